Source: an optimization exercise on an open RTL-to-GDS flow (aim: small area and a short achievable clock period). Production flows keep margins and buffers that such runs may drop.
RTL that was checked went through simulation tests only; none was proved equivalent to the original.
Order is by start time. A run may have started before the one above it ended, and the first run may already hold edits.
The series may have gaps, and a smaller design here may also do less where the tests do not look.
Function not checked in runs 6, 7, 10 to 12, 23, 27, 29 and 35: the RTL went through the layout flow alone.

File: run.sh
#!/bin/bash
# synth_recipe.tcl (not shown) runs the flow's synth.tcl, then flattens the netlist and writes it again
# the make line also repeats each setting of config.mk as NAME=value (left out here)
make -C /OpenROAD-flow-scripts/flow DESIGN_CONFIG=/design/flow/config.mk WORK_HOME=/design/flow/orfs CLKGATE_MAP_FILE= SYNTH_SCRIPT=/design/flow/synth_recipe.tcl finish
File: config.mk
export PLATFORM = sky130hd
export DESIGN_NAME = filter
export DESIGN_NICKNAME = filter
export VERILOG_FILES = /design/flow/design.v
export SDC_FILE = /design/flow/constraint.sdc
export NUM_CORES = 4
export LEC_CHECK = 0
export CAP_MARGIN = 20
export CORE_MARGIN = 2
export CORE_UTILIZATION = 40
export SLEW_MARGIN = 20
File: constraint.sdc
create_clock -name core_clock -period 10.0 [get_ports {clk}]
set_input_delay 2.0000 -clock core_clock [delete_from_list [all_inputs] [get_ports {clk}]]
set_output_delay 2.0000 -clock core_clock [all_outputs]
set_load 0.01 [all_outputs]
File: design.v
module multiply
  #(
    parameter WDTH = 0
    )
   (
    input wire                   clk,
    input wire                   rst_n,
    input wire                   ce,
    input wire signed [WDTH-1:0] x,
    input wire signed [WDTH-1:0] y,
    output wire signed [WDTH-1:0] z
    );
   wire signed [17:0]            xb;
   wire signed [17:0]            yb;
   assign xb = x;
   assign yb = y;
   wire signed [35:0]       xy;
   reg signed [WDTH-1:0]    zr;
   assign xy = xb * yb;
   always @ (posedge clk)
     if (~rst_n)
       zr <= {WDTH{1'b0}};
     else if (ce)
       zr <= xy >>> (WDTH-1);
   assign z = zr;
endmodule
module summult 
  #(
    parameter WDTH = 16,
    parameter MWDTH = 1,
    parameter N = 10
    )
   (
    input wire                clk,
    input wire                rst_n,
    input wire                in_nd,
    input wire [MWDTH-1:0]    in_m,
    input wire [2*WDTH*N-1:0] in_xs,
    input wire [WDTH*N-1:0]   in_ys,
    output wire [2*WDTH-1:0]  out_data,
    output reg                out_nd,
    output reg [MWDTH-1:0]    out_m,
    output reg                overflow
    );
   wire signed [WDTH-1:0]     x_re_y [N-1:0];
   wire signed [WDTH-1:0]     x_im_y [N-1:0];
   reg signed [WDTH-1:0]      out_data_re;
   reg signed [WDTH-1:0]      out_data_im;
   reg [1:0]                  p_nd;
   reg [MWDTH-1:0]            p_m[1:0];           
   assign out_data = {out_data_re, out_data_im};
   genvar i;
   generate
      for (i=0; i<N; i=i+1) begin: loop_0
         wire signed [WDTH-1:0]     x_re;
         wire signed [WDTH-1:0]     x_im;
         wire signed [WDTH-1:0]     y;
         assign x_re = in_xs[WDTH*(2*(i+1))-1 -:WDTH];
         assign x_im = in_xs[WDTH*(2*(i+1)-1)-1 -:WDTH];
         assign y = in_ys[WDTH*(i+1)-1 -:WDTH];
         multiply #(WDTH) mult_inst0 (clk, rst_n, in_nd, x_re, y, x_re_y[i]);
         multiply #(WDTH) mult_inst1 (clk, rst_n, in_nd, x_im, y, x_im_y[i]);
      end
   endgenerate
   always @ (posedge clk)
     if (~rst_n)
       begin
          p_nd <= 2'b0;
          out_nd <= 1'b0;
          overflow <= 1'b0;
       end
     else
       begin
          p_nd[0] <= in_nd;
          p_nd[1] <= p_nd[0];
          out_nd <= p_nd[1];
          p_m[0] <= in_m;
          p_m[1] <= p_m[0];
          out_m <= p_m[1];
          if (p_nd[1])
            begin
               out_data_re <= x_re_y[0] + x_re_y[1] + x_re_y[2] + x_re_y[3] + x_re_y[4] + x_re_y[5] + x_re_y[6] + x_re_y[7];
               out_data_im <= x_im_y[0] + x_im_y[1] + x_im_y[2] + x_im_y[3] + x_im_y[4] + x_im_y[5] + x_im_y[6] + x_im_y[7];
            end
       end
endmodule
module filter
  #(
    parameter WIDTH = 32,
    parameter MWIDTH = 1,
    parameter FLTLEN = 8,
    parameter ID = 123
    )
   (
    input wire                   clk,
    input wire                   rst_n,
    input wire [WIDTH-1:0]       in_data,
    input wire                   in_nd,
    input wire [MWIDTH-1:0]      in_m,
    input wire [32-1:0]  in_msg,
    input wire                   in_msg_nd, 
    output wire [WIDTH-1:0]      out_data,
    output wire                  out_nd,
    output wire [MWIDTH-1:0]     out_m,
    output wire                  error
    );
   function integer clog2;
      input integer              value;
      begin
         value = value-1;
         for (clog2=0; value>0; clog2=clog2+1)
           value = value>>1;
      end
   endfunction
   localparam integer            LOG_FLTLEN = clog2(FLTLEN);
   reg [WIDTH*(FLTLEN-1)-1:0]   history;
   wire                         in_first_filter;
   reg [LOG_FLTLEN-1:0]         which_pos;
   reg                          setting_taps;
   reg [WIDTH/2-1:0]            tapvalues[FLTLEN-1:0];
   wire signed [32-1:0] signed_msg;
   wire signed [WIDTH/2-1:0]    small_signed_msg;
   wire                         summult_error;
   reg                          tap_set_error;
   assign error = summult_error | tap_set_error;
   assign signed_msg = in_msg;
   assign small_signed_msg = signed_msg;
   genvar                       i;
   generate
      for (i=0; i<FLTLEN; i=i+1) begin: loop_0
         always @ (posedge clk)
           if (!rst_n)
             tapvalues[i] <= {WIDTH/2{1'b0}};
           else if (in_msg_nd & setting_taps)
             if (which_pos == i)
               tapvalues[i] <= small_signed_msg;
      end
   endgenerate
   always @ (posedge clk)
     if (!rst_n)
       begin
          setting_taps <= 1'b0;
          tap_set_error <= 1'b0;
       end
     else if (in_msg_nd)
       begin
          if (in_msg[32-1])
            begin
               if (setting_taps)
                 begin
                    tap_set_error <= 1'b1;
                 end
               if (in_msg[16:7] == ID)
                 begin
                    which_pos <= {LOG_FLTLEN{1'b0}};
                    setting_taps <= 1'b1;
                 end
            end
          else if (setting_taps)
            begin
               if (which_pos == FLTLEN-1)
                 begin
                    which_pos <= {LOG_FLTLEN{1'b0}};
                    setting_taps <= 1'b0;
                 end
               else
                 which_pos <= which_pos + 1;
            end
       end
   always @ (posedge clk)
     begin
        if (~rst_n)
          begin
             history <= {WIDTH*(FLTLEN-1){1'b0}};
          end
        else
          begin
             if (in_nd)
               begin
                  history <= {history[WIDTH*(FLTLEN-2)-1:0], in_data};
               end
           end
     end
   summult #(WIDTH/2, MWIDTH, FLTLEN) summult_i
     (.clk(clk),
      .rst_n(rst_n),
      .in_nd(in_nd),
      .in_m({in_m}),
      .in_xs({history, in_data}),
      .in_ys({tapvalues[7], tapvalues[6], tapvalues[5], tapvalues[4], tapvalues[3], tapvalues[2], tapvalues[1], tapvalues[0]}),
      .out_data(out_data),
      .out_nd(out_nd),
      .out_m({out_m}),
      .overflow(summult_error)
      );
endmodule
==> results.yml, run 1 <==
status:
  status: "complete, no violations"
placed_design:
  numPortBuffers: 89
  dp_hpwl_um: 391000
  place_congestion: 0.907
synthesis:
  ys_warn_count: 6
  ys_async_sr_fraction_pct: 0
  ys_ff_latch: 651
  yosysUniqueCellTypes: 86
  netlist_area_um2: 174000
  yosysSeqAreaShare_pct: 7.72
  syn_avg_cell_area_um2: 9.28
  synth_edf_count: 38
  synthFlopType: "dfxtp_1"
  syn_nets: 24315
  syn_inst: 18722
route:
  vias_per_cell: 5.03
  wl_per_cell_um: 20.7
  drt_iter0_markers: 7822
  antenna_left: 0
  remaining_drc_errors: 0
  finalWirelength_um: 501000
  vias: 121833
  firstDrtPassIters: 8
floorplan:
  fp.coreArea_um2: 434000
  rows: 242
  io_pins: 104
  initial_core_util_pct: 40.1
  die_w_um: 663
  die_h_um: 663
  fp.dieArea_um2: 440000
clock_network:
  cts-htree-levels: 3
  max-clock-path-buffers: 4
  cts-resized-gates: 0
  worstSkewPairLatency_ns: 0.85
  path_clk_slew_ns: 0.06
  clockRootBuffer: "clkbuf_16"
  cts_hold_buf: 0
  cts_sinks: 651
  cts_setup_buffers: 0
  cts_tree: "built"
  numCtsBuffers: 93
critical_path:
  critPathMaxFanout: 18
  start_kind: "input port"
  critPathKind: "input port to flip-flop"
  cp_slowest_cell: "clkdlybuf4s50_1"
  required_ns: 10.71
  cp_cell_sequence: "clkdlybuf4s50_1 -> nand2_1 -> inv_1 -> fa_1 -> inv_1 -> fa_1 -> fa_1 -> inv_1 -> fa_1 -> fa_1 -> inv_1 -> fa_1 -> inv_1 -> ha_1 -> a21o_1 -> a211o_1 -> nor3b_2 -> a21oi_1 -> a31o_2 -> a211o_1 -> a31o_1 -> a21oi_2 -> xnor2_1 -> o21ai_1"
  worst_ep_arrival_time_ns: 9.00
  cpMostUsedCell: "fa_1"
  max_stage_delay_ns: 1.15
  end_kind: "flip-flop"
global_route:
  gr-usage-met2_pct: 38.5
  grt_pass1_wl_um: 791000
  met3_usage_pct: 3.76
  use_met1_pct: 30.8
  grt_pass1_vias: 131665
  overflow: 0
  grt_use_total_pct: 23.4
  antenna_found_initial: 26
  grt_max_degree: 115
  top_usage_layer: "met2"
sta:
  min_period_over_period_pct: 82.8
  skew_ns: 0.0513
  setup_tns_ns: 0
  relSlewSlack_pct: 17.2
  rsz0062_at_grt: "false"
  finalCriticalPeriod_ns: 8.28
  worstMarginPinSlew_ns: 1.23
  max_freq_mhz: 121
  hold_violations: 0
  finalMaxSlewViolations: 0
  setup_viol: 0
final_layout:
  area_growth_pct: 5.98
  drive_gt1_share_pct: 2.95
  nets: 23969
  nFillCells: 42812
flow_run:
  cap_violations: 0
min_path:
  hold_class: "flip-flop to flip-flop"
[cell families (layout without fill, tap and decap cells)]
kind of cell,count (synthesis),in the layout,share of synthesized area (%)
compound gates,987,987,3.58
xor+xnor,478,478,2.41
fa+ha+maj,5524,5524,58.1
buf+inv,5529,5254,12.0
flops,651,651,7.72
mux,291,291,1.68
other cells,0,40,0
simple gates,5262,5262,14.5
[per-stage QoR]
step | cells | hold slack [ns] | util [%] | worst slack [ns] | instance area, um2
2_1_floorplan | 18722 | 0.400 | - | 2.15 | 174000
3_3_place_gp | 24014 | 0.401 | 41.8 | 0.943 | 181000
3_5_place_dp | 24014 | 0.406 | 41.8 | 0.872 | 181000
4_1_cts | 24180 | 0.417 | 42.5 | 1.77 | 184000
5_1_grt | 24203 | 0.419 | 42.5 | 1.46 | 184000
6_report | 24221 | 0.395 | 42.5 | 1.72 | 184000
[cells in the mapped netlist (48+ instances only)]
master    count  area, um2
a21o_1      107        803
o21ai_0     203       1020
nand4_1      52        325
fa_1       4254      85200
ha_1       1270      15900
inv_1      4693      17600
nand2b_1    101        632
mux2i_1     291       2910
xnor2_1     351       3070
a21oi_1     337       1690
nor2_1      612       2300
xor2_1      127       1110
clkbuf_1    803       3010
nand2_1    2435       9140
and2_1     1866      11700
nor3_1       48        240
dfxtp_1     613      12300
[registers in the layout, summed over array words and instances (netlist names)]
signal / cells
summult_i.out_m: 1
summult_i.loop_0.mult_inst0.zr: 128
summult_i.loop_0.mult_inst1.zr: 128
setting_taps: 1
tap_set_error: 1
summult_i.p_nd: 2
summult_i.out_data_im: 16
history: 224
summult_i.out_nd: 1
summult_i.out_data_re: 16
which_pos: 3
summult_i.p_m: 2
tapvalues: 128
[layer usage]
metal,share of wire [%],up-vias,wire length [um]
li1,-,53473,-
met1,41,63882,208000
met2,47,3655,235000
met3,6.8,804,34300
met4,4.7,19,23800
met5,0.048,-,241
[cell usage in the layout, fill, tap and decap left out, types with 101 or more instances in the layout]
cell and count:
ha_1 1270, inv_1 4692, dfxtp_1 584, nand2_1 2434, buf_4 301, mux2i_1 291, nand2b_1 101, and2_1 1865
o21ai_0 203, xor2_1 127, a21o_1 107, a21oi_1 337, xnor2_1 351, fa_1 4254, nor2_1 609
[final timing paths]
check                                      start                                    end  slack, ns  depth (start not counted)
worst max-delay path                 in_data[15]  summult_i.loop_0[0].mult_inst1.zr[15]       1.72                         24
worst min-delay path            summult_i.p_m[0]                       summult_i.p_m[1]       0.40                          0
worst max register to register   tapvalues[4][3]  summult_i.loop_0[4].mult_inst1.zr[12]       2.15                         21
worst min register to register  summult_i.p_m[0]                       summult_i.p_m[1]       0.40                          0
[critical path: cells and delay by family]
family                     cells  cell delay [ns]
adders and majority gates      7             3.14
and+or+nand+nor                2             0.38
xor gates and xnor gates       1             0.13
buffers and inverters          6             1.61
AOI/OAI and AO/OA              8             1.71
[layout make-up]
type	count	area (um2)	share of cell area [%]
Multi-Input combinational cell	12542	140000	75.8
Inverter	4695	17600	9.57
Sequential cell	651	13400	7.30
Tap cell	5734	7170	3.89
Timing Repair Buffer	393	3150	1.71
Clock buffer	122	2570	1.39
Clock inverter	44	494	0.268
Antenna cell	40	100	0.0543
Power of run 1 is not shown: the default activity estimate is doubtful for this run.
==> inputs of run 2 (changes only) <==
==> design.v (replaced) <==
module multiply
  (
   input wire               clk,
   input wire signed [15:0] x,
   input wire signed [15:0] y,
   output reg [15:0]        z
   );
   wire signed [31:0] xy = x * y;
   always @(posedge clk)
     z <= xy[30:15];
endmodule
module summult
  (
   input wire         clk,
   input wire         first,
   input wire [15:0]  p_ra,
   input wire [15:0]  p_rb,
   input wire [15:0]  p_ia,
   input wire [15:0]  p_ib,
   output wire [31:0] out_data
   );
   reg [15:0] acc_re, acc_im;
   always @(posedge clk) begin
      acc_re <= (first ? 16'd0 : acc_re) + p_ra + p_rb;
      acc_im <= (first ? 16'd0 : acc_im) + p_ia + p_ib;
   end
   assign out_data = {acc_re, acc_im};
endmodule
module filter
  #(
    parameter WIDTH = 32,
    parameter MWIDTH = 1,
    parameter FLTLEN = 8,
    parameter ID = 123
    )
   (
    input wire                   clk,
    input wire                   rst_n,
    input wire [WIDTH-1:0]       in_data,
    input wire                   in_nd,
    input wire [MWIDTH-1:0]      in_m,
    input wire [32-1:0]  in_msg,
    input wire                   in_msg_nd,
    output wire [WIDTH-1:0]      out_data,
    output wire                  out_nd,
    output wire [MWIDTH-1:0]     out_m,
    output wire                  error
    );
   reg [2:0]   which_pos;
   reg         setting_taps;
   reg         tap_set_error;
   reg [15:0]  tap [0:7];
   reg [7:0]   tap_ok;
   assign error = tap_set_error;
   wire hdr    = in_msg[32-1];
   wire our_id = (in_msg[16:7] == ID);
   genvar i;
   generate
      for (i = 0; i < 8; i = i + 1) begin: taps
         always @(posedge clk)
           if (in_msg_nd & setting_taps & (which_pos == i))
             tap[i] <= in_msg[15:0];
         always @(posedge clk)
           if (!rst_n)
             tap_ok[i] <= 1'b0;
           else if (in_msg_nd & setting_taps & (which_pos == i))
             tap_ok[i] <= 1'b1;
      end
   endgenerate
   always @(posedge clk)
     if (!rst_n) begin
        setting_taps <= 1'b0;
        tap_set_error <= 1'b0;
     end else if (in_msg_nd) begin
        if (hdr) begin
           if (setting_taps)
             tap_set_error <= 1'b1;
           if (our_id) begin
              which_pos <= 3'd0;
              setting_taps <= 1'b1;
           end
        end else if (setting_taps) begin
           if (which_pos == 3'd7) begin
              which_pos <= 3'd0;
              setting_taps <= 1'b0;
           end else
             which_pos <= which_pos + 3'd1;
        end
     end
   reg [31:0]  hist [0:7];
   reg [7:0]   hist_ok;
   integer     j;
   always @(posedge clk)
     if (in_nd) begin
        hist[0] <= in_data;
        for (j = 1; j < 8; j = j + 1)
          hist[j] <= hist[j-1];
     end
   always @(posedge clk)
     if (!rst_n)
       hist_ok <= 8'd0;
     else if (in_nd)
       hist_ok <= {hist_ok[6:0], 1'b1};
   reg [5:0]   st;
   always @(posedge clk)
     if (!rst_n)
       st <= 6'd0;
     else
       st <= {st[4:0], in_nd};
   reg m0, m1;
   always @(posedge clk) begin
      if (in_nd)  m0 <= in_m;
      if (st[3])  m1 <= m0;
   end
   assign out_m  = m1;
   assign out_nd = st[5];
   reg [31:0] xa, xb;
   reg [15:0] ta, tb;
   integer k;
   always @* begin
      xa = 32'd0; xb = 32'd0; ta = 16'd0; tb = 16'd0;
      for (k = 0; k < 4; k = k + 1) begin
         xa = xa | ({32{st[k] & hist_ok[2*k]}}   & hist[2*k]);
         xb = xb | ({32{st[k] & hist_ok[2*k+1]}} & hist[2*k+1]);
         ta = ta | ({16{st[k] & tap_ok[2*k]}}    & tap[2*k]);
         tb = tb | ({16{st[k] & tap_ok[2*k+1]}}  & tap[2*k+1]);
      end
   end
   wire [15:0] p_ra, p_rb, p_ia, p_ib;
   multiply mra (.clk(clk), .x(xa[31:16]), .y(ta), .z(p_ra));
   multiply mrb (.clk(clk), .x(xb[31:16]), .y(tb), .z(p_rb));
   multiply mia (.clk(clk), .x(xa[15:0]),  .y(ta), .z(p_ia));
   multiply mib (.clk(clk), .x(xb[15:0]),  .y(tb), .z(p_ib));
   summult acc (.clk(clk), .first(st[1]),
                .p_ra(p_ra), .p_rb(p_rb), .p_ia(p_ia), .p_ib(p_ib),
                .out_data(out_data));
endmodule
==> results.yml, run 2 <==
clock_network:
  worstSkewPairLatency_ns: 0.69
  cts_setup_buffers: 0
  numCtsBuffers: 60
  path_clk_slew_ns: 0.06
  max-clock-path-buffers: 3
  cts_hold_buf: 0
  cts-resized-gates: 0
  clockRootBuffer: "clkbuf_16"
  cts_tree: "built"
  cts-htree-levels: 2
  cts_sinks: 509
critical_path:
  cp_cell_sequence: "and2_1 -> buf_4 -> a22o_1 -> a221o_1 -> nand2_1 -> fa_1 -> fa_1 -> fa_1 -> inv_1 -> fa_1 -> fa_1 -> inv_1 -> fa_1 -> inv_1 -> ha_1 -> a211o_1 -> o22a_1 -> a31oi_1 -> a31oi_2 -> o311a_1 -> a211oi_2 -> nor2_1 -> xnor2_1"
  worst_ep_arrival_time_ns: 9.12
  end_kind: "flip-flop"
  start_kind: "flip-flop"
  critPathKind: "flip-flop to flip-flop"
  cpMostUsedCell: "fa_1"
  required_ns: 10.46
  critPathMaxFanout: 16
  max_stage_delay_ns: 0.77
  cp_slowest_cell: "and2_1"
  rr_worst_depth: 23
synthesis:
  synth_top_area_share_pct: 37.9
  synthFlopType: "edfxtp_1"
  synth_edf_count: 389
  ys_warn_count: 5
  yosysSeqAreaShare_pct: 25.3
  syn_avg_cell_area_um2: 10.6
  yosysTopAreaCell: "fa_1"
  yosysMostFrequentCell: "inv_1"
  netlist_area_um2: 55600
  yosys-top-cells-count: "1164 x inv_1, 1052 x fa_1, 573 x nor2_1"
  ys_async_sr_fraction_pct: 0
  syn_nets: 6692
  yosysUniqueCellTypes: 85
  syn_inst: 5229
  yosys-top-cells-area: "fa_1 38%, edfxtp_1 21%, inv_1 7.9%"
  ys_ff_latch: 509
sta:
  worstMarginPinSlew_ns: 1.16
  max_freq_mhz: 115
  setup_tns_ns: 0
  setup_viol: 0
  min_period_over_period_pct: 86.6
  relSlewSlack_pct: 22.6
  skew_ns: 0.0737
  finalMaxSlewViolations: 0
  rsz0062_at_grt: "false"
  finalCriticalPeriod_ns: 8.66
  hold_violations: 0
global_route:
  grt_max_degree: 180
  grt_pass1_vias: 41334
  grt_use_total_pct: 22.7
  antenna_found_initial: 3
  grt_pass1_wl_um: 243000
  overflow: 0
min_path:
  hold_depth: 0
  hold_class: "flip-flop to flip-flop"
floorplan:
  rows: 136
  die_h_um: 377
  die_w_um: 377
  io_pins: 104
  fp.dieArea_um2: 142000
  fp.coreArea_um2: 138000
  initial_core_util_pct: 40.4
final_layout:
  nFillCells: 12895
  drive_gt1_share_pct: 5.51
  area_growth_pct: 10.3
  top_regs: "hist: 256 flops, tap: 128 flops"
  largest-register: "hist"
  multi_input_area_um2: 36700
  nets: 6786
  seq_area_um2: 14100
  final_cell_mix: "1164 x inv_1, 1052 x fa_1, 573 x nor2_1, 516 x nand2_1, 389 x edfxtp_1"
  final_common_cell: "inv_1"
  largest_reg_flops: 256
route:
  antenna_left: 0
  vias: 38201
  drt_iter0_markers: 3076
  finalWirelength_um: 156000
  firstDrtPassIters: 6
  vias_per_cell: 5.33
  wl_per_cell_um: 21.7
  remaining_drc_errors: 0
flow_run:
  cap_violations: 0
placed_design:
  numPortBuffers: 89
  dp_hpwl_um: 124000
  place_congestion: 0.931
status:
  status: "complete, no violations"
run 2: cell types whose count changed after synthesis, sizes merged, moves of 493 or more:
| cell | before | now |
|---|---|---|
| nand2 | 2435 | 516 |
| fa | 4254 | 1052 |
| ha | 1270 | 342 |
| dfxtp | 613 | 120 |
| inv | 4693 | 1164 |
| and2 | 1867 | 31 |
| clkbuf | 803 | 153 |
run 2: worst max-delay path: cells and delay by family (launching register included):
kind	cells	cell delay (ns)
adder cells (fa/ha/maj)	7	3.33
AO/OA/AOI/OAI	8	2.34
AND/OR/NAND/NOR	3	1.06
flip-flops	1	0.73
buffers and inverters	4	0.53
XOR/XNOR	1	0.43
run 2: path summary, 6_finish.rpt:
check,startpoint,to,slack (ns)
hold reg to reg,m0,m1,0.42
hold / removal,m0,m1,0.42
setup reg to reg,st[3],mra.z[9],1.34
setup / recovery,st[3],mra.z[9],1.34
run 2: logic make-up after synthesis:
family | Yosys count | synth area share, %
fa+ha+maj | 1394 | 45.6
buf+inv | 1353 | 9.22
compound gates | 494 | 7.49
flops | 509 | 25.3
xor+xnor | 126 | 1.99
mux | 8 | 0.144
simple gates | 1345 | 10.2
run 2: stage by stage:
stage	hold WS (ns)	util, %	worst slack, ns	instance area [um2]	std cells
floorplan	0.400	-	2.60	55600	5229
global placement	0.403	43.0	1.48	59200	7050
detailed placement	0.408	43.0	1.43	59200	7050
CTS	0.423	44.5	1.37	61300	7164
global route	0.424	44.5	0.972	61300	7169
finish	0.419	44.5	1.34	61300	7170
run 2: cell type report:
cell class              count  area share [%]
flip-flops and latches    509            23.0
multi-input cells        3367            59.8
inverters                1165            7.13
clock inverters            36           0.704
repair buffers            220            3.09
diodes                      1         0.00408
well taps                1794            3.66
clock buffers              78            2.62
run 2: metal layers:
metal / wire length (um) / vias to the layer above / global-route usage, % / share of wire, %
li1: - / 16588 / - / -
met4: 6810 / 2 / 8.97 / 4.4
met5: 13 / - / 0 / 0.0083
met1: 62700 / 19908 / 29.3 / 40
met3: 10200 / 331 / 3.20 / 6.6
met2: 76000 / 1372 / 38.5 / 49
Power of run 2 is not shown: the default activity estimate is doubtful for this run.
==> inputs of run 3 (changes only) <==
==> design.v (replaced) <==
module multiply
  (
   input wire [15:0]  x,
   input wire [23:0]  d,    
   output wire [15:0] z0,
   output wire [15:0] z1,
   output wire        zc
   );
   wire [17:0] xs = {x[15], x, 1'b0};   
   wire one0 = d[0], two0 = d[1], neg0 = d[2];
   wire [16:0] pp0 = (({17{one0}} & xs[17:1]) | ({17{two0}} & xs[16:0])) ^ {17{neg0}};
   wire one1 = d[3], two1 = d[4], neg1 = d[5];
   wire [16:0] pp1 = (({17{one1}} & xs[17:1]) | ({17{two1}} & xs[16:0])) ^ {17{neg1}};
   wire one2 = d[6], two2 = d[7], neg2 = d[8];
   wire [16:0] pp2 = (({17{one2}} & xs[17:1]) | ({17{two2}} & xs[16:0])) ^ {17{neg2}};
   wire one3 = d[9], two3 = d[10], neg3 = d[11];
   wire [16:0] pp3 = (({17{one3}} & xs[17:1]) | ({17{two3}} & xs[16:0])) ^ {17{neg3}};
   wire one4 = d[12], two4 = d[13], neg4 = d[14];
   wire [16:0] pp4 = (({17{one4}} & xs[17:1]) | ({17{two4}} & xs[16:0])) ^ {17{neg4}};
   wire one5 = d[15], two5 = d[16], neg5 = d[17];
   wire [16:0] pp5 = (({17{one5}} & xs[17:1]) | ({17{two5}} & xs[16:0])) ^ {17{neg5}};
   wire one6 = d[18], two6 = d[19], neg6 = d[20];
   wire [16:0] pp6 = (({17{one6}} & xs[17:1]) | ({17{two6}} & xs[16:0])) ^ {17{neg6}};
   wire one7 = d[21], two7 = d[22], neg7 = d[23];
   wire [16:0] pp7 = (({17{one7}} & xs[17:1]) | ({17{two7}} & xs[16:0])) ^ {17{neg7}};
   wire n0 = pp0[10] ^ pp1[8];
   wire n1 = pp0[10] & pp1[8];
   wire n2 = pp0[11] ^ pp1[9];
   wire n3 = pp0[11] & pp1[9];
   wire n4 = pp0[12] ^ pp1[10] ^ pp2[8];
   wire n5 = (pp0[12] & pp1[10]) | (pp0[12] & pp2[8]) | (pp1[10] & pp2[8]);
   wire n6 = pp3[6] ^ pp4[4];
   wire n7 = pp3[6] & pp4[4];
   wire n8 = pp0[13] ^ pp1[11] ^ pp2[9];
   wire n9 = (pp0[13] & pp1[11]) | (pp0[13] & pp2[9]) | (pp1[11] & pp2[9]);
   wire n10 = pp3[7] ^ pp4[5];
   wire n11 = pp3[7] & pp4[5];
   wire n12 = pp0[14] ^ pp1[12] ^ pp2[10];
   wire n13 = (pp0[14] & pp1[12]) | (pp0[14] & pp2[10]) | (pp1[12] & pp2[10]);
   wire n14 = pp3[8] ^ pp4[6] ^ pp5[4];
   wire n15 = (pp3[8] & pp4[6]) | (pp3[8] & pp5[4]) | (pp4[6] & pp5[4]);
   wire n16 = pp6[2] ^ pp7[0];
   wire n17 = pp6[2] & pp7[0];
   wire n18 = pp0[15] ^ pp1[13] ^ pp2[11];
   wire n19 = (pp0[15] & pp1[13]) | (pp0[15] & pp2[11]) | (pp1[13] & pp2[11]);
   wire n20 = pp3[9] ^ pp4[7] ^ pp5[5];
   wire n21 = (pp3[9] & pp4[7]) | (pp3[9] & pp5[5]) | (pp4[7] & pp5[5]);
   wire n22 = pp6[3] ^ pp7[1];
   wire n23 = pp6[3] & pp7[1];
   wire n24 = ~pp0[16] ^ pp1[14] ^ pp2[12];
   wire n25 = (~pp0[16] & pp1[14]) | (~pp0[16] & pp2[12]) | (pp1[14] & pp2[12]);
   wire n26 = pp3[10] ^ pp4[8] ^ pp5[6];
   wire n27 = (pp3[10] & pp4[8]) | (pp3[10] & pp5[6]) | (pp4[8] & pp5[6]);
   wire n28 = pp6[4] ^ pp7[2] ^ 1'b1;
   wire n29 = (pp6[4] & pp7[2]) | (pp6[4] & 1'b1) | (pp7[2] & 1'b1);
   wire n30 = pp1[15] ^ pp2[13] ^ pp3[11];
   wire n31 = (pp1[15] & pp2[13]) | (pp1[15] & pp3[11]) | (pp2[13] & pp3[11]);
   wire n32 = pp4[9] ^ pp5[7] ^ pp6[5];
   wire n33 = (pp4[9] & pp5[7]) | (pp4[9] & pp6[5]) | (pp5[7] & pp6[5]);
   wire n34 = pp7[3] ^ 1'b1;
   wire n35 = pp7[3] & 1'b1;
   wire n36 = ~pp1[16] ^ pp2[14] ^ pp3[12];
   wire n37 = (~pp1[16] & pp2[14]) | (~pp1[16] & pp3[12]) | (pp2[14] & pp3[12]);
   wire n38 = pp4[10] ^ pp5[8] ^ pp6[6];
   wire n39 = (pp4[10] & pp5[8]) | (pp4[10] & pp6[6]) | (pp5[8] & pp6[6]);
   wire n40 = pp2[15] ^ pp3[13] ^ pp4[11];
   wire n41 = (pp2[15] & pp3[13]) | (pp2[15] & pp4[11]) | (pp3[13] & pp4[11]);
   wire n42 = pp5[9] ^ pp6[7];
   wire n43 = pp5[9] & pp6[7];
   wire n44 = ~pp2[16] ^ pp3[14] ^ pp4[12];
   wire n45 = (~pp2[16] & pp3[14]) | (~pp2[16] & pp4[12]) | (pp3[14] & pp4[12]);
   wire n46 = pp3[15] ^ pp4[13];
   wire n47 = pp3[15] & pp4[13];
   wire n48 = pp0[6] ^ pp1[4];
   wire n49 = pp0[6] & pp1[4];
   wire n50 = pp0[7] ^ pp1[5];
   wire n51 = pp0[7] & pp1[5];
   wire n52 = pp0[8] ^ pp1[6] ^ pp2[4];
   wire n53 = (pp0[8] & pp1[6]) | (pp0[8] & pp2[4]) | (pp1[6] & pp2[4]);
   wire n54 = pp3[2] ^ pp4[0];
   wire n55 = pp3[2] & pp4[0];
   wire n56 = pp0[9] ^ pp1[7] ^ pp2[5];
   wire n57 = (pp0[9] & pp1[7]) | (pp0[9] & pp2[5]) | (pp1[7] & pp2[5]);
   wire n58 = pp3[3] ^ pp4[1];
   wire n59 = pp3[3] & pp4[1];
   wire n60 = pp2[6] ^ pp3[4] ^ pp4[2];
   wire n61 = (pp2[6] & pp3[4]) | (pp2[6] & pp4[2]) | (pp3[4] & pp4[2]);
   wire n62 = pp5[0] ^ neg5 ^ n0;
   wire n63 = (pp5[0] & neg5) | (pp5[0] & n0) | (neg5 & n0);
   wire n64 = pp2[7] ^ pp3[5] ^ pp4[3];
   wire n65 = (pp2[7] & pp3[5]) | (pp2[7] & pp4[3]) | (pp3[5] & pp4[3]);
   wire n66 = pp5[1] ^ n1 ^ n2;
   wire n67 = (pp5[1] & n1) | (pp5[1] & n2) | (n1 & n2);
   wire n68 = pp5[2] ^ pp6[0] ^ neg6;
   wire n69 = (pp5[2] & pp6[0]) | (pp5[2] & neg6) | (pp6[0] & neg6);
   wire n70 = n3 ^ n6 ^ n4;
   wire n71 = (n3 & n6) | (n3 & n4) | (n6 & n4);
   wire n72 = pp5[3] ^ pp6[1] ^ n7;
   wire n73 = (pp5[3] & pp6[1]) | (pp5[3] & n7) | (pp6[1] & n7);
   wire n74 = n10 ^ n5 ^ n8;
   wire n75 = (n10 & n5) | (n10 & n8) | (n5 & n8);
   wire n76 = neg7 ^ n11 ^ n16;
   wire n77 = (neg7 & n11) | (neg7 & n16) | (n11 & n16);
   wire n78 = n9 ^ n12 ^ n14;
   wire n79 = (n9 & n12) | (n9 & n14) | (n12 & n14);
   wire n80 = n17 ^ n22 ^ n13;
   wire n81 = (n17 & n22) | (n17 & n13) | (n22 & n13);
   wire n82 = n15 ^ n18 ^ n20;
   wire n83 = (n15 & n18) | (n15 & n20) | (n18 & n20);
   wire n84 = n23 ^ n19 ^ n21;
   wire n85 = (n23 & n19) | (n23 & n21) | (n19 & n21);
   wire n86 = n24 ^ n26 ^ n28;
   wire n87 = (n24 & n26) | (n24 & n28) | (n26 & n28);
   wire n88 = n34 ^ n25 ^ n27;
   wire n89 = (n34 & n25) | (n34 & n27) | (n25 & n27);
   wire n90 = n29 ^ n30 ^ n32;
   wire n91 = (n29 & n30) | (n29 & n32) | (n30 & n32);
   wire n92 = pp7[4] ^ n35 ^ n31;
   wire n93 = (pp7[4] & n35) | (pp7[4] & n31) | (n35 & n31);
   wire n94 = n33 ^ n36 ^ n38;
   wire n95 = (n33 & n36) | (n33 & n38) | (n36 & n38);
   wire n96 = pp7[5] ^ 1'b1 ^ n42;
   wire n97 = (pp7[5] & 1'b1) | (pp7[5] & n42) | (1'b1 & n42);
   wire n98 = n37 ^ n39 ^ n40;
   wire n99 = (n37 & n39) | (n37 & n40) | (n39 & n40);
   wire n100 = pp5[10] ^ pp6[8] ^ pp7[6];
   wire n101 = (pp5[10] & pp6[8]) | (pp5[10] & pp7[6]) | (pp6[8] & pp7[6]);
   wire n102 = n43 ^ n41 ^ n44;
   wire n103 = (n43 & n41) | (n43 & n44) | (n41 & n44);
   wire n104 = pp5[11] ^ pp6[9] ^ pp7[7];
   wire n105 = (pp5[11] & pp6[9]) | (pp5[11] & pp7[7]) | (pp6[9] & pp7[7]);
   wire n106 = 1'b1 ^ n46 ^ n45;
   wire n107 = (1'b1 & n46) | (1'b1 & n45) | (n46 & n45);
   wire n108 = ~pp3[16] ^ pp4[14] ^ pp5[12];
   wire n109 = (~pp3[16] & pp4[14]) | (~pp3[16] & pp5[12]) | (pp4[14] & pp5[12]);
   wire n110 = pp6[10] ^ pp7[8] ^ n47;
   wire n111 = (pp6[10] & pp7[8]) | (pp6[10] & n47) | (pp7[8] & n47);
   wire n112 = pp4[15] ^ pp5[13] ^ pp6[11];
   wire n113 = (pp4[15] & pp5[13]) | (pp4[15] & pp6[11]) | (pp5[13] & pp6[11]);
   wire n114 = pp7[9] ^ 1'b1;
   wire n115 = pp7[9] & 1'b1;
   wire n116 = ~pp4[16] ^ pp5[14] ^ pp6[12];
   wire n117 = (~pp4[16] & pp5[14]) | (~pp4[16] & pp6[12]) | (pp5[14] & pp6[12]);
   wire n118 = pp5[15] ^ pp6[13];
   wire n119 = pp5[15] & pp6[13];
   wire n120 = pp0[4] ^ pp1[2];
   wire n121 = pp0[4] & pp1[2];
   wire n122 = pp0[5] ^ pp1[3];
   wire n123 = pp0[5] & pp1[3];
   wire n124 = pp2[2] ^ pp3[0] ^ neg3;
   wire n125 = (pp2[2] & pp3[0]) | (pp2[2] & neg3) | (pp3[0] & neg3);
   wire n126 = pp2[3] ^ pp3[1] ^ n49;
   wire n127 = (pp2[3] & pp3[1]) | (pp2[3] & n49) | (pp3[1] & n49);
   wire n128 = neg4 ^ n51 ^ n54;
   wire n129 = (neg4 & n51) | (neg4 & n54) | (n51 & n54);
   wire n130 = n55 ^ n58 ^ n53;
   wire n131 = (n55 & n58) | (n55 & n53) | (n58 & n53);
   wire n132 = n59 ^ n57 ^ n60;
   wire n133 = (n59 & n57) | (n59 & n60) | (n57 & n60);
   wire n134 = n61 ^ n64 ^ n63;
   wire n135 = (n61 & n64) | (n61 & n63) | (n64 & n63);
   wire n136 = n65 ^ n68 ^ n67;
   wire n137 = (n65 & n68) | (n65 & n67) | (n68 & n67);
   wire n138 = n69 ^ n72 ^ n71;
   wire n139 = (n69 & n72) | (n69 & n71) | (n72 & n71);
   wire n140 = n73 ^ n76 ^ n75;
   wire n141 = (n73 & n76) | (n73 & n75) | (n76 & n75);
   wire n142 = n77 ^ n79 ^ n80;
   wire n143 = (n77 & n79) | (n77 & n80) | (n79 & n80);
   wire n144 = n81 ^ n83 ^ n84;
   wire n145 = (n81 & n83) | (n81 & n84) | (n83 & n84);
   wire n146 = n85 ^ n87 ^ n88;
   wire n147 = (n85 & n87) | (n85 & n88) | (n87 & n88);
   wire n148 = n89 ^ n91 ^ n92;
   wire n149 = (n89 & n91) | (n89 & n92) | (n91 & n92);
   wire n150 = n93 ^ n96 ^ n95;
   wire n151 = (n93 & n96) | (n93 & n95) | (n96 & n95);
   wire n152 = n100 ^ n97 ^ n99;
   wire n153 = (n100 & n97) | (n100 & n99) | (n97 & n99);
   wire n154 = n101 ^ n104 ^ n103;
   wire n155 = (n101 & n104) | (n101 & n103) | (n104 & n103);
   wire n156 = n105 ^ n108 ^ n110;
   wire n157 = (n105 & n108) | (n105 & n110) | (n108 & n110);
   wire n158 = n114 ^ n109 ^ n112;
   wire n159 = (n114 & n109) | (n114 & n112) | (n109 & n112);
   wire n160 = pp7[10] ^ n115 ^ n113;
   wire n161 = (pp7[10] & n115) | (pp7[10] & n113) | (n115 & n113);
   wire n162 = pp7[11] ^ 1'b1 ^ n118;
   wire n163 = (pp7[11] & 1'b1) | (pp7[11] & n118) | (1'b1 & n118);
   wire n164 = ~pp5[16] ^ pp6[14] ^ pp7[12];
   wire n165 = (~pp5[16] & pp6[14]) | (~pp5[16] & pp7[12]) | (pp6[14] & pp7[12]);
   wire n166 = pp6[15] ^ pp7[13];
   wire n167 = pp6[15] & pp7[13];
   wire n168 = pp0[2] ^ pp1[0];
   wire n169 = pp0[2] & pp1[0];
   wire n170 = pp0[3] ^ pp1[1];
   wire n171 = pp0[3] & pp1[1];
   wire n172 = pp2[0] ^ neg2 ^ n120;
   wire n173 = (pp2[0] & neg2) | (pp2[0] & n120) | (neg2 & n120);
   wire n174 = pp2[1] ^ n121 ^ n122;
   wire n175 = (pp2[1] & n121) | (pp2[1] & n122) | (n121 & n122);
   wire n176 = n123 ^ n48 ^ n124;
   wire n177 = (n123 & n48) | (n123 & n124) | (n48 & n124);
   wire n178 = n50 ^ n125 ^ n126;
   wire n179 = (n50 & n125) | (n50 & n126) | (n125 & n126);
   wire n180 = n52 ^ n127 ^ n128;
   wire n181 = (n52 & n127) | (n52 & n128) | (n127 & n128);
   wire n182 = n56 ^ n129 ^ n130;
   wire n183 = (n56 & n129) | (n56 & n130) | (n129 & n130);
   wire n184 = n131 ^ n62 ^ n132;
   wire n185 = (n131 & n62) | (n131 & n132) | (n62 & n132);
   wire n186 = n66 ^ n133 ^ n134;
   wire n187 = (n66 & n133) | (n66 & n134) | (n133 & n134);
   wire n188 = n70 ^ n135 ^ n136;
   wire n189 = (n70 & n135) | (n70 & n136) | (n135 & n136);
   wire n190 = n74 ^ n137 ^ n138;
   wire n191 = (n74 & n137) | (n74 & n138) | (n137 & n138);
   wire n192 = n78 ^ n139 ^ n140;
   wire n193 = (n78 & n139) | (n78 & n140) | (n139 & n140);
   wire n194 = n82 ^ n141 ^ n142;
   wire n195 = (n82 & n141) | (n82 & n142) | (n141 & n142);
   wire n196 = n86 ^ n143 ^ n144;
   wire n197 = (n86 & n143) | (n86 & n144) | (n143 & n144);
   wire n198 = n90 ^ n145 ^ n146;
   wire n199 = (n90 & n145) | (n90 & n146) | (n145 & n146);
   wire n200 = n94 ^ n147 ^ n148;
   wire n201 = (n94 & n147) | (n94 & n148) | (n147 & n148);
   wire n202 = n98 ^ n149 ^ n150;
   wire n203 = (n98 & n149) | (n98 & n150) | (n149 & n150);
   wire n204 = n102 ^ n151 ^ n152;
   wire n205 = (n102 & n151) | (n102 & n152) | (n151 & n152);
   wire n206 = n106 ^ n153 ^ n154;
   wire n207 = (n106 & n153) | (n106 & n154) | (n153 & n154);
   wire n208 = n107 ^ n156 ^ n155;
   wire n209 = (n107 & n156) | (n107 & n155) | (n156 & n155);
   wire n210 = n111 ^ n158 ^ n157;
   wire n211 = (n111 & n158) | (n111 & n157) | (n158 & n157);
   wire n212 = n116 ^ n159 ^ n160;
   wire n213 = (n116 & n159) | (n116 & n160) | (n159 & n160);
   wire n214 = n117 ^ n161 ^ n162;
   wire n215 = (n117 & n161) | (n117 & n162) | (n161 & n162);
   wire n216 = n119 ^ n164 ^ n163;
   wire n217 = (n119 & n164) | (n119 & n163) | (n164 & n163);
   wire n218 = 1'b1 ^ n166 ^ n165;
   wire n219 = (1'b1 & n166) | (1'b1 & n165) | (n166 & n165);
   wire n220 = ~pp6[16] ^ pp7[14] ^ n167;
   wire n221 = (~pp6[16] & pp7[14]) | (~pp6[16] & n167) | (pp7[14] & n167);
   wire n222 = pp7[15] ^ 1'b1;
   wire n223 = pp7[15] & 1'b1;
   wire n224 = pp0[0] & neg0;
   wire n225 = pp0[0] | neg0;
   wire n226 = n168 & neg1;
   wire n227 = n168 | neg1;
   wire n228 = n169 & n170;
   wire n229 = n169 | n170;
   wire n230 = n171 & n172;
   wire n231 = n171 | n172;
   wire n232 = n173 & n174;
   wire n233 = n173 | n174;
   wire n234 = n175 & n176;
   wire n235 = n175 | n176;
   wire n236 = n177 & n178;
   wire n237 = n177 | n178;
   wire n238 = n179 & n180;
   wire n239 = n179 | n180;
   wire n240 = n181 & n182;
   wire n241 = n181 | n182;
   wire n242 = n183 & n184;
   wire n243 = n183 | n184;
   wire n244 = n185 & n186;
   wire n245 = n185 | n186;
   wire n246 = n187 & n188;
   wire n247 = n187 | n188;
   wire n248 = n189 & n190;
   wire n249 = n189 | n190;
   wire n250 = n191 & n192;
   wire n251 = n191 | n192;
   wire n252 = pp0[1] & n224;
   wire n253 = n228 | (n229 & n226);
   wire n254 = n229 & n227;
   wire n255 = n253 | (n254 & n252);
   wire n256 = n232 | (n233 & n230);
   wire n257 = n233 & n231;
   wire n258 = n236 | (n237 & n234);
   wire n259 = n237 & n235;
   wire n260 = n256 | (n257 & n255);
   wire n261 = n240 | (n241 & n238);
   wire n262 = n241 & n239;
   wire n263 = n244 | (n245 & n242);
   wire n264 = n245 & n243;
   wire n265 = n258 | (n259 & n260);
   wire n266 = n248 | (n249 & n246);
   wire n267 = n249 & n247;
   wire n268 = n263 | (n264 & n261);
   wire n269 = n264 & n262;
   wire n270 = n250 | (n251 & n266);
   wire n271 = n251 & n267;
   wire n272 = n268 | (n269 & n265);
   wire n273 = n270 | (n271 & n272);
   assign zc = n273;
   assign z0 = {n223, n221, n219, n217, n215, n213, n211, n209, n207, n205, n203, n201, n199, n197, n195, n193};
   assign z1 = {~pp7[16], n222, n220, n218, n216, n214, n212, n210, n208, n206, n204, n202, n200, n198, n196, n194};
endmodule
module recode
  (
   input wire [15:0]  y,
   output wire [23:0] d
   );
   wire [16:0] yy = {y, 1'b0};
   genvar j;
   generate
      for (j = 0; j < 8; j = j + 1) begin: dig
         wire b2 = yy[2*j+2], b1 = yy[2*j+1], b0 = yy[2*j];
         assign d[3*j]   = b1 ^ b0;
         assign d[3*j+1] = (b2 & ~b1 & ~b0) | (~b2 & b1 & b0);
         assign d[3*j+2] = b2 & ~(b1 & b0);
      end
   endgenerate
endmodule
module summult
  (
   input wire         clk,
   input wire         first,
   input wire [15:0]  a0,
   input wire [15:0]  a1,
   input wire         ac,
   input wire [15:0]  b0,
   input wire [15:0]  b1,
   input wire         bc,
   output reg [15:0]  acc
   );
   wire [15:0] q = acc & {16{~first}};
   wire s0 = q[0] ^ a0[0];
   wire s1 = q[0] & a0[0];
   wire s2 = a1[0] ^ b0[0] ^ b1[0];
   wire s3 = (a1[0] & b0[0]) | (a1[0] & b1[0]) | (b0[0] & b1[0]);
   wire s4 = q[1] ^ a0[1] ^ a1[1];
   wire s5 = (q[1] & a0[1]) | (q[1] & a1[1]) | (a0[1] & a1[1]);
   wire s6 = b0[1] ^ b1[1];
   wire s7 = b0[1] & b1[1];
   wire s8 = q[2] ^ a0[2] ^ a1[2];
   wire s9 = (q[2] & a0[2]) | (q[2] & a1[2]) | (a0[2] & a1[2]);
   wire s10 = b0[2] ^ b1[2];
   wire s11 = b0[2] & b1[2];
   wire s12 = q[3] ^ a0[3] ^ a1[3];
   wire s13 = (q[3] & a0[3]) | (q[3] & a1[3]) | (a0[3] & a1[3]);
   wire s14 = b0[3] ^ b1[3];
   wire s15 = b0[3] & b1[3];
   wire s16 = q[4] ^ a0[4] ^ a1[4];
   wire s17 = (q[4] & a0[4]) | (q[4] & a1[4]) | (a0[4] & a1[4]);
   wire s18 = b0[4] ^ b1[4];
   wire s19 = b0[4] & b1[4];
   wire s20 = q[5] ^ a0[5] ^ a1[5];
   wire s21 = (q[5] & a0[5]) | (q[5] & a1[5]) | (a0[5] & a1[5]);
   wire s22 = b0[5] ^ b1[5];
   wire s23 = b0[5] & b1[5];
   wire s24 = q[6] ^ a0[6] ^ a1[6];
   wire s25 = (q[6] & a0[6]) | (q[6] & a1[6]) | (a0[6] & a1[6]);
   wire s26 = b0[6] ^ b1[6];
   wire s27 = b0[6] & b1[6];
   wire s28 = q[7] ^ a0[7] ^ a1[7];
   wire s29 = (q[7] & a0[7]) | (q[7] & a1[7]) | (a0[7] & a1[7]);
   wire s30 = b0[7] ^ b1[7];
   wire s31 = b0[7] & b1[7];
   wire s32 = q[8] ^ a0[8] ^ a1[8];
   wire s33 = (q[8] & a0[8]) | (q[8] & a1[8]) | (a0[8] & a1[8]);
   wire s34 = b0[8] ^ b1[8];
   wire s35 = b0[8] & b1[8];
   wire s36 = q[9] ^ a0[9] ^ a1[9];
   wire s37 = (q[9] & a0[9]) | (q[9] & a1[9]) | (a0[9] & a1[9]);
   wire s38 = b0[9] ^ b1[9];
   wire s39 = b0[9] & b1[9];
   wire s40 = q[10] ^ a0[10] ^ a1[10];
   wire s41 = (q[10] & a0[10]) | (q[10] & a1[10]) | (a0[10] & a1[10]);
   wire s42 = b0[10] ^ b1[10];
   wire s43 = b0[10] & b1[10];
   wire s44 = q[11] ^ a0[11] ^ a1[11];
   wire s45 = (q[11] & a0[11]) | (q[11] & a1[11]) | (a0[11] & a1[11]);
   wire s46 = b0[11] ^ b1[11];
   wire s47 = b0[11] & b1[11];
   wire s48 = q[12] ^ a0[12] ^ a1[12];
   wire s49 = (q[12] & a0[12]) | (q[12] & a1[12]) | (a0[12] & a1[12]);
   wire s50 = b0[12] ^ b1[12];
   wire s51 = b0[12] & b1[12];
   wire s52 = q[13] ^ a0[13] ^ a1[13];
   wire s53 = (q[13] & a0[13]) | (q[13] & a1[13]) | (a0[13] & a1[13]);
   wire s54 = b0[13] ^ b1[13];
   wire s55 = b0[13] & b1[13];
   wire s56 = q[14] ^ a0[14] ^ a1[14];
   wire s57 = (q[14] & a0[14]) | (q[14] & a1[14]) | (a0[14] & a1[14]);
   wire s58 = b0[14] ^ b1[14];
   wire s59 = b0[14] & b1[14];
   wire s60 = q[15] ^ a0[15] ^ a1[15];
   wire s61 = (q[15] & a0[15]) | (q[15] & a1[15]) | (a0[15] & a1[15]);
   wire s62 = b0[15] ^ b1[15];
   wire s63 = b0[15] & b1[15];
   wire s64 = ac ^ bc;
   wire s65 = ac & bc;
   wire s66 = s1 ^ s6 ^ s3;
   wire s67 = (s1 & s6) | (s1 & s3) | (s6 & s3);
   wire s68 = s7 ^ s10 ^ s5;
   wire s69 = (s7 & s10) | (s7 & s5) | (s10 & s5);
   wire s70 = s11 ^ s14 ^ s9;
   wire s71 = (s11 & s14) | (s11 & s9) | (s14 & s9);
   wire s72 = s15 ^ s18 ^ s13;
   wire s73 = (s15 & s18) | (s15 & s13) | (s18 & s13);
   wire s74 = s19 ^ s22 ^ s17;
   wire s75 = (s19 & s22) | (s19 & s17) | (s22 & s17);
   wire s76 = s23 ^ s26 ^ s21;
   wire s77 = (s23 & s26) | (s23 & s21) | (s26 & s21);
   wire s78 = s27 ^ s30 ^ s25;
   wire s79 = (s27 & s30) | (s27 & s25) | (s30 & s25);
   wire s80 = s31 ^ s34 ^ s29;
   wire s81 = (s31 & s34) | (s31 & s29) | (s34 & s29);
   wire s82 = s35 ^ s38 ^ s33;
   wire s83 = (s35 & s38) | (s35 & s33) | (s38 & s33);
   wire s84 = s39 ^ s42 ^ s37;
   wire s85 = (s39 & s42) | (s39 & s37) | (s42 & s37);
   wire s86 = s43 ^ s46 ^ s41;
   wire s87 = (s43 & s46) | (s43 & s41) | (s46 & s41);
   wire s88 = s47 ^ s50 ^ s45;
   wire s89 = (s47 & s50) | (s47 & s45) | (s50 & s45);
   wire s90 = s51 ^ s54 ^ s49;
   wire s91 = (s51 & s54) | (s51 & s49) | (s54 & s49);
   wire s92 = s55 ^ s58 ^ s53;
   wire s93 = (s55 & s58) | (s55 & s53) | (s58 & s53);
   wire s94 = s59 ^ s62 ^ s57;
   wire s95 = (s59 & s62) | (s59 & s57) | (s62 & s57);
   wire s96 = s64 ^ s0;
   wire s97 = s64 & s0;
   wire s98 = s65 ^ s4 ^ s66;
   wire s99 = (s65 & s4) | (s65 & s66) | (s4 & s66);
   wire s100 = s8 ^ s67 ^ s68;
   wire s101 = (s8 & s67) | (s8 & s68) | (s67 & s68);
   wire s102 = s12 ^ s69 ^ s70;
   wire s103 = (s12 & s69) | (s12 & s70) | (s69 & s70);
   wire s104 = s16 ^ s71 ^ s72;
   wire s105 = (s16 & s71) | (s16 & s72) | (s71 & s72);
   wire s106 = s20 ^ s73 ^ s74;
   wire s107 = (s20 & s73) | (s20 & s74) | (s73 & s74);
   wire s108 = s24 ^ s75 ^ s76;
   wire s109 = (s24 & s75) | (s24 & s76) | (s75 & s76);
   wire s110 = s28 ^ s77 ^ s78;
   wire s111 = (s28 & s77) | (s28 & s78) | (s77 & s78);
   wire s112 = s32 ^ s79 ^ s80;
   wire s113 = (s32 & s79) | (s32 & s80) | (s79 & s80);
   wire s114 = s36 ^ s81 ^ s82;
   wire s115 = (s36 & s81) | (s36 & s82) | (s81 & s82);
   wire s116 = s40 ^ s83 ^ s84;
   wire s117 = (s40 & s83) | (s40 & s84) | (s83 & s84);
   wire s118 = s44 ^ s85 ^ s86;
   wire s119 = (s44 & s85) | (s44 & s86) | (s85 & s86);
   wire s120 = s48 ^ s87 ^ s88;
   wire s121 = (s48 & s87) | (s48 & s88) | (s87 & s88);
   wire s122 = s52 ^ s89 ^ s90;
   wire s123 = (s52 & s89) | (s52 & s90) | (s89 & s90);
   wire s124 = s56 ^ s91 ^ s92;
   wire s125 = (s56 & s91) | (s56 & s92) | (s91 & s92);
   wire s126 = s60 ^ s93 ^ s94;
   wire s127 = (s60 & s93) | (s60 & s94) | (s93 & s94);
   wire [15:0] r0 = {s125, s123, s121, s119, s117, s115, s113, s111, s109, s107, s105, s103, s101, s99, s97, s96};
   wire [15:0] r1 = {s126, s124, s122, s120, s118, s116, s114, s112, s110, s108, s106, s104, s102, s100, s98, s2};
   always @(posedge clk)
     acc <= r0 + r1;
endmodule
module filter
  #(
    parameter WIDTH = 32,
    parameter MWIDTH = 1,
    parameter FLTLEN = 8,
    parameter ID = 123
    )
   (
    input wire                   clk,
    input wire                   rst_n,
    input wire [WIDTH-1:0]       in_data,
    input wire                   in_nd,
    input wire [MWIDTH-1:0]      in_m,
    input wire [32-1:0]  in_msg,
    input wire                   in_msg_nd,
    output wire [WIDTH-1:0]      out_data,
    output wire                  out_nd,
    output wire [MWIDTH-1:0]     out_m,
    output wire                  error
    );
   integer j;
   reg [1:0] g;
   always @(posedge clk)
     if (!rst_n)
       g <= 2'd0;
     else
       g <= g + 2'd1;
   wire last = (g == 2'd3);
   reg [2:0]   which_pos;
   reg         setting_taps;
   reg         tap_set_error;
   assign error = tap_set_error;
   wire hdr    = in_msg[32-1];
   wire our_id = (in_msg[16:7] == ID);
   always @(posedge clk)
     if (!rst_n) begin
        setting_taps <= 1'b0;
        tap_set_error <= 1'b0;
     end else if (in_msg_nd) begin
        if (hdr) begin
           if (setting_taps)
             tap_set_error <= 1'b1;
           if (our_id) begin
              which_pos <= 3'd0;
              setting_taps <= 1'b1;
           end
        end else if (setting_taps) begin
           if (which_pos == 3'd7) begin
              which_pos <= 3'd0;
              setting_taps <= 1'b0;
           end else
             which_pos <= which_pos + 3'd1;
        end
     end
   reg [15:0]  tr [0:7];
   reg [7:0]   tv;
   wire [2:0]  wslot = which_pos - {g, 1'b0} - 3'd2;
   wire        twr = in_msg_nd & setting_taps;
   reg [15:0]  tr_d [0:7];
   reg [7:0]   tv_d;
   always @* begin
      for (j = 0; j < 8; j = j + 1) begin
         tr_d[j] = (twr && wslot == j) ? in_msg[15:0] : tr[(j+2)%8];
         tv_d[j] = rst_n & ((twr && wslot == j) | tv[(j+2)%8]);
      end
   end
   always @(posedge clk)
     for (j = 0; j < 8; j = j + 1)
       tr[j] <= tr_d[j];
   always @(posedge clk)
     tv <= tv_d;
   reg [31:0]  inbuf;
   reg         mbuf;
   reg         pending;
   always @(posedge clk)
     if (in_nd) begin
        inbuf <= in_data;
        mbuf <= in_m;
     end
   always @(posedge clk)
     if (!rst_n)
       pending <= 1'b0;
     else
       pending <= in_nd | (pending & ~last);
   wire ins = pending & last;
   reg [31:0]  hr [0:7];
   reg [7:0]   hv;
   always @(posedge clk)
     if (ins) begin
        hr[0] <= inbuf;
        for (j = 1; j < 8; j = j + 1)
          hr[j] <= hr[(j+1)%8];
     end else
       for (j = 0; j < 8; j = j + 1)
         hr[j] <= hr[(j+2)%8];
   wire [7:0]  hv_d = !rst_n ? 8'd0 :
                      ins ? ({hv[0], hv[7:1]} | 8'd1) : {hv[1:0], hv[7:2]};
   always @(posedge clk)
     hv <= hv_d;
   reg [5:0]   q;
   always @(posedge clk)
     if (!rst_n)
       q <= 6'd0;
     else
       q <= {q[4:0], ins};
   assign out_nd = q[5];
   reg mframe, mout;
   always @(posedge clk)
     if (last) begin
        mout <= mframe;
        if (pending)
          mframe <= mbuf;
     end
   assign out_m = mout;
   wire [15:0] ta_d = tr_d[0] & {16{tv_d[0] & hv_d[0]}};
   wire [15:0] tb_d = tr_d[1] & {16{tv_d[1] & hv_d[1]}};
   wire [23:0] da_d, db_d;
   recode rca (.y(ta_d), .d(da_d));
   recode rcb (.y(tb_d), .d(db_d));
   reg [23:0]  da, db;
   always @(posedge clk) begin
      da <= da_d;
      db <= db_d;
   end
   wire [15:0] ra0, ra1, rb0, rb1, ia0, ia1, ib0, ib1;
   wire        rac, rbc, iac, ibc;
   multiply mra (.x(hr[0][31:16]), .d(da), .z0(ra0), .z1(ra1), .zc(rac));
   multiply mrb (.x(hr[1][31:16]), .d(db), .z0(rb0), .z1(rb1), .zc(rbc));
   multiply mia (.x(hr[0][15:0]),  .d(da), .z0(ia0), .z1(ia1), .zc(iac));
   multiply mib (.x(hr[1][15:0]),  .d(db), .z0(ib0), .z1(ib1), .zc(ibc));
   reg [15:0] pra0, pra1, prb0, prb1, pia0, pia1, pib0, pib1;
   reg        prac, prbc, piac, pibc;
   always @(posedge clk) begin
      pra0 <= ra0; pra1 <= ra1; prac <= rac;
      prb0 <= rb0; prb1 <= rb1; prbc <= rbc;
      pia0 <= ia0; pia1 <= ia1; piac <= iac;
      pib0 <= ib0; pib1 <= ib1; pibc <= ibc;
   end
   wire [15:0] acc_re, acc_im;
   summult sre (.clk(clk), .first(q[1]),
                .a0(pra0), .a1(pra1), .ac(prac), .b0(prb0), .b1(prb1), .bc(prbc),
                .acc(acc_re));
   summult sim (.clk(clk), .first(q[1]),
                .a0(pia0), .a1(pia1), .ac(piac), .b0(pib0), .b1(pib1), .bc(pibc),
                .acc(acc_im));
   assign out_data = {acc_re, acc_im};
endmodule
==> results.yml, run 3 <==
synthesis:
  ys_ff_latch: 661
  yosysTopAreaCell: "dfxtp_1"
  synth_edf_count: 38
  netlist_area_um2: 43300
  yosys-top-cells-area: "dfxtp_1 29%, fa_1 19%, a22oi_1 8.3%"
  yosysUniqueCellTypes: 68
  synthFlopType: "dfxtp_1"
  yosys-top-cells-count: "829 x nand2_1, 623 x dfxtp_1, 477 x a22oi_1"
  yosysSeqAreaShare_pct: 31.5
  syn_inst: 4554
  synth_top_area_share_pct: 28.8
  ys_warn_count: 8
  yosysMostFrequentCell: "nand2_1"
  syn_nets: 5213
  ys_async_sr_fraction_pct: 0
  syn_avg_cell_area_um2: 9.50
min_path:
  hold_class: "flip-flop to flip-flop"
  hold_depth: 2
flow_run:
  cap_violations: 0
status:
  status: "complete, no violations"
sta:
  finalCriticalPeriod_ns: 4.51
  hold_ws_ns: 0.412
  min_period_over_period_pct: 45.1
  finalMaxSlewViolations: 0
  worstMarginPinSlew_ns: 1.14
  rsz0062_at_grt: "false"
  hold_violations: 0
  skew_ns: 0.0335
  setup_tns_ns: 0
  max_freq_mhz: 222
  relSlewSlack_pct: 24.3
  setup_viol: 0
global_route:
  overflow: 0
  grt_use_total_pct: 20.9
  antenna_found_initial: 2
  grt_max_degree: 119
  grt_pass1_vias: 31355
  grt_pass1_wl_um: 183000
critical_path:
  critical_path_cell_count: 13
  rr_worst_depth: 13
  critPathMaxFanout: 32
  path_delay_family: "adder cells"
  start_kind: "flip-flop"
  worst_ep_arrival_time_ns: 5.10
  max_stage_delay_ns: 0.91
  cp_cell_sequence: "a22oi_1 -> xor2_1 -> fa_1 -> fa_1 -> inv_1 -> fa_1 -> o22a_1 -> nand2_1 -> o311ai_1 -> o22ai_1 -> a21oi_1 -> maj3_2 -> maj3_2"
  cp.buffers_inverters: 1
  critPathKind: "flip-flop to flip-flop"
  cp_slowest_cell: "dfxtp_2"
  end_kind: "flip-flop"
  cpMostUsedCell: "fa_1"
  required_ns: 10.59
route:
  vias_per_cell: 5.23
  vias: 30743
  remaining_drc_errors: 0
  finalWirelength_um: 116000
  antenna_left: 0
  wl_per_cell_um: 19.7
  drt_iter0_markers: 2500
  firstDrtPassIters: 6
floorplan:
  io_pins: 104
  rows: 120
  die_h_um: 333
  die_w_um: 333
  initial_core_util_pct: 40.4
  fp.coreArea_um2: 107000
  fp.dieArea_um2: 111000
clock_network:
  worstSkewPairLatency_ns: 0.65
  path_clk_slew_ns: 0.06
  cts_tree: "built"
  cts-htree-levels: 3
  max-clock-path-buffers: 3
  cts_setup_buffers: 0
  numCtsBuffers: 70
  clockRootBuffer: "clkbuf_16"
  cts_hold_buf: 0
  cts_sinks: 661
  cts-resized-gates: 0
final_layout:
  drive_gt1_share_pct: 8.12
  largest-register: "hr"
  final_cell_mix: "828 x nand2_1, 601 x dfxtp_1, 477 x a22oi_1, 468 x inv_1, 416 x fa_1"
  nets: 5077
  final_common_cell: "nand2_1"
  finalNonFillerCells: 5876
  area_growth_pct: 9.92
  top_regs: "hr: 256 flops, tr: 128 flops, inbuf: 32 flops"
  largest_reg_flops: 256
placed_design:
  dp.cells: 5749
  place_congestion: 0.864
  dp_hpwl_um: 76200
  numPortBuffers: 89
run 3: cell families after synthesis:
| family | synth area share, % |
|---|---|
| muxes | 3.70 |
| and+or+nand+nor | 9.72 |
| adders and majority gates | 24.6 |
| xor gates and xnor gates | 11.8 |
| DFF | 31.5 |
| AOI/OAI and AO/OA | 11.3 |
| buffers and inverters | 7.51 |
run 3: layout make-up:
cell class / instances / area (um2)
clock inverters: 21 / 249
well taps: 1403 / 1760
inverters: 469 / 1770
clock buffers: 105 / 2130
multi-input cells: 3036 / 26500
repair buffers: 180 / 1570
diodes: 1 / 2.50
flip-flops and latches: 661 / 13600
fillers: 10327 / 59600
run 3: final timing paths:
kind / slack [ns] / start / end
setup / recovery: 5.49 / db[13] / prbc
hold / removal: 0.41 / hr[3][12] / hr[2][12]
hold reg to reg: 0.41 / hr[3][12] / hr[2][12]
setup reg to reg: 5.49 / db[13] / prbc
run 3: metrics by stage:
step	cell area [um2]	util [%]	setup slack [ns]
global route	47600	44.4	5.24
detailed placement	45200	42.2	5.42
finish	47600	44.4	5.49
global placement	45200	42.2	5.46
floorplan	43300	-	5.85
CTS	47600	44.4	5.47
run 3: routing by layer:
layer  global-route usage (%)  up-vias  share of wire (%)
met5                        0        -              0.020
met4                     7.82        4                3.5
met3                     3.29      223                6.8
met2                     33.3     1123                 45
met1                     28.7    15049                 44
li1                         -    14344                  -
run 3: worst min-delay path: cells and delay by family, from the launching register on:
kind             cells  cell delay [ns]
DFF                  1             0.31
and+or+nand+nor      2             0.09
Power of run 3 is not shown: the default activity estimate is doubtful for this run.
==> inputs of run 4 (changes only) <==
--- a/config.mk
+++ b/config.mk
@@ -5,7 +5,9 @@
 export SDC_FILE = /design/flow/constraint.sdc
 export NUM_CORES = 4
 export LEC_CHECK = 0
+export ABC_CLOCK_PERIOD_IN_PS = 3000
 export CAP_MARGIN = 20
 export CORE_MARGIN = 2
 export CORE_UTILIZATION = 40
+export GPL_TIMING_DRIVEN = 0
 export SLEW_MARGIN = 20
==> results.yml, run 4 <==
final_layout:
  final_common_cell: "nand2_1"
  final_cell_mix: "829 x nand2_1, 623 x dfxtp_1, 477 x a22oi_1, 469 x inv_1, 416 x fa_1"
  area_growth_pct: 11.7
  largest_reg_flops: 256
  drive_gt1_share_pct: 5.66
  top_regs: "hr: 256 flops, tr: 128 flops, inbuf: 32 flops"
  largest-register: "hr"
  nets: 5369
global_route:
  overflow: 0
  grt_pass1_vias: 33182
  grt_pass1_wl_um: 220000
  grt_use_total_pct: 26.8
  grt_max_degree: 21
  antenna_found_initial: 3
flow_run:
  cap_violations: 0
sta:
  finalCriticalPeriod_ns: 5.48
  max_freq_mhz: 182
  hold_violations: 0
  setup_tns_ns: 0
  relSlewSlack_pct: 22.7
  finalMaxSlewViolations: 0
  min_period_over_period_pct: 54.8
  rsz0062_at_grt: "false"
  worstMarginPinSlew_ns: 1.16
  skew_ns: 0.0399
  setup_viol: 0
route:
  firstDrtPassIters: 7
  wl_per_cell_um: 24.3
  vias: 33423
  vias_per_cell: 5.41
  finalWirelength_um: 150000
  remaining_drc_errors: 0
  antenna_left: 0
  drt_iter0_markers: 3891
floorplan:
  fp.dieArea_um2: 111000
  fp.coreArea_um2: 107000
  initial_core_util_pct: 40.4
  io_pins: 104
  die_w_um: 333
  rows: 120
  die_h_um: 333
synthesis:
  yosysSeqAreaShare_pct: 31.5
  ys_ff_latch: 661
  yosys-top-cells-area: "dfxtp_1 29%, fa_1 19%, a22oi_1 8.3%"
  yosysMostFrequentCell: "nand2_1"
  syn_inst: 4554
  ys_warn_count: 8
  synth_edf_count: 38
  syn_avg_cell_area_um2: 9.50
  yosysTopAreaCell: "dfxtp_1"
  netlist_area_um2: 43300
  synthFlopType: "dfxtp_1"
  ys_async_sr_fraction_pct: 0
  syn_nets: 5213
  yosys-top-cells-count: "829 x nand2_1, 623 x dfxtp_1, 477 x a22oi_1"
  synth_top_area_share_pct: 28.8
  yosysUniqueCellTypes: 68
clock_network:
  worstSkewPairLatency_ns: 0.65
  max-clock-path-buffers: 3
  path_clk_slew_ns: 0.07
  numCtsBuffers: 71
  cts-htree-levels: 3
  clockRootBuffer: "clkbuf_16"
  cts-resized-gates: 0
  cts_hold_buf: 0
  cts_setup_buffers: 0
  cts_sinks: 661
  cts_tree: "built"
critical_path:
  start_kind: "flip-flop"
  max_stage_delay_ns: 0.77
  cp.buffers_inverters: 3
  critPathMaxFanout: 10
  critPathKind: "flip-flop to flip-flop"
  cp_slowest_cell: "clkbuf_1"
  path_delay_family: "adder cells"
  required_ns: 10.59
  worst_ep_arrival_time_ns: 6.07
  end_kind: "flip-flop"
  cp_cell_sequence: "clkbuf_1 -> clkbuf_1 -> a22oi_1 -> xor2_1 -> fa_1 -> inv_1 -> fa_1 -> fa_1 -> o22a_1 -> nand2_1 -> o311ai_1 -> o22ai_1 -> a21oi_1 -> maj3_2 -> maj3_2"
  cpMostUsedCell: "fa_1"
placed_design:
  numPortBuffers: 82
  place_congestion: 1.00
  dp_hpwl_um: 115000
status:
  status: "complete, no violations"
min_path:
  hold_class: "flip-flop to flip-flop"
==> run 4: layout make-up <==
cell class / instances / area (um2)
buffer: 388 / 1490
fill: 10429 / 58900
multi-input combinational: 3036 / 26400
sequential: 661 / 13600
tap: 1403 / 1760
timing repair buffer: 83 / 836
inverter: 469 / 1760
clock inverter: 34 / 417
clock buffer: 97 / 2030
antenna: 2 / 5.00
==> run 4: path summary, 6_finish.rpt <==
kind | end | slack, ns | cells after the start | startpoint
max | prbc | 4.52 | 15 | hr[1][18]
min | hr[5][10] | 0.43 | 2 | hr[6][10]
max reg2reg | prbc | 4.52 | 15 | hr[1][18]
min reg2reg | hr[5][10] | 0.43 | 2 | hr[6][10]
==> run 4: layer usage <==
metal	share of wire [%]	up-vias	GRT usage (%)	wire (um)
met3	10	321	6.82	15400
met1	42	16369	36.2	63300
li1	-	14965	-	-
met2	43	1768	41.0	65000
met5	0	-	0	0
met4	4.4	0	10.3	6560
==> run 4: logic make-up after synthesis <==
family | after synthesis | share of synthesized area, %
AND/OR/NAND/NOR | 1030 | 9.72
buffers and inverters | 857 | 7.51
adder cells (fa/ha/maj) | 602 | 24.6
AO/OA/AOI/OAI | 682 | 11.3
flip-flops | 661 | 31.5
multiplexers | 143 | 3.70
XOR/XNOR | 579 | 11.8
==> run 4: through the flow <==
stage	hold slack [ns]	setup slack [ns]	area (um2)	utilization, %	std cells
2_1_floorplan	0.400	5.85	43300	-	4554
3_3_place_gp	0.405	4.67	45900	42.8	6039
3_5_place_dp	0.408	4.70	45900	42.8	6040
4_1_cts	0.423	4.63	48300	45.1	6171
5_1_grt	0.439	4.35	48300	45.1	6171
6_report	0.428	4.52	48300	45.1	6173
==> run 4: worst min-delay path, delay by kind of cell (launching register included) <==
family / cells / cell delay [ns]
DFF: 1 / 0.31
and+or+nand+nor: 2 / 0.09
Power of run 4 is not shown: the default activity estimate is doubtful for this run.
==> inputs of run 5 (changes only) <==
==> flow/run.sh (new file) <==
#!/bin/bash
# Standard layout, with timing repair aiming past the 10 ns constraint and
# regular buffers on the ports. Each tool's log stays under orfs/logs/.
set -euo pipefail
bash standard.sh SETUP_SLACK_MARGIN=6.5 "BUFFER_PORTS_ARGS=-buffer_cell sky130_fd_sc_hd__buf_2" finish > make_finish.log 2>&1
==> standard.sh (new file) <==
#!/bin/bash
# synth_recipe.tcl (not shown) runs the flow's synth.tcl, then flattens the netlist and writes it again
# the make line also repeats each setting of config.mk as NAME=value (left out here)
make -C /OpenROAD-flow-scripts/flow DESIGN_CONFIG=/design/flow/config.mk WORK_HOME=/design/flow/orfs CLKGATE_MAP_FILE= SYNTH_SCRIPT=/design/flow/synth_recipe.tcl "${@:-finish}"
--- a/config.mk
+++ b/config.mk
@@ -5,9 +5,7 @@
 export SDC_FILE = /design/flow/constraint.sdc
 export NUM_CORES = 4
 export LEC_CHECK = 0
-export ABC_CLOCK_PERIOD_IN_PS = 3000
 export CAP_MARGIN = 20
 export CORE_MARGIN = 2
 export CORE_UTILIZATION = 40
-export GPL_TIMING_DRIVEN = 0
 export SLEW_MARGIN = 20
removed: run.sh
==> results.yml, run 5 <==
status:
  status: "complete, no violations"
route:
  remaining_drc_errors: 0
  drt_iter0_markers: 3375
  met2_wirelength_um: 57800
  top_layer_used: "met5"
  firstDrtPassIters: 6
  vias_per_cell: 5.36
  vias: 32647
  wl_per_cell_um: 21.6
  routed-wl-met3_um: 12700
  wl_met1_um: 54600
  antenna_left: 0
  finalWirelength_um: 131000
final_layout:
  nets: 5282
  multi_input_area_um2: 27600
  final_common_cell: "nand2_1"
  area_growth_pct: 19.1
  drive_gt1_share_pct: 20.3
  final_cell_mix: "824 x nand2_1, 546 x dfxtp_1, 456 x inv_1, 415 x a22oi_1, 379 x xnor2_1"
  seq_area_um2: 13800
  largest-register: "hr"
  nFillCells: 9831
  largest_reg_flops: 256
  top_regs: "hr: 256 flops, tr: 128 flops, inbuf: 32 flops"
critical_path:
  start_kind: "flip-flop"
  required_ns: 10.53
  reg2reg_from: "db[12]"
  worst_ep_arrival_time_ns: 4.37
  critPathMaxFanout: 8
  crit_start: "db[12]"
  critPathKind: "flip-flop to flip-flop"
  end_kind: "flip-flop"
synthesis:
  ys_warn_count: 8
  yosysSeqAreaShare_pct: 31.5
  yosysMostFrequentCell: "nand2_1"
  yosys-top-cells-area: "dfxtp_1 29%, fa_1 19%, a22oi_1 8.3%"
  syn_nets: 5213
  ys_ff_latch: 661
  yosysTopAreaCell: "dfxtp_1"
  synthFlopType: "dfxtp_1"
  syn_inst: 4554
  yosysUniqueCellTypes: 68
  syn_avg_cell_area_um2: 9.50
  yosys-top-cells-count: "829 x nand2_1, 623 x dfxtp_1, 477 x a22oi_1"
  synth_top_area_share_pct: 28.8
  ys_async_sr_fraction_pct: 0
  netlist_area_um2: 43300
  synth_edf_count: 38
sta:
  hold_violations: 0
  rsz0062_at_grt: "true"
  finalMaxSlewViolations: 0
  skew_ns: 0.0183
  relSlewSlack_pct: 36.9
  setup_viol: 0
  min_period_over_period_pct: 38.4
  worstMarginPinSlew_ns: 0.943
  max_freq_mhz: 261
  finalCriticalPeriod_ns: 3.84
  setup_tns_ns: 0
global_route:
  grt_use_total_pct: 23.6
  overflow: 0
  grt_max_degree: 104
  antenna_found_initial: 12
  grt_pass1_wl_um: 201000
  grt_pass1_vias: 32678
clock_network:
  worstSkewPairLatency_ns: 0.64
  max-clock-path-buffers: 3
  cts_sinks: 661
  path_clk_slew_ns: 0.06
  cts_tree: "built"
  clockRootBuffer: "clkbuf_16"
  cts-htree-levels: 3
  numCtsBuffers: 73
floorplan:
  rows: 120
  die_w_um: 333
  io_pins: 104
  initial_core_util_pct: 40.4
  fp.coreArea_um2: 107000
  fp.dieArea_um2: 111000
  die_h_um: 333
placed_design:
  numPortBuffers: 89
  dp_hpwl_um: 76200
  place_congestion: 0.849
flow_run:
  cap_violations: 0
min_path:
  hold_class: "flip-flop to flip-flop"
  hold_path.startpoint: "hr[2][20]"
-- run 5: changes by cell type in the layout (fill, tap and decap cells not counted), moves of 77 or more --
cell             before  now
clkbuf_1            344   15
dfxtp_1             623  546
buf_4                 1  182
buf_2                11   88
clkdlybuf4s50_1      81    0
-- run 5: cells by family (layout without fill, tap and decap cells) --
family	count (synthesis)	after routing	share of synthesized area [%]
other cells	0	4	0
buf+inv	857	985	7.51
fa+ha+maj	602	602	24.6
mux	143	143	3.70
xor+xnor	579	579	11.8
simple gates	1030	1030	9.72
flops	661	661	31.5
compound gates	682	682	11.3
-- run 5: routing by layer --
metal / global-route usage, % / up-vias
met5: 0 / -
met2: 36.0 / 1563
met1: 31.8 / 15979
li1: - / 14784
met4: 10.6 / 12
met3: 5.45 / 309
-- run 5: critical path: stages (launching register included) --
cell and delay [ns]:
dfxtp_4 0.35, buf_12 0.14, a22oi_2 0.20, xor2_1 0.12
fa_1 0.57, inv_1 0.06, fa_1 0.50, fa_1 0.45
a31oi_2 0.18, a2bb2oi_2 0.18, o311ai_2 0.13, nor2_1 0.16
a21oi_2 0.09, maj3_2 0.30, maj3_2 0.28
-- run 5: worst paths after layout --
kind / endpoint / slack (ns) / cells after the start
hold / removal: hr[0][20] / 0.42 / 2
setup reg to reg: prbc / 6.16 / 14
setup / recovery: prbc / 6.16 / 14
hold reg to reg: hr[0][20] / 0.42 / 2
-- run 5: final cells by class --
| class | count | area share, % |
|---|---|---|
| Tap cell | 1403 | 3.41 |
| Antenna cell | 4 | 0.0194 |
| Multi-Input combinational cell | 3036 | 53.6 |
| Clock buffer | 104 | 4.12 |
| Clock inverter | 30 | 0.716 |
| Inverter | 469 | 3.45 |
| Timing Repair Buffer | 382 | 7.86 |
| Sequential cell | 661 | 26.8 |
-- run 5: metrics by stage --
stage	instances	utilization [%]	instance area (um2)	setup WS, ns	hold slack [ns]
6_report	6089	48.1	51600	6.16	0.419
5_1_grt	6086	48.1	51500	6.04	0.436
4_1_cts	6059	47.4	50800	6.18	0.420
3_5_place_dp	5734	41.8	44800	5.65	0.408
3_3_place_gp	5734	41.8	44800	5.68	0.406
2_1_floorplan	4554	-	44100	6.37	0.400
-- run 5: timing repair --
action | 4_1_cts | 5_1_grt
gates resized for setup | 345 | 124
hold endpoints to repair | 0 | 0
hold buffers | 0 | 0
setup endpoints to repair | 203 | 251
cloned | 18 | 0
buffers inserted | 173 | 26
pin swaps | 115 | 100
Power of run 5 is not shown: the default activity estimate is doubtful for this run.
## Run 6: large edit since run 5, in outline
design.v: 612 -> 620 lines; modules unchanged: 1
  multiply: edited, 303 -> 289 lines, shown in part
  summult: edited, 146 -> 162 lines
  filter: edited, 147 -> 153 lines
==> module multiply, changes in run 6, first 42 of 372 lines <==
@@ -4,9 +4,11 @@
    input wire [23:0]  d,    
    output wire [15:0] z0,
    output wire [15:0] z1,
-   output wire        zc
+   output wire        zg,
+   output wire [5:0]  zl0,
+   output wire [5:0]  zl1
    );
-   wire [17:0] xs = {x[15], x, 1'b0};   
+   wire [17:0] xs = {x[15], x, 1'b0};
    wire one0 = d[0], two0 = d[1], neg0 = d[2];
    wire [16:0] pp0 = (({17{one0}} & xs[17:1]) | ({17{two0}} & xs[16:0])) ^ {17{neg0}};
    wire one1 = d[3], two1 = d[4], neg1 = d[5];
@@ -83,58 +85,58 @@
    wire n57 = (pp0[9] & pp1[7]) | (pp0[9] & pp2[5]) | (pp1[7] & pp2[5]);
    wire n58 = pp3[3] ^ pp4[1];
    wire n59 = pp3[3] & pp4[1];
-   wire n60 = pp2[6] ^ pp3[4] ^ pp4[2];
-   wire n61 = (pp2[6] & pp3[4]) | (pp2[6] & pp4[2]) | (pp3[4] & pp4[2]);
-   wire n62 = pp5[0] ^ neg5 ^ n0;
-   wire n63 = (pp5[0] & neg5) | (pp5[0] & n0) | (neg5 & n0);
-   wire n64 = pp2[7] ^ pp3[5] ^ pp4[3];
-   wire n65 = (pp2[7] & pp3[5]) | (pp2[7] & pp4[3]) | (pp3[5] & pp4[3]);
-   wire n66 = pp5[1] ^ n1 ^ n2;
-   wire n67 = (pp5[1] & n1) | (pp5[1] & n2) | (n1 & n2);
-   wire n68 = pp5[2] ^ pp6[0] ^ neg6;
-   wire n69 = (pp5[2] & pp6[0]) | (pp5[2] & neg6) | (pp6[0] & neg6);
-   wire n70 = n3 ^ n6 ^ n4;
-   wire n71 = (n3 & n6) | (n3 & n4) | (n6 & n4);
-   wire n72 = pp5[3] ^ pp6[1] ^ n7;
-   wire n73 = (pp5[3] & pp6[1]) | (pp5[3] & n7) | (pp6[1] & n7);
-   wire n74 = n10 ^ n5 ^ n8;
-   wire n75 = (n10 & n5) | (n10 & n8) | (n5 & n8);
-   wire n76 = neg7 ^ n11 ^ n16;
-   wire n77 = (neg7 & n11) | (neg7 & n16) | (n11 & n16);
-   wire n78 = n9 ^ n12 ^ n14;
-   wire n79 = (n9 & n12) | (n9 & n14) | (n12 & n14);
-   wire n80 = n17 ^ n22 ^ n13;
-   wire n81 = (n17 & n22) | (n17 & n13) | (n22 & n13);
-   wire n82 = n15 ^ n18 ^ n20;
-   wire n83 = (n15 & n18) | (n15 & n20) | (n18 & n20);
==> module summult as of run 6 <==
module summult
  (
   input wire         clk,
   input wire         first,
   input wire [15:0]  a0,
   input wire [15:0]  a1,
   input wire         ag,
   input wire [5:0]  al0,
   input wire [5:0]  al1,
   input wire [15:0]  b0,
   input wire [15:0]  b1,
   input wire         bg,
   input wire [5:0]  bl0,
   input wire [5:0]  bl1,
   output reg [15:0]  acc
   );
   wire [15:0] q = acc & {16{~first}};
   wire s0 = al0[0] & al1[0];
   wire s1 = al0[0] | al1[0];
   wire s2 = al0[1] & al1[1];
   wire s3 = al0[1] | al1[1];
   wire s4 = al0[2] & al1[2];
   wire s5 = al0[2] | al1[2];
   wire s6 = al0[3] & al1[3];
   wire s7 = al0[3] | al1[3];
   wire s8 = al0[4] & al1[4];
   wire s9 = al0[4] | al1[4];
   wire s10 = al0[5] & al1[5];
   wire s11 = al0[5] | al1[5];
   wire s12 = s2 | (s3 & s0);
   wire s13 = s3 & s1;
   wire s14 = s12 | (s13 & ag);
   wire s15 = s6 | (s7 & s4);
   wire s16 = s7 & s5;
   wire s17 = s10 | (s11 & s8);
   wire s18 = s11 & s9;
   wire s19 = s17 | (s18 & s15);
   wire s20 = s18 & s16;
   wire s21 = s19 | (s20 & s14);
   wire s22 = bl0[0] & bl1[0];
   wire s23 = bl0[0] | bl1[0];
   wire s24 = bl0[1] & bl1[1];
   wire s25 = bl0[1] | bl1[1];
   wire s26 = bl0[2] & bl1[2];
   wire s27 = bl0[2] | bl1[2];
   wire s28 = bl0[3] & bl1[3];
   wire s29 = bl0[3] | bl1[3];
   wire s30 = bl0[4] & bl1[4];
   wire s31 = bl0[4] | bl1[4];
   wire s32 = bl0[5] & bl1[5];
   wire s33 = bl0[5] | bl1[5];
   wire s34 = s24 | (s25 & s22);
   wire s35 = s25 & s23;
   wire s36 = s34 | (s35 & bg);
   wire s37 = s28 | (s29 & s26);
   wire s38 = s29 & s27;
   wire s39 = s32 | (s33 & s30);
   wire s40 = s33 & s31;
   wire s41 = s39 | (s40 & s37);
   wire s42 = s40 & s38;
   wire s43 = s41 | (s42 & s36);
   wire s44 = q[0] ^ a0[0];
   wire s45 = q[0] & a0[0];
   wire s46 = q[1] ^ a0[1] ^ a1[1];
   wire s47 = (q[1] & a0[1]) | (q[1] & a1[1]) | (a0[1] & a1[1]);
   wire s48 = q[2] ^ a0[2] ^ a1[2];
   wire s49 = (q[2] & a0[2]) | (q[2] & a1[2]) | (a0[2] & a1[2]);
   wire s50 = q[3] ^ a0[3] ^ a1[3];
   wire s51 = (q[3] & a0[3]) | (q[3] & a1[3]) | (a0[3] & a1[3]);
   wire s52 = q[4] ^ a0[4] ^ a1[4];
   wire s53 = (q[4] & a0[4]) | (q[4] & a1[4]) | (a0[4] & a1[4]);
   wire s54 = q[5] ^ a0[5] ^ a1[5];
   wire s55 = (q[5] & a0[5]) | (q[5] & a1[5]) | (a0[5] & a1[5]);
   wire s56 = q[6] ^ a0[6] ^ a1[6];
   wire s57 = (q[6] & a0[6]) | (q[6] & a1[6]) | (a0[6] & a1[6]);
   wire s58 = q[7] ^ a0[7] ^ a1[7];
   wire s59 = (q[7] & a0[7]) | (q[7] & a1[7]) | (a0[7] & a1[7]);
   wire s60 = q[8] ^ a0[8] ^ a1[8];
   wire s61 = (q[8] & a0[8]) | (q[8] & a1[8]) | (a0[8] & a1[8]);
   wire s62 = q[9] ^ a0[9] ^ a1[9];
   wire s63 = (q[9] & a0[9]) | (q[9] & a1[9]) | (a0[9] & a1[9]);
   wire s64 = q[10] ^ a0[10] ^ a1[10];
   wire s65 = (q[10] & a0[10]) | (q[10] & a1[10]) | (a0[10] & a1[10]);
   wire s66 = q[11] ^ a0[11] ^ a1[11];
   wire s67 = (q[11] & a0[11]) | (q[11] & a1[11]) | (a0[11] & a1[11]);
   wire s68 = q[12] ^ a0[12] ^ a1[12];
   wire s69 = (q[12] & a0[12]) | (q[12] & a1[12]) | (a0[12] & a1[12]);
   wire s70 = q[13] ^ a0[13] ^ a1[13];
   wire s71 = (q[13] & a0[13]) | (q[13] & a1[13]) | (a0[13] & a1[13]);
   wire s72 = q[14] ^ a0[14] ^ a1[14];
   wire s73 = (q[14] & a0[14]) | (q[14] & a1[14]) | (a0[14] & a1[14]);
   wire s74 = q[15] ^ a0[15] ^ a1[15];
   wire s75 = (q[15] & a0[15]) | (q[15] & a1[15]) | (a0[15] & a1[15]);
   wire s76 = s44 ^ a1[0];
   wire s77 = s44 & a1[0];
   wire s78 = s45 ^ s46 ^ b0[1];
   wire s79 = (s45 & s46) | (s45 & b0[1]) | (s46 & b0[1]);
   wire s80 = s47 ^ s48 ^ b0[2];
   wire s81 = (s47 & s48) | (s47 & b0[2]) | (s48 & b0[2]);
   wire s82 = s49 ^ s50 ^ b0[3];
   wire s83 = (s49 & s50) | (s49 & b0[3]) | (s50 & b0[3]);
   wire s84 = s51 ^ s52 ^ b0[4];
   wire s85 = (s51 & s52) | (s51 & b0[4]) | (s52 & b0[4]);
   wire s86 = s53 ^ s54 ^ b0[5];
   wire s87 = (s53 & s54) | (s53 & b0[5]) | (s54 & b0[5]);
   wire s88 = s55 ^ s56 ^ b0[6];
   wire s89 = (s55 & s56) | (s55 & b0[6]) | (s56 & b0[6]);
   wire s90 = s57 ^ s58 ^ b0[7];
   wire s91 = (s57 & s58) | (s57 & b0[7]) | (s58 & b0[7]);
   wire s92 = s59 ^ s60 ^ b0[8];
   wire s93 = (s59 & s60) | (s59 & b0[8]) | (s60 & b0[8]);
   wire s94 = s61 ^ s62 ^ b0[9];
   wire s95 = (s61 & s62) | (s61 & b0[9]) | (s62 & b0[9]);
   wire s96 = s63 ^ s64 ^ b0[10];
   wire s97 = (s63 & s64) | (s63 & b0[10]) | (s64 & b0[10]);
   wire s98 = s65 ^ s66 ^ b0[11];
   wire s99 = (s65 & s66) | (s65 & b0[11]) | (s66 & b0[11]);
   wire s100 = s67 ^ s68 ^ b0[12];
   wire s101 = (s67 & s68) | (s67 & b0[12]) | (s68 & b0[12]);
   wire s102 = s69 ^ s70 ^ b0[13];
   wire s103 = (s69 & s70) | (s69 & b0[13]) | (s70 & b0[13]);
   wire s104 = s71 ^ s72 ^ b0[14];
   wire s105 = (s71 & s72) | (s71 & b0[14]) | (s72 & b0[14]);
   wire s106 = s73 ^ s74 ^ b0[15];
   wire s107 = (s73 & s74) | (s73 & b0[15]) | (s74 & b0[15]);
   wire s108 = s76 ^ b0[0] ^ b1[0];
   wire s109 = (s76 & b0[0]) | (s76 & b1[0]) | (b0[0] & b1[0]);
   wire s110 = s77 ^ s78 ^ b1[1];
   wire s111 = (s77 & s78) | (s77 & b1[1]) | (s78 & b1[1]);
   wire s112 = s79 ^ s80 ^ b1[2];
   wire s113 = (s79 & s80) | (s79 & b1[2]) | (s80 & b1[2]);
   wire s114 = s81 ^ s82 ^ b1[3];
   wire s115 = (s81 & s82) | (s81 & b1[3]) | (s82 & b1[3]);
   wire s116 = s83 ^ s84 ^ b1[4];
   wire s117 = (s83 & s84) | (s83 & b1[4]) | (s84 & b1[4]);
   wire s118 = s85 ^ s86 ^ b1[5];
   wire s119 = (s85 & s86) | (s85 & b1[5]) | (s86 & b1[5]);
   wire s120 = s87 ^ s88 ^ b1[6];
   wire s121 = (s87 & s88) | (s87 & b1[6]) | (s88 & b1[6]);
   wire s122 = s89 ^ s90 ^ b1[7];
   wire s123 = (s89 & s90) | (s89 & b1[7]) | (s90 & b1[7]);
   wire s124 = s91 ^ s92 ^ b1[8];
   wire s125 = (s91 & s92) | (s91 & b1[8]) | (s92 & b1[8]);
   wire s126 = s93 ^ s94 ^ b1[9];
   wire s127 = (s93 & s94) | (s93 & b1[9]) | (s94 & b1[9]);
   wire s128 = s95 ^ s96 ^ b1[10];
   wire s129 = (s95 & s96) | (s95 & b1[10]) | (s96 & b1[10]);
   wire s130 = s97 ^ s98 ^ b1[11];
   wire s131 = (s97 & s98) | (s97 & b1[11]) | (s98 & b1[11]);
   wire s132 = s99 ^ s100 ^ b1[12];
   wire s133 = (s99 & s100) | (s99 & b1[12]) | (s100 & b1[12]);
   wire s134 = s101 ^ s102 ^ b1[13];
   wire s135 = (s101 & s102) | (s101 & b1[13]) | (s102 & b1[13]);
   wire s136 = s103 ^ s104 ^ b1[14];
   wire s137 = (s103 & s104) | (s103 & b1[14]) | (s104 & b1[14]);
   wire s138 = s105 ^ s106 ^ b1[15];
   wire s139 = (s105 & s106) | (s105 & b1[15]) | (s106 & b1[15]);
   wire [15:0] r0 = {s137, s135, s133, s131, s129, s127, s125, s123, s121, s119, s117, s115, s113, s111, s109, s108};
   wire [15:0] r1 = {s138, s136, s134, s132, s130, s128, s126, s124, s122, s120, s118, s116, s114, s112, s110, s43};
   always @(posedge clk)
     acc <= r0 + r1 + {15'd0, s21};
endmodule
==> module filter, changes in run 6 <==
@@ -112,8 +112,8 @@
           mframe <= mbuf;
      end
    assign out_m = mout;
-   wire [15:0] ta_d = tr_d[0] & {16{tv_d[0] & hv_d[0]}};
-   wire [15:0] tb_d = tr_d[1] & {16{tv_d[1] & hv_d[1]}};
+   wire [15:0] ta_d = tr[2] & {16{tv[2] & hv_d[0]}};
+   wire [15:0] tb_d = tr[3] & {16{tv[3] & hv_d[1]}};
    wire [23:0] da_d, db_d;
    recode rca (.y(ta_d), .d(da_d));
    recode rcb (.y(tb_d), .d(db_d));
@@ -122,26 +122,32 @@
       da <= da_d;
       db <= db_d;
    end
-   wire [15:0] ra0, ra1, rb0, rb1, ia0, ia1, ib0, ib1;
-   wire        rac, rbc, iac, ibc;
-   multiply mra (.x(hr[0][31:16]), .d(da), .z0(ra0), .z1(ra1), .zc(rac));
-   multiply mrb (.x(hr[1][31:16]), .d(db), .z0(rb0), .z1(rb1), .zc(rbc));
-   multiply mia (.x(hr[0][15:0]),  .d(da), .z0(ia0), .z1(ia1), .zc(iac));
-   multiply mib (.x(hr[1][15:0]),  .d(db), .z0(ib0), .z1(ib1), .zc(ibc));
-   reg [15:0] pra0, pra1, prb0, prb1, pia0, pia1, pib0, pib1;
-   reg        prac, prbc, piac, pibc;
+   localparam K = 8;             
+   localparam W = 14 - K;
+   wire [15:0]  ra0, ra1, rb0, rb1, ia0, ia1, ib0, ib1;
+   wire         rag, rbg, iag, ibg;
+   wire [W-1:0] ral0, ral1, rbl0, rbl1, ial0, ial1, ibl0, ibl1;
+   multiply mra (.x(hr[0][31:16]), .d(da), .z0(ra0), .z1(ra1), .zg(rag), .zl0(ral0), .zl1(ral1));
+   multiply mrb (.x(hr[1][31:16]), .d(db), .z0(rb0), .z1(rb1), .zg(rbg), .zl0(rbl0), .zl1(rbl1));
+   multiply mia (.x(hr[0][15:0]),  .d(da), .z0(ia0), .z1(ia1), .zg(iag), .zl0(ial0), .zl1(ial1));
+   multiply mib (.x(hr[1][15:0]),  .d(db), .z0(ib0), .z1(ib1), .zg(ibg), .zl0(ibl0), .zl1(ibl1));
+   reg [15:0]  pra0, pra1, prb0, prb1, pia0, pia1, pib0, pib1;
+   reg         prag, prbg, piag, pibg;
+   reg [W-1:0] pral0, pral1, prbl0, prbl1, pial0, pial1, pibl0, pibl1;
    always @(posedge clk) begin
-      pra0 <= ra0; pra1 <= ra1; prac <= rac;
-      prb0 <= rb0; prb1 <= rb1; prbc <= rbc;
-      pia0 <= ia0; pia1 <= ia1; piac <= iac;
-      pib0 <= ib0; pib1 <= ib1; pibc <= ibc;
+      pra0 <= ra0; pra1 <= ra1; prag <= rag; pral0 <= ral0; pral1 <= ral1;
+      prb0 <= rb0; prb1 <= rb1; prbg <= rbg; prbl0 <= rbl0; prbl1 <= rbl1;
+      pia0 <= ia0; pia1 <= ia1; piag <= iag; pial0 <= ial0; pial1 <= ial1;
+      pib0 <= ib0; pib1 <= ib1; pibg <= ibg; pibl0 <= ibl0; pibl1 <= ibl1;
    end
    wire [15:0] acc_re, acc_im;
    summult sre (.clk(clk), .first(q[1]),
-                .a0(pra0), .a1(pra1), .ac(prac), .b0(prb0), .b1(prb1), .bc(prbc),
+                .a0(pra0), .a1(pra1), .ag(prag), .al0(pral0), .al1(pral1),
+                .b0(prb0), .b1(prb1), .bg(prbg), .bl0(prbl0), .bl1(prbl1),
                 .acc(acc_re));
    summult sim (.clk(clk), .first(q[1]),
-                .a0(pia0), .a1(pia1), .ac(piac), .b0(pib0), .b1(pib1), .bc(pibc),
+                .a0(pia0), .a1(pia1), .ag(piag), .al0(pial0), .al1(pial1),
+                .b0(pib0), .b1(pib1), .bg(pibg), .bl0(pibl0), .bl1(pibl1),
                 .acc(acc_im));
    assign out_data = {acc_re, acc_im};
 endmodule
==> flow/run.sh (replaced) <==
#!/bin/bash
# Standard layout, with timing repair aiming past the 10 ns constraint and
# regular buffers on the ports. Each tool's log stays under orfs/logs/.
set -euo pipefail
bash standard.sh SETUP_SLACK_MARGIN=7.0 "BUFFER_PORTS_ARGS=-buffer_cell sky130_fd_sc_hd__buf_2" finish > make_finish.log 2>&1
==> results.yml, run 6 <==
sta:
  min_period_over_period_pct: 39.8
  relSlewSlack_pct: 24.2
  worstMarginPinSlew_ns: 1.13
  setup_tns_ns: 0
  finalMaxSlewViolations: 0
  setup_viol: 0
  finalCriticalPeriod_ns: 3.98
  rsz0062_at_grt: "true"
  skew_ns: 0.0313
  hold_violations: 0
  max_freq_mhz: 251
final_layout:
  top_regs: "hr: 256 flops, tr: 128 flops, inbuf: 32 flops"
  drive_gt1_share_pct: 28.4
  final_cell_mix: "844 x nand2_1, 559 x dfxtp_1, 477 x inv_1, 355 x xnor2_1, 306 x fa_1"
  largest-register: "hr"
  largest_reg_flops: 256
  nets: 5552
  area_growth_pct: 26.8
  final_common_cell: "nand2_1"
synthesis:
  syn_inst: 4706
  yosysTopAreaCell: "dfxtp_1"
  yosys-top-cells-count: "848 x nand2_1, 671 x dfxtp_1, 575 x inv_1"
  synth_top_area_share_pct: 30.1
  synth-compound-area-share_pct: 11.1
  synth_xor_area_share_pct: 11.3
  ys_ff_latch: 709
  syn_avg_cell_area_um2: 9.47
  ys_warn_count: 8
  yosysUniqueCellTypes: 69
  yosys-top-cells-area: "dfxtp_1 30%, fa_1 19%, a22oi_1 8.0%"
  yosysMostFrequentCell: "nand2_1"
  syn_nets: 5339
  synth_top_family_by_area: "adder cells"
  muxShareOfSynthArea_pct: 3.56
  yosysSeqAreaShare_pct: 32.7
  ys_async_sr_fraction_pct: 0
  synth_fa_ha_area_share_pct: 23.2
  synth_edf_count: 38
  synthFlopType: "dfxtp_1"
  synthSimpleGateAreaFrac_pct: 9.82
  netlist_area_um2: 44600
critical_path:
  rr_worst_depth: 15
  start_kind: "flip-flop"
  r2r-end: "sre.acc[15]"
  reg2reg_from: "q[1]"
  cp_cell_sequence: "buf_12 -> nand2b_1 -> fa_1 -> inv_1 -> fa_1 -> inv_1 -> fa_1 -> inv_1 -> ha_4 -> and3_1 -> a221oi_2 -> o22ai_1 -> o31a_1 -> nor2_2 -> xnor2_1"
  cp_slowest_cell: "fa_1"
  critPathKind: "flip-flop to flip-flop"
  critPathMaxFanout: 9
  required_ns: 10.56
  worst_ep_arrival_time_ns: 4.55
  timing.reg2reg.setup_slack_ns: 6.02
  max_stage_delay_ns: 0.49
  end_kind: "flip-flop"
route:
  wl_per_cell_um: 21.0
  antenna_left: 0
  finalWirelength_um: 136000
  vias: 34246
  vias_per_cell: 5.29
  drt_iter0_markers: 3189
  firstDrtPassIters: 6
  remaining_drc_errors: 0
global_route:
  grt_pass1_wl_um: 206000
  overflow: 0
  grt_pass1_vias: 33488
  grt_max_degree: 93
  grt_use_total_pct: 23.6
  antenna_found_initial: 7
floorplan:
  fp.dieArea_um2: 114000
  die_h_um: 338
  rows: 122
  initial_core_util_pct: 40.3
  fp.coreArea_um2: 111000
  io_pins: 104
  die_w_um: 338
placed_design:
  dp_hpwl_um: 78800
  numPortBuffers: 89
  place_congestion: 0.837
clock_network:
  path_clk_slew_ns: 0.06
  cts_sinks: 709
  worstSkewPairLatency_ns: 0.66
  numCtsBuffers: 77
  cts_tree: "built"
  cts-htree-levels: 3
  clockRootBuffer: "clkbuf_16"
  max-clock-path-buffers: 3
min_path:
  hold_depth: 0
  holdPathEnd: "mframe"
  hold_class: "flip-flop to flip-flop"
  hold_path.startpoint: "mbuf"
status:
  status: "complete, no violations"
flow_run:
  cap_violations: 0
[run 6: cell count changes in the layout (fill, tap and decap cells not counted), moves of 34 or more]
cell	delta
inv_2	+83
fa_2	+66
a22oi_1	-113
mux2_4	+34
buf_12	+41
fa_1	-60
a22oi_2	+113
buf_6	+70
[run 6: area by class of cell]
cell class / instances / area [um2]
timing repair inverter: 2 / 17.5
clock buffer: 105 / 2150
sequential: 709 / 14900
antenna: 2 / 5.00
fill: 9727 / 54000
tap: 1488 / 1860
clock inverter: 38 / 558
timing repair buffer: 513 / 6350
multi-input combinational: 3039 / 28400
inverter: 577 / 2230
[run 6: critical path, delay by kind of cell (launching register included)]
| family | cells | cell delay, ns |
|---|---|---|
| buf+inv | 4 | 0.34 |
| flops | 1 | 0.43 |
| compound gates | 3 | 0.75 |
| xor+xnor | 1 | 0.12 |
| fa+ha+maj | 4 | 1.72 |
| simple gates | 3 | 0.50 |
[run 6: cell families after synthesis]
logic type	after synthesis
xor gates and xnor gates	576
AOI/OAI and AO/OA	685
buffers and inverters	959
and+or+nand+nor	1061
adders and majority gates	577
muxes	139
DFF	709
[run 6: routing by layer]
metal  track usage [%]  wire length (um)  vias to the layer above
li1                  -                 -                    15419
met1              31.8             58200                    16906
met2              36.0             59600                     1555
met3              5.62             11800                      362
met4              10.5              6590                        4
met5                 0                27                        -
[run 6: how the worst max path moves through the flow]
stage,from,slack [ns],depth (start not counted),to
3_3_place_gp,q[1],5.58,12,sre.acc[15]
5_1_grt,q[1],5.90,13,sim.acc[12]
3_5_place_dp,q[1],5.60,12,sre.acc[15]
6_report,q[1],6.02,15,sre.acc[15]
2_1_floorplan,q[1],6.36,13,sim.acc[12]
4_1_cts,q[1],6.05,13,sim.acc[12]
[run 6: timing repair]
| item | in CTS | in global routing |
|---|---|---|
| setup buffers | 228 | 66 |
| pin swaps | 256 | 218 |
| gates resized for setup | 677 | 238 |
| cloned | 44 | 3 |
| hold buffers | 0 | 0 |
| hold endpoints to repair | 0 | 0 |
| setup endpoints to repair | 363 | 221 |
[run 6: per-stage QoR]
stage / cells / setup WS (ns) / instance area [um2] / hold WS (ns) / utilization [%]
floorplan: 4706 / 6.36 / 46500 / 0.400 / -
global placement: 5987 / 5.58 / 46700 / 0.402 / 42.3
detailed placement: 5987 / 5.60 / 46700 / 0.406 / 42.3
CTS: 6402 / 6.05 / 55200 / 0.421 / 50.0
global route: 6471 / 5.90 / 56500 / 0.433 / 51.1
finish: 6473 / 6.02 / 56500 / 0.418 / 51.1
Power of run 6 is not shown: the default activity estimate is doubtful for this run.
==> inputs of run 7 (changes only) <==
==> flow/run.sh (replaced) <==
#!/bin/bash
# Standard layout, with timing repair aiming past the 10 ns constraint and
# regular buffers on the ports. Each tool's log stays under orfs/logs/.
set -euo pipefail
bash standard.sh SETUP_SLACK_MARGIN=6.5 "BUFFER_PORTS_ARGS=-buffer_cell sky130_fd_sc_hd__buf_2" finish > make_finish.log 2>&1
==> results.yml, run 7 <==
status:
  status: "complete, no violations"
route:
  wl_per_cell_um: 19.5
  antenna_left: 0
  remaining_drc_errors: 0
  vias_per_cell: 5.17
  drt_iter0_markers: 2768
  vias: 32042
  finalWirelength_um: 121000
  firstDrtPassIters: 5
synthesis:
  yosys-top-cells-area: "dfxtp_1 30%, fa_1 19%, a22oi_1 8.0%"
  syn_nets: 5339
  yosysSeqAreaShare_pct: 32.7
  synth_top_area_share_pct: 30.1
  ys_async_sr_fraction_pct: 0
  ys_warn_count: 8
  syn_avg_cell_area_um2: 9.47
  synthFlopType: "dfxtp_1"
  yosysTopAreaCell: "dfxtp_1"
  synth_edf_count: 38
  yosysMostFrequentCell: "nand2_1"
  syn_inst: 4706
  yosysUniqueCellTypes: 69
  netlist_area_um2: 44600
  ys_ff_latch: 709
  yosys-top-cells-count: "848 x nand2_1, 671 x dfxtp_1, 575 x inv_1"
clock_network:
  cts_hold_buf: 0
  cts_sinks: 709
  numCtsBuffers: 75
  cts-htree-levels: 3
  cts_tree: "built"
  max-clock-path-buffers: 3
  clockRootBuffer: "clkbuf_16"
  worstSkewPairLatency_ns: 0.66
  path_clk_slew_ns: 0.06
final_layout:
  nFillCells: 10545
  seq_area_um2: 14700
  multi_input_area_um2: 26700
  drive_gt1_share_pct: 13.8
  area_growth_pct: 13.2
  nets: 5279
  largest-register: "hr"
  final_cell_mix: "847 x nand2_1, 609 x dfxtp_1, 570 x inv_1, 470 x a22oi_1, 419 x fa_1"
  final_common_cell: "nand2_1"
  largest_reg_flops: 256
  top_regs: "hr: 256 flops, tr: 128 flops, inbuf: 32 flops"
critical_path:
  critPathKind: "flip-flop to flip-flop"
  end_kind: "flip-flop"
  critPathMaxFanout: 16
  required_ns: 10.58
  start_kind: "flip-flop"
  worst_ep_arrival_time_ns: 4.48
placed_design:
  place_congestion: 0.848
  numPortBuffers: 89
  dp_hpwl_um: 79300
sta:
  finalMaxSlewViolations: 0
  finalCriticalPeriod_ns: 3.90
  worstMarginPinSlew_ns: 1.01
  skew_ns: 0.0359
  min_period_over_period_pct: 39.0
  relSlewSlack_pct: 32.8
  setup_tns_ns: 0
  setup_viol: 0
  rsz0062_at_grt: "true"
  hold_violations: 0
  max_freq_mhz: 257
floorplan:
  fp.coreArea_um2: 111000
  io_pins: 104
  rows: 122
  fp.dieArea_um2: 114000
  die_h_um: 338
  initial_core_util_pct: 40.3
  die_w_um: 338
flow_run:
  cap_violations: 0
global_route:
  grt_pass1_wl_um: 185000
  grt_max_degree: 202
  grt_pass1_vias: 31685
  grt_use_total_pct: 20.7
  overflow: 0
  antenna_found_initial: 6
min_path:
  hold_class: "flip-flop to flip-flop"
==> run 7: cell counts after synthesis <==
Identical to the previous run, type by type.
==> run 7: repair_timing <==
action / 4_1_cts / 5_1_grt
gates resized for setup: 125 / 94
pin swaps: 8 / 30
setup endpoints to repair: 113 / 71
cloned: 5 / 9
buffers inserted: 23 / 32
==> run 7: worst paths after layout <==
kind | start | end | slack (ns) | cells past startpoint
setup / recovery | q[1] | sim.acc[12] | 6.10 | 13
hold reg to reg | hr[4][27] | hr[3][27] | 0.42 | 2
setup reg to reg | q[1] | sim.acc[12] | 6.10 | 13
hold / removal | hr[4][27] | hr[3][27] | 0.42 | 2
==> run 7: through the flow <==
step | instance area [um2] | std cells | util (%) | setup WS (ns) | hold slack, ns
floorplan | 44700 | 4706 | - | 6.36 | 0.400
global placement | 46200 | 5988 | 41.8 | 5.76 | 0.403
detailed placement | 46200 | 5988 | 41.8 | 5.75 | 0.413
CTS | 49700 | 6155 | 44.9 | 6.10 | 0.416
global route | 50400 | 6199 | 45.6 | 5.93 | 0.432
finish | 50400 | 6199 | 45.6 | 6.10 | 0.421
==> run 7: cell type report <==
cell class                 instances  area share, %
sequential                       709           29.1
inverter                         577           4.36
clock buffer                     102           4.24
antenna                            3         0.0149
tap                             1488           3.69
multi-input combinational       3038           53.0
clock inverter                    37           1.11
timing repair buffer             245           4.45
==> run 7: cell families (layout without fill, tap and decap cells) <==
family                   after synthesis  in the layout  share of synthesized area [%]
AND/OR/NAND/NOR                     1061           1061                           9.82
buffers and inverters                959            961                           8.24
flip-flops                           709            709                           32.7
AO/OA/AOI/OAI                        685            685                           11.1
adder cells (fa/ha/maj)              577            577                           23.2
XOR/XNOR                             576            576                           11.3
multiplexers                         139            139                           3.56
other                                  0              3                              0
==> run 7: routing by layer <==
| metal | vias to the layer above | GRT usage [%] | wire length [um] |
|---|---|---|---|
| met5 | - | 0 | 22 |
| li1 | 14861 | - | - |
| met3 | 222 | 4.14 | 9630 |
| met1 | 15718 | 29.6 | 55200 |
| met2 | 1237 | 31.6 | 52200 |
| met4 | 4 | 6.34 | 4020 |
==> run 7: worst max-delay path: stages (launching register included) <==
cell      delay (ns)
dfxtp_4         0.36
buf_12          0.19
nand2b_4        0.15
fa_1            0.42
fa_1            0.51
inv_1           0.05
fa_1            0.48
fa_2            0.38
a21o_1          0.17
a21o_1          0.21
a211o_1         0.33
a311o_1         0.30
a21oi_2         0.13
xnor2_1         0.12
Power of run 7 is not shown: the default activity estimate is doubtful for this run.
## Run 8: large edit since run 7, in outline
design.v: 620 -> 673 lines; modules unchanged: 1
  multiply: edited, 289 -> 275 lines, shown in part
  summult: edited, 162 -> 229 lines
  filter: edited, 153 -> 153 lines
==> module multiply as of run 8, first 38 of 275 lines <==
module multiply
  (
   input wire [15:0]  x,
   input wire [23:0]  d,    
   output wire [15:0] z0,
   output wire [15:0] z1,
   output wire        zg,
   output wire [5:0]  zl0,
   output wire [5:0]  zl1
   );
   wire [17:0] xs = {x[15], x, 1'b0};
   wire one0 = d[0], two0 = d[1], neg0 = d[2];
   wire [16:0] pp0 = (({17{one0}} & xs[17:1]) | ({17{two0}} & xs[16:0])) ^ {17{neg0}};
   wire one1 = d[3], two1 = d[4], neg1 = d[5];
   wire [16:0] pp1 = (({17{one1}} & xs[17:1]) | ({17{two1}} & xs[16:0])) ^ {17{neg1}};
   wire one2 = d[6], two2 = d[7], neg2 = d[8];
   wire [16:0] pp2 = (({17{one2}} & xs[17:1]) | ({17{two2}} & xs[16:0])) ^ {17{neg2}};
   wire one3 = d[9], two3 = d[10], neg3 = d[11];
   wire [16:0] pp3 = (({17{one3}} & xs[17:1]) | ({17{two3}} & xs[16:0])) ^ {17{neg3}};
   wire one4 = d[12], two4 = d[13], neg4 = d[14];
   wire [16:0] pp4 = (({17{one4}} & xs[17:1]) | ({17{two4}} & xs[16:0])) ^ {17{neg4}};
   wire one5 = d[15], two5 = d[16], neg5 = d[17];
   wire [16:0] pp5 = (({17{one5}} & xs[17:1]) | ({17{two5}} & xs[16:0])) ^ {17{neg5}};
   wire one6 = d[18], two6 = d[19], neg6 = d[20];
   wire [16:0] pp6 = (({17{one6}} & xs[17:1]) | ({17{two6}} & xs[16:0])) ^ {17{neg6}};
   wire one7 = d[21], two7 = d[22], neg7 = d[23];
   wire [16:0] pp7 = (({17{one7}} & xs[17:1]) | ({17{two7}} & xs[16:0])) ^ {17{neg7}};
   wire n0 = pp0[10] ^ pp1[8];
   wire n1 = pp0[10] & pp1[8];
   wire n2 = pp0[11] ^ pp1[9];
   wire n3 = pp0[11] & pp1[9];
   wire n4 = pp0[12] ^ pp1[10] ^ pp2[8];
   wire n5 = (pp0[12] & pp1[10]) | (pp0[12] & pp2[8]) | (pp1[10] & pp2[8]);
   wire n6 = pp3[6] ^ pp4[4];
   wire n7 = pp3[6] & pp4[4];
   wire n8 = pp0[13] ^ pp1[11] ^ pp2[9];
   wire n9 = (pp0[13] & pp1[11]) | (pp0[13] & pp2[9]) | (pp1[11] & pp2[9]);
   wire n10 = pp3[7] ^ pp4[5];
==> module summult as of run 8 <==
module summult
  (
   input wire         clk,
   input wire         first,
   input wire [15:0]  a0,
   input wire [15:0]  a1,
   input wire         ag,
   input wire [5:0]  al0,
   input wire [5:0]  al1,
   input wire [15:0]  b0,
   input wire [15:0]  b1,
   input wire         bg,
   input wire [5:0]  bl0,
   input wire [5:0]  bl1,
   output reg [15:0]  sum
   );
   reg [15:0] acc0, acc1;
   wire [15:0] q0 = first ? 16'hAAB0 : acc0;
   wire [15:0] q1 = first ? 16'h0000 : acc1;
   wire s0 = al0[0] & al1[0];
   wire s1 = al0[0] | al1[0];
   wire s2 = al0[1] & al1[1];
   wire s3 = al0[1] | al1[1];
   wire s4 = al0[2] & al1[2];
   wire s5 = al0[2] | al1[2];
   wire s6 = al0[3] & al1[3];
   wire s7 = al0[3] | al1[3];
   wire s8 = al0[4] & al1[4];
   wire s9 = al0[4] | al1[4];
   wire s10 = al0[5] & al1[5];
   wire s11 = al0[5] | al1[5];
   wire s12 = s2 | (s3 & s0);
   wire s13 = s3 & s1;
   wire s14 = s12 | (s13 & ag);
   wire s15 = s6 | (s7 & s4);
   wire s16 = s7 & s5;
   wire s17 = s10 | (s11 & s8);
   wire s18 = s11 & s9;
   wire s19 = s17 | (s18 & s15);
   wire s20 = s18 & s16;
   wire s21 = s19 | (s20 & s14);
   wire s22 = bl0[0] & bl1[0];
   wire s23 = bl0[0] | bl1[0];
   wire s24 = bl0[1] & bl1[1];
   wire s25 = bl0[1] | bl1[1];
   wire s26 = bl0[2] & bl1[2];
   wire s27 = bl0[2] | bl1[2];
   wire s28 = bl0[3] & bl1[3];
   wire s29 = bl0[3] | bl1[3];
   wire s30 = bl0[4] & bl1[4];
   wire s31 = bl0[4] | bl1[4];
   wire s32 = bl0[5] & bl1[5];
   wire s33 = bl0[5] | bl1[5];
   wire s34 = s24 | (s25 & s22);
   wire s35 = s25 & s23;
   wire s36 = s34 | (s35 & bg);
   wire s37 = s28 | (s29 & s26);
   wire s38 = s29 & s27;
   wire s39 = s32 | (s33 & s30);
   wire s40 = s33 & s31;
   wire s41 = s39 | (s40 & s37);
   wire s42 = s40 & s38;
   wire s43 = s41 | (s42 & s36);
   wire s44 = q0[0] ^ q1[0] ^ a0[0];
   wire s45 = (q0[0] & q1[0]) | (q0[0] & a0[0]) | (q1[0] & a0[0]);
   wire s46 = q0[1] ^ q1[1];
   wire s47 = q0[1] & q1[1];
   wire s48 = q0[2] ^ q1[2];
   wire s49 = q0[2] & q1[2];
   wire s50 = q0[3] ^ q1[3];
   wire s51 = q0[3] & q1[3];
   wire s52 = q0[4] ^ q1[4];
   wire s53 = q0[4] & q1[4];
   wire s54 = q0[5] ^ q1[5];
   wire s55 = q0[5] & q1[5];
   wire s56 = q0[6] ^ q1[6];
   wire s57 = q0[6] & q1[6];
   wire s58 = q0[7] ^ q1[7];
   wire s59 = q0[7] & q1[7];
   wire s60 = q0[8] ^ q1[8];
   wire s61 = q0[8] & q1[8];
   wire s62 = q0[9] ^ q1[9];
   wire s63 = q0[9] & q1[9];
   wire s64 = q0[10] ^ q1[10];
   wire s65 = q0[10] & q1[10];
   wire s66 = q0[11] ^ q1[11];
   wire s67 = q0[11] & q1[11];
   wire s68 = q0[12] ^ q1[12];
   wire s69 = q0[12] & q1[12];
   wire s70 = q0[13] ^ q1[13];
   wire s71 = q0[13] & q1[13];
   wire s72 = q0[14] ^ q1[14];
   wire s73 = q0[14] & q1[14];
   wire s74 = q0[15] ^ q1[15];
   wire s75 = q0[15] & q1[15];
   wire s76 = s44 ^ a1[0] ^ b0[0];
   wire s77 = (s44 & a1[0]) | (s44 & b0[0]) | (a1[0] & b0[0]);
   wire s78 = s45 ^ s46 ^ a0[1];
   wire s79 = (s45 & s46) | (s45 & a0[1]) | (s46 & a0[1]);
   wire s80 = a1[1] ^ b0[1];
   wire s81 = a1[1] & b0[1];
   wire s82 = s47 ^ s48 ^ a0[2];
   wire s83 = (s47 & s48) | (s47 & a0[2]) | (s48 & a0[2]);
   wire s84 = a1[2] ^ b0[2] ^ b1[2];
   wire s85 = (a1[2] & b0[2]) | (a1[2] & b1[2]) | (b0[2] & b1[2]);
   wire s86 = s49 ^ s50 ^ a0[3];
   wire s87 = (s49 & s50) | (s49 & a0[3]) | (s50 & a0[3]);
   wire s88 = a1[3] ^ b0[3] ^ b1[3];
   wire s89 = (a1[3] & b0[3]) | (a1[3] & b1[3]) | (b0[3] & b1[3]);
   wire s90 = s51 ^ s52 ^ a0[4];
   wire s91 = (s51 & s52) | (s51 & a0[4]) | (s52 & a0[4]);
   wire s92 = a1[4] ^ b0[4] ^ b1[4];
   wire s93 = (a1[4] & b0[4]) | (a1[4] & b1[4]) | (b0[4] & b1[4]);
   wire s94 = s53 ^ s54 ^ a0[5];
   wire s95 = (s53 & s54) | (s53 & a0[5]) | (s54 & a0[5]);
   wire s96 = a1[5] ^ b0[5] ^ b1[5];
   wire s97 = (a1[5] & b0[5]) | (a1[5] & b1[5]) | (b0[5] & b1[5]);
   wire s98 = s55 ^ s56 ^ a0[6];
   wire s99 = (s55 & s56) | (s55 & a0[6]) | (s56 & a0[6]);
   wire s100 = a1[6] ^ b0[6] ^ b1[6];
   wire s101 = (a1[6] & b0[6]) | (a1[6] & b1[6]) | (b0[6] & b1[6]);
   wire s102 = s57 ^ s58 ^ a0[7];
   wire s103 = (s57 & s58) | (s57 & a0[7]) | (s58 & a0[7]);
   wire s104 = a1[7] ^ b0[7] ^ b1[7];
   wire s105 = (a1[7] & b0[7]) | (a1[7] & b1[7]) | (b0[7] & b1[7]);
   wire s106 = s59 ^ s60 ^ a0[8];
   wire s107 = (s59 & s60) | (s59 & a0[8]) | (s60 & a0[8]);
   wire s108 = a1[8] ^ b0[8] ^ b1[8];
   wire s109 = (a1[8] & b0[8]) | (a1[8] & b1[8]) | (b0[8] & b1[8]);
   wire s110 = s61 ^ s62 ^ a0[9];
   wire s111 = (s61 & s62) | (s61 & a0[9]) | (s62 & a0[9]);
   wire s112 = a1[9] ^ b0[9] ^ b1[9];
   wire s113 = (a1[9] & b0[9]) | (a1[9] & b1[9]) | (b0[9] & b1[9]);
   wire s114 = s63 ^ s64 ^ a0[10];
   wire s115 = (s63 & s64) | (s63 & a0[10]) | (s64 & a0[10]);
   wire s116 = a1[10] ^ b0[10] ^ b1[10];
   wire s117 = (a1[10] & b0[10]) | (a1[10] & b1[10]) | (b0[10] & b1[10]);
   wire s118 = s65 ^ s66 ^ a0[11];
   wire s119 = (s65 & s66) | (s65 & a0[11]) | (s66 & a0[11]);
   wire s120 = a1[11] ^ b0[11] ^ b1[11];
   wire s121 = (a1[11] & b0[11]) | (a1[11] & b1[11]) | (b0[11] & b1[11]);
   wire s122 = s67 ^ s68 ^ a0[12];
   wire s123 = (s67 & s68) | (s67 & a0[12]) | (s68 & a0[12]);
   wire s124 = a1[12] ^ b0[12] ^ b1[12];
   wire s125 = (a1[12] & b0[12]) | (a1[12] & b1[12]) | (b0[12] & b1[12]);
   wire s126 = s69 ^ s70 ^ a0[13];
   wire s127 = (s69 & s70) | (s69 & a0[13]) | (s70 & a0[13]);
   wire s128 = a1[13] ^ b0[13] ^ b1[13];
   wire s129 = (a1[13] & b0[13]) | (a1[13] & b1[13]) | (b0[13] & b1[13]);
   wire s130 = s71 ^ s72 ^ a0[14];
   wire s131 = (s71 & s72) | (s71 & a0[14]) | (s72 & a0[14]);
   wire s132 = a1[14] ^ b0[14] ^ b1[14];
   wire s133 = (a1[14] & b0[14]) | (a1[14] & b1[14]) | (b0[14] & b1[14]);
   wire s134 = s73 ^ s74 ^ a0[15];
   wire s135 = (s73 & s74) | (s73 & a0[15]) | (s74 & a0[15]);
   wire s136 = a1[15] ^ b0[15] ^ b1[15];
   wire s137 = (a1[15] & b0[15]) | (a1[15] & b1[15]) | (b0[15] & b1[15]);
   wire s138 = s76 ^ b1[0];
   wire s139 = s76 & b1[0];
   wire s140 = s77 ^ s78 ^ s80;
   wire s141 = (s77 & s78) | (s77 & s80) | (s78 & s80);
   wire s142 = s79 ^ s81 ^ s82;
   wire s143 = (s79 & s81) | (s79 & s82) | (s81 & s82);
   wire s144 = s83 ^ s85 ^ s86;
   wire s145 = (s83 & s85) | (s83 & s86) | (s85 & s86);
   wire s146 = s87 ^ s89 ^ s90;
   wire s147 = (s87 & s89) | (s87 & s90) | (s89 & s90);
   wire s148 = s91 ^ s93 ^ s94;
   wire s149 = (s91 & s93) | (s91 & s94) | (s93 & s94);
   wire s150 = s95 ^ s97 ^ s98;
   wire s151 = (s95 & s97) | (s95 & s98) | (s97 & s98);
   wire s152 = s99 ^ s101 ^ s102;
   wire s153 = (s99 & s101) | (s99 & s102) | (s101 & s102);
   wire s154 = s103 ^ s105 ^ s106;
   wire s155 = (s103 & s105) | (s103 & s106) | (s105 & s106);
   wire s156 = s107 ^ s109 ^ s110;
   wire s157 = (s107 & s109) | (s107 & s110) | (s109 & s110);
   wire s158 = s111 ^ s113 ^ s114;
   wire s159 = (s111 & s113) | (s111 & s114) | (s113 & s114);
   wire s160 = s115 ^ s117 ^ s118;
   wire s161 = (s115 & s117) | (s115 & s118) | (s117 & s118);
   wire s162 = s119 ^ s121 ^ s122;
   wire s163 = (s119 & s121) | (s119 & s122) | (s121 & s122);
   wire s164 = s123 ^ s125 ^ s126;
   wire s165 = (s123 & s125) | (s123 & s126) | (s125 & s126);
   wire s166 = s127 ^ s129 ^ s130;
   wire s167 = (s127 & s129) | (s127 & s130) | (s129 & s130);
   wire s168 = s131 ^ s133 ^ s134;
   wire s169 = (s131 & s133) | (s131 & s134) | (s133 & s134);
   wire s170 = s138 ^ s21;
   wire s171 = s138 & s21;
   wire s172 = s139 ^ s140 ^ b1[1];
   wire s173 = (s139 & s140) | (s139 & b1[1]) | (s140 & b1[1]);
   wire s174 = s141 ^ s142 ^ s84;
   wire s175 = (s141 & s142) | (s141 & s84) | (s142 & s84);
   wire s176 = s143 ^ s144 ^ s88;
   wire s177 = (s143 & s144) | (s143 & s88) | (s144 & s88);
   wire s178 = s145 ^ s146 ^ s92;
   wire s179 = (s145 & s146) | (s145 & s92) | (s146 & s92);
   wire s180 = s147 ^ s148 ^ s96;
   wire s181 = (s147 & s148) | (s147 & s96) | (s148 & s96);
   wire s182 = s149 ^ s150 ^ s100;
   wire s183 = (s149 & s150) | (s149 & s100) | (s150 & s100);
   wire s184 = s151 ^ s152 ^ s104;
   wire s185 = (s151 & s152) | (s151 & s104) | (s152 & s104);
   wire s186 = s153 ^ s154 ^ s108;
   wire s187 = (s153 & s154) | (s153 & s108) | (s154 & s108);
   wire s188 = s155 ^ s156 ^ s112;
   wire s189 = (s155 & s156) | (s155 & s112) | (s156 & s112);
   wire s190 = s157 ^ s158 ^ s116;
   wire s191 = (s157 & s158) | (s157 & s116) | (s158 & s116);
   wire s192 = s159 ^ s160 ^ s120;
   wire s193 = (s159 & s160) | (s159 & s120) | (s160 & s120);
   wire s194 = s161 ^ s162 ^ s124;
   wire s195 = (s161 & s162) | (s161 & s124) | (s162 & s124);
   wire s196 = s163 ^ s164 ^ s128;
   wire s197 = (s163 & s164) | (s163 & s128) | (s164 & s128);
   wire s198 = s165 ^ s166 ^ s132;
   wire s199 = (s165 & s166) | (s165 & s132) | (s166 & s132);
   wire s200 = s167 ^ s168 ^ s136;
   wire s201 = (s167 & s168) | (s167 & s136) | (s168 & s136);
   wire [15:0] r0 = {s199, s197, s195, s193, s191, s189, s187, s185, s183, s181, s179, s177, s175, s173, s171, s170};
   wire [15:0] r1 = {s200, s198, s196, s194, s192, s190, s188, s186, s184, s182, s180, s178, s176, s174, s172, s43};
   always @(posedge clk) begin
      acc0 <= r0;
      acc1 <= r1;
      sum <= acc0 + acc1;
   end
endmodule
==> module filter, changes in run 8 <==
@@ -97,13 +97,13 @@
                       ins ? ({hv[0], hv[7:1]} | 8'd1) : {hv[1:0], hv[7:2]};
    always @(posedge clk)
      hv <= hv_d;
-   reg [5:0]   q;
+   reg [6:0]   q;
    always @(posedge clk)
      if (!rst_n)
-       q <= 6'd0;
+       q <= 7'd0;
      else
-       q <= {q[4:0], ins};
-   assign out_nd = q[5];
+       q <= {q[5:0], ins};
+   assign out_nd = q[6];
    reg mframe, mout;
    always @(posedge clk)
      if (last) begin
@@ -144,10 +144,10 @@
    summult sre (.clk(clk), .first(q[1]),
                 .a0(pra0), .a1(pra1), .ag(prag), .al0(pral0), .al1(pral1),
                 .b0(prb0), .b1(prb1), .bg(prbg), .bl0(prbl0), .bl1(prbl1),
-                .acc(acc_re));
+                .sum(acc_re));
    summult sim (.clk(clk), .first(q[1]),
                 .a0(pia0), .a1(pia1), .ag(piag), .al0(pial0), .al1(pial1),
                 .b0(pib0), .b1(pib1), .bg(pibg), .bl0(pibl0), .bl1(pibl1),
-                .acc(acc_im));
+                .sum(acc_im));
    assign out_data = {acc_re, acc_im};
 endmodule
==> flow/run.sh (replaced) <==
#!/bin/bash
# Standard layout, with timing repair aiming past the 10 ns constraint and
# regular buffers on the ports. Each tool's log stays under orfs/logs/.
set -euo pipefail
bash standard.sh SETUP_SLACK_MARGIN=6.8 "BUFFER_PORTS_ARGS=-buffer_cell sky130_fd_sc_hd__buf_2" finish > make_finish.log 2>&1
==> results.yml, run 8 <==
route:
  wl_per_cell_um: 20.1
  remaining_drc_errors: 0
  drt_iter0_markers: 2986
  finalWirelength_um: 127000
  antenna_left: 0
  firstDrtPassIters: 6
  vias: 32923
  vias_per_cell: 5.20
min_path:
  hold_class: "flip-flop to flip-flop"
  hold_path.startpoint: "hr[2][1]"
  holdPathEnd: "hr[1][1]"
  hold_depth: 2
critical_path:
  timing.reg2reg.setup_slack_ns: 6.74
  critPathMaxFanout: 5
  required_ns: 10.59
  cp_cell_sequence: "buf_12 -> a22oi_2 -> xor2_1 -> fa_1 -> inv_2 -> fa_1 -> inv_1 -> fa_1 -> nor2b_2 -> a311oi_2 -> o21ai_1 -> nor2_1 -> nor2_1"
  rr_worst_depth: 13
  crit_start: "da[6]"
  path_delay_family: "adder cells"
  end_kind: "flip-flop"
  max_stage_delay_ns: 0.57
  cp_slowest_cell: "fa_1"
  worst_ep_arrival_time_ns: 3.85
  cpMostUsedCell: "fa_1"
  cp.buffers_inverters: 3
  critPathKind: "flip-flop to flip-flop"
  reg2reg_from: "da[6]"
  start_kind: "flip-flop"
  r2r-end: "piag"
floorplan:
  io_pins: 104
  die_h_um: 344
  die_w_um: 344
  fp.dieArea_um2: 118000
  fp.coreArea_um2: 114000
  initial_core_util_pct: 40.4
  rows: 124
synthesis:
  yosys-top-cells-count: "849 x nand2_1, 732 x dfxtp_1, 527 x inv_1"
  yosys-top-cells-area: "dfxtp_1 32%, fa_1 19%, a22oi_1 7.7%"
  synthFlopType: "dfxtp_1"
  ys_ff_latch: 770
  yosysSeqAreaShare_pct: 34.2
  syn_inst: 4763
  synth_top_area_share_pct: 31.8
  yosysTopAreaCell: "dfxtp_1"
  syn_avg_cell_area_um2: 9.69
  yosysMostFrequentCell: "nand2_1"
  synth_edf_count: 38
  netlist_area_um2: 46100
  ys_async_sr_fraction_pct: 0
  ys_warn_count: 8
  yosysUniqueCellTypes: 55
  syn_nets: 5438
final_layout:
  drive_gt1_share_pct: 18.4
  area_growth_pct: 17.4
  top_regs: "hr: 256 flops, tr: 128 flops, inbuf: 32 flops"
  final_cell_mix: "848 x nand2_1, 644 x dfxtp_1, 497 x inv_1, 410 x fa_1, 379 x a22oi_1"
  largest-register: "hr"
  largest_reg_flops: 256
  nets: 5426
  final_common_cell: "nand2_1"
status:
  status: "complete, no violations"
global_route:
  grt_pass1_wl_um: 192000
  grt_use_total_pct: 20.9
  grt_pass1_vias: 32556
  grt_max_degree: 93
  overflow: 0
  antenna_found_initial: 5
flow_run:
  cap_violations: 0
clock_network:
  cts_sinks: 770
  numCtsBuffers: 85
  max-clock-path-buffers: 3
  worstSkewPairLatency_ns: 0.71
  cts_hold_buf: 0
  cts-htree-levels: 3
  clockRootBuffer: "clkbuf_16"
  path_clk_slew_ns: 0.06
  cts_tree: "built"
sta:
  finalMaxSlewViolations: 0
  relSlewSlack_pct: 31.6
  worstMarginPinSlew_ns: 1.02
  skew_ns: 0.0490
  setup_tns_ns: 0
  hold_ws_ns: 0.384
  min_period_over_period_pct: 32.6
  max_freq_mhz: 307
  finalCriticalPeriod_ns: 3.26
  setup_viol: 0
  hold_violations: 0
  rsz0062_at_grt: "true"
placed_design:
  numPortBuffers: 89
  place_congestion: 0.847
  dp_hpwl_um: 75600
## run 8: how the worst max path moves through the flow
| stage | cells after the start | endpoint |
|---|---|---|
| 5_1_grt | 13 | piag |
| 6_report | 13 | piag |
| 4_1_cts | 1 | out_m[0] |
| 3_3_place_gp | 9 | pral1[4] |
| 2_1_floorplan | 4 | tr[3][0] |
| 3_5_place_dp | 9 | pral1[5] |
## run 8: stage by stage
stage / cells / cell area (um2) / util, % / setup slack [ns]
after global placement: 6052 / 47600 / 41.7 / 6.24
after CTS: 6286 / 52800 / 46.2 / 6.68
after global routing: 6335 / 54200 / 47.4 / 6.65
after detailed placement: 6052 / 47600 / 41.7 / 6.20
final: 6335 / 54200 / 47.4 / 6.74
after floorplan: 4763 / 46300 / - / 6.72
## run 8: final cells by class
class | count | area [um2]
well taps | 1512 | 1890
clock buffers | 118 | 2450
inverters | 531 | 2030
diodes | 1 | 2.50
multi-input cells | 3077 | 27800
clock inverters | 40 | 559
flip-flops and latches | 770 | 16100
repair buffers | 286 | 3350
fillers | 10523 | 60200
## run 8: cell families (layout without fill, tap and decap cells)
family,count (synthesis),in the layout,share of synthesized area (%)
other cells,0,1,0
buf+inv,916,975,7.47
simple gates,1082,1082,9.66
compound gates,639,639,9.96
fa+ha+maj,640,640,24.4
xor+xnor,577,577,11.0
flops,770,770,34.2
mux,139,139,3.37
## run 8: timing repair
action,in CTS,in global routing
buffers inserted,55,34
pin swaps,58,128
gates resized for setup,290,209
setup endpoints to repair,120,81
cloned,21,13
## run 8: worst min-delay path: cells and delay by family, from the launching register on
family           cells  cell delay, ns
DFF                  1            0.31
and+or+nand+nor      2            0.09
## run 8: layer usage
metal  share of wire, %  up-vias  GRT usage [%]
met4                4.9        8           8.89
li1                   -    15120              -
met2                 42     1388           31.0
met1                 44    16072           29.4
met5              0.027        -              0
met3                8.9      335           4.64
Power of run 8 is not shown: the default activity estimate is doubtful for this run.
==> inputs of run 9 (changes only) <==
==> flow/run.sh (replaced) <==
#!/bin/bash
# Standard layout, with timing repair aiming past the 10 ns constraint and
# regular buffers on the ports. Each tool's log stays under orfs/logs/.
set -euo pipefail
bash standard.sh SETUP_SLACK_MARGIN=6.5 "BUFFER_PORTS_ARGS=-buffer_cell sky130_fd_sc_hd__buf_2" finish > make_finish.log 2>&1
==> results.yml, run 9 <==
floorplan:
  die_w_um: 344
  io_pins: 104
  initial_core_util_pct: 40.4
  rows: 124
  die_h_um: 344
  fp.dieArea_um2: 118000
  fp.coreArea_um2: 114000
final_layout:
  largest_reg_flops: 256
  final_common_cell: "nand2_1"
  drive_gt1_share_pct: 11.3
  nets: 5312
  largest-register: "hr"
  top_regs: "hr: 256 flops, tr: 128 flops, inbuf: 32 flops"
  final_cell_mix: "848 x nand2_1, 679 x dfxtp_1, 526 x inv_1, 476 x a22oi_1, 440 x fa_1"
  area_growth_pct: 10.4
flow_run:
  cap_violations: 0
synthesis:
  syn_inst: 4763
  ys_warn_count: 8
  synth_edf_count: 38
  syn_avg_cell_area_um2: 9.69
  yosys-top-cells-count: "849 x nand2_1, 732 x dfxtp_1, 527 x inv_1"
  yosysTopAreaCell: "dfxtp_1"
  yosysMostFrequentCell: "nand2_1"
  ys_async_sr_fraction_pct: 0
  ys_ff_latch: 770
  yosysUniqueCellTypes: 55
  yosysSeqAreaShare_pct: 34.2
  synthFlopType: "dfxtp_1"
  netlist_area_um2: 46100
  yosys-top-cells-area: "dfxtp_1 32%, fa_1 19%, a22oi_1 7.7%"
  syn_nets: 5438
  synth_top_area_share_pct: 31.8
sta:
  setup_tns_ns: 0
  hold_ws_ns: 0.377
  max_freq_mhz: 292
  finalMaxSlewViolations: 0
  skew_ns: 0.0535
  finalCriticalPeriod_ns: 3.42
  worstMarginPinSlew_ns: 1.01
  hold_violations: 0
  setup_viol: 0
  rsz0062_at_grt: "true"
  min_period_over_period_pct: 34.2
  relSlewSlack_pct: 32.7
min_path:
  hold_class: "flip-flop to flip-flop"
critical_path:
  cp_slowest_cell: "buf_4"
  critPathCapture: "pia1[0]"
  cp_cell_sequence: "buf_4 -> xor2_1 -> fa_1 -> fa_1 -> fa_1 -> inv_1 -> fa_1"
  crit_start: "da[17]"
  cpMostUsedCell: "fa_1"
  worst_ep_arrival_time_ns: 3.95
  end_kind: "flip-flop"
  required_ns: 10.52
  start_kind: "flip-flop"
  critPathKind: "flip-flop to flip-flop"
  r2r-end: "pia1[0]"
  reg2reg_from: "da[17]"
  timing.reg2reg.setup_slack_ns: 6.58
  rr_worst_depth: 7
  critPathMaxFanout: 34
  max_stage_delay_ns: 0.56
clock_network:
  worstSkewPairLatency_ns: 0.70
  path_clk_slew_ns: 0.07
  numCtsBuffers: 84
  max-clock-path-buffers: 3
  cts-htree-levels: 3
  cts_tree: "built"
  cts_sinks: 770
  clockRootBuffer: "clkbuf_16"
  cts_hold_buf: 0
placed_design:
  place_congestion: 0.854
  dp_hpwl_um: 76300
  numPortBuffers: 89
global_route:
  grt_use_total_pct: 19.7
  grt_pass1_vias: 31810
  grt_pass1_wl_um: 184000
  antenna_found_initial: 5
  overflow: 0
  grt_max_degree: 105
route:
  finalWirelength_um: 116000
  remaining_drc_errors: 0
  wl_per_cell_um: 18.6
  firstDrtPassIters: 7
  vias_per_cell: 5.08
  antenna_left: 0
  drt_iter0_markers: 2518
  vias: 31568
status:
  status: "complete, no violations"
[run 9: changes by cell type in the layout (fill, tap and decap cells not counted), sizes merged]
cell	before	now
inv	535	537
bufbuf	13	0
clkinvlp	2	4
clkinv	27	24
clkbuf	132	119
bufinv	7	6
buf	259	170
[run 9: what timing repair did]
item,in CTS,in global routing
gates resized for setup,40,46
endpoints found under the setup margin,73,45
buffers inserted,0,4
[run 9: worst min-delay path by stage]
stage / startpoint / endpoint / slack (ns) / cells past startpoint
4_1_cts: hr[2][5] / hr[1][5] / 0.37 / 2
6_report: hr[2][5] / hr[1][5] / 0.38 / 2
2_1_floorplan: tr[2][0] / da[1] / 0.40 / 1
3_5_place_dp: mbuf / mframe / 0.41 / 0
5_1_grt: hr[2][5] / hr[0][5] / 0.39 / 2
3_3_place_gp: mbuf / mframe / 0.40 / 0
[run 9: cell families after synthesis]
kind of cell               Yosys count  share of synthesized area (%)
AOI/OAI and AO/OA                  639                           9.96
DFF                                770                           34.2
buffers and inverters              916                           7.47
xor gates and xnor gates           577                           11.0
adders and majority gates          640                           24.4
and+or+nand+nor                   1082                           9.66
muxes                              139                           3.37
[run 9: stage by stage]
step	worst slack, ns	cell area [um2]	instances	util, %
6_report	6.58	51000	6220	44.6
2_1_floorplan	6.52	46200	4763	-
5_1_grt	6.45	51000	6219	44.6
4_1_cts	6.51	50700	6215	44.3
3_5_place_dp	6.21	47700	6059	41.7
3_3_place_gp	6.27	47700	6059	41.7
[run 9: layout make-up]
cell class,count,area [um2]
diodes,1,2.50
clock buffers,116,2400
clock inverters,40,557
fillers,10826,63400
inverters,531,2010
multi-input cells,3077,26900
flip-flops and latches,770,15900
well taps,1512,1890
repair buffers,173,1280
[run 9: metal layers]
layer	track usage (%)	wire length [um]
met4	7.16	4190
met2	30.1	50000
met1	27.7	52900
met5	0	53
met3	3.88	8300
[run 9: critical path: cells and delay by family, from the launching register on]
family / cells / cell delay, ns
XOR/XNOR: 1 / 0.20
buffers and inverters: 2 / 0.62
flip-flops: 1 / 0.32
adder cells (fa/ha/maj): 4 / 2.10
Power of run 9 is not shown: the default activity estimate is doubtful for this run.
==> inputs of run 10 (changes only) <==
--- a/design.v
+++ b/design.v
@@ -602,17 +602,21 @@
        pending <= 1'b0;
      else
        pending <= in_nd | (pending & ~last);
-   wire ins = pending & last;
+   reg ins, ins_n;
+   wire ins_d = rst_n & (g == 2'd2) & (in_nd | pending);
+   always @(posedge clk) begin
+      ins <= ins_d;
+      ins_n <= ~ins_d;
+   end
    reg [31:0]  hr [0:7];
    reg [7:0]   hv;
-   always @(posedge clk)
-     if (ins) begin
-        hr[0] <= inbuf;
-        for (j = 1; j < 8; j = j + 1)
-          hr[j] <= hr[(j+1)%8];
-     end else
-       for (j = 0; j < 8; j = j + 1)
-         hr[j] <= hr[(j+2)%8];
+   always @(posedge clk) begin
+      hr[0] <= ins ? inbuf : hr[2];
+      for (j = 1; j < 4; j = j + 1)
+        hr[j] <= ins ? hr[j+1] : hr[j+2];
+      for (j = 4; j < 8; j = j + 1)
+        hr[j] <= !ins_n ? hr[(j+1)%8] : hr[(j+2)%8];
+   end
    wire [7:0]  hv_d = !rst_n ? 8'd0 :
                       ins ? ({hv[0], hv[7:1]} | 8'd1) : {hv[1:0], hv[7:2]};
    always @(posedge clk)
@@ -624,6 +628,9 @@
      else
        q <= {q[5:0], ins};
    assign out_nd = q[6];
+   reg first_n;
+   always @(posedge clk)
+     first_n <= ~(rst_n & q[0]);
    reg mframe, mout;
    always @(posedge clk)
      if (last) begin
@@ -637,10 +644,12 @@
    wire [23:0] da_d, db_d;
    recode rca (.y(ta_d), .d(da_d));
    recode rcb (.y(tb_d), .d(db_d));
-   reg [23:0]  da, db;
+   reg [23:0]  da, db, da_n, db_n;
    always @(posedge clk) begin
       da <= da_d;
       db <= db_d;
+      da_n <= ~da_d;
+      db_n <= ~db_d;
    end
    localparam K = 8;             
    localparam W = 14 - K;
@@ -649,8 +658,8 @@
    wire [W-1:0] ral0, ral1, rbl0, rbl1, ial0, ial1, ibl0, ibl1;
    multiply mra (.x(hr[0][31:16]), .d(da), .z0(ra0), .z1(ra1), .zg(rag), .zl0(ral0), .zl1(ral1));
    multiply mrb (.x(hr[1][31:16]), .d(db), .z0(rb0), .z1(rb1), .zg(rbg), .zl0(rbl0), .zl1(rbl1));
-   multiply mia (.x(hr[0][15:0]),  .d(da), .z0(ia0), .z1(ia1), .zg(iag), .zl0(ial0), .zl1(ial1));
-   multiply mib (.x(hr[1][15:0]),  .d(db), .z0(ib0), .z1(ib1), .zg(ibg), .zl0(ibl0), .zl1(ibl1));
+   multiply mia (.x(hr[0][15:0]),  .d(~da_n), .z0(ia0), .z1(ia1), .zg(iag), .zl0(ial0), .zl1(ial1));
+   multiply mib (.x(hr[1][15:0]),  .d(~db_n), .z0(ib0), .z1(ib1), .zg(ibg), .zl0(ibl0), .zl1(ibl1));
    reg [15:0]  pra0, pra1, prb0, prb1, pia0, pia1, pib0, pib1;
    reg         prag, prbg, piag, pibg;
    reg [W-1:0] pral0, pral1, prbl0, prbl1, pial0, pial1, pibl0, pibl1;
@@ -665,7 +674,7 @@
                 .a0(pra0), .a1(pra1), .ag(prag), .al0(pral0), .al1(pral1),
                 .b0(prb0), .b1(prb1), .bg(prbg), .bl0(prbl0), .bl1(prbl1),
                 .sum(acc_re));
-   summult sim (.clk(clk), .first(q[1]),
+   summult sim (.clk(clk), .first(~first_n),
                 .a0(pia0), .a1(pia1), .ag(piag), .al0(pial0), .al1(pial1),
                 .b0(pib0), .b1(pib1), .bg(pibg), .bl0(pibl0), .bl1(pibl1),
                 .sum(acc_im));
==> results.yml, run 10 <==
status:
  status: "complete, no violations"
sta:
  worstMarginPinSlew_ns: 0.971
  setup_tns_ns: 0
  rsz0062_at_grt: "true"
  max_freq_mhz: 294
  min_period_over_period_pct: 34.0
  hold_violations: 0
  relSlewSlack_pct: 35.0
  skew_ns: 0.0261
  finalMaxSlewViolations: 0
  setup_ws_ns: 6.60
  finalCriticalPeriod_ns: 3.40
  setup_viol: 0
synthesis:
  yosys-top-cells-count: "783 x dfxtp_1, 594 x inv_1, 440 x fa_1"
  ys_async_sr_fraction_pct: 0
  yosysSeqAreaShare_pct: 35.8
  ys_warn_count: 8
  yosys-top-cells-area: "dfxtp_1 33%, fa_1 19%, mux2_2 9.0%"
  netlist_area_um2: 47000
  synth_top_area_share_pct: 33.4
  synthFlopType: "dfxtp_1"
  yosysMostFrequentCell: "dfxtp_1"
  yosysTopAreaCell: "dfxtp_1"
  syn_inst: 4342
  synth_edf_count: 38
  syn_nets: 5018
  ys_ff_latch: 821
  yosysUniqueCellTypes: 57
  syn_avg_cell_area_um2: 10.8
floorplan:
  io_pins: 104
  fp.coreArea_um2: 116000
  die_w_um: 347
  fp.dieArea_um2: 120000
  initial_core_util_pct: 40.4
  rows: 125
  die_h_um: 347
final_layout:
  multi_input_area_um2: 26700
  final_common_cell: "dfxtp_1"
  area_growth_pct: 10.8
  nFillCells: 10911
  largest-register: "hr"
  nets: 4963
  drive_gt1_share_pct: 19.8
  top_regs: "hr: 256 flops, tr: 128 flops, inbuf: 32 flops"
  final_cell_mix: "697 x dfxtp_1, 580 x inv_1, 440 x fa_1, 394 x xnor2_1, 374 x mux2_2"
  largest_reg_flops: 256
  seq_area_um2: 16900
critical_path:
  cp_cell_sequence: "o22ai_1 -> xnor2_1 -> ha_1 -> inv_1 -> fa_1 -> fa_1 -> inv_1 -> fa_1"
  critPathKind: "flip-flop to flip-flop"
  end_kind: "flip-flop"
  start_kind: "flip-flop"
  timing.reg2reg.setup_slack_ns: 6.60
  required_ns: 10.50
  cp_slowest_cell: "dfxtp_1"
  path_delay_family: "adder cells"
  cp.buffers_inverters: 2
  crit_start: "da_n[21]"
  r2r-end: "pia1[1]"
  worst_ep_arrival_time_ns: 3.90
  cpMostUsedCell: "fa_1"
  rr_worst_depth: 8
  critPathMaxFanout: 17
  reg2reg_from: "da_n[21]"
  max_stage_delay_ns: 0.88
min_path:
  holdPathEnd: "mout"
  hold_depth: 0
  hold_path.startpoint: "mframe"
  hold_class: "flip-flop to flip-flop"
route:
  wl_per_cell_um: 18.4
  met2_wirelength_um: 49000
  finalWirelength_um: 108000
  drt_iter0_markers: 2028
  remaining_drc_errors: 0
  vias: 29724
  top_layer_used: "met5"
  vias_per_cell: 5.05
  wl_met1_um: 50500
  routed-wl-met3_um: 5950
  antenna_left: 0
  firstDrtPassIters: 6
placed_design:
  dp_slack_ns: 6.07
  dp_hpwl_um: 77500
  place_congestion: 0.852
  numPortBuffers: 89
global_route:
  grt_max_degree: 61
  overflow: 0
  grt_use_total_pct: 18.2
  grt_pass1_wl_um: 175000
  grt_pass1_vias: 30934
  antenna_found_initial: 7
clock_network:
  clockRootBuffer: "clkbuf_16"
  path_clk_slew_ns: 0.06
  numCtsBuffers: 88
  worstSkewPairLatency_ns: 0.67
  cts-htree-levels: 3
  cts_tree: "built"
  max-clock-path-buffers: 3
  cts_sinks: 821
flow_run:
  cap_violations: 0
[run 10: through the flow]
stage          hold WS (ns)  util (%)  instances  instance area [um2]
5_1_grt               0.441      44.7       5885                52000
6_report              0.422      44.7       5887                52000
2_1_floorplan         0.382         -       4342                47000
3_5_place_dp          0.414      41.7       5685                48500
4_1_cts               0.426      44.4       5856                51700
3_3_place_gp          0.402      41.7       5685                48500
[run 10: logic make-up after synthesis]
| family | Yosys count | share of synthesized area, % |
|---|---|---|
| buffers and inverters | 932 | 7.47 |
| flip-flops | 821 | 35.8 |
| adder cells (fa/ha/maj) | 642 | 24.0 |
| AO/OA/AOI/OAI | 631 | 9.02 |
| XOR/XNOR | 575 | 10.7 |
| multiplexers | 386 | 9.22 |
| AND/OR/NAND/NOR | 355 | 3.74 |
[run 10: repair_timing]
item,CTS,global route
setup endpoints to repair,60,55
cloned,0,2
hold buffers,0,0
buffers inserted,7,27
gates resized for setup,71,49
[run 10: worst max-delay path by stage]
stage,cells after the start,to,slack (ns)
6_report,8,pia1[1],6.60
5_1_grt,12,pibg,6.40
4_1_cts,10,prbg,6.49
3_5_place_dp,8,da[5],6.07
3_3_place_gp,8,da[5],6.10
2_1_floorplan,9,pial1[4],6.52
[run 10: cell type report]
type | count | share of cell area (%)
Inverter | 616 | 4.59
Timing Repair Buffer | 169 | 2.08
Clock buffer | 119 | 5.00
Sequential cell | 821 | 32.5
Clock inverter | 45 | 0.873
Tap cell | 1524 | 3.66
Antenna cell | 2 | 0.00962
Multi-Input combinational cell | 2589 | 51.2
Timing Repair inverter | 2 | 0.0192
[run 10: metal layers]
| metal | global-route usage [%] | vias to the layer above |
|---|---|---|
| li1 | - | 14045 |
| met1 | 25.4 | 14750 |
| met2 | 28.8 | 753 |
| met3 | 3.02 | 162 |
| met4 | 5.74 | 14 |
| met5 | 0 | - |
Power of run 10 is not shown: the default activity estimate is doubtful for this run.
==> inputs of run 11 (changes only) <==
==> flow/run.sh (replaced) <==
#!/bin/bash
# Standard layout, with timing repair aiming past the 10 ns constraint and
# regular buffers on the ports. Each tool's log stays under orfs/logs/.
set -euo pipefail
bash standard.sh SETUP_SLACK_MARGIN=6.8 "BUFFER_PORTS_ARGS=-buffer_cell sky130_fd_sc_hd__buf_2" finish > make_finish.log 2>&1
==> results.yml, run 11 <==
status:
  status: "complete, no violations"
synthesis:
  synth_xor_area_share_pct: 10.7
  synth_top_family_by_area: "adder cells"
  yosysUniqueCellTypes: 57
  synth_top_area_share_pct: 33.4
  synthSimpleGateAreaFrac_pct: 3.74
  yosys-top-cells-count: "783 x dfxtp_1, 594 x inv_1, 440 x fa_1"
  synth_fa_ha_area_share_pct: 24.0
  yosysTopAreaCell: "dfxtp_1"
  muxShareOfSynthArea_pct: 9.22
  netlist_area_um2: 47000
  yosys-top-cells-area: "dfxtp_1 33%, fa_1 19%, mux2_2 9.0%"
  syn_inst: 4342
  ys_warn_count: 8
  syn_avg_cell_area_um2: 10.8
  yosysSeqAreaShare_pct: 35.8
  yosysMostFrequentCell: "dfxtp_1"
  syn_nets: 5018
  ys_async_sr_fraction_pct: 0
  synth_edf_count: 38
  ys_ff_latch: 821
  synth-compound-area-share_pct: 9.02
  synthFlopType: "dfxtp_1"
final_layout:
  nets: 5128
  largest-register: "hr"
  top_regs: "hr: 256 flops, tr: 128 flops, inbuf: 32 flops"
  largest_reg_flops: 256
  final_cell_mix: "654 x dfxtp_1, 567 x inv_1, 419 x fa_1, 374 x mux2_2, 370 x xnor2_1"
  drive_gt1_share_pct: 26.7
  final_common_cell: "dfxtp_1"
  area_growth_pct: 16.8
global_route:
  grt_max_degree: 61
  antenna_found_initial: 5
  grt_pass1_vias: 31274
  overflow: 0
  grt_pass1_wl_um: 177000
  grt_use_total_pct: 18.5
placed_design:
  place_congestion: 0.854
  numPortBuffers: 89
  dp_hpwl_um: 77700
flow_run:
  cap_violations: 0
sta:
  skew_ns: 0.0202
  worstMarginPinSlew_ns: 1.04
  finalMaxSlewViolations: 0
  finalCriticalPeriod_ns: 3.22
  relSlewSlack_pct: 30.9
  hold_violations: 0
  rsz0062_at_grt: "true"
  max_freq_mhz: 311
  setup_tns_ns: 0
  setup_viol: 0
  min_period_over_period_pct: 32.2
critical_path:
  crit_start: "hr[1][7]"
  reg2reg_from: "hr[1][7]"
  cp_cell_sequence: "clkinvlp_4 -> buf_4 -> o22ai_2 -> xor2_1 -> fa_1 -> inv_1 -> fa_1 -> inv_1 -> fa_1 -> inv_1 -> fa_1"
  end_kind: "flip-flop"
  path_delay_family: "adder cells"
  cp_slowest_cell: "fa_1"
  critPathMaxFanout: 4
  critPathKind: "flip-flop to flip-flop"
  required_ns: 10.54
  cp.buffers_inverters: 5
  start_kind: "flip-flop"
  worst_ep_arrival_time_ns: 3.76
  cpMostUsedCell: "fa_1"
  max_stage_delay_ns: 0.55
route:
  vias_per_cell: 5.12
  routed-wl-met3_um: 7730
  wl_met1_um: 51500
  firstDrtPassIters: 6
  antenna_left: 0
  top_layer_used: "met5"
  finalWirelength_um: 114000
  remaining_drc_errors: 0
  wl_per_cell_um: 18.9
  met2_wirelength_um: 52500
  drt_iter0_markers: 2445
  vias: 31001
floorplan:
  fp.dieArea_um2: 120000
  die_h_um: 347
  io_pins: 104
  fp.coreArea_um2: 116000
  initial_core_util_pct: 40.4
  die_w_um: 347
  rows: 125
clock_network:
  clockRootBuffer: "clkbuf_16"
  cts_tree: "built"
  numCtsBuffers: 88
  worstSkewPairLatency_ns: 0.67
  path_clk_slew_ns: 0.06
  cts_sinks: 821
  cts-htree-levels: 3
  max-clock-path-buffers: 3
min_path:
  hold_path.startpoint: "mframe"
  hold_class: "flip-flop to flip-flop"
[run 11: layout make-up]
class,count,area (um2)
fill,10632,61500
multi-input combinational,2589,27500
sequential,821,17200
clock buffer,115,2540
timing repair buffer,326,2480
inverter,616,2460
tap,1524,1910
clock inverter,49,676
timing repair inverter,10,61.3
antenna,1,2.50
[run 11: final timing paths]
kind         cells past startpoint       end  slack [ns]
max                             11  pibl1[3]        6.78
min                              0      mout        0.42
max reg2reg                     11  pibl1[3]        6.78
min reg2reg                      0      mout        0.42
[run 11: timing repair]
action	4_1_cts	5_1_grt
hold buffers	0	0
resized for setup	257	213
pin swaps	15	96
buffers inserted	78	122
gates cloned	4	7
endpoints found under the setup margin	114	110
hold endpoints to repair	0	0
[run 11: metal layers]
metal / global-route usage [%] / vias to the layer above
met1: 25.5 / 15421
li1: - / 14381
met2: 29.7 / 1002
met3: 3.21 / 187
met4: 5.11 / 10
met5: 0 / -
[run 11: cell families (layout without fill, tap and decap cells)]
group	count (synthesis)	in the layout
and+or+nand+nor	355	355
xor gates and xnor gates	575	575
DFF	821	821
AOI/OAI and AO/OA	631	631
other	0	1
buffers and inverters	932	1116
adders and majority gates	642	642
muxes	386	386
[run 11: metrics by stage]
step,worst slack (ns),cell area (um2),hold slack (ns),util [%],std cells
3_5_place_dp,5.90,48400,0.409,41.6,5675
2_1_floorplan,6.69,47200,0.382,-,4342
4_1_cts,6.62,52900,0.423,45.4,5921
6_report,6.78,54800,0.421,47.1,6051
3_3_place_gp,5.91,48400,0.403,41.6,5675
5_1_grt,6.69,54800,0.422,47.1,6050
Power of run 11 is not shown: the default activity estimate is doubtful for this run.
==> inputs of run 12 (changes only) <==
==> flow/run.sh (replaced) <==
#!/bin/bash
# Standard layout, with timing repair aiming past the 10 ns constraint and
# regular buffers on the ports. Each tool's log stays under orfs/logs/.
set -euo pipefail
bash standard.sh SETUP_SLACK_MARGIN=7.0 "BUFFER_PORTS_ARGS=-buffer_cell sky130_fd_sc_hd__buf_2" finish > make_finish.log 2>&1
==> results.yml, run 12 <==
status:
  status: "complete, no violations"
clock_network:
  cts_tree: "built"
  cts_hold_buf: 0
  max-clock-path-buffers: 3
  path_clk_slew_ns: 0.06
  clockRootBuffer: "clkbuf_16"
  cts-htree-levels: 3
  cts_sinks: 821
  numCtsBuffers: 91
  worstSkewPairLatency_ns: 0.70
sta:
  setup_tns_ns: 0
  skew_ns: 0.0401
  min_period_over_period_pct: 33.1
  setup_viol: 0
  finalCriticalPeriod_ns: 3.31
  max_freq_mhz: 302
  hold_violations: 0
  finalMaxSlewViolations: 0
  worstMarginPinSlew_ns: 1.00
  rsz0062_at_grt: "true"
  relSlewSlack_pct: 33.2
critical_path:
  critPathKind: "flip-flop to flip-flop"
  required_ns: 10.63
  end_kind: "flip-flop"
  critPathMaxFanout: 4
  worst_ep_arrival_time_ns: 3.94
  start_kind: "flip-flop"
synthesis:
  synth_top_area_share_pct: 33.4
  yosysUniqueCellTypes: 57
  ys_async_sr_fraction_pct: 0
  yosys-top-cells-area: "dfxtp_1 33%, fa_1 19%, mux2_2 9.0%"
  yosysMostFrequentCell: "dfxtp_1"
  yosysSeqAreaShare_pct: 35.8
  ys_warn_count: 8
  synthFlopType: "dfxtp_1"
  syn_avg_cell_area_um2: 10.8
  syn_inst: 4342
  synth_edf_count: 38
  yosysTopAreaCell: "dfxtp_1"
  yosys-top-cells-count: "783 x dfxtp_1, 594 x inv_1, 440 x fa_1"
  netlist_area_um2: 47000
  ys_ff_latch: 821
  syn_nets: 5018
placed_design:
  numPortBuffers: 89
  dp_hpwl_um: 77800
  place_congestion: 0.852
final_layout:
  final_cell_mix: "631 x dfxtp_1, 517 x inv_1, 356 x mux2_2, 351 x fa_1, 346 x xnor2_1"
  top_regs: "hr: 256 flops, tr: 128 flops, inbuf: 32 flops"
  drive_gt1_share_pct: 34.3
  final_common_cell: "dfxtp_1"
  seq_area_um2: 17300
  area_growth_pct: 22.5
  largest_reg_flops: 256
  nFillCells: 10367
  multi_input_area_um2: 28500
  largest-register: "hr"
  nets: 5275
global_route:
  top_usage_layer: "met2"
  grt_max_degree: 81
  grt_pass1_vias: 32672
  use_met1_pct: 26.9
  grt_pass1_wl_um: 187000
  met3_usage_pct: 3.36
  overflow: 0
  grt_use_total_pct: 19.7
  antenna_found_initial: 5
  gr-usage-met2_pct: 31.6
flow_run:
  cap_violations: 0
route:
  firstDrtPassIters: 6
  vias_per_cell: 5.15
  drt_iter0_markers: 2432
  antenna_left: 0
  vias: 31930
  remaining_drc_errors: 0
  finalWirelength_um: 121000
  wl_per_cell_um: 19.4
floorplan:
  io_pins: 104
  initial_core_util_pct: 40.4
  rows: 125
  fp.dieArea_um2: 120000
  fp.coreArea_um2: 116000
  die_h_um: 347
  die_w_um: 347
min_path:
  hold_class: "flip-flop to flip-flop"
## run 12: cell counts after synthesis
Identical to the previous run, type by type.
## run 12: cell families (layout without fill, tap and decap cells)
group                    Yosys count  count (layout)  share of synthesized area [%]
flip-flops                       821             821                           35.8
AO/OA/AOI/OAI                    631             631                           9.02
buffers and inverters            932            1265                           7.47
other                              0               3                              0
adder cells (fa/ha/maj)          642             642                           24.0
multiplexers                     386             386                           9.22
XOR/XNOR                         575             575                           10.7
AND/OR/NAND/NOR                  355             355                           3.74
## run 12: cell type report
class,instances,area share [%]
well taps,1524,3.31
repair buffers,473,7.15
inverters,616,4.35
clock inverters,39,0.998
diodes,3,0.0130
multi-input cells,2589,49.4
flip-flops and latches,821,30.0
repair inverters,7,0.0848
clock buffers,130,4.60
## run 12: stage by stage
stage / instances / hold WS (ns) / instance area (um2) / util (%) / setup WS (ns)
3_3_place_gp: 5673 / 0.404 / 48800 / 42.0 / 6.14
4_1_cts: 6115 / 0.422 / 55800 / 48.0 / 6.79
3_5_place_dp: 5673 / 0.408 / 48800 / 42.0 / 6.09
2_1_floorplan: 4342 / 0.382 / 48600 / - / 6.72
6_report: 6202 / 0.419 / 57500 / 49.5 / 6.69
5_1_grt: 6199 / 0.441 / 57500 / 49.4 / 6.61
## run 12: per-layer routing
layer / wire length (um) / vias to the layer above
li1: - / 14680
met1: 53100 / 15835
met2: 55000 / 1137
met3: 8110 / 270
met4: 4400 / 8
met5: 54 / -
## run 12: final timing paths
check,startpoint,endpoint,slack [ns],cells past startpoint
max,hr[1][7],pibl1[3],6.69,12
min,mbuf,mframe,0.42,0
max reg2reg,hr[1][7],pibl1[3],6.69,12
min reg2reg,mbuf,mframe,0.42,0
## run 12: timing repair
action                     CTS  global route
resized for setup          516           261
cloned                       5             3
buffers inserted           268            80
setup endpoints to repair  224           173
pin swaps                  132           155
## run 12: critical path: stages, from the launching register on
cell and delay, ns:
dfxtp_4 0.39, clkinvlp_4 0.17, buf_12 0.17, buf_12 0.13, o22ai_4 0.18, xor2_2 0.09, fa_2 0.53, inv_2 0.04
fa_1 0.48, inv_2 0.04, fa_2 0.52, inv_2 0.04, fa_2 0.50
Power of run 12 is not shown: the default activity estimate is doubtful for this run.
==> inputs of run 13 (changes only) <==
==> design.v: back to that of run 8 <==
==> flow/run.sh (replaced) <==
#!/bin/bash
# Standard layout, with timing repair aiming past the 10 ns constraint and
# regular buffers on the ports. Each tool's log stays under orfs/logs/.
set -euo pipefail
bash standard.sh SETUP_SLACK_MARGIN=6.5 "BUFFER_PORTS_ARGS=-buffer_cell sky130_fd_sc_hd__buf_2" finish > make_finish.log 2>&1
--- a/config.mk
+++ b/config.mk
@@ -5,6 +5,7 @@
 export SDC_FILE = /design/flow/constraint.sdc
 export NUM_CORES = 4
 export LEC_CHECK = 0
+export ABC_CLOCK_PERIOD_IN_PS = 3400
 export CAP_MARGIN = 20
 export CORE_MARGIN = 2
 export CORE_UTILIZATION = 40
==> results.yml, run 13 <==
sta:
  skew_ns: 0.0535
  max_freq_mhz: 292
  setup_ws_ns: 6.58
  setup_tns_ns: 0
  finalCriticalPeriod_ns: 3.42
  worstMarginPinSlew_ns: 1.01
  rsz0062_at_grt: "true"
  setup_viol: 0
  min_period_over_period_pct: 34.2
  hold_violations: 0
  finalMaxSlewViolations: 0
  relSlewSlack_pct: 32.7
final_layout:
  drive_gt1_share_pct: 11.3
  largest-register: "hr"
  nets: 5312
  final_cell_mix: "848 x nand2_1, 679 x dfxtp_1, 526 x inv_1, 476 x a22oi_1, 440 x fa_1"
  multi_input_area_um2: 26900
  final_common_cell: "nand2_1"
  finalNonFillerCells: 6220
  nFillCells: 10826
  area_growth_pct: 10.4
  top_regs: "hr: 256 flops, tr: 128 flops, inbuf: 32 flops"
  post-route-util_pct: 44.6
  largest_reg_flops: 256
  seq_area_um2: 15900
route:
  finalWirelength_um: 116000
  vias: 31568
  drt_iter0_markers: 2518
  antenna_left: 0
  vias_per_cell: 5.08
  wl_per_cell_um: 18.6
  remaining_drc_errors: 0
  firstDrtPassIters: 7
clock_network:
  cts-htree-levels: 3
  worstSkewPairLatency_ns: 0.70
  cts_tree: "built"
  cts_hold_buf: 0
  numCtsBuffers: 84
  path_clk_slew_ns: 0.07
  max-clock-path-buffers: 3
  cts_sinks: 770
  clockRootBuffer: "clkbuf_16"
status:
  status: "complete, no violations"
synthesis:
  ys_ff_latch: 770
  yosysMostFrequentCell: "nand2_1"
  netlist_area_um2: 46100
  synth_top_area_share_pct: 31.8
  syn_inst: 4763
  syn_nets: 5438
  ys_async_sr_fraction_pct: 0
  syn_avg_cell_area_um2: 9.69
  synthFlopType: "dfxtp_1"
  yosys-top-cells-count: "849 x nand2_1, 732 x dfxtp_1, 527 x inv_1"
  yosys-top-cells-area: "dfxtp_1 32%, fa_1 19%, a22oi_1 7.7%"
  yosysUniqueCellTypes: 55
  yosysTopAreaCell: "dfxtp_1"
  yosysSeqAreaShare_pct: 34.2
  ys_warn_count: 8
  synth_edf_count: 38
flow_run:
  cap_violations: 0
floorplan:
  io_pins: 104
  fp.coreArea_um2: 114000
  fp.dieArea_um2: 118000
  die_h_um: 344
  rows: 124
  initial_core_util_pct: 40.4
  die_w_um: 344
critical_path:
  critPathMaxFanout: 34
  max_stage_delay_ns: 0.56
  r2r-end: "pia1[0]"
  critPathKind: "flip-flop to flip-flop"
  cp.buffers_inverters: 2
  timing.reg2reg.setup_slack_ns: 6.58
  rr_worst_depth: 7
  cpMostUsedCell: "fa_1"
  cp_slowest_cell: "buf_4"
  worst_ep_arrival_time_ns: 3.95
  required_ns: 10.52
  start_kind: "flip-flop"
  path_delay_family: "adder cells"
  reg2reg_from: "da[17]"
  end_kind: "flip-flop"
  cp_cell_sequence: "buf_4 -> xor2_1 -> fa_1 -> fa_1 -> fa_1 -> inv_1 -> fa_1"
global_route:
  overflow: 0
  grt_max_degree: 105
  antenna_found_initial: 5
  grt_use_total_pct: 19.7
  grt_pass1_vias: 31810
  grt_pass1_wl_um: 184000
placed_design:
  place_congestion: 0.854
  dp.cells: 6059
  dp_slack_ns: 6.21
  numPortBuffers: 89
  dp_hpwl_um: 76300
min_path:
  hold_depth: 2
  holdPathEnd: "hr[1][5]"
  hold_path.startpoint: "hr[2][5]"
  hold_class: "flip-flop to flip-flop"
run 13: cell types whose count changed after synthesis, sizes merged, moves of 22 or more:
| cell | delta |
|---|---|
| nand2 | +722 |
| mux2 | -243 |
| o22ai | -238 |
| a22oi | +236 |
| inv | -71 |
| clkbuf | +56 |
| dfxtp | -51 |
| nor2b | +30 |
| and2 | -27 |
| nor2 | +22 |
run 13: worst register-to-register path, delay by kind of cell, from the launching register on:
kind / cells / cell delay (ns)
buffers and inverters: 2 / 0.62
XOR/XNOR: 1 / 0.22
adder cells (fa/ha/maj): 4 / 2.10
flip-flops: 1 / 0.32
run 13: kinds of logic (layout without fill, tap and decap cells):
| group | Yosys count | after routing | synth area share [%] |
|---|---|---|---|
| xor gates and xnor gates | 577 | 577 | 11.0 |
| and+or+nand+nor | 1082 | 1082 | 9.66 |
| buffers and inverters | 916 | 860 | 7.47 |
| AOI/OAI and AO/OA | 639 | 639 | 9.96 |
| adders and majority gates | 640 | 640 | 24.4 |
| other | 0 | 1 | 0 |
| DFF | 770 | 770 | 34.2 |
| muxes | 139 | 139 | 3.37 |
run 13: layout make-up:
cell class,instances,area share [%]
Tap cell,1512,3.71
Clock buffer,116,4.72
Antenna cell,1,0.00491
Multi-Input combinational cell,3077,52.8
Sequential cell,770,31.2
Inverter,531,3.95
Clock inverter,40,1.09
Timing Repair Buffer,173,2.52
run 13: worst max-delay path by stage:
stage | slack, ns | endpoint | start | cells past startpoint
after floorplan | 6.52 | pibl1[4] | db[5] | 9
after global placement | 6.27 | prbl1[3] | hr[1][23] | 9
after detailed placement | 6.21 | prbg | hr[1][21] | 10
after CTS | 6.51 | piag | hr[0][1] | 10
after global routing | 6.45 | piag | da[7] | 12
final | 6.58 | pia1[0] | da[17] | 7
run 13: what timing repair did:
| item | CTS | global route |
|---|---|---|
| buffers inserted | 0 | 4 |
| gates resized for setup | 40 | 46 |
| endpoints found under the hold margin | 0 | 0 |
| endpoints found under the setup margin | 73 | 45 |
run 13: routing by layer:
layer	vias up	global-route usage, %	wire, um
li1	14899	-	-
met1	15354	27.7	52900
met2	1092	30.1	50000
met3	215	3.88	8300
met4	8	7.16	4190
met5	-	0	53
run 13: metrics by stage:
step | hold slack [ns] | instance area, um2
after floorplan | 0.400 | 46200
after detailed placement | 0.411 | 47700
after global routing | 0.393 | 51000
final | 0.377 | 51000
after global placement | 0.402 | 47700
after CTS | 0.371 | 50700
Power of run 13 is not shown: the default activity estimate is doubtful for this run.
==> inputs of run 14 (changes only) <==
==> flow/run.sh (replaced) <==
#!/bin/bash
# Standard layout, with timing repair aiming past the 10 ns constraint and
# regular buffers on the ports. Each tool's log stays under orfs/logs/.
set -euo pipefail
bash standard.sh SETUP_SLACK_MARGIN=0 "BUFFER_PORTS_ARGS=-buffer_cell sky130_fd_sc_hd__buf_2" finish > make_finish.log 2>&1
--- a/config.mk
+++ b/config.mk
@@ -5,7 +5,6 @@
 export SDC_FILE = /design/flow/constraint.sdc
 export NUM_CORES = 4
 export LEC_CHECK = 0
-export ABC_CLOCK_PERIOD_IN_PS = 3400
 export CAP_MARGIN = 20
 export CORE_MARGIN = 2
 export CORE_UTILIZATION = 40
==> results.yml, run 14 <==
sta:
  relSlewSlack_pct: 28.7
  worstMarginPinSlew_ns: 1.07
  setup_viol: 0
  min_period_over_period_pct: 38.3
  setup_tns_ns: 0
  finalCriticalPeriod_ns: 3.83
  hold_violations: 0
  skew_ns: 0.0644
  max_freq_mhz: 261
  rsz0062_at_grt: "false"
  finalMaxSlewViolations: 0
critical_path:
  reg2reg_from: "da[14]"
  timing.reg2reg.setup_slack_ns: 6.17
  path_delay_family: "adder cells"
  critPathKind: "flip-flop to flip-flop"
  required_ns: 10.51
  r2r-end: "pia1[0]"
  end_kind: "flip-flop"
  cp_cell_sequence: "buf_4 -> inv_2 -> xnor2_1 -> fa_1 -> fa_1 -> fa_1 -> inv_1 -> fa_1"
  cpMostUsedCell: "fa_1"
  cp.buffers_inverters: 3
  rr_worst_depth: 8
  critPathMaxFanout: 20
  worst_ep_arrival_time_ns: 4.35
  max_stage_delay_ns: 0.68
  start_kind: "flip-flop"
  cp_slowest_cell: "inv_2"
route:
  finalWirelength_um: 116000
  vias_per_cell: 5.10
  wl_per_cell_um: 18.6
  vias: 31751
  antenna_left: 0
  remaining_drc_errors: 0
  drt_iter0_markers: 2658
  firstDrtPassIters: 6
final_layout:
  largest_reg_flops: 256
  area_growth_pct: 10.2
  top_regs: "hr: 256 flops, tr: 128 flops, inbuf: 32 flops"
  final_cell_mix: "848 x nand2_1, 713 x dfxtp_1, 526 x inv_1, 476 x a22oi_1, 440 x fa_1"
  final_common_cell: "nand2_1"
  largest-register: "hr"
  nFillCells: 10932
  drive_gt1_share_pct: 10.7
  nets: 5313
synthesis:
  syn_inst: 4763
  yosysUniqueCellTypes: 55
  syn_avg_cell_area_um2: 9.69
  syn_nets: 5438
  synth_top_area_share_pct: 31.8
  ys_async_sr_fraction_pct: 0
  ys_ff_latch: 770
  yosys-top-cells-count: "849 x nand2_1, 732 x dfxtp_1, 527 x inv_1"
  yosys-top-cells-area: "dfxtp_1 32%, fa_1 19%, a22oi_1 7.7%"
  ys_warn_count: 8
  synthFlopType: "dfxtp_1"
  netlist_area_um2: 46100
  yosysTopAreaCell: "dfxtp_1"
  yosysMostFrequentCell: "nand2_1"
  synth_edf_count: 38
  yosysSeqAreaShare_pct: 34.2
floorplan:
  fp.coreArea_um2: 114000
  die_w_um: 344
  fp.dieArea_um2: 118000
  initial_core_util_pct: 40.4
  io_pins: 104
  rows: 124
  die_h_um: 344
min_path:
  hold_path.startpoint: "hr[3][1]"
  hold_class: "flip-flop to flip-flop"
  holdPathEnd: "hr[2][1]"
  hold_depth: 2
clock_network:
  max-clock-path-buffers: 3
  cts_hold_buf: 0
  cts_setup_buffers: 0
  cts_sinks: 770
  cts-resized-gates: 0
  worstSkewPairLatency_ns: 0.70
  cts-htree-levels: 3
  numCtsBuffers: 86
  path_clk_slew_ns: 0.06
  cts_tree: "built"
  clockRootBuffer: "clkbuf_16"
placed_design:
  place_congestion: 0.862
  dp_hpwl_um: 76700
  numPortBuffers: 89
global_route:
  grt_pass1_wl_um: 184000
  grt_max_degree: 98
  grt_use_total_pct: 19.8
  grt_pass1_vias: 31857
  antenna_found_initial: 4
  overflow: 0
flow_run:
  cap_violations: 0
status:
  status: "complete, no violations"
run 14: kinds of logic after synthesis:
kind of cell	count (synthesis)	synth area share, %
AOI/OAI and AO/OA	639	9.96
xor gates and xnor gates	577	11.0
adders and majority gates	640	24.4
buffers and inverters	916	7.47
DFF	770	34.2
muxes	139	3.37
and+or+nand+nor	1082	9.66
run 14: worst max path at each step:
stage              from       to  slack, ns  depth (start not counted)
3_5_place_dp     da[14]  pia1[0]       6.22                          8
3_3_place_gp     da[11]  pia1[0]       6.23                          8
4_1_cts          da[14]  pia1[0]       6.20                          8
5_1_grt        hr[0][4]     piag       6.02                         12
2_1_floorplan     db[5]     prbg       6.46                         11
6_report         da[14]  pia1[0]       6.17                          8
run 14: layout make-up:
type	count	area, um2	area share (%)
repair buffers	172	1070	2.10
diodes	1	2.50	0.00492
multi-input cells	3077	26900	52.9
inverters	531	2000	3.93
flip-flops and latches	770	15800	31.1
clock buffers	119	2530	4.98
clock inverters	41	617	1.21
well taps	1512	1890	3.72
run 14: worst register-to-register path, stage by stage (launching register included):
cell	delay [ns]
dfxtp_1	0.30
buf_4	0.26
inv_2	0.70
xnor2_1	0.21
fa_1	0.47
fa_1	0.51
fa_1	0.58
inv_1	0.07
fa_1	0.55
run 14: metrics by stage:
step | util, % | std cells | hold WS (ns) | setup WS [ns] | cell area [um2]
4_1_cts | 44.5 | 6222 | 0.371 | 6.20 | 50900
2_1_floorplan | - | 4763 | 0.400 | 6.46 | 46100
6_report | 44.5 | 6223 | 0.377 | 6.17 | 50900
5_1_grt | 44.5 | 6222 | 0.396 | 6.02 | 50900
3_5_place_dp | 41.7 | 6062 | 0.408 | 6.22 | 47700
3_3_place_gp | 41.7 | 6062 | 0.403 | 6.23 | 47700
run 14: routing by layer:
| metal | share of wire [%] | wire (um) | GRT usage [%] | vias to the layer above |
|---|---|---|---|---|
| li1 | - | - | - | 14868 |
| met1 | 45 | 52100 | 27.6 | 15447 |
| met2 | 44 | 50800 | 30.5 | 1197 |
| met3 | 7.3 | 8430 | 3.51 | 231 |
| met4 | 3.9 | 4550 | 7.78 | 8 |
| met5 | 0.034 | 40 | 0 | - |
Power of run 14 is not shown: the default activity estimate is doubtful for this run.
==> inputs of run 15 (changes only) <==
==> flow/run.sh (replaced) <==
#!/bin/bash
# Standard layout, with timing repair aiming past the 10 ns constraint and
# regular buffers on the ports. Each tool's log stays under orfs/logs/.
set -euo pipefail
bash standard.sh SETUP_SLACK_MARGIN=6.5 "BUFFER_PORTS_ARGS=-buffer_cell sky130_fd_sc_hd__buf_2" finish > make_finish.log 2>&1
--- a/config.mk
+++ b/config.mk
@@ -8,4 +8,5 @@
 export CAP_MARGIN = 20
 export CORE_MARGIN = 2
 export CORE_UTILIZATION = 40
+export CTS_BUF_LIST = sky130_fd_sc_hd__clkbuf_2 sky130_fd_sc_hd__clkbuf_4 sky130_fd_sc_hd__clkbuf_8
 export SLEW_MARGIN = 20
==> results.yml, run 15 <==
floorplan:
  die_w_um: 344
  fp.dieArea_um2: 118000
  fp.coreArea_um2: 114000
  rows: 124
  io_pins: 104
  initial_core_util_pct: 40.4
  die_h_um: 344
route:
  vias: 31858
  wl_per_cell_um: 18.4
  wl_met1_um: 52900
  vias_per_cell: 5.05
  top_layer_used: "met5"
  finalWirelength_um: 116000
  met2_wirelength_um: 50500
  remaining_drc_errors: 0
  routed-wl-met3_um: 8390
  drt_iter0_markers: 2461
  firstDrtPassIters: 8
  antenna_left: 0
synthesis:
  yosys-top-cells-count: "849 x nand2_1, 732 x dfxtp_1, 527 x inv_1"
  syn_inst: 4763
  ys_ff_latch: 770
  syn_nets: 5438
  yosysUniqueCellTypes: 55
  yosys-top-cells-area: "dfxtp_1 32%, fa_1 19%, a22oi_1 7.7%"
  synth_edf_count: 38
  ys_async_sr_fraction_pct: 0
  yosysTopAreaCell: "dfxtp_1"
  synth_top_area_share_pct: 31.8
  yosysMostFrequentCell: "nand2_1"
  netlist_area_um2: 46100
  synthFlopType: "dfxtp_1"
  yosysSeqAreaShare_pct: 34.2
  ys_warn_count: 8
  syn_avg_cell_area_um2: 9.69
final_layout:
  top_regs: "hr: 256 flops, tr: 128 flops, inbuf: 32 flops"
  final_cell_mix: "848 x nand2_1, 679 x dfxtp_1, 526 x inv_1, 476 x a22oi_1, 440 x fa_1"
  area_growth_pct: 10.2
  largest_reg_flops: 256
  nets: 5361
  drive_gt1_share_pct: 13.2
  largest-register: "hr"
  final_common_cell: "nand2_1"
sta:
  rsz0062_at_grt: "true"
  relSlewSlack_pct: 32.9
  finalMaxSlewViolations: 0
  max_freq_mhz: 290
  hold_violations: 0
  finalCriticalPeriod_ns: 3.45
  setup_tns_ns: 0
  setup_viol: 0
  skew_ns: 0.0512
  worstMarginPinSlew_ns: 1.01
  min_period_over_period_pct: 34.5
min_path:
  hold_class: "flip-flop to flip-flop"
global_route:
  antenna_found_initial: 6
  grt_use_total_pct: 19.9
  grt_pass1_vias: 32337
  grt_pass1_wl_um: 185000
  grt_max_degree: 105
  overflow: 0
clock_network:
  path_clk_slew_ns: 0.06
  cts_hold_buf: 0
  cts-htree-levels: 4
  max-clock-path-buffers: 3
  numCtsBuffers: 134
  worstSkewPairLatency_ns: 0.87
  clockRootBuffer: "clkbuf_8"
  cts_sinks: 770
  cts_tree: "built"
critical_path:
  required_ns: 10.69
  critPathKind: "flip-flop to flip-flop"
  end_kind: "flip-flop"
  worst_ep_arrival_time_ns: 4.14
  start_kind: "flip-flop"
  critPathMaxFanout: 32
placed_design:
  dp_hpwl_um: 76300
  place_congestion: 0.854
  numPortBuffers: 89
status:
  status: "complete, no violations"
flow_run:
  cap_violations: 0
run 15: cell counts after synthesis:
Identical to the previous run, type by type.
run 15: cells by family after synthesis:
kind of cell | synth area share [%]
adders and majority gates | 24.4
DFF | 34.2
and+or+nand+nor | 9.66
buffers and inverters | 7.47
xor gates and xnor gates | 11.0
muxes | 3.37
AOI/OAI and AO/OA | 9.96
run 15: layout make-up:
cell class                      count  area, um2
Antenna cell                        3       7.51
Clock buffer                      196       2480
Clock inverter                     46        418
Fill cell                       10870      63500
Inverter                          531       2010
Multi-Input combinational cell   3077      26900
Sequential cell                   770      15900
Tap cell                         1512       1890
Timing Repair Buffer              172       1230
run 15: worst paths after layout:
| check | startpoint | endpoint | slack, ns | depth (start not counted) |
|---|---|---|---|---|
| hold reg to reg | hr[2][5] | hr[1][5] | 0.40 | 2 |
| setup reg to reg | da[16] | pia1[0] | 6.55 | 8 |
| hold / removal | hr[2][5] | hr[1][5] | 0.40 | 2 |
| setup / recovery | da[16] | pia1[0] | 6.55 | 8 |
run 15: critical path, stage by stage, from the launching register on:
cell	delay (ns)
dfxtp_1	0.31
buf_4	0.42
a22oi_1	0.19
xor2_1	0.20
fa_1	0.49
fa_1	0.50
fa_1	0.56
inv_1	0.06
fa_1	0.55
run 15: repair_timing:
item | 4_1_cts | 5_1_grt
resized for setup | 40 | 35
endpoints found under the hold margin | 0 | 0
endpoints found under the setup margin | 72 | 41
setup buffers | 0 | 3
run 15: stage by stage:
| stage | hold WS [ns] | cells | instance area [um2] | util, % | setup WS (ns) |
|---|---|---|---|---|---|
| detailed placement | 0.411 | 6059 | 47700 | 41.7 | 6.21 |
| global placement | 0.402 | 6059 | 47700 | 41.7 | 6.27 |
| finish | 0.398 | 6307 | 50800 | 44.5 | 6.55 |
| floorplan | 0.400 | 4763 | 46200 | - | 6.52 |
| global route | 0.418 | 6306 | 50800 | 44.5 | 6.47 |
| CTS | 0.409 | 6301 | 50600 | 44.3 | 6.51 |
run 15: routing by layer:
layer	up-vias	GRT usage (%)
li1	15000	-
met3	233	4.17
met1	15488	27.6
met5	-	0
met2	1129	30.3
met4	8	8.09
Power of run 15 is not shown: the default activity estimate is doubtful for this run.
==> inputs of run 16 (changes only) <==
--- a/config.mk
+++ b/config.mk
@@ -8,5 +8,5 @@
 export CAP_MARGIN = 20
 export CORE_MARGIN = 2
 export CORE_UTILIZATION = 40
-export CTS_BUF_LIST = sky130_fd_sc_hd__clkbuf_2 sky130_fd_sc_hd__clkbuf_4 sky130_fd_sc_hd__clkbuf_8
+export CTS_BUF_LIST = sky130_fd_sc_hd__clkbuf_4
 export SLEW_MARGIN = 20
==> results.yml, run 16 <==
synthesis:
  synth_top_family_by_area: "adder cells"
  yosys-top-cells-area: "dfxtp_1 32%, fa_1 19%, a22oi_1 7.7%"
  netlist_area_um2: 46100
  synthSimpleGateAreaFrac_pct: 9.66
  ys_warn_count: 8
  yosysTopAreaCell: "dfxtp_1"
  synth_top_area_share_pct: 31.8
  yosysMostFrequentCell: "nand2_1"
  synth_fa_ha_area_share_pct: 24.4
  yosysUniqueCellTypes: 55
  ys_async_sr_fraction_pct: 0
  syn_avg_cell_area_um2: 9.69
  synthFlopType: "dfxtp_1"
  syn_nets: 5438
  yosys-top-cells-count: "849 x nand2_1, 732 x dfxtp_1, 527 x inv_1"
  yosysSeqAreaShare_pct: 34.2
  ys_ff_latch: 770
  synth-compound-area-share_pct: 9.96
  muxShareOfSynthArea_pct: 3.37
  syn_inst: 4763
  synth_xor_area_share_pct: 11.0
  synth_edf_count: 38
clock_network:
  cts-htree-levels: 4
  max-clock-path-buffers: 3
  numCtsBuffers: 198
  path_clk_slew_ns: 0.07
  clockRootBuffer: "clkbuf_4"
  worstSkewPairLatency_ns: 1.11
  cts_tree: "built"
  cts_sinks: 770
sta:
  hold_violations: 0
  setup_tns_ns: 0
  worstMarginPinSlew_ns: 1.01
  finalCriticalPeriod_ns: 3.63
  setup_ws_ns: 6.37
  rsz0062_at_grt: "true"
  finalMaxSlewViolations: 0
  relSlewSlack_pct: 32.5
  max_freq_mhz: 276
  min_period_over_period_pct: 36.3
  setup_viol: 0
  skew_ns: 0.0876
global_route:
  grt_use_total_pct: 20.0
  overflow: 0
  grt_pass1_vias: 32989
  grt_pass1_wl_um: 185000
  grt_max_degree: 105
  antenna_found_initial: 7
final_layout:
  largest-register: "hr"
  drive_gt1_share_pct: 14.4
  largest_reg_flops: 256
  final_area_um2: 50600
  top_regs: "hr: 256 flops, tr: 128 flops, inbuf: 32 flops"
  area_growth_pct: 9.71
  final_common_cell: "nand2_1"
  nets: 5425
  final_cell_mix: "848 x nand2_1, 662 x dfxtp_1, 526 x inv_1, 475 x a22oi_1, 440 x fa_1"
  nFillCells: 10980
critical_path:
  reg2reg_from: "hr[0][13]"
  max_stage_delay_ns: 0.38
  cp_cell_sequence: "buf_2"
  critical_path_cell_count: 1
  critPathMaxFanout: 1
  crit_start: "mout"
  cp_slowest_cell: "edfxtp_1"
  end_kind: "primary output"
  rr_worst_depth: 8
  required_ns: 8.00
  path_delay_family: "flip-flops"
  critPathKind: "flip-flop to primary output"
  start_kind: "flip-flop"
  cp.buffers_inverters: 1
  worst_ep_arrival_time_ns: 1.63
route:
  finalWirelength_um: 116000
  vias: 32256
  drt_iter0_markers: 2374
  vias_per_cell: 5.03
  antenna_left: 0
  wl_per_cell_um: 18.0
  remaining_drc_errors: 0
  firstDrtPassIters: 5
floorplan:
  initial_core_util_pct: 40.4
  fp.dieArea_um2: 118000
  die_h_um: 344
  io_pins: 104
  fp.coreArea_um2: 114000
  rows: 124
  die_w_um: 344
placed_design:
  dp_slack_ns: 6.21
  placed_area_um2: 47700
  dp_hpwl_um: 76300
  place_congestion: 0.854
  numPortBuffers: 89
flow_run:
  cap_violations: 0
status:
  status: "complete, no violations"
min_path:
  hold_path.startpoint: "hr[7][13]"
  hold_depth: 2
  hold_class: "flip-flop to flip-flop"
## run 16: cells by family (layout without fill, tap and decap cells)
kind of cell	Yosys count	after routing
simple gates	1082	1082
buf+inv	916	1048
xor+xnor	577	577
compound gates	639	639
fa+ha+maj	640	640
flops	770	770
mux	139	139
other cells	0	6
## run 16: final timing paths
check,endpoint,slack [ns]
max,out_m[0],6.37
min,hr[5][13],0.37
max reg2reg,pia1[0],6.57
min reg2reg,hr[5][13],0.37
## run 16: through the flow
step           util [%]  instances  hold slack (ns)
2_1_floorplan         -       4763            0.400
3_5_place_dp       41.7       6059            0.411
4_1_cts            44.0       6404            0.369
6_report           44.3       6413            0.368
3_3_place_gp       41.7       6059            0.402
5_1_grt            44.3       6412            0.401
## run 16: layer usage
layer / global-route usage [%] / vias to the layer above / share of wire [%]
li1: - / 15251 / -
met1: 27.3 / 15573 / 45
met2: 30.3 / 1168 / 44
met3: 4.29 / 256 / 7.3
met4: 8.96 / 8 / 3.8
met5: 0 / - / 0.047
## run 16: cell type report
class	instances	area, um2	share of cell area [%]
repair buffers	172	1380	2.72
clock inverters	77	493	0.974
multi-input cells	3077	26900	53.2
clock buffers	268	2010	3.97
well taps	1512	1890	3.74
diodes	6	15.0	0.0297
flip-flops and latches	770	15900	31.4
inverters	531	2010	3.97
## run 16: repair_timing
action / 4_1_cts / 5_1_grt
resized for setup: 57 / 71
buffers inserted: 0 / 3
hold buffers: 0 / 0
endpoints found under the setup margin: 104 / 82
pin swaps: 0 / 0
Power of run 16 is not shown: the default activity estimate is doubtful for this run.
==> inputs of run 17 (changes only) <==
==> flow/run.sh (replaced) <==
#!/bin/bash
# The standard layout with two changes in how it is made:
#  - after the standard synthesis, flow/fapol.py chooses the polarity of each
#    full-adder cell so that fewer inverters are needed (registers and their
#    names are untouched; the netlist computes the same function);
#  - timing repair aims past the 10 ns constraint, and the ports are buffered
#    with buf_2 cells.
# Each step's output goes to a log file of its own here (and ORFS's own logs
# stay under orfs/logs/).
set -euo pipefail
R=orfs/results/sky130hd/filter/base
bash standard.sh synth > make_synth.log 2>&1
cp $R/1_2_yosys.v $R/1_2_yosys_std.v
python3 flow/fapol.py $R/1_2_yosys_std.v $R/1_2_yosys.v > fapol.log 2>&1
rm -f $R/1_synth.odb
bash standard.sh SETUP_SLACK_MARGIN=6.5 "BUFFER_PORTS_ARGS=-buffer_cell sky130_fd_sc_hd__buf_2" finish > make_finish.log 2>&1
==> flow/fapol.py (new file) <==
#!/usr/bin/env python3
"""Full-adder polarity clean-up on a Yosys gate netlist (sky130hd).

A full adder is self-dual: FA(~a, ~b, ~c) = (~sum, ~cout). Yosys's
extract_fa leaves many inverters between full adders. This pass chooses,
for each fa cell, whether it computes its true or its complemented outputs
(by taking the complements of all three inputs), so that fewer inverters are
needed, and writes the netlist back with the inverters that the choice needs.
Registers and all other cells are kept as they are, with their names; every
net that is kept carries the same function as before.

Usage: fapol.py IN.v OUT.v
"""
import re, sys
from collections import defaultdict

INV = {"sky130_fd_sc_hd__inv_1", "sky130_fd_sc_hd__inv_2"}
FA = "sky130_fd_sc_hd__fa_1"
OUTPINS = {"X", "Y", "Q", "Q_N", "SUM", "COUT", "HI", "LO"}

cell_re = re.compile(r'^[ \t]*(sky130_fd_sc_hd__\w+)\s+(\S+)\s*\((.*?)\);[ \t]*\n', re.S | re.M)
pin_re = re.compile(r'\.(\w+)\(\s*(.*?)\s*\)\s*(?:,|$)', re.S)


def main(inp, outp):
    txt = open(inp).read()
    cells = []
    for m in cell_re.finditer(txt):
        typ, name, body = m.group(1), m.group(2), m.group(3)
        pins = {}
        for pm in pin_re.finditer(body.strip()):
            pins[pm.group(1)] = pm.group(2).strip()
        cells.append({"typ": typ, "name": name, "pins": pins, "span": m.span()})
    rest = cell_re.sub("", txt)
    if re.search(r'\bassign\b', rest):
        raise SystemExit("fapol: netlist has assign statements; not handled")
    if len(re.findall(r'\bmodule\b', txt)) != 1:
        raise SystemExit("fapol: expected exactly one module")
    hdr = re.search(r'module\s+\S+\s*\((.*?)\);', txt, re.S)
    ports = set(p.strip() for p in hdr.group(1).split(','))

    def is_port(n):
        return n.split('[')[0].strip() in ports

    # the cells must sit together, with nothing else between them
    body_start = cells[0]["span"][0]
    body_end = cells[-1]["span"][1]
    between = txt[body_start:body_end]
    if cell_re.sub("", between).strip():
        raise SystemExit("fapol: unexpected text between cells")

    driver = {}
    for i, c in enumerate(cells):
        for p, n in c["pins"].items():
            if n and p in OUTPINS:
                if n in driver:
                    raise SystemExit(f"fapol: net {n} has two drivers")
                driver[n] = (i, p)

    # removable inverters: out net -> in net
    inv_of = {}
    for i, c in enumerate(cells):
        if c["typ"] in INV and not is_port(c["pins"]["Y"]):
            c["removable"] = True
            inv_of[c["pins"]["Y"]] = c["pins"]["A"]

    def base(n):
        pol = 0
        while n in inv_of:
            n = inv_of[n]
            pol ^= 1
        return n, pol

    fas = [i for i, c in enumerate(cells) if c["typ"] == FA
           and not any(is_port(c["pins"][p]) for p in ("SUM", "COUT"))]
    fa_set = set(fas)
    flip = defaultdict(int)

    # consumers of each base signal: (polarity wanted, cell index)
    req = defaultdict(list)
    for i, c in enumerate(cells):
        if c.get("removable"):
            continue
        for p, n in c["pins"].items():
            if p in OUTPINS or not n:
                continue
            b, pol = base(n)
            req[b].append((pol, i))

    def prod(b):
        d = driver.get(b)
        return flip[d[0]] if d is not None and d[0] in fa_set else 0

    def cost_of(b):
        pp = prod(b)
        for pol, i in req.get(b, []):
            if pol ^ flip[i] != pp:
                return 1
        return 0

    def fa_signals(i):
        c = cells[i]
        return {base(c["pins"][p])[0] for p in ("A", "B", "CIN")} | \
               {c["pins"][p] for p in ("SUM", "COUT")}

    allb = set(req) | set(driver)
    before = sum(cost_of(b) for b in allb)
    for _ in range(30):
        improved = False
        for i in fas:
            sig = fa_signals(i)
            c0 = sum(cost_of(b) for b in sig)
            flip[i] ^= 1
            if sum(cost_of(b) for b in sig) < c0:
                improved = True
            else:
                flip[i] ^= 1
        if not improved:
            break
    after = sum(cost_of(b) for b in allb)
    nflip = sum(flip[i] for i in fas)
    print(f"fapol: inverters {before} -> {after}; {nflip} of {len(fas)} fa cells complemented",
          file=sys.stderr)
    if outp is None:
        return

    # net names: polarity 0 of b keeps the name b; polarity 1 reuses the
    # name of an old inverter output of b if there is one
    inv_names = defaultdict(list)
    for n in inv_of:
        b, pol = base(n)
        if pol == 1:
            inv_names[b].append(n)
    wires = []
    cnt = [0]

    def fresh():
        cnt[0] += 1
        n = f"_fapol{cnt[0]}_"
        wires.append(n)
        return n

    names = {}

    def name_for(b, pol):
        if (b, pol) not in names:
            if pol == 0:
                names[(b, pol)] = b
            elif inv_names[b]:
                names[(b, pol)] = inv_names[b][0]
            else:
                names[(b, pol)] = fresh()
        return names[(b, pol)]

    made = set()
    newcells = []

    def net_at(b, want):
        pp = prod(b)
        if want != pp and (b, want) not in made:
            made.add((b, want))
            cnt[0] += 1
            newcells.append(("sky130_fd_sc_hd__inv_1", f"_fapolinv{cnt[0]}_",
                             {"A": name_for(b, pp), "Y": name_for(b, want)}))
        return name_for(b, want)

    out_cells = []
    for i, c in enumerate(cells):
        if c.get("removable"):
            continue
        f = flip[i]
        pins = {}
        for p, n in c["pins"].items():
            if not n:
                pins[p] = n
            elif p in OUTPINS:
                pins[p] = name_for(n, f)
            else:
                b, pol = base(n)
                pins[p] = net_at(b, pol ^ f)
        out_cells.append((c["typ"], c["name"], pins))

    head = txt[:body_start]
    tail = txt[body_end:]
    decl = "".join(f"  wire {w};\n" for w in wires)
    lines = []
    for typ, name, pins in out_cells + newcells:
        ps = ",\n".join(f"    .{p}({n} )" for p, n in pins.items())
        lines.append(f"  {typ} {name} (\n{ps}\n  );\n")
    open(outp, "w").write(head + decl + "".join(lines) + tail)


if __name__ == "__main__":
    main(sys.argv[1], sys.argv[2] if len(sys.argv) > 2 else None)
--- a/config.mk
+++ b/config.mk
@@ -8,5 +8,4 @@
 export CAP_MARGIN = 20
 export CORE_MARGIN = 2
 export CORE_UTILIZATION = 40
-export CTS_BUF_LIST = sky130_fd_sc_hd__clkbuf_4
 export SLEW_MARGIN = 20
==> results.yml, run 17 <==
floorplan:
  fp.coreArea_um2: 112000
  initial_core_util_pct: 40.2
  fp.dieArea_um2: 115000
  io_pins: 104
  rows: 123
  die_w_um: 339
  die_h_um: 339
critical_path:
  start_kind: "flip-flop"
  critPathKind: "flip-flop to flip-flop"
  worst_ep_arrival_time_ns: 4.01
  critPathMaxFanout: 17
  required_ns: 10.57
  end_kind: "flip-flop"
global_route:
  overflow: 0
  grt_use_total_pct: 20.3
  grt_max_degree: 100
  grt_pass1_vias: 31421
  antenna_found_initial: 6
  grt_pass1_wl_um: 185000
placed_design:
  placed_area_um2: 46600
  numPortBuffers: 89
  place_congestion: 0.852
  dp_hpwl_um: 76100
sta:
  setup_tns_ns: 0
  setup_viol: 0
  max_freq_mhz: 291
  worstMarginPinSlew_ns: 0.996
  min_period_over_period_pct: 34.4
  finalMaxSlewViolations: 0
  hold_violations: 0
  finalCriticalPeriod_ns: 3.44
  hold_ws_ns: 0.399
  rsz0062_at_grt: "true"
  relSlewSlack_pct: 33.6
  skew_ns: 0.0550
route:
  wl_per_cell_um: 19.6
  finalWirelength_um: 116000
  wl_met1_um: 52300
  vias_per_cell: 5.19
  vias: 30674
  top_layer_used: "met5"
  firstDrtPassIters: 6
  remaining_drc_errors: 0
  routed-wl-met3_um: 8270
  met2_wirelength_um: 48900
  drt_iter0_markers: 2562
  antenna_left: 0
clock_network:
  path_clk_slew_ns: 0.06
  cts_hold_buf: 0
  clockRootBuffer: "clkbuf_16"
  max-clock-path-buffers: 3
  cts_tree: "built"
  numCtsBuffers: 84
  worstSkewPairLatency_ns: 0.69
  cts-htree-levels: 3
  cts_sinks: 770
synthesis:
  syn_nets: 5131
  syn_inst: 4456
  ys_warn_count: 8
  syn_avg_cell_area_um2: 10.1
  netlist_area_um2: 45000
final_layout:
  nFillCells: 10740
  nets: 5020
  final_cell_mix: "848 x nand2_1, 686 x dfxtp_1, 476 x a22oi_1, 439 x fa_1, 381 x xnor2_1"
  largest-register: "hr"
  final_area_um2: 49700
  largest_reg_flops: 256
  final_common_cell: "nand2_1"
  drive_gt1_share_pct: 12.0
  seq_area_um2: 15900
  post-route-util_pct: 44.4
  area_growth_pct: 10.5
  top_regs: "hr: 256 flops, tr: 128 flops, inbuf: 32 flops"
  multi_input_area_um2: 26900
status:
  status: "complete, no violations"
min_path:
  hold_class: "flip-flop to flip-flop"
flow_run:
  cap_violations: 0
-- run 17: worst paths after layout --
kind	from	end	slack, ns	cells past startpoint
setup / recovery	hr[1][21]	prbg	6.56	10
hold / removal	hr[4][11]	hr[3][11]	0.40	2
setup reg to reg	hr[1][21]	prbg	6.56	10
hold reg to reg	hr[4][11]	hr[3][11]	0.40	2
-- run 17: layout make-up --
type | count | area share (%)
diodes | 1 | 0.00503
clock buffers | 129 | 5.08
clock inverters | 26 | 0.798
inverters | 224 | 1.73
multi-input cells | 3077 | 54.2
flip-flops and latches | 770 | 31.9
well taps | 1500 | 3.77
repair buffers | 188 | 2.56
-- run 17: critical path: stages, from the launching register on --
cell	delay (ns)
dfxtp_2	0.71
a22oi_1	0.21
xnor2_1	0.16
ha_1	0.29
inv_1	0.04
fa_1	0.45
fa_1	0.54
nor2_1	0.05
maj3_1	0.35
maj3_1	0.36
a21o_1	0.17
-- run 17: repair_timing --
item | CTS | global route
endpoints found under the setup margin | 51 | 42
gates cloned | 0 | 0
gates resized for setup | 27 | 30
setup buffers | 6 | 0
-- run 17: layer usage --
metal,up-vias,track usage [%]
li1,14293,-
met1,14932,28.2
met2,1165,30.1
met3,278,4.11
met4,6,9.96
met5,-,0
-- run 17: stage by stage --
stage | cells | worst slack [ns]
final | 5915 | 6.56
after global routing | 5914 | 6.38
after CTS | 5914 | 6.51
after detailed placement | 5753 | 6.18
after global placement | 5753 | 6.20
after floorplan | 4456 | 6.52
Power of run 17 is not shown: the default activity estimate is doubtful for this run.
==> inputs of run 18 (changes only) <==
--- a/flow/run.sh
+++ b/flow/run.sh
@@ -13,4 +13,4 @@
 cp $R/1_2_yosys.v $R/1_2_yosys_std.v
 python3 flow/fapol.py $R/1_2_yosys_std.v $R/1_2_yosys.v > fapol.log 2>&1
 rm -f $R/1_synth.odb
-bash standard.sh SETUP_SLACK_MARGIN=6.5 "BUFFER_PORTS_ARGS=-buffer_cell sky130_fd_sc_hd__buf_2" finish > make_finish.log 2>&1
+bash standard.sh SETUP_SLACK_MARGIN=6.9 "BUFFER_PORTS_ARGS=-buffer_cell sky130_fd_sc_hd__buf_2" finish > make_finish.log 2>&1
==> results.yml, run 18 <==
clock_network:
  cts-htree-levels: 3
  cts_tree: "built"
  cts_sinks: 770
  worstSkewPairLatency_ns: 0.71
  path_clk_slew_ns: 0.06
  max-clock-path-buffers: 3
  numCtsBuffers: 88
  clockRootBuffer: "clkbuf_16"
floorplan:
  rows: 123
  fp.dieArea_um2: 115000
  die_w_um: 339
  fp.coreArea_um2: 112000
  die_h_um: 339
  initial_core_util_pct: 40.2
  io_pins: 104
route:
  finalWirelength_um: 131000
  drt_iter0_markers: 3293
  vias: 32531
  wl_per_cell_um: 21.6
  antenna_left: 0
  remaining_drc_errors: 0
  vias_per_cell: 5.35
  firstDrtPassIters: 6
sta:
  worstMarginPinSlew_ns: 1.08
  min_period_over_period_pct: 32.7
  skew_ns: 0.0467
  setup_tns_ns: 0
  rsz0062_at_grt: "true"
  finalCriticalPeriod_ns: 3.27
  hold_violations: 0
  max_freq_mhz: 306
  relSlewSlack_pct: 27.5
  setup_viol: 0
  finalMaxSlewViolations: 0
critical_path:
  cp.buffers_inverters: 1
  critPathMaxFanout: 1
  path_delay_family: "flip-flops"
  required_ns: 8.00
  end_kind: "primary output"
  max_stage_delay_ns: 0.40
  worst_ep_arrival_time_ns: 1.27
  start_kind: "flip-flop"
  cp_slowest_cell: "edfxtp_1"
  cp_cell_sequence: "buf_2"
  critPathKind: "flip-flop to primary output"
final_layout:
  area_growth_pct: 20.4
  drive_gt1_share_pct: 21.2
  finalNonFillerCells: 6086
  final_cell_mix: "848 x nand2_1, 638 x dfxtp_1, 379 x fa_1, 371 x a22oi_1, 363 x xnor2_1"
  largest_reg_flops: 256
  final_common_cell: "nand2_1"
  nets: 5187
  largest-register: "hr"
  top_regs: "hr: 256 flops, tr: 128 flops, inbuf: 32 flops"
placed_design:
  dp_hpwl_um: 76200
  dp.cells: 5743
  place_congestion: 0.850
  numPortBuffers: 89
global_route:
  grt_pass1_wl_um: 197000
  overflow: 0
  grt_max_degree: 107
  antenna_found_initial: 6
  grt_use_total_pct: 22.0
  grt_pass1_vias: 32414
synthesis:
  syn_nets: 5131
  netlist_area_um2: 45000
  syn_inst: 4456
  ys_warn_count: 8
  syn_avg_cell_area_um2: 10.1
min_path:
  hold_class: "flip-flop to flip-flop"
status:
  status: "complete, no violations"
flow_run:
  cap_violations: 0
## run 18: cell type report
cell class                 count  area [um2]
clock inverter                45         646
sequential                   770       16100
tap                         1500        1880
inverter                     224         868
antenna                        1        2.50
multi-input combinational   3077       27900
clock buffer                 118        2490
fill                       10161       57900
timing repair buffer         351        4300
## run 18: final timing paths
kind	slack, ns	start	depth (start not counted)	to
min	0.39	hr[5][2]	2	hr[3][2]
max reg2reg	6.79	db[7]	8	pibl1[5]
max	6.73	mout	1	out_m[0]
min reg2reg	0.39	hr[5][2]	2	hr[3][2]
## run 18: timing repair
action                     in CTS  in global routing
pin swaps                      88                175
gates cloned                   25                 16
setup endpoints to repair     280                245
resized for setup             321                259
hold buffers                    0                  0
setup buffers                  51                 87
## run 18: through the flow
stage | cell area, um2 | setup WS [ns] | hold WS (ns) | util (%)
3_3_place_gp | 46600 | 5.92 | 0.405 | 41.6
6_report | 54200 | 6.73 | 0.391 | 48.3
5_1_grt | 54200 | 6.69 | 0.419 | 48.3
4_1_cts | 52100 | 6.69 | 0.394 | 46.5
3_5_place_dp | 46600 | 5.91 | 0.413 | 41.6
2_1_floorplan | 45400 | 6.72 | 0.400 | -
## run 18: routing by layer
| layer | up-vias | GRT usage [%] | wire (um) |
|---|---|---|---|
| met3 | 417 | 4.70 | 12900 |
| met4 | 10 | 9.95 | 6970 |
| met2 | 1646 | 33.0 | 56200 |
| met5 | - | 0 | 51 |
| li1 | 14660 | - | - |
| met1 | 15798 | 30.3 | 55300 |
Power of run 18 is not shown: the default activity estimate is doubtful for this run.
==> inputs of run 19 (changes only) <==
--- a/flow/run.sh
+++ b/flow/run.sh
@@ -13,4 +13,4 @@
 cp $R/1_2_yosys.v $R/1_2_yosys_std.v
 python3 flow/fapol.py $R/1_2_yosys_std.v $R/1_2_yosys.v > fapol.log 2>&1
 rm -f $R/1_synth.odb
-bash standard.sh SETUP_SLACK_MARGIN=6.9 "BUFFER_PORTS_ARGS=-buffer_cell sky130_fd_sc_hd__buf_2" finish > make_finish.log 2>&1
+bash standard.sh SETUP_SLACK_MARGIN=6.7 "BUFFER_PORTS_ARGS=-buffer_cell sky130_fd_sc_hd__buf_2" finish > make_finish.log 2>&1
==> results.yml, run 19 <==
sta:
  min_period_over_period_pct: 32.5
  hold_violations: 0
  rsz0062_at_grt: "true"
  worstMarginPinSlew_ns: 1.07
  skew_ns: 0.0321
  max_freq_mhz: 307
  finalCriticalPeriod_ns: 3.25
  setup_viol: 0
  setup_ws_ns: 6.75
  finalMaxSlewViolations: 0
  relSlewSlack_pct: 28.8
  setup_tns_ns: 0
critical_path:
  crit_start: "db[4]"
  worst_ep_arrival_time_ns: 3.82
  required_ns: 10.57
  start_kind: "flip-flop"
  reg2reg_from: "db[4]"
  critPathKind: "flip-flop to flip-flop"
  end_kind: "flip-flop"
  critPathMaxFanout: 16
final_layout:
  post-route-util_pct: 45.1
  nFillCells: 10586
  seq_area_um2: 15900
  nets: 5045
  multi_input_area_um2: 27000
  antenna_cells: 0
  largest_reg_flops: 256
  area_growth_pct: 12.3
  final_cell_mix: "848 x nand2_1, 673 x dfxtp_1, 470 x a22oi_1, 437 x fa_1, 381 x xnor2_1"
  drive_gt1_share_pct: 13.0
  final_common_cell: "nand2_1"
  top_regs: "hr: 256 flops, tr: 128 flops, inbuf: 32 flops"
  largest-register: "hr"
  finalNonFillerCells: 5933
floorplan:
  io_pins: 104
  initial_core_util_pct: 40.2
  fp.coreArea_um2: 112000
  die_w_um: 339
  rows: 123
  fp.dieArea_um2: 115000
  die_h_um: 339
synthesis:
  syn_avg_cell_area_um2: 10.1
  syn_nets: 5131
  netlist_area_um2: 45000
  syn_inst: 4456
  ys_warn_count: 8
min_path:
  hold_path.startpoint: "hr[2][4]"
  hold_class: "flip-flop to flip-flop"
global_route:
  grt_max_degree: 111
  overflow: 0
  grt_pass1_vias: 30935
  grt_use_total_pct: 20.1
  grt_pass1_wl_um: 183000
  antenna_found_initial: 4
clock_network:
  path_clk_slew_ns: 0.06
  max-clock-path-buffers: 3
  cts_sinks: 770
  cts-htree-levels: 3
  worstSkewPairLatency_ns: 0.68
  cts_tree: "built"
  numCtsBuffers: 86
  clockRootBuffer: "clkbuf_16"
placed_design:
  dp_hpwl_um: 75500
  place_congestion: 0.862
  numPortBuffers: 89
  dp_slack_ns: 6.07
  dp.cells: 5748
route:
  routed-wl-met3_um: 8950
  vias_per_cell: 5.23
  remaining_drc_errors: 0
  antenna_left: 0
  wl_per_cell_um: 20.0
  drt_iter0_markers: 2829
  met2_wirelength_um: 51500
  top_layer_used: "met5"
  finalWirelength_um: 118000
  firstDrtPassIters: 6
  wl_met1_um: 52800
  vias: 31000
status:
  status: "complete, no violations"
flow_run:
  cap_violations: 0
-- run 19: cell count changes in the layout (fill, tap and decap cells not counted), sizes merged --
cell / delta
buf: -120
bufbuf: -16
clkbuf: -9
clkinv: -11
clkinvlp: +1
diode: -1
inv: +3
-- run 19: through the flow --
stage / hold slack [ns] / area, um2
finish: 0.417 / 50500
global route: 0.442 / 50500
CTS: 0.423 / 49800
detailed placement: 0.417 / 46600
global placement: 0.404 / 46600
floorplan: 0.400 / 45000
-- run 19: what timing repair did --
item,4_1_cts,5_1_grt
pin swaps,0,2
hold buffers,0,0
gates resized for setup,89,125
buffers inserted,7,19
cloned,0,8
endpoints found under the setup margin,197,148
-- run 19: cell type report --
type                    instances  share of cell area, %
multi-input cells            3077                   53.4
flip-flops and latches        770                   31.5
clock buffers                 113                   4.68
repair buffers                211                   3.93
well taps                    1500                   3.71
inverters                     224                   1.72
clock inverters                38                   1.03
-- run 19: worst max-delay path, cell delays in order, from the launching register on --
cell     delay [ns]
dfxtp_4        0.37
buf_12         0.16
a22oi_2        0.19
xnor2_1        0.15
ha_1           0.25
inv_1          0.07
fa_1           0.43
fa_1           0.55
nor2_1         0.06
maj3_1         0.38
maj3_1         0.37
a21o_1         0.17
-- run 19: final timing paths --
kind                    to  slack (ns)  depth (start not counted)
hold / removal    hr[1][4]        0.42                          2
setup / recovery      prbg        6.75                         11
setup reg to reg      prbg        6.75                         11
hold reg to reg   hr[1][4]        0.42                          2
-- run 19: layer usage --
layer | track usage [%] | up-vias
li1 | - | 14357
met1 | 28.1 | 15153
met2 | 30.1 | 1230
met3 | 4.31 | 252
met4 | 8.43 | 8
met5 | 0 | -
Power of run 19 is not shown: the default activity estimate is doubtful for this run.
==> inputs of run 20 (changes only) <==
--- a/config.mk
+++ b/config.mk
@@ -7,5 +7,5 @@
 export LEC_CHECK = 0
 export CAP_MARGIN = 20
 export CORE_MARGIN = 2
-export CORE_UTILIZATION = 40
+export CORE_UTILIZATION = 55
 export SLEW_MARGIN = 20
==> results.yml, run 20 <==
clock_network:
  cts_sinks: 770
  path_clk_slew_ns: 0.06
  max-clock-path-buffers: 3
  clockRootBuffer: "clkbuf_16"
  worstSkewPairLatency_ns: 0.67
  cts-htree-levels: 3
  numCtsBuffers: 86
  cts_hold_buf: 0
  cts_tree: "built"
sta:
  skew_ns: 0.0451
  worstMarginPinSlew_ns: 1.07
  finalMaxSlewViolations: 0
  hold_violations: 0
  rsz0062_at_grt: "true"
  min_period_over_period_pct: 32.7
  finalCriticalPeriod_ns: 3.27
  relSlewSlack_pct: 28.9
  setup_tns_ns: 0
  max_freq_mhz: 306
  setup_viol: 0
  setup_ws_ns: 6.73
final_layout:
  finalNonFillerCells: 5481
  antenna_cells: 0
  largest_reg_flops: 256
  drive_gt1_share_pct: 12.8
  area_growth_pct: 11.0
  final_common_cell: "nand2_1"
  largest-register: "hr"
  nFillCells: 6680
  final_cell_mix: "848 x nand2_1, 669 x dfxtp_1, 470 x a22oi_1, 440 x fa_1, 381 x xnor2_1"
  top_regs: "hr: 256 flops, tr: 128 flops, inbuf: 32 flops"
  nets: 5026
  final_area_um2: 50000
synthesis:
  netlist_area_um2: 45000
  ys_warn_count: 8
  syn_avg_cell_area_um2: 10.1
  syn_inst: 4456
  syn_nets: 5131
route:
  drt_iter0_markers: 2653
  vias: 30760
  vias_per_cell: 5.61
  wl_per_cell_um: 20.9
  firstDrtPassIters: 6
  finalWirelength_um: 115000
  remaining_drc_errors: 0
  antenna_left: 0
placed_design:
  place_congestion: 0.833
  numPortBuffers: 89
  dp_slack_ns: 6.25
  dp_hpwl_um: 73600
  dp.cells: 5301
  placed_area_um2: 46000
status:
  status: "complete, no violations"
critical_path:
  critPathCapture: "prbg"
  rr_worst_depth: 10
  start_kind: "flip-flop"
  crit_start: "db[5]"
  end_kind: "flip-flop"
  r2r-end: "prbg"
  critPathMaxFanout: 38
  critPathKind: "flip-flop to flip-flop"
  reg2reg_from: "db[5]"
  worst_ep_arrival_time_ns: 3.79
  timing.reg2reg.setup_slack_ns: 6.73
  required_ns: 10.53
global_route:
  grt_pass1_vias: 30619
  grt_use_total_pct: 26.8
  grt_max_degree: 233
  overflow: 0
  grt_pass1_wl_um: 179000
  antenna_found_initial: 1
min_path:
  hold_depth: 0
  hold_class: "flip-flop to flip-flop"
floorplan:
  die_h_um: 290
  fp.coreArea_um2: 80800
  io_pins: 104
  rows: 104
  die_w_um: 290
  fp.dieArea_um2: 84100
  initial_core_util_pct: 55.7
flow_run:
  cap_violations: 0
## run 20: worst min-delay path by stage
stage,from,slack (ns),end
3_5_place_dp,mframe,0.41,mout
3_3_place_gp,mbuf,0.40,mframe
6_report,mframe,0.42,mout
2_1_floorplan,tr[2][0],0.40,da[1]
4_1_cts,hr[7][30],0.42,hr[6][30]
5_1_grt,mframe,0.44,mout
## run 20: through the flow
step / utilization, % / hold slack (ns)
detailed placement: 56.9 / 0.409
floorplan: - / 0.400
global route: 61.8 / 0.441
global placement: 56.9 / 0.401
CTS: 60.9 / 0.423
finish: 61.8 / 0.419
## run 20: area by class of cell
cell class / instances / area (um2) / share of cell area (%)
clock inverters: 31 / 489 / 0.979
inverters: 224 / 861 / 1.72
clock buffers: 127 / 2550 / 5.10
repair buffers: 192 / 1790 / 3.57
well taps: 1060 / 1330 / 2.66
flip-flops and latches: 770 / 16000 / 32.0
multi-input cells: 3077 / 27000 / 54.0
## run 20: timing repair
| action | in CTS | in global routing |
|---|---|---|
| buffers inserted | 3 | 10 |
| pin swaps | 0 | 6 |
| gates cloned | 0 | 9 |
| endpoints found under the setup margin | 91 | 55 |
| gates resized for setup | 76 | 124 |
## run 20: layer usage
metal  up-vias  wire, um  track usage (%)  part of all wire, %
met5         -         0                0                    0
met4         0      3900             7.94                  3.4
met3       221      8450             4.38                  7.4
met2      1138     50800             41.6                   44
met1     15090     51400             38.6                   45
li1      14311         -                -                    -
## run 20: critical path, cell delays in order (launching register included)
cell     delay, ns
dfxtp_2       0.33
buf_8         0.33
xnor2_1       0.13
ha_1          0.30
inv_1         0.07
fa_1          0.45
fa_1          0.55
nor2_1        0.05
maj3_1        0.35
maj3_1        0.37
a21o_1        0.18
Power of run 20 is not shown: the default activity estimate is doubtful for this run.
==> inputs of run 21 (changes only) <==
--- a/config.mk
+++ b/config.mk
@@ -7,5 +7,8 @@
 export LEC_CHECK = 0
 export CAP_MARGIN = 20
 export CORE_MARGIN = 2
-export CORE_UTILIZATION = 55
+export CORE_UTILIZATION = 40
+export CTS_BUF_LIST = sky130_fd_sc_hd__clkbuf_8
+export CTS_CLUSTER_DIAMETER = 80
+export CTS_CLUSTER_SIZE = 15
 export SLEW_MARGIN = 20
==> results.yml, run 21 <==
global_route:
  antenna_found_initial: 7
  overflow: 0
  grt_max_degree: 111
  grt_pass1_vias: 30650
  grt_pass1_wl_um: 182000
  grt_use_total_pct: 20.0
sta:
  max_freq_mhz: 303
  finalMaxSlewViolations: 0
  min_period_over_period_pct: 33.0
  hold_violations: 0
  skew_ns: 0.0395
  setup_viol: 0
  relSlewSlack_pct: 27.6
  setup_tns_ns: 0
  finalCriticalPeriod_ns: 3.30
  rsz0062_at_grt: "true"
  setup_ws_ns: 6.70
  worstMarginPinSlew_ns: 1.09
clock_network:
  cts-htree-levels: 3
  max-clock-path-buffers: 3
  cts_sinks: 770
  cts_hold_buf: 0
  numCtsBuffers: 66
  worstSkewPairLatency_ns: 0.77
  path_clk_slew_ns: 0.09
  cts_tree: "built"
  clockRootBuffer: "clkbuf_8"
status:
  status: "complete, no violations"
route:
  finalWirelength_um: 118000
  drt_iter0_markers: 2945
  wl_per_cell_um: 20.1
  vias_per_cell: 5.26
  remaining_drc_errors: 0
  antenna_left: 0
  firstDrtPassIters: 6
  vias: 30930
final_layout:
  largest_reg_flops: 256
  final_cell_mix: "848 x nand2_1, 666 x dfxtp_1, 468 x a22oi_1, 437 x fa_1, 381 x xnor2_1"
  largest-register: "hr"
  nFillCells: 10748
  seq_area_um2: 16000
  multi_input_area_um2: 27000
  top_regs: "hr: 256 flops, tr: 128 flops, inbuf: 32 flops"
  nets: 5020
  area_growth_pct: 8.70
  final_common_cell: "nand2_1"
  drive_gt1_share_pct: 12.2
critical_path:
  required_ns: 8.00
  r2r-end: "prbg"
  critPathKind: "flip-flop to primary output"
  reg2reg_from: "db[3]"
  path_delay_family: "flip-flops"
  end_kind: "primary output"
  critical_path_cell_count: 1
  start_kind: "flip-flop"
  rr_worst_depth: 11
  timing.reg2reg.setup_slack_ns: 6.71
  critPathMaxFanout: 1
  cp_cell_sequence: "buf_2"
  worst_ep_arrival_time_ns: 1.30
  cp.buffers_inverters: 1
  max_stage_delay_ns: 0.40
  cp_slowest_cell: "edfxtp_1"
  crit_start: "mout"
  critPathCapture: "out_m[0]"
placed_design:
  dp_hpwl_um: 75500
  place_congestion: 0.862
  dp_slack_ns: 6.07
  numPortBuffers: 89
synthesis:
  syn_nets: 5131
  syn_avg_cell_area_um2: 10.1
  netlist_area_um2: 45000
  ys_warn_count: 8
  syn_inst: 4456
flow_run:
  cap_violations: 0
floorplan:
  die_h_um: 339
  fp.dieArea_um2: 115000
  die_w_um: 339
  fp.coreArea_um2: 112000
  rows: 123
  io_pins: 104
  initial_core_util_pct: 40.2
min_path:
  hold_class: "flip-flop to flip-flop"
[run 21: layout make-up]
| type | count | area share [%] |
|---|---|---|
| Clock buffer | 69 | 1.94 |
| Antenna cell | 6 | 0.0307 |
| Multi-Input combinational cell | 3077 | 55.2 |
| Tap cell | 1500 | 3.84 |
| Inverter | 224 | 1.78 |
| Sequential cell | 770 | 32.6 |
| Timing Repair Buffer | 206 | 4.14 |
| Clock inverter | 27 | 0.468 |
[run 21: repair_timing]
action / in CTS / in global routing
resized for setup: 92 / 142
cloned: 0 / 10
setup buffers: 8 / 11
pin swaps: 0 / 4
setup endpoints to repair: 199 / 155
[run 21: worst min path at each step]
stage | startpoint | slack (ns) | to | depth (start not counted)
2_1_floorplan | tr[2][0] | 0.40 | da[1] | 1
3_3_place_gp | mframe | 0.40 | mout | 0
3_5_place_dp | q[0] | 0.42 | q[1] | 1
4_1_cts | hr[5][1] | 0.41 | hr[4][1] | 2
5_1_grt | hr[7][25] | 0.44 | hr[5][25] | 2
6_report | hr[5][1] | 0.40 | hr[4][1] | 2
[run 21: worst register-to-register path, cell delays in order, from the launching register on]
cell and delay (ns):
dfxtp_2 0.42, buf_12 0.19, a22oi_2 0.10, xnor2_1 0.15, ha_1 0.30, inv_1 0.07, fa_1 0.43, fa_1 0.55
nor2_1 0.06, maj3_1 0.39, maj3_1 0.37, a21o_1 0.17
[run 21: metrics by stage]
step	std cells	utilization [%]	hold WS [ns]	cell area [um2]
2_1_floorplan	4456	-	0.400	45000
3_5_place_dp	5748	41.6	0.417	46600
5_1_grt	5878	43.6	0.440	48900
6_report	5879	43.7	0.402	48900
3_3_place_gp	5748	41.6	0.404	46600
4_1_cts	5852	42.9	0.410	48100
[run 21: metal layers]
metal | part of all wire (%) | global-route usage, %
met4 | 4.2 | 7.94
met3 | 8.0 | 3.94
met1 | 44 | 28.1
met5 | 0.043 | 0
met2 | 43 | 30.1
Power of run 21 is not shown: the default activity estimate is doubtful for this run.
==> inputs of run 22 (changes only) <==
--- a/config.mk
+++ b/config.mk
@@ -8,7 +8,7 @@
 export CAP_MARGIN = 20
 export CORE_MARGIN = 2
 export CORE_UTILIZATION = 40
-export CTS_BUF_LIST = sky130_fd_sc_hd__clkbuf_8
-export CTS_CLUSTER_DIAMETER = 80
-export CTS_CLUSTER_SIZE = 15
+export CTS_BUF_LIST = sky130_fd_sc_hd__clkbuf_8 sky130_fd_sc_hd__clkbuf_16
+export CTS_CLUSTER_DIAMETER = 100
+export CTS_CLUSTER_SIZE = 20
 export SLEW_MARGIN = 20
==> results.yml, run 22 <==
global_route:
  grt_max_degree: 111
  grt_pass1_wl_um: 181000
  met3_usage_pct: 3.94
  use_met1_pct: 28.0
  antenna_found_initial: 7
  overflow: 0
  gr-usage-met2_pct: 30.3
  top_usage_layer: "met2"
  grt_pass1_vias: 30585
  grt_use_total_pct: 19.9
sta:
  finalMaxSlewViolations: 0
  setup_viol: 0
  min_period_over_period_pct: 32.4
  setup_tns_ns: 0
  relSlewSlack_pct: 28.3
  skew_ns: 0.0325
  hold_violations: 0
  finalCriticalPeriod_ns: 3.24
  worstMarginPinSlew_ns: 1.08
  max_freq_mhz: 309
  rsz0062_at_grt: "true"
critical_path:
  worst_ep_arrival_time_ns: 3.73
  cp_cell_sequence: "buf_12 -> clkinvlp_4 -> buf_4 -> xnor2_1 -> fa_1 -> inv_1 -> fa_1 -> fa_1 -> fa_1"
  r2r-end: "pia0[2]"
  cp.buffers_inverters: 4
  max_stage_delay_ns: 0.53
  critPathMaxFanout: 11
  critPathKind: "flip-flop to flip-flop"
  rr_worst_depth: 9
  reg2reg_from: "da[11]"
  required_ns: 10.50
  end_kind: "flip-flop"
  path_delay_family: "adder cells"
  cp_slowest_cell: "fa_1"
  critical_path_cell_count: 9
  timing.reg2reg.setup_slack_ns: 6.76
  cpMostUsedCell: "fa_1"
  start_kind: "flip-flop"
min_path:
  hold_class: "flip-flop to flip-flop"
  holdPathEnd: "hr[0][27]"
  hold_depth: 2
  hold_path.startpoint: "hr[2][27]"
floorplan:
  die_w_um: 339
  die_h_um: 339
  rows: 123
  fp.coreArea_um2: 112000
  io_pins: 104
  initial_core_util_pct: 40.2
  fp.dieArea_um2: 115000
synthesis:
  ys_warn_count: 8
  netlist_area_um2: 45000
  syn_avg_cell_area_um2: 10.1
  syn_inst: 4456
  syn_nets: 5131
final_layout:
  drive_gt1_share_pct: 11.7
  final_common_cell: "nand2_1"
  final_cell_mix: "848 x nand2_1, 670 x dfxtp_1, 469 x a22oi_1, 437 x fa_1, 381 x xnor2_1"
  nets: 5002
  area_growth_pct: 9.21
  largest-register: "hr"
  largest_reg_flops: 256
  post-route-util_pct: 43.9
  top_regs: "hr: 256 flops, tr: 128 flops, inbuf: 32 flops"
clock_network:
  path_clk_slew_ns: 0.09
  max-clock-path-buffers: 3
  worstSkewPairLatency_ns: 0.67
  cts_hold_buf: 0
  clockRootBuffer: "clkbuf_16"
  cts_sinks: 770
  numCtsBuffers: 48
  cts_tree: "built"
  cts-htree-levels: 2
route:
  antenna_left: 0
  firstDrtPassIters: 5
  remaining_drc_errors: 0
  finalWirelength_um: 118000
  wl_per_cell_um: 20.1
  vias_per_cell: 5.25
  vias: 30700
  drt_iter0_markers: 2896
status:
  status: "complete, no violations"
placed_design:
  place_congestion: 0.862
  numPortBuffers: 89
  dp_hpwl_um: 75500
flow_run:
  cap_violations: 0
==> run 22: how the worst max path moves through the flow <==
stage,start,slack (ns),endpoint
final,da[11],6.76,pia0[2]
after detailed placement,da[11],6.07,pia1[0]
after floorplan,hr[1][22],6.65,prbg
after CTS,da[14],6.67,pia1[0]
after global placement,da[11],6.04,pia1[0]
after global routing,db[8],6.67,pibl1[3]
==> run 22: final cells by class <==
class	count	area (um2)
diodes	1	2.50
clock buffers	49	1230
clock inverters	22	189
fillers	10707	62900
inverters	224	870
multi-input cells	3077	27000
flip-flops and latches	770	15900
well taps	1500	1880
repair buffers	206	2030
==> run 22: tightest hold or removal path, cell delays in order (launching register included) <==
cell and delay [ns]:
dfxtp_1 0.31, nand2_1 0.05, nand2_1 0.04
==> run 22: metrics by stage <==
step,instance area (um2),setup WS [ns],hold WS [ns],instances
final,49100,6.76,0.412,5849
after floorplan,45000,6.65,0.400,4456
after detailed placement,46600,6.07,0.417,5748
after global placement,46600,6.04,0.404,5748
after CTS,48300,6.67,0.417,5827
after global routing,49100,6.67,0.431,5848
==> run 22: metal layers <==
| layer | up-vias | share of wire (%) |
|---|---|---|
| li1 | 14225 | - |
| met1 | 15015 | 45 |
| met2 | 1231 | 43 |
| met3 | 221 | 7.8 |
| met4 | 8 | 4.1 |
| met5 | - | 0.043 |
==> run 22: repair_timing <==
item / CTS / global route
gates cloned: 0 / 10
pin swaps: 0 / 4
resized for setup: 91 / 144
endpoints found under the hold margin: 0 / 0
endpoints found under the setup margin: 197 / 151
buffers inserted: 8 / 11
Power of run 22 is not shown: the default activity estimate is doubtful for this run.
==> inputs of run 23 (changes only) <==
==> design.v: back to that of run 10 <==
==> results.yml, run 23 <==
floorplan:
  initial_core_util_pct: 40.2
  io_pins: 104
  die_h_um: 342
  fp.dieArea_um2: 117000
  rows: 124
  fp.coreArea_um2: 114000
  die_w_um: 342
synthesis:
  syn_nets: 4703
  syn_inst: 4027
  syn_avg_cell_area_um2: 11.4
  netlist_area_um2: 45800
  ys_warn_count: 8
critical_path:
  rr_worst_depth: 12
  worst_ep_arrival_time_ns: 3.87
  r2r-end: "pibg"
  cpMostUsedCell: "fa_1"
  required_ns: 10.60
  cp_slowest_cell: "fa_1"
  critPathKind: "flip-flop to flip-flop"
  cp.buffers_inverters: 1
  crit_start: "db_n[6]"
  start_kind: "flip-flop"
  path_delay_family: "adder cells"
  critical_path_cell_count: 12
  reg2reg_from: "db_n[6]"
  critPathCapture: "pibg"
  max_stage_delay_ns: 0.56
  end_kind: "flip-flop"
  timing.reg2reg.setup_slack_ns: 6.73
  critPathMaxFanout: 17
  cp_cell_sequence: "o22ai_2 -> xor2_1 -> fa_1 -> inv_1 -> fa_1 -> fa_1 -> nor2_1 -> a21oi_1 -> o21ai_0 -> a221oi_1 -> nand3_1 -> o21ai_2"
status:
  status: "complete, no violations"
clock_network:
  numCtsBuffers: 51
  cts_tree: "built"
  cts_sinks: 821
  worstSkewPairLatency_ns: 0.68
  cts-htree-levels: 2
  max-clock-path-buffers: 3
  clockRootBuffer: "clkbuf_16"
  cts_hold_buf: 0
  path_clk_slew_ns: 0.08
sta:
  finalMaxSlewViolations: 0
  relSlewSlack_pct: 39.5
  max_freq_mhz: 306
  hold_violations: 0
  skew_ns: 0.0234
  setup_tns_ns: 0
  setup_viol: 0
  rsz0062_at_grt: "true"
  min_period_over_period_pct: 32.7
  worstMarginPinSlew_ns: 0.905
  finalCriticalPeriod_ns: 3.27
final_layout:
  nFillCells: 10725
  post-route-util_pct: 43.8
  final_common_cell: "dfxtp_1"
  largest-register: "hr"
  top_regs: "hr: 256 flops, tr: 128 flops, inbuf: 32 flops"
  drive_gt1_share_pct: 20.9
  finalNonFillerCells: 5506
  largest_reg_flops: 256
  area_growth_pct: 8.86
  nets: 4648
  final_cell_mix: "687 x dfxtp_1, 438 x fa_1, 393 x xnor2_1, 374 x mux2_2, 271 x inv_1"
route:
  vias: 28770
  firstDrtPassIters: 5
  vias_per_cell: 5.23
  finalWirelength_um: 109000
  wl_per_cell_um: 19.7
  antenna_left: 0
  drt_iter0_markers: 2049
  remaining_drc_errors: 0
global_route:
  grt_use_total_pct: 18.7
  grt_pass1_wl_um: 173000
  antenna_found_initial: 4
  grt_max_degree: 76
  grt_pass1_vias: 29674
  overflow: 0
min_path:
  hold_path.startpoint: "mframe"
  hold_class: "flip-flop to flip-flop"
placed_design:
  dp_hpwl_um: 77300
  numPortBuffers: 89
  dp.cells: 5367
  place_congestion: 0.855
flow_run:
  cap_violations: 0
run 23: area by class of cell:
cell class	count	area [um2]	share of cell area, %
clock inverter	22	213	0.427
antenna	1	2.50	0.00502
clock buffer	52	1300	2.61
inverter	301	1250	2.51
tap	1512	1890	3.80
timing repair buffer	205	1380	2.77
timing repair inverter	3	15.0	0.0301
sequential	821	17000	34.2
multi-input combinational	2589	26700	53.7
run 23: worst min path at each step:
stage               cells past startpoint  slack (ns)      end
finish                                  0        0.43     mout
global route                            0        0.44     mout
CTS                                     0        0.43     mout
detailed placement                      0        0.41     mout
global placement                        0        0.40     mout
floorplan                               1        0.38  da_n[0]
run 23: stage by stage:
step           setup WS, ns  hold slack, ns  area [um2]
2_1_floorplan          6.62           0.382       45800
3_3_place_gp           6.07           0.401       47400
3_5_place_dp           6.09           0.405       47400
4_1_cts                6.60           0.425       49400
5_1_grt                6.55           0.441       49800
6_report               6.73           0.425       49800
run 23: worst register-to-register path, cell delays in order (launching register included):
cell      delay (ns)
dfxtp_4         0.50
o22ai_2         0.12
xor2_1          0.17
fa_1            0.56
inv_1           0.06
fa_1            0.47
fa_1            0.53
nor2_1          0.08
a21oi_1         0.10
o21ai_0         0.12
a221oi_1        0.25
nand3_1         0.16
o21ai_2         0.10
run 23: what timing repair did:
| action | 4_1_cts | 5_1_grt |
|---|---|---|
| pin swaps | 0 | 10 |
| cloned | 3 | 0 |
| resized for setup | 130 | 80 |
| setup buffers | 39 | 22 |
| setup endpoints to repair | 79 | 55 |
| hold endpoints to repair | 0 | 0 |
run 23: metal layers:
layer  share of wire (%)  routed length (um)  vias up  track usage (%)
li1                    -                   -    13345                -
met2                  45               48400      801             29.2
met5               0.025                  27        -                0
met4                 2.7                2990        2             5.92
met3                 5.7                6160      177             2.62
met1                  47               51100    14445             26.8
Power of run 23 is not shown: the default activity estimate is doubtful for this run.
==> inputs of run 24 (changes only) <==
==> design.v: back to that of run 8 <==
--- a/config.mk
+++ b/config.mk
@@ -8,7 +8,7 @@
 export CAP_MARGIN = 20
 export CORE_MARGIN = 2
 export CORE_UTILIZATION = 40
-export CTS_BUF_LIST = sky130_fd_sc_hd__clkbuf_8 sky130_fd_sc_hd__clkbuf_16
-export CTS_CLUSTER_DIAMETER = 100
-export CTS_CLUSTER_SIZE = 20
+export CTS_BUF_LIST = sky130_fd_sc_hd__clkbuf_8
+export CTS_CLUSTER_DIAMETER = 90
+export CTS_CLUSTER_SIZE = 18
 export SLEW_MARGIN = 20
==> results.yml, run 24 <==
route:
  remaining_drc_errors: 0
  wl_per_cell_um: 20.1
  firstDrtPassIters: 6
  vias: 30599
  finalWirelength_um: 117000
  vias_per_cell: 5.23
  antenna_left: 0
  drt_iter0_markers: 2689
clock_network:
  cts_hold_buf: 0
  max-clock-path-buffers: 3
  cts_tree: "built"
  numCtsBuffers: 52
  cts_sinks: 770
  cts-htree-levels: 2
  worstSkewPairLatency_ns: 0.80
  path_clk_slew_ns: 0.11
  clockRootBuffer: "clkbuf_8"
global_route:
  overflow: 0
  grt_pass1_wl_um: 182000
  grt_use_total_pct: 19.9
  antenna_found_initial: 5
  grt_pass1_vias: 30499
  grt_max_degree: 111
placed_design:
  placed_area_um2: 46600
  dp.cells: 5748
  dp_hpwl_um: 75500
  numPortBuffers: 89
  place_congestion: 0.862
final_layout:
  largest_reg_flops: 256
  final_common_cell: "nand2_1"
  finalNonFillerCells: 5851
  top_regs: "hr: 256 flops, tr: 128 flops, inbuf: 32 flops"
  final_area_um2: 48700
  nFillCells: 10787
  multi_input_area_um2: 27000
  nets: 5002
  drive_gt1_share_pct: 12.0
  final_cell_mix: "848 x nand2_1, 658 x dfxtp_1, 469 x a22oi_1, 436 x fa_1, 381 x xnor2_1"
  area_growth_pct: 8.16
  largest-register: "hr"
  seq_area_um2: 16000
status:
  status: "complete, no violations"
sta:
  rsz0062_at_grt: "true"
  relSlewSlack_pct: 27.9
  setup_tns_ns: 0
  setup_viol: 0
  max_freq_mhz: 298
  finalCriticalPeriod_ns: 3.36
  finalMaxSlewViolations: 0
  hold_violations: 0
  skew_ns: 0.0711
  worstMarginPinSlew_ns: 1.08
  min_period_over_period_pct: 33.6
synthesis:
  netlist_area_um2: 45000
  syn_avg_cell_area_um2: 10.1
  syn_inst: 4456
  ys_warn_count: 8
  syn_nets: 5131
min_path:
  hold_class: "flip-flop to flip-flop"
critical_path:
  worst_ep_arrival_time_ns: 1.36
  critPathKind: "flip-flop to primary output"
  end_kind: "primary output"
  path_delay_family: "flip-flops"
  critPathMaxFanout: 1
  cp_slowest_cell: "edfxtp_1"
  required_ns: 8.00
  start_kind: "flip-flop"
  cp_cell_sequence: "buf_2"
  cp.buffers_inverters: 1
  max_stage_delay_ns: 0.40
floorplan:
  initial_core_util_pct: 40.2
  die_w_um: 339
  rows: 123
  io_pins: 104
  fp.coreArea_um2: 112000
  die_h_um: 339
  fp.dieArea_um2: 115000
flow_run:
  cap_violations: 0
[run 24: changes by cell type in the layout (fill, tap and decap cells not counted), moves of 22 or more]
cell and change:
inv_1 -43, o22ai_1 -230, a22oi_1 +231, mux2_2 -243, nor2b_1 +30, nand2_1 +721
and2_1 -27, clkbuf_8 +58, buf_12 +28, buf_4 -59, dfxtp_1 -29, clkbuf_16 -44
nor2_1 +22, buf_6 +24
[run 24: cell type report]
type	count	area share (%)
Clock inverter	22	0.347
Clock buffer	54	1.53
Tap cell	1500	3.86
Sequential cell	770	32.8
Multi-Input combinational cell	3077	55.5
Inverter	224	1.79
Antenna cell	2	0.0103
Timing Repair Buffer	202	4.20
[run 24: path summary, 6_finish.rpt]
check | from | end | slack (ns) | cells after the start
setup / recovery | mout | out_m[0] | 6.64 | 1
setup reg to reg | da[11] | pia0[3] | 6.75 | 9
hold reg to reg | hr[3][3] | hr[2][3] | 0.40 | 2
hold / removal | hr[3][3] | hr[2][3] | 0.40 | 2
[run 24: per-stage QoR]
| step | utilization (%) | hold slack (ns) | worst slack, ns |
|---|---|---|---|
| finish | 43.4 | 0.395 | 6.64 |
| global route | 43.4 | 0.408 | 6.54 |
| CTS | 42.8 | 0.393 | 6.55 |
| detailed placement | 41.6 | 0.417 | 6.07 |
| global placement | 41.6 | 0.404 | 6.04 |
| floorplan | - | 0.400 | 6.65 |
[run 24: what timing repair did]
action,in CTS,in global routing
gates cloned,0,8
gates resized for setup,110,153
endpoints found under the setup margin,226,172
buffers inserted,14,3
pin swaps,0,4
[run 24: layer usage]
| metal | vias to the layer above | global-route usage (%) | share of wire (%) |
|---|---|---|---|
| met1 | 14975 | 28.1 | 45 |
| met2 | 1184 | 30.2 | 44 |
| met3 | 215 | 3.80 | 7.6 |
| li1 | 14217 | - | - |
| met4 | 8 | 7.88 | 3.7 |
| met5 | - | 0 | 0.043 |
Power of run 24 is not shown: the default activity estimate is doubtful for this run.
==> inputs of run 25 (changes only) <==
--- a/flow/run.sh
+++ b/flow/run.sh
@@ -13,4 +13,4 @@
 cp $R/1_2_yosys.v $R/1_2_yosys_std.v
 python3 flow/fapol.py $R/1_2_yosys_std.v $R/1_2_yosys.v > fapol.log 2>&1
 rm -f $R/1_synth.odb
-bash standard.sh SETUP_SLACK_MARGIN=6.7 "BUFFER_PORTS_ARGS=-buffer_cell sky130_fd_sc_hd__buf_2" finish > make_finish.log 2>&1
+bash standard.sh SETUP_SLACK_MARGIN=6.8 "BUFFER_PORTS_ARGS=-buffer_cell sky130_fd_sc_hd__buf_2" finish > make_finish.log 2>&1
--- a/config.mk
+++ b/config.mk
@@ -8,7 +8,7 @@
 export CAP_MARGIN = 20
 export CORE_MARGIN = 2
 export CORE_UTILIZATION = 40
-export CTS_BUF_LIST = sky130_fd_sc_hd__clkbuf_8
-export CTS_CLUSTER_DIAMETER = 90
-export CTS_CLUSTER_SIZE = 18
+export CTS_BUF_LIST = sky130_fd_sc_hd__clkbuf_8 sky130_fd_sc_hd__clkbuf_16
+export CTS_CLUSTER_DIAMETER = 100
+export CTS_CLUSTER_SIZE = 20
 export SLEW_MARGIN = 20
==> results.yml, run 25 <==
status:
  status: "complete, no violations"
critical_path:
  timing.reg2reg.setup_slack_ns: 6.79
  max_stage_delay_ns: 0.39
  critPathMaxFanout: 1
  cp_slowest_cell: "edfxtp_1"
  required_ns: 8.00
  cp_cell_sequence: "buf_2"
  worst_ep_arrival_time_ns: 1.22
  path_delay_family: "flip-flops"
  start_kind: "flip-flop"
  critPathKind: "flip-flop to primary output"
  end_kind: "primary output"
  cp.buffers_inverters: 1
floorplan:
  fp.coreArea_um2: 112000
  rows: 123
  initial_core_util_pct: 40.2
  die_w_um: 339
  io_pins: 104
  die_h_um: 339
  fp.dieArea_um2: 115000
placed_design:
  dp_hpwl_um: 76300
  dp_slack_ns: 6.21
  place_congestion: 0.869
  numPortBuffers: 89
  dp.cells: 5740
route:
  remaining_drc_errors: 0
  drt_iter0_markers: 3123
  vias: 31504
  wl_per_cell_um: 21.2
  finalWirelength_um: 125000
  firstDrtPassIters: 9
  vias_per_cell: 5.34
  antenna_left: 0
global_route:
  grt_pass1_wl_um: 189000
  grt_max_degree: 112
  antenna_found_initial: 6
  grt_pass1_vias: 31224
  grt_use_total_pct: 21.0
  overflow: 0
clock_network:
  cts_sinks: 770
  max-clock-path-buffers: 3
  clockRootBuffer: "clkbuf_16"
  path_clk_slew_ns: 0.08
  cts_tree: "built"
  worstSkewPairLatency_ns: 0.68
  cts-htree-levels: 2
  numCtsBuffers: 48
  cts_hold_buf: 0
min_path:
  hold_class: "flip-flop to flip-flop"
synthesis:
  netlist_area_um2: 45000
  syn_inst: 4456
  syn_avg_cell_area_um2: 10.1
  ys_warn_count: 8
  syn_nets: 5131
sta:
  worstMarginPinSlew_ns: 1.01
  setup_ws_ns: 6.78
  finalMaxSlewViolations: 0
  rsz0062_at_grt: "true"
  finalCriticalPeriod_ns: 3.22
  min_period_over_period_pct: 32.2
  hold_ws_ns: 0.415
  hold_violations: 0
  setup_tns_ns: 0
  skew_ns: 0.0320
  setup_viol: 0
  max_freq_mhz: 310
  relSlewSlack_pct: 32.7
final_layout:
  largest-register: "hr"
  nFillCells: 10676
  finalNonFillerCells: 5898
  nets: 5050
  drive_gt1_share_pct: 13.7
  final_common_cell: "nand2_1"
  final_cell_mix: "848 x nand2_1, 656 x dfxtp_1, 450 x a22oi_1, 428 x fa_1, 379 x xnor2_1"
  largest_reg_flops: 256
  area_growth_pct: 11.5
  top_regs: "hr: 256 flops, tr: 128 flops, inbuf: 32 flops"
flow_run:
  cap_violations: 0
run 25: worst paths after layout:
check        depth (start not counted)       from         to
max                                  1       mout   out_m[0]
min                                  2  hr[5][16]  hr[4][16]
max reg2reg                         13      da[4]       piag
min reg2reg                          2  hr[5][16]  hr[4][16]
run 25: cell type report:
class / count / area, um2 / share of cell area, %
well taps: 1500 / 1880 / 3.74
clock buffers: 49 / 1210 / 2.42
inverters: 224 / 868 / 1.73
flip-flops and latches: 770 / 16000 / 31.9
diodes: 1 / 2.50 / 0.00499
repair buffers: 254 / 2870 / 5.71
multi-input cells: 3077 / 27100 / 54.1
clock inverters: 23 / 209 / 0.416
run 25: worst reg2reg max path: cells and delay by family, from the launching register on:
family / cells / cell delay, ns
XOR/XNOR: 1 / 0.14
adder cells (fa/ha/maj): 4 / 1.62
AND/OR/NAND/NOR: 3 / 0.20
buffers and inverters: 2 / 0.28
AO/OA/AOI/OAI: 3 / 0.49
flip-flops: 1 / 0.37
run 25: routing by layer:
metal  vias up  routed length, um  track usage (%)
li1      14313                  -                -
met1     15416              53900             29.3
met2      1439              54300             32.0
met3       326              11200             4.13
met4        10               5490             8.21
met5         -                 65                0
run 25: what timing repair did:
item                                    4_1_cts  5_1_grt
setup buffers                                26       39
gates cloned                                  4       16
gates resized for setup                     159      156
pin swaps                                     2       54
endpoints found under the setup margin      199      179
run 25: stage by stage:
stage / instance area, um2 / util [%]
6_report: 50200 / 44.8
3_3_place_gp: 46500 / 41.5
5_1_grt: 50200 / 44.8
3_5_place_dp: 46500 / 41.5
2_1_floorplan: 45100 / -
4_1_cts: 48900 / 43.6
Power of run 25 is not shown: the default activity estimate is doubtful for this run.
==> inputs of run 26 (changes only) <==
--- a/flow/run.sh
+++ b/flow/run.sh
@@ -13,4 +13,4 @@
 cp $R/1_2_yosys.v $R/1_2_yosys_std.v
 python3 flow/fapol.py $R/1_2_yosys_std.v $R/1_2_yosys.v > fapol.log 2>&1
 rm -f $R/1_synth.odb
-bash standard.sh SETUP_SLACK_MARGIN=6.8 "BUFFER_PORTS_ARGS=-buffer_cell sky130_fd_sc_hd__buf_2" finish > make_finish.log 2>&1
+bash standard.sh SETUP_SLACK_MARGIN=6.6 "BUFFER_PORTS_ARGS=-buffer_cell sky130_fd_sc_hd__buf_2" finish > make_finish.log 2>&1
--- a/config.mk
+++ b/config.mk
@@ -8,7 +8,7 @@
 export CAP_MARGIN = 20
 export CORE_MARGIN = 2
 export CORE_UTILIZATION = 40
-export CTS_BUF_LIST = sky130_fd_sc_hd__clkbuf_8 sky130_fd_sc_hd__clkbuf_16
-export CTS_CLUSTER_DIAMETER = 100
-export CTS_CLUSTER_SIZE = 20
+export CTS_BUF_LIST = sky130_fd_sc_hd__clkbuf_8
+export CTS_CLUSTER_DIAMETER = 90
+export CTS_CLUSTER_SIZE = 18
 export SLEW_MARGIN = 20
==> results.yml, run 26 <==
status:
  status: "complete, no violations"
route:
  drt_iter0_markers: 2577
  finalWirelength_um: 116000
  remaining_drc_errors: 0
  vias: 30302
  wl_per_cell_um: 19.8
  vias_per_cell: 5.19
  antenna_left: 0
  firstDrtPassIters: 6
global_route:
  grt_pass1_vias: 30730
  antenna_found_initial: 7
  grt_pass1_wl_um: 183000
  top_usage_layer: "met2"
  overflow: 0
  met3_usage_pct: 3.49
  gr-usage-met2_pct: 30.9
  use_met1_pct: 27.7
  grt_use_total_pct: 20.0
  grt_max_degree: 112
clock_network:
  worstSkewPairLatency_ns: 0.78
  numCtsBuffers: 53
  cts_tree: "built"
  clockRootBuffer: "clkbuf_8"
  cts-htree-levels: 2
  cts_sinks: 770
  max-clock-path-buffers: 3
  path_clk_slew_ns: 0.11
synthesis:
  syn_inst: 4456
  netlist_area_um2: 45000
  ys_warn_count: 8
  syn_avg_cell_area_um2: 10.1
  syn_nets: 5131
critical_path:
  worst_ep_arrival_time_ns: 1.34
  cp_slowest_cell: "edfxtp_1"
  r2r-end: "pia1[1]"
  cp_cell_sequence: "buf_2"
  cp.buffers_inverters: 1
  max_stage_delay_ns: 0.40
  critical_path_cell_count: 1
  required_ns: 8.00
  start_kind: "flip-flop"
  timing.reg2reg.setup_slack_ns: 6.68
  rr_worst_depth: 9
  critPathMaxFanout: 1
  end_kind: "primary output"
  critPathCapture: "out_m[0]"
  reg2reg_from: "da[14]"
  crit_start: "mout"
  critPathKind: "flip-flop to primary output"
  path_delay_family: "flip-flops"
final_layout:
  final_common_cell: "nand2_1"
  area_growth_pct: 6.80
  finalNonFillerCells: 5841
  final_cell_mix: "848 x nand2_1, 687 x dfxtp_1, 476 x a22oi_1, 437 x fa_1, 381 x xnor2_1"
  multi_input_area_um2: 26900
  drive_gt1_share_pct: 10.7
  nets: 4988
  largest_reg_flops: 256
  top_regs: "hr: 256 flops, tr: 128 flops, inbuf: 32 flops"
  largest-register: "hr"
  seq_area_um2: 15900
  nFillCells: 10905
floorplan:
  rows: 123
  io_pins: 104
  fp.dieArea_um2: 115000
  fp.coreArea_um2: 112000
  die_h_um: 339
  die_w_um: 339
  initial_core_util_pct: 40.2
sta:
  setup_tns_ns: 0
  setup_ws_ns: 6.66
  setup_viol: 0
  rsz0062_at_grt: "true"
  relSlewSlack_pct: 33.4
  min_period_over_period_pct: 33.4
  skew_ns: 0.0475
  finalCriticalPeriod_ns: 3.34
  hold_violations: 0
  max_freq_mhz: 300
  hold_ws_ns: 0.397
  finalMaxSlewViolations: 0
  worstMarginPinSlew_ns: 0.999
placed_design:
  dp_slack_ns: 6.25
  dp_hpwl_um: 76200
  place_congestion: 0.863
  dp.cells: 5752
  numPortBuffers: 89
flow_run:
  cap_violations: 0
min_path:
  hold_class: "flip-flop to flip-flop"
-- run 26: area by class of cell --
class,count,share of cell area [%]
diodes,5,0.0260
clock buffers,53,1.52
clock inverters,25,0.544
inverters,224,1.77
multi-input cells,3077,56.0
flip-flops and latches,770,33.0
well taps,1500,3.91
repair buffers,187,3.15
-- run 26: how the worst min path moves through the flow --
| stage | endpoint | start | cells past startpoint | slack [ns] |
|---|---|---|---|---|
| 5_1_grt | mout | mframe | 0 | 0.40 |
| 3_3_place_gp | mframe | mbuf | 0 | 0.40 |
| 2_1_floorplan | da[1] | tr[2][0] | 1 | 0.40 |
| 3_5_place_dp | mframe | mbuf | 0 | 0.41 |
| 4_1_cts | mout | mframe | 0 | 0.40 |
| 6_report | mout | mframe | 0 | 0.40 |
-- run 26: metrics by stage --
| step | util [%] | area [um2] |
|---|---|---|
| 2_1_floorplan | - | 45000 |
| 3_3_place_gp | 41.6 | 46600 |
| 3_5_place_dp | 41.6 | 46600 |
| 4_1_cts | 42.6 | 47700 |
| 5_1_grt | 42.9 | 48100 |
| 6_report | 42.9 | 48100 |
-- run 26: repair_timing --
| item | 4_1_cts | 5_1_grt |
|---|---|---|
| setup endpoints to repair | 78 | 48 |
| gates cloned | 0 | 2 |
| buffers inserted | 1 | 2 |
| gates resized for setup | 48 | 66 |
| hold buffers | 0 | 0 |
| pin swaps | 0 | 1 |
-- run 26: layer usage --
| metal | wire length [um] | share of wire, % |
|---|---|---|
| met1 | 52000 | 45 |
| met2 | 51100 | 44 |
| met3 | 7790 | 6.7 |
| met4 | 5000 | 4.3 |
| met5 | 48 | 0.041 |
Power of run 26 is not shown: the default activity estimate is doubtful for this run.
==> inputs of run 27 (changes only) <==
--- a/design.v
+++ b/design.v
@@ -5,8 +5,8 @@
    output wire [15:0] z0,
    output wire [15:0] z1,
    output wire        zg,
-   output wire [5:0]  zl0,
-   output wire [5:0]  zl1
+   output wire [3:0]  zl0,
+   output wire [3:0]  zl1
    );
    wire [17:0] xs = {x[15], x, 1'b0};
    wire one0 = d[0], two0 = d[1], neg0 = d[2];
@@ -251,25 +251,33 @@
    wire n223 = n165 | n166;
    wire n224 = n167 & n168;
    wire n225 = n167 | n168;
-   wire n226 = pp0[1] & n210;
-   wire n227 = pp0[1] & n211;
-   wire n228 = n214 | (n215 & n212);
-   wire n229 = n215 & n213;
-   wire n230 = n228 | (n229 & n226);
-   wire n231 = n229 & n227;
-   wire n232 = n218 | (n219 & n216);
-   wire n233 = n219 & n217;
-   wire n234 = n224 | (n225 & n222);
-   wire n235 = n225 & n223;
-   wire n236 = n234 | (n235 & n220);
-   wire n237 = n235 & n221;
-   wire n238 = n236 | (n237 & n232);
-   wire n239 = n237 & n233;
-   wire n240 = n238 | (n239 & n230);
-   wire n241 = n239 & n231;
-   assign zg = n240;
-   assign zl0 = {n179, n177, n175, n173, n171, n169};
-   assign zl1 = {n180, n178, n176, n174, n172, n170};
+   wire n226 = n169 & n170;
+   wire n227 = n169 | n170;
+   wire n228 = n171 & n172;
+   wire n229 = n171 | n172;
+   wire n230 = pp0[1] & n210;
+   wire n231 = pp0[1] & n211;
+   wire n232 = n216 | (n217 & n214);
+   wire n233 = n217 & n215;
+   wire n234 = n232 | (n233 & n212);
+   wire n235 = n233 & n213;
+   wire n236 = n234 | (n235 & n230);
+   wire n237 = n235 & n231;
+   wire n238 = n222 | (n223 & n220);
+   wire n239 = n223 & n221;
+   wire n240 = n238 | (n239 & n218);
+   wire n241 = n239 & n219;
+   wire n242 = n228 | (n229 & n226);
+   wire n243 = n229 & n227;
+   wire n244 = n242 | (n243 & n224);
+   wire n245 = n243 & n225;
+   wire n246 = n244 | (n245 & n240);
+   wire n247 = n245 & n241;
+   wire n248 = n246 | (n247 & n236);
+   wire n249 = n247 & n237;
+   assign zg = n248;
+   assign zl0 = {n179, n177, n175, n173};
+   assign zl1 = {n180, n178, n176, n174};
    assign z0 = {~pp7[16], n209, n207, n205, n203, n201, n199, n197, n195, n193, n191, n189, n187, n185, n183, n181};
    assign z1 = {1'b0, pp7[15], n208, n206, n204, n202, n200, n198, n196, n194, n192, n190, n188, n186, n184, n182};
 endmodule
@@ -296,13 +304,13 @@
    input wire [15:0]  a0,
    input wire [15:0]  a1,
    input wire         ag,
-   input wire [5:0]  al0,
-   input wire [5:0]  al1,
+   input wire [3:0]  al0,
+   input wire [3:0]  al1,
    input wire [15:0]  b0,
    input wire [15:0]  b1,
    input wire         bg,
-   input wire [5:0]  bl0,
-   input wire [5:0]  bl1,
+   input wire [3:0]  bl0,
+   input wire [3:0]  bl1,
    output reg [15:0]  sum
    );
    reg [15:0] acc0, acc1;
@@ -316,202 +324,186 @@
    wire s5 = al0[2] | al1[2];
    wire s6 = al0[3] & al1[3];
    wire s7 = al0[3] | al1[3];
-   wire s8 = al0[4] & al1[4];
-   wire s9 = al0[4] | al1[4];
-   wire s10 = al0[5] & al1[5];
-   wire s11 = al0[5] | al1[5];
-   wire s12 = s2 | (s3 & s0);
-   wire s13 = s3 & s1;
-   wire s14 = s12 | (s13 & ag);
-   wire s15 = s6 | (s7 & s4);
-   wire s16 = s7 & s5;
-   wire s17 = s10 | (s11 & s8);
-   wire s18 = s11 & s9;
-   wire s19 = s17 | (s18 & s15);
-   wire s20 = s18 & s16;
-   wire s21 = s19 | (s20 & s14);
-   wire s22 = bl0[0] & bl1[0];
-   wire s23 = bl0[0] | bl1[0];
-   wire s24 = bl0[1] & bl1[1];
-   wire s25 = bl0[1] | bl1[1];
-   wire s26 = bl0[2] & bl1[2];
-   wire s27 = bl0[2] | bl1[2];
-   wire s28 = bl0[3] & bl1[3];
-   wire s29 = bl0[3] | bl1[3];
-   wire s30 = bl0[4] & bl1[4];
-   wire s31 = bl0[4] | bl1[4];
-   wire s32 = bl0[5] & bl1[5];
-   wire s33 = bl0[5] | bl1[5];
-   wire s34 = s24 | (s25 & s22);
-   wire s35 = s25 & s23;
-   wire s36 = s34 | (s35 & bg);
-   wire s37 = s28 | (s29 & s26);
-   wire s38 = s29 & s27;
-   wire s39 = s32 | (s33 & s30);
-   wire s40 = s33 & s31;
-   wire s41 = s39 | (s40 & s37);
-   wire s42 = s40 & s38;
-   wire s43 = s41 | (s42 & s36);
-   wire s44 = q0[0] ^ q1[0] ^ a0[0];
-   wire s45 = (q0[0] & q1[0]) | (q0[0] & a0[0]) | (q1[0] & a0[0]);
-   wire s46 = q0[1] ^ q1[1];
-   wire s47 = q0[1] & q1[1];
-   wire s48 = q0[2] ^ q1[2];
-   wire s49 = q0[2] & q1[2];
-   wire s50 = q0[3] ^ q1[3];
-   wire s51 = q0[3] & q1[3];
-   wire s52 = q0[4] ^ q1[4];
-   wire s53 = q0[4] & q1[4];
-   wire s54 = q0[5] ^ q1[5];
-   wire s55 = q0[5] & q1[5];
-   wire s56 = q0[6] ^ q1[6];
-   wire s57 = q0[6] & q1[6];
-   wire s58 = q0[7] ^ q1[7];
-   wire s59 = q0[7] & q1[7];
-   wire s60 = q0[8] ^ q1[8];
-   wire s61 = q0[8] & q1[8];
-   wire s62 = q0[9] ^ q1[9];
-   wire s63 = q0[9] & q1[9];
-   wire s64 = q0[10] ^ q1[10];
-   wire s65 = q0[10] & q1[10];
-   wire s66 = q0[11] ^ q1[11];
-   wire s67 = q0[11] & q1[11];
-   wire s68 = q0[12] ^ q1[12];
-   wire s69 = q0[12] & q1[12];
-   wire s70 = q0[13] ^ q1[13];
-   wire s71 = q0[13] & q1[13];
-   wire s72 = q0[14] ^ q1[14];
-   wire s73 = q0[14] & q1[14];
-   wire s74 = q0[15] ^ q1[15];
-   wire s75 = q0[15] & q1[15];
-   wire s76 = s44 ^ a1[0] ^ b0[0];
-   wire s77 = (s44 & a1[0]) | (s44 & b0[0]) | (a1[0] & b0[0]);
-   wire s78 = s45 ^ s46 ^ a0[1];
-   wire s79 = (s45 & s46) | (s45 & a0[1]) | (s46 & a0[1]);
-   wire s80 = a1[1] ^ b0[1];
-   wire s81 = a1[1] & b0[1];
-   wire s82 = s47 ^ s48 ^ a0[2];
-   wire s83 = (s47 & s48) | (s47 & a0[2]) | (s48 & a0[2]);
-   wire s84 = a1[2] ^ b0[2] ^ b1[2];
-   wire s85 = (a1[2] & b0[2]) | (a1[2] & b1[2]) | (b0[2] & b1[2]);
-   wire s86 = s49 ^ s50 ^ a0[3];
-   wire s87 = (s49 & s50) | (s49 & a0[3]) | (s50 & a0[3]);
-   wire s88 = a1[3] ^ b0[3] ^ b1[3];
-   wire s89 = (a1[3] & b0[3]) | (a1[3] & b1[3]) | (b0[3] & b1[3]);
-   wire s90 = s51 ^ s52 ^ a0[4];
-   wire s91 = (s51 & s52) | (s51 & a0[4]) | (s52 & a0[4]);
-   wire s92 = a1[4] ^ b0[4] ^ b1[4];
-   wire s93 = (a1[4] & b0[4]) | (a1[4] & b1[4]) | (b0[4] & b1[4]);
-   wire s94 = s53 ^ s54 ^ a0[5];
-   wire s95 = (s53 & s54) | (s53 & a0[5]) | (s54 & a0[5]);
-   wire s96 = a1[5] ^ b0[5] ^ b1[5];
-   wire s97 = (a1[5] & b0[5]) | (a1[5] & b1[5]) | (b0[5] & b1[5]);
-   wire s98 = s55 ^ s56 ^ a0[6];
-   wire s99 = (s55 & s56) | (s55 & a0[6]) | (s56 & a0[6]);
-   wire s100 = a1[6] ^ b0[6] ^ b1[6];
-   wire s101 = (a1[6] & b0[6]) | (a1[6] & b1[6]) | (b0[6] & b1[6]);
-   wire s102 = s57 ^ s58 ^ a0[7];
-   wire s103 = (s57 & s58) | (s57 & a0[7]) | (s58 & a0[7]);
-   wire s104 = a1[7] ^ b0[7] ^ b1[7];
-   wire s105 = (a1[7] & b0[7]) | (a1[7] & b1[7]) | (b0[7] & b1[7]);
-   wire s106 = s59 ^ s60 ^ a0[8];
-   wire s107 = (s59 & s60) | (s59 & a0[8]) | (s60 & a0[8]);
-   wire s108 = a1[8] ^ b0[8] ^ b1[8];
-   wire s109 = (a1[8] & b0[8]) | (a1[8] & b1[8]) | (b0[8] & b1[8]);
-   wire s110 = s61 ^ s62 ^ a0[9];
-   wire s111 = (s61 & s62) | (s61 & a0[9]) | (s62 & a0[9]);
-   wire s112 = a1[9] ^ b0[9] ^ b1[9];
-   wire s113 = (a1[9] & b0[9]) | (a1[9] & b1[9]) | (b0[9] & b1[9]);
-   wire s114 = s63 ^ s64 ^ a0[10];
-   wire s115 = (s63 & s64) | (s63 & a0[10]) | (s64 & a0[10]);
-   wire s116 = a1[10] ^ b0[10] ^ b1[10];
-   wire s117 = (a1[10] & b0[10]) | (a1[10] & b1[10]) | (b0[10] & b1[10]);
-   wire s118 = s65 ^ s66 ^ a0[11];
-   wire s119 = (s65 & s66) | (s65 & a0[11]) | (s66 & a0[11]);
-   wire s120 = a1[11] ^ b0[11] ^ b1[11];
-   wire s121 = (a1[11] & b0[11]) | (a1[11] & b1[11]) | (b0[11] & b1[11]);
-   wire s122 = s67 ^ s68 ^ a0[12];
-   wire s123 = (s67 & s68) | (s67 & a0[12]) | (s68 & a0[12]);
-   wire s124 = a1[12] ^ b0[12] ^ b1[12];
-   wire s125 = (a1[12] & b0[12]) | (a1[12] & b1[12]) | (b0[12] & b1[12]);
-   wire s126 = s69 ^ s70 ^ a0[13];
-   wire s127 = (s69 & s70) | (s69 & a0[13]) | (s70 & a0[13]);
-   wire s128 = a1[13] ^ b0[13] ^ b1[13];
-   wire s129 = (a1[13] & b0[13]) | (a1[13] & b1[13]) | (b0[13] & b1[13]);
-   wire s130 = s71 ^ s72 ^ a0[14];
-   wire s131 = (s71 & s72) | (s71 & a0[14]) | (s72 & a0[14]);
-   wire s132 = a1[14] ^ b0[14] ^ b1[14];
-   wire s133 = (a1[14] & b0[14]) | (a1[14] & b1[14]) | (b0[14] & b1[14]);
-   wire s134 = s73 ^ s74 ^ a0[15];
-   wire s135 = (s73 & s74) | (s73 & a0[15]) | (s74 & a0[15]);
-   wire s136 = a1[15] ^ b0[15] ^ b1[15];
-   wire s137 = (a1[15] & b0[15]) | (a1[15] & b1[15]) | (b0[15] & b1[15]);
-   wire s138 = s76 ^ b1[0];
-   wire s139 = s76 & b1[0];
-   wire s140 = s77 ^ s78 ^ s80;
-   wire s141 = (s77 & s78) | (s77 & s80) | (s78 & s80);
-   wire s142 = s79 ^ s81 ^ s82;
-   wire s143 = (s79 & s81) | (s79 & s82) | (s81 & s82);
-   wire s144 = s83 ^ s85 ^ s86;
-   wire s145 = (s83 & s85) | (s83 & s86) | (s85 & s86);
-   wire s146 = s87 ^ s89 ^ s90;
-   wire s147 = (s87 & s89) | (s87 & s90) | (s89 & s90);
-   wire s148 = s91 ^ s93 ^ s94;
-   wire s149 = (s91 & s93) | (s91 & s94) | (s93 & s94);
-   wire s150 = s95 ^ s97 ^ s98;
-   wire s151 = (s95 & s97) | (s95 & s98) | (s97 & s98);
-   wire s152 = s99 ^ s101 ^ s102;
-   wire s153 = (s99 & s101) | (s99 & s102) | (s101 & s102);
-   wire s154 = s103 ^ s105 ^ s106;
-   wire s155 = (s103 & s105) | (s103 & s106) | (s105 & s106);
-   wire s156 = s107 ^ s109 ^ s110;
-   wire s157 = (s107 & s109) | (s107 & s110) | (s109 & s110);
-   wire s158 = s111 ^ s113 ^ s114;
-   wire s159 = (s111 & s113) | (s111 & s114) | (s113 & s114);
-   wire s160 = s115 ^ s117 ^ s118;
-   wire s161 = (s115 & s117) | (s115 & s118) | (s117 & s118);
-   wire s162 = s119 ^ s121 ^ s122;
-   wire s163 = (s119 & s121) | (s119 & s122) | (s121 & s122);
-   wire s164 = s123 ^ s125 ^ s126;
-   wire s165 = (s123 & s125) | (s123 & s126) | (s125 & s126);
-   wire s166 = s127 ^ s129 ^ s130;
-   wire s167 = (s127 & s129) | (s127 & s130) | (s129 & s130);
-   wire s168 = s131 ^ s133 ^ s134;
-   wire s169 = (s131 & s133) | (s131 & s134) | (s133 & s134);
-   wire s170 = s138 ^ s21;
-   wire s171 = s138 & s21;
-   wire s172 = s139 ^ s140 ^ b1[1];
-   wire s173 = (s139 & s140) | (s139 & b1[1]) | (s140 & b1[1]);
-   wire s174 = s141 ^ s142 ^ s84;
-   wire s175 = (s141 & s142) | (s141 & s84) | (s142 & s84);
-   wire s176 = s143 ^ s144 ^ s88;
-   wire s177 = (s143 & s144) | (s143 & s88) | (s144 & s88);
-   wire s178 = s145 ^ s146 ^ s92;
-   wire s179 = (s145 & s146) | (s145 & s92) | (s146 & s92);
-   wire s180 = s147 ^ s148 ^ s96;
-   wire s181 = (s147 & s148) | (s147 & s96) | (s148 & s96);
-   wire s182 = s149 ^ s150 ^ s100;
-   wire s183 = (s149 & s150) | (s149 & s100) | (s150 & s100);
-   wire s184 = s151 ^ s152 ^ s104;
-   wire s185 = (s151 & s152) | (s151 & s104) | (s152 & s104);
-   wire s186 = s153 ^ s154 ^ s108;
-   wire s187 = (s153 & s154) | (s153 & s108) | (s154 & s108);
-   wire s188 = s155 ^ s156 ^ s112;
-   wire s189 = (s155 & s156) | (s155 & s112) | (s156 & s112);
-   wire s190 = s157 ^ s158 ^ s116;
-   wire s191 = (s157 & s158) | (s157 & s116) | (s158 & s116);
-   wire s192 = s159 ^ s160 ^ s120;
-   wire s193 = (s159 & s160) | (s159 & s120) | (s160 & s120);
-   wire s194 = s161 ^ s162 ^ s124;
-   wire s195 = (s161 & s162) | (s161 & s124) | (s162 & s124);
-   wire s196 = s163 ^ s164 ^ s128;
-   wire s197 = (s163 & s164) | (s163 & s128) | (s164 & s128);
-   wire s198 = s165 ^ s166 ^ s132;
-   wire s199 = (s165 & s166) | (s165 & s132) | (s166 & s132);
-   wire s200 = s167 ^ s168 ^ s136;
-   wire s201 = (s167 & s168) | (s167 & s136) | (s168 & s136);
-   wire [15:0] r0 = {s199, s197, s195, s193, s191, s189, s187, s185, s183, s181, s179, s177, s175, s173, s171, s170};
-   wire [15:0] r1 = {s200, s198, s196, s194, s192, s190, s188, s186, s184, s182, s180, s178, s176, s174, s172, s43};
+   wire s8 = s0 | (s1 & ag);
+   wire s9 = s6 | (s7 & s4);
+   wire s10 = s7 & s5;
+   wire s11 = s9 | (s10 & s2);
+   wire s12 = s10 & s3;
+   wire s13 = s11 | (s12 & s8);
+   wire s14 = bl0[0] & bl1[0];
+   wire s15 = bl0[0] | bl1[0];
+   wire s16 = bl0[1] & bl1[1];
+   wire s17 = bl0[1] | bl1[1];
+   wire s18 = bl0[2] & bl1[2];
+   wire s19 = bl0[2] | bl1[2];
+   wire s20 = bl0[3] & bl1[3];
+   wire s21 = bl0[3] | bl1[3];
+   wire s22 = s14 | (s15 & bg);
+   wire s23 = s20 | (s21 & s18);
+   wire s24 = s21 & s19;
+   wire s25 = s23 | (s24 & s16);
+   wire s26 = s24 & s17;
+   wire s27 = s25 | (s26 & s22);
+   wire s28 = q0[0] ^ q1[0] ^ a0[0];
+   wire s29 = (q0[0] & q1[0]) | (q0[0] & a0[0]) | (q1[0] & a0[0]);
+   wire s30 = q0[1] ^ q1[1];
+   wire s31 = q0[1] & q1[1];
+   wire s32 = q0[2] ^ q1[2];
+   wire s33 = q0[2] & q1[2];
+   wire s34 = q0[3] ^ q1[3];
+   wire s35 = q0[3] & q1[3];
+   wire s36 = q0[4] ^ q1[4];
+   wire s37 = q0[4] & q1[4];
+   wire s38 = q0[5] ^ q1[5];
+   wire s39 = q0[5] & q1[5];
+   wire s40 = q0[6] ^ q1[6];
+   wire s41 = q0[6] & q1[6];
+   wire s42 = q0[7] ^ q1[7];
+   wire s43 = q0[7] & q1[7];
+   wire s44 = q0[8] ^ q1[8];
+   wire s45 = q0[8] & q1[8];
+   wire s46 = q0[9] ^ q1[9];
+   wire s47 = q0[9] & q1[9];
+   wire s48 = q0[10] ^ q1[10];
+   wire s49 = q0[10] & q1[10];
+   wire s50 = q0[11] ^ q1[11];
+   wire s51 = q0[11] & q1[11];
+   wire s52 = q0[12] ^ q1[12];
+   wire s53 = q0[12] & q1[12];
+   wire s54 = q0[13] ^ q1[13];
+   wire s55 = q0[13] & q1[13];
+   wire s56 = q0[14] ^ q1[14];
+   wire s57 = q0[14] & q1[14];
+   wire s58 = q0[15] ^ q1[15];
+   wire s59 = q0[15] & q1[15];
+   wire s60 = s28 ^ a1[0] ^ b0[0];
+   wire s61 = (s28 & a1[0]) | (s28 & b0[0]) | (a1[0] & b0[0]);
+   wire s62 = s29 ^ s30 ^ a0[1];
+   wire s63 = (s29 & s30) | (s29 & a0[1]) | (s30 & a0[1]);
+   wire s64 = a1[1] ^ b0[1];
+   wire s65 = a1[1] & b0[1];
+   wire s66 = s31 ^ s32 ^ a0[2];
+   wire s67 = (s31 & s32) | (s31 & a0[2]) | (s32 & a0[2]);
+   wire s68 = a1[2] ^ b0[2] ^ b1[2];
+   wire s69 = (a1[2] & b0[2]) | (a1[2] & b1[2]) | (b0[2] & b1[2]);
+   wire s70 = s33 ^ s34 ^ a0[3];
+   wire s71 = (s33 & s34) | (s33 & a0[3]) | (s34 & a0[3]);
+   wire s72 = a1[3] ^ b0[3] ^ b1[3];
+   wire s73 = (a1[3] & b0[3]) | (a1[3] & b1[3]) | (b0[3] & b1[3]);
+   wire s74 = s35 ^ s36 ^ a0[4];
+   wire s75 = (s35 & s36) | (s35 & a0[4]) | (s36 & a0[4]);
+   wire s76 = a1[4] ^ b0[4] ^ b1[4];
+   wire s77 = (a1[4] & b0[4]) | (a1[4] & b1[4]) | (b0[4] & b1[4]);
+   wire s78 = s37 ^ s38 ^ a0[5];
+   wire s79 = (s37 & s38) | (s37 & a0[5]) | (s38 & a0[5]);
+   wire s80 = a1[5] ^ b0[5] ^ b1[5];
+   wire s81 = (a1[5] & b0[5]) | (a1[5] & b1[5]) | (b0[5] & b1[5]);
+   wire s82 = s39 ^ s40 ^ a0[6];
+   wire s83 = (s39 & s40) | (s39 & a0[6]) | (s40 & a0[6]);
+   wire s84 = a1[6] ^ b0[6] ^ b1[6];
+   wire s85 = (a1[6] & b0[6]) | (a1[6] & b1[6]) | (b0[6] & b1[6]);
+   wire s86 = s41 ^ s42 ^ a0[7];
+   wire s87 = (s41 & s42) | (s41 & a0[7]) | (s42 & a0[7]);
+   wire s88 = a1[7] ^ b0[7] ^ b1[7];
+   wire s89 = (a1[7] & b0[7]) | (a1[7] & b1[7]) | (b0[7] & b1[7]);
+   wire s90 = s43 ^ s44 ^ a0[8];
+   wire s91 = (s43 & s44) | (s43 & a0[8]) | (s44 & a0[8]);
+   wire s92 = a1[8] ^ b0[8] ^ b1[8];
+   wire s93 = (a1[8] & b0[8]) | (a1[8] & b1[8]) | (b0[8] & b1[8]);
+   wire s94 = s45 ^ s46 ^ a0[9];
+   wire s95 = (s45 & s46) | (s45 & a0[9]) | (s46 & a0[9]);
+   wire s96 = a1[9] ^ b0[9] ^ b1[9];
+   wire s97 = (a1[9] & b0[9]) | (a1[9] & b1[9]) | (b0[9] & b1[9]);
+   wire s98 = s47 ^ s48 ^ a0[10];
+   wire s99 = (s47 & s48) | (s47 & a0[10]) | (s48 & a0[10]);
+   wire s100 = a1[10] ^ b0[10] ^ b1[10];
+   wire s101 = (a1[10] & b0[10]) | (a1[10] & b1[10]) | (b0[10] & b1[10]);
+   wire s102 = s49 ^ s50 ^ a0[11];
+   wire s103 = (s49 & s50) | (s49 & a0[11]) | (s50 & a0[11]);
+   wire s104 = a1[11] ^ b0[11] ^ b1[11];
+   wire s105 = (a1[11] & b0[11]) | (a1[11] & b1[11]) | (b0[11] & b1[11]);
+   wire s106 = s51 ^ s52 ^ a0[12];
+   wire s107 = (s51 & s52) | (s51 & a0[12]) | (s52 & a0[12]);
+   wire s108 = a1[12] ^ b0[12] ^ b1[12];
+   wire s109 = (a1[12] & b0[12]) | (a1[12] & b1[12]) | (b0[12] & b1[12]);
+   wire s110 = s53 ^ s54 ^ a0[13];
+   wire s111 = (s53 & s54) | (s53 & a0[13]) | (s54 & a0[13]);
+   wire s112 = a1[13] ^ b0[13] ^ b1[13];
+   wire s113 = (a1[13] & b0[13]) | (a1[13] & b1[13]) | (b0[13] & b1[13]);
+   wire s114 = s55 ^ s56 ^ a0[14];
+   wire s115 = (s55 & s56) | (s55 & a0[14]) | (s56 & a0[14]);
+   wire s116 = a1[14] ^ b0[14] ^ b1[14];
+   wire s117 = (a1[14] & b0[14]) | (a1[14] & b1[14]) | (b0[14] & b1[14]);
+   wire s118 = s57 ^ s58 ^ a0[15];
+   wire s119 = (s57 & s58) | (s57 & a0[15]) | (s58 & a0[15]);
+   wire s120 = a1[15] ^ b0[15] ^ b1[15];
+   wire s121 = (a1[15] & b0[15]) | (a1[15] & b1[15]) | (b0[15] & b1[15]);
+   wire s122 = s60 ^ b1[0];
+   wire s123 = s60 & b1[0];
+   wire s124 = s61 ^ s62 ^ s64;
+   wire s125 = (s61 & s62) | (s61 & s64) | (s62 & s64);
+   wire s126 = s63 ^ s65 ^ s66;
+   wire s127 = (s63 & s65) | (s63 & s66) | (s65 & s66);
+   wire s128 = s67 ^ s69 ^ s70;
+   wire s129 = (s67 & s69) | (s67 & s70) | (s69 & s70);
+   wire s130 = s71 ^ s73 ^ s74;
+   wire s131 = (s71 & s73) | (s71 & s74) | (s73 & s74);
+   wire s132 = s75 ^ s77 ^ s78;
+   wire s133 = (s75 & s77) | (s75 & s78) | (s77 & s78);
+   wire s134 = s79 ^ s81 ^ s82;
+   wire s135 = (s79 & s81) | (s79 & s82) | (s81 & s82);
+   wire s136 = s83 ^ s85 ^ s86;
+   wire s137 = (s83 & s85) | (s83 & s86) | (s85 & s86);
+   wire s138 = s87 ^ s89 ^ s90;
+   wire s139 = (s87 & s89) | (s87 & s90) | (s89 & s90);
+   wire s140 = s91 ^ s93 ^ s94;
+   wire s141 = (s91 & s93) | (s91 & s94) | (s93 & s94);
+   wire s142 = s95 ^ s97 ^ s98;
+   wire s143 = (s95 & s97) | (s95 & s98) | (s97 & s98);
+   wire s144 = s99 ^ s101 ^ s102;
+   wire s145 = (s99 & s101) | (s99 & s102) | (s101 & s102);
+   wire s146 = s103 ^ s105 ^ s106;
+   wire s147 = (s103 & s105) | (s103 & s106) | (s105 & s106);
+   wire s148 = s107 ^ s109 ^ s110;
+   wire s149 = (s107 & s109) | (s107 & s110) | (s109 & s110);
+   wire s150 = s111 ^ s113 ^ s114;
+   wire s151 = (s111 & s113) | (s111 & s114) | (s113 & s114);
+   wire s152 = s115 ^ s117 ^ s118;
+   wire s153 = (s115 & s117) | (s115 & s118) | (s117 & s118);
+   wire s154 = s122 ^ s13;
+   wire s155 = s122 & s13;
+   wire s156 = s123 ^ s124 ^ b1[1];
+   wire s157 = (s123 & s124) | (s123 & b1[1]) | (s124 & b1[1]);
+   wire s158 = s125 ^ s126 ^ s68;
+   wire s159 = (s125 & s126) | (s125 & s68) | (s126 & s68);
+   wire s160 = s127 ^ s128 ^ s72;
+   wire s161 = (s127 & s128) | (s127 & s72) | (s128 & s72);
+   wire s162 = s129 ^ s130 ^ s76;
+   wire s163 = (s129 & s130) | (s129 & s76) | (s130 & s76);
+   wire s164 = s131 ^ s132 ^ s80;
+   wire s165 = (s131 & s132) | (s131 & s80) | (s132 & s80);
+   wire s166 = s133 ^ s134 ^ s84;
+   wire s167 = (s133 & s134) | (s133 & s84) | (s134 & s84);
+   wire s168 = s135 ^ s136 ^ s88;
+   wire s169 = (s135 & s136) | (s135 & s88) | (s136 & s88);
+   wire s170 = s137 ^ s138 ^ s92;
+   wire s171 = (s137 & s138) | (s137 & s92) | (s138 & s92);
+   wire s172 = s139 ^ s140 ^ s96;
+   wire s173 = (s139 & s140) | (s139 & s96) | (s140 & s96);
+   wire s174 = s141 ^ s142 ^ s100;
+   wire s175 = (s141 & s142) | (s141 & s100) | (s142 & s100);
+   wire s176 = s143 ^ s144 ^ s104;
+   wire s177 = (s143 & s144) | (s143 & s104) | (s144 & s104);
+   wire s178 = s145 ^ s146 ^ s108;
+   wire s179 = (s145 & s146) | (s145 & s108) | (s146 & s108);
+   wire s180 = s147 ^ s148 ^ s112;
+   wire s181 = (s147 & s148) | (s147 & s112) | (s148 & s112);
+   wire s182 = s149 ^ s150 ^ s116;
+   wire s183 = (s149 & s150) | (s149 & s116) | (s150 & s116);
+   wire s184 = s151 ^ s152 ^ s120;
+   wire s185 = (s151 & s152) | (s151 & s120) | (s152 & s120);
+   wire [15:0] r0 = {s183, s181, s179, s177, s175, s173, s171, s169, s167, s165, s163, s161, s159, s157, s155, s154};
+   wire [15:0] r1 = {s184, s182, s180, s178, s176, s174, s172, s170, s168, s166, s164, s162, s160, s158, s156, s27};
    always @(posedge clk) begin
       acc0 <= r0;
       acc1 <= r1;
@@ -642,7 +634,7 @@
       da <= da_d;
       db <= db_d;
    end
-   localparam K = 8;             
+   localparam K = 10;             
    localparam W = 14 - K;
    wire [15:0]  ra0, ra1, rb0, rb1, ia0, ia1, ib0, ib1;
    wire         rag, rbg, iag, ibg;
--- a/flow/run.sh
+++ b/flow/run.sh
@@ -13,4 +13,4 @@
 cp $R/1_2_yosys.v $R/1_2_yosys_std.v
 python3 flow/fapol.py $R/1_2_yosys_std.v $R/1_2_yosys.v > fapol.log 2>&1
 rm -f $R/1_synth.odb
-bash standard.sh SETUP_SLACK_MARGIN=6.6 "BUFFER_PORTS_ARGS=-buffer_cell sky130_fd_sc_hd__buf_2" finish > make_finish.log 2>&1
+bash standard.sh SETUP_SLACK_MARGIN=6.7 "BUFFER_PORTS_ARGS=-buffer_cell sky130_fd_sc_hd__buf_2" finish > make_finish.log 2>&1
--- a/config.mk
+++ b/config.mk
@@ -8,7 +8,7 @@
 export CAP_MARGIN = 20
 export CORE_MARGIN = 2
 export CORE_UTILIZATION = 40
-export CTS_BUF_LIST = sky130_fd_sc_hd__clkbuf_8
-export CTS_CLUSTER_DIAMETER = 90
-export CTS_CLUSTER_SIZE = 18
+export CTS_BUF_LIST = sky130_fd_sc_hd__clkbuf_8 sky130_fd_sc_hd__clkbuf_16
+export CTS_CLUSTER_DIAMETER = 100
+export CTS_CLUSTER_SIZE = 20
 export SLEW_MARGIN = 20
==> results.yml, run 27 <==
status:
  status: "complete, no violations"
final_layout:
  drive_gt1_share_pct: 13.3
  top_regs: "hr: 256 flops, tr: 128 flops, inbuf: 32 flops"
  area_growth_pct: 10.8
  final_cell_mix: "847 x nand2_1, 653 x dfxtp_1, 450 x a22oi_1, 427 x fa_1, 401 x xnor2_1"
  largest_reg_flops: 256
  nets: 5057
  post-route-util_pct: 44.5
  largest-register: "hr"
  final_common_cell: "nand2_1"
  multi_input_area_um2: 27400
  seq_area_um2: 15600
  nFillCells: 10625
clock_network:
  clockRootBuffer: "clkbuf_16"
  worstSkewPairLatency_ns: 0.67
  cts_tree: "built"
  path_clk_slew_ns: 0.08
  numCtsBuffers: 49
  cts_sinks: 754
  cts-htree-levels: 2
  max-clock-path-buffers: 3
sta:
  setup_tns_ns: 0
  max_freq_mhz: 293
  skew_ns: 0.0305
  rsz0062_at_grt: "true"
  worstMarginPinSlew_ns: 1.03
  min_period_over_period_pct: 34.2
  finalCriticalPeriod_ns: 3.42
  relSlewSlack_pct: 31.3
  finalMaxSlewViolations: 0
  setup_viol: 0
  hold_violations: 0
route:
  drt_iter0_markers: 2778
  finalWirelength_um: 119000
  wl_per_cell_um: 20.2
  vias_per_cell: 5.27
  antenna_left: 0
  firstDrtPassIters: 6
  remaining_drc_errors: 0
  vias: 31127
critical_path:
  required_ns: 10.59
  rr_worst_depth: 13
  worst_ep_arrival_time_ns: 4.01
  critPathKind: "flip-flop to flip-flop"
  end_kind: "flip-flop"
  timing.reg2reg.setup_slack_ns: 6.58
  reg2reg_from: "da[0]"
  start_kind: "flip-flop"
  r2r-end: "piag"
  critPathMaxFanout: 17
min_path:
  hold_class: "flip-flop to flip-flop"
  holdPathEnd: "hr[1][4]"
  hold_path.startpoint: "hr[3][4]"
  hold_depth: 2
flow_run:
  cap_violations: 0
synthesis:
  syn_nets: 5150
  ys_warn_count: 8
  syn_avg_cell_area_um2: 10.1
  netlist_area_um2: 45000
  syn_inst: 4475
global_route:
  grt_use_total_pct: 20.6
  overflow: 0
  grt_pass1_vias: 31601
  antenna_found_initial: 5
  grt_max_degree: 108
  grt_pass1_wl_um: 187000
floorplan:
  fp.dieArea_um2: 115000
  initial_core_util_pct: 40.2
  rows: 123
  die_w_um: 339
  io_pins: 104
  fp.coreArea_um2: 112000
  die_h_um: 339
placed_design:
  numPortBuffers: 89
  place_congestion: 0.854
  dp_hpwl_um: 76600
## run 27: critical path: stages, from the launching register on
cell      delay (ns)
dfxtp_2         0.39
buf_12          0.17
a22oi_2         0.07
xnor2_1         0.13
ha_1            0.32
fa_1            0.46
fa_1            0.54
nand2b_4        0.15
o211ai_1        0.09
nor4_1          0.34
o21ai_1         0.14
and3_1          0.16
o211ai_1        0.18
maj3_2          0.21
## run 27: worst max-delay path by stage
stage          startpoint  slack [ns]  endpoint
6_report            da[0]        6.58      piag
5_1_grt         hr[0][21]        6.44      prag
4_1_cts         hr[0][19]        6.55      prag
3_5_place_dp       da[11]        5.64      prag
3_3_place_gp       da[11]        5.63      prag
2_1_floorplan       da[6]        6.61      prag
## run 27: per-stage QoR
step                setup WS [ns]  hold WS, ns  instances  instance area, um2
floorplan                    6.61        0.400       4475               45100
global placement             5.63        0.402       5765               46500
detailed placement           5.64        0.411       5765               46500
CTS                          6.55        0.422       5884               49200
global route                 6.44        0.435       5906               49800
finish                       6.58        0.416       5907               49800
## run 27: final cells by class
cell class	count	share of cell area, %
Clock inverter	26	0.522
Multi-Input combinational cell	3101	55.0
Inverter	236	1.87
Antenna cell	1	0.00502
Sequential cell	754	31.4
Clock buffer	49	2.46
Tap cell	1500	3.77
Timing Repair Buffer	240	4.99
## run 27: routing by layer
metal | vias to the layer above | share of wire [%] | wire (um) | GRT usage, %
met2 | 1215 | 44 | 51900 | 32.0
met3 | 265 | 7.7 | 9160 | 3.66
met5 | - | 0.023 | 27 | 0
li1 | 14392 | - | - | -
met1 | 15249 | 44 | 52000 | 28.1
met4 | 6 | 5.2 | 6250 | 9.06
## run 27: what timing repair did
item                                    CTS  global route
hold buffers                              0             0
pin swaps                                19            67
gates resized for setup                 177           112
gates cloned                             11             3
endpoints found under the setup margin  109            46
buffers inserted                         33            19
Power of run 27 is not shown: the default activity estimate is doubtful for this run.
==> inputs of run 28 (changes only) <==
==> design.v: back to that of run 8 <==
--- a/config.mk
+++ b/config.mk
@@ -11,4 +11,5 @@
 export CTS_BUF_LIST = sky130_fd_sc_hd__clkbuf_8 sky130_fd_sc_hd__clkbuf_16
 export CTS_CLUSTER_DIAMETER = 100
 export CTS_CLUSTER_SIZE = 20
+export PLACE_DENSITY = 0.75
 export SLEW_MARGIN = 20
==> results.yml, run 28 <==
flow_run:
  cap_violations: 0
clock_network:
  worstSkewPairLatency_ns: 0.65
  cts-htree-levels: 2
  path_clk_slew_ns: 0.08
  cts_tree: "built"
  clockRootBuffer: "clkbuf_16"
  numCtsBuffers: 48
  max-clock-path-buffers: 3
  cts_sinks: 770
placed_design:
  dp_hpwl_um: 74100
  numPortBuffers: 89
  dp.cells: 5729
  place_congestion: 0.906
route:
  vias: 31527
  vias_per_cell: 5.40
  wl_met1_um: 47400
  antenna_left: 0
  met2_wirelength_um: 49500
  top_layer_used: "met5"
  firstDrtPassIters: 6
  wl_per_cell_um: 19.8
  remaining_drc_errors: 0
  drt_iter0_markers: 3506
  finalWirelength_um: 115000
  routed-wl-met3_um: 11900
critical_path:
  required_ns: 10.59
  critPathMaxFanout: 17
  worst_ep_arrival_time_ns: 3.90
  start_kind: "flip-flop"
  critPathKind: "flip-flop to flip-flop"
  end_kind: "flip-flop"
sta:
  finalCriticalPeriod_ns: 3.31
  relSlewSlack_pct: 32.9
  worstMarginPinSlew_ns: 1.01
  max_freq_mhz: 302
  skew_ns: 0.0398
  finalMaxSlewViolations: 0
  setup_viol: 0
  min_period_over_period_pct: 33.1
  hold_violations: 0
  setup_tns_ns: 0
  rsz0062_at_grt: "true"
floorplan:
  die_w_um: 339
  rows: 123
  fp.coreArea_um2: 112000
  fp.dieArea_um2: 115000
  die_h_um: 339
  initial_core_util_pct: 40.2
  io_pins: 104
final_layout:
  antenna_cells: 0
  finalNonFillerCells: 5834
  largest-register: "hr"
  final_common_cell: "nand2_1"
  final_cell_mix: "848 x nand2_1, 659 x dfxtp_1, 472 x a22oi_1, 436 x fa_1, 381 x xnor2_1"
  drive_gt1_share_pct: 11.7
  nets: 4991
  largest_reg_flops: 256
  top_regs: "hr: 256 flops, tr: 128 flops, inbuf: 32 flops"
  area_growth_pct: 8.76
synthesis:
  ys_warn_count: 8
  syn_avg_cell_area_um2: 10.1
  syn_inst: 4456
  netlist_area_um2: 45000
  syn_nets: 5131
global_route:
  grt_max_degree: 108
  antenna_found_initial: 8
  overflow: 0
  grt_pass1_wl_um: 178000
  grt_pass1_vias: 31426
  grt_use_total_pct: 19.3
min_path:
  hold_class: "flip-flop to flip-flop"
status:
  status: "complete, no violations"
## run 28: changes by cell type in the layout (fill, tap and decap cells not counted), sizes merged, moves of 8 or more
cell	change
inv	-18
xnor2	-26
dfxtp	+16
bufbuf	-11
o211ai	-8
buf	-39
xor2	+27
maj3	+12
## run 28: worst max-delay path, cell delays in order, from the launching register on
cell and delay (ns):
dfxtp_2 0.69, a22oi_1 0.21, xor2_1 0.20, fa_1 0.53, inv_1 0.06, fa_1 0.49
fa_1 0.54, inv_1 0.07, a222oi_1 0.24, a22o_1 0.18
## run 28: final cells by class
cell class	count	area, um2
fill	10451	63100
multi-input combinational	3077	27000
sequential	770	16000
tap	1500	1880
timing repair buffer	195	1870
clock buffer	48	1200
inverter	224	865
clock inverter	20	180
## run 28: what timing repair did
action	CTS	global route
pin swaps	0	8
buffers inserted	7	21
endpoints found under the setup margin	163	191
resized for setup	84	124
hold buffers	0	0
cloned	0	9
## run 28: routing by layer
metal  vias to the layer above  track usage, %
li1                      14200               -
met3                       346            4.25
met2                      1674            29.2
met4                        16            9.31
met1                     15291            26.1
met5                         -               0
## run 28: worst paths after layout
| kind | start | to | slack [ns] | cells after the start |
|---|---|---|---|---|
| min reg2reg | hr[2][31] | hr[1][31] | 0.42 | 2 |
| max reg2reg | hr[1][6] | pibg | 6.69 | 9 |
| min | hr[2][31] | hr[1][31] | 0.42 | 2 |
| max | hr[1][6] | pibg | 6.69 | 9 |
## run 28: stage by stage
stage	worst slack, ns	area (um2)	util, %	hold WS, ns
3_5_place_dp	6.25	46400	41.4	0.419
6_report	6.69	48900	43.7	0.418
5_1_grt	6.55	48900	43.7	0.432
4_1_cts	6.61	48100	42.9	0.415
3_3_place_gp	6.30	46400	41.4	0.401
2_1_floorplan	6.65	45000	-	0.400
Power of run 28 is not shown: the default activity estimate is doubtful for this run.
==> inputs of run 29 (changes only) <==
--- a/design.v
+++ b/design.v
@@ -5,8 +5,8 @@
    output wire [15:0] z0,
    output wire [15:0] z1,
    output wire        zg,
-   output wire [5:0]  zl0,
-   output wire [5:0]  zl1
+   output wire [9:0]  zl0,
+   output wire [9:0]  zl1
    );
    wire [17:0] xs = {x[15], x, 1'b0};
    wire one0 = d[0], two0 = d[1], neg0 = d[2];
@@ -243,33 +243,17 @@
    wire n215 = n157 | n158;
    wire n216 = n159 & n160;
    wire n217 = n159 | n160;
-   wire n218 = n161 & n162;
-   wire n219 = n161 | n162;
-   wire n220 = n163 & n164;
-   wire n221 = n163 | n164;
-   wire n222 = n165 & n166;
-   wire n223 = n165 | n166;
-   wire n224 = n167 & n168;
-   wire n225 = n167 | n168;
-   wire n226 = pp0[1] & n210;
-   wire n227 = pp0[1] & n211;
-   wire n228 = n214 | (n215 & n212);
-   wire n229 = n215 & n213;
-   wire n230 = n228 | (n229 & n226);
-   wire n231 = n229 & n227;
-   wire n232 = n218 | (n219 & n216);
-   wire n233 = n219 & n217;
-   wire n234 = n224 | (n225 & n222);
-   wire n235 = n225 & n223;
-   wire n236 = n234 | (n235 & n220);
-   wire n237 = n235 & n221;
-   wire n238 = n236 | (n237 & n232);
-   wire n239 = n237 & n233;
-   wire n240 = n238 | (n239 & n230);
-   wire n241 = n239 & n231;
-   assign zg = n240;
-   assign zl0 = {n179, n177, n175, n173, n171, n169};
-   assign zl1 = {n180, n178, n176, n174, n172, n170};
+   wire n218 = pp0[1] & n210;
+   wire n219 = pp0[1] & n211;
+   wire n220 = n216 | (n217 & n214);
+   wire n221 = n217 & n215;
+   wire n222 = n220 | (n221 & n212);
+   wire n223 = n221 & n213;
+   wire n224 = n222 | (n223 & n218);
+   wire n225 = n223 & n219;
+   assign zg = n224;
+   assign zl0 = {n179, n177, n175, n173, n171, n169, n167, n165, n163, n161};
+   assign zl1 = {n180, n178, n176, n174, n172, n170, n168, n166, n164, n162};
    assign z0 = {~pp7[16], n209, n207, n205, n203, n201, n199, n197, n195, n193, n191, n189, n187, n185, n183, n181};
    assign z1 = {1'b0, pp7[15], n208, n206, n204, n202, n200, n198, n196, n194, n192, n190, n188, n186, n184, n182};
 endmodule
@@ -296,13 +280,13 @@
    input wire [15:0]  a0,
    input wire [15:0]  a1,
    input wire         ag,
-   input wire [5:0]  al0,
-   input wire [5:0]  al1,
+   input wire [9:0]  al0,
+   input wire [9:0]  al1,
    input wire [15:0]  b0,
    input wire [15:0]  b1,
    input wire         bg,
-   input wire [5:0]  bl0,
-   input wire [5:0]  bl1,
+   input wire [9:0]  bl0,
+   input wire [9:0]  bl1,
    output reg [15:0]  sum
    );
    reg [15:0] acc0, acc1;
@@ -320,198 +304,228 @@
    wire s9 = al0[4] | al1[4];
    wire s10 = al0[5] & al1[5];
    wire s11 = al0[5] | al1[5];
-   wire s12 = s2 | (s3 & s0);
-   wire s13 = s3 & s1;
-   wire s14 = s12 | (s13 & ag);
-   wire s15 = s6 | (s7 & s4);
-   wire s16 = s7 & s5;
-   wire s17 = s10 | (s11 & s8);
-   wire s18 = s11 & s9;
-   wire s19 = s17 | (s18 & s15);
-   wire s20 = s18 & s16;
-   wire s21 = s19 | (s20 & s14);
-   wire s22 = bl0[0] & bl1[0];
-   wire s23 = bl0[0] | bl1[0];
-   wire s24 = bl0[1] & bl1[1];
-   wire s25 = bl0[1] | bl1[1];
-   wire s26 = bl0[2] & bl1[2];
-   wire s27 = bl0[2] | bl1[2];
-   wire s28 = bl0[3] & bl1[3];
-   wire s29 = bl0[3] | bl1[3];
-   wire s30 = bl0[4] & bl1[4];
-   wire s31 = bl0[4] | bl1[4];
-   wire s32 = bl0[5] & bl1[5];
-   wire s33 = bl0[5] | bl1[5];
-   wire s34 = s24 | (s25 & s22);
-   wire s35 = s25 & s23;
-   wire s36 = s34 | (s35 & bg);
-   wire s37 = s28 | (s29 & s26);
-   wire s38 = s29 & s27;
-   wire s39 = s32 | (s33 & s30);
-   wire s40 = s33 & s31;
-   wire s41 = s39 | (s40 & s37);
-   wire s42 = s40 & s38;
-   wire s43 = s41 | (s42 & s36);
-   wire s44 = q0[0] ^ q1[0] ^ a0[0];
-   wire s45 = (q0[0] & q1[0]) | (q0[0] & a0[0]) | (q1[0] & a0[0]);
-   wire s46 = q0[1] ^ q1[1];
-   wire s47 = q0[1] & q1[1];
-   wire s48 = q0[2] ^ q1[2];
-   wire s49 = q0[2] & q1[2];
-   wire s50 = q0[3] ^ q1[3];
-   wire s51 = q0[3] & q1[3];
-   wire s52 = q0[4] ^ q1[4];
-   wire s53 = q0[4] & q1[4];
-   wire s54 = q0[5] ^ q1[5];
-   wire s55 = q0[5] & q1[5];
-   wire s56 = q0[6] ^ q1[6];
-   wire s57 = q0[6] & q1[6];
-   wire s58 = q0[7] ^ q1[7];
-   wire s59 = q0[7] & q1[7];
-   wire s60 = q0[8] ^ q1[8];
-   wire s61 = q0[8] & q1[8];
-   wire s62 = q0[9] ^ q1[9];
-   wire s63 = q0[9] & q1[9];
-   wire s64 = q0[10] ^ q1[10];
-   wire s65 = q0[10] & q1[10];
-   wire s66 = q0[11] ^ q1[11];
-   wire s67 = q0[11] & q1[11];
-   wire s68 = q0[12] ^ q1[12];
-   wire s69 = q0[12] & q1[12];
-   wire s70 = q0[13] ^ q1[13];
-   wire s71 = q0[13] & q1[13];
-   wire s72 = q0[14] ^ q1[14];
-   wire s73 = q0[14] & q1[14];
-   wire s74 = q0[15] ^ q1[15];
-   wire s75 = q0[15] & q1[15];
-   wire s76 = s44 ^ a1[0] ^ b0[0];
-   wire s77 = (s44 & a1[0]) | (s44 & b0[0]) | (a1[0] & b0[0]);
-   wire s78 = s45 ^ s46 ^ a0[1];
-   wire s79 = (s45 & s46) | (s45 & a0[1]) | (s46 & a0[1]);
-   wire s80 = a1[1] ^ b0[1];
-   wire s81 = a1[1] & b0[1];
-   wire s82 = s47 ^ s48 ^ a0[2];
-   wire s83 = (s47 & s48) | (s47 & a0[2]) | (s48 & a0[2]);
-   wire s84 = a1[2] ^ b0[2] ^ b1[2];
-   wire s85 = (a1[2] & b0[2]) | (a1[2] & b1[2]) | (b0[2] & b1[2]);
-   wire s86 = s49 ^ s50 ^ a0[3];
-   wire s87 = (s49 & s50) | (s49 & a0[3]) | (s50 & a0[3]);
-   wire s88 = a1[3] ^ b0[3] ^ b1[3];
-   wire s89 = (a1[3] & b0[3]) | (a1[3] & b1[3]) | (b0[3] & b1[3]);
-   wire s90 = s51 ^ s52 ^ a0[4];
-   wire s91 = (s51 & s52) | (s51 & a0[4]) | (s52 & a0[4]);
-   wire s92 = a1[4] ^ b0[4] ^ b1[4];
-   wire s93 = (a1[4] & b0[4]) | (a1[4] & b1[4]) | (b0[4] & b1[4]);
-   wire s94 = s53 ^ s54 ^ a0[5];
-   wire s95 = (s53 & s54) | (s53 & a0[5]) | (s54 & a0[5]);
-   wire s96 = a1[5] ^ b0[5] ^ b1[5];
-   wire s97 = (a1[5] & b0[5]) | (a1[5] & b1[5]) | (b0[5] & b1[5]);
-   wire s98 = s55 ^ s56 ^ a0[6];
-   wire s99 = (s55 & s56) | (s55 & a0[6]) | (s56 & a0[6]);
-   wire s100 = a1[6] ^ b0[6] ^ b1[6];
-   wire s101 = (a1[6] & b0[6]) | (a1[6] & b1[6]) | (b0[6] & b1[6]);
-   wire s102 = s57 ^ s58 ^ a0[7];
-   wire s103 = (s57 & s58) | (s57 & a0[7]) | (s58 & a0[7]);
-   wire s104 = a1[7] ^ b0[7] ^ b1[7];
-   wire s105 = (a1[7] & b0[7]) | (a1[7] & b1[7]) | (b0[7] & b1[7]);
-   wire s106 = s59 ^ s60 ^ a0[8];
-   wire s107 = (s59 & s60) | (s59 & a0[8]) | (s60 & a0[8]);
-   wire s108 = a1[8] ^ b0[8] ^ b1[8];
-   wire s109 = (a1[8] & b0[8]) | (a1[8] & b1[8]) | (b0[8] & b1[8]);
-   wire s110 = s61 ^ s62 ^ a0[9];
-   wire s111 = (s61 & s62) | (s61 & a0[9]) | (s62 & a0[9]);
-   wire s112 = a1[9] ^ b0[9] ^ b1[9];
-   wire s113 = (a1[9] & b0[9]) | (a1[9] & b1[9]) | (b0[9] & b1[9]);
-   wire s114 = s63 ^ s64 ^ a0[10];
-   wire s115 = (s63 & s64) | (s63 & a0[10]) | (s64 & a0[10]);
-   wire s116 = a1[10] ^ b0[10] ^ b1[10];
-   wire s117 = (a1[10] & b0[10]) | (a1[10] & b1[10]) | (b0[10] & b1[10]);
-   wire s118 = s65 ^ s66 ^ a0[11];
-   wire s119 = (s65 & s66) | (s65 & a0[11]) | (s66 & a0[11]);
-   wire s120 = a1[11] ^ b0[11] ^ b1[11];
-   wire s121 = (a1[11] & b0[11]) | (a1[11] & b1[11]) | (b0[11] & b1[11]);
-   wire s122 = s67 ^ s68 ^ a0[12];
-   wire s123 = (s67 & s68) | (s67 & a0[12]) | (s68 & a0[12]);
-   wire s124 = a1[12] ^ b0[12] ^ b1[12];
-   wire s125 = (a1[12] & b0[12]) | (a1[12] & b1[12]) | (b0[12] & b1[12]);
-   wire s126 = s69 ^ s70 ^ a0[13];
-   wire s127 = (s69 & s70) | (s69 & a0[13]) | (s70 & a0[13]);
-   wire s128 = a1[13] ^ b0[13] ^ b1[13];
-   wire s129 = (a1[13] & b0[13]) | (a1[13] & b1[13]) | (b0[13] & b1[13]);
-   wire s130 = s71 ^ s72 ^ a0[14];
-   wire s131 = (s71 & s72) | (s71 & a0[14]) | (s72 & a0[14]);
-   wire s132 = a1[14] ^ b0[14] ^ b1[14];
-   wire s133 = (a1[14] & b0[14]) | (a1[14] & b1[14]) | (b0[14] & b1[14]);
-   wire s134 = s73 ^ s74 ^ a0[15];
-   wire s135 = (s73 & s74) | (s73 & a0[15]) | (s74 & a0[15]);
-   wire s136 = a1[15] ^ b0[15] ^ b1[15];
-   wire s137 = (a1[15] & b0[15]) | (a1[15] & b1[15]) | (b0[15] & b1[15]);
-   wire s138 = s76 ^ b1[0];
-   wire s139 = s76 & b1[0];
-   wire s140 = s77 ^ s78 ^ s80;
-   wire s141 = (s77 & s78) | (s77 & s80) | (s78 & s80);
-   wire s142 = s79 ^ s81 ^ s82;
-   wire s143 = (s79 & s81) | (s79 & s82) | (s81 & s82);
-   wire s144 = s83 ^ s85 ^ s86;
-   wire s145 = (s83 & s85) | (s83 & s86) | (s85 & s86);
-   wire s146 = s87 ^ s89 ^ s90;
-   wire s147 = (s87 & s89) | (s87 & s90) | (s89 & s90);
-   wire s148 = s91 ^ s93 ^ s94;
-   wire s149 = (s91 & s93) | (s91 & s94) | (s93 & s94);
-   wire s150 = s95 ^ s97 ^ s98;
-   wire s151 = (s95 & s97) | (s95 & s98) | (s97 & s98);
-   wire s152 = s99 ^ s101 ^ s102;
-   wire s153 = (s99 & s101) | (s99 & s102) | (s101 & s102);
-   wire s154 = s103 ^ s105 ^ s106;
-   wire s155 = (s103 & s105) | (s103 & s106) | (s105 & s106);
-   wire s156 = s107 ^ s109 ^ s110;
-   wire s157 = (s107 & s109) | (s107 & s110) | (s109 & s110);
-   wire s158 = s111 ^ s113 ^ s114;
-   wire s159 = (s111 & s113) | (s111 & s114) | (s113 & s114);
-   wire s160 = s115 ^ s117 ^ s118;
-   wire s161 = (s115 & s117) | (s115 & s118) | (s117 & s118);
-   wire s162 = s119 ^ s121 ^ s122;
-   wire s163 = (s119 & s121) | (s119 & s122) | (s121 & s122);
-   wire s164 = s123 ^ s125 ^ s126;
-   wire s165 = (s123 & s125) | (s123 & s126) | (s125 & s126);
-   wire s166 = s127 ^ s129 ^ s130;
-   wire s167 = (s127 & s129) | (s127 & s130) | (s129 & s130);
-   wire s168 = s131 ^ s133 ^ s134;
-   wire s169 = (s131 & s133) | (s131 & s134) | (s133 & s134);
-   wire s170 = s138 ^ s21;
-   wire s171 = s138 & s21;
-   wire s172 = s139 ^ s140 ^ b1[1];
-   wire s173 = (s139 & s140) | (s139 & b1[1]) | (s140 & b1[1]);
-   wire s174 = s141 ^ s142 ^ s84;
-   wire s175 = (s141 & s142) | (s141 & s84) | (s142 & s84);
-   wire s176 = s143 ^ s144 ^ s88;
-   wire s177 = (s143 & s144) | (s143 & s88) | (s144 & s88);
-   wire s178 = s145 ^ s146 ^ s92;
-   wire s179 = (s145 & s146) | (s145 & s92) | (s146 & s92);
-   wire s180 = s147 ^ s148 ^ s96;
-   wire s181 = (s147 & s148) | (s147 & s96) | (s148 & s96);
-   wire s182 = s149 ^ s150 ^ s100;
-   wire s183 = (s149 & s150) | (s149 & s100) | (s150 & s100);
-   wire s184 = s151 ^ s152 ^ s104;
-   wire s185 = (s151 & s152) | (s151 & s104) | (s152 & s104);
-   wire s186 = s153 ^ s154 ^ s108;
-   wire s187 = (s153 & s154) | (s153 & s108) | (s154 & s108);
-   wire s188 = s155 ^ s156 ^ s112;
-   wire s189 = (s155 & s156) | (s155 & s112) | (s156 & s112);
-   wire s190 = s157 ^ s158 ^ s116;
-   wire s191 = (s157 & s158) | (s157 & s116) | (s158 & s116);
-   wire s192 = s159 ^ s160 ^ s120;
-   wire s193 = (s159 & s160) | (s159 & s120) | (s160 & s120);
-   wire s194 = s161 ^ s162 ^ s124;
-   wire s195 = (s161 & s162) | (s161 & s124) | (s162 & s124);
-   wire s196 = s163 ^ s164 ^ s128;
-   wire s197 = (s163 & s164) | (s163 & s128) | (s164 & s128);
-   wire s198 = s165 ^ s166 ^ s132;
-   wire s199 = (s165 & s166) | (s165 & s132) | (s166 & s132);
-   wire s200 = s167 ^ s168 ^ s136;
-   wire s201 = (s167 & s168) | (s167 & s136) | (s168 & s136);
-   wire [15:0] r0 = {s199, s197, s195, s193, s191, s189, s187, s185, s183, s181, s179, s177, s175, s173, s171, s170};
-   wire [15:0] r1 = {s200, s198, s196, s194, s192, s190, s188, s186, s184, s182, s180, s178, s176, s174, s172, s43};
+   wire s12 = al0[6] & al1[6];
+   wire s13 = al0[6] | al1[6];
+   wire s14 = al0[7] & al1[7];
+   wire s15 = al0[7] | al1[7];
+   wire s16 = al0[8] & al1[8];
+   wire s17 = al0[8] | al1[8];
+   wire s18 = al0[9] & al1[9];
+   wire s19 = al0[9] | al1[9];
+   wire s20 = s0 | (s1 & ag);
+   wire s21 = s6 | (s7 & s4);
+   wire s22 = s7 & s5;
+   wire s23 = s21 | (s22 & s2);
+   wire s24 = s22 & s3;
+   wire s25 = s23 | (s24 & s20);
+   wire s26 = s12 | (s13 & s10);
+   wire s27 = s13 & s11;
+   wire s28 = s26 | (s27 & s8);
+   wire s29 = s27 & s9;
+   wire s30 = s18 | (s19 & s16);
+   wire s31 = s19 & s17;
+   wire s32 = s30 | (s31 & s14);
+   wire s33 = s31 & s15;
+   wire s34 = s32 | (s33 & s28);
+   wire s35 = s33 & s29;
+   wire s36 = s34 | (s35 & s25);
+   wire s37 = bl0[0] & bl1[0];
+   wire s38 = bl0[0] | bl1[0];
+   wire s39 = bl0[1] & bl1[1];
+   wire s40 = bl0[1] | bl1[1];
+   wire s41 = bl0[2] & bl1[2];
+   wire s42 = bl0[2] | bl1[2];
+   wire s43 = bl0[3] & bl1[3];
+   wire s44 = bl0[3] | bl1[3];
+   wire s45 = bl0[4] & bl1[4];
+   wire s46 = bl0[4] | bl1[4];
+   wire s47 = bl0[5] & bl1[5];
+   wire s48 = bl0[5] | bl1[5];
+   wire s49 = bl0[6] & bl1[6];
+   wire s50 = bl0[6] | bl1[6];
+   wire s51 = bl0[7] & bl1[7];
+   wire s52 = bl0[7] | bl1[7];
+   wire s53 = bl0[8] & bl1[8];
+   wire s54 = bl0[8] | bl1[8];
+   wire s55 = bl0[9] & bl1[9];
+   wire s56 = bl0[9] | bl1[9];
+   wire s57 = s37 | (s38 & bg);
+   wire s58 = s43 | (s44 & s41);
+   wire s59 = s44 & s42;
+   wire s60 = s58 | (s59 & s39);
+   wire s61 = s59 & s40;
+   wire s62 = s60 | (s61 & s57);
+   wire s63 = s49 | (s50 & s47);
+   wire s64 = s50 & s48;
+   wire s65 = s63 | (s64 & s45);
+   wire s66 = s64 & s46;
+   wire s67 = s55 | (s56 & s53);
+   wire s68 = s56 & s54;
+   wire s69 = s67 | (s68 & s51);
+   wire s70 = s68 & s52;
+   wire s71 = s69 | (s70 & s65);
+   wire s72 = s70 & s66;
+   wire s73 = s71 | (s72 & s62);
+   wire s74 = q0[0] ^ q1[0] ^ a0[0];
+   wire s75 = (q0[0] & q1[0]) | (q0[0] & a0[0]) | (q1[0] & a0[0]);
+   wire s76 = q0[1] ^ q1[1];
+   wire s77 = q0[1] & q1[1];
+   wire s78 = q0[2] ^ q1[2];
+   wire s79 = q0[2] & q1[2];
+   wire s80 = q0[3] ^ q1[3];
+   wire s81 = q0[3] & q1[3];
+   wire s82 = q0[4] ^ q1[4];
+   wire s83 = q0[4] & q1[4];
+   wire s84 = q0[5] ^ q1[5];
+   wire s85 = q0[5] & q1[5];
+   wire s86 = q0[6] ^ q1[6];
+   wire s87 = q0[6] & q1[6];
+   wire s88 = q0[7] ^ q1[7];
+   wire s89 = q0[7] & q1[7];
+   wire s90 = q0[8] ^ q1[8];
+   wire s91 = q0[8] & q1[8];
+   wire s92 = q0[9] ^ q1[9];
+   wire s93 = q0[9] & q1[9];
+   wire s94 = q0[10] ^ q1[10];
+   wire s95 = q0[10] & q1[10];
+   wire s96 = q0[11] ^ q1[11];
+   wire s97 = q0[11] & q1[11];
+   wire s98 = q0[12] ^ q1[12];
+   wire s99 = q0[12] & q1[12];
+   wire s100 = q0[13] ^ q1[13];
+   wire s101 = q0[13] & q1[13];
+   wire s102 = q0[14] ^ q1[14];
+   wire s103 = q0[14] & q1[14];
+   wire s104 = q0[15] ^ q1[15];
+   wire s105 = q0[15] & q1[15];
+   wire s106 = s74 ^ a1[0] ^ b0[0];
+   wire s107 = (s74 & a1[0]) | (s74 & b0[0]) | (a1[0] & b0[0]);
+   wire s108 = s75 ^ s76 ^ a0[1];
+   wire s109 = (s75 & s76) | (s75 & a0[1]) | (s76 & a0[1]);
+   wire s110 = a1[1] ^ b0[1];
+   wire s111 = a1[1] & b0[1];
+   wire s112 = s77 ^ s78 ^ a0[2];
+   wire s113 = (s77 & s78) | (s77 & a0[2]) | (s78 & a0[2]);
+   wire s114 = a1[2] ^ b0[2] ^ b1[2];
+   wire s115 = (a1[2] & b0[2]) | (a1[2] & b1[2]) | (b0[2] & b1[2]);
+   wire s116 = s79 ^ s80 ^ a0[3];
+   wire s117 = (s79 & s80) | (s79 & a0[3]) | (s80 & a0[3]);
+   wire s118 = a1[3] ^ b0[3] ^ b1[3];
+   wire s119 = (a1[3] & b0[3]) | (a1[3] & b1[3]) | (b0[3] & b1[3]);
+   wire s120 = s81 ^ s82 ^ a0[4];
+   wire s121 = (s81 & s82) | (s81 & a0[4]) | (s82 & a0[4]);
+   wire s122 = a1[4] ^ b0[4] ^ b1[4];
+   wire s123 = (a1[4] & b0[4]) | (a1[4] & b1[4]) | (b0[4] & b1[4]);
+   wire s124 = s83 ^ s84 ^ a0[5];
+   wire s125 = (s83 & s84) | (s83 & a0[5]) | (s84 & a0[5]);
+   wire s126 = a1[5] ^ b0[5] ^ b1[5];
+   wire s127 = (a1[5] & b0[5]) | (a1[5] & b1[5]) | (b0[5] & b1[5]);
+   wire s128 = s85 ^ s86 ^ a0[6];
+   wire s129 = (s85 & s86) | (s85 & a0[6]) | (s86 & a0[6]);
+   wire s130 = a1[6] ^ b0[6] ^ b1[6];
+   wire s131 = (a1[6] & b0[6]) | (a1[6] & b1[6]) | (b0[6] & b1[6]);
+   wire s132 = s87 ^ s88 ^ a0[7];
+   wire s133 = (s87 & s88) | (s87 & a0[7]) | (s88 & a0[7]);
+   wire s134 = a1[7] ^ b0[7] ^ b1[7];
+   wire s135 = (a1[7] & b0[7]) | (a1[7] & b1[7]) | (b0[7] & b1[7]);
+   wire s136 = s89 ^ s90 ^ a0[8];
+   wire s137 = (s89 & s90) | (s89 & a0[8]) | (s90 & a0[8]);
+   wire s138 = a1[8] ^ b0[8] ^ b1[8];
+   wire s139 = (a1[8] & b0[8]) | (a1[8] & b1[8]) | (b0[8] & b1[8]);
+   wire s140 = s91 ^ s92 ^ a0[9];
+   wire s141 = (s91 & s92) | (s91 & a0[9]) | (s92 & a0[9]);
+   wire s142 = a1[9] ^ b0[9] ^ b1[9];
+   wire s143 = (a1[9] & b0[9]) | (a1[9] & b1[9]) | (b0[9] & b1[9]);
+   wire s144 = s93 ^ s94 ^ a0[10];
+   wire s145 = (s93 & s94) | (s93 & a0[10]) | (s94 & a0[10]);
+   wire s146 = a1[10] ^ b0[10] ^ b1[10];
+   wire s147 = (a1[10] & b0[10]) | (a1[10] & b1[10]) | (b0[10] & b1[10]);
+   wire s148 = s95 ^ s96 ^ a0[11];
+   wire s149 = (s95 & s96) | (s95 & a0[11]) | (s96 & a0[11]);
+   wire s150 = a1[11] ^ b0[11] ^ b1[11];
+   wire s151 = (a1[11] & b0[11]) | (a1[11] & b1[11]) | (b0[11] & b1[11]);
+   wire s152 = s97 ^ s98 ^ a0[12];
+   wire s153 = (s97 & s98) | (s97 & a0[12]) | (s98 & a0[12]);
+   wire s154 = a1[12] ^ b0[12] ^ b1[12];
+   wire s155 = (a1[12] & b0[12]) | (a1[12] & b1[12]) | (b0[12] & b1[12]);
+   wire s156 = s99 ^ s100 ^ a0[13];
+   wire s157 = (s99 & s100) | (s99 & a0[13]) | (s100 & a0[13]);
+   wire s158 = a1[13] ^ b0[13] ^ b1[13];
+   wire s159 = (a1[13] & b0[13]) | (a1[13] & b1[13]) | (b0[13] & b1[13]);
+   wire s160 = s101 ^ s102 ^ a0[14];
+   wire s161 = (s101 & s102) | (s101 & a0[14]) | (s102 & a0[14]);
+   wire s162 = a1[14] ^ b0[14] ^ b1[14];
+   wire s163 = (a1[14] & b0[14]) | (a1[14] & b1[14]) | (b0[14] & b1[14]);
+   wire s164 = s103 ^ s104 ^ a0[15];
+   wire s165 = (s103 & s104) | (s103 & a0[15]) | (s104 & a0[15]);
+   wire s166 = a1[15] ^ b0[15] ^ b1[15];
+   wire s167 = (a1[15] & b0[15]) | (a1[15] & b1[15]) | (b0[15] & b1[15]);
+   wire s168 = s106 ^ b1[0];
+   wire s169 = s106 & b1[0];
+   wire s170 = s107 ^ s108 ^ s110;
+   wire s171 = (s107 & s108) | (s107 & s110) | (s108 & s110);
+   wire s172 = s109 ^ s111 ^ s112;
+   wire s173 = (s109 & s111) | (s109 & s112) | (s111 & s112);
+   wire s174 = s113 ^ s115 ^ s116;
+   wire s175 = (s113 & s115) | (s113 & s116) | (s115 & s116);
+   wire s176 = s117 ^ s119 ^ s120;
+   wire s177 = (s117 & s119) | (s117 & s120) | (s119 & s120);
+   wire s178 = s121 ^ s123 ^ s124;
+   wire s179 = (s121 & s123) | (s121 & s124) | (s123 & s124);
+   wire s180 = s125 ^ s127 ^ s128;
+   wire s181 = (s125 & s127) | (s125 & s128) | (s127 & s128);
+   wire s182 = s129 ^ s131 ^ s132;
+   wire s183 = (s129 & s131) | (s129 & s132) | (s131 & s132);
+   wire s184 = s133 ^ s135 ^ s136;
+   wire s185 = (s133 & s135) | (s133 & s136) | (s135 & s136);
+   wire s186 = s137 ^ s139 ^ s140;
+   wire s187 = (s137 & s139) | (s137 & s140) | (s139 & s140);
+   wire s188 = s141 ^ s143 ^ s144;
+   wire s189 = (s141 & s143) | (s141 & s144) | (s143 & s144);
+   wire s190 = s145 ^ s147 ^ s148;
+   wire s191 = (s145 & s147) | (s145 & s148) | (s147 & s148);
+   wire s192 = s149 ^ s151 ^ s152;
+   wire s193 = (s149 & s151) | (s149 & s152) | (s151 & s152);
+   wire s194 = s153 ^ s155 ^ s156;
+   wire s195 = (s153 & s155) | (s153 & s156) | (s155 & s156);
+   wire s196 = s157 ^ s159 ^ s160;
+   wire s197 = (s157 & s159) | (s157 & s160) | (s159 & s160);
+   wire s198 = s161 ^ s163 ^ s164;
+   wire s199 = (s161 & s163) | (s161 & s164) | (s163 & s164);
+   wire s200 = s168 ^ s36;
+   wire s201 = s168 & s36;
+   wire s202 = s169 ^ s170 ^ b1[1];
+   wire s203 = (s169 & s170) | (s169 & b1[1]) | (s170 & b1[1]);
+   wire s204 = s171 ^ s172 ^ s114;
+   wire s205 = (s171 & s172) | (s171 & s114) | (s172 & s114);
+   wire s206 = s173 ^ s174 ^ s118;
+   wire s207 = (s173 & s174) | (s173 & s118) | (s174 & s118);
+   wire s208 = s175 ^ s176 ^ s122;
+   wire s209 = (s175 & s176) | (s175 & s122) | (s176 & s122);
+   wire s210 = s177 ^ s178 ^ s126;
+   wire s211 = (s177 & s178) | (s177 & s126) | (s178 & s126);
+   wire s212 = s179 ^ s180 ^ s130;
+   wire s213 = (s179 & s180) | (s179 & s130) | (s180 & s130);
+   wire s214 = s181 ^ s182 ^ s134;
+   wire s215 = (s181 & s182) | (s181 & s134) | (s182 & s134);
+   wire s216 = s183 ^ s184 ^ s138;
+   wire s217 = (s183 & s184) | (s183 & s138) | (s184 & s138);
+   wire s218 = s185 ^ s186 ^ s142;
+   wire s219 = (s185 & s186) | (s185 & s142) | (s186 & s142);
+   wire s220 = s187 ^ s188 ^ s146;
+   wire s221 = (s187 & s188) | (s187 & s146) | (s188 & s146);
+   wire s222 = s189 ^ s190 ^ s150;
+   wire s223 = (s189 & s190) | (s189 & s150) | (s190 & s150);
+   wire s224 = s191 ^ s192 ^ s154;
+   wire s225 = (s191 & s192) | (s191 & s154) | (s192 & s154);
+   wire s226 = s193 ^ s194 ^ s158;
+   wire s227 = (s193 & s194) | (s193 & s158) | (s194 & s158);
+   wire s228 = s195 ^ s196 ^ s162;
+   wire s229 = (s195 & s196) | (s195 & s162) | (s196 & s162);
+   wire s230 = s197 ^ s198 ^ s166;
+   wire s231 = (s197 & s198) | (s197 & s166) | (s198 & s166);
+   wire [15:0] r0 = {s229, s227, s225, s223, s221, s219, s217, s215, s213, s211, s209, s207, s205, s203, s201, s200};
+   wire [15:0] r1 = {s230, s228, s226, s224, s222, s220, s218, s216, s214, s212, s210, s208, s206, s204, s202, s73};
    always @(posedge clk) begin
       acc0 <= r0;
       acc1 <= r1;
@@ -642,7 +656,7 @@
       da <= da_d;
       db <= db_d;
    end
-   localparam K = 8;             
+   localparam K = 4;             
    localparam W = 14 - K;
    wire [15:0]  ra0, ra1, rb0, rb1, ia0, ia1, ib0, ib1;
    wire         rag, rbg, iag, ibg;
--- a/config.mk
+++ b/config.mk
@@ -11,5 +11,4 @@
 export CTS_BUF_LIST = sky130_fd_sc_hd__clkbuf_8 sky130_fd_sc_hd__clkbuf_16
 export CTS_CLUSTER_DIAMETER = 100
 export CTS_CLUSTER_SIZE = 20
-export PLACE_DENSITY = 0.75
 export SLEW_MARGIN = 20
==> results.yml, run 29 <==
sta:
  relSlewSlack_pct: 35.5
  setup_tns_ns: 0
  finalMaxSlewViolations: 0
  skew_ns: 0.0483
  worstMarginPinSlew_ns: 0.965
  rsz0062_at_grt: "true"
  hold_violations: 0
  finalCriticalPeriod_ns: 3.34
  max_freq_mhz: 299
  min_period_over_period_pct: 33.4
  setup_viol: 0
global_route:
  grt_pass1_vias: 30773
  grt_pass1_wl_um: 184000
  grt_use_total_pct: 20.1
  overflow: 0
  grt_max_degree: 103
  antenna_found_initial: 4
min_path:
  holdPathEnd: "hr[4][18]"
  hold_class: "flip-flop to flip-flop"
  hold_path.startpoint: "hr[5][18]"
  hold_depth: 2
floorplan:
  fp.dieArea_um2: 116000
  die_h_um: 341
  die_w_um: 341
  io_pins: 104
  fp.coreArea_um2: 112000
  rows: 123
  initial_core_util_pct: 40.4
clock_network:
  numCtsBuffers: 49
  cts-htree-levels: 2
  path_clk_slew_ns: 0.09
  clockRootBuffer: "clkbuf_16"
  worstSkewPairLatency_ns: 0.66
  cts_hold_buf: 0
  cts_sinks: 802
  cts_tree: "built"
  max-clock-path-buffers: 3
critical_path:
  cp_slowest_cell: "fa_1"
  max_stage_delay_ns: 0.72
  r2r-end: "pia1[1]"
  rr_worst_depth: 8
  critPathMaxFanout: 34
  worst_ep_arrival_time_ns: 3.87
  critPathKind: "flip-flop to flip-flop"
  cp_cell_sequence: "buf_8 -> a22oi_1 -> xor2_1 -> fa_1 -> inv_1 -> fa_1 -> fa_1 -> fa_1"
  timing.reg2reg.setup_slack_ns: 6.66
  end_kind: "flip-flop"
  start_kind: "flip-flop"
  required_ns: 10.52
  cp.buffers_inverters: 2
  reg2reg_from: "da[15]"
  cpMostUsedCell: "fa_1"
  path_delay_family: "adder cells"
final_layout:
  largest-register: "hr"
  antenna_cells: 0
  drive_gt1_share_pct: 11.2
  final_common_cell: "nand2_1"
  nets: 4969
  final_cell_mix: "856 x nand2_1, 701 x dfxtp_1, 482 x a22oi_1, 439 x fa_1, 413 x xnor2_1"
  largest_reg_flops: 256
  area_growth_pct: 8.50
  top_regs: "hr: 256 flops, tr: 128 flops, inbuf: 32 flops"
route:
  antenna_left: 0
  drt_iter0_markers: 2608
  vias_per_cell: 5.31
  wl_per_cell_um: 20.5
  firstDrtPassIters: 6
  vias: 30872
  remaining_drc_errors: 0
  finalWirelength_um: 119000
placed_design:
  dp_hpwl_um: 78500
  place_congestion: 0.861
  numPortBuffers: 89
synthesis:
  syn_nets: 5111
  syn_avg_cell_area_um2: 10.2
  netlist_area_um2: 45400
  ys_warn_count: 8
  syn_inst: 4436
status:
  status: "complete, no violations"
flow_run:
  cap_violations: 0
## run 29: metal layers
layer / part of all wire [%] / GRT usage, % / wire (um) / up-vias
li1: - / - / - / 14266
met1: 45 / 28.3 / 53800 / 15269
met2: 44 / 31.5 / 52800 / 1127
met3: 6.8 / 2.96 / 8110 / 202
met4: 3.6 / 7.09 / 4260 / 8
met5: 0.046 / 0 / 55 / -
## run 29: layout make-up
class	instances	area, um2
Inverter	138	538
Tap cell	1500	1880
Multi-Input combinational cell	3107	27000
Timing Repair Buffer	196	1790
Fill cell	10701	63200
Clock inverter	23	219
Sequential cell	802	16600
Clock buffer	49	1230
## run 29: worst max-delay path by stage
| stage | from | end | slack (ns) | depth (start not counted) |
|---|---|---|---|---|
| floorplan | da[8] | pial1[7] | 6.71 | 8 |
| global placement | da[11] | pia1[1] | 6.11 | 8 |
| detailed placement | da[11] | pia1[1] | 6.08 | 8 |
| CTS | hr[0][0] | pia1[1] | 6.53 | 6 |
| global route | hr[0][4] | pia1[1] | 6.62 | 8 |
| finish | da[15] | pia1[1] | 6.66 | 8 |
## run 29: timing repair
action,4_1_cts,5_1_grt
setup endpoints to repair,183,249
resized for setup,77,108
setup buffers,11,4
pin swaps,0,10
gates cloned,0,9
## run 29: through the flow
step / instance area [um2] / cells / utilization [%] / hold WS [ns] / setup slack (ns)
3_3_place_gp: 47000 / 5719 / 41.7 / 0.403 / 6.11
3_5_place_dp: 47000 / 5719 / 41.7 / 0.410 / 6.08
4_1_cts: 48700 / 5802 / 43.3 / 0.413 / 6.53
2_1_floorplan: 45400 / 4436 / - / 0.400 / 6.71
6_report: 49300 / 5815 / 43.8 / 0.410 / 6.66
5_1_grt: 49300 / 5815 / 43.8 / 0.432 / 6.62
## run 29: worst register-to-register path: cells and delay by family (launching register included)
kind,cells,cell delay [ns]
AOI/OAI and AO/OA,1,0.16
xor gates and xnor gates,1,0.18
adders and majority gates,4,2.17
buffers and inverters,2,0.34
DFF,1,0.35
Power of run 29 is not shown: the default activity estimate is doubtful for this run.
==> inputs of run 30 (changes only) <==
--- a/design.v
+++ b/design.v
@@ -5,8 +5,8 @@
    output wire [15:0] z0,
    output wire [15:0] z1,
    output wire        zg,
-   output wire [9:0]  zl0,
-   output wire [9:0]  zl1
+   output wire [7:0]  zl0,
+   output wire [7:0]  zl1
    );
    wire [17:0] xs = {x[15], x, 1'b0};
    wire one0 = d[0], two0 = d[1], neg0 = d[2];
@@ -243,17 +243,24 @@
    wire n215 = n157 | n158;
    wire n216 = n159 & n160;
    wire n217 = n159 | n160;
-   wire n218 = pp0[1] & n210;
-   wire n219 = pp0[1] & n211;
-   wire n220 = n216 | (n217 & n214);
-   wire n221 = n217 & n215;
-   wire n222 = n220 | (n221 & n212);
-   wire n223 = n221 & n213;
-   wire n224 = n222 | (n223 & n218);
-   wire n225 = n223 & n219;
-   assign zg = n224;
-   assign zl0 = {n179, n177, n175, n173, n171, n169, n167, n165, n163, n161};
-   assign zl1 = {n180, n178, n176, n174, n172, n170, n168, n166, n164, n162};
+   wire n218 = n161 & n162;
+   wire n219 = n161 | n162;
+   wire n220 = n163 & n164;
+   wire n221 = n163 | n164;
+   wire n222 = n213 & pp0[1];
+   wire n223 = n212 | (n222 & n210);
+   wire n224 = n222 & n211;
+   wire n225 = n216 | (n217 & n214);
+   wire n226 = n217 & n215;
+   wire n227 = n220 | (n221 & n218);
+   wire n228 = n221 & n219;
+   wire n229 = n227 | (n228 & n225);
+   wire n230 = n228 & n226;
+   wire n231 = n229 | (n230 & n223);
+   wire n232 = n230 & n224;
+   assign zg = n231;
+   assign zl0 = {n179, n177, n175, n173, n171, n169, n167, n165};
+   assign zl1 = {n180, n178, n176, n174, n172, n170, n168, n166};
    assign z0 = {~pp7[16], n209, n207, n205, n203, n201, n199, n197, n195, n193, n191, n189, n187, n185, n183, n181};
    assign z1 = {1'b0, pp7[15], n208, n206, n204, n202, n200, n198, n196, n194, n192, n190, n188, n186, n184, n182};
 endmodule
@@ -280,13 +287,13 @@
    input wire [15:0]  a0,
    input wire [15:0]  a1,
    input wire         ag,
-   input wire [9:0]  al0,
-   input wire [9:0]  al1,
+   input wire [7:0]  al0,
+   input wire [7:0]  al1,
    input wire [15:0]  b0,
    input wire [15:0]  b1,
    input wire         bg,
-   input wire [9:0]  bl0,
-   input wire [9:0]  bl1,
+   input wire [7:0]  bl0,
+   input wire [7:0]  bl1,
    output reg [15:0]  sum
    );
    reg [15:0] acc0, acc1;
@@ -308,224 +315,208 @@
    wire s13 = al0[6] | al1[6];
    wire s14 = al0[7] & al1[7];
    wire s15 = al0[7] | al1[7];
-   wire s16 = al0[8] & al1[8];
-   wire s17 = al0[8] | al1[8];
-   wire s18 = al0[9] & al1[9];
-   wire s19 = al0[9] | al1[9];
-   wire s20 = s0 | (s1 & ag);
-   wire s21 = s6 | (s7 & s4);
-   wire s22 = s7 & s5;
-   wire s23 = s21 | (s22 & s2);
-   wire s24 = s22 & s3;
-   wire s25 = s23 | (s24 & s20);
-   wire s26 = s12 | (s13 & s10);
-   wire s27 = s13 & s11;
-   wire s28 = s26 | (s27 & s8);
-   wire s29 = s27 & s9;
-   wire s30 = s18 | (s19 & s16);
-   wire s31 = s19 & s17;
-   wire s32 = s30 | (s31 & s14);
-   wire s33 = s31 & s15;
-   wire s34 = s32 | (s33 & s28);
-   wire s35 = s33 & s29;
-   wire s36 = s34 | (s35 & s25);
-   wire s37 = bl0[0] & bl1[0];
-   wire s38 = bl0[0] | bl1[0];
-   wire s39 = bl0[1] & bl1[1];
-   wire s40 = bl0[1] | bl1[1];
-   wire s41 = bl0[2] & bl1[2];
-   wire s42 = bl0[2] | bl1[2];
-   wire s43 = bl0[3] & bl1[3];
-   wire s44 = bl0[3] | bl1[3];
-   wire s45 = bl0[4] & bl1[4];
-   wire s46 = bl0[4] | bl1[4];
-   wire s47 = bl0[5] & bl1[5];
-   wire s48 = bl0[5] | bl1[5];
-   wire s49 = bl0[6] & bl1[6];
-   wire s50 = bl0[6] | bl1[6];
-   wire s51 = bl0[7] & bl1[7];
-   wire s52 = bl0[7] | bl1[7];
-   wire s53 = bl0[8] & bl1[8];
-   wire s54 = bl0[8] | bl1[8];
-   wire s55 = bl0[9] & bl1[9];
-   wire s56 = bl0[9] | bl1[9];
-   wire s57 = s37 | (s38 & bg);
-   wire s58 = s43 | (s44 & s41);
-   wire s59 = s44 & s42;
-   wire s60 = s58 | (s59 & s39);
-   wire s61 = s59 & s40;
-   wire s62 = s60 | (s61 & s57);
-   wire s63 = s49 | (s50 & s47);
-   wire s64 = s50 & s48;
-   wire s65 = s63 | (s64 & s45);
-   wire s66 = s64 & s46;
-   wire s67 = s55 | (s56 & s53);
-   wire s68 = s56 & s54;
-   wire s69 = s67 | (s68 & s51);
-   wire s70 = s68 & s52;
-   wire s71 = s69 | (s70 & s65);
-   wire s72 = s70 & s66;
-   wire s73 = s71 | (s72 & s62);
-   wire s74 = q0[0] ^ q1[0] ^ a0[0];
-   wire s75 = (q0[0] & q1[0]) | (q0[0] & a0[0]) | (q1[0] & a0[0]);
-   wire s76 = q0[1] ^ q1[1];
-   wire s77 = q0[1] & q1[1];
-   wire s78 = q0[2] ^ q1[2];
-   wire s79 = q0[2] & q1[2];
-   wire s80 = q0[3] ^ q1[3];
-   wire s81 = q0[3] & q1[3];
-   wire s82 = q0[4] ^ q1[4];
-   wire s83 = q0[4] & q1[4];
-   wire s84 = q0[5] ^ q1[5];
-   wire s85 = q0[5] & q1[5];
-   wire s86 = q0[6] ^ q1[6];
-   wire s87 = q0[6] & q1[6];
-   wire s88 = q0[7] ^ q1[7];
-   wire s89 = q0[7] & q1[7];
-   wire s90 = q0[8] ^ q1[8];
-   wire s91 = q0[8] & q1[8];
-   wire s92 = q0[9] ^ q1[9];
-   wire s93 = q0[9] & q1[9];
-   wire s94 = q0[10] ^ q1[10];
-   wire s95 = q0[10] & q1[10];
-   wire s96 = q0[11] ^ q1[11];
-   wire s97 = q0[11] & q1[11];
-   wire s98 = q0[12] ^ q1[12];
-   wire s99 = q0[12] & q1[12];
-   wire s100 = q0[13] ^ q1[13];
-   wire s101 = q0[13] & q1[13];
-   wire s102 = q0[14] ^ q1[14];
-   wire s103 = q0[14] & q1[14];
-   wire s104 = q0[15] ^ q1[15];
-   wire s105 = q0[15] & q1[15];
-   wire s106 = s74 ^ a1[0] ^ b0[0];
-   wire s107 = (s74 & a1[0]) | (s74 & b0[0]) | (a1[0] & b0[0]);
-   wire s108 = s75 ^ s76 ^ a0[1];
-   wire s109 = (s75 & s76) | (s75 & a0[1]) | (s76 & a0[1]);
-   wire s110 = a1[1] ^ b0[1];
-   wire s111 = a1[1] & b0[1];
-   wire s112 = s77 ^ s78 ^ a0[2];
-   wire s113 = (s77 & s78) | (s77 & a0[2]) | (s78 & a0[2]);
-   wire s114 = a1[2] ^ b0[2] ^ b1[2];
-   wire s115 = (a1[2] & b0[2]) | (a1[2] & b1[2]) | (b0[2] & b1[2]);
-   wire s116 = s79 ^ s80 ^ a0[3];
-   wire s117 = (s79 & s80) | (s79 & a0[3]) | (s80 & a0[3]);
-   wire s118 = a1[3] ^ b0[3] ^ b1[3];
-   wire s119 = (a1[3] & b0[3]) | (a1[3] & b1[3]) | (b0[3] & b1[3]);
-   wire s120 = s81 ^ s82 ^ a0[4];
-   wire s121 = (s81 & s82) | (s81 & a0[4]) | (s82 & a0[4]);
-   wire s122 = a1[4] ^ b0[4] ^ b1[4];
-   wire s123 = (a1[4] & b0[4]) | (a1[4] & b1[4]) | (b0[4] & b1[4]);
-   wire s124 = s83 ^ s84 ^ a0[5];
-   wire s125 = (s83 & s84) | (s83 & a0[5]) | (s84 & a0[5]);
-   wire s126 = a1[5] ^ b0[5] ^ b1[5];
-   wire s127 = (a1[5] & b0[5]) | (a1[5] & b1[5]) | (b0[5] & b1[5]);
-   wire s128 = s85 ^ s86 ^ a0[6];
-   wire s129 = (s85 & s86) | (s85 & a0[6]) | (s86 & a0[6]);
-   wire s130 = a1[6] ^ b0[6] ^ b1[6];
-   wire s131 = (a1[6] & b0[6]) | (a1[6] & b1[6]) | (b0[6] & b1[6]);
-   wire s132 = s87 ^ s88 ^ a0[7];
-   wire s133 = (s87 & s88) | (s87 & a0[7]) | (s88 & a0[7]);
-   wire s134 = a1[7] ^ b0[7] ^ b1[7];
-   wire s135 = (a1[7] & b0[7]) | (a1[7] & b1[7]) | (b0[7] & b1[7]);
-   wire s136 = s89 ^ s90 ^ a0[8];
-   wire s137 = (s89 & s90) | (s89 & a0[8]) | (s90 & a0[8]);
-   wire s138 = a1[8] ^ b0[8] ^ b1[8];
-   wire s139 = (a1[8] & b0[8]) | (a1[8] & b1[8]) | (b0[8] & b1[8]);
-   wire s140 = s91 ^ s92 ^ a0[9];
-   wire s141 = (s91 & s92) | (s91 & a0[9]) | (s92 & a0[9]);
-   wire s142 = a1[9] ^ b0[9] ^ b1[9];
-   wire s143 = (a1[9] & b0[9]) | (a1[9] & b1[9]) | (b0[9] & b1[9]);
-   wire s144 = s93 ^ s94 ^ a0[10];
-   wire s145 = (s93 & s94) | (s93 & a0[10]) | (s94 & a0[10]);
-   wire s146 = a1[10] ^ b0[10] ^ b1[10];
-   wire s147 = (a1[10] & b0[10]) | (a1[10] & b1[10]) | (b0[10] & b1[10]);
-   wire s148 = s95 ^ s96 ^ a0[11];
-   wire s149 = (s95 & s96) | (s95 & a0[11]) | (s96 & a0[11]);
-   wire s150 = a1[11] ^ b0[11] ^ b1[11];
-   wire s151 = (a1[11] & b0[11]) | (a1[11] & b1[11]) | (b0[11] & b1[11]);
-   wire s152 = s97 ^ s98 ^ a0[12];
-   wire s153 = (s97 & s98) | (s97 & a0[12]) | (s98 & a0[12]);
-   wire s154 = a1[12] ^ b0[12] ^ b1[12];
-   wire s155 = (a1[12] & b0[12]) | (a1[12] & b1[12]) | (b0[12] & b1[12]);
-   wire s156 = s99 ^ s100 ^ a0[13];
-   wire s157 = (s99 & s100) | (s99 & a0[13]) | (s100 & a0[13]);
-   wire s158 = a1[13] ^ b0[13] ^ b1[13];
-   wire s159 = (a1[13] & b0[13]) | (a1[13] & b1[13]) | (b0[13] & b1[13]);
-   wire s160 = s101 ^ s102 ^ a0[14];
-   wire s161 = (s101 & s102) | (s101 & a0[14]) | (s102 & a0[14]);
-   wire s162 = a1[14] ^ b0[14] ^ b1[14];
-   wire s163 = (a1[14] & b0[14]) | (a1[14] & b1[14]) | (b0[14] & b1[14]);
-   wire s164 = s103 ^ s104 ^ a0[15];
-   wire s165 = (s103 & s104) | (s103 & a0[15]) | (s104 & a0[15]);
-   wire s166 = a1[15] ^ b0[15] ^ b1[15];
-   wire s167 = (a1[15] & b0[15]) | (a1[15] & b1[15]) | (b0[15] & b1[15]);
-   wire s168 = s106 ^ b1[0];
-   wire s169 = s106 & b1[0];
-   wire s170 = s107 ^ s108 ^ s110;
-   wire s171 = (s107 & s108) | (s107 & s110) | (s108 & s110);
-   wire s172 = s109 ^ s111 ^ s112;
-   wire s173 = (s109 & s111) | (s109 & s112) | (s111 & s112);
-   wire s174 = s113 ^ s115 ^ s116;
-   wire s175 = (s113 & s115) | (s113 & s116) | (s115 & s116);
-   wire s176 = s117 ^ s119 ^ s120;
-   wire s177 = (s117 & s119) | (s117 & s120) | (s119 & s120);
-   wire s178 = s121 ^ s123 ^ s124;
-   wire s179 = (s121 & s123) | (s121 & s124) | (s123 & s124);
-   wire s180 = s125 ^ s127 ^ s128;
-   wire s181 = (s125 & s127) | (s125 & s128) | (s127 & s128);
-   wire s182 = s129 ^ s131 ^ s132;
-   wire s183 = (s129 & s131) | (s129 & s132) | (s131 & s132);
-   wire s184 = s133 ^ s135 ^ s136;
-   wire s185 = (s133 & s135) | (s133 & s136) | (s135 & s136);
-   wire s186 = s137 ^ s139 ^ s140;
-   wire s187 = (s137 & s139) | (s137 & s140) | (s139 & s140);
-   wire s188 = s141 ^ s143 ^ s144;
-   wire s189 = (s141 & s143) | (s141 & s144) | (s143 & s144);
-   wire s190 = s145 ^ s147 ^ s148;
-   wire s191 = (s145 & s147) | (s145 & s148) | (s147 & s148);
-   wire s192 = s149 ^ s151 ^ s152;
-   wire s193 = (s149 & s151) | (s149 & s152) | (s151 & s152);
-   wire s194 = s153 ^ s155 ^ s156;
-   wire s195 = (s153 & s155) | (s153 & s156) | (s155 & s156);
-   wire s196 = s157 ^ s159 ^ s160;
-   wire s197 = (s157 & s159) | (s157 & s160) | (s159 & s160);
-   wire s198 = s161 ^ s163 ^ s164;
-   wire s199 = (s161 & s163) | (s161 & s164) | (s163 & s164);
-   wire s200 = s168 ^ s36;
-   wire s201 = s168 & s36;
-   wire s202 = s169 ^ s170 ^ b1[1];
-   wire s203 = (s169 & s170) | (s169 & b1[1]) | (s170 & b1[1]);
-   wire s204 = s171 ^ s172 ^ s114;
-   wire s205 = (s171 & s172) | (s171 & s114) | (s172 & s114);
-   wire s206 = s173 ^ s174 ^ s118;
-   wire s207 = (s173 & s174) | (s173 & s118) | (s174 & s118);
-   wire s208 = s175 ^ s176 ^ s122;
-   wire s209 = (s175 & s176) | (s175 & s122) | (s176 & s122);
-   wire s210 = s177 ^ s178 ^ s126;
-   wire s211 = (s177 & s178) | (s177 & s126) | (s178 & s126);
-   wire s212 = s179 ^ s180 ^ s130;
-   wire s213 = (s179 & s180) | (s179 & s130) | (s180 & s130);
-   wire s214 = s181 ^ s182 ^ s134;
-   wire s215 = (s181 & s182) | (s181 & s134) | (s182 & s134);
-   wire s216 = s183 ^ s184 ^ s138;
-   wire s217 = (s183 & s184) | (s183 & s138) | (s184 & s138);
-   wire s218 = s185 ^ s186 ^ s142;
-   wire s219 = (s185 & s186) | (s185 & s142) | (s186 & s142);
-   wire s220 = s187 ^ s188 ^ s146;
-   wire s221 = (s187 & s188) | (s187 & s146) | (s188 & s146);
-   wire s222 = s189 ^ s190 ^ s150;
-   wire s223 = (s189 & s190) | (s189 & s150) | (s190 & s150);
-   wire s224 = s191 ^ s192 ^ s154;
-   wire s225 = (s191 & s192) | (s191 & s154) | (s192 & s154);
-   wire s226 = s193 ^ s194 ^ s158;
-   wire s227 = (s193 & s194) | (s193 & s158) | (s194 & s158);
-   wire s228 = s195 ^ s196 ^ s162;
-   wire s229 = (s195 & s196) | (s195 & s162) | (s196 & s162);
-   wire s230 = s197 ^ s198 ^ s166;
-   wire s231 = (s197 & s198) | (s197 & s166) | (s198 & s166);
-   wire [15:0] r0 = {s229, s227, s225, s223, s221, s219, s217, s215, s213, s211, s209, s207, s205, s203, s201, s200};
-   wire [15:0] r1 = {s230, s228, s226, s224, s222, s220, s218, s216, s214, s212, s210, s208, s206, s204, s202, s73};
+   wire s16 = s0 | (s1 & ag);
+   wire s17 = s4 | (s5 & s2);
+   wire s18 = s5 & s3;
+   wire s19 = s17 | (s18 & s16);
+   wire s20 = s8 | (s9 & s6);
+   wire s21 = s9 & s7;
+   wire s22 = s14 | (s15 & s12);
+   wire s23 = s15 & s13;
+   wire s24 = s22 | (s23 & s10);
+   wire s25 = s23 & s11;
+   wire s26 = s24 | (s25 & s20);
+   wire s27 = s25 & s21;
+   wire s28 = s26 | (s27 & s19);
+   wire s29 = bl0[0] & bl1[0];
+   wire s30 = bl0[0] | bl1[0];
+   wire s31 = bl0[1] & bl1[1];
+   wire s32 = bl0[1] | bl1[1];
+   wire s33 = bl0[2] & bl1[2];
+   wire s34 = bl0[2] | bl1[2];
+   wire s35 = bl0[3] & bl1[3];
+   wire s36 = bl0[3] | bl1[3];
+   wire s37 = bl0[4] & bl1[4];
+   wire s38 = bl0[4] | bl1[4];
+   wire s39 = bl0[5] & bl1[5];
+   wire s40 = bl0[5] | bl1[5];
+   wire s41 = bl0[6] & bl1[6];
+   wire s42 = bl0[6] | bl1[6];
+   wire s43 = bl0[7] & bl1[7];
+   wire s44 = bl0[7] | bl1[7];
+   wire s45 = s29 | (s30 & bg);
+   wire s46 = s33 | (s34 & s31);
+   wire s47 = s34 & s32;
+   wire s48 = s46 | (s47 & s45);
+   wire s49 = s37 | (s38 & s35);
+   wire s50 = s38 & s36;
+   wire s51 = s43 | (s44 & s41);
+   wire s52 = s44 & s42;
+   wire s53 = s51 | (s52 & s39);
+   wire s54 = s52 & s40;
+   wire s55 = s53 | (s54 & s49);
+   wire s56 = s54 & s50;
+   wire s57 = s55 | (s56 & s48);
+   wire s58 = q0[0] ^ q1[0] ^ a0[0];
+   wire s59 = (q0[0] & q1[0]) | (q0[0] & a0[0]) | (q1[0] & a0[0]);
+   wire s60 = q0[1] ^ q1[1];
+   wire s61 = q0[1] & q1[1];
+   wire s62 = q0[2] ^ q1[2];
+   wire s63 = q0[2] & q1[2];
+   wire s64 = q0[3] ^ q1[3];
+   wire s65 = q0[3] & q1[3];
+   wire s66 = q0[4] ^ q1[4];
+   wire s67 = q0[4] & q1[4];
+   wire s68 = q0[5] ^ q1[5];
+   wire s69 = q0[5] & q1[5];
+   wire s70 = q0[6] ^ q1[6];
+   wire s71 = q0[6] & q1[6];
+   wire s72 = q0[7] ^ q1[7];
+   wire s73 = q0[7] & q1[7];
+   wire s74 = q0[8] ^ q1[8];
+   wire s75 = q0[8] & q1[8];
+   wire s76 = q0[9] ^ q1[9];
+   wire s77 = q0[9] & q1[9];
+   wire s78 = q0[10] ^ q1[10];
+   wire s79 = q0[10] & q1[10];
+   wire s80 = q0[11] ^ q1[11];
+   wire s81 = q0[11] & q1[11];
+   wire s82 = q0[12] ^ q1[12];
+   wire s83 = q0[12] & q1[12];
+   wire s84 = q0[13] ^ q1[13];
+   wire s85 = q0[13] & q1[13];
+   wire s86 = q0[14] ^ q1[14];
+   wire s87 = q0[14] & q1[14];
+   wire s88 = q0[15] ^ q1[15];
+   wire s89 = q0[15] & q1[15];
+   wire s90 = s58 ^ a1[0] ^ b0[0];
+   wire s91 = (s58 & a1[0]) | (s58 & b0[0]) | (a1[0] & b0[0]);
+   wire s92 = s59 ^ s60 ^ a0[1];
+   wire s93 = (s59 & s60) | (s59 & a0[1]) | (s60 & a0[1]);
+   wire s94 = a1[1] ^ b0[1];
+   wire s95 = a1[1] & b0[1];
+   wire s96 = s61 ^ s62 ^ a0[2];
+   wire s97 = (s61 & s62) | (s61 & a0[2]) | (s62 & a0[2]);
+   wire s98 = a1[2] ^ b0[2] ^ b1[2];
+   wire s99 = (a1[2] & b0[2]) | (a1[2] & b1[2]) | (b0[2] & b1[2]);
+   wire s100 = s63 ^ s64 ^ a0[3];
+   wire s101 = (s63 & s64) | (s63 & a0[3]) | (s64 & a0[3]);
+   wire s102 = a1[3] ^ b0[3] ^ b1[3];
+   wire s103 = (a1[3] & b0[3]) | (a1[3] & b1[3]) | (b0[3] & b1[3]);
+   wire s104 = s65 ^ s66 ^ a0[4];
+   wire s105 = (s65 & s66) | (s65 & a0[4]) | (s66 & a0[4]);
+   wire s106 = a1[4] ^ b0[4] ^ b1[4];
+   wire s107 = (a1[4] & b0[4]) | (a1[4] & b1[4]) | (b0[4] & b1[4]);
+   wire s108 = s67 ^ s68 ^ a0[5];
+   wire s109 = (s67 & s68) | (s67 & a0[5]) | (s68 & a0[5]);
+   wire s110 = a1[5] ^ b0[5] ^ b1[5];
+   wire s111 = (a1[5] & b0[5]) | (a1[5] & b1[5]) | (b0[5] & b1[5]);
+   wire s112 = s69 ^ s70 ^ a0[6];
+   wire s113 = (s69 & s70) | (s69 & a0[6]) | (s70 & a0[6]);
+   wire s114 = a1[6] ^ b0[6] ^ b1[6];
+   wire s115 = (a1[6] & b0[6]) | (a1[6] & b1[6]) | (b0[6] & b1[6]);
+   wire s116 = s71 ^ s72 ^ a0[7];
+   wire s117 = (s71 & s72) | (s71 & a0[7]) | (s72 & a0[7]);
+   wire s118 = a1[7] ^ b0[7] ^ b1[7];
+   wire s119 = (a1[7] & b0[7]) | (a1[7] & b1[7]) | (b0[7] & b1[7]);
+   wire s120 = s73 ^ s74 ^ a0[8];
+   wire s121 = (s73 & s74) | (s73 & a0[8]) | (s74 & a0[8]);
+   wire s122 = a1[8] ^ b0[8] ^ b1[8];
+   wire s123 = (a1[8] & b0[8]) | (a1[8] & b1[8]) | (b0[8] & b1[8]);
+   wire s124 = s75 ^ s76 ^ a0[9];
+   wire s125 = (s75 & s76) | (s75 & a0[9]) | (s76 & a0[9]);
+   wire s126 = a1[9] ^ b0[9] ^ b1[9];
+   wire s127 = (a1[9] & b0[9]) | (a1[9] & b1[9]) | (b0[9] & b1[9]);
+   wire s128 = s77 ^ s78 ^ a0[10];
+   wire s129 = (s77 & s78) | (s77 & a0[10]) | (s78 & a0[10]);
+   wire s130 = a1[10] ^ b0[10] ^ b1[10];
+   wire s131 = (a1[10] & b0[10]) | (a1[10] & b1[10]) | (b0[10] & b1[10]);
+   wire s132 = s79 ^ s80 ^ a0[11];
+   wire s133 = (s79 & s80) | (s79 & a0[11]) | (s80 & a0[11]);
+   wire s134 = a1[11] ^ b0[11] ^ b1[11];
+   wire s135 = (a1[11] & b0[11]) | (a1[11] & b1[11]) | (b0[11] & b1[11]);
+   wire s136 = s81 ^ s82 ^ a0[12];
+   wire s137 = (s81 & s82) | (s81 & a0[12]) | (s82 & a0[12]);
+   wire s138 = a1[12] ^ b0[12] ^ b1[12];
+   wire s139 = (a1[12] & b0[12]) | (a1[12] & b1[12]) | (b0[12] & b1[12]);
+   wire s140 = s83 ^ s84 ^ a0[13];
+   wire s141 = (s83 & s84) | (s83 & a0[13]) | (s84 & a0[13]);
+   wire s142 = a1[13] ^ b0[13] ^ b1[13];
+   wire s143 = (a1[13] & b0[13]) | (a1[13] & b1[13]) | (b0[13] & b1[13]);
+   wire s144 = s85 ^ s86 ^ a0[14];
+   wire s145 = (s85 & s86) | (s85 & a0[14]) | (s86 & a0[14]);
+   wire s146 = a1[14] ^ b0[14] ^ b1[14];
+   wire s147 = (a1[14] & b0[14]) | (a1[14] & b1[14]) | (b0[14] & b1[14]);
+   wire s148 = s87 ^ s88 ^ a0[15];
+   wire s149 = (s87 & s88) | (s87 & a0[15]) | (s88 & a0[15]);
+   wire s150 = a1[15] ^ b0[15] ^ b1[15];
+   wire s151 = (a1[15] & b0[15]) | (a1[15] & b1[15]) | (b0[15] & b1[15]);
+   wire s152 = s90 ^ b1[0];
+   wire s153 = s90 & b1[0];
+   wire s154 = s91 ^ s92 ^ s94;
+   wire s155 = (s91 & s92) | (s91 & s94) | (s92 & s94);
+   wire s156 = s93 ^ s95 ^ s96;
+   wire s157 = (s93 & s95) | (s93 & s96) | (s95 & s96);
+   wire s158 = s97 ^ s99 ^ s100;
+   wire s159 = (s97 & s99) | (s97 & s100) | (s99 & s100);
+   wire s160 = s101 ^ s103 ^ s104;
+   wire s161 = (s101 & s103) | (s101 & s104) | (s103 & s104);
+   wire s162 = s105 ^ s107 ^ s108;
+   wire s163 = (s105 & s107) | (s105 & s108) | (s107 & s108);
+   wire s164 = s109 ^ s111 ^ s112;
+   wire s165 = (s109 & s111) | (s109 & s112) | (s111 & s112);
+   wire s166 = s113 ^ s115 ^ s116;
+   wire s167 = (s113 & s115) | (s113 & s116) | (s115 & s116);
+   wire s168 = s117 ^ s119 ^ s120;
+   wire s169 = (s117 & s119) | (s117 & s120) | (s119 & s120);
+   wire s170 = s121 ^ s123 ^ s124;
+   wire s171 = (s121 & s123) | (s121 & s124) | (s123 & s124);
+   wire s172 = s125 ^ s127 ^ s128;
+   wire s173 = (s125 & s127) | (s125 & s128) | (s127 & s128);
+   wire s174 = s129 ^ s131 ^ s132;
+   wire s175 = (s129 & s131) | (s129 & s132) | (s131 & s132);
+   wire s176 = s133 ^ s135 ^ s136;
+   wire s177 = (s133 & s135) | (s133 & s136) | (s135 & s136);
+   wire s178 = s137 ^ s139 ^ s140;
+   wire s179 = (s137 & s139) | (s137 & s140) | (s139 & s140);
+   wire s180 = s141 ^ s143 ^ s144;
+   wire s181 = (s141 & s143) | (s141 & s144) | (s143 & s144);
+   wire s182 = s145 ^ s147 ^ s148;
+   wire s183 = (s145 & s147) | (s145 & s148) | (s147 & s148);
+   wire s184 = s152 ^ s28;
+   wire s185 = s152 & s28;
+   wire s186 = s153 ^ s154 ^ b1[1];
+   wire s187 = (s153 & s154) | (s153 & b1[1]) | (s154 & b1[1]);
+   wire s188 = s155 ^ s156 ^ s98;
+   wire s189 = (s155 & s156) | (s155 & s98) | (s156 & s98);
+   wire s190 = s157 ^ s158 ^ s102;
+   wire s191 = (s157 & s158) | (s157 & s102) | (s158 & s102);
+   wire s192 = s159 ^ s160 ^ s106;
+   wire s193 = (s159 & s160) | (s159 & s106) | (s160 & s106);
+   wire s194 = s161 ^ s162 ^ s110;
+   wire s195 = (s161 & s162) | (s161 & s110) | (s162 & s110);
+   wire s196 = s163 ^ s164 ^ s114;
+   wire s197 = (s163 & s164) | (s163 & s114) | (s164 & s114);
+   wire s198 = s165 ^ s166 ^ s118;
+   wire s199 = (s165 & s166) | (s165 & s118) | (s166 & s118);
+   wire s200 = s167 ^ s168 ^ s122;
+   wire s201 = (s167 & s168) | (s167 & s122) | (s168 & s122);
+   wire s202 = s169 ^ s170 ^ s126;
+   wire s203 = (s169 & s170) | (s169 & s126) | (s170 & s126);
+   wire s204 = s171 ^ s172 ^ s130;
+   wire s205 = (s171 & s172) | (s171 & s130) | (s172 & s130);
+   wire s206 = s173 ^ s174 ^ s134;
+   wire s207 = (s173 & s174) | (s173 & s134) | (s174 & s134);
+   wire s208 = s175 ^ s176 ^ s138;
+   wire s209 = (s175 & s176) | (s175 & s138) | (s176 & s138);
+   wire s210 = s177 ^ s178 ^ s142;
+   wire s211 = (s177 & s178) | (s177 & s142) | (s178 & s142);
+   wire s212 = s179 ^ s180 ^ s146;
+   wire s213 = (s179 & s180) | (s179 & s146) | (s180 & s146);
+   wire s214 = s181 ^ s182 ^ s150;
+   wire s215 = (s181 & s182) | (s181 & s150) | (s182 & s150);
+   wire [15:0] r0 = {s213, s211, s209, s207, s205, s203, s201, s199, s197, s195, s193, s191, s189, s187, s185, s184};
+   wire [15:0] r1 = {s214, s212, s210, s208, s206, s204, s202, s200, s198, s196, s194, s192, s190, s188, s186, s57};
    always @(posedge clk) begin
       acc0 <= r0;
       acc1 <= r1;
@@ -656,7 +647,7 @@
       da <= da_d;
       db <= db_d;
    end
-   localparam K = 4;             
+   localparam K = 6;             
    localparam W = 14 - K;
    wire [15:0]  ra0, ra1, rb0, rb1, ia0, ia1, ib0, ib1;
    wire         rag, rbg, iag, ibg;
==> results.yml, run 30 <==
status:
  status: "complete, no violations"
critical_path:
  start_kind: "flip-flop"
  reg2reg_from: "db[12]"
  timing.reg2reg.setup_slack_ns: 6.78
  critPathMaxFanout: 34
  critPathKind: "flip-flop to flip-flop"
  worst_ep_arrival_time_ns: 3.75
  end_kind: "flip-flop"
  r2r-end: "prb1[4]"
  rr_worst_depth: 7
  required_ns: 10.53
route:
  routed-wl-met3_um: 8540
  wl_met1_um: 53500
  finalWirelength_um: 116000
  met2_wirelength_um: 50000
  vias_per_cell: 5.30
  top_layer_used: "met5"
  remaining_drc_errors: 0
  antenna_left: 0
  vias: 30755
  firstDrtPassIters: 6
  drt_iter0_markers: 2675
  wl_per_cell_um: 20.1
floorplan:
  die_w_um: 340
  fp.dieArea_um2: 116000
  die_h_um: 340
  initial_core_util_pct: 40.3
  rows: 123
  fp.coreArea_um2: 112000
  io_pins: 104
sta:
  rsz0062_at_grt: "false"
  finalCriticalPeriod_ns: 3.22
  hold_violations: 0
  worstMarginPinSlew_ns: 1.01
  min_period_over_period_pct: 32.2
  finalMaxSlewViolations: 0
  skew_ns: 0.0332
  relSlewSlack_pct: 32.5
  setup_ws_ns: 6.78
  setup_viol: 0
  setup_tns_ns: 0
  max_freq_mhz: 310
final_layout:
  finalNonFillerCells: 5804
  area_growth_pct: 8.05
  largest_reg_flops: 256
  drive_gt1_share_pct: 11.2
  final_common_cell: "nand2_1"
  final_cell_mix: "859 x nand2_1, 690 x dfxtp_1, 480 x a22oi_1, 438 x fa_1, 408 x xnor2_1"
  top_regs: "hr: 256 flops, tr: 128 flops, inbuf: 32 flops"
  nets: 4955
  largest-register: "hr"
clock_network:
  clockRootBuffer: "clkbuf_16"
  cts_hold_buf: 0
  cts_tree: "built"
  cts_sinks: 786
  max-clock-path-buffers: 3
  path_clk_slew_ns: 0.09
  worstSkewPairLatency_ns: 0.67
  numCtsBuffers: 49
  cts-htree-levels: 2
placed_design:
  place_congestion: 0.847
  dp.cells: 5716
  dp_slack_ns: 6.18
  dp_hpwl_um: 75800
  numPortBuffers: 89
flow_run:
  cap_violations: 0
global_route:
  overflow: 0
  antenna_found_initial: 7
  grt_pass1_vias: 31030
  grt_max_degree: 186
  grt_pass1_wl_um: 182000
  grt_use_total_pct: 19.9
synthesis:
  ys_warn_count: 8
  syn_inst: 4431
  syn_avg_cell_area_um2: 10.2
  netlist_area_um2: 45200
  syn_nets: 5106
min_path:
  holdPathEnd: "hr[5][4]"
  hold_path.startpoint: "hr[6][4]"
  hold_depth: 2
  hold_class: "flip-flop to flip-flop"
[run 30: final cells by class]
cell class / instances / area, um2
Fill cell: 10759 / 63500
Multi-Input combinational cell: 3115 / 27100
Sequential cell: 786 / 16200
Tap cell: 1500 / 1880
Timing Repair Buffer: 187 / 1590
Clock buffer: 51 / 1250
Inverter: 141 / 553
Clock inverter: 23 / 221
Antenna cell: 1 / 2.50
[run 30: worst max path at each step]
| stage | slack, ns | start | endpoint |
|---|---|---|---|
| floorplan | 6.70 | db[8] | pibl1[5] |
| global placement | 6.22 | db[11] | prb1[1] |
| detailed placement | 6.18 | da[11] | pra1[2] |
| CTS | 6.70 | da[18] | pra1[3] |
| global route | 6.70 | da[13] | pra1[4] |
| finish | 6.78 | db[12] | prb1[4] |
[run 30: worst max-delay path: stages (launching register included)]
cell and delay, ns:
dfxtp_1 0.35, buf_6 0.33, a22oi_1 0.14, xnor2_1 0.17, fa_1 0.54, fa_1 0.53
fa_1 0.58, fa_1 0.44
[run 30: per-layer routing]
metal  up-vias  global-route usage (%)
met3       256                    3.18
met2      1203                    30.5
met1     15053                    28.4
li1      14231                       -
met5         -                       0
met4        12                    6.96
[run 30: what timing repair did]
action,CTS,global route
endpoints found under the setup margin,83,145
cloned,0,3
resized for setup,66,84
pin swaps,0,3
hold endpoints to repair,0,0
buffers inserted,7,3
[run 30: through the flow]
stage          instance area [um2]  hold WS (ns)  utilization (%)
5_1_grt                      48900         0.438             43.5
4_1_cts                      48500         0.412             43.1
3_3_place_gp                 46800         0.402             41.6
6_report                     48900         0.418             43.5
2_1_floorplan                45200         0.400                -
3_5_place_dp                 46800         0.406             41.6
Power of run 30 is not shown: the default activity estimate is doubtful for this run.
==> inputs of run 31 (changes only) <==
--- a/flow/run.sh
+++ b/flow/run.sh
@@ -13,4 +13,4 @@
 cp $R/1_2_yosys.v $R/1_2_yosys_std.v
 python3 flow/fapol.py $R/1_2_yosys_std.v $R/1_2_yosys.v > fapol.log 2>&1
 rm -f $R/1_synth.odb
-bash standard.sh SETUP_SLACK_MARGIN=6.7 "BUFFER_PORTS_ARGS=-buffer_cell sky130_fd_sc_hd__buf_2" finish > make_finish.log 2>&1
+bash standard.sh SETUP_SLACK_MARGIN=6.8 "BUFFER_PORTS_ARGS=-buffer_cell sky130_fd_sc_hd__buf_2" finish > make_finish.log 2>&1
==> results.yml, run 31 <==
sta:
  worstMarginPinSlew_ns: 0.951
  rsz0062_at_grt: "true"
  setup_tns_ns: 0
  finalCriticalPeriod_ns: 3.18
  setup_ws_ns: 6.82
  max_freq_mhz: 315
  finalMaxSlewViolations: 0
  skew_ns: 0.0321
  relSlewSlack_pct: 36.6
  hold_violations: 0
  setup_viol: 0
  min_period_over_period_pct: 31.8
critical_path:
  worst_ep_arrival_time_ns: 1.18
  reg2reg_from: "db[14]"
  cp_cell_sequence: "buf_6"
  timing.reg2reg.setup_slack_ns: 6.84
  critPathCapture: "out_m[0]"
  rr_worst_depth: 6
  max_stage_delay_ns: 0.41
  critPathMaxFanout: 1
  cp_slowest_cell: "edfxtp_1"
  required_ns: 8.00
  critPathKind: "flip-flop to primary output"
  crit_start: "mout"
  end_kind: "primary output"
  path_delay_family: "flip-flops"
  critical_path_cell_count: 1
  cp.buffers_inverters: 1
  start_kind: "flip-flop"
  r2r-end: "prb1[4]"
clock_network:
  clockRootBuffer: "clkbuf_16"
  cts_sinks: 786
  cts_tree: "built"
  max-clock-path-buffers: 3
  cts_hold_buf: 0
  numCtsBuffers: 48
  worstSkewPairLatency_ns: 0.65
  cts-htree-levels: 2
  path_clk_slew_ns: 0.09
placed_design:
  dp.cells: 5716
  dp_slack_ns: 6.07
  dp_hpwl_um: 76200
  place_congestion: 0.842
  numPortBuffers: 89
route:
  vias_per_cell: 5.33
  finalWirelength_um: 121000
  drt_iter0_markers: 2915
  wl_per_cell_um: 20.7
  vias: 31101
  remaining_drc_errors: 0
  firstDrtPassIters: 6
  antenna_left: 0
floorplan:
  rows: 123
  initial_core_util_pct: 40.3
  fp.dieArea_um2: 116000
  die_h_um: 340
  fp.coreArea_um2: 112000
  die_w_um: 340
  io_pins: 104
min_path:
  hold_class: "flip-flop to flip-flop"
global_route:
  grt_pass1_wl_um: 185000
  grt_pass1_vias: 31306
  grt_max_degree: 92
  grt_use_total_pct: 20.2
  antenna_found_initial: 5
  overflow: 0
final_layout:
  finalNonFillerCells: 5837
  drive_gt1_share_pct: 12.4
  top_regs: "hr: 256 flops, tr: 128 flops, inbuf: 32 flops"
  nets: 4993
  antenna_cells: 0
  largest-register: "hr"
  area_growth_pct: 9.93
  largest_reg_flops: 256
  final_cell_mix: "859 x nand2_1, 681 x dfxtp_1, 474 x a22oi_1, 439 x fa_1, 408 x xnor2_1"
  final_common_cell: "nand2_1"
status:
  status: "complete, no violations"
flow_run:
  cap_violations: 0
synthesis:
  ys_warn_count: 8
  syn_inst: 4431
  syn_avg_cell_area_um2: 10.2
  syn_nets: 5106
  netlist_area_um2: 45200
run 31: cell type report:
class                      count  area, um2
timing repair inverter         1       8.76
multi-input combinational   3116      27200
inverter                     141        553
timing repair buffer         224       2360
sequential                   786      16300
clock buffer                  49       1210
tap                         1500       1880
fill                       10674      62600
clock inverter                20        188
run 31: worst min path at each step:
stage / start / endpoint / slack (ns) / cells past startpoint
2_1_floorplan: tr[2][0] / da[1] / 0.40 / 1
3_3_place_gp: mbuf / mframe / 0.40 / 0
3_5_place_dp: mbuf / mframe / 0.41 / 0
4_1_cts: hr[7][15] / hr[6][15] / 0.42 / 2
5_1_grt: mbuf / mframe / 0.44 / 0
6_report: hr[6][26] / hr[5][26] / 0.42 / 2
run 31: routing by layer:
metal	GRT usage, %	vias up	wire length [um]
met4	6.80	8	4420
met5	0	-	48
met1	28.5	15284	54400
met3	3.62	241	9910
met2	31.3	1249	52200
li1	-	14319	-
run 31: metrics by stage:
step           hold slack [ns]  area (um2)  util (%)
2_1_floorplan            0.400       45300         -
3_3_place_gp             0.405       46800      41.6
3_5_place_dp             0.406       46800      41.6
4_1_cts                  0.422       48800      43.4
5_1_grt                  0.437       49700      44.2
6_report                 0.421       49700      44.2
run 31: repair_timing:
action                     4_1_cts  5_1_grt
cloned                           2       14
pin swaps                        0       17
hold endpoints to repair         0        0
setup buffers                   15       21
gates resized for setup         97      132
setup endpoints to repair      158       95
Power of run 31 is not shown: the default activity estimate is doubtful for this run.
==> inputs of run 32 (changes only) <==
==> run.sh (new file) <==
#!/bin/bash
# synth_recipe.tcl (not shown) runs the flow's synth.tcl, then flattens the netlist and writes it again
# the make line also repeats each setting of config.mk as NAME=value (left out here)
make -C /OpenROAD-flow-scripts/flow DESIGN_CONFIG=/design/flow/config.mk WORK_HOME=/design/flow/orfs CLKGATE_MAP_FILE= SYNTH_SCRIPT=/design/flow/synth_recipe.tcl finish
--- a/config.mk
+++ b/config.mk
@@ -11,4 +11,5 @@
 export CTS_BUF_LIST = sky130_fd_sc_hd__clkbuf_8 sky130_fd_sc_hd__clkbuf_16
 export CTS_CLUSTER_DIAMETER = 100
 export CTS_CLUSTER_SIZE = 20
+export SETUP_SLACK_MARGIN = 5
 export SLEW_MARGIN = 20
removed: flow/run.sh
removed: flow/fapol.py
removed: standard.sh
==> results.yml, run 32 <==
clock_network:
  cts_setup_buffers: 0
  cts_hold_buf: 0
  clockRootBuffer: "clkbuf_16"
  path_clk_slew_ns: 0.09
  cts_tree: "built"
  cts-resized-gates: 0
  worstSkewPairLatency_ns: 0.67
  cts_sinks: 786
  numCtsBuffers: 48
  max-clock-path-buffers: 3
  cts-htree-levels: 2
critical_path:
  end_kind: "flip-flop"
  required_ns: 10.52
  reg2reg_from: "da[11]"
  rr_worst_depth: 9
  critPathMaxFanout: 25
  critPathKind: "flip-flop to flip-flop"
  start_kind: "flip-flop"
  timing.reg2reg.setup_slack_ns: 6.03
  worst_ep_arrival_time_ns: 4.49
  r2r-end: "pia1[1]"
global_route:
  grt_pass1_wl_um: 183000
  overflow: 0
  antenna_found_initial: 2
  grt_pass1_vias: 31733
  grt_max_degree: 105
  grt_use_total_pct: 19.2
synthesis:
  yosysMostFrequentCell: "nand2_1"
  synth_top_area_share_pct: 32.2
  yosysSeqAreaShare_pct: 34.6
  ys_async_sr_fraction_pct: 0
  yosysTopAreaCell: "dfxtp_1"
  yosys-top-cells-count: "860 x nand2_1, 748 x dfxtp_1, 501 x inv_1"
  synth_edf_count: 38
  syn_inst: 4791
  netlist_area_um2: 46600
  ys_warn_count: 8
  yosys-top-cells-area: "dfxtp_1 32%, fa_1 19%, a22oi_1 7.7%"
  yosysUniqueCellTypes: 62
  synthFlopType: "dfxtp_1"
  ys_ff_latch: 786
  syn_nets: 5466
  syn_avg_cell_area_um2: 9.72
sta:
  rsz0062_at_grt: "false"
  finalCriticalPeriod_ns: 3.97
  max_freq_mhz: 252
  worstMarginPinSlew_ns: 1.09
  min_period_over_period_pct: 39.7
  setup_ws_ns: 6.03
  finalMaxSlewViolations: 0
  setup_tns_ns: 0
  skew_ns: 0.0328
  hold_violations: 0
  setup_viol: 0
  relSlewSlack_pct: 27.4
placed_design:
  dp.cells: 6104
  placed_area_um2: 48600
  dp_slack_ns: 5.81
  numPortBuffers: 89
  place_congestion: 0.833
  dp_hpwl_um: 77600
floorplan:
  die_h_um: 345
  fp.coreArea_um2: 116000
  rows: 125
  io_pins: 104
  fp.dieArea_um2: 119000
  initial_core_util_pct: 40.2
  die_w_um: 345
route:
  wl_per_cell_um: 18.5
  firstDrtPassIters: 7
  antenna_left: 0
  drt_iter0_markers: 2789
  finalWirelength_um: 114000
  remaining_drc_errors: 0
  vias: 31572
  vias_per_cell: 5.11
final_layout:
  final_cell_mix: "859 x nand2_1, 724 x dfxtp_1, 509 x inv_1, 480 x a22oi_1, 440 x fa_1"
  drive_gt1_share_pct: 7.42
  largest-register: "hr"
  top_regs: "hr: 256 flops, tr: 128 flops, inbuf: 32 flops"
  finalNonFillerCells: 6175
  final_area_um2: 50100
  nFillCells: 11119
  area_growth_pct: 7.48
  nets: 5305
  antenna_cells: 0
  largest_reg_flops: 256
  final_common_cell: "nand2_1"
flow_run:
  cap_violations: 0
min_path:
  hold_depth: 2
  holdPathEnd: "hr[1][0]"
  hold_path.startpoint: "hr[2][0]"
  hold_class: "flip-flop to flip-flop"
status:
  status: "complete, no violations"
[run 32: worst max path at each step]
stage / slack [ns] / startpoint / depth (start not counted) / end
after global routing: 5.96 / da[11] / 9 / pia1[0]
after floorplan: 6.45 / db[14] / 9 / pib1[4]
final: 6.03 / da[11] / 9 / pia1[1]
after global placement: 5.86 / in_msg_nd / 4 / tr[6][1]
after detailed placement: 5.81 / in_msg_nd / 4 / tr[6][3]
after CTS: 6.05 / da[11] / 9 / pia1[2]
[run 32: layout make-up]
type | count | area (um2) | area share (%)
Multi-Input combinational cell | 3115 | 27100 | 54.2
Sequential cell | 786 | 16100 | 32.3
Tap cell | 1524 | 1910 | 3.81
Inverter | 501 | 1890 | 3.77
Timing Repair Buffer | 178 | 1550 | 3.10
Clock buffer | 48 | 1200 | 2.40
Clock inverter | 23 | 234 | 0.467
[run 32: worst max-delay path, cell delays in order (launching register included)]
cell	delay [ns]
dfxtp_1	0.32
buf_4	0.46
inv_1	0.45
buf_4	0.34
xnor2_1	0.23
fa_1	0.47
fa_1	0.42
fa_1	0.51
inv_1	0.05
fa_1	0.51
[run 32: cells by family after synthesis]
logic type | Yosys count | synth area share (%)
simple gates | 1116 | 9.94
buf+inv | 890 | 7.19
flops | 786 | 34.6
compound gates | 656 | 10.2
fa+ha+maj | 632 | 24.0
xor+xnor | 571 | 10.7
mux | 140 | 3.36
[run 32: metrics by stage]
stage	util [%]	hold slack, ns
after floorplan	-	0.400
after global placement	42.0	0.403
after detailed placement	42.0	0.419
after CTS	43.2	0.419
after global routing	43.2	0.441
final	43.2	0.419
[run 32: routing by layer]
metal  routed length [um]  global-route usage (%)  share of wire (%)
met2                49200                    29.5                 43
met4                 3690                    6.36                3.2
met1                53400                    27.4                 47
met5                   11                       0             0.0096
met3                 8120                    3.27                7.1
Power of run 32 is not shown: the default activity estimate is doubtful for this run.
==> inputs of run 33 (changes only) <==
==> flow/run.sh (new file) <==
#!/bin/bash
# The standard layout with two changes in how it is made:
#  - after the standard synthesis, flow/fapol.py chooses the polarity of each
#    full-adder cell so that fewer inverters are needed (registers and their
#    names are untouched; the netlist computes the same function);
#  - timing repair aims past the 10 ns constraint, and the ports are buffered
#    with buf_2 cells.
# Each step's output goes to a log file of its own here (and ORFS's own logs
# stay under orfs/logs/).
set -euo pipefail
R=orfs/results/sky130hd/filter/base
bash standard.sh synth > make_synth.log 2>&1
cp $R/1_2_yosys.v $R/1_2_yosys_std.v
python3 flow/fapol.py $R/1_2_yosys_std.v $R/1_2_yosys.v > fapol.log 2>&1
rm -f $R/1_synth.odb
bash standard.sh SETUP_SLACK_MARGIN=6.7 "BUFFER_PORTS_ARGS=-buffer_cell sky130_fd_sc_hd__buf_2" finish > make_finish.log 2>&1
==> flow/fapol.py: back to that of run 17 <==
==> standard.sh (new file) <==
#!/bin/bash
# synth_recipe.tcl (not shown) runs the flow's synth.tcl, then flattens the netlist and writes it again
# the make line also repeats each setting of config.mk as NAME=value (left out here)
make -C /OpenROAD-flow-scripts/flow DESIGN_CONFIG=/design/flow/config.mk WORK_HOME=/design/flow/orfs CLKGATE_MAP_FILE= SYNTH_SCRIPT=/design/flow/synth_recipe.tcl "${@:-finish}"
--- a/config.mk
+++ b/config.mk
@@ -11,5 +11,5 @@
 export CTS_BUF_LIST = sky130_fd_sc_hd__clkbuf_8 sky130_fd_sc_hd__clkbuf_16
 export CTS_CLUSTER_DIAMETER = 100
 export CTS_CLUSTER_SIZE = 20
-export SETUP_SLACK_MARGIN = 5
+export GPL_ROUTABILITY_DRIVEN = 0
 export SLEW_MARGIN = 20
removed: run.sh
==> results.yml, run 33 <==
placed_design:
  numPortBuffers: 89
  dp_hpwl_um: 75800
floorplan:
  io_pins: 104
  die_h_um: 340
  rows: 123
  initial_core_util_pct: 40.3
  fp.dieArea_um2: 116000
  fp.coreArea_um2: 112000
  die_w_um: 340
sta:
  finalMaxSlewViolations: 0
  min_period_over_period_pct: 32.2
  setup_viol: 0
  relSlewSlack_pct: 32.5
  setup_tns_ns: 0
  hold_violations: 0
  finalCriticalPeriod_ns: 3.22
  rsz0062_at_grt: "false"
  worstMarginPinSlew_ns: 1.01
  skew_ns: 0.0332
  max_freq_mhz: 310
final_layout:
  largest_reg_flops: 256
  drive_gt1_share_pct: 11.2
  nFillCells: 10759
  area_growth_pct: 8.05
  nets: 4955
  top_regs: "hr: 256 flops, tr: 128 flops, inbuf: 32 flops"
  largest-register: "hr"
  final_common_cell: "nand2_1"
  final_cell_mix: "859 x nand2_1, 690 x dfxtp_1, 480 x a22oi_1, 438 x fa_1, 408 x xnor2_1"
route:
  vias_per_cell: 5.30
  remaining_drc_errors: 0
  firstDrtPassIters: 6
  vias: 30755
  finalWirelength_um: 116000
  drt_iter0_markers: 2675
  wl_per_cell_um: 20.1
  antenna_left: 0
clock_network:
  max-clock-path-buffers: 3
  cts_sinks: 786
  cts_tree: "built"
  worstSkewPairLatency_ns: 0.67
  path_clk_slew_ns: 0.09
  cts-htree-levels: 2
  clockRootBuffer: "clkbuf_16"
  cts_hold_buf: 0
  numCtsBuffers: 49
synthesis:
  ys_warn_count: 8
  syn_avg_cell_area_um2: 10.2
  netlist_area_um2: 45200
  syn_nets: 5106
  syn_inst: 4431
global_route:
  grt_pass1_wl_um: 182000
  grt_use_total_pct: 19.9
  antenna_found_initial: 7
  overflow: 0
  grt_max_degree: 186
  grt_pass1_vias: 31030
min_path:
  hold_class: "flip-flop to flip-flop"
status:
  status: "complete, no violations"
critical_path:
  critPathMaxFanout: 34
  critPathKind: "flip-flop to flip-flop"
  end_kind: "flip-flop"
  start_kind: "flip-flop"
  required_ns: 10.53
  worst_ep_arrival_time_ns: 3.75
flow_run:
  cap_violations: 0
[run 33: cell types whose count changed in the layout (fill, tap and decap cells not counted), moves of 5 or more]
cell / change
buf_6: +23
dfxtp_1: -34
clkbuf_16: +5
clkdlybuf4s50_1: -88
buf_8: +5
dfxtp_2: +15
buf_12: +13
buf_2: +87
dfxtp_4: +19
inv_1: -362
buf_4: -38
[run 33: layout make-up]
cell class / instances / area, um2 / share of cell area [%]
antenna: 1 / 2.50 / 0.00512
clock buffer: 51 / 1250 / 2.57
clock inverter: 23 / 221 / 0.453
inverter: 141 / 553 / 1.13
multi-input combinational: 3115 / 27100 / 55.5
sequential: 786 / 16200 / 33.2
tap: 1500 / 1880 / 3.84
timing repair buffer: 187 / 1590 / 3.25
[run 33: path summary, 6_finish.rpt]
check,startpoint,end,slack [ns],cells after the start
worst max register to register,db[12],prb1[4],6.78,7
worst min-delay path,hr[6][4],hr[5][4],0.42,2
worst min register to register,hr[6][4],hr[5][4],0.42,2
worst max-delay path,db[12],prb1[4],6.78,7
[run 33: stage by stage]
stage	utilization [%]	instances	setup WS, ns	area, um2	hold slack [ns]
5_1_grt	43.5	5803	6.70	48900	0.438
4_1_cts	43.1	5797	6.70	48500	0.412
2_1_floorplan	-	4431	6.70	45200	0.400
3_3_place_gp	41.6	5716	6.22	46800	0.402
3_5_place_dp	41.6	5716	6.18	46800	0.406
6_report	43.5	5804	6.78	48900	0.418
[run 33: per-layer routing]
| metal | up-vias | routed length, um | track usage [%] |
|---|---|---|---|
| met1 | 15053 | 53500 | 28.4 |
| met4 | 12 | 4280 | 6.96 |
| met3 | 256 | 8540 | 3.18 |
| li1 | 14231 | - | - |
| met2 | 1203 | 50000 | 30.5 |
| met5 | - | 81 | 0 |
[run 33: critical path, stage by stage (launching register included)]
cell	delay [ns]
dfxtp_1	0.35
buf_6	0.33
a22oi_1	0.14
xnor2_1	0.17
fa_1	0.54
fa_1	0.53
fa_1	0.58
fa_1	0.44
[run 33: repair_timing]
action / CTS / global route
setup endpoints to repair: 83 / 145
pin swaps: 0 / 3
gates cloned: 0 / 3
resized for setup: 66 / 84
setup buffers: 7 / 3
endpoints found under the hold margin: 0 / 0
Power of run 33 is not shown: the default activity estimate is doubtful for this run.
==> inputs of run 34 (changes only) <==
--- a/config.mk
+++ b/config.mk
@@ -5,11 +5,11 @@
 export SDC_FILE = /design/flow/constraint.sdc
 export NUM_CORES = 4
 export LEC_CHECK = 0
+export ABC_AREA = 1
 export CAP_MARGIN = 20
 export CORE_MARGIN = 2
 export CORE_UTILIZATION = 40
 export CTS_BUF_LIST = sky130_fd_sc_hd__clkbuf_8 sky130_fd_sc_hd__clkbuf_16
 export CTS_CLUSTER_DIAMETER = 100
 export CTS_CLUSTER_SIZE = 20
-export GPL_ROUTABILITY_DRIVEN = 0
 export SLEW_MARGIN = 20
==> results.yml, run 34 <==
critical_path:
  cp.buffers_inverters: 2
  worst_ep_arrival_time_ns: 3.78
  crit_start: "da[9]"
  cp_cell_sequence: "clkinvlp_4 -> buf_12 -> o22ai_4 -> xor2_2 -> fa_1 -> fa_1 -> fa_1 -> fa_2"
  required_ns: 10.51
  r2r-end: "pia1[5]"
  start_kind: "flip-flop"
  reg2reg_from: "da[9]"
  rr_worst_depth: 8
  cp_slowest_cell: "fa_1"
  critPathMaxFanout: 22
  path_delay_family: "adder cells"
  critPathKind: "flip-flop to flip-flop"
  critPathCapture: "pia1[5]"
  max_stage_delay_ns: 0.60
  timing.reg2reg.setup_slack_ns: 6.73
  cpMostUsedCell: "fa_1"
  critical_path_cell_count: 8
  end_kind: "flip-flop"
sta:
  skew_ns: 0.0519
  setup_tns_ns: 0
  finalCriticalPeriod_ns: 3.27
  min_period_over_period_pct: 32.7
  max_freq_mhz: 306
  hold_violations: 0
  rsz0062_at_grt: "true"
  setup_viol: 0
  relSlewSlack_pct: 31.8
  worstMarginPinSlew_ns: 1.02
  finalMaxSlewViolations: 0
route:
  drt_iter0_markers: 3504
  remaining_drc_errors: 0
  firstDrtPassIters: 6
  vias: 34200
  finalWirelength_um: 127000
  vias_per_cell: 5.14
  met2_wirelength_um: 53700
  wl_per_cell_um: 19.1
  wl_met1_um: 54300
  top_layer_used: "met5"
  routed-wl-met3_um: 11700
  antenna_left: 0
synthesis:
  ys_warn_count: 8
  netlist_area_um2: 45400
  syn_nets: 5654
  syn_inst: 4979
  syn_avg_cell_area_um2: 9.12
placed_design:
  place_congestion: 0.922
  numPortBuffers: 89
  dp_hpwl_um: 84500
flow_run:
  cap_violations: 0
final_layout:
  top_regs: "hr: 256 flops, tr: 128 flops, inbuf: 32 flops"
  nets: 5806
  multi_input_area_um2: 26500
  area_growth_pct: 13.4
  nFillCells: 10565
  final_cell_mix: "1129 x nand2_1, 679 x dfxtp_1, 517 x xor2_1, 431 x fa_1, 429 x o22ai_1"
  seq_area_um2: 16300
  drive_gt1_share_pct: 14.3
  largest-register: "hr"
  final_common_cell: "nand2_1"
  largest_reg_flops: 256
clock_network:
  numCtsBuffers: 49
  worstSkewPairLatency_ns: 0.67
  max-clock-path-buffers: 3
  cts_sinks: 786
  cts-htree-levels: 2
  cts_tree: "built"
  clockRootBuffer: "clkbuf_16"
  path_clk_slew_ns: 0.09
  cts_hold_buf: 0
min_path:
  hold_class: "flip-flop to flip-flop"
global_route:
  grt_use_total_pct: 21.3
  overflow: 0
  antenna_found_initial: 3
  grt_pass1_vias: 33315
  grt_pass1_wl_um: 194000
  grt_max_degree: 159
floorplan:
  rows: 123
  initial_core_util_pct: 40.4
  die_h_um: 341
  fp.coreArea_um2: 112000
  fp.dieArea_um2: 116000
  io_pins: 104
  die_w_um: 341
status:
  status: "complete, no violations"
## run 34: final cells by class
class	instances	area share, %
repair inverters	19	0.253
repair buffers	381	5.78
flip-flops and latches	786	31.7
multi-input cells	3406	51.5
well taps	1500	3.64
inverters	488	4.22
clock inverters	21	0.427
diodes	1	0.00486
clock buffers	53	2.53
## run 34: tightest hold or removal path, cell delays in order (launching register included)
cell,delay [ns]
dfxtp_1,0.30
nand2_1,0.05
inv_1,0.03
## run 34: routing by layer
| layer | vias to the layer above | GRT usage (%) |
|---|---|---|
| met5 | - | 0 |
| met1 | 16132 | 28.8 |
| met2 | 1508 | 31.6 |
| li1 | 16212 | - |
| met3 | 346 | 4.51 |
| met4 | 2 | 12.0 |
## run 34: timing repair
action                                  CTS  global route
endpoints found under the setup margin  222           119
gates cloned                             19             5
pin swaps                                 6            66
gates resized for setup                 219           142
setup buffers                           162            86
## run 34: worst min path at each step
stage / to / cells past startpoint / slack [ns] / start
3_5_place_dp: q[1] / 2 / 0.40 / q[0]
4_1_cts: q[1] / 2 / 0.42 / q[0]
6_report: q[1] / 2 / 0.41 / q[0]
5_1_grt: mout / 0 / 0.43 / mframe
2_1_floorplan: q[1] / 2 / 0.39 / q[0]
3_3_place_gp: q[1] / 2 / 0.39 / q[0]
## run 34: per-stage QoR
| step | cells | instance area [um2] | setup slack, ns | utilization (%) | hold WS, ns |
|---|---|---|---|---|---|
| 2_1_floorplan | 4979 | 45400 | 6.75 | - | 0.390 |
| 3_3_place_gp | 6308 | 46700 | 5.99 | 41.5 | 0.394 |
| 3_5_place_dp | 6308 | 46700 | 5.93 | 41.5 | 0.404 |
| 4_1_cts | 6563 | 50200 | 6.68 | 44.6 | 0.419 |
| 5_1_grt | 6654 | 51500 | 6.64 | 45.8 | 0.434 |
| 6_report | 6655 | 51500 | 6.73 | 45.8 | 0.415 |
Power of run 34 is not shown: the default activity estimate is doubtful for this run.
==> inputs of run 35 (changes only) <==
--- a/design.v
+++ b/design.v
@@ -5,8 +5,8 @@
    output wire [15:0] z0,
    output wire [15:0] z1,
    output wire        zg,
-   output wire [7:0]  zl0,
-   output wire [7:0]  zl1
+   output wire [6:0]  zl0,
+   output wire [6:0]  zl1
    );
    wire [17:0] xs = {x[15], x, 1'b0};
    wire one0 = d[0], two0 = d[1], neg0 = d[2];
@@ -247,20 +247,25 @@
    wire n219 = n161 | n162;
    wire n220 = n163 & n164;
    wire n221 = n163 | n164;
-   wire n222 = n213 & pp0[1];
-   wire n223 = n212 | (n222 & n210);
-   wire n224 = n222 & n211;
-   wire n225 = n216 | (n217 & n214);
-   wire n226 = n217 & n215;
-   wire n227 = n220 | (n221 & n218);
-   wire n228 = n221 & n219;
-   wire n229 = n227 | (n228 & n225);
-   wire n230 = n228 & n226;
-   wire n231 = n229 | (n230 & n223);
-   wire n232 = n230 & n224;
-   assign zg = n231;
-   assign zl0 = {n179, n177, n175, n173, n171, n169, n167, n165};
-   assign zl1 = {n180, n178, n176, n174, n172, n170, n168, n166};
+   wire n222 = n165 & n166;
+   wire n223 = n165 | n166;
+   wire n224 = pp0[1] & n210;
+   wire n225 = pp0[1] & n211;
+   wire n226 = n214 | (n215 & n212);
+   wire n227 = n215 & n213;
+   wire n228 = n226 | (n227 & n224);
+   wire n229 = n227 & n225;
+   wire n230 = n218 | (n219 & n216);
+   wire n231 = n219 & n217;
+   wire n232 = n222 | (n223 & n220);
+   wire n233 = n223 & n221;
+   wire n234 = n232 | (n233 & n230);
+   wire n235 = n233 & n231;
+   wire n236 = n234 | (n235 & n228);
+   wire n237 = n235 & n229;
+   assign zg = n236;
+   assign zl0 = {n179, n177, n175, n173, n171, n169, n167};
+   assign zl1 = {n180, n178, n176, n174, n172, n170, n168};
    assign z0 = {~pp7[16], n209, n207, n205, n203, n201, n199, n197, n195, n193, n191, n189, n187, n185, n183, n181};
    assign z1 = {1'b0, pp7[15], n208, n206, n204, n202, n200, n198, n196, n194, n192, n190, n188, n186, n184, n182};
 endmodule
@@ -287,13 +292,13 @@
    input wire [15:0]  a0,
    input wire [15:0]  a1,
    input wire         ag,
-   input wire [7:0]  al0,
-   input wire [7:0]  al1,
+   input wire [6:0]  al0,
+   input wire [6:0]  al1,
    input wire [15:0]  b0,
    input wire [15:0]  b1,
    input wire         bg,
-   input wire [7:0]  bl0,
-   input wire [7:0]  bl1,
+   input wire [6:0]  bl0,
+   input wire [6:0]  bl1,
    output reg [15:0]  sum
    );
    reg [15:0] acc0, acc1;
@@ -313,210 +318,202 @@
    wire s11 = al0[5] | al1[5];
    wire s12 = al0[6] & al1[6];
    wire s13 = al0[6] | al1[6];
-   wire s14 = al0[7] & al1[7];
-   wire s15 = al0[7] | al1[7];
-   wire s16 = s0 | (s1 & ag);
-   wire s17 = s4 | (s5 & s2);
-   wire s18 = s5 & s3;
-   wire s19 = s17 | (s18 & s16);
-   wire s20 = s8 | (s9 & s6);
-   wire s21 = s9 & s7;
-   wire s22 = s14 | (s15 & s12);
-   wire s23 = s15 & s13;
-   wire s24 = s22 | (s23 & s10);
-   wire s25 = s23 & s11;
-   wire s26 = s24 | (s25 & s20);
-   wire s27 = s25 & s21;
-   wire s28 = s26 | (s27 & s19);
-   wire s29 = bl0[0] & bl1[0];
-   wire s30 = bl0[0] | bl1[0];
-   wire s31 = bl0[1] & bl1[1];
-   wire s32 = bl0[1] | bl1[1];
-   wire s33 = bl0[2] & bl1[2];
-   wire s34 = bl0[2] | bl1[2];
-   wire s35 = bl0[3] & bl1[3];
-   wire s36 = bl0[3] | bl1[3];
-   wire s37 = bl0[4] & bl1[4];
-   wire s38 = bl0[4] | bl1[4];
-   wire s39 = bl0[5] & bl1[5];
-   wire s40 = bl0[5] | bl1[5];
-   wire s41 = bl0[6] & bl1[6];
-   wire s42 = bl0[6] | bl1[6];
-   wire s43 = bl0[7] & bl1[7];
-   wire s44 = bl0[7] | bl1[7];
-   wire s45 = s29 | (s30 & bg);
-   wire s46 = s33 | (s34 & s31);
-   wire s47 = s34 & s32;
-   wire s48 = s46 | (s47 & s45);
-   wire s49 = s37 | (s38 & s35);
-   wire s50 = s38 & s36;
-   wire s51 = s43 | (s44 & s41);
-   wire s52 = s44 & s42;
-   wire s53 = s51 | (s52 & s39);
-   wire s54 = s52 & s40;
-   wire s55 = s53 | (s54 & s49);
-   wire s56 = s54 & s50;
-   wire s57 = s55 | (s56 & s48);
-   wire s58 = q0[0] ^ q1[0] ^ a0[0];
-   wire s59 = (q0[0] & q1[0]) | (q0[0] & a0[0]) | (q1[0] & a0[0]);
-   wire s60 = q0[1] ^ q1[1];
-   wire s61 = q0[1] & q1[1];
-   wire s62 = q0[2] ^ q1[2];
-   wire s63 = q0[2] & q1[2];
-   wire s64 = q0[3] ^ q1[3];
-   wire s65 = q0[3] & q1[3];
-   wire s66 = q0[4] ^ q1[4];
-   wire s67 = q0[4] & q1[4];
-   wire s68 = q0[5] ^ q1[5];
-   wire s69 = q0[5] & q1[5];
-   wire s70 = q0[6] ^ q1[6];
-   wire s71 = q0[6] & q1[6];
-   wire s72 = q0[7] ^ q1[7];
-   wire s73 = q0[7] & q1[7];
-   wire s74 = q0[8] ^ q1[8];
-   wire s75 = q0[8] & q1[8];
-   wire s76 = q0[9] ^ q1[9];
-   wire s77 = q0[9] & q1[9];
-   wire s78 = q0[10] ^ q1[10];
-   wire s79 = q0[10] & q1[10];
-   wire s80 = q0[11] ^ q1[11];
-   wire s81 = q0[11] & q1[11];
-   wire s82 = q0[12] ^ q1[12];
-   wire s83 = q0[12] & q1[12];
-   wire s84 = q0[13] ^ q1[13];
-   wire s85 = q0[13] & q1[13];
-   wire s86 = q0[14] ^ q1[14];
-   wire s87 = q0[14] & q1[14];
-   wire s88 = q0[15] ^ q1[15];
-   wire s89 = q0[15] & q1[15];
-   wire s90 = s58 ^ a1[0] ^ b0[0];
-   wire s91 = (s58 & a1[0]) | (s58 & b0[0]) | (a1[0] & b0[0]);
-   wire s92 = s59 ^ s60 ^ a0[1];
-   wire s93 = (s59 & s60) | (s59 & a0[1]) | (s60 & a0[1]);
-   wire s94 = a1[1] ^ b0[1];
-   wire s95 = a1[1] & b0[1];
-   wire s96 = s61 ^ s62 ^ a0[2];
-   wire s97 = (s61 & s62) | (s61 & a0[2]) | (s62 & a0[2]);
-   wire s98 = a1[2] ^ b0[2] ^ b1[2];
-   wire s99 = (a1[2] & b0[2]) | (a1[2] & b1[2]) | (b0[2] & b1[2]);
-   wire s100 = s63 ^ s64 ^ a0[3];
-   wire s101 = (s63 & s64) | (s63 & a0[3]) | (s64 & a0[3]);
-   wire s102 = a1[3] ^ b0[3] ^ b1[3];
-   wire s103 = (a1[3] & b0[3]) | (a1[3] & b1[3]) | (b0[3] & b1[3]);
-   wire s104 = s65 ^ s66 ^ a0[4];
-   wire s105 = (s65 & s66) | (s65 & a0[4]) | (s66 & a0[4]);
-   wire s106 = a1[4] ^ b0[4] ^ b1[4];
-   wire s107 = (a1[4] & b0[4]) | (a1[4] & b1[4]) | (b0[4] & b1[4]);
-   wire s108 = s67 ^ s68 ^ a0[5];
-   wire s109 = (s67 & s68) | (s67 & a0[5]) | (s68 & a0[5]);
-   wire s110 = a1[5] ^ b0[5] ^ b1[5];
-   wire s111 = (a1[5] & b0[5]) | (a1[5] & b1[5]) | (b0[5] & b1[5]);
-   wire s112 = s69 ^ s70 ^ a0[6];
-   wire s113 = (s69 & s70) | (s69 & a0[6]) | (s70 & a0[6]);
-   wire s114 = a1[6] ^ b0[6] ^ b1[6];
-   wire s115 = (a1[6] & b0[6]) | (a1[6] & b1[6]) | (b0[6] & b1[6]);
-   wire s116 = s71 ^ s72 ^ a0[7];
-   wire s117 = (s71 & s72) | (s71 & a0[7]) | (s72 & a0[7]);
-   wire s118 = a1[7] ^ b0[7] ^ b1[7];
-   wire s119 = (a1[7] & b0[7]) | (a1[7] & b1[7]) | (b0[7] & b1[7]);
-   wire s120 = s73 ^ s74 ^ a0[8];
-   wire s121 = (s73 & s74) | (s73 & a0[8]) | (s74 & a0[8]);
-   wire s122 = a1[8] ^ b0[8] ^ b1[8];
-   wire s123 = (a1[8] & b0[8]) | (a1[8] & b1[8]) | (b0[8] & b1[8]);
-   wire s124 = s75 ^ s76 ^ a0[9];
-   wire s125 = (s75 & s76) | (s75 & a0[9]) | (s76 & a0[9]);
-   wire s126 = a1[9] ^ b0[9] ^ b1[9];
-   wire s127 = (a1[9] & b0[9]) | (a1[9] & b1[9]) | (b0[9] & b1[9]);
-   wire s128 = s77 ^ s78 ^ a0[10];
-   wire s129 = (s77 & s78) | (s77 & a0[10]) | (s78 & a0[10]);
-   wire s130 = a1[10] ^ b0[10] ^ b1[10];
-   wire s131 = (a1[10] & b0[10]) | (a1[10] & b1[10]) | (b0[10] & b1[10]);
-   wire s132 = s79 ^ s80 ^ a0[11];
-   wire s133 = (s79 & s80) | (s79 & a0[11]) | (s80 & a0[11]);
-   wire s134 = a1[11] ^ b0[11] ^ b1[11];
-   wire s135 = (a1[11] & b0[11]) | (a1[11] & b1[11]) | (b0[11] & b1[11]);
-   wire s136 = s81 ^ s82 ^ a0[12];
-   wire s137 = (s81 & s82) | (s81 & a0[12]) | (s82 & a0[12]);
-   wire s138 = a1[12] ^ b0[12] ^ b1[12];
-   wire s139 = (a1[12] & b0[12]) | (a1[12] & b1[12]) | (b0[12] & b1[12]);
-   wire s140 = s83 ^ s84 ^ a0[13];
-   wire s141 = (s83 & s84) | (s83 & a0[13]) | (s84 & a0[13]);
-   wire s142 = a1[13] ^ b0[13] ^ b1[13];
-   wire s143 = (a1[13] & b0[13]) | (a1[13] & b1[13]) | (b0[13] & b1[13]);
-   wire s144 = s85 ^ s86 ^ a0[14];
-   wire s145 = (s85 & s86) | (s85 & a0[14]) | (s86 & a0[14]);
-   wire s146 = a1[14] ^ b0[14] ^ b1[14];
-   wire s147 = (a1[14] & b0[14]) | (a1[14] & b1[14]) | (b0[14] & b1[14]);
-   wire s148 = s87 ^ s88 ^ a0[15];
-   wire s149 = (s87 & s88) | (s87 & a0[15]) | (s88 & a0[15]);
-   wire s150 = a1[15] ^ b0[15] ^ b1[15];
-   wire s151 = (a1[15] & b0[15]) | (a1[15] & b1[15]) | (b0[15] & b1[15]);
-   wire s152 = s90 ^ b1[0];
-   wire s153 = s90 & b1[0];
-   wire s154 = s91 ^ s92 ^ s94;
-   wire s155 = (s91 & s92) | (s91 & s94) | (s92 & s94);
-   wire s156 = s93 ^ s95 ^ s96;
-   wire s157 = (s93 & s95) | (s93 & s96) | (s95 & s96);
-   wire s158 = s97 ^ s99 ^ s100;
-   wire s159 = (s97 & s99) | (s97 & s100) | (s99 & s100);
-   wire s160 = s101 ^ s103 ^ s104;
-   wire s161 = (s101 & s103) | (s101 & s104) | (s103 & s104);
-   wire s162 = s105 ^ s107 ^ s108;
-   wire s163 = (s105 & s107) | (s105 & s108) | (s107 & s108);
-   wire s164 = s109 ^ s111 ^ s112;
-   wire s165 = (s109 & s111) | (s109 & s112) | (s111 & s112);
-   wire s166 = s113 ^ s115 ^ s116;
-   wire s167 = (s113 & s115) | (s113 & s116) | (s115 & s116);
-   wire s168 = s117 ^ s119 ^ s120;
-   wire s169 = (s117 & s119) | (s117 & s120) | (s119 & s120);
-   wire s170 = s121 ^ s123 ^ s124;
-   wire s171 = (s121 & s123) | (s121 & s124) | (s123 & s124);
-   wire s172 = s125 ^ s127 ^ s128;
-   wire s173 = (s125 & s127) | (s125 & s128) | (s127 & s128);
-   wire s174 = s129 ^ s131 ^ s132;
-   wire s175 = (s129 & s131) | (s129 & s132) | (s131 & s132);
-   wire s176 = s133 ^ s135 ^ s136;
-   wire s177 = (s133 & s135) | (s133 & s136) | (s135 & s136);
-   wire s178 = s137 ^ s139 ^ s140;
-   wire s179 = (s137 & s139) | (s137 & s140) | (s139 & s140);
-   wire s180 = s141 ^ s143 ^ s144;
-   wire s181 = (s141 & s143) | (s141 & s144) | (s143 & s144);
-   wire s182 = s145 ^ s147 ^ s148;
-   wire s183 = (s145 & s147) | (s145 & s148) | (s147 & s148);
-   wire s184 = s152 ^ s28;
-   wire s185 = s152 & s28;
-   wire s186 = s153 ^ s154 ^ b1[1];
-   wire s187 = (s153 & s154) | (s153 & b1[1]) | (s154 & b1[1]);
-   wire s188 = s155 ^ s156 ^ s98;
-   wire s189 = (s155 & s156) | (s155 & s98) | (s156 & s98);
-   wire s190 = s157 ^ s158 ^ s102;
-   wire s191 = (s157 & s158) | (s157 & s102) | (s158 & s102);
-   wire s192 = s159 ^ s160 ^ s106;
-   wire s193 = (s159 & s160) | (s159 & s106) | (s160 & s106);
-   wire s194 = s161 ^ s162 ^ s110;
-   wire s195 = (s161 & s162) | (s161 & s110) | (s162 & s110);
-   wire s196 = s163 ^ s164 ^ s114;
-   wire s197 = (s163 & s164) | (s163 & s114) | (s164 & s114);
-   wire s198 = s165 ^ s166 ^ s118;
-   wire s199 = (s165 & s166) | (s165 & s118) | (s166 & s118);
-   wire s200 = s167 ^ s168 ^ s122;
-   wire s201 = (s167 & s168) | (s167 & s122) | (s168 & s122);
-   wire s202 = s169 ^ s170 ^ s126;
-   wire s203 = (s169 & s170) | (s169 & s126) | (s170 & s126);
-   wire s204 = s171 ^ s172 ^ s130;
-   wire s205 = (s171 & s172) | (s171 & s130) | (s172 & s130);
-   wire s206 = s173 ^ s174 ^ s134;
-   wire s207 = (s173 & s174) | (s173 & s134) | (s174 & s134);
-   wire s208 = s175 ^ s176 ^ s138;
-   wire s209 = (s175 & s176) | (s175 & s138) | (s176 & s138);
-   wire s210 = s177 ^ s178 ^ s142;
-   wire s211 = (s177 & s178) | (s177 & s142) | (s178 & s142);
-   wire s212 = s179 ^ s180 ^ s146;
-   wire s213 = (s179 & s180) | (s179 & s146) | (s180 & s146);
-   wire s214 = s181 ^ s182 ^ s150;
-   wire s215 = (s181 & s182) | (s181 & s150) | (s182 & s150);
-   wire [15:0] r0 = {s213, s211, s209, s207, s205, s203, s201, s199, s197, s195, s193, s191, s189, s187, s185, s184};
-   wire [15:0] r1 = {s214, s212, s210, s208, s206, s204, s202, s200, s198, s196, s194, s192, s190, s188, s186, s57};
+   wire s14 = s0 | (s1 & ag);
+   wire s15 = s4 | (s5 & s2);
+   wire s16 = s5 & s3;
+   wire s17 = s15 | (s16 & s14);
+   wire s18 = s8 | (s9 & s6);
+   wire s19 = s9 & s7;
+   wire s20 = s12 | (s13 & s10);
+   wire s21 = s13 & s11;
+   wire s22 = s20 | (s21 & s18);
+   wire s23 = s21 & s19;
+   wire s24 = s22 | (s23 & s17);
+   wire s25 = bl0[0] & bl1[0];
+   wire s26 = bl0[0] | bl1[0];
+   wire s27 = bl0[1] & bl1[1];
+   wire s28 = bl0[1] | bl1[1];
+   wire s29 = bl0[2] & bl1[2];
+   wire s30 = bl0[2] | bl1[2];
+   wire s31 = bl0[3] & bl1[3];
+   wire s32 = bl0[3] | bl1[3];
+   wire s33 = bl0[4] & bl1[4];
+   wire s34 = bl0[4] | bl1[4];
+   wire s35 = bl0[5] & bl1[5];
+   wire s36 = bl0[5] | bl1[5];
+   wire s37 = bl0[6] & bl1[6];
+   wire s38 = bl0[6] | bl1[6];
+   wire s39 = s25 | (s26 & bg);
+   wire s40 = s29 | (s30 & s27);
+   wire s41 = s30 & s28;
+   wire s42 = s40 | (s41 & s39);
+   wire s43 = s33 | (s34 & s31);
+   wire s44 = s34 & s32;
+   wire s45 = s37 | (s38 & s35);
+   wire s46 = s38 & s36;
+   wire s47 = s45 | (s46 & s43);
+   wire s48 = s46 & s44;
+   wire s49 = s47 | (s48 & s42);
+   wire s50 = q0[0] ^ q1[0] ^ a0[0];
+   wire s51 = (q0[0] & q1[0]) | (q0[0] & a0[0]) | (q1[0] & a0[0]);
+   wire s52 = q0[1] ^ q1[1];
+   wire s53 = q0[1] & q1[1];
+   wire s54 = q0[2] ^ q1[2];
+   wire s55 = q0[2] & q1[2];
+   wire s56 = q0[3] ^ q1[3];
+   wire s57 = q0[3] & q1[3];
+   wire s58 = q0[4] ^ q1[4];
+   wire s59 = q0[4] & q1[4];
+   wire s60 = q0[5] ^ q1[5];
+   wire s61 = q0[5] & q1[5];
+   wire s62 = q0[6] ^ q1[6];
+   wire s63 = q0[6] & q1[6];
+   wire s64 = q0[7] ^ q1[7];
+   wire s65 = q0[7] & q1[7];
+   wire s66 = q0[8] ^ q1[8];
+   wire s67 = q0[8] & q1[8];
+   wire s68 = q0[9] ^ q1[9];
+   wire s69 = q0[9] & q1[9];
+   wire s70 = q0[10] ^ q1[10];
+   wire s71 = q0[10] & q1[10];
+   wire s72 = q0[11] ^ q1[11];
+   wire s73 = q0[11] & q1[11];
+   wire s74 = q0[12] ^ q1[12];
+   wire s75 = q0[12] & q1[12];
+   wire s76 = q0[13] ^ q1[13];
+   wire s77 = q0[13] & q1[13];
+   wire s78 = q0[14] ^ q1[14];
+   wire s79 = q0[14] & q1[14];
+   wire s80 = q0[15] ^ q1[15];
+   wire s81 = q0[15] & q1[15];
+   wire s82 = s50 ^ a1[0] ^ b0[0];
+   wire s83 = (s50 & a1[0]) | (s50 & b0[0]) | (a1[0] & b0[0]);
+   wire s84 = s51 ^ s52 ^ a0[1];
+   wire s85 = (s51 & s52) | (s51 & a0[1]) | (s52 & a0[1]);
+   wire s86 = a1[1] ^ b0[1];
+   wire s87 = a1[1] & b0[1];
+   wire s88 = s53 ^ s54 ^ a0[2];
+   wire s89 = (s53 & s54) | (s53 & a0[2]) | (s54 & a0[2]);
+   wire s90 = a1[2] ^ b0[2] ^ b1[2];
+   wire s91 = (a1[2] & b0[2]) | (a1[2] & b1[2]) | (b0[2] & b1[2]);
+   wire s92 = s55 ^ s56 ^ a0[3];
+   wire s93 = (s55 & s56) | (s55 & a0[3]) | (s56 & a0[3]);
+   wire s94 = a1[3] ^ b0[3] ^ b1[3];
+   wire s95 = (a1[3] & b0[3]) | (a1[3] & b1[3]) | (b0[3] & b1[3]);
+   wire s96 = s57 ^ s58 ^ a0[4];
+   wire s97 = (s57 & s58) | (s57 & a0[4]) | (s58 & a0[4]);
+   wire s98 = a1[4] ^ b0[4] ^ b1[4];
+   wire s99 = (a1[4] & b0[4]) | (a1[4] & b1[4]) | (b0[4] & b1[4]);
+   wire s100 = s59 ^ s60 ^ a0[5];
+   wire s101 = (s59 & s60) | (s59 & a0[5]) | (s60 & a0[5]);
+   wire s102 = a1[5] ^ b0[5] ^ b1[5];
+   wire s103 = (a1[5] & b0[5]) | (a1[5] & b1[5]) | (b0[5] & b1[5]);
+   wire s104 = s61 ^ s62 ^ a0[6];
+   wire s105 = (s61 & s62) | (s61 & a0[6]) | (s62 & a0[6]);
+   wire s106 = a1[6] ^ b0[6] ^ b1[6];
+   wire s107 = (a1[6] & b0[6]) | (a1[6] & b1[6]) | (b0[6] & b1[6]);
+   wire s108 = s63 ^ s64 ^ a0[7];
+   wire s109 = (s63 & s64) | (s63 & a0[7]) | (s64 & a0[7]);
+   wire s110 = a1[7] ^ b0[7] ^ b1[7];
+   wire s111 = (a1[7] & b0[7]) | (a1[7] & b1[7]) | (b0[7] & b1[7]);
+   wire s112 = s65 ^ s66 ^ a0[8];
+   wire s113 = (s65 & s66) | (s65 & a0[8]) | (s66 & a0[8]);
+   wire s114 = a1[8] ^ b0[8] ^ b1[8];
+   wire s115 = (a1[8] & b0[8]) | (a1[8] & b1[8]) | (b0[8] & b1[8]);
+   wire s116 = s67 ^ s68 ^ a0[9];
+   wire s117 = (s67 & s68) | (s67 & a0[9]) | (s68 & a0[9]);
+   wire s118 = a1[9] ^ b0[9] ^ b1[9];
+   wire s119 = (a1[9] & b0[9]) | (a1[9] & b1[9]) | (b0[9] & b1[9]);
+   wire s120 = s69 ^ s70 ^ a0[10];
+   wire s121 = (s69 & s70) | (s69 & a0[10]) | (s70 & a0[10]);
+   wire s122 = a1[10] ^ b0[10] ^ b1[10];
+   wire s123 = (a1[10] & b0[10]) | (a1[10] & b1[10]) | (b0[10] & b1[10]);
+   wire s124 = s71 ^ s72 ^ a0[11];
+   wire s125 = (s71 & s72) | (s71 & a0[11]) | (s72 & a0[11]);
+   wire s126 = a1[11] ^ b0[11] ^ b1[11];
+   wire s127 = (a1[11] & b0[11]) | (a1[11] & b1[11]) | (b0[11] & b1[11]);
+   wire s128 = s73 ^ s74 ^ a0[12];
+   wire s129 = (s73 & s74) | (s73 & a0[12]) | (s74 & a0[12]);
+   wire s130 = a1[12] ^ b0[12] ^ b1[12];
+   wire s131 = (a1[12] & b0[12]) | (a1[12] & b1[12]) | (b0[12] & b1[12]);
+   wire s132 = s75 ^ s76 ^ a0[13];
+   wire s133 = (s75 & s76) | (s75 & a0[13]) | (s76 & a0[13]);
+   wire s134 = a1[13] ^ b0[13] ^ b1[13];
+   wire s135 = (a1[13] & b0[13]) | (a1[13] & b1[13]) | (b0[13] & b1[13]);
+   wire s136 = s77 ^ s78 ^ a0[14];
+   wire s137 = (s77 & s78) | (s77 & a0[14]) | (s78 & a0[14]);
+   wire s138 = a1[14] ^ b0[14] ^ b1[14];
+   wire s139 = (a1[14] & b0[14]) | (a1[14] & b1[14]) | (b0[14] & b1[14]);
+   wire s140 = s79 ^ s80 ^ a0[15];
+   wire s141 = (s79 & s80) | (s79 & a0[15]) | (s80 & a0[15]);
+   wire s142 = a1[15] ^ b0[15] ^ b1[15];
+   wire s143 = (a1[15] & b0[15]) | (a1[15] & b1[15]) | (b0[15] & b1[15]);
+   wire s144 = s82 ^ b1[0];
+   wire s145 = s82 & b1[0];
+   wire s146 = s83 ^ s84 ^ s86;
+   wire s147 = (s83 & s84) | (s83 & s86) | (s84 & s86);
+   wire s148 = s85 ^ s87 ^ s88;
+   wire s149 = (s85 & s87) | (s85 & s88) | (s87 & s88);
+   wire s150 = s89 ^ s91 ^ s92;
+   wire s151 = (s89 & s91) | (s89 & s92) | (s91 & s92);
+   wire s152 = s93 ^ s95 ^ s96;
+   wire s153 = (s93 & s95) | (s93 & s96) | (s95 & s96);
+   wire s154 = s97 ^ s99 ^ s100;
+   wire s155 = (s97 & s99) | (s97 & s100) | (s99 & s100);
+   wire s156 = s101 ^ s103 ^ s104;
+   wire s157 = (s101 & s103) | (s101 & s104) | (s103 & s104);
+   wire s158 = s105 ^ s107 ^ s108;
+   wire s159 = (s105 & s107) | (s105 & s108) | (s107 & s108);
+   wire s160 = s109 ^ s111 ^ s112;
+   wire s161 = (s109 & s111) | (s109 & s112) | (s111 & s112);
+   wire s162 = s113 ^ s115 ^ s116;
+   wire s163 = (s113 & s115) | (s113 & s116) | (s115 & s116);
+   wire s164 = s117 ^ s119 ^ s120;
+   wire s165 = (s117 & s119) | (s117 & s120) | (s119 & s120);
+   wire s166 = s121 ^ s123 ^ s124;
+   wire s167 = (s121 & s123) | (s121 & s124) | (s123 & s124);
+   wire s168 = s125 ^ s127 ^ s128;
+   wire s169 = (s125 & s127) | (s125 & s128) | (s127 & s128);
+   wire s170 = s129 ^ s131 ^ s132;
+   wire s171 = (s129 & s131) | (s129 & s132) | (s131 & s132);
+   wire s172 = s133 ^ s135 ^ s136;
+   wire s173 = (s133 & s135) | (s133 & s136) | (s135 & s136);
+   wire s174 = s137 ^ s139 ^ s140;
+   wire s175 = (s137 & s139) | (s137 & s140) | (s139 & s140);
+   wire s176 = s144 ^ s24;
+   wire s177 = s144 & s24;
+   wire s178 = s145 ^ s146 ^ b1[1];
+   wire s179 = (s145 & s146) | (s145 & b1[1]) | (s146 & b1[1]);
+   wire s180 = s147 ^ s148 ^ s90;
+   wire s181 = (s147 & s148) | (s147 & s90) | (s148 & s90);
+   wire s182 = s149 ^ s150 ^ s94;
+   wire s183 = (s149 & s150) | (s149 & s94) | (s150 & s94);
+   wire s184 = s151 ^ s152 ^ s98;
+   wire s185 = (s151 & s152) | (s151 & s98) | (s152 & s98);
+   wire s186 = s153 ^ s154 ^ s102;
+   wire s187 = (s153 & s154) | (s153 & s102) | (s154 & s102);
+   wire s188 = s155 ^ s156 ^ s106;
+   wire s189 = (s155 & s156) | (s155 & s106) | (s156 & s106);
+   wire s190 = s157 ^ s158 ^ s110;
+   wire s191 = (s157 & s158) | (s157 & s110) | (s158 & s110);
+   wire s192 = s159 ^ s160 ^ s114;
+   wire s193 = (s159 & s160) | (s159 & s114) | (s160 & s114);
+   wire s194 = s161 ^ s162 ^ s118;
+   wire s195 = (s161 & s162) | (s161 & s118) | (s162 & s118);
+   wire s196 = s163 ^ s164 ^ s122;
+   wire s197 = (s163 & s164) | (s163 & s122) | (s164 & s122);
+   wire s198 = s165 ^ s166 ^ s126;
+   wire s199 = (s165 & s166) | (s165 & s126) | (s166 & s126);
+   wire s200 = s167 ^ s168 ^ s130;
+   wire s201 = (s167 & s168) | (s167 & s130) | (s168 & s130);
+   wire s202 = s169 ^ s170 ^ s134;
+   wire s203 = (s169 & s170) | (s169 & s134) | (s170 & s134);
+   wire s204 = s171 ^ s172 ^ s138;
+   wire s205 = (s171 & s172) | (s171 & s138) | (s172 & s138);
+   wire s206 = s173 ^ s174 ^ s142;
+   wire s207 = (s173 & s174) | (s173 & s142) | (s174 & s142);
+   wire [15:0] r0 = {s205, s203, s201, s199, s197, s195, s193, s191, s189, s187, s185, s183, s181, s179, s177, s176};
+   wire [15:0] r1 = {s206, s204, s202, s200, s198, s196, s194, s192, s190, s188, s186, s184, s182, s180, s178, s49};
    always @(posedge clk) begin
       acc0 <= r0;
       acc1 <= r1;
@@ -647,7 +644,7 @@
       da <= da_d;
       db <= db_d;
    end
-   localparam K = 6;             
+   localparam K = 7;             
    localparam W = 14 - K;
    wire [15:0]  ra0, ra1, rb0, rb1, ia0, ia1, ib0, ib1;
    wire         rag, rbg, iag, ibg;
--- a/config.mk
+++ b/config.mk
@@ -5,7 +5,6 @@
 export SDC_FILE = /design/flow/constraint.sdc
 export NUM_CORES = 4
 export LEC_CHECK = 0
-export ABC_AREA = 1
 export CAP_MARGIN = 20
 export CORE_MARGIN = 2
 export CORE_UTILIZATION = 40
==> results.yml, run 35 <==
synthesis:
  syn_nets: 5073
  netlist_area_um2: 44900
  syn_avg_cell_area_um2: 10.2
  syn_inst: 4398
  ys_warn_count: 8
global_route:
  grt_pass1_wl_um: 181000
  gr-usage-met2_pct: 30.7
  grt_pass1_vias: 30194
  overflow: 0
  grt_max_degree: 127
  met3_usage_pct: 3.60
  top_usage_layer: "met2"
  antenna_found_initial: 6
  grt_use_total_pct: 19.9
  use_met1_pct: 28.6
floorplan:
  fp.dieArea_um2: 115000
  die_h_um: 339
  io_pins: 104
  die_w_um: 339
  initial_core_util_pct: 40.5
  fp.coreArea_um2: 111000
  rows: 122
sta:
  min_period_over_period_pct: 32.4
  finalMaxSlewViolations: 0
  max_freq_mhz: 308
  setup_viol: 0
  skew_ns: 0.0493
  finalCriticalPeriod_ns: 3.24
  rsz0062_at_grt: "true"
  setup_tns_ns: 0
  worstMarginPinSlew_ns: 0.988
  relSlewSlack_pct: 34.1
  hold_violations: 0
placed_design:
  dp_hpwl_um: 75500
  place_congestion: 0.847
  numPortBuffers: 89
route:
  finalWirelength_um: 116000
  remaining_drc_errors: 0
  drt_iter0_markers: 2615
  vias_per_cell: 5.31
  antenna_left: 0
  firstDrtPassIters: 6
  wl_per_cell_um: 20.3
  vias: 30505
final_layout:
  area_growth_pct: 8.06
  nets: 4912
  final_cell_mix: "841 x nand2_1, 681 x dfxtp_1, 479 x a22oi_1, 440 x fa_1, 404 x xnor2_1"
  largest-register: "hr"
  largest_reg_flops: 256
  drive_gt1_share_pct: 11.2
  final_common_cell: "nand2_1"
  top_regs: "hr: 256 flops, tr: 128 flops, inbuf: 32 flops"
  nFillCells: 10539
flow_run:
  cap_violations: 0
critical_path:
  cp_slowest_cell: "fa_1"
  end_kind: "flip-flop"
  critPathKind: "flip-flop to flip-flop"
  crit_start: "db[11]"
  max_stage_delay_ns: 0.58
  critPathMaxFanout: 23
  timing.reg2reg.setup_slack_ns: 6.76
  start_kind: "flip-flop"
  required_ns: 10.48
  path_delay_family: "adder cells"
  cp.buffers_inverters: 3
  cpMostUsedCell: "fa_1"
  reg2reg_from: "db[11]"
  worst_ep_arrival_time_ns: 3.72
  cp_cell_sequence: "buf_8 -> clkinv_8 -> xnor2_1 -> fa_1 -> inv_1 -> fa_1 -> fa_1 -> fa_1"
clock_network:
  cts_tree: "built"
  cts_hold_buf: 0
  cts-htree-levels: 2
  worstSkewPairLatency_ns: 0.66
  max-clock-path-buffers: 3
  cts_sinks: 778
  clockRootBuffer: "clkbuf_16"
  numCtsBuffers: 47
  path_clk_slew_ns: 0.08
status:
  status: "complete, no violations"
min_path:
  hold_path.startpoint: "hr[2][2]"
  hold_class: "flip-flop to flip-flop"
==> run 35: metal layers <==
metal	share of wire, %	vias to the layer above	wire length, um
met2	44	1189	50800
met4	2.7	8	3140
met5	0.052	-	60
met3	7.9	184	9150
met1	46	15041	53300
li1	-	14083	-
==> run 35: cell type report <==
class / count / area [um2] / area share (%)
diodes: 2 / 5.00 / 0.0103
inverters: 154 / 611 / 1.26
flip-flops and latches: 778 / 16100 / 33.1
clock inverters: 23 / 243 / 0.500
clock buffers: 47 / 1180 / 2.42
well taps: 1488 / 1860 / 3.83
multi-input cells: 3079 / 27000 / 55.6
repair buffers: 177 / 1560 / 3.22
==> run 35: timing repair <==
action,in CTS,in global routing
pin swaps,0,6
resized for setup,69,99
gates cloned,0,4
setup buffers,4,2
endpoints found under the setup margin,108,51
==> run 35: final timing paths <==
path,cells past startpoint,end
max,8,prb1[0]
min,2,hr[1][2]
max reg2reg,8,prb1[0]
min reg2reg,2,hr[1][2]
==> run 35: through the flow <==
step	util [%]	cell area (um2)	setup WS (ns)	hold slack, ns	cells
2_1_floorplan	-	45000	6.60	0.400	4398
3_3_place_gp	41.9	46500	5.91	0.406	5666
3_5_place_dp	41.9	46500	5.83	0.419	5666
4_1_cts	43.4	48100	6.70	0.408	5740
5_1_grt	43.8	48600	6.65	0.433	5746
6_report	43.8	48600	6.76	0.407	5748
==> run 35: tightest hold or removal path, stage by stage (launching register included) <==
cell and delay, ns:
dfxtp_1 0.32, nand2_1 0.05, nand2_1 0.04
Power of run 35 is not shown: the default activity estimate is doubtful for this run.

port drivers added, routing unchanged:
The flow's constraints put no driver on any port. The routed layouts listed below were extracted and timed again, unchanged, in two steps.
Step 1: set_driving_cell puts a clkbuf_16 on clk and a buf_2 on each other input, an assumption about the parent block.
Step 2 moves the port delays by t, midway between the first and last clock arrival at a register: inputs arrive t later, outputs are due t later. That takes back most of the time a late clock gives input paths.
a / b / c = ideal / step 1 / step 2; a / b = the first two.
run	t (ns)	setup slack, ns	worst setup path after step 2	clock arrival spread, ns
run 1	0.918	1.717 / 1.776 / 0.857	input to register	0.052 / 0.053
run 2	0.730	1.337 / 1.337 / 1.337	register to register	0.076 / 0.077
run 3	0.705	5.488 / 5.488 / 5.393	input to register	0.034 / 0.034
run 4	0.710	4.520 / 4.520 / 4.520	register to register	0.040 / 0.041
run 5	0.706	6.164 / 6.164 / 5.952	input to register	0.020 / 0.019
run 6	0.710	6.015 / 6.015 / 6.015	register to register	0.034 / 0.033
run 7	0.708	6.104 / 6.104 / 6.104	register to register	0.036 / 0.036
run 8	0.756	6.742 / 6.680 / 6.293	input to register	0.049 / 0.049
run 9	0.748	6.578 / 6.578 / 6.342	input to register	0.054 / 0.055
run 10	0.729	6.596 / 6.596 / 6.079	input to register	0.030 / 0.030
run 11	0.734	6.781 / 6.759 / 6.255	input to register	0.021 / 0.021
run 12	0.749	6.690 / 6.690 / 6.370	input to register	0.040 / 0.040
run 13	0.748	6.578 / 6.578 / 6.342	input to register	0.054 / 0.055
run 14	0.742	6.165 / 6.165 / 6.165	register to register	0.066 / 0.066
run 15	0.903	6.551 / 6.549 / 6.337	input to register	0.060 / 0.060
run 16	1.139	6.375 / 6.302 / 6.343	input to register	0.095 / 0.095
run 17	0.732	6.559 / 6.559 / 6.210	input to register	0.055 / 0.056
run 18	0.754	6.733 / 6.662 / 6.281	input to register	0.048 / 0.048
run 19	0.734	6.747 / 6.735 / 6.277	input to register	0.034 / 0.034
run 20	0.717	6.733 / 6.733 / 6.310	input to register	0.047 / 0.046
run 21	0.815	6.699 / 6.627 / 6.339	input to register	0.049 / 0.050
run 22	0.721	6.764 / 6.714 / 6.320	input to register	0.038 / 0.038
run 23	0.736	6.727 / 6.679 / 6.243	input to register	0.027 / 0.027
run 24	0.834	6.643 / 6.578 / 6.367	input to register	0.073 / 0.073
run 25	0.738	6.778 / 6.703 / 6.321	input to register	0.034 / 0.035
run 26	0.833	6.663 / 6.591 / 6.255	input to register	0.058 / 0.058
run 27	0.718	6.584 / 6.584 / 6.241	input to register	0.041 / 0.041
run 28	0.702	6.690 / 6.690 / 6.315	input to register	0.042 / 0.042
run 29	0.711	6.656 / 6.656 / 6.220	input to register	0.049 / 0.050
run 30	0.726	6.778 / 6.720 / 6.312	input to register	0.038 / 0.038
run 31	0.710	6.821 / 6.748 / 6.268	input to register	0.034 / 0.034
run 32	0.718	6.032 / 6.032 / 5.826	input to register	0.039 / 0.040
run 33	0.726	6.778 / 6.720 / 6.312	input to register	0.038 / 0.038
run 34	0.720	6.733 / 6.733 / 6.238	input to register	0.052 / 0.052
run 35	0.707	6.757 / 6.727 / 6.314	input to register	0.050 / 0.050
After both steps every run listed still meets setup and hold. For run 1, which loses most, drivers alone change the setup slack by +0.059 ns; drivers and shift together by -0.860 ns.
